Context: an optimization exercise on an open-source flow, tuned for small area and a short achievable clock period. The choices shown serve that exercise and are no tape-out recipe.
RTL that was checked went through simulation tests only; none was proved equivalent to the original.
The runs stand in the order in which they began. Some may have run side by side, so a run need not build on the results above it, and the first need not be the original design.
The series may have gaps, and a smaller design here may also do less where the tests do not look.
Function not checked in runs 2 to 7, 9, 11 and 20: the RTL went through the layout flow alone.

==> flow/design.v <==
module Multiplier_unit	(
					input a,Sin,Cin,
					input b,
					output Sout,Cout
					);
	full_adder block0(.a(Sin),.b(a&b),.Cin(Cin),.Sout(Sout),.Cout(Cout));
endmodule 
module full_adder(
						input a,b,Cin,
						output Sout,Cout
					  );
		assign Sout = ((a^b)^Cin);
		assign Cout = (a&b)|((a^b)&Cin);
endmodule 
module Multiplier(
	input			[15:0]	A,
	input			[15:0]	B,
	output	   [31:0]   OUT
);
wire [16:-1][16:-1] Sout,Cout;
wire [15:0]cout;
genvar i,j; 
generate 
		for(i=0;i<16;i++)
		begin : row
			Multiplier_unit bits(.a(A[i]), .b(B[0]), .Sin(Sout[i][-1]), .Cin(0)            , .Sout(Sout[i][0]), .Cout(Cout[i][0]));
			assign Sout[i][-1]=0;
		end
	for(j=1;j<16;j++)
	begin : columns
		for(i=0;i<15;i++)
		begin : rows
			Multiplier_unit bits(.a(A[i]), .b(B[j]), .Sin(Sout[i+1][j-1]), .Cin(Cout[i][j-1])  , .Sout(Sout[i][j]), .Cout(Cout[i][j]));
		end
	end
		for(j=1;j<16;j++)
		begin : column
			Multiplier_unit bits(.a(A[15]), .b(B[j]), .Sin(0), .Cin(Cout[15][j-1]) , .Sout(Sout[15][j]), .Cout(Cout[15][j]));
			assign Sout[16][j]=0;
		end		 
		for(i=0;i<16;i++) 
		begin: as
			assign OUT[i]=Sout[0][i];
		end
		full_adder merge0(.a(Sout[1][15]), .b(Cout[0][15]), .Cin(1'b0), .Sout(OUT[16]), .Cout(cout[0]));
		for(i=1;i<16;i++) 
		begin: merge
			full_adder fa(.a(Sout[i+1][15]), .b(Cout[i][15]), .Cin(cout[i-1]), .Sout(OUT[i+16]), .Cout(cout[i]));
		end
endgenerate 
endmodule 
	module full_adder_1_bit(a,b,sum_dif,p,g,cin,add_sub);
				input a,b,cin,add_sub;
				output sum_dif,p,g;
				wire B;
				assign B = b ^ add_sub ;
				assign g = a & B ;
				assign p = a ^ B ;
				assign sum_dif =  a ^ B ^ cin ;
	endmodule
module carry_block_4bits(cin,p,g,carry_in,cout,P);		 
				output		[3:0] cin ;
				input 		 carry_in ;
				input  [3:0] p , g ;
				output 		 cout, P ;
				assign cin[0] = carry_in ;   						 
				assign cin[1] = ( cin[0] & p[0] ) | g[0] ; 	 
				assign cin[2] = ( cin[1] & p[1] ) | g[1] ;  	 
				assign cin[3] = ( cin[2] & p[2] ) | g[2] ;  	 
				assign cout   = ( cin[3] & p[3] ) | g[3] ;  	 
				assign P      = p[0] & p[1] & p[2] & p[3] ; 	 
	endmodule
		module FA_4bits(a,b,sum_dif,carry_in,cout,P,add_sub);
				input  [3:0] a , b ;
				wire   [3:0] cin , p , g ;
				input        carry_in , add_sub;
				output [3:0] sum_dif ;
				output       cout , P ;
							full_adder_1_bit FA_0 (a[0],b[0],sum_dif[0],p[0],g[0],cin[0],add_sub);
							full_adder_1_bit FA_1 (a[1],b[1],sum_dif[1],p[1],g[1],cin[1],add_sub);
							full_adder_1_bit FA_2 (a[2],b[2],sum_dif[2],p[2],g[2],cin[2],add_sub);
							full_adder_1_bit FA_3 (a[3],b[3],sum_dif[3],p[3],g[3],cin[3],add_sub);
			carry_block_4bits CLA_4bits_0(cin[3:0],p[3:0],g[3:0],carry_in,cout,P);
		endmodule
		module Adder(a,b,sum_dif,carry_in,C,V,add_sub);	 
				input  [31:0] a , b ;  
				wire   [7:0] cin , p ,g ;		 
				wire   [1:0] Cin;			 
				input  	carry_in , add_sub;
				output [31:0] sum_dif ;
				wire [1:0]  P, G;
				output C,V; 
				FA_4bits block0(a[3:0],b[3:0],sum_dif[3:0],cin[0],g[0],p[0],add_sub);
				FA_4bits block1(a[7:4],b[7:4],sum_dif[7:4],cin[1],g[1],p[1],add_sub);
				FA_4bits block2(a[11:8],b[11:8],sum_dif[11:8],cin[2],g[2],p[2],add_sub);
				FA_4bits block3(a[15:12],b[15:12],sum_dif[15:12],cin[3],g[3],p[3],add_sub);
				carry_block_4bits CLA_4bits_1(cin[3:0],p[3:0],g[3:0],Cin[0],G[0],P[0]); 
				FA_4bits block4(a[19:16],b[19:16],sum_dif[19:16],cin[4],g[4],p[4],add_sub);
				FA_4bits block5(a[23:20],b[23:20],sum_dif[23:20],cin[5],g[5],p[5],add_sub);
				FA_4bits block6(a[27:24],b[27:24],sum_dif[27:24],cin[6],g[6],p[6],add_sub);
				FA_4bits block7(a[31:28],b[31:28],sum_dif[31:28],cin[7],g[7],p[7],add_sub);
				carry_block_4bits CLA_4bits_2(cin[7:4],p[7:4],g[7:4],Cin[1],G[1],P[1]); 
				assign  Cin[0]  = carry_in ;
				assign  Cin[1]  = ( Cin[0] & P[0] ) | G[0] ; 
				assign  C 	 	 = ( Cin[1] & P[1] ) | G[1] ;
				assign V = C^g[6];  
		endmodule
module Register_(Q,D,Data_RW,clk); 
		input D;
		input clk,Data_RW;
		output reg Q;
		generate 
		always @ ( posedge clk )
			begin
			if(Data_RW)
					Q <= D;
				end
		endgenerate
endmodule 
module Register(D,Data_RW,data_out,select,clk); 
		input [15:0]D;
		input [3:0]select;
		input Data_RW,clk; 
		output[8:0][15:0]data_out;
		wire [8:0][15:0]Q;
		wire [8:0]decode,clock;
		wire [15:0][8:0]mux_;
		decoder_4bits deco(.sel(select),.out_put(decode));
		genvar i,j;	
		generate 
		for(j=0;j<9;j++)
		begin : wiring_address
			for(i=0;i<16;i++)
			begin : wiring_width
					Register_ cell_(Q[j][i],D[i],decode[j]&Data_RW,clk);
			end 
		end
		assign data_out=Q;
		endgenerate
endmodule 
module Register_32bits(D,Data_RW,select,clk,out); 
		input [31:0]D;
		input [3:0]select;
		input Data_RW,clk; 
		wire [8:0][31:0]Q;
		wire [8:0]decode;
		output[8:0][31:0] out;
		decoder_4bits deco(.sel(select),.out_put(decode));
		genvar i,j;	
		generate 
		for(j=0;j<9;j++)
		begin : wiring_address
		for(i=0;i<32;i++)
			begin : wiring_width
					Register_ cell_(Q[j][i],D[i],decode[j]&~Data_RW,clk);
			end 
			assign out[j][31:0]=Q[j][31:0];
		end
		endgenerate
endmodule 
module decoder_4bits(sel,out_put);
		input [3:0]sel;
		output [8:0]out_put;
					assign out_put[0]=~sel[3]&~sel[2]&~sel[1]&~sel[0];
					assign out_put[1]=~sel[3]&~sel[2]&~sel[1]&sel[0];
					assign out_put[2]=~sel[3]&~sel[2]&sel[1]&~sel[0];
					assign out_put[3]=~sel[3]&~sel[2]&sel[1]&sel[0];
					assign out_put[4]=~sel[3]&sel[2]&~sel[1]&~sel[0];
					assign out_put[5]=~sel[3]&sel[2]&~sel[1]&sel[0];
					assign out_put[6]=~sel[3]&sel[2]&sel[1]&~sel[0];
					assign out_put[7]=~sel[3]&sel[2]&sel[1]&sel[0];
					assign out_put[8]=sel[3]&~sel[2]&~sel[1]&~sel[0];
endmodule
module MUX_9_to_1bits(in_put,sel,final_out);
		input[3:0]sel;
		input[8:0] in_put;
		wire [8:0]out_put;
		output final_out;
					assign out_put[0]=in_put[0]&~sel[3]&~sel[2]&~sel[1]&~sel[0];
					assign out_put[1]=in_put[1]&~sel[3]&~sel[2]&~sel[1]&sel[0];
					assign out_put[2]=in_put[2]&~sel[3]&~sel[2]&sel[1]&~sel[0];
					assign out_put[3]=in_put[3]&~sel[3]&~sel[2]&sel[1]&sel[0];
					assign out_put[4]=in_put[4]&~sel[3]&sel[2]&~sel[1]&~sel[0];
					assign out_put[5]=in_put[5]&~sel[3]&sel[2]&~sel[1]&sel[0];
					assign out_put[6]=in_put[6]&~sel[3]&sel[2]&sel[1]&~sel[0];
					assign out_put[7]=in_put[7]&~sel[3]&sel[2]&sel[1]&sel[0];
					assign out_put[8]=in_put[8]&sel[3]&~sel[2]&~sel[1]&~sel[0];
			assign final_out = out_put[0]|out_put[1]|out_put[2]|out_put[3]|out_put[4]|out_put[5]|out_put[6]|out_put[7]|out_put[8];	
		endmodule
module FSM(clk,reset,d,sel,en); 
input   clk,reset,en;
output [3:0] d,sel;
reg [3:0] Q;
wire [3:0] b;
		always @ ( posedge clk or posedge reset )
			begin
				if(reset)
					Q <= 4'd0;
				else if(en)
					Q <= (Q==4'd8) ? 4'd0 : Q+4'd1;
			end
		assign sel=Q;
		assign b=Q;
		assign d[3]=(b[3]&~b[2]&~b[1]&~b[0])|(~b[3]&b[2]&b[1]);
		assign d[2]=(~b[3]&~b[2]&b[1]&b[0])|(~b[3]&b[2]&~b[1]);
		assign d[1]=(~b[3]&~b[2]&b[1]&~b[0])|(~b[3]&b[2]&~b[1]&b[0])|(b[3]&~b[2]&~b[1]&~b[0]);
		assign d[0]=(~b[3]&~b[2]&~b[1]&b[0])|(~b[3]&b[2]&~b[1]&~b[0])|(~b[3]&b[2]&b[1]&b[0]);
endmodule 
module 	one_hot(clk,reset,en,state); 
input 	clk,reset,en;
output 	[1:0]state;
reg Q;
		always @ ( posedge clk or posedge reset )
			begin
				if(reset)
					Q <= 1'b0;
				else if(en)
					Q <= ~Q;
			end
		assign state[0] = ~Q;
		assign state[1] = Q;
endmodule
module Dot_product(in,clk,reset,en,out,sel,done,ready);          
	input clk,reset,en;
	input [31:0]in;
	wire 	[3:0]d,sel_wire,d_wire;
	output [3:0]sel;
	wire fsm_done;
	output [31:0] out;
	output ready,done;
	wire data_RW;
	wire [1:0]state_temp;
	assign data_RW=ready;
		assign sel_wire[0] = sel[0]&data_RW;
		assign sel_wire[1] = sel[1]&data_RW;
		assign sel_wire[2] = sel[2]&data_RW;
		assign sel_wire[3] = sel[3]&data_RW;
		assign d_wire[3]=d[3]&~data_RW;
		assign d_wire[2]=d[2]&~data_RW;
		assign d_wire[1]=d[1]&~data_RW;
		assign d_wire[0]=d[0]&~data_RW;
		assign fsm_done = sel[3]&~sel[2]&~sel[1]&~sel[0]&en;  
		assign ready=state_temp[0];
		assign done=state_temp[1];
		FSM fsm(
									.clk(clk),
									.reset(reset),
									.d(d),
									.sel(sel),
									.en(en)
				 ); 
		one_hot one( 
					.clk(clk),
					.en(fsm_done),
					.reset(reset),
					.state(state_temp)
				 );
		Dot_product_ dot(
									.in(in),
									.sel(d_wire),
									.mem_sel(sel_wire),
									.data_RW(data_RW),
									.clk(clk),
									.out(out)
						     );
endmodule  
 module Dot_product_(
									in,
									sel,
									mem_sel,
									data_RW,
									clk,
									out
						      );
	input [31:0]in;							
	wire  [1:0][15:0]			data_in;
	input 						data_RW,clk; 
	wire  [8:0][15:0]			left_data_out,right_data_out;
	input [3:0] 				sel; 
	input [3:0] 				mem_sel;
	output[31:0]				out;
	wire  [5:0][15:0]			transfer;
	wire  [15:0][5:0]			transfer_rev;
	wire 	[15:0][17:0]		in_wire_rev;
	wire 	[17:0][15:0]		in_wire;
		assign data_in[1][15:0]=in[31:16];
		assign data_in[0][15:0]=in[15:0];
      Register left( 
								.D(data_in[1][15:0]),
								.Data_RW(data_RW),
								.data_out(left_data_out),
								.select(mem_sel),
								.clk(clk)
						 ); 
		Register right( 
								.D(data_in[0][15:0]),
								.Data_RW(data_RW),
								.data_out(right_data_out),
								.select(mem_sel),
								.clk(clk)
						  );
		genvar i,j;
		generate
		for(j=0;j<16;j++)
		begin : block_rev
				for(i=0;i<6;i++)
				begin : block
					assign transfer[i][j] = transfer_rev[j][i];
				end
		end
		for(j=0;j<18;j++)
		begin : block_rev_
				for(i=0;i<16;i++)
				begin : block_
					assign in_wire_rev[i][j] = in_wire[j][i];
				end
		end
		for(j=0;j<16;j++)
		begin : block
					slot_scan slot(
											.in(in_wire_rev[j][17:0]),
											.out(transfer_rev[j][5:0]),
											.sel(sel)
									  );
		end
			for(j=0;j<9;j++)
			begin : wiring
				assign in_wire[j][15:0]=left_data_out[j][15:0];
				assign in_wire[j+9][15:0]=right_data_out[j][15:0];
		end
		endgenerate
		Dot_product_single_slot S_1(	
												.a(transfer[5][15:0]),
												.b(transfer[2][15:0]),
												.c(transfer[4][15:0]),
												.d(transfer[1][15:0]),
												.e(transfer[3][15:0]),
												.f(transfer[0][15:0]),
												.x(out)
											);
endmodule  
module Dot_product_single_slot(a,b,c,d,e,f,x);
	input [15:0] a,b,c,d,e,f; 
	output[31:0] x; 
	wire 	[31:0] OUT_1,OUT_2,OUT_3,OUT_4,OUT_5;
			Multiplier M_1(.A(a),.B(b),.OUT(OUT_1));
			Multiplier M_2(.A(c),.B(d),.OUT(OUT_2));
			Multiplier M_3(.A(e),.B(f),.OUT(OUT_3));
			Adder A_1(.a(OUT_1),.b(OUT_2),.sum_dif(OUT_4),.carry_in(0),.C(),.V(),.add_sub(0));
			Adder A_2(.a(OUT_3),.b(OUT_4),.sum_dif(OUT_5),.carry_in(0),.C(),.V(),.add_sub(0));
	assign x = OUT_5;		
endmodule
	module mux_ALU_select_3_to_1_functions(slot,out,sel);
		input [2:0] slot;
		input [1:0] sel;
		wire [2:0]outlet;
		output out;
				assign outlet[2] 	= slot[2] & (~sel[1]) & (~sel[0]);                 
				assign outlet[1] 	= slot[1] & (~sel[1]) & (sel[0]);
				assign outlet[0] 	= slot[0] & (sel[1]) & (~sel[0]);
				assign out = outlet[0]|outlet[1]|outlet[2];
	endmodule
	module	slot_scan(in,out,sel);
		input [17:0]in;
		input [3:0]sel;
		output[5:0]out;
		wire [17:0]in_wire;
		assign in_wire[17]=in[17]; 
		assign in_wire[16]=in[14]; 
		assign in_wire[15]=in[11];
		assign in_wire[14]=in[16]; 
		assign in_wire[13]=in[13]; 
		assign in_wire[12]=in[10]; 
		assign in_wire[11]=in[15]; 
		assign in_wire[10]=in[12]; 
		assign in_wire[9]=in[9]; 
		assign in_wire[8]=in[8]; 
		assign in_wire[7]=in[7]; 
		assign in_wire[6]=in[6];
		assign in_wire[5]=in[5]; 
		assign in_wire[4]=in[4]; 
		assign in_wire[3]=in[3]; 
		assign in_wire[2]=in[2]; 
		assign in_wire[1]=in[1]; 
		assign in_wire[0]=in[0]; 
		genvar i,j;
			generate
			for(j=0;j<2;j++)
				begin : matrix_
					mux_ALU_select_3_to_1_functions Mux_1(.slot(in_wire[8+(j*9):6+(j*9)]),.out(out[2+(j*3)]),.sel(sel[(j*2)+1:(j*2)]));
					mux_ALU_select_3_to_1_functions Mux_2(.slot(in_wire[5+(j*9):3+(j*9)]),.out(out[1+(j*3)]),.sel(sel[(j*2)+1:(j*2)]));
					mux_ALU_select_3_to_1_functions Mux_3(.slot(in_wire[2+(j*9):0+(j*9)]),.out(out[0+(j*3)]),.sel(sel[(j*2)+1:(j*2)]));
				end
			endgenerate
	endmodule
==> flow/run.sh <==
#!/bin/bash
# synth_recipe.tcl (not shown) runs the flow's synth.tcl, then flattens the netlist and writes it again
# the make line also repeats each setting of config.mk as NAME=value (left out here)
make -C /OpenROAD-flow-scripts/flow DESIGN_CONFIG=/design/flow/config.mk WORK_HOME=/design/flow/orfs CLKGATE_MAP_FILE= SYNTH_SCRIPT=/design/flow/synth_recipe.tcl finish
==> flow/config.mk <==
export PLATFORM = sky130hd
export DESIGN_NAME = Dot_product
export DESIGN_NICKNAME = Dot_product
export VERILOG_FILES = /design/flow/design.v
export SDC_FILE = /design/flow/constraint.sdc
export NUM_CORES = 4
export LEC_CHECK = 0
export CAP_MARGIN = 20
export CORE_MARGIN = 2
export CORE_UTILIZATION = 40
export SLEW_MARGIN = 20
==> flow/constraint.sdc <==
create_clock -name core_clock -period 27.0 [get_ports {clk}]
set_input_delay 5.4000 -clock core_clock [delete_from_list [all_inputs] [get_ports {clk}]]
set_output_delay 5.4000 -clock core_clock [all_outputs]
set_load 0.01 [all_outputs]
==> summary.txt, run 1 <==
outcome: complete, no violations
Post-CTS Hold Buffers: 0
CTS sink count: 293
clk latency of the worst-skew pair: 0.55 ns
Rows: 105
ranking of synthesized cells by area: fa_1 (45%), edfxtp_1 (26%), nor2_1 (8.4%)
vias in the first global route: 21,760
skew final: 0.01975 ns
register bit count reported by yosys: 293
Yosys top cell area share: 0.4467
kind of critical path: flip-flop to primary output
Slew headroom: 0.2085
Top cell by count, worst path: fa_1
drc violations: 0
total CTS buffers: 26
DP Area: 34,600 um2
Initial DRC Count: 1,388
CTS resizes: 0
gr usage total: 0.1910
grt met3 use: 0.03021
postcts setup bufs: 0
post-route setup slack: 1.154 ns
Netlist Area Pre-Place: 32,800 um2
final hold viol count: 0
Final Setup Violations: 0
root buf cell: clkbuf_16
min cycle time layout: 25.85 ns
Post-Synthesis Cells: 2,808
Worst Setup End Kind: primary output
worst-margin pin slew: 1.172 ns
via count: 19,860
Placer Congestion: 0.8611
via/cell ratio: 5.084
clock buffer depth: 3
Initial Util: 0.4021
Ys Warns: 38
WL/cell: 20.11 um
num ports: 73
gr busiest metal: met2
first-pass GRT wire length: 124,400 um
Antenna Nets Post-Route: 0
most instantiated library cell after synthesis: nor2_1
Yosys cell types: 47
TritonRoute pass-1 iters: 5
grt ovf: 0
Die Height: 290.4 um
met1 GRT Util: 0.2583
RSZ-0062 raised after global routing: no
worst r2r path cells: 4
Die W: 290.4 um
CP Data Arrival Time: 20.45 ns
post-synth top area cell: fa_1
total core area: 81,580 um2
largest net degree at the start of global routing: 49
hold path cells: 1
crit path max fanout: 21
htree depth: 1
Seq/Total Area, Yosys: 0.2674
crit path launch type: flip-flop
CTS tree: done
GR Util met2: 0.3242
Routed WL: 78,550 um
port bufs: 72
max_cap viols: 0
TNS Setup: 0 ns
pre-CTS WS: 1.559 ns
DP HPWL: 63,470 um
Final Instance Area: 35,470 um2
initial antenna violation count: 9
Post-synth EDFFs: 288
proportion of layout cells with a drive suffix above 1: 0.06422
fin crit share: 0.9573
CP max stage cell: or4b_4
Syn Nets: 3,675
Peak Freq: 38.69 MHz
Min-Delay Path Class: flip-flop to flip-flop
Post-synth ARST share: 0.01706
clk slew on worst S/H paths: 0.07 ns
Pins Over Slew Limit: 0
Avg Synthesized Cell Area: 11.68 um2
dominant synthesized flop cell: edfxtp_1
Critical Path Max Stage Delay: 0.68 ns
Post-synth top cells: nor2_1 (735), fa_1 (732), inv_1 (416), edfxtp_1 (288), ha_1 (100)
nets: 3,683
area growth from synthesis to layout: 8.136%
CP required: 21.60 ns
die area: 84,320 um2
==> final timing paths <==
path / startpoint / slack [ns] / to
min in group asynchronous: reset / 5.04 / one.Q
hold / removal: fsm.Q[3] / 0.82 / fsm.Q[3]
hold reg to reg: fsm.Q[3] / 0.82 / fsm.Q[3]
setup reg to reg: fsm.Q[1] / 24.62 / dot.left.wiring_address[7].wiring_width[4].cell_.Q
setup / recovery: fsm.Q[2] / 1.15 / out[31]
max in group asynchronous: reset / 21.77 / fsm.Q[2]
==> sequential cells by signal, summed over array words and instances (netlist names) <==
signal                                         flops
dot.right.wiring_address.wiring_width.cell_.Q    144
fsm.Q                                              4
one.Q                                              1
dot.left.wiring_address.wiring_width.cell_.Q     144
==> final cells by class <==
type / instances / area, um2
timing repair buffer: 145 / 1339
inverter: 416 / 1562
clock buffer: 32 / 673.1
sequential: 293 / 8773
antenna: 2 / 5.005
multi-input combinational: 1934 / 21610
clock inverter: 14 / 171.4
fill: 7515 / 46110
tap: 1070 / 1339
==> stage by stage <==
| step | hold WS [ns] | std cells | util |
|---|---|---|---|
| after floorplan | 0.7381 | 2808 | - |
| after global placement | 0.7680 | 3852 | 0.4231 |
| after detailed placement | 0.7956 | 3856 | 0.4240 |
| after CTS | 0.8120 | 3902 | 0.4344 |
| after global routing | 0.8622 | 3904 | 0.4347 |
| final | 0.8219 | 3906 | 0.4348 |
==> critical path, delay by kind of cell (launching register included) <==
family | cells | cell delay (ns)
AOI/OAI and AO/OA | 6 | 1.49
xor gates and xnor gates | 3 | 0.68
adders and majority gates | 32 | 14.49
buffers and inverters | 4 | 1.00
DFF | 1 | 0.62
muxes | 2 | 0.59
and+or+nand+nor | 4 | 0.98
==> per-layer routing <==
layer | part of all wire | vias to the layer above
li1 | - | 8561
met5 | 0 | -
met1 | 0.43 | 10680
met2 | 0.49 | 530
met3 | 0.064 | 84
met4 | 0.024 | 0
==> placed cells by master (no fill, tap or decap), types with 10 or more instances in the layout <==
| cell | count |
|---|---|
| fa_1 | 732 |
| buf_4 | 68 |
| nor2b_1 | 10 |
| ha_1 | 100 |
| inv_1 | 416 |
| clkdlybuf4s50_1 | 72 |
| mux2_2 | 46 |
| clkbuf_16 | 26 |
| nand2b_1 | 57 |
| or2_1 | 36 |
| a221o_1 | 46 |
| nor2_1 | 727 |
| mux2i_1 | 44 |
| edfxtp_1 | 288 |
| nand2_1 | 59 |
==> cell families after synthesis <==
kind of cell               share of synthesized area
AOI/OAI and AO/OA                            0.02243
xor gates and xnor gates                    0.001869
adders and majority gates                     0.4849
buffers and inverters                        0.07667
DFF                                           0.2674
muxes                                        0.03013
and+or+nand+nor                               0.1166
Power of run 1 is left out: the tool's default activity adds up to more than one toggle a clock period on the data nets, which glitch-free logic cannot reach.
==> run 2: too many edits to list; what changed since run 1 <==
flow/design.v: 395 -> 2361 lines; modules unchanged: 0
  Multiplier: edited, 37 -> 2279 lines, shown in part
  Adder: edited, 23 -> 5 lines
  Register: edited, 21 -> 10 lines
  FSM: edited, 19 -> 14 lines
  Dot_product: edited, 44 -> 53 lines
  removed: Multiplier_unit, full_adder, full_adder_1_bit, carry_block_4bits, FA_4bits, Register_, Register_32bits, decoder_4bits, MUX_9_to_1bits, one_hot, Dot_product_, Dot_product_single_slot, mux_ALU_select_3_to_1_functions, slot_scan
==> module Multiplier, changes in run 2, first 73 of 2317 lines <==
@@ -1,37 +1,2279 @@
-module Multiplier(
-	input			[15:0]	A,
-	input			[15:0]	B,
-	output	   [31:0]   OUT
-);
-wire [16:-1][16:-1] Sout,Cout;
-wire [15:0]cout;
-genvar i,j; 
-generate 
-		for(i=0;i<16;i++)
-		begin : row
-			Multiplier_unit bits(.a(A[i]), .b(B[0]), .Sin(Sout[i][-1]), .Cin(0)            , .Sout(Sout[i][0]), .Cout(Cout[i][0]));
-			assign Sout[i][-1]=0;
-		end
-	for(j=1;j<16;j++)
-	begin : columns
-		for(i=0;i<15;i++)
-		begin : rows
-			Multiplier_unit bits(.a(A[i]), .b(B[j]), .Sin(Sout[i+1][j-1]), .Cin(Cout[i][j-1])  , .Sout(Sout[i][j]), .Cout(Cout[i][j]));
-		end
-	end
-		for(j=1;j<16;j++)
-		begin : column
-			Multiplier_unit bits(.a(A[15]), .b(B[j]), .Sin(0), .Cin(Cout[15][j-1]) , .Sout(Sout[15][j]), .Cout(Cout[15][j]));
-			assign Sout[16][j]=0;
-		end		 
-		for(i=0;i<16;i++) 
-		begin: as
-			assign OUT[i]=Sout[0][i];
-		end
-		full_adder merge0(.a(Sout[1][15]), .b(Cout[0][15]), .Cin(1'b0), .Sout(OUT[16]), .Cout(cout[0]));
-		for(i=1;i<16;i++) 
-		begin: merge
-			full_adder fa(.a(Sout[i+1][15]), .b(Cout[i][15]), .Cin(cout[i-1]), .Sout(OUT[i+16]), .Cout(cout[i]));
-		end
-endgenerate 
-endmodule 
+module Multiplier(a0, b0, a1, b1, a2, b2, s, c);
+  input  [15:0] a0, b0, a1, b1, a2, b2;
+  output [31:0] s, c;
+  wire s0, c0;
+  wire s1, c1;
+  wire s2, c2;
+  wire h0, k0;
+  wire s3, c3;
+  wire s4, c4;
+  wire h1, k1;
+  wire s5, c5;
+  wire h2, k2;
+  wire h3, k3;
+  wire s6, c6;
+  wire s7, c7;
+  wire s8, c8;
+  wire s9, c9;
+  wire s10, c10;
+  wire h4, k4;
+  wire s11, c11;
+  wire s12, c12;
+  wire s13, c13;
+  wire s14, c14;
+  wire s15, c15;
+  wire h5, k5;
+  wire s16, c16;
+  wire s17, c17;
+  wire s18, c18;
+  wire s19, c19;
+  wire s20, c20;
+  wire s21, c21;
+  wire s22, c22;
+  wire h6, k6;
+  wire s23, c23;
+  wire s24, c24;
==> module Adder as of run 2 <==
module Adder(a, b, sum);
  input  [31:0] a, b;
  output [31:0] sum;
  assign sum = a + b;
endmodule
==> module Register as of run 2 <==
module Register(clk, we, sel, D, Q);
  input             clk, we;
  input      [3:0]  sel;
  input      [31:0] D;
  output reg [8:0][31:0] Q;
  integer s;
  always @(posedge clk)
    for (s = 0; s < 9; s = s + 1)
      if (we && sel == s) Q[s] <= D;
endmodule
==> module FSM as of run 2 <==
module FSM(clk, reset, en, sel, ph);
  input        clk, reset, en;
  output reg [3:0] sel;
  output reg       ph;
  wire last = (sel == 4'd8);
  always @(posedge clk or posedge reset)
    if (reset) begin
      sel <= 4'd0;
      ph  <= 1'b0;
    end else if (en) begin
      sel <= last ? 4'd0 : sel + 4'd1;
      if (last) ph <= ~ph;
    end
endmodule
==> module Dot_product as of run 2 <==
module Dot_product(in, clk, reset, en, out, sel, done, ready);
  input         clk, reset, en;
  input  [31:0] in;
  output [31:0] out;
  output [3:0]  sel;
  output        done, ready;
  wire ph;
  FSM fsm(.clk(clk), .reset(reset), .en(en), .sel(sel), .ph(ph));
  assign ready = ~ph;
  assign done  = ph;
  wire [8:0][31:0] w;
  Register mem(.clk(clk), .we(~ph), .sel(sel), .D(in), .Q(w));
  reg [2:0] rs, cs;    
  always @* begin
    rs = 3'b100; cs = 3'b100;            
    if (ph)
      case (sel)
        4'd0: begin rs = 3'b100; cs = 3'b010; end
        4'd1: begin rs = 3'b100; cs = 3'b001; end
        4'd2: begin rs = 3'b010; cs = 3'b100; end
        4'd3: begin rs = 3'b010; cs = 3'b010; end
        4'd4: begin rs = 3'b010; cs = 3'b001; end
        4'd5: begin rs = 3'b001; cs = 3'b100; end
        4'd6: begin rs = 3'b001; cs = 3'b010; end
        default: begin rs = 3'b001; cs = 3'b001; end
      endcase
  end
  wire from_in = ~ph;    
  wire [2:0][15:0] a, b;    
  genvar m;
  generate
    for (m = 0; m < 3; m = m + 1) begin : lane
      wire [15:0] l = ({16{rs[0]}} & w[m][15:0])      | ({16{rs[1]}} & w[3+m][15:0])  | ({16{rs[2]}} & w[6+m][15:0]);
      wire [15:0] h = ({16{cs[0]}} & w[3*m][31:16])   | ({16{cs[1]}} & w[3*m+1][31:16]) | ({16{cs[2]}} & w[3*m+2][31:16]);
      if (m == 2) begin : late
        assign a[m] = from_in ? in[15:0]  : l;
        assign b[m] = from_in ? in[31:16] : h;
      end else begin : early
        assign a[m] = l;
        assign b[m] = h;
      end
    end
  endgenerate
  wire [31:0] s, c;
  Multiplier mul(.a0(a[0]), .b0(b[0]), .a1(a[1]), .b1(b[1]), .a2(a[2]), .b2(b[2]), .s(s), .c(c));
  reg [31:0] rsum, rcar;
  always @(posedge clk)
    if (en) begin
      rsum <= s;
      rcar <= c;
    end
  Adder add(.a(rsum), .b(rcar), .sum(out));
endmodule
==> run 2 against run 1 <==
First-iteration DRC count increased by 52%. Clock-buffer cell count grew 15. Utilization up 1.1 points. Final area grew 11%. Synthesized cell count is 19% higher. Clock skew up 0.0086 ns. Non-clock buffer count grew 6. Largest cell class unchanged. Still clean on timing, DRC and antenna. Die area up 9.0%. Critical path depth decreased by 20. Sequential share of layout area rose by 2.4 points. Register-to-register slack got worse by 8.4 ns. Hold slack lost 0.14 ns.
==> summary.txt, run 2 <==
Post-synth ARST share: 0.01401 (was 0.01706)
CP bufs+invs: 10 (was 4)
Worst Setup End Kind: flip-flop (was primary output)
Rows: 109 (was 105)
via count: 23,900 (was 19,860)
Avg Synthesized Cell Area: 10.72 um2 (was 11.68 um2)
reg2reg start: fsm.sel[0] (was fsm.Q[1])
Die Height: 303.1 um (was 290.4 um)
fin crit share: 0.4002 (was 0.9573)
WL/cell: 22.17 um (was 20.11 um)
register bit count reported by yosys: 357 (was 293)
skew final: 0.02840 ns (was 0.01975 ns)
clk latency of the worst-skew pair: 0.60 ns (was 0.55 ns)
CP max stage cell: nor2_4 (was or4b_4)
Biggest register: mem.Q
RSZ-0062 raised after global routing: no (unchanged)
outcome: complete, no violations (unchanged)
Antenna Nets Post-Route: 0 (unchanged)
CTS tree: done (unchanged)
HP Start: fsm.sel[1] (was fsm.Q[3])
drc violations: 0 (unchanged)
gr usage total: 0.2292 (was 0.1910)
TritonRoute pass-1 iters: 5 (unchanged)
postcts setup bufs: 0 (unchanged)
ranking of synthesized cells by area: fa_1 (39%), edfxtp_1 (30%), inv_1 (7.8%) (was fa_1 (45%), edfxtp_1 (26%), nor2_1 (8.4%))
Min-Delay Path Class: flip-flop to flip-flop (unchanged)
Initial Util: 0.4044 (was 0.4021)
DP HPWL: 79,580 um (was 63,470 um)
via/cell ratio: 5.201 (was 5.084)
vias in the first global route: 25,410 (was 21,760)
CP delay by family, top: adder cells (unchanged)
Final Setup Violations: 0 (unchanged)
Worst R2R End: rcar[18] (was dot.left.wiring_address[7].wiring_width[4].cell_.Q)
Yosys top cell area share: 0.3932 (was 0.4467)
Slew headroom: 0.2348 (was 0.2085)
num ports: 73 (unchanged)
kind of critical path: flip-flop to flip-flop (was flip-flop to primary output)
CTS sink count: 357 (was 293)
port bufs: 72 (unchanged)
nets: 4,206 (was 3,683)
fillers: 8,297 (was 7,515)
initial antenna violation count: 2 (was 9)
Post-synth top cells: inv_1 (748), fa_1 (703), nor2_1 (512), edfxtp_1 (352), nand2_1 (290) (was nor2_1 (735), fa_1 (732), inv_1 (416), edfxtp_1 (288), ha_1 (100))
Pins Over Slew Limit: 0 (unchanged)
CP required: 27.32 ns (was 21.60 ns)
grt ovf: 0 (unchanged)
reg-to-reg slack, setup: 16.19 ns (was 24.62 ns)
die area: 91,900 um2 (was 84,320 um2)
worst r2r path cells: 31 (was 4)
Netlist Area Pre-Place: 35,800 um2 (was 32,800 um2)
Initial DRC Count: 2,106 (was 1,388)
CTS resizes: 0 (unchanged)
Post-synth EDFFs: 352 (was 288)
crit path launch type: flip-flop (unchanged)
Post-CTS Hold Buffers: 0 (unchanged)
commonest non-fill, non-tap cell in the layout: inv_1 (was fa_1)
TNS Setup: 0 ns (unchanged)
clock buffer depth: 3 (unchanged)
Hold EP: fsm.sel[1] (was fsm.Q[3])
Peak Freq: 92.54 MHz (was 38.69 MHz)
root buf cell: clkbuf_16 (unchanged)
total CTS buffers: 40 (was 26)
total core area: 88,510 um2 (was 81,580 um2)
Critical Path Max Stage Delay: 0.58 ns (was 0.68 ns)
Ys Warns: 3 (was 38)
area growth from synthesis to layout: 10.17% (was 8.136%)
dominant synthesized flop cell: edfxtp_1 (unchanged)
Multi-input gate area: 21,790 um2 (was 21,610 um2)
min cycle time layout: 10.81 ns (was 25.85 ns)
htree depth: 2 (was 1)
first-pass GRT wire length: 156,100 um (was 124,400 um)
max reg flops: 288
worst-margin pin slew: 1.148 ns (was 1.172 ns)
crit path max fanout: 49 (was 21)
Regs by FF count: mem.Q: 288 flops, rcar: 32 flops, rsum: 32 flops (was dot.left.wiring_address.wiring_width.cell_.Q: 144 flops, dot.right.wiring_address.wiring_width.cell_.Q: 144 flops, fsm.Q: 4 flops)
Finished Layout Cells: 4,595 (was 3,906)
final hold viol count: 0 (unchanged)
most instantiated library cell after synthesis: inv_1 (was nor2_1)
max_cap viols: 0 (unchanged)
Reg area: 10,700 um2 (was 8773 um2)
CP Data Arrival Time: 11.12 ns (was 20.45 ns)
Top cell by count, worst path: fa_1 (unchanged)
Placed Instances: 4,521 (was 3,856)
post-synth top area cell: fa_1 (unchanged)
hold path cells: 2 (was 1)
Syn Nets: 4,147 (was 3,675)
Yosys cell types: 56 (was 47)
Placer Congestion: 1.010 (was 0.8611)
proportion of layout cells with a drive suffix above 1: 0.07028 (was 0.06422)
Post-Synthesis Cells: 3,339 (was 2,808)
Die W: 303.1 um (was 290.4 um)
Seq/Total Area, Yosys: 0.2988 (was 0.2674)
Routed WL: 101,900 um (was 78,550 um)
largest net degree at the start of global routing: 82 (was 49)
clk slew on worst S/H paths: 0.06 ns (was 0.07 ns)
most frequent cells in the layout: inv_1 (748), fa_1 (703), nor2_1 (510), edfxtp_1 (352), nand2_1 (290) (was fa_1 (732), nor2_1 (727), inv_1 (416), edfxtp_1 (288), ha_1 (100))
[run 2: cell count changes after synthesis, sizes merged, moves of 38 or more]
cell | before | now
a221o | 46 | 8
a22o | 2 | 65
a22oi | 1 | 71
buf | 118 | 68
edfxtp | 288 | 352
inv | 416 | 748
mux2 | 46 | 1
mux2i | 47 | 1
nand2 | 59 | 290
nor2 | 735 | 512
o21ai | 5 | 58
[run 2: layout make-up]
cell class	count	share of cell area
inverters	748	0.07120
repair buffers	151	0.03325
clock buffers	47	0.02681
clock inverters	26	0.007805
diodes	1	0.00006346
multi-input cells	2100	0.5526
flip-flops and latches	357	0.2713
well taps	1165	0.03696
[run 2: worst reg2reg max path: cells and delay by family, from the launching register on]
kind / cells / cell delay (ns)
buf+inv: 10 / 1.23
simple gates: 4 / 1.40
flops: 1 / 0.42
compound gates: 2 / 0.44
fa+ha+maj: 15 / 7.03
[run 2: worst max path at each step]
stage	from	to	slack, ns	cells past startpoint
2_1_floorplan	fsm.sel[0]	rcar[19]	17.54	32
3_3_place_gp	fsm.sel[0]	rcar[17]	16.36	31
3_5_place_dp	fsm.sel[0]	rcar[18]	16.22	31
4_1_cts	fsm.sel[0]	rcar[17]	16.19	31
5_1_grt	fsm.sel[0]	rcar[18]	15.72	31
6_report	fsm.sel[0]	rcar[18]	16.19	31
[run 2: routing by layer]
layer,GRT usage,wire length (um),share of wire
met1,0.3230,43290,0.42
met3,0.04348,9359,0.092
met4,0.08023,3995,0.039
met2,0.3568,45240,0.44
met5,0,0,0
[run 2: metrics by stage]
step	util	hold WS [ns]	area, um2	setup slack (ns)
4_1_cts	0.4454	0.6942	39430	16.19
3_3_place_gp	0.4300	0.6728	38060	16.36
5_1_grt	0.4455	0.7404	39430	15.72
3_5_place_dp	0.4300	0.6793	38060	16.22
6_report	0.4455	0.6856	39440	16.19
2_1_floorplan	-	0.6667	35800	17.54
[run 2: cells by family (layout without fill, tap and decap cells)]
family,after synthesis,in the layout,synth area share
and+or+nand+nor,992,992,0.1169
buffers and inverters,882,972,0.09466
adders and majority gates,773,773,0.4176
DFF,357,357,0.2988
AOI/OAI and AO/OA,301,301,0.06355
xor gates and xnor gates,32,32,0.007830
muxes,2,2,0.0006990
other,0,1,0
Power of run 2 is left out for the same reason.
==> inputs of run 3 (changes only) <==
==> flow/design.v (replaced) <==
module Multiplier(a0, b0, a1, b1, a2, b2, s, c);
  input  [15:0] a0, b0, a1, b1, a2, b2;
  output [31:0] s, c;
  wire s0, c0;
  wire s1, c1;
  wire s2, c2;
  wire h0, k0;
  wire s3, c3;
  wire s4, c4;
  wire h1, k1;
  wire s5, c5;
  wire h2, k2;
  wire h3, k3;
  wire s6, c6;
  wire s7, c7;
  wire s8, c8;
  wire s9, c9;
  wire s10, c10;
  wire h4, k4;
  wire s11, c11;
  wire s12, c12;
  wire s13, c13;
  wire s14, c14;
  wire s15, c15;
  wire h5, k5;
  wire s16, c16;
  wire s17, c17;
  wire s18, c18;
  wire s19, c19;
  wire s20, c20;
  wire s21, c21;
  wire s22, c22;
  wire h6, k6;
  wire s23, c23;
  wire s24, c24;
  wire s25, c25;
  wire s26, c26;
  wire s27, c27;
  wire s28, c28;
  wire s29, c29;
  wire s30, c30;
  wire h7, k7;
  wire s31, c31;
  wire s32, c32;
  wire s33, c33;
  wire s34, c34;
  wire s35, c35;
  wire s36, c36;
  wire s37, c37;
  wire s38, c38;
  wire s39, c39;
  wire s40, c40;
  wire s41, c41;
  wire s42, c42;
  wire s43, c43;
  wire s44, c44;
  wire s45, c45;
  wire s46, c46;
  wire s47, c47;
  wire s48, c48;
  wire s49, c49;
  wire s50, c50;
  wire s51, c51;
  wire s52, c52;
  wire s53, c53;
  wire s54, c54;
  wire s55, c55;
  wire s56, c56;
  wire s57, c57;
  wire s58, c58;
  wire s59, c59;
  wire s60, c60;
  wire s61, c61;
  wire s62, c62;
  wire s63, c63;
  wire s64, c64;
  wire s65, c65;
  wire s66, c66;
  wire s67, c67;
  wire s68, c68;
  wire s69, c69;
  wire s70, c70;
  wire s71, c71;
  wire s72, c72;
  wire s73, c73;
  wire s74, c74;
  wire s75, c75;
  wire s76, c76;
  wire s77, c77;
  wire s78, c78;
  wire s79, c79;
  wire s80, c80;
  wire s81, c81;
  wire s82, c82;
  wire h8, k8;
  wire s83, c83;
  wire s84, c84;
  wire s85, c85;
  wire s86, c86;
  wire s87, c87;
  wire h9, k9;
  wire s88, c88;
  wire s89, c89;
  wire s90, c90;
  wire s91, c91;
  wire s92, c92;
  wire s93, c93;
  wire s94, c94;
  wire s95, c95;
  wire s96, c96;
  wire s97, c97;
  wire h10, k10;
  wire s98, c98;
  wire s99, c99;
  wire s100, c100;
  wire s101, c101;
  wire s102, c102;
  wire s103, c103;
  wire s104, c104;
  wire s105, c105;
  wire s106, c106;
  wire s107, c107;
  wire s108, c108;
  wire s109, c109;
  wire s110, c110;
  wire s111, c111;
  wire s112, c112;
  wire s113, c113;
  wire s114, c114;
  wire s115, c115;
  wire s116, c116;
  wire s117, c117;
  wire s118, c118;
  wire s119, c119;
  wire s120, c120;
  wire s121, c121;
  wire s122, c122;
  wire s123, c123;
  wire s124, c124;
  wire s125, c125;
  wire s126, c126;
  wire s127, c127;
  wire s128, c128;
  wire s129, c129;
  wire s130, c130;
  wire s131, c131;
  wire s132, c132;
  wire s133, c133;
  wire s134, c134;
  wire s135, c135;
  wire s136, c136;
  wire s137, c137;
  wire s138, c138;
  wire s139, c139;
  wire s140, c140;
  wire s141, c141;
  wire s142, c142;
  wire s143, c143;
  wire s144, c144;
  wire s145, c145;
  wire s146, c146;
  wire s147, c147;
  wire s148, c148;
  wire s149, c149;
  wire s150, c150;
  wire s151, c151;
  wire s152, c152;
  wire s153, c153;
  wire s154, c154;
  wire s155, c155;
  wire s156, c156;
  wire s157, c157;
  wire s158, c158;
  wire s159, c159;
  wire s160, c160;
  wire s161, c161;
  wire s162, c162;
  wire s163, c163;
  wire s164, c164;
  wire s165, c165;
  wire s166, c166;
  wire s167, c167;
  wire s168, c168;
  wire s169, c169;
  wire s170, c170;
  wire s171, c171;
  wire s172, c172;
  wire s173, c173;
  wire s174, c174;
  wire s175, c175;
  wire s176, c176;
  wire s177, c177;
  wire s178, c178;
  wire h11, k11;
  wire s179, c179;
  wire s180, c180;
  wire s181, c181;
  wire s182, c182;
  wire s183, c183;
  wire s184, c184;
  wire s185, c185;
  wire s186, c186;
  wire h12, k12;
  wire s187, c187;
  wire s188, c188;
  wire s189, c189;
  wire s190, c190;
  wire s191, c191;
  wire s192, c192;
  wire s193, c193;
  wire s194, c194;
  wire s195, c195;
  wire s196, c196;
  wire s197, c197;
  wire s198, c198;
  wire s199, c199;
  wire s200, c200;
  wire s201, c201;
  wire s202, c202;
  wire s203, c203;
  wire s204, c204;
  wire s205, c205;
  wire s206, c206;
  wire s207, c207;
  wire s208, c208;
  wire s209, c209;
  wire s210, c210;
  wire s211, c211;
  wire s212, c212;
  wire s213, c213;
  wire s214, c214;
  wire s215, c215;
  wire s216, c216;
  wire s217, c217;
  wire s218, c218;
  wire s219, c219;
  wire s220, c220;
  wire s221, c221;
  wire s222, c222;
  wire s223, c223;
  wire s224, c224;
  wire s225, c225;
  wire s226, c226;
  wire s227, c227;
  wire s228, c228;
  wire s229, c229;
  wire s230, c230;
  wire s231, c231;
  wire s232, c232;
  wire s233, c233;
  wire s234, c234;
  wire s235, c235;
  wire s236, c236;
  wire s237, c237;
  wire s238, c238;
  wire s239, c239;
  wire s240, c240;
  wire s241, c241;
  wire s242, c242;
  wire s243, c243;
  wire s244, c244;
  wire s245, c245;
  wire s246, c246;
  wire s247, c247;
  wire s248, c248;
  wire s249, c249;
  wire s250, c250;
  wire s251, c251;
  wire s252, c252;
  wire s253, c253;
  wire s254, c254;
  wire s255, c255;
  wire s256, c256;
  wire s257, c257;
  wire s258, c258;
  wire s259, c259;
  wire s260, c260;
  wire s261, c261;
  wire s262, c262;
  wire s263, c263;
  wire s264, c264;
  wire s265, c265;
  wire s266, c266;
  wire s267, c267;
  wire h13, k13;
  wire s268, c268;
  wire s269, c269;
  wire s270, c270;
  wire s271, c271;
  wire s272, c272;
  wire s273, c273;
  wire s274, c274;
  wire s275, c275;
  wire s276, c276;
  wire s277, c277;
  wire s278, c278;
  wire s279, c279;
  wire s280, c280;
  wire s281, c281;
  wire s282, c282;
  wire s283, c283;
  wire s284, c284;
  wire s285, c285;
  wire s286, c286;
  wire s287, c287;
  wire s288, c288;
  wire s289, c289;
  wire s290, c290;
  wire s291, c291;
  wire s292, c292;
  wire s293, c293;
  wire s294, c294;
  wire s295, c295;
  wire s296, c296;
  wire s297, c297;
  wire s298, c298;
  wire s299, c299;
  wire s300, c300;
  wire s301, c301;
  wire s302, c302;
  wire s303, c303;
  wire s304, c304;
  wire s305, c305;
  wire s306, c306;
  wire s307, c307;
  wire s308, c308;
  wire s309, c309;
  wire s310, c310;
  wire s311, c311;
  wire s312, c312;
  wire s313, c313;
  wire s314, c314;
  wire s315, c315;
  wire s316, c316;
  wire s317, c317;
  wire s318, c318;
  wire s319, c319;
  wire s320, c320;
  wire s321, c321;
  wire s322, c322;
  wire s323, c323;
  wire s324, c324;
  wire s325, c325;
  wire s326, c326;
  wire s327, c327;
  wire s328, c328;
  wire s329, c329;
  wire s330, c330;
  wire s331, c331;
  wire s332, c332;
  wire s333, c333;
  wire s334, c334;
  wire s335, c335;
  wire s336, c336;
  wire s337, c337;
  wire h14, k14;
  wire s338, c338;
  wire s339, c339;
  wire s340, c340;
  wire s341, c341;
  wire s342, c342;
  wire s343, c343;
  wire s344, c344;
  wire s345, c345;
  wire s346, c346;
  wire s347, c347;
  wire s348, c348;
  wire s349, c349;
  wire s350, c350;
  wire s351, c351;
  wire s352, c352;
  wire s353, c353;
  wire s354, c354;
  wire s355, c355;
  wire s356, c356;
  wire s357, c357;
  wire s358, c358;
  wire s359, c359;
  wire s360, c360;
  wire s361, c361;
  wire s362, c362;
  wire s363, c363;
  wire s364, c364;
  wire s365, c365;
  wire s366, c366;
  wire s367, c367;
  wire s368, c368;
  wire s369, c369;
  wire s370, c370;
  wire s371, c371;
  wire s372, c372;
  wire s373, c373;
  wire s374, c374;
  wire s375, c375;
  wire s376, c376;
  wire s377, c377;
  wire s378, c378;
  wire s379, c379;
  wire s380, c380;
  wire s381, c381;
  wire s382, c382;
  wire s383, c383;
  wire s384, c384;
  wire s385, c385;
  wire s386, c386;
  wire s387, c387;
  wire s388, c388;
  wire s389, c389;
  wire h15, k15;
  wire s390, c390;
  wire s391, c391;
  wire s392, c392;
  wire s393, c393;
  wire s394, c394;
  wire s395, c395;
  wire s396, c396;
  wire s397, c397;
  wire s398, c398;
  wire s399, c399;
  wire s400, c400;
  wire s401, c401;
  wire s402, c402;
  wire s403, c403;
  wire s404, c404;
  wire s405, c405;
  wire s406, c406;
  wire s407, c407;
  wire s408, c408;
  wire s409, c409;
  wire s410, c410;
  wire s411, c411;
  wire s412, c412;
  wire s413, c413;
  wire s414, c414;
  wire s415, c415;
  wire s416, c416;
  wire s417, c417;
  wire s418, c418;
  wire h16, k16;
  wire s419, c419;
  wire s420, c420;
  wire s421, c421;
  wire s422, c422;
  wire s423, c423;
  wire s424, c424;
  wire s425, c425;
  wire s426, c426;
  wire s427, c427;
  wire s428, c428;
  wire s429, c429;
  wire s430, c430;
  wire s431, c431;
  wire s432, c432;
  wire s433, c433;
  wire s434, c434;
  wire s435, c435;
  wire s436, c436;
  wire s437, c437;
  wire s438, c438;
  wire s439, c439;
  wire s440, c440;
  wire s441, c441;
  wire s442, c442;
  wire s443, c443;
  wire s444, c444;
  wire s445, c445;
  wire s446, c446;
  wire s447, c447;
  wire h17, k17;
  wire s448, c448;
  wire h18, k18;
  wire s449, c449;
  wire s450, c450;
  wire h19, k19;
  wire s451, c451;
  wire s452, c452;
  wire s453, c453;
  wire h20, k20;
  wire s454, c454;
  wire s455, c455;
  wire s456, c456;
  wire s457, c457;
  wire h21, k21;
  wire s458, c458;
  wire s459, c459;
  wire s460, c460;
  wire s461, c461;
  wire h22, k22;
  wire s462, c462;
  wire s463, c463;
  wire s464, c464;
  wire s465, c465;
  wire s466, c466;
  wire s467, c467;
  wire s468, c468;
  wire s469, c469;
  wire s470, c470;
  wire s471, c471;
  wire h23, k23;
  wire s472, c472;
  wire h24, k24;
  wire s473, c473;
  wire s474, c474;
  wire h25, k25;
  wire s475, c475;
  wire s476, c476;
  wire s477, c477;
  wire h26, k26;
  wire s478, c478;
  wire s479, c479;
  wire s480, c480;
  wire s481, c481;
  wire s482, c482;
  wire s483, c483;
  wire s484, c484;
  wire s485, c485;
  wire s486, c486;
  wire s487, c487;
  wire s488, c488;
  wire s489, c489;
  wire s490, c490;
  wire s491, c491;
  wire s492, c492;
  wire s493, c493;
  wire s494, c494;
  wire s495, c495;
  wire s496, c496;
  wire s497, c497;
  wire s498, c498;
  wire s499, c499;
  wire s500, c500;
  wire s501, c501;
  wire s502, c502;
  wire s503, c503;
  wire s504, c504;
  wire s505, c505;
  wire s506, c506;
  wire s507, c507;
  wire s508, c508;
  wire s509, c509;
  wire s510, c510;
  wire s511, c511;
  wire s512, c512;
  wire s513, c513;
  wire s514, c514;
  wire s515, c515;
  wire s516, c516;
  wire s517, c517;
  wire s518, c518;
  wire s519, c519;
  wire s520, c520;
  wire s521, c521;
  wire s522, c522;
  wire s523, c523;
  wire s524, c524;
  wire s525, c525;
  wire s526, c526;
  wire s527, c527;
  wire h27, k27;
  wire s528, c528;
  wire h28, k28;
  wire s529, c529;
  wire s530, c530;
  wire h29, k29;
  wire s531, c531;
  wire s532, c532;
  wire s533, c533;
  wire s534, c534;
  wire s535, c535;
  wire s536, c536;
  wire s537, c537;
  wire s538, c538;
  wire s539, c539;
  wire s540, c540;
  wire s541, c541;
  wire s542, c542;
  wire s543, c543;
  wire s544, c544;
  wire s545, c545;
  wire s546, c546;
  wire s547, c547;
  wire s548, c548;
  wire s549, c549;
  wire s550, c550;
  wire s551, c551;
  wire s552, c552;
  wire s553, c553;
  wire s554, c554;
  wire s555, c555;
  wire s556, c556;
  wire s557, c557;
  wire s558, c558;
  wire s559, c559;
  wire s560, c560;
  wire s561, c561;
  wire s562, c562;
  wire s563, c563;
  wire s564, c564;
  wire s565, c565;
  wire s566, c566;
  wire s567, c567;
  wire s568, c568;
  wire s569, c569;
  wire s570, c570;
  wire s571, c571;
  wire s572, c572;
  wire s573, c573;
  wire s574, c574;
  wire s575, c575;
  wire s576, c576;
  wire s577, c577;
  wire s578, c578;
  wire s579, c579;
  wire s580, c580;
  wire s581, c581;
  wire s582, c582;
  wire s583, c583;
  wire s584, c584;
  wire s585, c585;
  wire s586, c586;
  wire s587, c587;
  wire s588, c588;
  wire s589, c589;
  wire s590, c590;
  wire h30, k30;
  wire s591, c591;
  wire h31, k31;
  wire s592, c592;
  wire s593, c593;
  wire s594, c594;
  wire s595, c595;
  wire s596, c596;
  wire s597, c597;
  wire s598, c598;
  wire s599, c599;
  wire s600, c600;
  wire s601, c601;
  wire s602, c602;
  wire s603, c603;
  wire s604, c604;
  wire s605, c605;
  wire s606, c606;
  wire s607, c607;
  wire s608, c608;
  wire s609, c609;
  wire s610, c610;
  wire s611, c611;
  wire s612, c612;
  wire s613, c613;
  wire s614, c614;
  wire s615, c615;
  wire s616, c616;
  wire s617, c617;
  wire s618, c618;
  wire s619, c619;
  wire s620, c620;
  wire s621, c621;
  wire s622, c622;
  wire s623, c623;
  wire s624, c624;
  wire s625, c625;
  wire s626, c626;
  wire s627, c627;
  wire s628, c628;
  wire s629, c629;
  wire s630, c630;
  wire s631, c631;
  wire s632, c632;
  wire s633, c633;
  wire s634, c634;
  wire s635, c635;
  wire s636, c636;
  wire s637, c637;
  wire s638, c638;
  wire s639, c639;
  wire s640, c640;
  wire s641, c641;
  wire s642, c642;
  wire h32, k32;
  wire s643, c643;
  wire s644, c644;
  wire s645, c645;
  wire s646, c646;
  wire s647, c647;
  wire s648, c648;
  wire s649, c649;
  wire s650, c650;
  wire s651, c651;
  wire s652, c652;
  wire s653, c653;
  wire s654, c654;
  wire s655, c655;
  wire s656, c656;
  wire s657, c657;
  wire s658, c658;
  wire s659, c659;
  wire s660, c660;
  wire s661, c661;
  wire s662, c662;
  wire s663, c663;
  wire s664, c664;
  wire s665, c665;
  wire s666, c666;
  wire s667, c667;
  wire s668, c668;
  wire s669, c669;
  wire s670, c670;
  wire s671, c671;
  wire h33, k33;
  wire s672, c672;
  wire s673, c673;
  wire s674, c674;
  wire s675, c675;
  wire s676, c676;
  wire s677, c677;
  wire s678, c678;
  wire s679, c679;
  wire s680, c680;
  wire s681, c681;
  wire s682, c682;
  wire s683, c683;
  wire s684, c684;
  wire s685, c685;
  wire s686, c686;
  wire s687, c687;
  wire s688, c688;
  wire s689, c689;
  wire s690, c690;
  wire s691, c691;
  wire s692, c692;
  wire s693, c693;
  wire s694, c694;
  wire s695, c695;
  wire s696, c696;
  wire s697, c697;
  wire s698, c698;
  wire s699, c699;
  wire s700, c700;
  wire s701, c701;
  wire s702, c702;
  FA f0(.a(~(a0[0] & b0[14])), .b(~(a0[1] & b0[13])), .c(~(a0[2] & b0[12])), .s(s0), .co(c0));
  FA f1(.a(~(a0[0] & b0[15])), .b(~(a0[1] & b0[14])), .c(~(a0[2] & b0[13])), .s(s1), .co(c1));
  FA f2(.a(~(a0[3] & b0[12])), .b(~(a0[4] & b0[11])), .c(~(a0[5] & b0[10])), .s(s2), .co(c2));
  assign h0 = ~(~(a0[6] & b0[9]) ^ ~(a0[7] & b0[8]));
  assign k0 = ~(a0[6] & b0[9]) | ~(a0[7] & b0[8]);
  FA f3(.a(~(a0[1] & b0[15])), .b(~(a0[2] & b0[14])), .c(~(a0[3] & b0[13])), .s(s3), .co(c3));
  FA f4(.a(~(a0[4] & b0[12])), .b(~(a0[5] & b0[11])), .c(~(a0[6] & b0[10])), .s(s4), .co(c4));
  assign h1 = ~(~(a0[7] & b0[9]) ^ ~(a0[8] & b0[8]));
  assign k1 = ~(a0[7] & b0[9]) | ~(a0[8] & b0[8]);
  FA f5(.a(~(a0[2] & b0[15])), .b(~(a0[3] & b0[14])), .c(~(a0[4] & b0[13])), .s(s5), .co(c5));
  assign h2 = ~(~(a0[5] & b0[12]) ^ ~(a0[6] & b0[11]));
  assign k2 = ~(a0[5] & b0[12]) | ~(a0[6] & b0[11]);
  assign h3 = ~(~(a0[0] & b0[9]) ^ ~(a0[1] & b0[8]));
  assign k3 = ~(a0[0] & b0[9]) | ~(a0[1] & b0[8]);
  FA f6(.a(~(a0[0] & b0[10])), .b(~(a0[1] & b0[9])), .c(~(a0[2] & b0[8])), .s(s6), .co(c6));
  FA f7(.a(~(a0[3] & b0[7])), .b(~(a0[4] & b0[6])), .c(~(a0[5] & b0[5])), .s(s7), .co(c7));
  FA f8(.a(~(a0[0] & b0[11])), .b(~(a0[1] & b0[10])), .c(~(a0[2] & b0[9])), .s(s8), .co(c8));
  FA f9(.a(~(a0[3] & b0[8])), .b(~(a0[4] & b0[7])), .c(~(a0[5] & b0[6])), .s(s9), .co(c9));
  FA f10(.a(~(a0[6] & b0[5])), .b(~(a0[7] & b0[4])), .c(~(a0[8] & b0[3])), .s(s10), .co(c10));
  assign h4 = ~(~(a0[9] & b0[2]) ^ ~(a0[10] & b0[1]));
  assign k4 = ~(a0[9] & b0[2]) | ~(a0[10] & b0[1]);
  FA f11(.a(~(a0[0] & b0[12])), .b(~(a0[1] & b0[11])), .c(~(a0[2] & b0[10])), .s(s11), .co(c11));
  FA f12(.a(~(a0[3] & b0[9])), .b(~(a0[4] & b0[8])), .c(~(a0[5] & b0[7])), .s(s12), .co(c12));
  FA f13(.a(~(a0[6] & b0[6])), .b(~(a0[7] & b0[5])), .c(~(a0[8] & b0[4])), .s(s13), .co(c13));
  FA f14(.a(~(a0[9] & b0[3])), .b(~(a0[10] & b0[2])), .c(~(a0[11] & b0[1])), .s(s14), .co(c14));
  FA f15(.a(~(a0[12] & b0[0])), .b(~(a1[0] & b1[12])), .c(~(a1[1] & b1[11])), .s(s15), .co(c15));
  assign h5 = ~(~(a1[2] & b1[10]) ^ ~(a1[3] & b1[9]));
  assign k5 = ~(a1[2] & b1[10]) | ~(a1[3] & b1[9]);
  FA f16(.a(~(a0[0] & b0[13])), .b(~(a0[1] & b0[12])), .c(~(a0[2] & b0[11])), .s(s16), .co(c16));
  FA f17(.a(~(a0[3] & b0[10])), .b(~(a0[4] & b0[9])), .c(~(a0[5] & b0[8])), .s(s17), .co(c17));
  FA f18(.a(~(a0[6] & b0[7])), .b(~(a0[7] & b0[6])), .c(~(a0[8] & b0[5])), .s(s18), .co(c18));
  FA f19(.a(~(a0[9] & b0[4])), .b(~(a0[10] & b0[3])), .c(~(a0[11] & b0[2])), .s(s19), .co(c19));
  FA f20(.a(~(a0[12] & b0[1])), .b(~(a0[13] & b0[0])), .c(~(a1[0] & b1[13])), .s(s20), .co(c20));
  FA f21(.a(~(a1[1] & b1[12])), .b(~(a1[2] & b1[11])), .c(~(a1[3] & b1[10])), .s(s21), .co(c21));
  FA f22(.a(~(a1[4] & b1[9])), .b(~(a1[5] & b1[8])), .c(~(a1[6] & b1[7])), .s(s22), .co(c22));
  assign h6 = ~(~(a1[7] & b1[6]) ^ ~(a1[8] & b1[5]));
  assign k6 = ~(a1[7] & b1[6]) | ~(a1[8] & b1[5]);
  FA f23(.a(s0), .b(~(a0[3] & b0[11])), .c(~(a0[4] & b0[10])), .s(s23), .co(c23));
  FA f24(.a(~(a0[5] & b0[9])), .b(~(a0[6] & b0[8])), .c(~(a0[7] & b0[7])), .s(s24), .co(c24));
  FA f25(.a(~(a0[8] & b0[6])), .b(~(a0[9] & b0[5])), .c(~(a0[10] & b0[4])), .s(s25), .co(c25));
  FA f26(.a(~(a0[11] & b0[3])), .b(~(a0[12] & b0[2])), .c(~(a0[13] & b0[1])), .s(s26), .co(c26));
  FA f27(.a(~(a0[14] & b0[0])), .b(~(a1[0] & b1[14])), .c(~(a1[1] & b1[13])), .s(s27), .co(c27));
  FA f28(.a(~(a1[2] & b1[12])), .b(~(a1[3] & b1[11])), .c(~(a1[4] & b1[10])), .s(s28), .co(c28));
  FA f29(.a(~(a1[5] & b1[9])), .b(~(a1[6] & b1[8])), .c(~(a1[7] & b1[7])), .s(s29), .co(c29));
  FA f30(.a(~(a1[8] & b1[6])), .b(~(a1[9] & b1[5])), .c(~(a1[10] & b1[4])), .s(s30), .co(c30));
  assign h7 = ~(~(a1[11] & b1[3]) ^ ~(a1[12] & b1[2]));
  assign k7 = ~(a1[11] & b1[3]) | ~(a1[12] & b1[2]);
  FA f31(.a(c0), .b(s1), .c(s2), .s(s31), .co(c31));
  FA f32(.a(h0), .b(~(a0[8] & b0[7])), .c(~(a0[9] & b0[6])), .s(s32), .co(c32));
  FA f33(.a(~(a0[10] & b0[5])), .b(~(a0[11] & b0[4])), .c(~(a0[12] & b0[3])), .s(s33), .co(c33));
  FA f34(.a(~(a0[13] & b0[2])), .b(~(a0[14] & b0[1])), .c(~(a0[15] & b0[0])), .s(s34), .co(c34));
  FA f35(.a(~(a1[0] & b1[15])), .b(~(a1[1] & b1[14])), .c(~(a1[2] & b1[13])), .s(s35), .co(c35));
  FA f36(.a(~(a1[3] & b1[12])), .b(~(a1[4] & b1[11])), .c(~(a1[5] & b1[10])), .s(s36), .co(c36));
  FA f37(.a(~(a1[6] & b1[9])), .b(~(a1[7] & b1[8])), .c(~(a1[8] & b1[7])), .s(s37), .co(c37));
  FA f38(.a(~(a1[9] & b1[6])), .b(~(a1[10] & b1[5])), .c(~(a1[11] & b1[4])), .s(s38), .co(c38));
  FA f39(.a(~(a1[12] & b1[3])), .b(~(a1[13] & b1[2])), .c(~(a1[14] & b1[1])), .s(s39), .co(c39));
  FA f40(.a(c1), .b(c2), .c(k0), .s(s40), .co(c40));
  FA f41(.a(s3), .b(s4), .c(h1), .s(s41), .co(c41));
  FA f42(.a(~(a0[9] & b0[7])), .b(~(a0[10] & b0[6])), .c(~(a0[11] & b0[5])), .s(s42), .co(c42));
  FA f43(.a(~(a0[12] & b0[4])), .b(~(a0[13] & b0[3])), .c(~(a0[14] & b0[2])), .s(s43), .co(c43));
  FA f44(.a(~(a0[15] & b0[1])), .b(~(a1[1] & b1[15])), .c(~(a1[2] & b1[14])), .s(s44), .co(c44));
  FA f45(.a(~(a1[3] & b1[13])), .b(~(a1[4] & b1[12])), .c(~(a1[5] & b1[11])), .s(s45), .co(c45));
  FA f46(.a(~(a1[6] & b1[10])), .b(~(a1[7] & b1[9])), .c(~(a1[8] & b1[8])), .s(s46), .co(c46));
  FA f47(.a(~(a1[9] & b1[7])), .b(~(a1[10] & b1[6])), .c(~(a1[11] & b1[5])), .s(s47), .co(c47));
  FA f48(.a(~(a1[12] & b1[4])), .b(~(a1[13] & b1[3])), .c(~(a1[14] & b1[2])), .s(s48), .co(c48));
  FA f49(.a(c3), .b(c4), .c(k1), .s(s49), .co(c49));
  FA f50(.a(s5), .b(h2), .c(~(a0[7] & b0[10])), .s(s50), .co(c50));
  FA f51(.a(~(a0[8] & b0[9])), .b(~(a0[9] & b0[8])), .c(~(a0[10] & b0[7])), .s(s51), .co(c51));
  FA f52(.a(~(a0[11] & b0[6])), .b(~(a0[12] & b0[5])), .c(~(a0[13] & b0[4])), .s(s52), .co(c52));
  FA f53(.a(~(a0[14] & b0[3])), .b(~(a0[15] & b0[2])), .c(~(a1[2] & b1[15])), .s(s53), .co(c53));
  FA f54(.a(~(a1[3] & b1[14])), .b(~(a1[4] & b1[13])), .c(~(a1[5] & b1[12])), .s(s54), .co(c54));
  FA f55(.a(~(a1[6] & b1[11])), .b(~(a1[7] & b1[10])), .c(~(a1[8] & b1[9])), .s(s55), .co(c55));
  FA f56(.a(~(a1[9] & b1[8])), .b(~(a1[10] & b1[7])), .c(~(a1[11] & b1[6])), .s(s56), .co(c56));
  FA f57(.a(~(a1[12] & b1[5])), .b(~(a1[13] & b1[4])), .c(~(a1[14] & b1[3])), .s(s57), .co(c57));
  FA f58(.a(c5), .b(k2), .c(~(a0[3] & b0[15])), .s(s58), .co(c58));
  FA f59(.a(~(a0[4] & b0[14])), .b(~(a0[5] & b0[13])), .c(~(a0[6] & b0[12])), .s(s59), .co(c59));
  FA f60(.a(~(a0[7] & b0[11])), .b(~(a0[8] & b0[10])), .c(~(a0[9] & b0[9])), .s(s60), .co(c60));
  FA f61(.a(~(a0[10] & b0[8])), .b(~(a0[11] & b0[7])), .c(~(a0[12] & b0[6])), .s(s61), .co(c61));
  FA f62(.a(~(a0[13] & b0[5])), .b(~(a0[14] & b0[4])), .c(~(a0[15] & b0[3])), .s(s62), .co(c62));
  FA f63(.a(~(a1[3] & b1[15])), .b(~(a1[4] & b1[14])), .c(~(a1[5] & b1[13])), .s(s63), .co(c63));
  FA f64(.a(~(a1[6] & b1[12])), .b(~(a1[7] & b1[11])), .c(~(a1[8] & b1[10])), .s(s64), .co(c64));
  FA f65(.a(~(a1[9] & b1[9])), .b(~(a1[10] & b1[8])), .c(~(a1[11] & b1[7])), .s(s65), .co(c65));
  FA f66(.a(~(a1[12] & b1[6])), .b(~(a1[13] & b1[5])), .c(~(a1[14] & b1[4])), .s(s66), .co(c66));
  FA f67(.a(~(a0[4] & b0[15])), .b(~(a0[5] & b0[14])), .c(~(a0[6] & b0[13])), .s(s67), .co(c67));
  FA f68(.a(~(a0[7] & b0[12])), .b(~(a0[8] & b0[11])), .c(~(a0[9] & b0[10])), .s(s68), .co(c68));
  FA f69(.a(~(a0[10] & b0[9])), .b(~(a0[11] & b0[8])), .c(~(a0[12] & b0[7])), .s(s69), .co(c69));
  FA f70(.a(~(a0[13] & b0[6])), .b(~(a0[14] & b0[5])), .c(~(a0[15] & b0[4])), .s(s70), .co(c70));
  FA f71(.a(~(a1[4] & b1[15])), .b(~(a1[5] & b1[14])), .c(~(a1[6] & b1[13])), .s(s71), .co(c71));
  FA f72(.a(~(a1[7] & b1[12])), .b(~(a1[8] & b1[11])), .c(~(a1[9] & b1[10])), .s(s72), .co(c72));
  FA f73(.a(~(a1[10] & b1[9])), .b(~(a1[11] & b1[8])), .c(~(a1[12] & b1[7])), .s(s73), .co(c73));
  FA f74(.a(~(a0[5] & b0[15])), .b(~(a0[6] & b0[14])), .c(~(a0[7] & b0[13])), .s(s74), .co(c74));
  FA f75(.a(~(a0[8] & b0[12])), .b(~(a0[9] & b0[11])), .c(~(a0[10] & b0[10])), .s(s75), .co(c75));
  FA f76(.a(~(a0[11] & b0[9])), .b(~(a0[12] & b0[8])), .c(~(a0[13] & b0[7])), .s(s76), .co(c76));
  FA f77(.a(~(a0[14] & b0[6])), .b(~(a0[15] & b0[5])), .c(~(a1[5] & b1[15])), .s(s77), .co(c77));
  FA f78(.a(~(a1[6] & b1[14])), .b(~(a1[7] & b1[13])), .c(~(a1[8] & b1[12])), .s(s78), .co(c78));
  FA f79(.a(~(a0[6] & b0[15])), .b(~(a0[7] & b0[14])), .c(~(a0[8] & b0[13])), .s(s79), .co(c79));
  FA f80(.a(~(a0[9] & b0[12])), .b(~(a0[10] & b0[11])), .c(~(a0[11] & b0[10])), .s(s80), .co(c80));
  FA f81(.a(~(a0[12] & b0[9])), .b(~(a0[13] & b0[8])), .c(~(a0[14] & b0[7])), .s(s81), .co(c81));
  FA f82(.a(~(a0[7] & b0[15])), .b(~(a0[8] & b0[14])), .c(~(a0[9] & b0[13])), .s(s82), .co(c82));
  assign h8 = ~(~(a0[0] & b0[6]) ^ ~(a0[1] & b0[5]));
  assign k8 = ~(a0[0] & b0[6]) | ~(a0[1] & b0[5]);
  FA f83(.a(~(a0[0] & b0[7])), .b(~(a0[1] & b0[6])), .c(~(a0[2] & b0[5])), .s(s83), .co(c83));
  FA f84(.a(~(a0[3] & b0[4])), .b(~(a0[4] & b0[3])), .c(~(a0[5] & b0[2])), .s(s84), .co(c84));
  FA f85(.a(~(a0[0] & b0[8])), .b(~(a0[1] & b0[7])), .c(~(a0[2] & b0[6])), .s(s85), .co(c85));
  FA f86(.a(~(a0[3] & b0[5])), .b(~(a0[4] & b0[4])), .c(~(a0[5] & b0[3])), .s(s86), .co(c86));
  FA f87(.a(~(a0[6] & b0[2])), .b(~(a0[7] & b0[1])), .c(~(a0[8] & b0[0])), .s(s87), .co(c87));
  assign h9 = ~(~(a1[0] & b1[8]) ^ ~(a1[1] & b1[7]));
  assign k9 = ~(a1[0] & b1[8]) | ~(a1[1] & b1[7]);
  FA f88(.a(h3), .b(~(a0[2] & b0[7])), .c(~(a0[3] & b0[6])), .s(s88), .co(c88));
  FA f89(.a(~(a0[4] & b0[5])), .b(~(a0[5] & b0[4])), .c(~(a0[6] & b0[3])), .s(s89), .co(c89));
  FA f90(.a(~(a0[7] & b0[2])), .b(~(a0[8] & b0[1])), .c(~(a0[9] & b0[0])), .s(s90), .co(c90));
  FA f91(.a(~(a1[0] & b1[9])), .b(~(a1[1] & b1[8])), .c(~(a1[2] & b1[7])), .s(s91), .co(c91));
  FA f92(.a(~(a1[3] & b1[6])), .b(~(a1[4] & b1[5])), .c(~(a1[5] & b1[4])), .s(s92), .co(c92));
  FA f93(.a(k3), .b(s6), .c(s7), .s(s93), .co(c93));
  FA f94(.a(~(a0[6] & b0[4])), .b(~(a0[7] & b0[3])), .c(~(a0[8] & b0[2])), .s(s94), .co(c94));
  FA f95(.a(~(a0[9] & b0[1])), .b(~(a0[10] & b0[0])), .c(~(a1[0] & b1[10])), .s(s95), .co(c95));
  FA f96(.a(~(a1[1] & b1[9])), .b(~(a1[2] & b1[8])), .c(~(a1[3] & b1[7])), .s(s96), .co(c96));
  FA f97(.a(~(a1[4] & b1[6])), .b(~(a1[5] & b1[5])), .c(~(a1[6] & b1[4])), .s(s97), .co(c97));
  assign h10 = ~(~(a1[7] & b1[3]) ^ ~(a1[8] & b1[2]));
  assign k10 = ~(a1[7] & b1[3]) | ~(a1[8] & b1[2]);
  FA f98(.a(c6), .b(c7), .c(s8), .s(s98), .co(c98));
  FA f99(.a(s9), .b(s10), .c(h4), .s(s99), .co(c99));
  FA f100(.a(~(a0[11] & b0[0])), .b(~(a1[0] & b1[11])), .c(~(a1[1] & b1[10])), .s(s100), .co(c100));
  FA f101(.a(~(a1[2] & b1[9])), .b(~(a1[3] & b1[8])), .c(~(a1[4] & b1[7])), .s(s101), .co(c101));
  FA f102(.a(~(a1[5] & b1[6])), .b(~(a1[6] & b1[5])), .c(~(a1[7] & b1[4])), .s(s102), .co(c102));
  FA f103(.a(~(a1[8] & b1[3])), .b(~(a1[9] & b1[2])), .c(~(a1[10] & b1[1])), .s(s103), .co(c103));
  FA f104(.a(c8), .b(c9), .c(c10), .s(s104), .co(c104));
  FA f105(.a(k4), .b(s11), .c(s12), .s(s105), .co(c105));
  FA f106(.a(s13), .b(s14), .c(s15), .s(s106), .co(c106));
  FA f107(.a(h5), .b(~(a1[4] & b1[8])), .c(~(a1[5] & b1[7])), .s(s107), .co(c107));
  FA f108(.a(~(a1[6] & b1[6])), .b(~(a1[7] & b1[5])), .c(~(a1[8] & b1[4])), .s(s108), .co(c108));
  FA f109(.a(~(a1[9] & b1[3])), .b(~(a1[10] & b1[2])), .c(~(a1[11] & b1[1])), .s(s109), .co(c109));
  FA f110(.a(c11), .b(c12), .c(c13), .s(s110), .co(c110));
  FA f111(.a(c14), .b(c15), .c(k5), .s(s111), .co(c111));
  FA f112(.a(s16), .b(s17), .c(s18), .s(s112), .co(c112));
  FA f113(.a(s19), .b(s20), .c(s21), .s(s113), .co(c113));
  FA f114(.a(s22), .b(h6), .c(~(a1[9] & b1[4])), .s(s114), .co(c114));
  FA f115(.a(~(a1[10] & b1[3])), .b(~(a1[11] & b1[2])), .c(~(a1[12] & b1[1])), .s(s115), .co(c115));
  FA f116(.a(c16), .b(c17), .c(c18), .s(s116), .co(c116));
  FA f117(.a(c19), .b(c20), .c(c21), .s(s117), .co(c117));
  FA f118(.a(c22), .b(k6), .c(s23), .s(s118), .co(c118));
  FA f119(.a(s24), .b(s25), .c(s26), .s(s119), .co(c119));
  FA f120(.a(s27), .b(s28), .c(s29), .s(s120), .co(c120));
  FA f121(.a(s30), .b(h7), .c(~(a1[13] & b1[1])), .s(s121), .co(c121));
  FA f122(.a(c23), .b(c24), .c(c25), .s(s122), .co(c122));
  FA f123(.a(c26), .b(c27), .c(c28), .s(s123), .co(c123));
  FA f124(.a(c29), .b(c30), .c(k7), .s(s124), .co(c124));
  FA f125(.a(s31), .b(s32), .c(s33), .s(s125), .co(c125));
  FA f126(.a(s34), .b(s35), .c(s36), .s(s126), .co(c126));
  FA f127(.a(s37), .b(s38), .c(s39), .s(s127), .co(c127));
  FA f128(.a(c31), .b(c32), .c(c33), .s(s128), .co(c128));
  FA f129(.a(c34), .b(c35), .c(c36), .s(s129), .co(c129));
  FA f130(.a(c37), .b(c38), .c(c39), .s(s130), .co(c130));
  FA f131(.a(s40), .b(s41), .c(s42), .s(s131), .co(c131));
  FA f132(.a(s43), .b(s44), .c(s45), .s(s132), .co(c132));
  FA f133(.a(s46), .b(s47), .c(s48), .s(s133), .co(c133));
  FA f134(.a(c40), .b(c41), .c(c42), .s(s134), .co(c134));
  FA f135(.a(c43), .b(c44), .c(c45), .s(s135), .co(c135));
  FA f136(.a(c46), .b(c47), .c(c48), .s(s136), .co(c136));
  FA f137(.a(s49), .b(s50), .c(s51), .s(s137), .co(c137));
  FA f138(.a(s52), .b(s53), .c(s54), .s(s138), .co(c138));
  FA f139(.a(s55), .b(s56), .c(s57), .s(s139), .co(c139));
  FA f140(.a(c49), .b(c50), .c(c51), .s(s140), .co(c140));
  FA f141(.a(c52), .b(c53), .c(c54), .s(s141), .co(c141));
  FA f142(.a(c55), .b(c56), .c(c57), .s(s142), .co(c142));
  FA f143(.a(s58), .b(s59), .c(s60), .s(s143), .co(c143));
  FA f144(.a(s61), .b(s62), .c(s63), .s(s144), .co(c144));
  FA f145(.a(s64), .b(s65), .c(s66), .s(s145), .co(c145));
  FA f146(.a(c58), .b(c59), .c(c60), .s(s146), .co(c146));
  FA f147(.a(c61), .b(c62), .c(c63), .s(s147), .co(c147));
  FA f148(.a(c64), .b(c65), .c(c66), .s(s148), .co(c148));
  FA f149(.a(s67), .b(s68), .c(s69), .s(s149), .co(c149));
  FA f150(.a(s70), .b(s71), .c(s72), .s(s150), .co(c150));
  FA f151(.a(s73), .b(~(a1[13] & b1[6])), .c(~(a1[14] & b1[5])), .s(s151), .co(c151));
  FA f152(.a(c67), .b(c68), .c(c69), .s(s152), .co(c152));
  FA f153(.a(c70), .b(c71), .c(c72), .s(s153), .co(c153));
  FA f154(.a(c73), .b(s74), .c(s75), .s(s154), .co(c154));
  FA f155(.a(s76), .b(s77), .c(s78), .s(s155), .co(c155));
  FA f156(.a(~(a1[9] & b1[11])), .b(~(a1[10] & b1[10])), .c(~(a1[11] & b1[9])), .s(s156), .co(c156));
  FA f157(.a(~(a1[12] & b1[8])), .b(~(a1[13] & b1[7])), .c(~(a1[14] & b1[6])), .s(s157), .co(c157));
  FA f158(.a(c74), .b(c75), .c(c76), .s(s158), .co(c158));
  FA f159(.a(c77), .b(c78), .c(s79), .s(s159), .co(c159));
  FA f160(.a(s80), .b(s81), .c(~(a0[15] & b0[6])), .s(s160), .co(c160));
  FA f161(.a(~(a1[6] & b1[15])), .b(~(a1[7] & b1[14])), .c(~(a1[8] & b1[13])), .s(s161), .co(c161));
  FA f162(.a(~(a1[9] & b1[12])), .b(~(a1[10] & b1[11])), .c(~(a1[11] & b1[10])), .s(s162), .co(c162));
  FA f163(.a(~(a1[12] & b1[9])), .b(~(a1[13] & b1[8])), .c(~(a1[14] & b1[7])), .s(s163), .co(c163));
  FA f164(.a(c79), .b(c80), .c(c81), .s(s164), .co(c164));
  FA f165(.a(s82), .b(~(a0[10] & b0[12])), .c(~(a0[11] & b0[11])), .s(s165), .co(c165));
  FA f166(.a(~(a0[12] & b0[10])), .b(~(a0[13] & b0[9])), .c(~(a0[14] & b0[8])), .s(s166), .co(c166));
  FA f167(.a(~(a0[15] & b0[7])), .b(~(a1[7] & b1[15])), .c(~(a1[8] & b1[14])), .s(s167), .co(c167));
  FA f168(.a(~(a1[9] & b1[13])), .b(~(a1[10] & b1[12])), .c(~(a1[11] & b1[11])), .s(s168), .co(c168));
  FA f169(.a(~(a1[12] & b1[10])), .b(~(a1[13] & b1[9])), .c(~(a1[14] & b1[8])), .s(s169), .co(c169));
  FA f170(.a(c82), .b(~(a0[8] & b0[15])), .c(~(a0[9] & b0[14])), .s(s170), .co(c170));
  FA f171(.a(~(a0[10] & b0[13])), .b(~(a0[11] & b0[12])), .c(~(a0[12] & b0[11])), .s(s171), .co(c171));
  FA f172(.a(~(a0[13] & b0[10])), .b(~(a0[14] & b0[9])), .c(~(a0[15] & b0[8])), .s(s172), .co(c172));
  FA f173(.a(~(a1[8] & b1[15])), .b(~(a1[9] & b1[14])), .c(~(a1[10] & b1[13])), .s(s173), .co(c173));
  FA f174(.a(~(a1[11] & b1[12])), .b(~(a1[12] & b1[11])), .c(~(a1[13] & b1[10])), .s(s174), .co(c174));
  FA f175(.a(~(a0[9] & b0[15])), .b(~(a0[10] & b0[14])), .c(~(a0[11] & b0[13])), .s(s175), .co(c175));
  FA f176(.a(~(a0[12] & b0[12])), .b(~(a0[13] & b0[11])), .c(~(a0[14] & b0[10])), .s(s176), .co(c176));
  FA f177(.a(~(a0[15] & b0[9])), .b(~(a1[9] & b1[15])), .c(~(a1[10] & b1[14])), .s(s177), .co(c177));
  FA f178(.a(~(a0[10] & b0[15])), .b(~(a0[11] & b0[14])), .c(~(a0[12] & b0[13])), .s(s178), .co(c178));
  assign h11 = ~(~(a0[0] & b0[4]) ^ ~(a0[1] & b0[3]));
  assign k11 = ~(a0[0] & b0[4]) | ~(a0[1] & b0[3]);
  FA f179(.a(~(a0[0] & b0[5])), .b(~(a0[1] & b0[4])), .c(~(a0[2] & b0[3])), .s(s179), .co(c179));
  FA f180(.a(~(a0[3] & b0[2])), .b(~(a0[4] & b0[1])), .c(~(a0[5] & b0[0])), .s(s180), .co(c180));
  FA f181(.a(h8), .b(~(a0[2] & b0[4])), .c(~(a0[3] & b0[3])), .s(s181), .co(c181));
  FA f182(.a(~(a0[4] & b0[2])), .b(~(a0[5] & b0[1])), .c(~(a0[6] & b0[0])), .s(s182), .co(c182));
  FA f183(.a(~(a1[0] & b1[6])), .b(~(a1[1] & b1[5])), .c(~(a1[2] & b1[4])), .s(s183), .co(c183));
  FA f184(.a(k8), .b(s83), .c(s84), .s(s184), .co(c184));
  FA f185(.a(~(a0[6] & b0[1])), .b(~(a0[7] & b0[0])), .c(~(a1[0] & b1[7])), .s(s185), .co(c185));
  FA f186(.a(~(a1[1] & b1[6])), .b(~(a1[2] & b1[5])), .c(~(a1[3] & b1[4])), .s(s186), .co(c186));
  assign h12 = ~(~(a1[4] & b1[3]) ^ ~(a1[5] & b1[2]));
  assign k12 = ~(a1[4] & b1[3]) | ~(a1[5] & b1[2]);
  FA f187(.a(c83), .b(c84), .c(s85), .s(s187), .co(c187));
  FA f188(.a(s86), .b(s87), .c(h9), .s(s188), .co(c188));
  FA f189(.a(~(a1[2] & b1[6])), .b(~(a1[3] & b1[5])), .c(~(a1[4] & b1[4])), .s(s189), .co(c189));
  FA f190(.a(~(a1[5] & b1[3])), .b(~(a1[6] & b1[2])), .c(~(a1[7] & b1[1])), .s(s190), .co(c190));
  FA f191(.a(c85), .b(c86), .c(c87), .s(s191), .co(c191));
  FA f192(.a(k9), .b(s88), .c(s89), .s(s192), .co(c192));
  FA f193(.a(s90), .b(s91), .c(s92), .s(s193), .co(c193));
  FA f194(.a(~(a1[6] & b1[3])), .b(~(a1[7] & b1[2])), .c(~(a1[8] & b1[1])), .s(s194), .co(c194));
  FA f195(.a(c88), .b(c89), .c(c90), .s(s195), .co(c195));
  FA f196(.a(c91), .b(c92), .c(s93), .s(s196), .co(c196));
  FA f197(.a(s94), .b(s95), .c(s96), .s(s197), .co(c197));
  FA f198(.a(s97), .b(h10), .c(~(a1[9] & b1[1])), .s(s198), .co(c198));
  FA f199(.a(c93), .b(c94), .c(c95), .s(s199), .co(c199));
  FA f200(.a(c96), .b(c97), .c(k10), .s(s200), .co(c200));
  FA f201(.a(s98), .b(s99), .c(s100), .s(s201), .co(c201));
  FA f202(.a(s101), .b(s102), .c(s103), .s(s202), .co(c202));
  FA f203(.a(c98), .b(c99), .c(c100), .s(s203), .co(c203));
  FA f204(.a(c101), .b(c102), .c(c103), .s(s204), .co(c204));
  FA f205(.a(s104), .b(s105), .c(s106), .s(s205), .co(c205));
  FA f206(.a(s107), .b(s108), .c(s109), .s(s206), .co(c206));
  FA f207(.a(c104), .b(c105), .c(c106), .s(s207), .co(c207));
  FA f208(.a(c107), .b(c108), .c(c109), .s(s208), .co(c208));
  FA f209(.a(s110), .b(s111), .c(s112), .s(s209), .co(c209));
  FA f210(.a(s113), .b(s114), .c(s115), .s(s210), .co(c210));
  FA f211(.a(c110), .b(c111), .c(c112), .s(s211), .co(c211));
  FA f212(.a(c113), .b(c114), .c(c115), .s(s212), .co(c212));
  FA f213(.a(s116), .b(s117), .c(s118), .s(s213), .co(c213));
  FA f214(.a(s119), .b(s120), .c(s121), .s(s214), .co(c214));
  FA f215(.a(c116), .b(c117), .c(c118), .s(s215), .co(c215));
  FA f216(.a(c119), .b(c120), .c(c121), .s(s216), .co(c216));
  FA f217(.a(s122), .b(s123), .c(s124), .s(s217), .co(c217));
  FA f218(.a(s125), .b(s126), .c(s127), .s(s218), .co(c218));
  FA f219(.a(c122), .b(c123), .c(c124), .s(s219), .co(c219));
  FA f220(.a(c125), .b(c126), .c(c127), .s(s220), .co(c220));
  FA f221(.a(s128), .b(s129), .c(s130), .s(s221), .co(c221));
  FA f222(.a(s131), .b(s132), .c(s133), .s(s222), .co(c222));
  FA f223(.a(c128), .b(c129), .c(c130), .s(s223), .co(c223));
  FA f224(.a(c131), .b(c132), .c(c133), .s(s224), .co(c224));
  FA f225(.a(s134), .b(s135), .c(s136), .s(s225), .co(c225));
  FA f226(.a(s137), .b(s138), .c(s139), .s(s226), .co(c226));
  FA f227(.a(c134), .b(c135), .c(c136), .s(s227), .co(c227));
  FA f228(.a(c137), .b(c138), .c(c139), .s(s228), .co(c228));
  FA f229(.a(s140), .b(s141), .c(s142), .s(s229), .co(c229));
  FA f230(.a(s143), .b(s144), .c(s145), .s(s230), .co(c230));
  FA f231(.a(c140), .b(c141), .c(c142), .s(s231), .co(c231));
  FA f232(.a(c143), .b(c144), .c(c145), .s(s232), .co(c232));
  FA f233(.a(s146), .b(s147), .c(s148), .s(s233), .co(c233));
  FA f234(.a(s149), .b(s150), .c(s151), .s(s234), .co(c234));
  FA f235(.a(c146), .b(c147), .c(c148), .s(s235), .co(c235));
  FA f236(.a(c149), .b(c150), .c(c151), .s(s236), .co(c236));
  FA f237(.a(s152), .b(s153), .c(s154), .s(s237), .co(c237));
  FA f238(.a(s155), .b(s156), .c(s157), .s(s238), .co(c238));
  FA f239(.a(c152), .b(c153), .c(c154), .s(s239), .co(c239));
  FA f240(.a(c155), .b(c156), .c(c157), .s(s240), .co(c240));
  FA f241(.a(s158), .b(s159), .c(s160), .s(s241), .co(c241));
  FA f242(.a(s161), .b(s162), .c(s163), .s(s242), .co(c242));
  FA f243(.a(c158), .b(c159), .c(c160), .s(s243), .co(c243));
  FA f244(.a(c161), .b(c162), .c(c163), .s(s244), .co(c244));
  FA f245(.a(s164), .b(s165), .c(s166), .s(s245), .co(c245));
  FA f246(.a(s167), .b(s168), .c(s169), .s(s246), .co(c246));
  FA f247(.a(c164), .b(c165), .c(c166), .s(s247), .co(c247));
  FA f248(.a(c167), .b(c168), .c(c169), .s(s248), .co(c248));
  FA f249(.a(s170), .b(s171), .c(s172), .s(s249), .co(c249));
  FA f250(.a(s173), .b(s174), .c(~(a1[14] & b1[9])), .s(s250), .co(c250));
  FA f251(.a(c170), .b(c171), .c(c172), .s(s251), .co(c251));
  FA f252(.a(c173), .b(c174), .c(s175), .s(s252), .co(c252));
  FA f253(.a(s176), .b(s177), .c(~(a1[11] & b1[13])), .s(s253), .co(c253));
  FA f254(.a(~(a1[12] & b1[12])), .b(~(a1[13] & b1[11])), .c(~(a1[14] & b1[10])), .s(s254), .co(c254));
  FA f255(.a(c175), .b(c176), .c(c177), .s(s255), .co(c255));
  FA f256(.a(s178), .b(~(a0[13] & b0[12])), .c(~(a0[14] & b0[11])), .s(s256), .co(c256));
  FA f257(.a(~(a0[15] & b0[10])), .b(~(a1[10] & b1[15])), .c(~(a1[11] & b1[14])), .s(s257), .co(c257));
  FA f258(.a(~(a1[12] & b1[13])), .b(~(a1[13] & b1[12])), .c(~(a1[14] & b1[11])), .s(s258), .co(c258));
  FA f259(.a(c178), .b(~(a0[11] & b0[15])), .c(~(a0[12] & b0[14])), .s(s259), .co(c259));
  FA f260(.a(~(a0[13] & b0[13])), .b(~(a0[14] & b0[12])), .c(~(a0[15] & b0[11])), .s(s260), .co(c260));
  FA f261(.a(~(a1[11] & b1[15])), .b(~(a1[12] & b1[14])), .c(~(a1[13] & b1[13])), .s(s261), .co(c261));
  FA f262(.a(~(a0[12] & b0[15])), .b(~(a0[13] & b0[14])), .c(~(a0[14] & b0[13])), .s(s262), .co(c262));
  FA f263(.a(~(a0[0] & b0[3])), .b(~(a0[1] & b0[2])), .c(~(a0[2] & b0[1])), .s(s263), .co(c263));
  FA f264(.a(h11), .b(~(a0[2] & b0[2])), .c(~(a0[3] & b0[1])), .s(s264), .co(c264));
  FA f265(.a(~(a0[4] & b0[0])), .b(~(a1[0] & b1[4])), .c(~(a1[1] & b1[3])), .s(s265), .co(c265));
  FA f266(.a(k11), .b(s179), .c(s180), .s(s266), .co(c266));
  FA f267(.a(~(a1[0] & b1[5])), .b(~(a1[1] & b1[4])), .c(~(a1[2] & b1[3])), .s(s267), .co(c267));
  assign h13 = ~(~(a1[3] & b1[2]) ^ ~(a1[4] & b1[1]));
  assign k13 = ~(a1[3] & b1[2]) | ~(a1[4] & b1[1]);
  FA f268(.a(c179), .b(c180), .c(s181), .s(s268), .co(c268));
  FA f269(.a(s182), .b(s183), .c(~(a1[3] & b1[3])), .s(s269), .co(c269));
  FA f270(.a(~(a1[4] & b1[2])), .b(~(a1[5] & b1[1])), .c(~(a1[6] & b1[0])), .s(s270), .co(c270));
  FA f271(.a(c181), .b(c182), .c(c183), .s(s271), .co(c271));
  FA f272(.a(s184), .b(s185), .c(s186), .s(s272), .co(c272));
  FA f273(.a(h12), .b(~(a1[6] & b1[1])), .c(~(a1[7] & b1[0])), .s(s273), .co(c273));
  FA f274(.a(c184), .b(c185), .c(c186), .s(s274), .co(c274));
  FA f275(.a(k12), .b(s187), .c(s188), .s(s275), .co(c275));
  FA f276(.a(s189), .b(s190), .c(~(a1[8] & b1[0])), .s(s276), .co(c276));
  FA f277(.a(c187), .b(c188), .c(c189), .s(s277), .co(c277));
  FA f278(.a(c190), .b(s191), .c(s192), .s(s278), .co(c278));
  FA f279(.a(s193), .b(s194), .c(~(a1[9] & b1[0])), .s(s279), .co(c279));
  FA f280(.a(c191), .b(c192), .c(c193), .s(s280), .co(c280));
  FA f281(.a(c194), .b(s195), .c(s196), .s(s281), .co(c281));
  FA f282(.a(s197), .b(s198), .c(~(a1[10] & b1[0])), .s(s282), .co(c282));
  FA f283(.a(c195), .b(c196), .c(c197), .s(s283), .co(c283));
  FA f284(.a(c198), .b(s199), .c(s200), .s(s284), .co(c284));
  FA f285(.a(s201), .b(s202), .c(~(a1[11] & b1[0])), .s(s285), .co(c285));
  FA f286(.a(c199), .b(c200), .c(c201), .s(s286), .co(c286));
  FA f287(.a(c202), .b(s203), .c(s204), .s(s287), .co(c287));
  FA f288(.a(s205), .b(s206), .c(~(a1[12] & b1[0])), .s(s288), .co(c288));
  FA f289(.a(c203), .b(c204), .c(c205), .s(s289), .co(c289));
  FA f290(.a(c206), .b(s207), .c(s208), .s(s290), .co(c290));
  FA f291(.a(s209), .b(s210), .c(~(a1[13] & b1[0])), .s(s291), .co(c291));
  FA f292(.a(c207), .b(c208), .c(c209), .s(s292), .co(c292));
  FA f293(.a(c210), .b(s211), .c(s212), .s(s293), .co(c293));
  FA f294(.a(s213), .b(s214), .c(~(a1[14] & b1[0])), .s(s294), .co(c294));
  FA f295(.a(c211), .b(c212), .c(c213), .s(s295), .co(c295));
  FA f296(.a(c214), .b(s215), .c(s216), .s(s296), .co(c296));
  FA f297(.a(s217), .b(s218), .c(~(a1[15] & b1[0])), .s(s297), .co(c297));
  FA f298(.a(c215), .b(c216), .c(c217), .s(s298), .co(c298));
  FA f299(.a(c218), .b(s219), .c(s220), .s(s299), .co(c299));
  FA f300(.a(s221), .b(s222), .c(~(a1[15] & b1[1])), .s(s300), .co(c300));
  FA f301(.a(c219), .b(c220), .c(c221), .s(s301), .co(c301));
  FA f302(.a(c222), .b(s223), .c(s224), .s(s302), .co(c302));
  FA f303(.a(s225), .b(s226), .c(~(a1[15] & b1[2])), .s(s303), .co(c303));
  FA f304(.a(c223), .b(c224), .c(c225), .s(s304), .co(c304));
  FA f305(.a(c226), .b(s227), .c(s228), .s(s305), .co(c305));
  FA f306(.a(s229), .b(s230), .c(~(a1[15] & b1[3])), .s(s306), .co(c306));
  FA f307(.a(c227), .b(c228), .c(c229), .s(s307), .co(c307));
  FA f308(.a(c230), .b(s231), .c(s232), .s(s308), .co(c308));
  FA f309(.a(s233), .b(s234), .c(~(a1[15] & b1[4])), .s(s309), .co(c309));
  FA f310(.a(c231), .b(c232), .c(c233), .s(s310), .co(c310));
  FA f311(.a(c234), .b(s235), .c(s236), .s(s311), .co(c311));
  FA f312(.a(s237), .b(s238), .c(~(a1[15] & b1[5])), .s(s312), .co(c312));
  FA f313(.a(c235), .b(c236), .c(c237), .s(s313), .co(c313));
  FA f314(.a(c238), .b(s239), .c(s240), .s(s314), .co(c314));
  FA f315(.a(s241), .b(s242), .c(~(a1[15] & b1[6])), .s(s315), .co(c315));
  FA f316(.a(c239), .b(c240), .c(c241), .s(s316), .co(c316));
  FA f317(.a(c242), .b(s243), .c(s244), .s(s317), .co(c317));
  FA f318(.a(s245), .b(s246), .c(~(a1[15] & b1[7])), .s(s318), .co(c318));
  FA f319(.a(c243), .b(c244), .c(c245), .s(s319), .co(c319));
  FA f320(.a(c246), .b(s247), .c(s248), .s(s320), .co(c320));
  FA f321(.a(s249), .b(s250), .c(~(a1[15] & b1[8])), .s(s321), .co(c321));
  FA f322(.a(c247), .b(c248), .c(c249), .s(s322), .co(c322));
  FA f323(.a(c250), .b(s251), .c(s252), .s(s323), .co(c323));
  FA f324(.a(s253), .b(s254), .c(~(a1[15] & b1[9])), .s(s324), .co(c324));
  FA f325(.a(c251), .b(c252), .c(c253), .s(s325), .co(c325));
  FA f326(.a(c254), .b(s255), .c(s256), .s(s326), .co(c326));
  FA f327(.a(s257), .b(s258), .c(~(a1[15] & b1[10])), .s(s327), .co(c327));
  FA f328(.a(c255), .b(c256), .c(c257), .s(s328), .co(c328));
  FA f329(.a(c258), .b(s259), .c(s260), .s(s329), .co(c329));
  FA f330(.a(s261), .b(~(a1[14] & b1[12])), .c(~(a1[15] & b1[11])), .s(s330), .co(c330));
  FA f331(.a(c259), .b(c260), .c(c261), .s(s331), .co(c331));
  FA f332(.a(s262), .b(~(a0[15] & b0[12])), .c(~(a1[12] & b1[15])), .s(s332), .co(c332));
  FA f333(.a(~(a1[13] & b1[14])), .b(~(a1[14] & b1[13])), .c(~(a1[15] & b1[12])), .s(s333), .co(c333));
  FA f334(.a(c262), .b(~(a0[13] & b0[15])), .c(~(a0[14] & b0[14])), .s(s334), .co(c334));
  FA f335(.a(~(a0[15] & b0[13])), .b(~(a1[13] & b1[15])), .c(~(a1[14] & b1[14])), .s(s335), .co(c335));
  FA f336(.a(~(a0[0] & b0[2])), .b(~(a0[1] & b0[1])), .c(~(a0[2] & b0[0])), .s(s336), .co(c336));
  FA f337(.a(s263), .b(~(a0[3] & b0[0])), .c(~(a1[0] & b1[3])), .s(s337), .co(c337));
  assign h14 = ~(~(a1[1] & b1[2]) ^ ~(a1[2] & b1[1]));
  assign k14 = ~(a1[1] & b1[2]) | ~(a1[2] & b1[1]);
  FA f338(.a(c263), .b(s264), .c(s265), .s(s338), .co(c338));
  FA f339(.a(~(a1[2] & b1[2])), .b(~(a1[3] & b1[1])), .c(~(a1[4] & b1[0])), .s(s339), .co(c339));
  FA f340(.a(c264), .b(c265), .c(s266), .s(s340), .co(c340));
  FA f341(.a(s267), .b(h13), .c(~(a1[5] & b1[0])), .s(s341), .co(c341));
  FA f342(.a(c266), .b(c267), .c(k13), .s(s342), .co(c342));
  FA f343(.a(s268), .b(s269), .c(s270), .s(s343), .co(c343));
  FA f344(.a(c268), .b(c269), .c(c270), .s(s344), .co(c344));
  FA f345(.a(s271), .b(s272), .c(s273), .s(s345), .co(c345));
  FA f346(.a(c271), .b(c272), .c(c273), .s(s346), .co(c346));
  FA f347(.a(s274), .b(s275), .c(s276), .s(s347), .co(c347));
  FA f348(.a(c274), .b(c275), .c(c276), .s(s348), .co(c348));
  FA f349(.a(s277), .b(s278), .c(s279), .s(s349), .co(c349));
  FA f350(.a(c277), .b(c278), .c(c279), .s(s350), .co(c350));
  FA f351(.a(s280), .b(s281), .c(s282), .s(s351), .co(c351));
  FA f352(.a(c280), .b(c281), .c(c282), .s(s352), .co(c352));
  FA f353(.a(s283), .b(s284), .c(s285), .s(s353), .co(c353));
  FA f354(.a(c283), .b(c284), .c(c285), .s(s354), .co(c354));
  FA f355(.a(s286), .b(s287), .c(s288), .s(s355), .co(c355));
  FA f356(.a(c286), .b(c287), .c(c288), .s(s356), .co(c356));
  FA f357(.a(s289), .b(s290), .c(s291), .s(s357), .co(c357));
  FA f358(.a(c289), .b(c290), .c(c291), .s(s358), .co(c358));
  FA f359(.a(s292), .b(s293), .c(s294), .s(s359), .co(c359));
  FA f360(.a(c292), .b(c293), .c(c294), .s(s360), .co(c360));
  FA f361(.a(s295), .b(s296), .c(s297), .s(s361), .co(c361));
  FA f362(.a(c295), .b(c296), .c(c297), .s(s362), .co(c362));
  FA f363(.a(s298), .b(s299), .c(s300), .s(s363), .co(c363));
  FA f364(.a(c298), .b(c299), .c(c300), .s(s364), .co(c364));
  FA f365(.a(s301), .b(s302), .c(s303), .s(s365), .co(c365));
  FA f366(.a(c301), .b(c302), .c(c303), .s(s366), .co(c366));
  FA f367(.a(s304), .b(s305), .c(s306), .s(s367), .co(c367));
  FA f368(.a(c304), .b(c305), .c(c306), .s(s368), .co(c368));
  FA f369(.a(s307), .b(s308), .c(s309), .s(s369), .co(c369));
  FA f370(.a(c307), .b(c308), .c(c309), .s(s370), .co(c370));
  FA f371(.a(s310), .b(s311), .c(s312), .s(s371), .co(c371));
  FA f372(.a(c310), .b(c311), .c(c312), .s(s372), .co(c372));
  FA f373(.a(s313), .b(s314), .c(s315), .s(s373), .co(c373));
  FA f374(.a(c313), .b(c314), .c(c315), .s(s374), .co(c374));
  FA f375(.a(s316), .b(s317), .c(s318), .s(s375), .co(c375));
  FA f376(.a(c316), .b(c317), .c(c318), .s(s376), .co(c376));
  FA f377(.a(s319), .b(s320), .c(s321), .s(s377), .co(c377));
  FA f378(.a(c319), .b(c320), .c(c321), .s(s378), .co(c378));
  FA f379(.a(s322), .b(s323), .c(s324), .s(s379), .co(c379));
  FA f380(.a(c322), .b(c323), .c(c324), .s(s380), .co(c380));
  FA f381(.a(s325), .b(s326), .c(s327), .s(s381), .co(c381));
  FA f382(.a(c325), .b(c326), .c(c327), .s(s382), .co(c382));
  FA f383(.a(s328), .b(s329), .c(s330), .s(s383), .co(c383));
  FA f384(.a(c328), .b(c329), .c(c330), .s(s384), .co(c384));
  FA f385(.a(s331), .b(s332), .c(s333), .s(s385), .co(c385));
  FA f386(.a(c331), .b(c332), .c(c333), .s(s386), .co(c386));
  FA f387(.a(s334), .b(s335), .c(~(a1[15] & b1[13])), .s(s387), .co(c387));
  FA f388(.a(c334), .b(c335), .c(~(a0[14] & b0[15])), .s(s388), .co(c388));
  FA f389(.a(~(a0[15] & b0[14])), .b(~(a1[14] & b1[15])), .c(~(a1[15] & b1[14])), .s(s389), .co(c389));
  assign h15 = ~(~(a0[0] & b0[1]) ^ ~(a0[1] & b0[0]));
  assign k15 = ~(a0[0] & b0[1]) | ~(a0[1] & b0[0]);
  FA f390(.a(s336), .b(~(a1[0] & b1[2])), .c(~(a1[1] & b1[1])), .s(s390), .co(c390));
  FA f391(.a(c336), .b(s337), .c(h14), .s(s391), .co(c391));
  FA f392(.a(c337), .b(k14), .c(s338), .s(s392), .co(c392));
  FA f393(.a(c338), .b(c339), .c(s340), .s(s393), .co(c393));
  FA f394(.a(c340), .b(c341), .c(s342), .s(s394), .co(c394));
  FA f395(.a(c342), .b(c343), .c(s344), .s(s395), .co(c395));
  FA f396(.a(c344), .b(c345), .c(s346), .s(s396), .co(c396));
  FA f397(.a(c346), .b(c347), .c(s348), .s(s397), .co(c397));
  FA f398(.a(c348), .b(c349), .c(s350), .s(s398), .co(c398));
  FA f399(.a(c350), .b(c351), .c(s352), .s(s399), .co(c399));
  FA f400(.a(c352), .b(c353), .c(s354), .s(s400), .co(c400));
  FA f401(.a(c354), .b(c355), .c(s356), .s(s401), .co(c401));
  FA f402(.a(c356), .b(c357), .c(s358), .s(s402), .co(c402));
  FA f403(.a(c358), .b(c359), .c(s360), .s(s403), .co(c403));
  FA f404(.a(c360), .b(c361), .c(s362), .s(s404), .co(c404));
  FA f405(.a(c362), .b(c363), .c(s364), .s(s405), .co(c405));
  FA f406(.a(c364), .b(c365), .c(s366), .s(s406), .co(c406));
  FA f407(.a(c366), .b(c367), .c(s368), .s(s407), .co(c407));
  FA f408(.a(c368), .b(c369), .c(s370), .s(s408), .co(c408));
  FA f409(.a(c370), .b(c371), .c(s372), .s(s409), .co(c409));
  FA f410(.a(c372), .b(c373), .c(s374), .s(s410), .co(c410));
  FA f411(.a(c374), .b(c375), .c(s376), .s(s411), .co(c411));
  FA f412(.a(c376), .b(c377), .c(s378), .s(s412), .co(c412));
  FA f413(.a(c378), .b(c379), .c(s380), .s(s413), .co(c413));
  FA f414(.a(c380), .b(c381), .c(s382), .s(s414), .co(c414));
  FA f415(.a(c382), .b(c383), .c(s384), .s(s415), .co(c415));
  FA f416(.a(c384), .b(c385), .c(s386), .s(s416), .co(c416));
  FA f417(.a(c386), .b(c387), .c(s388), .s(s417), .co(c417));
  FA f418(.a(c388), .b(c389), .c(~(a0[15] & b0[15])), .s(s418), .co(c418));
  assign h16 = ~(h15 ^ ~(a1[0] & b1[1]));
  assign k16 = h15 | ~(a1[0] & b1[1]);
  FA f419(.a(k15), .b(s390), .c(~(a1[2] & b1[0])), .s(s419), .co(c419));
  FA f420(.a(c390), .b(s391), .c(~(a1[3] & b1[0])), .s(s420), .co(c420));
  FA f421(.a(c391), .b(s392), .c(s339), .s(s421), .co(c421));
  FA f422(.a(c392), .b(s393), .c(s341), .s(s422), .co(c422));
  FA f423(.a(c393), .b(s394), .c(s343), .s(s423), .co(c423));
  FA f424(.a(c394), .b(s395), .c(s345), .s(s424), .co(c424));
  FA f425(.a(c395), .b(s396), .c(s347), .s(s425), .co(c425));
  FA f426(.a(c396), .b(s397), .c(s349), .s(s426), .co(c426));
  FA f427(.a(c397), .b(s398), .c(s351), .s(s427), .co(c427));
  FA f428(.a(c398), .b(s399), .c(s353), .s(s428), .co(c428));
  FA f429(.a(c399), .b(s400), .c(s355), .s(s429), .co(c429));
  FA f430(.a(c400), .b(s401), .c(s357), .s(s430), .co(c430));
  FA f431(.a(c401), .b(s402), .c(s359), .s(s431), .co(c431));
  FA f432(.a(c402), .b(s403), .c(s361), .s(s432), .co(c432));
  FA f433(.a(c403), .b(s404), .c(s363), .s(s433), .co(c433));
  FA f434(.a(c404), .b(s405), .c(s365), .s(s434), .co(c434));
  FA f435(.a(c405), .b(s406), .c(s367), .s(s435), .co(c435));
  FA f436(.a(c406), .b(s407), .c(s369), .s(s436), .co(c436));
  FA f437(.a(c407), .b(s408), .c(s371), .s(s437), .co(c437));
  FA f438(.a(c408), .b(s409), .c(s373), .s(s438), .co(c438));
  FA f439(.a(c409), .b(s410), .c(s375), .s(s439), .co(c439));
  FA f440(.a(c410), .b(s411), .c(s377), .s(s440), .co(c440));
  FA f441(.a(c411), .b(s412), .c(s379), .s(s441), .co(c441));
  FA f442(.a(c412), .b(s413), .c(s381), .s(s442), .co(c442));
  FA f443(.a(c413), .b(s414), .c(s383), .s(s443), .co(c443));
  FA f444(.a(c414), .b(s415), .c(s385), .s(s444), .co(c444));
  FA f445(.a(c415), .b(s416), .c(s387), .s(s445), .co(c445));
  FA f446(.a(c416), .b(s417), .c(s389), .s(s446), .co(c446));
  FA f447(.a(c417), .b(s418), .c(~(a1[15] & b1[15])), .s(s447), .co(c447));
  assign h17 = ~(c427 ^ s428);
  assign k17 = c427 | s428;
  FA f448(.a(c428), .b(s429), .c(~(a2[0] & b2[12])), .s(s448), .co(c448));
  assign h18 = ~(~(a2[1] & b2[11]) ^ ~(a2[2] & b2[10]));
  assign k18 = ~(a2[1] & b2[11]) | ~(a2[2] & b2[10]);
  FA f449(.a(c429), .b(s430), .c(~(a2[0] & b2[13])), .s(s449), .co(c449));
  FA f450(.a(~(a2[1] & b2[12])), .b(~(a2[2] & b2[11])), .c(~(a2[3] & b2[10])), .s(s450), .co(c450));
  assign h19 = ~(~(a2[4] & b2[9]) ^ ~(a2[5] & b2[8]));
  assign k19 = ~(a2[4] & b2[9]) | ~(a2[5] & b2[8]);
  FA f451(.a(c430), .b(s431), .c(~(a2[0] & b2[14])), .s(s451), .co(c451));
  FA f452(.a(~(a2[1] & b2[13])), .b(~(a2[2] & b2[12])), .c(~(a2[3] & b2[11])), .s(s452), .co(c452));
  FA f453(.a(~(a2[4] & b2[10])), .b(~(a2[5] & b2[9])), .c(~(a2[6] & b2[8])), .s(s453), .co(c453));
  assign h20 = ~(~(a2[7] & b2[7]) ^ ~(a2[8] & b2[6]));
  assign k20 = ~(a2[7] & b2[7]) | ~(a2[8] & b2[6]);
  FA f454(.a(c431), .b(s432), .c(~(a2[0] & b2[15])), .s(s454), .co(c454));
  FA f455(.a(~(a2[1] & b2[14])), .b(~(a2[2] & b2[13])), .c(~(a2[3] & b2[12])), .s(s455), .co(c455));
  FA f456(.a(~(a2[4] & b2[11])), .b(~(a2[5] & b2[10])), .c(~(a2[6] & b2[9])), .s(s456), .co(c456));
  FA f457(.a(~(a2[7] & b2[8])), .b(~(a2[8] & b2[7])), .c(~(a2[9] & b2[6])), .s(s457), .co(c457));
  assign h21 = ~(~(a2[10] & b2[5]) ^ ~(a2[11] & b2[4]));
  assign k21 = ~(a2[10] & b2[5]) | ~(a2[11] & b2[4]);
  FA f458(.a(c432), .b(s433), .c(~(a2[1] & b2[15])), .s(s458), .co(c458));
  FA f459(.a(~(a2[2] & b2[14])), .b(~(a2[3] & b2[13])), .c(~(a2[4] & b2[12])), .s(s459), .co(c459));
  FA f460(.a(~(a2[5] & b2[11])), .b(~(a2[6] & b2[10])), .c(~(a2[7] & b2[9])), .s(s460), .co(c460));
  FA f461(.a(~(a2[8] & b2[8])), .b(~(a2[9] & b2[7])), .c(~(a2[10] & b2[6])), .s(s461), .co(c461));
  assign h22 = ~(~(a2[11] & b2[5]) ^ ~(a2[12] & b2[4]));
  assign k22 = ~(a2[11] & b2[5]) | ~(a2[12] & b2[4]);
  FA f462(.a(c433), .b(s434), .c(~(a2[2] & b2[15])), .s(s462), .co(c462));
  FA f463(.a(~(a2[3] & b2[14])), .b(~(a2[4] & b2[13])), .c(~(a2[5] & b2[12])), .s(s463), .co(c463));
  FA f464(.a(~(a2[6] & b2[11])), .b(~(a2[7] & b2[10])), .c(~(a2[8] & b2[9])), .s(s464), .co(c464));
  FA f465(.a(~(a2[9] & b2[8])), .b(~(a2[10] & b2[7])), .c(~(a2[11] & b2[6])), .s(s465), .co(c465));
  FA f466(.a(c434), .b(s435), .c(~(a2[3] & b2[15])), .s(s466), .co(c466));
  FA f467(.a(~(a2[4] & b2[14])), .b(~(a2[5] & b2[13])), .c(~(a2[6] & b2[12])), .s(s467), .co(c467));
  FA f468(.a(~(a2[7] & b2[11])), .b(~(a2[8] & b2[10])), .c(~(a2[9] & b2[9])), .s(s468), .co(c468));
  FA f469(.a(c435), .b(s436), .c(~(a2[4] & b2[15])), .s(s469), .co(c469));
  FA f470(.a(~(a2[5] & b2[14])), .b(~(a2[6] & b2[13])), .c(~(a2[7] & b2[12])), .s(s470), .co(c470));
  FA f471(.a(c436), .b(s437), .c(~(a2[5] & b2[15])), .s(s471), .co(c471));
  assign h23 = ~(c423 ^ s424);
  assign k23 = c423 | s424;
  FA f472(.a(c424), .b(s425), .c(~(a2[0] & b2[8])), .s(s472), .co(c472));
  assign h24 = ~(~(a2[1] & b2[7]) ^ ~(a2[2] & b2[6]));
  assign k24 = ~(a2[1] & b2[7]) | ~(a2[2] & b2[6]);
  FA f473(.a(c425), .b(s426), .c(~(a2[0] & b2[9])), .s(s473), .co(c473));
  FA f474(.a(~(a2[1] & b2[8])), .b(~(a2[2] & b2[7])), .c(~(a2[3] & b2[6])), .s(s474), .co(c474));
  assign h25 = ~(~(a2[4] & b2[5]) ^ ~(a2[5] & b2[4]));
  assign k25 = ~(a2[4] & b2[5]) | ~(a2[5] & b2[4]);
  FA f475(.a(c426), .b(s427), .c(~(a2[0] & b2[10])), .s(s475), .co(c475));
  FA f476(.a(~(a2[1] & b2[9])), .b(~(a2[2] & b2[8])), .c(~(a2[3] & b2[7])), .s(s476), .co(c476));
  FA f477(.a(~(a2[4] & b2[6])), .b(~(a2[5] & b2[5])), .c(~(a2[6] & b2[4])), .s(s477), .co(c477));
  assign h26 = ~(~(a2[7] & b2[3]) ^ ~(a2[8] & b2[2]));
  assign k26 = ~(a2[7] & b2[3]) | ~(a2[8] & b2[2]);
  FA f478(.a(h17), .b(~(a2[0] & b2[11])), .c(~(a2[1] & b2[10])), .s(s478), .co(c478));
  FA f479(.a(~(a2[2] & b2[9])), .b(~(a2[3] & b2[8])), .c(~(a2[4] & b2[7])), .s(s479), .co(c479));
  FA f480(.a(~(a2[5] & b2[6])), .b(~(a2[6] & b2[5])), .c(~(a2[7] & b2[4])), .s(s480), .co(c480));
  FA f481(.a(~(a2[8] & b2[3])), .b(~(a2[9] & b2[2])), .c(~(a2[10] & b2[1])), .s(s481), .co(c481));
  FA f482(.a(k17), .b(s448), .c(h18), .s(s482), .co(c482));
  FA f483(.a(~(a2[3] & b2[9])), .b(~(a2[4] & b2[8])), .c(~(a2[5] & b2[7])), .s(s483), .co(c483));
  FA f484(.a(~(a2[6] & b2[6])), .b(~(a2[7] & b2[5])), .c(~(a2[8] & b2[4])), .s(s484), .co(c484));
  FA f485(.a(~(a2[9] & b2[3])), .b(~(a2[10] & b2[2])), .c(~(a2[11] & b2[1])), .s(s485), .co(c485));
  FA f486(.a(c448), .b(k18), .c(s449), .s(s486), .co(c486));
  FA f487(.a(s450), .b(h19), .c(~(a2[6] & b2[7])), .s(s487), .co(c487));
  FA f488(.a(~(a2[7] & b2[6])), .b(~(a2[8] & b2[5])), .c(~(a2[9] & b2[4])), .s(s488), .co(c488));
  FA f489(.a(~(a2[10] & b2[3])), .b(~(a2[11] & b2[2])), .c(~(a2[12] & b2[1])), .s(s489), .co(c489));
  FA f490(.a(c449), .b(c450), .c(k19), .s(s490), .co(c490));
  FA f491(.a(s451), .b(s452), .c(s453), .s(s491), .co(c491));
  FA f492(.a(h20), .b(~(a2[9] & b2[5])), .c(~(a2[10] & b2[4])), .s(s492), .co(c492));
  FA f493(.a(~(a2[11] & b2[3])), .b(~(a2[12] & b2[2])), .c(~(a2[13] & b2[1])), .s(s493), .co(c493));
  FA f494(.a(c451), .b(c452), .c(c453), .s(s494), .co(c494));
  FA f495(.a(k20), .b(s454), .c(s455), .s(s495), .co(c495));
  FA f496(.a(s456), .b(s457), .c(h21), .s(s496), .co(c496));
  FA f497(.a(~(a2[12] & b2[3])), .b(~(a2[13] & b2[2])), .c(~(a2[14] & b2[1])), .s(s497), .co(c497));
  FA f498(.a(c454), .b(c455), .c(c456), .s(s498), .co(c498));
  FA f499(.a(c457), .b(k21), .c(s458), .s(s499), .co(c499));
  FA f500(.a(s459), .b(s460), .c(s461), .s(s500), .co(c500));
  FA f501(.a(h22), .b(~(a2[13] & b2[3])), .c(~(a2[14] & b2[2])), .s(s501), .co(c501));
  FA f502(.a(c458), .b(c459), .c(c460), .s(s502), .co(c502));
  FA f503(.a(c461), .b(k22), .c(s462), .s(s503), .co(c503));
  FA f504(.a(s463), .b(s464), .c(s465), .s(s504), .co(c504));
  FA f505(.a(~(a2[12] & b2[5])), .b(~(a2[13] & b2[4])), .c(~(a2[14] & b2[3])), .s(s505), .co(c505));
  FA f506(.a(c462), .b(c463), .c(c464), .s(s506), .co(c506));
  FA f507(.a(c465), .b(s466), .c(s467), .s(s507), .co(c507));
  FA f508(.a(s468), .b(~(a2[10] & b2[8])), .c(~(a2[11] & b2[7])), .s(s508), .co(c508));
  FA f509(.a(~(a2[12] & b2[6])), .b(~(a2[13] & b2[5])), .c(~(a2[14] & b2[4])), .s(s509), .co(c509));
  FA f510(.a(c466), .b(c467), .c(c468), .s(s510), .co(c510));
  FA f511(.a(s469), .b(s470), .c(~(a2[8] & b2[11])), .s(s511), .co(c511));
  FA f512(.a(~(a2[9] & b2[10])), .b(~(a2[10] & b2[9])), .c(~(a2[11] & b2[8])), .s(s512), .co(c512));
  FA f513(.a(~(a2[12] & b2[7])), .b(~(a2[13] & b2[6])), .c(~(a2[14] & b2[5])), .s(s513), .co(c513));
  FA f514(.a(c469), .b(c470), .c(s471), .s(s514), .co(c514));
  FA f515(.a(~(a2[6] & b2[14])), .b(~(a2[7] & b2[13])), .c(~(a2[8] & b2[12])), .s(s515), .co(c515));
  FA f516(.a(~(a2[9] & b2[11])), .b(~(a2[10] & b2[10])), .c(~(a2[11] & b2[9])), .s(s516), .co(c516));
  FA f517(.a(~(a2[12] & b2[8])), .b(~(a2[13] & b2[7])), .c(~(a2[14] & b2[6])), .s(s517), .co(c517));
  FA f518(.a(c471), .b(c437), .c(s438), .s(s518), .co(c518));
  FA f519(.a(~(a2[6] & b2[15])), .b(~(a2[7] & b2[14])), .c(~(a2[8] & b2[13])), .s(s519), .co(c519));
  FA f520(.a(~(a2[9] & b2[12])), .b(~(a2[10] & b2[11])), .c(~(a2[11] & b2[10])), .s(s520), .co(c520));
  FA f521(.a(~(a2[12] & b2[9])), .b(~(a2[13] & b2[8])), .c(~(a2[14] & b2[7])), .s(s521), .co(c521));
  FA f522(.a(c438), .b(s439), .c(~(a2[7] & b2[15])), .s(s522), .co(c522));
  FA f523(.a(~(a2[8] & b2[14])), .b(~(a2[9] & b2[13])), .c(~(a2[10] & b2[12])), .s(s523), .co(c523));
  FA f524(.a(~(a2[11] & b2[11])), .b(~(a2[12] & b2[10])), .c(~(a2[13] & b2[9])), .s(s524), .co(c524));
  FA f525(.a(c439), .b(s440), .c(~(a2[8] & b2[15])), .s(s525), .co(c525));
  FA f526(.a(~(a2[9] & b2[14])), .b(~(a2[10] & b2[13])), .c(~(a2[11] & b2[12])), .s(s526), .co(c526));
  FA f527(.a(c440), .b(s441), .c(~(a2[9] & b2[15])), .s(s527), .co(c527));
  assign h27 = ~(c420 ^ s421);
  assign k27 = c420 | s421;
  FA f528(.a(c421), .b(s422), .c(~(a2[0] & b2[5])), .s(s528), .co(c528));
  assign h28 = ~(~(a2[1] & b2[4]) ^ ~(a2[2] & b2[3]));
  assign k28 = ~(a2[1] & b2[4]) | ~(a2[2] & b2[3]);
  FA f529(.a(c422), .b(s423), .c(~(a2[0] & b2[6])), .s(s529), .co(c529));
  FA f530(.a(~(a2[1] & b2[5])), .b(~(a2[2] & b2[4])), .c(~(a2[3] & b2[3])), .s(s530), .co(c530));
  assign h29 = ~(~(a2[4] & b2[2]) ^ ~(a2[5] & b2[1]));
  assign k29 = ~(a2[4] & b2[2]) | ~(a2[5] & b2[1]);
  FA f531(.a(h23), .b(~(a2[0] & b2[7])), .c(~(a2[1] & b2[6])), .s(s531), .co(c531));
  FA f532(.a(~(a2[2] & b2[5])), .b(~(a2[3] & b2[4])), .c(~(a2[4] & b2[3])), .s(s532), .co(c532));
  FA f533(.a(~(a2[5] & b2[2])), .b(~(a2[6] & b2[1])), .c(~(a2[7] & b2[0])), .s(s533), .co(c533));
  FA f534(.a(k23), .b(s472), .c(h24), .s(s534), .co(c534));
  FA f535(.a(~(a2[3] & b2[5])), .b(~(a2[4] & b2[4])), .c(~(a2[5] & b2[3])), .s(s535), .co(c535));
  FA f536(.a(~(a2[6] & b2[2])), .b(~(a2[7] & b2[1])), .c(~(a2[8] & b2[0])), .s(s536), .co(c536));
  FA f537(.a(c472), .b(k24), .c(s473), .s(s537), .co(c537));
  FA f538(.a(s474), .b(h25), .c(~(a2[6] & b2[3])), .s(s538), .co(c538));
  FA f539(.a(~(a2[7] & b2[2])), .b(~(a2[8] & b2[1])), .c(~(a2[9] & b2[0])), .s(s539), .co(c539));
  FA f540(.a(c473), .b(c474), .c(k25), .s(s540), .co(c540));
  FA f541(.a(s475), .b(s476), .c(s477), .s(s541), .co(c541));
  FA f542(.a(h26), .b(~(a2[9] & b2[1])), .c(~(a2[10] & b2[0])), .s(s542), .co(c542));
  FA f543(.a(c475), .b(c476), .c(c477), .s(s543), .co(c543));
  FA f544(.a(k26), .b(s478), .c(s479), .s(s544), .co(c544));
  FA f545(.a(s480), .b(s481), .c(~(a2[11] & b2[0])), .s(s545), .co(c545));
  FA f546(.a(c478), .b(c479), .c(c480), .s(s546), .co(c546));
  FA f547(.a(c481), .b(s482), .c(s483), .s(s547), .co(c547));
  FA f548(.a(s484), .b(s485), .c(~(a2[12] & b2[0])), .s(s548), .co(c548));
  FA f549(.a(c482), .b(c483), .c(c484), .s(s549), .co(c549));
  FA f550(.a(c485), .b(s486), .c(s487), .s(s550), .co(c550));
  FA f551(.a(s488), .b(s489), .c(~(a2[13] & b2[0])), .s(s551), .co(c551));
  FA f552(.a(c486), .b(c487), .c(c488), .s(s552), .co(c552));
  FA f553(.a(c489), .b(s490), .c(s491), .s(s553), .co(c553));
  FA f554(.a(s492), .b(s493), .c(~(a2[14] & b2[0])), .s(s554), .co(c554));
  FA f555(.a(c490), .b(c491), .c(c492), .s(s555), .co(c555));
  FA f556(.a(c493), .b(s494), .c(s495), .s(s556), .co(c556));
  FA f557(.a(s496), .b(s497), .c(~(a2[15] & b2[0])), .s(s557), .co(c557));
  FA f558(.a(c494), .b(c495), .c(c496), .s(s558), .co(c558));
  FA f559(.a(c497), .b(s498), .c(s499), .s(s559), .co(c559));
  FA f560(.a(s500), .b(s501), .c(~(a2[15] & b2[1])), .s(s560), .co(c560));
  FA f561(.a(c498), .b(c499), .c(c500), .s(s561), .co(c561));
  FA f562(.a(c501), .b(s502), .c(s503), .s(s562), .co(c562));
  FA f563(.a(s504), .b(s505), .c(~(a2[15] & b2[2])), .s(s563), .co(c563));
  FA f564(.a(c502), .b(c503), .c(c504), .s(s564), .co(c564));
  FA f565(.a(c505), .b(s506), .c(s507), .s(s565), .co(c565));
  FA f566(.a(s508), .b(s509), .c(~(a2[15] & b2[3])), .s(s566), .co(c566));
  FA f567(.a(c506), .b(c507), .c(c508), .s(s567), .co(c567));
  FA f568(.a(c509), .b(s510), .c(s511), .s(s568), .co(c568));
  FA f569(.a(s512), .b(s513), .c(~(a2[15] & b2[4])), .s(s569), .co(c569));
  FA f570(.a(c510), .b(c511), .c(c512), .s(s570), .co(c570));
  FA f571(.a(c513), .b(s514), .c(s515), .s(s571), .co(c571));
  FA f572(.a(s516), .b(s517), .c(~(a2[15] & b2[5])), .s(s572), .co(c572));
  FA f573(.a(c514), .b(c515), .c(c516), .s(s573), .co(c573));
  FA f574(.a(c517), .b(s518), .c(s519), .s(s574), .co(c574));
  FA f575(.a(s520), .b(s521), .c(~(a2[15] & b2[6])), .s(s575), .co(c575));
  FA f576(.a(c518), .b(c519), .c(c520), .s(s576), .co(c576));
  FA f577(.a(c521), .b(s522), .c(s523), .s(s577), .co(c577));
  FA f578(.a(s524), .b(~(a2[14] & b2[8])), .c(~(a2[15] & b2[7])), .s(s578), .co(c578));
  FA f579(.a(c522), .b(c523), .c(c524), .s(s579), .co(c579));
  FA f580(.a(s525), .b(s526), .c(~(a2[12] & b2[11])), .s(s580), .co(c580));
  FA f581(.a(~(a2[13] & b2[10])), .b(~(a2[14] & b2[9])), .c(~(a2[15] & b2[8])), .s(s581), .co(c581));
  FA f582(.a(c525), .b(c526), .c(s527), .s(s582), .co(c582));
  FA f583(.a(~(a2[10] & b2[14])), .b(~(a2[11] & b2[13])), .c(~(a2[12] & b2[12])), .s(s583), .co(c583));
  FA f584(.a(~(a2[13] & b2[11])), .b(~(a2[14] & b2[10])), .c(~(a2[15] & b2[9])), .s(s584), .co(c584));
  FA f585(.a(c527), .b(c441), .c(s442), .s(s585), .co(c585));
  FA f586(.a(~(a2[10] & b2[15])), .b(~(a2[11] & b2[14])), .c(~(a2[12] & b2[13])), .s(s586), .co(c586));
  FA f587(.a(~(a2[13] & b2[12])), .b(~(a2[14] & b2[11])), .c(~(a2[15] & b2[10])), .s(s587), .co(c587));
  FA f588(.a(c442), .b(s443), .c(~(a2[11] & b2[15])), .s(s588), .co(c588));
  FA f589(.a(~(a2[12] & b2[14])), .b(~(a2[13] & b2[13])), .c(~(a2[14] & b2[12])), .s(s589), .co(c589));
  FA f590(.a(c443), .b(s444), .c(~(a2[12] & b2[15])), .s(s590), .co(c590));
  assign h30 = ~(k16 ^ s419);
  assign k30 = k16 | s419;
  FA f591(.a(c419), .b(s420), .c(~(a2[0] & b2[3])), .s(s591), .co(c591));
  assign h31 = ~(~(a2[1] & b2[2]) ^ ~(a2[2] & b2[1]));
  assign k31 = ~(a2[1] & b2[2]) | ~(a2[2] & b2[1]);
  FA f592(.a(h27), .b(~(a2[0] & b2[4])), .c(~(a2[1] & b2[3])), .s(s592), .co(c592));
  FA f593(.a(~(a2[2] & b2[2])), .b(~(a2[3] & b2[1])), .c(~(a2[4] & b2[0])), .s(s593), .co(c593));
  FA f594(.a(k27), .b(s528), .c(h28), .s(s594), .co(c594));
  FA f595(.a(~(a2[3] & b2[2])), .b(~(a2[4] & b2[1])), .c(~(a2[5] & b2[0])), .s(s595), .co(c595));
  FA f596(.a(c528), .b(k28), .c(s529), .s(s596), .co(c596));
  FA f597(.a(s530), .b(h29), .c(~(a2[6] & b2[0])), .s(s597), .co(c597));
  FA f598(.a(c529), .b(c530), .c(k29), .s(s598), .co(c598));
  FA f599(.a(s531), .b(s532), .c(s533), .s(s599), .co(c599));
  FA f600(.a(c531), .b(c532), .c(c533), .s(s600), .co(c600));
  FA f601(.a(s534), .b(s535), .c(s536), .s(s601), .co(c601));
  FA f602(.a(c534), .b(c535), .c(c536), .s(s602), .co(c602));
  FA f603(.a(s537), .b(s538), .c(s539), .s(s603), .co(c603));
  FA f604(.a(c537), .b(c538), .c(c539), .s(s604), .co(c604));
  FA f605(.a(s540), .b(s541), .c(s542), .s(s605), .co(c605));
  FA f606(.a(c540), .b(c541), .c(c542), .s(s606), .co(c606));
  FA f607(.a(s543), .b(s544), .c(s545), .s(s607), .co(c607));
  FA f608(.a(c543), .b(c544), .c(c545), .s(s608), .co(c608));
  FA f609(.a(s546), .b(s547), .c(s548), .s(s609), .co(c609));
  FA f610(.a(c546), .b(c547), .c(c548), .s(s610), .co(c610));
  FA f611(.a(s549), .b(s550), .c(s551), .s(s611), .co(c611));
  FA f612(.a(c549), .b(c550), .c(c551), .s(s612), .co(c612));
  FA f613(.a(s552), .b(s553), .c(s554), .s(s613), .co(c613));
  FA f614(.a(c552), .b(c553), .c(c554), .s(s614), .co(c614));
  FA f615(.a(s555), .b(s556), .c(s557), .s(s615), .co(c615));
  FA f616(.a(c555), .b(c556), .c(c557), .s(s616), .co(c616));
  FA f617(.a(s558), .b(s559), .c(s560), .s(s617), .co(c617));
  FA f618(.a(c558), .b(c559), .c(c560), .s(s618), .co(c618));
  FA f619(.a(s561), .b(s562), .c(s563), .s(s619), .co(c619));
  FA f620(.a(c561), .b(c562), .c(c563), .s(s620), .co(c620));
  FA f621(.a(s564), .b(s565), .c(s566), .s(s621), .co(c621));
  FA f622(.a(c564), .b(c565), .c(c566), .s(s622), .co(c622));
  FA f623(.a(s567), .b(s568), .c(s569), .s(s623), .co(c623));
  FA f624(.a(c567), .b(c568), .c(c569), .s(s624), .co(c624));
  FA f625(.a(s570), .b(s571), .c(s572), .s(s625), .co(c625));
  FA f626(.a(c570), .b(c571), .c(c572), .s(s626), .co(c626));
  FA f627(.a(s573), .b(s574), .c(s575), .s(s627), .co(c627));
  FA f628(.a(c573), .b(c574), .c(c575), .s(s628), .co(c628));
  FA f629(.a(s576), .b(s577), .c(s578), .s(s629), .co(c629));
  FA f630(.a(c576), .b(c577), .c(c578), .s(s630), .co(c630));
  FA f631(.a(s579), .b(s580), .c(s581), .s(s631), .co(c631));
  FA f632(.a(c579), .b(c580), .c(c581), .s(s632), .co(c632));
  FA f633(.a(s582), .b(s583), .c(s584), .s(s633), .co(c633));
  FA f634(.a(c582), .b(c583), .c(c584), .s(s634), .co(c634));
  FA f635(.a(s585), .b(s586), .c(s587), .s(s635), .co(c635));
  FA f636(.a(c585), .b(c586), .c(c587), .s(s636), .co(c636));
  FA f637(.a(s588), .b(s589), .c(~(a2[15] & b2[11])), .s(s637), .co(c637));
  FA f638(.a(c588), .b(c589), .c(s590), .s(s638), .co(c638));
  FA f639(.a(~(a2[13] & b2[14])), .b(~(a2[14] & b2[13])), .c(~(a2[15] & b2[12])), .s(s639), .co(c639));
  FA f640(.a(c590), .b(c444), .c(s445), .s(s640), .co(c640));
  FA f641(.a(~(a2[13] & b2[15])), .b(~(a2[14] & b2[14])), .c(~(a2[15] & b2[13])), .s(s641), .co(c641));
  FA f642(.a(c445), .b(s446), .c(~(a2[14] & b2[15])), .s(s642), .co(c642));
  assign h32 = ~(h16 ^ ~(a1[1] & b1[0]));
  assign k32 = h16 | ~(a1[1] & b1[0]);
  FA f643(.a(h30), .b(~(a2[0] & b2[2])), .c(~(a2[1] & b2[1])), .s(s643), .co(c643));
  FA f644(.a(k30), .b(s591), .c(h31), .s(s644), .co(c644));
  FA f645(.a(c591), .b(k31), .c(s592), .s(s645), .co(c645));
  FA f646(.a(c592), .b(c593), .c(s594), .s(s646), .co(c646));
  FA f647(.a(c594), .b(c595), .c(s596), .s(s647), .co(c647));
  FA f648(.a(c596), .b(c597), .c(s598), .s(s648), .co(c648));
  FA f649(.a(c598), .b(c599), .c(s600), .s(s649), .co(c649));
  FA f650(.a(c600), .b(c601), .c(s602), .s(s650), .co(c650));
  FA f651(.a(c602), .b(c603), .c(s604), .s(s651), .co(c651));
  FA f652(.a(c604), .b(c605), .c(s606), .s(s652), .co(c652));
  FA f653(.a(c606), .b(c607), .c(s608), .s(s653), .co(c653));
  FA f654(.a(c608), .b(c609), .c(s610), .s(s654), .co(c654));
  FA f655(.a(c610), .b(c611), .c(s612), .s(s655), .co(c655));
  FA f656(.a(c612), .b(c613), .c(s614), .s(s656), .co(c656));
  FA f657(.a(c614), .b(c615), .c(s616), .s(s657), .co(c657));
  FA f658(.a(c616), .b(c617), .c(s618), .s(s658), .co(c658));
  FA f659(.a(c618), .b(c619), .c(s620), .s(s659), .co(c659));
  FA f660(.a(c620), .b(c621), .c(s622), .s(s660), .co(c660));
  FA f661(.a(c622), .b(c623), .c(s624), .s(s661), .co(c661));
  FA f662(.a(c624), .b(c625), .c(s626), .s(s662), .co(c662));
  FA f663(.a(c626), .b(c627), .c(s628), .s(s663), .co(c663));
  FA f664(.a(c628), .b(c629), .c(s630), .s(s664), .co(c664));
  FA f665(.a(c630), .b(c631), .c(s632), .s(s665), .co(c665));
  FA f666(.a(c632), .b(c633), .c(s634), .s(s666), .co(c666));
  FA f667(.a(c634), .b(c635), .c(s636), .s(s667), .co(c667));
  FA f668(.a(c636), .b(c637), .c(s638), .s(s668), .co(c668));
  FA f669(.a(c638), .b(c639), .c(s640), .s(s669), .co(c669));
  FA f670(.a(c640), .b(c641), .c(s642), .s(s670), .co(c670));
  FA f671(.a(c642), .b(c446), .c(s447), .s(s671), .co(c671));
  assign h33 = ~(~(a0[0] & b0[0]) ^ ~(a1[0] & b1[0]));
  assign k33 = ~(a0[0] & b0[0]) | ~(a1[0] & b1[0]);
  FA f672(.a(h32), .b(~(a2[0] & b2[1])), .c(~(a2[1] & b2[0])), .s(s672), .co(c672));
  FA f673(.a(k32), .b(s643), .c(~(a2[2] & b2[0])), .s(s673), .co(c673));
  FA f674(.a(c643), .b(s644), .c(~(a2[3] & b2[0])), .s(s674), .co(c674));
  FA f675(.a(c644), .b(s645), .c(s593), .s(s675), .co(c675));
  FA f676(.a(c645), .b(s646), .c(s595), .s(s676), .co(c676));
  FA f677(.a(c646), .b(s647), .c(s597), .s(s677), .co(c677));
  FA f678(.a(c647), .b(s648), .c(s599), .s(s678), .co(c678));
  FA f679(.a(c648), .b(s649), .c(s601), .s(s679), .co(c679));
  FA f680(.a(c649), .b(s650), .c(s603), .s(s680), .co(c680));
  FA f681(.a(c650), .b(s651), .c(s605), .s(s681), .co(c681));
  FA f682(.a(c651), .b(s652), .c(s607), .s(s682), .co(c682));
  FA f683(.a(c652), .b(s653), .c(s609), .s(s683), .co(c683));
  FA f684(.a(c653), .b(s654), .c(s611), .s(s684), .co(c684));
  FA f685(.a(c654), .b(s655), .c(s613), .s(s685), .co(c685));
  FA f686(.a(c655), .b(s656), .c(s615), .s(s686), .co(c686));
  FA f687(.a(c656), .b(s657), .c(s617), .s(s687), .co(c687));
  FA f688(.a(c657), .b(s658), .c(s619), .s(s688), .co(c688));
  FA f689(.a(c658), .b(s659), .c(s621), .s(s689), .co(c689));
  FA f690(.a(c659), .b(s660), .c(s623), .s(s690), .co(c690));
  FA f691(.a(c660), .b(s661), .c(s625), .s(s691), .co(c691));
  FA f692(.a(c661), .b(s662), .c(s627), .s(s692), .co(c692));
  FA f693(.a(c662), .b(s663), .c(s629), .s(s693), .co(c693));
  FA f694(.a(c663), .b(s664), .c(s631), .s(s694), .co(c694));
  FA f695(.a(c664), .b(s665), .c(s633), .s(s695), .co(c695));
  FA f696(.a(c665), .b(s666), .c(s635), .s(s696), .co(c696));
  FA f697(.a(c666), .b(s667), .c(s637), .s(s697), .co(c697));
  FA f698(.a(c667), .b(s668), .c(s639), .s(s698), .co(c698));
  FA f699(.a(c668), .b(s669), .c(s641), .s(s699), .co(c699));
  FA f700(.a(c669), .b(s670), .c(~(a2[15] & b2[14])), .s(s700), .co(c700));
  FA f701(.a(c670), .b(s671), .c(~(a2[15] & b2[15])), .s(s701), .co(c701));
  FA f702(.a(c671), .b(c447), .c(c418), .s(s702), .co(c702));
  assign s[0] = h33;
  assign c[0] = ~(a2[0] & b2[0]);
  assign s[1] = k33;
  assign c[1] = s672;
  assign s[2] = c672;
  assign c[2] = s673;
  assign s[3] = c673;
  assign c[3] = s674;
  assign s[4] = c674;
  assign c[4] = s675;
  assign s[5] = c675;
  assign c[5] = s676;
  assign s[6] = c676;
  assign c[6] = s677;
  assign s[7] = c677;
  assign c[7] = s678;
  assign s[8] = c678;
  assign c[8] = s679;
  assign s[9] = c679;
  assign c[9] = s680;
  assign s[10] = c680;
  assign c[10] = s681;
  assign s[11] = c681;
  assign c[11] = s682;
  assign s[12] = c682;
  assign c[12] = s683;
  assign s[13] = c683;
  assign c[13] = s684;
  assign s[14] = c684;
  assign c[14] = s685;
  assign s[15] = c685;
  assign c[15] = s686;
  assign s[16] = c686;
  assign c[16] = s687;
  assign s[17] = c687;
  assign c[17] = s688;
  assign s[18] = c688;
  assign c[18] = s689;
  assign s[19] = c689;
  assign c[19] = s690;
  assign s[20] = c690;
  assign c[20] = s691;
  assign s[21] = c691;
  assign c[21] = s692;
  assign s[22] = c692;
  assign c[22] = s693;
  assign s[23] = c693;
  assign c[23] = s694;
  assign s[24] = c694;
  assign c[24] = s695;
  assign s[25] = c695;
  assign c[25] = s696;
  assign s[26] = c696;
  assign c[26] = s697;
  assign s[27] = c697;
  assign c[27] = s698;
  assign s[28] = c698;
  assign c[28] = s699;
  assign s[29] = c699;
  assign c[29] = s700;
  assign s[30] = c700;
  assign c[30] = s701;
  assign s[31] = c701;
  assign c[31] = s702;
endmodule
module Adder(a, b, sum);
  input  [31:0] a, b;
  output [31:0] sum;
  assign sum = a + b;
endmodule
module FA(a, b, c, s, co);
  input  a, b, c;
  output s, co;
  assign s  = a ^ b ^ c;
  assign co = (a & b) | (a & c) | (b & c);
endmodule
module FSM(sel, ph, nsel, nph, nrs, ncs);
  input      [3:0] sel;
  input            ph;
  output     [3:0] nsel;
  output           nph;
  output reg [2:0] nrs, ncs;
  wire last = (sel == 4'd8);
  assign nsel = last ? 4'd0 : sel + 4'd1;
  assign nph  = last ? ~ph : ph;
  always @* begin
    nrs = 3'b100; ncs = 3'b100;
    if (nph)
      case (nsel)
        4'd0: begin nrs = 3'b100; ncs = 3'b010; end
        4'd1: begin nrs = 3'b100; ncs = 3'b001; end
        4'd2: begin nrs = 3'b010; ncs = 3'b100; end
        4'd3: begin nrs = 3'b010; ncs = 3'b010; end
        4'd4: begin nrs = 3'b010; ncs = 3'b001; end
        4'd5: begin nrs = 3'b001; ncs = 3'b100; end
        4'd6: begin nrs = 3'b001; ncs = 3'b010; end
        default: begin nrs = 3'b001; ncs = 3'b001; end
      endcase
  end
endmodule
module Dot_product(in, clk, reset, en, out, sel, done, ready);
  input         clk, reset, en;
  input  [31:0] in;
  output [31:0] out;
  output [3:0]  sel;
  output        done, ready;
  reg  [3:0] cnt;
  reg        ph;
  reg  [2:0] rs, cs;
  wire [3:0] nsel;
  wire       nph;
  wire [2:0] nrs, ncs;
  FSM fsm(.sel(cnt), .ph(ph), .nsel(nsel), .nph(nph), .nrs(nrs), .ncs(ncs));
  always @(posedge clk or posedge reset)
    if (reset) begin
      cnt <= 4'd0;
      ph  <= 1'b0;
      rs  <= 3'b100;
      cs  <= 3'b100;
    end else if (en) begin
      cnt <= nsel;
      ph  <= nph;
      rs  <= nrs;
      cs  <= ncs;
    end
  assign sel   = cnt;
  assign ready = ~ph;
  assign done  = ph;
  reg [8:0][31:0] w;
  integer s;
  always @(posedge clk)
    for (s = 0; s < 9; s = s + 1)
      if (!ph && cnt == s) w[s] <= in;
  wire from_in = ~ph;    
  wire [2:0][15:0] a, b;    
  genvar m;
  generate
    for (m = 0; m < 3; m = m + 1) begin : lane
      wire [15:0] l = ({16{rs[0]}} & w[m][15:0])      | ({16{rs[1]}} & w[3+m][15:0])  | ({16{rs[2]}} & w[6+m][15:0]);
      wire [15:0] h = ({16{cs[0]}} & w[3*m][31:16])   | ({16{cs[1]}} & w[3*m+1][31:16]) | ({16{cs[2]}} & w[3*m+2][31:16]);
      if (m == 2) begin : late
        assign a[m] = from_in ? in[15:0]  : l;
        assign b[m] = from_in ? in[31:16] : h;
      end else begin : early
        assign a[m] = l;
        assign b[m] = h;
      end
    end
  endgenerate
  wire [31:0] sn, cn;    
  Multiplier mul(.a0(a[0]), .b0(b[0]), .a1(a[1]), .b1(b[1]), .a2(a[2]), .b2(b[2]), .s(sn), .c(cn));
  reg [31:0] rsum, rcar;    
  always @(posedge clk)
    if (en) begin
      rsum <= sn;
      rcar <= cn;
    end
  Adder add(.a(~rsum), .b(~rcar), .sum(out));
endmodule
--- a/flow/config.mk
+++ b/flow/config.mk
@@ -9,3 +9,5 @@
 export CORE_MARGIN = 2
 export CORE_UTILIZATION = 40
 export SLEW_MARGIN = 20
+export SYNTH_HIERARCHICAL = 1
+export SYNTH_MINIMUM_KEEP_SIZE = 0
==> run 3 against run 2 <==
Still clean on timing, DRC and antenna. Critical path depth shrank 20. Area after synthesis shrank 4.0%. Non-clock buffer count shrank 26. Clock skew grew 0.016 ns. Wire length shrank 7.3%. Sequential cell count grew 6. Via count shrank 9.3%. Die area shrank 4.0%. Final cell count shrank 16%.
==> summary.txt, run 3 <==
via/cell ratio: 5.607 (was 5.201)
outcome: complete, no violations (unchanged)
clock buffer depth: 3 (unchanged)
vias in the first global route: 23,980 (was 25,410)
grt ovf: 0 (unchanged)
Critical Path Max Stage Delay: 0.61 ns (was 0.58 ns)
CP delay by family, top: compound AO/OA/AOI/OAI gates (was adder cells)
area growth from synthesis to layout: 5.987% (was 10.17%)
diode count: 0 (was 1)
Initial Util: 0.4035 (was 0.4044)
crit path launch type: flip-flop (unchanged)
first-pass GRT wire length: 145,100 um (was 156,100 um)
Post-CTS Hold Buffers: 0 (unchanged)
Placed Instances: 3,794 (was 4,521)
DP HPWL: 66,800 um (was 79,580 um)
Seq/Total Area, Yosys: 0.3157 (was 0.2988)
clk latency of the worst-skew pair: 0.62 ns (was 0.60 ns)
Post-Synthesis Cells: 2,770 (was 3,339)
WL/cell: 24.44 um (was 22.17 um)
Netlist Area Pre-Place: 34,360 um2 (was 35,800 um2)
final hold slack: 0.5082 ns (was 0.6856 ns)
post-synth top area cell: fa_1 (unchanged)
Post-synth top cells: nand2_1 (733), fa_1 (704), edfxtp_1 (352), inv_1 (213), buf_4 (108) (was inv_1 (748), fa_1 (703), nor2_1 (512), edfxtp_1 (352), nand2_1 (290))
clk slew on worst S/H paths: 0.06 ns (about the same)
most instantiated library cell after synthesis: nand2_1 (was inv_1)
num ports: 73 (unchanged)
max reg flops: 288 (unchanged)
crit path max fanout: 4 (was 49)
postcts setup bufs: 0 (unchanged)
TNS Setup: 0 ns (unchanged)
RSZ-0062 raised after global routing: no (unchanged)
Biggest register: w (was mem.Q)
CP Data Arrival Time: 4.04 ns (was 11.12 ns)
Yosys cell types: 67 (was 56)
Finished Layout Cells: 3,866 (was 4,595)
gr usage total: 0.2150 (was 0.2292)
ranking of synthesized cells by area: fa_1 (41%), edfxtp_1 (31%), nand2_1 (8.0%) (was fa_1 (39%), edfxtp_1 (30%), inv_1 (7.8%))
most frequent cells in the layout: nand2_1 (733), fa_1 (704), edfxtp_1 (352), inv_1 (213), a222oi_1 (96) (was inv_1 (748), fa_1 (703), nor2_1 (510), edfxtp_1 (352), nand2_1 (290))
nets: 3,500 (was 4,206)
dominant synthesized flop cell: edfxtp_1 (unchanged)
Post-synth ARST share: 0.03030 (was 0.01401)
TritonRoute pass-1 iters: 8 (was 5)
CP bufs+invs: 2 (was 10)
CP Cell Sequence: inv_1 > ha_1 > fa_1 > a21o_1 > a31o_2 > nand3_1 > o221ai_1 > a311oi_1 > o21bai_1 > xor2_1 > clkdlybuf4s50_1
worst-margin pin slew: 1.126 ns (was 1.148 ns)
Yosys top cell area share: 0.4102 (was 0.3932)
root buf cell: clkbuf_16 (unchanged)
Ys Warns: 8 (was 3)
Regs by FF count: w: 288 flops, rcar: 32 flops, rsum: 32 flops (was mem.Q: 288 flops, rcar: 32 flops, rsum: 32 flops)
Post-synth EDFFs: 352 (unchanged)
drc violations: 0 (unchanged)
Avg Synthesized Cell Area: 12.40 um2 (was 10.72 um2)
Pins Over Slew Limit: 0 (unchanged)
via count: 21,680 (was 23,900)
commonest non-fill, non-tap cell in the layout: nand2_1 (was inv_1)
CTS sink count: 363 (was 357)
min cycle time layout: 9.443 ns (was 10.81 ns)
total core area: 85,150 um2 (was 88,510 um2)
fin crit share: 0.3497 (was 0.4002)
Routed WL: 94,490 um (was 101,900 um)
CTS resizes: 0 (unchanged)
Min-Delay Path Class: flip-flop to flip-flop (unchanged)
kind of critical path: flip-flop to primary output (was flip-flop to flip-flop)
register bit count reported by yosys: 363 (was 357)
fillers: 7,852 (was 8,297)
CP max stage cell: clkdlybuf4s50_1 (was nor2_4)
proportion of layout cells with a drive suffix above 1: 0.05143 (was 0.07028)
Worst Setup End Kind: primary output (was flip-flop)
Rows: 107 (was 109)
port bufs: 72 (unchanged)
Die W: 297.1 um (was 303.1 um)
Syn Nets: 3,578 (was 4,147)
Initial DRC Count: 2,644 (was 2,106)
Placer Congestion: 0.9381 (was 1.010)
CP required: 21.60 ns (was 27.32 ns)
Peak Freq: 105.9 MHz (was 92.54 MHz)
Die Height: 297.1 um (was 303.1 um)
total CTS buffers: 40 (unchanged)
Slew headroom: 0.2488 (was 0.2348)
initial antenna violation count: 0 (was 2)
largest net degree at the start of global routing: 77 (was 82)
Antenna Nets Post-Route: 0 (unchanged)
die area: 88,250 um2 (was 91,900 um2)
final hold viol count: 0 (unchanged)
skew final: 0.04481 ns (was 0.02840 ns)
htree depth: 2 (unchanged)
Final Setup Violations: 0 (unchanged)
max_cap viols: 0 (unchanged)
CTS tree: done (unchanged)
[run 3: changes by cell type after synthesis, moves of 57 or more]
cell / change
inv_1: -535
nor2_1: -456
nand2_1: +443
buf_4: +107
a222oi_1: +85
a22o_1: -64
a22oi_1: -62
or2_2: -59
buf_6: +57
[run 3: per-layer routing]
| metal | global-route usage | vias to the layer above | wire length (um) |
|---|---|---|---|
| met1 | 0.2870 | 11310 | 37570 |
| li1 | - | 8801 | - |
| met2 | 0.3413 | 1283 | 43380 |
| met4 | 0.08201 | 0 | 3523 |
| met5 | 0 | - | 0 |
| met3 | 0.05200 | 283 | 10010 |
[run 3: worst register-to-register path, delay by kind of cell (launching register included)]
| kind | cells | cell delay, ns |
|---|---|---|
| fa+ha+maj | 14 | 7.04 |
| flops | 1 | 0.56 |
| compound gates | 1 | 0.16 |
| simple gates | 1 | 0.21 |
| buf+inv | 2 | 1.17 |
[run 3: through the flow]
stage                     utilization  setup WS (ns)  area [um2]
after floorplan                     -          17.76       34360
after global placement         0.4128          17.06       35150
after detailed placement       0.4128          16.97       35150
after CTS                      0.4277          17.41       36410
after global routing           0.4277          17.32       36410
final                          0.4277          17.56       36410
[run 3: cell type report]
| class | count | area (um2) | area share |
|---|---|---|---|
| Clock inverter | 27 | 247.7 | 0.006803 |
| Timing Repair Buffer | 125 | 1116 | 0.03065 |
| Multi-Input combinational cell | 1949 | 20950 | 0.5753 |
| Sequential cell | 363 | 10850 | 0.2979 |
| Clock buffer | 45 | 1020 | 0.02800 |
| Tap cell | 1144 | 1431 | 0.03931 |
| Inverter | 213 | 799.5 | 0.02196 |
[run 3: Yosys stat by module (local to each module, per instance)]
| module | cells | area (um2) |
|---|---|---|
| Dot_product | 718 | 12970 |
| Multiplier | 1070 | 5298 |
| Adder | 241 | 1744 |
| FSM | 38 | 270.3 |
| FA | 1 | 20.02 |
[run 3: kinds of logic after synthesis]
group                    Yosys count  synth area share
buffers and inverters            458           0.07608
flip-flops                       363            0.3157
AO/OA/AOI/OAI                    237           0.05521
multiplexers                      12          0.003860
AND/OR/NAND/NOR                  897            0.1056
XOR/XNOR                          30          0.008194
adder cells (fa/ha/maj)          773            0.4353
[run 3: path summary, 6_finish.rpt]
check                        start  endpoint  slack (ns)  depth (start not counted)
setup reg to reg             rs[2]  rcar[19]       17.61                         18
min in group asynchronous    reset    cnt[3]        5.13                          2
setup / recovery           rsum[0]   out[26]       17.56                         11
hold reg to reg              rs[0]     rs[0]        0.51                          1
max in group asynchronous    reset     rs[2]       21.52                          2
hold / removal               rs[0]     rs[0]        0.51                          1
Power of run 3 is left out for the same reason.
--- run 4: outline of the changes from run 3 ---
flow/design.v: 1670 -> 3107 lines; modules unchanged: 2
  Multiplier: edited, 1576 -> 2993 lines, shown in part
  Adder: edited, 5 -> 7 lines
  HA: new, 6 lines
  PP: new, 5 lines
  Dot_product: edited, 59 -> 66 lines
==> module Multiplier, changes in run 4, first 100 of 3102 lines <==
@@ -1,6 +1,520 @@
-module Multiplier(a0, b0, a1, b1, a2, b2, s, c);
-  input  [15:0] a0, b0, a1, b1, a2, b2;
-  output [31:0] s, c;
+module Multiplier(a0n, b0n, a1n, b1n, a2n, b2n, s, c, ci);
+  input  [15:0] a0n, b0n, a1n, b1n, a2n, b2n;
+  output [31:0] s;
+  output [31:5] c;
+  output        ci;
+  wire p0_0_0;
+  wire p0_0_1;
+  wire p0_0_2;
+  wire p0_0_3;
+  wire p0_0_4;
+  wire p0_0_5;
+  wire p0_0_6;
+  wire p0_0_7;
+  wire p0_0_8;
+  wire p0_0_9;
+  wire p0_0_10;
+  wire p0_0_11;
+  wire p0_0_12;
+  wire p0_0_13;
+  wire p0_0_14;
+  wire p0_0_15;
+  wire p0_1_0;
+  wire p0_1_1;
+  wire p0_1_2;
+  wire p0_1_3;
+  wire p0_1_4;
+  wire p0_1_5;
+  wire p0_1_6;
+  wire p0_1_7;
+  wire p0_1_8;
+  wire p0_1_9;
+  wire p0_1_10;
+  wire p0_1_11;
+  wire p0_1_12;
+  wire p0_1_13;
+  wire p0_1_14;
+  wire p0_1_15;
+  wire p0_2_0;
+  wire p0_2_1;
+  wire p0_2_2;
+  wire p0_2_3;
+  wire p0_2_4;
+  wire p0_2_5;
+  wire p0_2_6;
+  wire p0_2_7;
+  wire p0_2_8;
+  wire p0_2_9;
+  wire p0_2_10;
+  wire p0_2_11;
+  wire p0_2_12;
+  wire p0_2_13;
+  wire p0_2_14;
+  wire p0_2_15;
+  wire p0_3_0;
+  wire p0_3_1;
+  wire p0_3_2;
+  wire p0_3_3;
+  wire p0_3_4;
+  wire p0_3_5;
+  wire p0_3_6;
+  wire p0_3_7;
+  wire p0_3_8;
+  wire p0_3_9;
+  wire p0_3_10;
+  wire p0_3_11;
+  wire p0_3_12;
+  wire p0_3_13;
+  wire p0_3_14;
+  wire p0_3_15;
+  wire p0_4_0;
+  wire p0_4_1;
+  wire p0_4_2;
+  wire p0_4_3;
+  wire p0_4_4;
+  wire p0_4_5;
+  wire p0_4_6;
+  wire p0_4_7;
+  wire p0_4_8;
+  wire p0_4_9;
+  wire p0_4_10;
+  wire p0_4_11;
+  wire p0_4_12;
+  wire p0_4_13;
+  wire p0_4_14;
+  wire p0_4_15;
+  wire p0_5_0;
+  wire p0_5_1;
+  wire p0_5_2;
+  wire p0_5_3;
+  wire p0_5_4;
+  wire p0_5_5;
+  wire p0_5_6;
+  wire p0_5_7;
+  wire p0_5_8;
+  wire p0_5_9;
+  wire p0_5_10;
==> module Adder as of run 4 <==
module Adder(a, b, ci, sum);
  parameter N = 32;
  input  [N-1:0] a, b;
  input          ci;
  output [N-1:0] sum;
  assign sum = a + b + ci;
endmodule
==> module HA as of run 4 <==
module HA(a, b, s, co);
  input  a, b;
  output s, co;
  assign s  = a ^ b;
  assign co = a & b;
endmodule
==> module PP as of run 4 <==
module PP(an, bn, p);
  input  an, bn;
  output p;
  assign p = ~(an | bn);
endmodule
==> module Dot_product as of run 4 <==
module Dot_product(in, clk, reset, en, out, sel, done, ready);
  input         clk, reset, en;
  input  [31:0] in;
  output [31:0] out;
  output [3:0]  sel;
  output        done, ready;
  reg  [3:0] cnt;
  reg        ph;
  reg  [2:0] rs, cs;
  wire [3:0] nsel;
  wire       nph;
  wire [2:0] nrs, ncs;
  FSM fsm(.sel(cnt), .ph(ph), .nsel(nsel), .nph(nph), .nrs(nrs), .ncs(ncs));
  always @(posedge clk or posedge reset)
    if (reset) begin
      cnt <= 4'd0;
      ph  <= 1'b0;
      rs  <= 3'b100;
      cs  <= 3'b100;
    end else if (en) begin
      cnt <= nsel;
      ph  <= nph;
      rs  <= nrs;
      cs  <= ncs;
    end
  assign sel   = cnt;
  assign ready = ~ph;
  assign done  = ph;
  reg [8:0][31:0] w;
  integer k;
  always @(posedge clk)
    for (k = 0; k < 9; k = k + 1)
      if (!ph && cnt == k) w[k] <= in;
  wire from_in = ~ph;    
  localparam K = 4;    
  wire [2:0][15:0] an, bn;    
  genvar m;
  generate
    for (m = 0; m < 3; m = m + 1) begin : lane
      wire [15:0] l = ({16{rs[0]}} & w[m][15:0])      | ({16{rs[1]}} & w[3+m][15:0])  | ({16{rs[2]}} & w[6+m][15:0]);
      wire [15:0] h = ({16{cs[0]}} & w[3*m][31:16])   | ({16{cs[1]}} & w[3*m+1][31:16]) | ({16{cs[2]}} & w[3*m+2][31:16]);
      if (m == 2) begin : late
        assign an[m] = ~(from_in ? in[15:0]  : l);
        assign bn[m] = ~(from_in ? in[31:16] : h);
      end else begin : early
        assign an[m] = ~l;
        assign bn[m] = ~h;
      end
    end
  endgenerate
  wire [31:0]  s;
  wire [31:K+1] c;
  wire        ci;
  Multiplier mul(.a0n(an[0]), .b0n(bn[0]), .a1n(an[1]), .b1n(bn[1]), .a2n(an[2]), .b2n(bn[2]), .s(s), .c(c), .ci(ci));
  reg [31:0]  rsum;
  reg [31:K+1] rcar;
  reg         rci;
  always @(posedge clk)
    if (en) begin
      rsum <= s;
      rcar <= c;
      rci  <= ci;
    end
  assign out[K:0] = rsum[K:0];
  Adder #(.N(31 - K)) add(.a(rsum[31:K+1]), .b(rcar), .ci(rci), .sum(out[31:K+1]));
endmodule
==> run 4 against run 3 <==
Via count decreased by 2.0%. Clock skew shrank 0.018 ns. Utilization grew 2.3 points. Clock-buffer cell count up 1. Die area is 7.2% lower. Critical path depth down 1. Final area down 2.4%. Area after synthesis is 7.3% lower. Non-clock buffer count rose by 34. Highest routed layer is now met5.
==> summary.txt, run 4 <==
DP HPWL: 68,810 um (was 66,800 um)
Post-synth top cells: nor2_1 (826), fa_1 (709), edfxtp_1 (348), a222oi_1 (96), ha_1 (64) (was nand2_1 (733), fa_1 (704), edfxtp_1 (352), inv_1 (213), buf_4 (108))
CP Cell Sequence: clkdlybuf4s50_1 > nor2_1 > a21o_1 > nor2_1 > fa_1 > fa_1 > fa_1 > fa_1 > fa_1 > fa_1 (was inv_1 > ha_1 > fa_1 > a21o_1 > a31o_2 > nand3_1 > o221ai_1 > a311oi_1 > o21bai_1 > xor2_1 > clkdlybuf4s50_1)
htree depth: 2 (unchanged)
port bufs: 72 (unchanged)
main combinational cell family by area after synthesis: adder cells (unchanged)
nets: 3,324 (was 3,500)
final hold viol count: 0 (unchanged)
kind of critical path: input port to flip-flop (was flip-flop to primary output)
Post-synth EDFFs: 348 (was 352)
max_cap viols: 0 (unchanged)
CP required: 27.30 ns (was 21.60 ns)
Rows: 103 (was 107)
root buf cell: clkbuf_16 (unchanged)
clk slew on worst S/H paths: 0.06 ns (about the same)
Final Instance Area: 35,540 um2 (was 36,410 um2)
min cycle time layout: 9.564 ns (was 9.443 ns)
Top cell by count, worst path: fa_1
crit path max fanout: 16 (was 4)
met2 WL: 46,160 um (was 43,380 um)
CP Data Arrival Time: 9.87 ns (was 4.04 ns)
register bit count reported by yosys: 359 (was 363)
first-pass GRT wire length: 149,300 um (was 145,100 um)
Antenna Nets Post-Route: 0 (unchanged)
postcts setup bufs: 0 (unchanged)
skew final: 0.02655 ns (was 0.04481 ns)
fin crit share: 0.3542 (was 0.3497)
Synth Area in Compound Gates: 0.05851 (was 0.05521)
RSZ-0062 raised after global routing: no (unchanged)
TNS Setup: 0 ns (unchanged)
Die W: 286.1 um (was 297.1 um)
ranking of synthesized cells by area: fa_1 (45%), edfxtp_1 (33%), nor2_1 (9.7%) (was fa_1 (41%), edfxtp_1 (31%), nand2_1 (8.0%))
post-route setup slack: 17.44 ns (was 17.56 ns)
Yosys top cell area share: 0.4458 (was 0.4102)
grt ovf: 0 (unchanged)
worst-margin pin slew: 1.027 ns (was 1.126 ns)
crit path launch type: input port (was flip-flop)
Regs by FF count: w: 288 flops, rsum: 32 flops, rcar: 27 flops (was w: 288 flops, rcar: 32 flops, rsum: 32 flops)
Synth Area in XOR/XNOR: 0.007466 (was 0.008194)
commonest non-fill, non-tap cell in the layout: nor2_1 (was nand2_1)
area growth from synthesis to layout: 11.62% (was 5.987%)
Met1 Routed Length: 39,040 um (was 37,570 um)
Pins Over Slew Limit: 0 (unchanged)
Ys Warns: 14 (was 8)
CP max stage cell: fa_1 (was clkdlybuf4s50_1)
clock buffer depth: 3 (unchanged)
total CTS buffers: 38 (was 40)
simple-gate share of the synthesized area: 0.1112 (was 0.1056)
WL/cell: 27.48 um (was 24.44 um)
Worst Setup End Kind: flip-flop (was primary output)
TritonRoute pass-1 iters: 9 (was 8)
DP Area: 34,290 um2 (was 35,150 um2)
Min-Delay Path Class: flip-flop to flip-flop (unchanged)
max reg flops: 288 (unchanged)
CTS resizes: 0 (unchanged)
mux contribution to synthesized area: 0.003851 (was 0.003860)
Initial DRC Count: 2,720 (was 2,644)
Syn Nets: 3,176 (was 3,578)
Final Setup Violations: 0 (unchanged)
proportion of layout cells with a drive suffix above 1: 0.07033 (was 0.05143)
Biggest register: w (unchanged)
Post-synth ARST share: 0.03064 (was 0.03030)
clk latency of the worst-skew pair: 0.59 ns (was 0.62 ns)
Post-Synthesis Cells: 2,368 (was 2,770)
via/cell ratio: 5.906 (was 5.607)
CTS sink count: 359 (was 363)
gr usage total: 0.2451 (was 0.2150)
Finished Layout Cells: 3,597 (was 3,866)
pre-CTS WS: 16.88 ns (was 16.97 ns)
Post-CTS Hold Buffers: 0 (unchanged)
Slew headroom: 0.3153 (was 0.2488)
Placer Congestion: 0.9239 (was 0.9381)
drc violations: 0 (unchanged)
Placed Instances: 3,526 (was 3,794)
Synth Area in Adders: 0.4709 (was 0.4353)
met3 WL post-DR: 9592 um (was 10,010 um)
die area: 81,880 um2 (was 88,250 um2)
most frequent cells in the layout: nor2_1 (820), fa_1 (709), edfxtp_1 (348), a222oi_1 (96), buf_4 (88) (was nand2_1 (733), fa_1 (704), edfxtp_1 (352), inv_1 (213), a222oi_1 (96))
num ports: 73 (unchanged)
outcome: complete, no violations (unchanged)
Seq/Total Area, Yosys: 0.3369 (was 0.3157)
via count: 21,240 (was 21,680)
vias in the first global route: 23,570 (was 23,980)
initial antenna violation count: 3 (was 0)
Yosys cell types: 66 (was 67)
Initial Util: 0.4037 (was 0.4035)
total core area: 78,870 um2 (was 85,150 um2)
largest net degree at the start of global routing: 67 (was 77)
Avg Synthesized Cell Area: 13.45 um2 (was 12.40 um2)
Critical Path Max Stage Delay: 0.58 ns (was 0.61 ns)
most instantiated library cell after synthesis: nor2_1 (was nand2_1)
fillers: 7,082 (was 7,852)
post-synth top area cell: fa_1 (unchanged)
Die Height: 286.1 um (was 297.1 um)
Netlist Area Pre-Place: 31,840 um2 (was 34,360 um2)
Routed WL: 98,830 um (was 94,490 um)
max layer used: met5 (was met4)
Peak Freq: 104.6 MHz (was 105.9 MHz)
CTS tree: done (unchanged)
dominant synthesized flop cell: edfxtp_1 (unchanged)
## run 4: cell count changes after synthesis, moves of 11 or more
cell / before / now
a21o_1: 19 / 38
a21oi_1: 62 / 31
and2_1: 61 / 2
buf_4: 108 / 8
buf_6: 57 / 6
clkbuf_1: 27 / 16
clkbuf_2: 32 / 0
inv_1: 213 / 17
nand2_1: 733 / 31
nor2_1: 56 / 826
## run 4: Yosys stat by module, one instance, submodules excluded, a selection
module,flops+latches,times used,cells
HA,0,35,1
FSM,0,1,45
Dot_product,359,1,591
PP,0,768,1
FA,0,707,1
## run 4: per-stage QoR
step	hold slack, ns	utilization
3_3_place_gp	0.4928	0.4348
4_1_cts	0.5092	0.4505
3_5_place_dp	0.4961	0.4348
6_report	0.5057	0.4506
2_1_floorplan	0.6331	-
5_1_grt	0.5261	0.4506
## run 4: logic make-up after synthesis
kind of cell	after synthesis
buffers and inverters	68
multiplexers	11
AO/OA/AOI/OAI	225
XOR/XNOR	25
flip-flops	359
adder cells (fa/ha/maj)	773
AND/OR/NAND/NOR	907
## run 4: layout make-up
cell class                      count  area, um2  share of cell area
Antenna cell                        2      5.005           0.0001408
Clock buffer                       46      980.9             0.02760
Clock inverter                     23      256.5            0.007217
Inverter                           17      63.81            0.001795
Multi-Input combinational cell   1941      20810              0.5856
Sequential cell                   359      10740              0.3021
Tap cell                         1050       1314             0.03696
Timing Repair Buffer              159       1371             0.03858
## run 4: critical path: cells and delay by family
kind	cells	cell delay [ns]
AND/OR/NAND/NOR	2	0.48
buffers and inverters	1	0.56
adder cells (fa/ha/maj)	6	2.84
AO/OA/AOI/OAI	1	0.57
## run 4: layer usage
layer / global-route usage / vias to the layer above
li1: - / 8417
met1: 0.3298 / 11230
met2: 0.3964 / 1294
met3: 0.05008 / 305
met4: 0.08874 / 2
met5: 0 / -
## run 4: worst paths after layout
| path | from | endpoint | slack [ns] | depth (start not counted) |
|---|---|---|---|---|
| max in group asynchronous | reset | ph | 21.46 | 2 |
| min in group asynchronous | reset | ph | 5.17 | 2 |
| max reg2reg | cs[0] | rcar[22] | 18.60 | 18 |
| min | rs[0] | rs[0] | 0.51 | 1 |
| min reg2reg | rs[0] | rs[0] | 0.51 | 1 |
| max | in[2] | rcar[18] | 17.44 | 10 |
Power of run 4 is left out for the same reason.
==> inputs of run 5 (changes only) <==
--- a/flow/config.mk
+++ b/flow/config.mk
@@ -7,7 +7,7 @@
 export LEC_CHECK = 0
 export CAP_MARGIN = 20
 export CORE_MARGIN = 2
-export CORE_UTILIZATION = 40
+export CORE_UTILIZATION = 65
 export SLEW_MARGIN = 20
 export SYNTH_HIERARCHICAL = 1
 export SYNTH_MINIMUM_KEEP_SIZE = 0
==> run 5 against run 4 <==
Critical path depth stayed put. First-iteration DRC count grew 21%. Fmax fell by 0.16%. Sequential share of layout area up 0.41 points. Wire length fell by 3.3%. Register-to-register slack got worse by 0.16 ns. Die area fell by 38%. Via count up 2.6%. Area after synthesis stayed put. Global-route usage up 15 points. Setup slack lost 0.015 ns. Hold slack improved by 0.11 ns. Highest routed layer is now met4.
==> summary.txt, run 5 <==
clock buffer depth: 3 (unchanged)
TritonRoute pass-1 iters: 7 (was 9)
CTS sink count: 359 (unchanged)
Placer Congestion: 0.9389 (was 0.9239)
vias in the first global route: 24,100 (was 23,570)
via/cell ratio: 6.882 (was 5.906)
ranking of synthesized cells by area: fa_1 (45%), edfxtp_1 (33%), nor2_1 (9.7%) (unchanged)
kind of critical path: input port to flip-flop (unchanged)
gr usage total: 0.3998 (was 0.2451)
postcts setup bufs: 0 (unchanged)
Synth Area in Compound Gates: 0.05851 (unchanged)
Initial Util: 0.6546 (was 0.4037)
Regs by FF count: w: 288 flops, rsum: 32 flops, rcar: 27 flops (unchanged)
outcome: complete, no violations (unchanged)
die area: 50,770 um2 (was 81,880 um2)
Die W: 225.3 um (was 286.1 um)
Final Setup Violations: 0 (unchanged)
clk latency of the worst-skew pair: 0.59 ns (about the same)
Post-synth ARST share: 0.03064 (unchanged)
Syn Nets: 3,176 (unchanged)
final hold viol count: 0 (unchanged)
TNS Setup: 0 ns (unchanged)
proportion of layout cells with a drive suffix above 1: 0.07073 (was 0.07033)
min cycle time layout: 9.579 ns (was 9.564 ns)
drc violations: 0 (unchanged)
largest net degree at the start of global routing: 74 (was 67)
Post-Synthesis Cells: 2,368 (unchanged)
CTS resizes: 0 (unchanged)
first-pass GRT wire length: 145,700 um (was 149,300 um)
Min-Delay Path Class: flip-flop to flip-flop (unchanged)
fin crit share: 0.3548 (was 0.3542)
Seq/Total Area, Yosys: 0.3369 (unchanged)
Routed WL: 95,530 um (was 98,830 um)
crit path launch type: input port (unchanged)
Worst Setup End Kind: flip-flop (unchanged)
Netlist Area Pre-Place: 31,840 um2 (unchanged)
DP HPWL: 65,490 um (was 68,810 um)
Post-synth top cells: nor2_1 (826), fa_1 (709), edfxtp_1 (348), a222oi_1 (96), ha_1 (64) (unchanged)
Peak Freq: 104.4 MHz (was 104.6 MHz)
worst-margin pin slew: 1.083 ns (was 1.027 ns)
CTS tree: done (unchanged)
Antenna Nets Post-Route: 0 (unchanged)
register bit count reported by yosys: 359 (unchanged)
port bufs: 72 (unchanged)
diode count: 0 (was 2)
skew final: 0.02947 ns (was 0.02655 ns)
clk slew on worst S/H paths: 0.06 ns (about the same)
most frequent cells in the layout: nor2_1 (820), fa_1 (709), edfxtp_1 (348), a222oi_1 (96), buf_4 (87) (was nor2_1 (820), fa_1 (709), edfxtp_1 (348), a222oi_1 (96), buf_4 (88))
Synth Area in XOR/XNOR: 0.007466 (unchanged)
Post-CTS Hold Buffers: 0 (unchanged)
root buf cell: clkbuf_16 (unchanged)
most instantiated library cell after synthesis: nor2_1 (unchanged)
htree depth: 2 (unchanged)
Ys Warns: 14 (unchanged)
Yosys cell types: 66 (unchanged)
post-synth top area cell: fa_1 (unchanged)
num ports: 73 (unchanged)
main combinational cell family by area after synthesis: adder cells (unchanged)
Slew headroom: 0.2780 (was 0.3153)
Yosys top cell area share: 0.4458 (unchanged)
max_cap viols: 0 (unchanged)
total core area: 48,650 um2 (was 78,870 um2)
Pins Over Slew Limit: 0 (unchanged)
area growth from synthesis to layout: 10.06% (was 11.62%)
max reg flops: 288 (unchanged)
crit path max fanout: 16 (unchanged)
Avg Synthesized Cell Area: 13.45 um2 (unchanged)
total CTS buffers: 38 (unchanged)
commonest non-fill, non-tap cell in the layout: nor2_1 (unchanged)
via count: 21,790 (was 21,240)
Post-synth EDFFs: 348 (unchanged)
Initial DRC Count: 3,297 (was 2,720)
dominant synthesized flop cell: edfxtp_1 (unchanged)
CP required: 27.33 ns (was 27.30 ns)
Biggest register: w (unchanged)
grt ovf: 0 (unchanged)
nets: 3,323 (was 3,324)
mux contribution to synthesized area: 0.003851 (unchanged)
WL/cell: 30.16 um (was 27.48 um)
initial antenna violation count: 0 (was 3)
RSZ-0062 raised after global routing: no (unchanged)
Rows: 81 (was 103)
CP Data Arrival Time: 9.91 ns (was 9.87 ns)
simple-gate share of the synthesized area: 0.1112 (unchanged)
Die Height: 225.3 um (was 286.1 um)
Synth Area in Adders: 0.4709 (unchanged)
[run 5: per-module statistics from Yosys (local to each module, per instance), a selection]
module       cells inside  flops+latches
Dot_product           591            359
PP                      1              0
HA                      1              0
FA                      1              0
FSM                    45              0
[run 5: critical path, cell delays in order]
cell	delay, ns
clkdlybuf4s50_1	0.56
nor2_1	0.15
a21o_1	0.69
nor2_1	0.17
fa_1	0.55
fa_1	0.55
fa_1	0.44
fa_1	0.42
fa_1	0.54
fa_1	0.43
[run 5: metal layers]
layer / GRT usage / wire length (um) / vias to the layer above
li1: - / - / 8422
met1: 0.5341 / 34060 / 11290
met2: 0.6085 / 43280 / 1654
met3: 0.1374 / 13180 / 430
met4: 0.1675 / 5015 / 0
met5: 0 / 0 / -
[run 5: path summary, 6_finish.rpt]
check                            start        to  slack, ns  cells past startpoint
worst max-delay path            in[12]  rcar[17]      17.42                     10
worst min-delay path             cs[2]     cs[2]       0.62                      1
worst max register to register   rs[2]  rcar[17]      18.44                     16
worst min register to register   cs[2]     cs[2]       0.62                      1
max in group asynchronous        reset        ph      21.50                      2
min in group asynchronous        reset     cs[1]       5.14                      2
[run 5: per-stage QoR]
stage	utilization	hold WS [ns]	setup slack [ns]	cell area, um2	cells
global route	0.7204	0.6304	17.26	35040	3167
global placement	0.6938	0.6064	16.93	33750	3097
finish	0.7204	0.6173	17.42	35040	3167
floorplan	-	0.6331	18.07	31840	2368
detailed placement	0.6938	0.6111	16.88	33750	3097
CTS	0.7204	0.6199	17.48	35040	3167
[run 5: logic make-up (layout without fill, tap and decap cells)]
family / count (synthesis) / count (layout)
buf+inv: 68 / 245
xor+xnor: 25 / 25
simple gates: 907 / 907
fa+ha+maj: 773 / 773
compound gates: 225 / 225
flops: 359 / 359
mux: 11 / 11
[run 5: cell type report]
| class | count | area, um2 |
|---|---|---|
| multi-input combinational | 1941 | 20810 |
| fill | 3316 | 13600 |
| sequential | 359 | 10730 |
| timing repair buffer | 158 | 1364 |
| clock buffer | 43 | 969.7 |
| tap | 622 | 778.2 |
| clock inverter | 27 | 326.6 |
| inverter | 17 | 63.81 |
Power of run 5 is left out for the same reason.
==> inputs of run 6 (changes only) <==
==> flow/flow/run.sh (new file) <==
#!/bin/bash
# Standard ORFS layout, with timing repair aimed below the achieved period
# (repair margin) and fast port buffers.  Each make run logs to its own file
# here; ORFS keeps every tool's log under orfs/logs/.
set -euo pipefail
bash standard.sh finish \
  SETUP_SLACK_MARGIN=18.5 \
  "BUFFER_PORTS_ARGS=-buffer_cell sky130_fd_sc_hd__buf_4" \
  > make_finish.log 2>&1
==> flow/standard.sh (new file) <==
#!/bin/bash
# synth_recipe.tcl (not shown) runs the flow's synth.tcl, then flattens the netlist and writes it again
# the make line also repeats each setting of config.mk as NAME=value (left out here)
make -C /OpenROAD-flow-scripts/flow DESIGN_CONFIG=/design/flow/config.mk WORK_HOME=/design/flow/orfs CLKGATE_MAP_FILE= SYNTH_SCRIPT=/design/flow/synth_recipe.tcl "${@:-finish}"
removed: flow/run.sh
==> run 6 against run 5 <==
Fmax grew 12%. Global-route usage is 0.84 points higher. Critical endpoint is now rcar[14]. Largest cell class unchanged. Sequential cell count is the same. Via count grew 4.1%. Utilization is 3.8 points higher. Critical path depth rose by 1. Final area rose by 5.2%. Synthesized cell count stayed put. Still clean on timing, DRC and antenna.
==> summary.txt, run 6 <==
Critical Path Max Stage Delay: 0.56 ns (was 0.69 ns)
Post-CTS Hold Buffers: 0 (unchanged)
final core occ: 0.7580 (was 0.7204)
grt met3 use: 0.1265 (was 0.1374)
final hold slack: 0.7745 ns (was 0.6173 ns)
CP required: 27.30 ns (was 27.33 ns)
fin crit share: 0.3168 (was 0.3548)
nets: 3,455 (was 3,323)
area growth from synthesis to layout: 15.80% (was 10.06%)
most frequent cells in the layout: nor2_1 (748), fa_1 (669), edfxtp_1 (348), buf_4 (245), a222oi_1 (96) (was nor2_1 (820), fa_1 (709), edfxtp_1 (348), a222oi_1 (96), buf_4 (87))
register bit count reported by yosys: 359 (unchanged)
TNS Setup: 0 ns (unchanged)
largest net degree at the start of global routing: 77 (was 74)
Post-Synthesis Cells: 2,368 (unchanged)
vias in the first global route: 24,430 (was 24,100)
Multi-input gate area: 21,680 um2 (was 20,810 um2)
Die Height: 225.3 um (unchanged)
diode count: 0 (unchanged)
grt ovf: 0 (unchanged)
Min-Delay Path Class: flip-flop to flip-flop (unchanged)
Finished Layout Cells: 3,295 (was 3,167)
dominant synthesized flop cell: edfxtp_1 (unchanged)
Slew headroom: 0.08524 (was 0.2780)
Netlist Area Pre-Place: 31,840 um2 (unchanged)
Initial Util: 0.6546 (unchanged)
crit path max fanout: 7 (was 16)
port bufs: 72 (unchanged)
Reg area: 10,740 um2 (was 10,730 um2)
Pins Over Slew Limit: 0 (unchanged)
first-pass GRT wire length: 148,400 um (was 145,700 um)
gr usage total: 0.4081 (was 0.3998)
drc violations: 0 (unchanged)
Antenna Nets Post-Route: 0 (unchanged)
CP max stage cell: fa_2 (was a21o_1)
met1 GRT Util: 0.5400 (was 0.5341)
die area: 50,770 um2 (unchanged)
WL/cell: 30.44 um (was 30.16 um)
Post-synth ARST share: 0.03064 (unchanged)
most instantiated library cell after synthesis: nor2_1 (unchanged)
Placed Instances: 3,090 (was 3,097)
RSZ-0062 raised after global routing: yes (was no)
TritonRoute pass-1 iters: 7 (unchanged)
gr busiest metal: met2 (unchanged)
htree depth: 2 (unchanged)
worst-margin pin slew: 1.372 ns (was 1.083 ns)
Post-synth top cells: nor2_1 (826), fa_1 (709), edfxtp_1 (348), a222oi_1 (96), ha_1 (64) (unchanged)
max_cap viols: 0 (unchanged)
Biggest register: w (unchanged)
proportion of layout cells with a drive suffix above 1: 0.2005 (was 0.07073)
max reg flops: 288 (unchanged)
ranking of synthesized cells by area: fa_1 (45%), edfxtp_1 (33%), nor2_1 (9.7%) (unchanged)
Yosys cell types: 66 (unchanged)
Seq/Total Area, Yosys: 0.3369 (unchanged)
post-synth top area cell: fa_1 (unchanged)
Rows: 81 (unchanged)
Worst Setup End Kind: flip-flop (unchanged)
initial antenna violation count: 0 (unchanged)
skew final: 0.03109 ns (was 0.02947 ns)
CTS sink count: 359 (unchanged)
clk slew on worst S/H paths: 0.06 ns (about the same)
Routed WL: 100,300 um (was 95,530 um)
Avg Synthesized Cell Area: 13.45 um2 (unchanged)
via/cell ratio: 6.885 (was 6.882)
Post-synth EDFFs: 348 (unchanged)
total CTS buffers: 37 (was 38)
CP Data Arrival Time: 8.85 ns (was 9.91 ns)
Die W: 225.3 um (unchanged)
Regs by FF count: w: 288 flops, rsum: 32 flops, rcar: 27 flops (unchanged)
Initial DRC Count: 3,140 (was 3,297)
DP HPWL: 64,660 um (was 65,490 um)
num ports: 73 (unchanged)
final hold viol count: 0 (unchanged)
Peak Freq: 116.9 MHz (was 104.4 MHz)
Ys Warns: 14 (unchanged)
fillers: 3,053 (was 3,316)
Placer Congestion: 0.9288 (was 0.9389)
GR Util met2: 0.6223 (was 0.6085)
clk latency of the worst-skew pair: 0.59 ns (about the same)
crit path launch type: input port (unchanged)
CP Cell Sequence: buf_12 > nor2_4 > a21o_4 > buf_6 > nor2_4 > fa_1 > fa_2 > fa_1 > fa_2 > fa_1 > fa_2 (was clkdlybuf4s50_1 > nor2_1 > a21o_1 > nor2_1 > fa_1 > fa_1 > fa_1 > fa_1 > fa_1 > fa_1)
min cycle time layout: 8.553 ns (was 9.579 ns)
clock buffer depth: 3 (unchanged)
root buf cell: clkbuf_16 (unchanged)
total core area: 48,650 um2 (unchanged)
via count: 22,690 (was 21,790)
kind of critical path: input port to flip-flop (unchanged)
CTS tree: done (unchanged)
commonest non-fill, non-tap cell in the layout: nor2_1 (unchanged)
Syn Nets: 3,176 (unchanged)
Yosys top cell area share: 0.4458 (unchanged)
Final Setup Violations: 0 (unchanged)
outcome: complete, no violations (unchanged)
[run 6: cell counts after synthesis]
No cell type changed its count.
[run 6: Yosys stat by module (local to each module, per instance), excerpt]
module / flip-flops and latches / cells / area (um2) / copies in the design
FSM: 0 / 45 / 336.6 / 1
HA: 0 / 1 / 12.51 / 35
PP: 0 / 1 / 3.754 / 768
Dot_product: 359 / 591 / 12490 / 1
FA: 0 / 1 / 20.02 / 707
[run 6: cell type report]
class,instances,share of cell area
multi-input cells,1947,0.5879
flip-flops and latches,359,0.2913
repair buffers,285,0.06532
clock buffers,41,0.02552
well taps,622,0.02111
clock inverters,24,0.007126
inverters,17,0.001731
[run 6: worst paths after layout]
check,from,to,slack [ns],depth (start not counted)
min in group asynchronous,reset,cnt[2],4.83,2
worst max register to register,rs[0],rcar[21],18.59,18
max in group asynchronous,reset,ph,21.82,2
worst max-delay path,in[19],rcar[14],18.45,11
worst min-delay path,cnt[0],cnt[0],0.77,1
worst min register to register,cnt[0],cnt[0],0.77,1
[run 6: what timing repair did]
item	CTS	global route
setup endpoints to repair	37	29
gates resized for setup	56	115
setup buffers	60	72
hold endpoints to repair	0	0
pin swaps	25	62
cloned	3	3
[run 6: layer usage]
| layer | vias up | share of wire | wire [um] |
|---|---|---|---|
| met4 | 0 | 0.062 | 6260 |
| met1 | 11650 | 0.35 | 34960 |
| li1 | 8704 | - | - |
| met5 | - | 0 | 0 |
| met3 | 485 | 0.14 | 13730 |
| met2 | 1845 | 0.45 | 45330 |
[run 6: critical path, delay by kind of cell]
family,cells,cell delay [ns]
simple gates,2,0.12
compound gates,1,0.27
buf+inv,2,0.23
fa+ha+maj,6,2.82
[run 6: logic make-up (layout without fill, tap and decap cells)]
group                      after synthesis  after routing  synth area share
and+or+nand+nor                        907            907            0.1112
adders and majority gates              773            773            0.4709
DFF                                    359            359            0.3369
AOI/OAI and AO/OA                      225            231           0.05851
buffers and inverters                   68            367           0.01116
xor gates and xnor gates                25             25          0.007466
muxes                                   11             11          0.003851
[run 6: per-stage QoR]
stage,setup WS [ns],instance area [um2]
6_report,18.45,36870
5_1_grt,18.37,36870
2_1_floorplan,18.22,32160
3_3_place_gp,17.67,33840
4_1_cts,18.40,35780
3_5_place_dp,17.54,33840
Power of run 6 is left out for the same reason.
## Run 7: large edit since run 6, in outline
flow/design.v: 3107 -> 3149 lines; modules unchanged: 4
  Multiplier: edited, 2993 -> 2993 lines, shown in part
  Adder: edited, 7 -> 34 lines
  GN: new, 5 lines
  AND2: new, 5 lines
  XOR2: new, 5 lines
  Dot_product: edited, 66 -> 66 lines
==> module Multiplier, changes in run 7, first 104 of 2088 lines <==
@@ -1,7 +1,7 @@
 module Multiplier(a0n, b0n, a1n, b1n, a2n, b2n, s, c, ci);
   input  [15:0] a0n, b0n, a1n, b1n, a2n, b2n;
   output [31:0] s;
-  output [31:5] c;
+  output [31:6] c;
   output        ci;
   wire p0_0_0;
   wire p0_0_1;
@@ -515,6 +515,262 @@
   wire p1_15_13;
   wire p1_15_14;
   wire p1_15_15;
+  wire p2_0_0;
+  wire p2_0_1;
+  wire p2_0_2;
+  wire p2_0_3;
+  wire p2_0_4;
+  wire p2_0_5;
+  wire p2_0_6;
+  wire p2_0_7;
+  wire p2_0_8;
+  wire p2_0_9;
+  wire p2_0_10;
+  wire p2_0_11;
+  wire p2_0_12;
+  wire p2_0_13;
+  wire p2_0_14;
+  wire p2_0_15;
+  wire p2_1_0;
+  wire p2_1_1;
+  wire p2_1_2;
+  wire p2_1_3;
+  wire p2_1_4;
+  wire p2_1_5;
+  wire p2_1_6;
+  wire p2_1_7;
+  wire p2_1_8;
+  wire p2_1_9;
+  wire p2_1_10;
+  wire p2_1_11;
+  wire p2_1_12;
+  wire p2_1_13;
+  wire p2_1_14;
+  wire p2_1_15;
+  wire p2_2_0;
+  wire p2_2_1;
+  wire p2_2_2;
+  wire p2_2_3;
+  wire p2_2_4;
+  wire p2_2_5;
+  wire p2_2_6;
+  wire p2_2_7;
+  wire p2_2_8;
+  wire p2_2_9;
+  wire p2_2_10;
+  wire p2_2_11;
+  wire p2_2_12;
+  wire p2_2_13;
+  wire p2_2_14;
+  wire p2_2_15;
+  wire p2_3_0;
+  wire p2_3_1;
+  wire p2_3_2;
+  wire p2_3_3;
+  wire p2_3_4;
+  wire p2_3_5;
+  wire p2_3_6;
+  wire p2_3_7;
+  wire p2_3_8;
+  wire p2_3_9;
+  wire p2_3_10;
+  wire p2_3_11;
+  wire p2_3_12;
+  wire p2_3_13;
+  wire p2_3_14;
+  wire p2_3_15;
+  wire p2_4_0;
+  wire p2_4_1;
+  wire p2_4_2;
+  wire p2_4_3;
+  wire p2_4_4;
+  wire p2_4_5;
+  wire p2_4_6;
+  wire p2_4_7;
+  wire p2_4_8;
+  wire p2_4_9;
+  wire p2_4_10;
+  wire p2_4_11;
+  wire p2_4_12;
+  wire p2_4_13;
+  wire p2_4_14;
+  wire p2_4_15;
+  wire p2_5_0;
+  wire p2_5_1;
+  wire p2_5_2;
+  wire p2_5_3;
+  wire p2_5_4;
+  wire p2_5_5;
+  wire p2_5_6;
+  wire p2_5_7;
+  wire p2_5_8;
+  wire p2_5_9;
+  wire p2_5_10;
==> module Adder as of run 7 <==
module Adder(a, b, ci, sum);
  parameter N = 32;
  input  [N-1:0] a, b;
  input          ci;
  output [N-1:0] sum;
  localparam L = $clog2(N + 1);
  wire [N:0] g [0:L];
  wire [N:0] p [0:L];
  assign g[0][0] = ci;
  genvar k, i;
  generate
    for (i = 0; i < N; i = i + 1) begin : pg
      HA h(.a(a[i]), .b(b[i]), .s(p[0][i+1]), .co(g[0][i+1]));
    end
    for (k = 0; k < L; k = k + 1) begin : lvl
      for (i = 0; i <= N; i = i + 1) begin : node
        if (i < (1 << k)) begin : pass
          assign g[k+1][i] = g[k][i];
          if (i > 0) begin : pp
            assign p[k+1][i] = p[k][i];
          end
        end else if (i < (2 << k)) begin : gonly    
          GN n(.gh(g[k][i]), .ph(p[k][i]), .gl(g[k][i - (1 << k)]), .g(g[k+1][i]));
        end else begin : full
          GN n(.gh(g[k][i]), .ph(p[k][i]), .gl(g[k][i - (1 << k)]), .g(g[k+1][i]));
          AND2 m(.a(p[k][i]), .b(p[k][i - (1 << k)]), .y(p[k+1][i]));
        end
      end
    end
    for (i = 0; i < N; i = i + 1) begin : sm
      XOR2 x(.a(p[0][i+1]), .b(g[L][i]), .y(sum[i]));
    end
  endgenerate
endmodule
==> module GN as of run 7 <==
module GN(gh, ph, gl, g);
  input  gh, ph, gl;
  output g;
  assign g = gh | (ph & gl);
endmodule
==> module AND2 as of run 7 <==
module AND2(a, b, y);
  input  a, b;
  output y;
  assign y = a & b;
endmodule
==> module XOR2 as of run 7 <==
module XOR2(a, b, y);
  input  a, b;
  output y;
  assign y = a ^ b;
endmodule
==> module Dot_product, changes in run 7 <==
@@ -32,7 +32,7 @@
     for (k = 0; k < 9; k = k + 1)
       if (!ph && cnt == k) w[k] <= in;
   wire from_in = ~ph;    
-  localparam K = 4;    
+  localparam K = 5;    
   wire [2:0][15:0] an, bn;    
   genvar m;
   generate
--- a/flow/config.mk
+++ b/flow/config.mk
@@ -8,6 +8,7 @@
 export CAP_MARGIN = 20
 export CORE_MARGIN = 2
 export CORE_UTILIZATION = 65
+export CTS_BUF_LIST = sky130_fd_sc_hd__clkbuf_8
 export SLEW_MARGIN = 20
 export SYNTH_HIERARCHICAL = 1
 export SYNTH_MINIMUM_KEEP_SIZE = 0
==> run 7 against run 6 <==
Still clean. Final area down 3.1%. Clock-buffer cell count up 20. Via count down 3.7%. Fmax up 1.1%. First-iteration DRC count down 1.1%. Hold slack better by 0.087 ns. Utilization down 2.6 points. Non-clock buffer count down 110. Sequential cell count down 1. Critical path depth down 1. Global-route usage down 1.6 points. Critical endpoint is now rcar[15]. Largest cell class unchanged. Highest routed layer unchanged.
==> summary.txt, run 7 <==
worst-margin pin slew: 1.158 ns (was 1.372 ns)
commonest non-fill, non-tap cell in the layout: nor2_1 (unchanged)
CP required: 27.42 ns (was 27.30 ns)
Slew headroom: 0.2280 (was 0.08524)
CP Cell Sequence: buf_4 > nor2_1 > a21o_4 > nor2_2 > fa_1 > fa_1 > fa_1 > fa_2 > fa_1 > fa_2 (was buf_12 > nor2_4 > a21o_4 > buf_6 > nor2_4 > fa_1 > fa_2 > fa_1 > fa_2 > fa_1 > fa_2)
port bufs: 72 (unchanged)
proportion of layout cells with a drive suffix above 1: 0.1527 (was 0.2005)
clock buffer depth: 3 (unchanged)
post-route setup slack: 18.54 ns (was 18.45 ns)
Post-synth ARST share: 0.03073 (was 0.03064)
total core area: 48,850 um2 (was 48,650 um2)
crit path max fanout: 14 (was 7)
final hold viol count: 0 (unchanged)
Initial DRC Count: 3,107 (was 3,140)
RSZ-0062 raised after global routing: yes (unchanged)
fin crit share: 0.3133 (was 0.3168)
Post-synth EDFFs: 347 (was 348)
Rows: 81 (unchanged)
CP delay by family, top: adder cells (unchanged)
largest net degree at the start of global routing: 72 (was 77)
clk slew on worst S/H paths: 0.06 ns (about the same)
die area: 51,190 um2 (was 50,770 um2)
ranking of synthesized cells by area: fa_1 (44%), edfxtp_1 (32%), nor2_1 (9.4%) (was fa_1 (45%), edfxtp_1 (33%), nor2_1 (9.7%))
register bit count reported by yosys: 358 (was 359)
Regs by FF count: w: 288 flops, rsum: 32 flops, rcar: 26 flops (was w: 288 flops, rsum: 32 flops, rcar: 27 flops)
DP HPWL: 66,080 um (was 64,660 um)
num ports: 73 (unchanged)
Ys Warns: 16 (was 14)
Placer Congestion: 0.9388 (was 0.9288)
Routed WL: 95,080 um (was 100,300 um)
Antenna Nets Post-Route: 0 (unchanged)
Biggest register: w (unchanged)
Post-Synthesis Cells: 2,376 (was 2,368)
Critical Path Max Stage Delay: 0.58 ns (was 0.56 ns)
Top cell by count, worst path: fa_1
gr usage total: 0.3925 (was 0.4081)
max_cap viols: 0 (unchanged)
outcome: complete, no violations (unchanged)
clk latency of the worst-skew pair: 0.69 ns (was 0.59 ns)
Die W: 226.3 um (was 225.3 um)
via count: 21,850 (was 22,690)
Yosys top cell area share: 0.4414 (was 0.4458)
dominant synthesized flop cell: edfxtp_1 (unchanged)
total CTS buffers: 59 (was 37)
Post-synth top cells: nor2_1 (808), fa_1 (708), edfxtp_1 (347), a21o_1 (133), a222oi_1 (96) (was nor2_1 (826), fa_1 (709), edfxtp_1 (348), a222oi_1 (96), ha_1 (64))
crit path launch type: input port (unchanged)
pre-CTS WS: 17.72 ns (was 17.54 ns)
CTS sink count: 358 (was 359)
post-synth top area cell: fa_1 (unchanged)
htree depth: 2 (unchanged)
Worst Setup End Kind: flip-flop (unchanged)
Avg Synthesized Cell Area: 13.51 um2 (was 13.45 um2)
area growth from synthesis to layout: 11.33% (was 15.80%)
Yosys cell types: 45 (was 66)
most instantiated library cell after synthesis: nor2_1 (unchanged)
nets: 3,376 (was 3,455)
drc violations: 0 (unchanged)
Peak Freq: 118.2 MHz (was 116.9 MHz)
max reg flops: 288 (unchanged)
Syn Nets: 3,183 (was 3,176)
via/cell ratio: 6.651 (was 6.885)
CTS tree: done (unchanged)
TNS Setup: 0 ns (unchanged)
grt ovf: 0 (unchanged)
WL/cell: 28.94 um (was 30.44 um)
initial antenna violation count: 1 (was 0)
first-pass GRT wire length: 145,100 um (was 148,400 um)
Min-Delay Path Class: flip-flop to flip-flop (unchanged)
skew final: 0.05570 ns (was 0.03109 ns)
CP max stage cell: fa_1 (was fa_2)
root buf cell: clkbuf_8 (was clkbuf_16)
kind of critical path: input port to flip-flop (unchanged)
Die Height: 226.3 um (was 225.3 um)
CP Data Arrival Time: 8.88 ns (was 8.85 ns)
Pins Over Slew Limit: 0 (unchanged)
TritonRoute pass-1 iters: 7 (unchanged)
most frequent cells in the layout: nor2_1 (751), fa_1 (681), edfxtp_1 (347), buf_4 (173), a21o_1 (101) (was nor2_1 (748), fa_1 (669), edfxtp_1 (348), buf_4 (245), a222oi_1 (96))
Final Setup Violations: 0 (unchanged)
Seq/Total Area, Yosys: 0.3332 (was 0.3369)
CP bufs+invs: 1 (was 2)
min cycle time layout: 8.459 ns (was 8.553 ns)
Initial Util: 0.6573 (was 0.6546)
Netlist Area Pre-Place: 32,110 um2 (was 31,840 um2)
vias in the first global route: 24,510 (was 24,430)
## run 7: cell types whose count changed in the layout (fill, tap and decap cells not counted), sizes merged, moves of 7 or more
cell / before / now
nor2: 826 / 808
and2: 3 / 76
xor2: 11 / 27
a21oi: 34 / 4
a21o: 44 / 137
o211ai: 7 / 0
o21ai: 17 / 4
inv: 20 / 31
nand2: 31 / 5
xnor2: 14 / 1
buf: 284 / 175
clkbuf: 42 / 61
## run 7: layout make-up
type | count | area (um2)
Multi-Input combinational cell | 1967 | 21660
Fill cell | 3384 | 13100
Sequential cell | 358 | 10710
Timing Repair Buffer | 175 | 1346
Clock buffer | 61 | 839.6
Tap cell | 664 | 830.8
Clock inverter | 51 | 324.1
Inverter | 8 | 32.53
Antenna cell | 1 | 2.502
## run 7: path summary, 6_finish.rpt
kind	cells after the start	slack [ns]	start	to
max in group asynchronous	2	21.85	reset	cs[2]
max reg2reg	16	19.22	rs[0]	rcar[15]
min	1	0.86	cnt[0]	cnt[0]
max	10	18.54	in[0]	rcar[15]
min in group asynchronous	2	4.77	reset	ph
min reg2reg	1	0.86	cnt[0]	cnt[0]
## run 7: repair_timing
item,CTS,global route
resized for setup,7,9
endpoints found under the setup margin,6,22
cloned,0,3
buffers inserted,0,23
hold buffers,0,0
## run 7: metrics by stage
stage	hold WS [ns]	instance area, um2	cells	util
finish	0.8615	35750	3285	0.7318
global route	0.8971	35740	3284	0.7317
CTS	0.8730	35460	3257	0.7260
detailed placement	0.8421	34260	3145	0.7012
global placement	0.8142	34260	3145	0.7012
floorplan	0.6331	32490	2376	-
## run 7: logic make-up (layout without fill, tap and decap cells)
logic type	count (synthesis)	in the layout	synth area share
AOI/OAI and AO/OA	247	250	0.06574
xor gates and xnor gates	28	28	0.008223
adders and majority gates	772	772	0.4664
buffers and inverters	54	295	0.009236
DFF	358	358	0.3332
muxes	10	10	0.003507
other	0	1	0
and+or+nand+nor	907	907	0.1137
## run 7: modules after synthesis, one instance, submodules excluded, a selection
module,cell area (um2),flip-flops and latches
FSM,394.1,0
Dot_product,12470,358
HA,12.51,0
PP,3.754,0
FA,20.02,0
XOR2,8.758,0
## run 7: worst register-to-register path, stage by stage, from the launching register on
cell	delay (ns)
dfrtp_1	0.62
buf_4	0.39
a222oi_1	0.53
buf_4	0.27
nor2_1	0.08
fa_1	0.53
fa_1	0.45
fa_1	0.40
fa_1	0.45
fa_1	0.49
ha_1	0.31
fa_1	0.62
fa_1	0.46
fa_1	0.53
fa_1	0.44
fa_1	0.54
fa_2	0.43
## run 7: metal layers
metal	up-vias	part of all wire	GRT usage
met3	430	0.12	0.09758
met4	0	0.061	0.2001
met5	-	0	0
li1	8519	-	-
met2	1616	0.46	0.6106
met1	11280	0.35	0.5232
Power of run 7 is left out for the same reason.
==> inputs of run 8 (changes only) <==
--- a/flow/design.v
+++ b/flow/design.v
@@ -2996,7 +2996,7 @@
   input  [N-1:0] a, b;
   input          ci;
   output [N-1:0] sum;
-  localparam L = $clog2(N + 1);
+  localparam L = (N < 2) ? 1 : (N < 4) ? 2 : (N < 8) ? 3 : (N < 16) ? 4 : (N < 32) ? 5 : 6;    
   wire [N:0] g [0:L];
   wire [N:0] p [0:L];
   assign g[0][0] = ci;
==> run 8 against run 7 <==
Utilization unchanged. Largest cell class unchanged. Highest routed layer unchanged. Wire length unchanged. Final cell count unchanged. Fmax stayed put. Hold slack unchanged. First-iteration DRC count unchanged. Critical path type unchanged. Still clean. Die area unchanged. Non-clock buffer count is the same. Clock skew did not move. Global-route usage unchanged.
==> summary.txt, run 8 <==
port bufs: 72 (unchanged)
Regs by FF count: w: 288 flops, rsum: 32 flops, rcar: 26 flops (unchanged)
register bit count reported by yosys: 358 (unchanged)
via/cell ratio: 6.651 (unchanged)
WL/cell: 28.94 um (unchanged)
most frequent cells in the layout: nor2_1 (751), fa_1 (681), edfxtp_1 (347), buf_4 (173), a21o_1 (101) (unchanged)
htree depth: 2 (unchanged)
proportion of layout cells with a drive suffix above 1: 0.1527 (unchanged)
Hold EP: cnt[0] (unchanged)
crit path max fanout: 14 (unchanged)
met1 GRT Util: 0.5232 (unchanged)
gr usage total: 0.3925 (unchanged)
via count: 21,850 (unchanged)
first-pass GRT wire length: 145,100 um (unchanged)
Biggest register: w (unchanged)
most instantiated library cell after synthesis: nor2_1 (unchanged)
Die Height: 226.3 um (unchanged)
Pins Over Slew Limit: 0 (unchanged)
post-route setup slack: 18.54 ns (unchanged)
Antenna Nets Post-Route: 0 (unchanged)
die area: 51,190 um2 (unchanged)
Ys Warns: 16 (unchanged)
min cycle time layout: 8.459 ns (unchanged)
Yosys top cell area share: 0.4414 (unchanged)
TNS Setup: 0 ns (unchanged)
grt ovf: 0 (unchanged)
Post-synth EDFFs: 347 (unchanged)
Post-synth top cells: nor2_1 (808), fa_1 (708), edfxtp_1 (347), a21o_1 (133), a222oi_1 (96) (unchanged)
worst-margin pin slew: 1.158 ns (unchanged)
RSZ-0062 raised after global routing: yes (unchanged)
initial antenna violation count: 1 (unchanged)
Rows: 81 (unchanged)
ranking of synthesized cells by area: fa_1 (44%), edfxtp_1 (32%), nor2_1 (9.4%) (unchanged)
nets: 3,376 (unchanged)
total CTS buffers: 59 (unchanged)
CP max stage cell: fa_1 (unchanged)
largest net degree at the start of global routing: 72 (unchanged)
CTS tree: done (unchanged)
Slew headroom: 0.2280 (unchanged)
vias in the first global route: 24,510 (unchanged)
post-synth top area cell: fa_1 (unchanged)
total core area: 48,850 um2 (unchanged)
Final Setup Violations: 0 (unchanged)
worst r2r path cells: 16 (unchanged)
kind of critical path: input port to flip-flop (unchanged)
outcome: complete, no violations (unchanged)
final hold viol count: 0 (unchanged)
Placed Instances: 3,145 (unchanged)
skew final: 0.05570 ns (unchanged)
pre-CTS WS: 17.72 ns (unchanged)
clk slew on worst S/H paths: 0.06 ns (about the same)
Die W: 226.3 um (unchanged)
root buf cell: clkbuf_8 (unchanged)
Worst R2R End: rcar[15] (unchanged)
CP Data Arrival Time: 8.88 ns (about the same)
Avg Synthesized Cell Area: 13.51 um2 (unchanged)
fin crit share: 0.3133 (unchanged)
CTS sink count: 358 (unchanged)
max_cap viols: 0 (unchanged)
GR Util met2: 0.6106 (unchanged)
Final Instance Area: 35,750 um2 (unchanged)
Post-synth ARST share: 0.03073 (unchanged)
reg2reg start: rs[0] (unchanged)
clock buffer depth: 3 (unchanged)
CP Cell Sequence: buf_4 > nor2_1 > a21o_4 > nor2_2 > fa_1 > fa_1 > fa_1 > fa_2 > fa_1 > fa_2 (unchanged)
dominant synthesized flop cell: edfxtp_1 (unchanged)
Post-Synthesis Cells: 2,376 (unchanged)
drc violations: 0 (unchanged)
Post-CTS Hold Buffers: 0 (unchanged)
Min-Delay Path Class: flip-flop to flip-flop (unchanged)
clk latency of the worst-skew pair: 0.69 ns (about the same)
Initial Util: 0.6573 (unchanged)
commonest non-fill, non-tap cell in the layout: nor2_1 (unchanged)
gr busiest metal: met2 (unchanged)
grt met3 use: 0.09758 (unchanged)
Netlist Area Pre-Place: 32,110 um2 (unchanged)
hold path cells: 1 (unchanged)
Finished Layout Cells: 3,285 (unchanged)
CP required: 27.42 ns (about the same)
Seq/Total Area, Yosys: 0.3332 (unchanged)
Initial DRC Count: 3,107 (unchanged)
Peak Freq: 118.2 MHz (unchanged)
num ports: 73 (unchanged)
HP Start: cnt[0] (unchanged)
Critical Path Max Stage Delay: 0.58 ns (about the same)
CP bufs+invs: 1 (unchanged)
Worst Setup End Kind: flip-flop (unchanged)
Top cell by count, worst path: fa_1 (unchanged)
DP HPWL: 66,080 um (unchanged)
max reg flops: 288 (unchanged)
Placer Congestion: 0.9388 (unchanged)
Routed WL: 95,080 um (unchanged)
DP Area: 34,260 um2 (unchanged)
reg-to-reg slack, setup: 19.22 ns (about the same)
crit path launch type: input port (unchanged)
CP delay by family, top: adder cells (unchanged)
Yosys cell types: 45 (unchanged)
TritonRoute pass-1 iters: 7 (unchanged)
Syn Nets: 3,183 (unchanged)
area growth from synthesis to layout: 11.33% (unchanged)
-- run 8: cells by family after synthesis --
group                      share of synthesized area
AOI/OAI and AO/OA                            0.06574
buffers and inverters                       0.009236
muxes                                       0.003507
xor gates and xnor gates                    0.008223
and+or+nand+nor                               0.1137
adders and majority gates                     0.4664
DFF                                           0.3332
-- run 8: worst max-delay path by stage --
stage / start / end / slack [ns] / depth (start not counted)
6_report: in[0] / rcar[15] / 18.54 / 10
5_1_grt: in[4] / rcar[19] / 18.49 / 11
4_1_cts: in[5] / rcar[21] / 18.50 / 10
3_5_place_dp: in[4] / rcar[21] / 17.72 / 10
3_3_place_gp: in[3] / rcar[17] / 17.71 / 10
2_1_floorplan: in[22] / rcar[17] / 18.24 / 9
-- run 8: timing repair --
action,in CTS,in global routing
endpoints found under the setup margin,6,22
setup buffers,0,23
resized for setup,7,9
gates cloned,0,3
-- run 8: final cells by class --
cell class | count | area, um2
Fill cell | 3384 | 13100
Antenna cell | 1 | 2.502
Clock inverter | 51 | 324.1
Timing Repair Buffer | 175 | 1346
Multi-Input combinational cell | 1967 | 21660
Inverter | 8 | 32.53
Sequential cell | 358 | 10710
Clock buffer | 61 | 839.6
Tap cell | 664 | 830.8
-- run 8: metal layers --
layer	part of all wire	up-vias
met4	0.061	0
met1	0.35	11280
met3	0.12	430
met5	0	-
met2	0.46	1616
li1	-	8519
-- run 8: Yosys stat by module, one instance, submodules excluded, a selection --
module	copies in the design	flops+latches	cells	area, um2
HA	60	0	1	12.51
FSM	1	0	50	394.1
PP	768	0	1	3.754
AND2	74	0	1	6.256
GN	99	0	1	7.507
FA	708	0	1	20.02
Dot_product	1	358	591	12470
XOR2	26	0	1	8.758
-- run 8: metrics by stage --
stage          utilization  hold WS, ns
2_1_floorplan            -       0.6331
3_3_place_gp        0.7012       0.8142
3_5_place_dp        0.7012       0.8421
4_1_cts             0.7260       0.8730
5_1_grt             0.7317       0.8971
6_report            0.7318       0.8615
Power of run 8 is left out for the same reason.
==> inputs of run 9 (changes only) <==
--- a/flow/design.v
+++ b/flow/design.v
@@ -1,5 +1,5 @@
-module Multiplier(a0n, b0n, a1n, b1n, a2n, b2n, s, c, ci);
-  input  [15:0] a0n, b0n, a1n, b1n, a2n, b2n;
+module Multiplier(a0n, b0n, a1n, b1n, a2n0, a2n1, b2n0, b2n1, s, c, ci);
+  input  [15:0] a0n, b0n, a1n, b1n, a2n0, a2n1, b2n0, b2n1;
   output [31:0] s;
   output [31:6] c;
   output        ci;
@@ -1992,262 +1992,262 @@
   PP q1_15_13(.an(a1n[15]), .bn(b1n[13]), .p(p1_15_13));
   PP q1_15_14(.an(a1n[15]), .bn(b1n[14]), .p(p1_15_14));
   PP q1_15_15(.an(a1n[15]), .bn(b1n[15]), .p(p1_15_15));
-  PP q2_0_0(.an(a2n[0]), .bn(b2n[0]), .p(p2_0_0));
-  PP q2_0_1(.an(a2n[0]), .bn(b2n[1]), .p(p2_0_1));
-  PP q2_0_2(.an(a2n[0]), .bn(b2n[2]), .p(p2_0_2));
-  PP q2_0_3(.an(a2n[0]), .bn(b2n[3]), .p(p2_0_3));
-  PP q2_0_4(.an(a2n[0]), .bn(b2n[4]), .p(p2_0_4));
-  PP q2_0_5(.an(a2n[0]), .bn(b2n[5]), .p(p2_0_5));
-  PP q2_0_6(.an(a2n[0]), .bn(b2n[6]), .p(p2_0_6));
-  PP q2_0_7(.an(a2n[0]), .bn(b2n[7]), .p(p2_0_7));
-  PP q2_0_8(.an(a2n[0]), .bn(b2n[8]), .p(p2_0_8));
-  PP q2_0_9(.an(a2n[0]), .bn(b2n[9]), .p(p2_0_9));
-  PP q2_0_10(.an(a2n[0]), .bn(b2n[10]), .p(p2_0_10));
-  PP q2_0_11(.an(a2n[0]), .bn(b2n[11]), .p(p2_0_11));
-  PP q2_0_12(.an(a2n[0]), .bn(b2n[12]), .p(p2_0_12));
-  PP q2_0_13(.an(a2n[0]), .bn(b2n[13]), .p(p2_0_13));
-  PP q2_0_14(.an(a2n[0]), .bn(b2n[14]), .p(p2_0_14));
-  PP q2_0_15(.an(a2n[0]), .bn(b2n[15]), .p(p2_0_15));
-  PP q2_1_0(.an(a2n[1]), .bn(b2n[0]), .p(p2_1_0));
-  PP q2_1_1(.an(a2n[1]), .bn(b2n[1]), .p(p2_1_1));
-  PP q2_1_2(.an(a2n[1]), .bn(b2n[2]), .p(p2_1_2));
-  PP q2_1_3(.an(a2n[1]), .bn(b2n[3]), .p(p2_1_3));
-  PP q2_1_4(.an(a2n[1]), .bn(b2n[4]), .p(p2_1_4));
-  PP q2_1_5(.an(a2n[1]), .bn(b2n[5]), .p(p2_1_5));
-  PP q2_1_6(.an(a2n[1]), .bn(b2n[6]), .p(p2_1_6));
-  PP q2_1_7(.an(a2n[1]), .bn(b2n[7]), .p(p2_1_7));
-  PP q2_1_8(.an(a2n[1]), .bn(b2n[8]), .p(p2_1_8));
-  PP q2_1_9(.an(a2n[1]), .bn(b2n[9]), .p(p2_1_9));
-  PP q2_1_10(.an(a2n[1]), .bn(b2n[10]), .p(p2_1_10));
-  PP q2_1_11(.an(a2n[1]), .bn(b2n[11]), .p(p2_1_11));
-  PP q2_1_12(.an(a2n[1]), .bn(b2n[12]), .p(p2_1_12));
-  PP q2_1_13(.an(a2n[1]), .bn(b2n[13]), .p(p2_1_13));
-  PP q2_1_14(.an(a2n[1]), .bn(b2n[14]), .p(p2_1_14));
-  PP q2_1_15(.an(a2n[1]), .bn(b2n[15]), .p(p2_1_15));
-  PP q2_2_0(.an(a2n[2]), .bn(b2n[0]), .p(p2_2_0));
-  PP q2_2_1(.an(a2n[2]), .bn(b2n[1]), .p(p2_2_1));
-  PP q2_2_2(.an(a2n[2]), .bn(b2n[2]), .p(p2_2_2));
-  PP q2_2_3(.an(a2n[2]), .bn(b2n[3]), .p(p2_2_3));
-  PP q2_2_4(.an(a2n[2]), .bn(b2n[4]), .p(p2_2_4));
-  PP q2_2_5(.an(a2n[2]), .bn(b2n[5]), .p(p2_2_5));
-  PP q2_2_6(.an(a2n[2]), .bn(b2n[6]), .p(p2_2_6));
-  PP q2_2_7(.an(a2n[2]), .bn(b2n[7]), .p(p2_2_7));
-  PP q2_2_8(.an(a2n[2]), .bn(b2n[8]), .p(p2_2_8));
-  PP q2_2_9(.an(a2n[2]), .bn(b2n[9]), .p(p2_2_9));
-  PP q2_2_10(.an(a2n[2]), .bn(b2n[10]), .p(p2_2_10));
-  PP q2_2_11(.an(a2n[2]), .bn(b2n[11]), .p(p2_2_11));
-  PP q2_2_12(.an(a2n[2]), .bn(b2n[12]), .p(p2_2_12));
-  PP q2_2_13(.an(a2n[2]), .bn(b2n[13]), .p(p2_2_13));
-  PP q2_2_14(.an(a2n[2]), .bn(b2n[14]), .p(p2_2_14));
-  PP q2_2_15(.an(a2n[2]), .bn(b2n[15]), .p(p2_2_15));
-  PP q2_3_0(.an(a2n[3]), .bn(b2n[0]), .p(p2_3_0));
-  PP q2_3_1(.an(a2n[3]), .bn(b2n[1]), .p(p2_3_1));
-  PP q2_3_2(.an(a2n[3]), .bn(b2n[2]), .p(p2_3_2));
-  PP q2_3_3(.an(a2n[3]), .bn(b2n[3]), .p(p2_3_3));
-  PP q2_3_4(.an(a2n[3]), .bn(b2n[4]), .p(p2_3_4));
-  PP q2_3_5(.an(a2n[3]), .bn(b2n[5]), .p(p2_3_5));
-  PP q2_3_6(.an(a2n[3]), .bn(b2n[6]), .p(p2_3_6));
-  PP q2_3_7(.an(a2n[3]), .bn(b2n[7]), .p(p2_3_7));
-  PP q2_3_8(.an(a2n[3]), .bn(b2n[8]), .p(p2_3_8));
-  PP q2_3_9(.an(a2n[3]), .bn(b2n[9]), .p(p2_3_9));
-  PP q2_3_10(.an(a2n[3]), .bn(b2n[10]), .p(p2_3_10));
-  PP q2_3_11(.an(a2n[3]), .bn(b2n[11]), .p(p2_3_11));
-  PP q2_3_12(.an(a2n[3]), .bn(b2n[12]), .p(p2_3_12));
-  PP q2_3_13(.an(a2n[3]), .bn(b2n[13]), .p(p2_3_13));
-  PP q2_3_14(.an(a2n[3]), .bn(b2n[14]), .p(p2_3_14));
-  PP q2_3_15(.an(a2n[3]), .bn(b2n[15]), .p(p2_3_15));
-  PP q2_4_0(.an(a2n[4]), .bn(b2n[0]), .p(p2_4_0));
-  PP q2_4_1(.an(a2n[4]), .bn(b2n[1]), .p(p2_4_1));
-  PP q2_4_2(.an(a2n[4]), .bn(b2n[2]), .p(p2_4_2));
-  PP q2_4_3(.an(a2n[4]), .bn(b2n[3]), .p(p2_4_3));
-  PP q2_4_4(.an(a2n[4]), .bn(b2n[4]), .p(p2_4_4));
-  PP q2_4_5(.an(a2n[4]), .bn(b2n[5]), .p(p2_4_5));
-  PP q2_4_6(.an(a2n[4]), .bn(b2n[6]), .p(p2_4_6));
-  PP q2_4_7(.an(a2n[4]), .bn(b2n[7]), .p(p2_4_7));
-  PP q2_4_8(.an(a2n[4]), .bn(b2n[8]), .p(p2_4_8));
-  PP q2_4_9(.an(a2n[4]), .bn(b2n[9]), .p(p2_4_9));
-  PP q2_4_10(.an(a2n[4]), .bn(b2n[10]), .p(p2_4_10));
-  PP q2_4_11(.an(a2n[4]), .bn(b2n[11]), .p(p2_4_11));
-  PP q2_4_12(.an(a2n[4]), .bn(b2n[12]), .p(p2_4_12));
-  PP q2_4_13(.an(a2n[4]), .bn(b2n[13]), .p(p2_4_13));
-  PP q2_4_14(.an(a2n[4]), .bn(b2n[14]), .p(p2_4_14));
-  PP q2_4_15(.an(a2n[4]), .bn(b2n[15]), .p(p2_4_15));
-  PP q2_5_0(.an(a2n[5]), .bn(b2n[0]), .p(p2_5_0));
-  PP q2_5_1(.an(a2n[5]), .bn(b2n[1]), .p(p2_5_1));
-  PP q2_5_2(.an(a2n[5]), .bn(b2n[2]), .p(p2_5_2));
-  PP q2_5_3(.an(a2n[5]), .bn(b2n[3]), .p(p2_5_3));
-  PP q2_5_4(.an(a2n[5]), .bn(b2n[4]), .p(p2_5_4));
-  PP q2_5_5(.an(a2n[5]), .bn(b2n[5]), .p(p2_5_5));
-  PP q2_5_6(.an(a2n[5]), .bn(b2n[6]), .p(p2_5_6));
-  PP q2_5_7(.an(a2n[5]), .bn(b2n[7]), .p(p2_5_7));
-  PP q2_5_8(.an(a2n[5]), .bn(b2n[8]), .p(p2_5_8));
-  PP q2_5_9(.an(a2n[5]), .bn(b2n[9]), .p(p2_5_9));
-  PP q2_5_10(.an(a2n[5]), .bn(b2n[10]), .p(p2_5_10));
-  PP q2_5_11(.an(a2n[5]), .bn(b2n[11]), .p(p2_5_11));
-  PP q2_5_12(.an(a2n[5]), .bn(b2n[12]), .p(p2_5_12));
-  PP q2_5_13(.an(a2n[5]), .bn(b2n[13]), .p(p2_5_13));
-  PP q2_5_14(.an(a2n[5]), .bn(b2n[14]), .p(p2_5_14));
-  PP q2_5_15(.an(a2n[5]), .bn(b2n[15]), .p(p2_5_15));
-  PP q2_6_0(.an(a2n[6]), .bn(b2n[0]), .p(p2_6_0));
-  PP q2_6_1(.an(a2n[6]), .bn(b2n[1]), .p(p2_6_1));
-  PP q2_6_2(.an(a2n[6]), .bn(b2n[2]), .p(p2_6_2));
-  PP q2_6_3(.an(a2n[6]), .bn(b2n[3]), .p(p2_6_3));
-  PP q2_6_4(.an(a2n[6]), .bn(b2n[4]), .p(p2_6_4));
-  PP q2_6_5(.an(a2n[6]), .bn(b2n[5]), .p(p2_6_5));
-  PP q2_6_6(.an(a2n[6]), .bn(b2n[6]), .p(p2_6_6));
-  PP q2_6_7(.an(a2n[6]), .bn(b2n[7]), .p(p2_6_7));
-  PP q2_6_8(.an(a2n[6]), .bn(b2n[8]), .p(p2_6_8));
-  PP q2_6_9(.an(a2n[6]), .bn(b2n[9]), .p(p2_6_9));
-  PP q2_6_10(.an(a2n[6]), .bn(b2n[10]), .p(p2_6_10));
-  PP q2_6_11(.an(a2n[6]), .bn(b2n[11]), .p(p2_6_11));
-  PP q2_6_12(.an(a2n[6]), .bn(b2n[12]), .p(p2_6_12));
-  PP q2_6_13(.an(a2n[6]), .bn(b2n[13]), .p(p2_6_13));
-  PP q2_6_14(.an(a2n[6]), .bn(b2n[14]), .p(p2_6_14));
-  PP q2_6_15(.an(a2n[6]), .bn(b2n[15]), .p(p2_6_15));
-  PP q2_7_0(.an(a2n[7]), .bn(b2n[0]), .p(p2_7_0));
-  PP q2_7_1(.an(a2n[7]), .bn(b2n[1]), .p(p2_7_1));
-  PP q2_7_2(.an(a2n[7]), .bn(b2n[2]), .p(p2_7_2));
-  PP q2_7_3(.an(a2n[7]), .bn(b2n[3]), .p(p2_7_3));
-  PP q2_7_4(.an(a2n[7]), .bn(b2n[4]), .p(p2_7_4));
-  PP q2_7_5(.an(a2n[7]), .bn(b2n[5]), .p(p2_7_5));
-  PP q2_7_6(.an(a2n[7]), .bn(b2n[6]), .p(p2_7_6));
-  PP q2_7_7(.an(a2n[7]), .bn(b2n[7]), .p(p2_7_7));
-  PP q2_7_8(.an(a2n[7]), .bn(b2n[8]), .p(p2_7_8));
-  PP q2_7_9(.an(a2n[7]), .bn(b2n[9]), .p(p2_7_9));
-  PP q2_7_10(.an(a2n[7]), .bn(b2n[10]), .p(p2_7_10));
-  PP q2_7_11(.an(a2n[7]), .bn(b2n[11]), .p(p2_7_11));
-  PP q2_7_12(.an(a2n[7]), .bn(b2n[12]), .p(p2_7_12));
-  PP q2_7_13(.an(a2n[7]), .bn(b2n[13]), .p(p2_7_13));
-  PP q2_7_14(.an(a2n[7]), .bn(b2n[14]), .p(p2_7_14));
-  PP q2_7_15(.an(a2n[7]), .bn(b2n[15]), .p(p2_7_15));
-  PP q2_8_0(.an(a2n[8]), .bn(b2n[0]), .p(p2_8_0));
-  PP q2_8_1(.an(a2n[8]), .bn(b2n[1]), .p(p2_8_1));
-  PP q2_8_2(.an(a2n[8]), .bn(b2n[2]), .p(p2_8_2));
-  PP q2_8_3(.an(a2n[8]), .bn(b2n[3]), .p(p2_8_3));
-  PP q2_8_4(.an(a2n[8]), .bn(b2n[4]), .p(p2_8_4));
-  PP q2_8_5(.an(a2n[8]), .bn(b2n[5]), .p(p2_8_5));
-  PP q2_8_6(.an(a2n[8]), .bn(b2n[6]), .p(p2_8_6));
-  PP q2_8_7(.an(a2n[8]), .bn(b2n[7]), .p(p2_8_7));
-  PP q2_8_8(.an(a2n[8]), .bn(b2n[8]), .p(p2_8_8));
-  PP q2_8_9(.an(a2n[8]), .bn(b2n[9]), .p(p2_8_9));
-  PP q2_8_10(.an(a2n[8]), .bn(b2n[10]), .p(p2_8_10));
-  PP q2_8_11(.an(a2n[8]), .bn(b2n[11]), .p(p2_8_11));
-  PP q2_8_12(.an(a2n[8]), .bn(b2n[12]), .p(p2_8_12));
-  PP q2_8_13(.an(a2n[8]), .bn(b2n[13]), .p(p2_8_13));
-  PP q2_8_14(.an(a2n[8]), .bn(b2n[14]), .p(p2_8_14));
-  PP q2_8_15(.an(a2n[8]), .bn(b2n[15]), .p(p2_8_15));
-  PP q2_9_0(.an(a2n[9]), .bn(b2n[0]), .p(p2_9_0));
-  PP q2_9_1(.an(a2n[9]), .bn(b2n[1]), .p(p2_9_1));
-  PP q2_9_2(.an(a2n[9]), .bn(b2n[2]), .p(p2_9_2));
-  PP q2_9_3(.an(a2n[9]), .bn(b2n[3]), .p(p2_9_3));
-  PP q2_9_4(.an(a2n[9]), .bn(b2n[4]), .p(p2_9_4));
-  PP q2_9_5(.an(a2n[9]), .bn(b2n[5]), .p(p2_9_5));
-  PP q2_9_6(.an(a2n[9]), .bn(b2n[6]), .p(p2_9_6));
-  PP q2_9_7(.an(a2n[9]), .bn(b2n[7]), .p(p2_9_7));
-  PP q2_9_8(.an(a2n[9]), .bn(b2n[8]), .p(p2_9_8));
-  PP q2_9_9(.an(a2n[9]), .bn(b2n[9]), .p(p2_9_9));
-  PP q2_9_10(.an(a2n[9]), .bn(b2n[10]), .p(p2_9_10));
-  PP q2_9_11(.an(a2n[9]), .bn(b2n[11]), .p(p2_9_11));
-  PP q2_9_12(.an(a2n[9]), .bn(b2n[12]), .p(p2_9_12));
-  PP q2_9_13(.an(a2n[9]), .bn(b2n[13]), .p(p2_9_13));
-  PP q2_9_14(.an(a2n[9]), .bn(b2n[14]), .p(p2_9_14));
-  PP q2_9_15(.an(a2n[9]), .bn(b2n[15]), .p(p2_9_15));
-  PP q2_10_0(.an(a2n[10]), .bn(b2n[0]), .p(p2_10_0));
-  PP q2_10_1(.an(a2n[10]), .bn(b2n[1]), .p(p2_10_1));
-  PP q2_10_2(.an(a2n[10]), .bn(b2n[2]), .p(p2_10_2));
-  PP q2_10_3(.an(a2n[10]), .bn(b2n[3]), .p(p2_10_3));
-  PP q2_10_4(.an(a2n[10]), .bn(b2n[4]), .p(p2_10_4));
-  PP q2_10_5(.an(a2n[10]), .bn(b2n[5]), .p(p2_10_5));
-  PP q2_10_6(.an(a2n[10]), .bn(b2n[6]), .p(p2_10_6));
-  PP q2_10_7(.an(a2n[10]), .bn(b2n[7]), .p(p2_10_7));
-  PP q2_10_8(.an(a2n[10]), .bn(b2n[8]), .p(p2_10_8));
-  PP q2_10_9(.an(a2n[10]), .bn(b2n[9]), .p(p2_10_9));
-  PP q2_10_10(.an(a2n[10]), .bn(b2n[10]), .p(p2_10_10));
-  PP q2_10_11(.an(a2n[10]), .bn(b2n[11]), .p(p2_10_11));
-  PP q2_10_12(.an(a2n[10]), .bn(b2n[12]), .p(p2_10_12));
-  PP q2_10_13(.an(a2n[10]), .bn(b2n[13]), .p(p2_10_13));
-  PP q2_10_14(.an(a2n[10]), .bn(b2n[14]), .p(p2_10_14));
-  PP q2_10_15(.an(a2n[10]), .bn(b2n[15]), .p(p2_10_15));
-  PP q2_11_0(.an(a2n[11]), .bn(b2n[0]), .p(p2_11_0));
-  PP q2_11_1(.an(a2n[11]), .bn(b2n[1]), .p(p2_11_1));
-  PP q2_11_2(.an(a2n[11]), .bn(b2n[2]), .p(p2_11_2));
-  PP q2_11_3(.an(a2n[11]), .bn(b2n[3]), .p(p2_11_3));
-  PP q2_11_4(.an(a2n[11]), .bn(b2n[4]), .p(p2_11_4));
-  PP q2_11_5(.an(a2n[11]), .bn(b2n[5]), .p(p2_11_5));
-  PP q2_11_6(.an(a2n[11]), .bn(b2n[6]), .p(p2_11_6));
-  PP q2_11_7(.an(a2n[11]), .bn(b2n[7]), .p(p2_11_7));
-  PP q2_11_8(.an(a2n[11]), .bn(b2n[8]), .p(p2_11_8));
-  PP q2_11_9(.an(a2n[11]), .bn(b2n[9]), .p(p2_11_9));
-  PP q2_11_10(.an(a2n[11]), .bn(b2n[10]), .p(p2_11_10));
-  PP q2_11_11(.an(a2n[11]), .bn(b2n[11]), .p(p2_11_11));
-  PP q2_11_12(.an(a2n[11]), .bn(b2n[12]), .p(p2_11_12));
-  PP q2_11_13(.an(a2n[11]), .bn(b2n[13]), .p(p2_11_13));
-  PP q2_11_14(.an(a2n[11]), .bn(b2n[14]), .p(p2_11_14));
-  PP q2_11_15(.an(a2n[11]), .bn(b2n[15]), .p(p2_11_15));
-  PP q2_12_0(.an(a2n[12]), .bn(b2n[0]), .p(p2_12_0));
-  PP q2_12_1(.an(a2n[12]), .bn(b2n[1]), .p(p2_12_1));
-  PP q2_12_2(.an(a2n[12]), .bn(b2n[2]), .p(p2_12_2));
-  PP q2_12_3(.an(a2n[12]), .bn(b2n[3]), .p(p2_12_3));
-  PP q2_12_4(.an(a2n[12]), .bn(b2n[4]), .p(p2_12_4));
-  PP q2_12_5(.an(a2n[12]), .bn(b2n[5]), .p(p2_12_5));
-  PP q2_12_6(.an(a2n[12]), .bn(b2n[6]), .p(p2_12_6));
-  PP q2_12_7(.an(a2n[12]), .bn(b2n[7]), .p(p2_12_7));
-  PP q2_12_8(.an(a2n[12]), .bn(b2n[8]), .p(p2_12_8));
-  PP q2_12_9(.an(a2n[12]), .bn(b2n[9]), .p(p2_12_9));
-  PP q2_12_10(.an(a2n[12]), .bn(b2n[10]), .p(p2_12_10));
-  PP q2_12_11(.an(a2n[12]), .bn(b2n[11]), .p(p2_12_11));
-  PP q2_12_12(.an(a2n[12]), .bn(b2n[12]), .p(p2_12_12));
-  PP q2_12_13(.an(a2n[12]), .bn(b2n[13]), .p(p2_12_13));
-  PP q2_12_14(.an(a2n[12]), .bn(b2n[14]), .p(p2_12_14));
-  PP q2_12_15(.an(a2n[12]), .bn(b2n[15]), .p(p2_12_15));
-  PP q2_13_0(.an(a2n[13]), .bn(b2n[0]), .p(p2_13_0));
-  PP q2_13_1(.an(a2n[13]), .bn(b2n[1]), .p(p2_13_1));
-  PP q2_13_2(.an(a2n[13]), .bn(b2n[2]), .p(p2_13_2));
-  PP q2_13_3(.an(a2n[13]), .bn(b2n[3]), .p(p2_13_3));
-  PP q2_13_4(.an(a2n[13]), .bn(b2n[4]), .p(p2_13_4));
-  PP q2_13_5(.an(a2n[13]), .bn(b2n[5]), .p(p2_13_5));
-  PP q2_13_6(.an(a2n[13]), .bn(b2n[6]), .p(p2_13_6));
-  PP q2_13_7(.an(a2n[13]), .bn(b2n[7]), .p(p2_13_7));
-  PP q2_13_8(.an(a2n[13]), .bn(b2n[8]), .p(p2_13_8));
-  PP q2_13_9(.an(a2n[13]), .bn(b2n[9]), .p(p2_13_9));
-  PP q2_13_10(.an(a2n[13]), .bn(b2n[10]), .p(p2_13_10));
-  PP q2_13_11(.an(a2n[13]), .bn(b2n[11]), .p(p2_13_11));
-  PP q2_13_12(.an(a2n[13]), .bn(b2n[12]), .p(p2_13_12));
-  PP q2_13_13(.an(a2n[13]), .bn(b2n[13]), .p(p2_13_13));
-  PP q2_13_14(.an(a2n[13]), .bn(b2n[14]), .p(p2_13_14));
-  PP q2_13_15(.an(a2n[13]), .bn(b2n[15]), .p(p2_13_15));
-  PP q2_14_0(.an(a2n[14]), .bn(b2n[0]), .p(p2_14_0));
-  PP q2_14_1(.an(a2n[14]), .bn(b2n[1]), .p(p2_14_1));
-  PP q2_14_2(.an(a2n[14]), .bn(b2n[2]), .p(p2_14_2));
-  PP q2_14_3(.an(a2n[14]), .bn(b2n[3]), .p(p2_14_3));
-  PP q2_14_4(.an(a2n[14]), .bn(b2n[4]), .p(p2_14_4));
-  PP q2_14_5(.an(a2n[14]), .bn(b2n[5]), .p(p2_14_5));
-  PP q2_14_6(.an(a2n[14]), .bn(b2n[6]), .p(p2_14_6));
-  PP q2_14_7(.an(a2n[14]), .bn(b2n[7]), .p(p2_14_7));
-  PP q2_14_8(.an(a2n[14]), .bn(b2n[8]), .p(p2_14_8));
-  PP q2_14_9(.an(a2n[14]), .bn(b2n[9]), .p(p2_14_9));
-  PP q2_14_10(.an(a2n[14]), .bn(b2n[10]), .p(p2_14_10));
-  PP q2_14_11(.an(a2n[14]), .bn(b2n[11]), .p(p2_14_11));
-  PP q2_14_12(.an(a2n[14]), .bn(b2n[12]), .p(p2_14_12));
-  PP q2_14_13(.an(a2n[14]), .bn(b2n[13]), .p(p2_14_13));
-  PP q2_14_14(.an(a2n[14]), .bn(b2n[14]), .p(p2_14_14));
-  PP q2_14_15(.an(a2n[14]), .bn(b2n[15]), .p(p2_14_15));
-  PP q2_15_0(.an(a2n[15]), .bn(b2n[0]), .p(p2_15_0));
-  PP q2_15_1(.an(a2n[15]), .bn(b2n[1]), .p(p2_15_1));
-  PP q2_15_2(.an(a2n[15]), .bn(b2n[2]), .p(p2_15_2));
-  PP q2_15_3(.an(a2n[15]), .bn(b2n[3]), .p(p2_15_3));
-  PP q2_15_4(.an(a2n[15]), .bn(b2n[4]), .p(p2_15_4));
-  PP q2_15_5(.an(a2n[15]), .bn(b2n[5]), .p(p2_15_5));
-  PP q2_15_6(.an(a2n[15]), .bn(b2n[6]), .p(p2_15_6));
-  PP q2_15_7(.an(a2n[15]), .bn(b2n[7]), .p(p2_15_7));
-  PP q2_15_8(.an(a2n[15]), .bn(b2n[8]), .p(p2_15_8));
-  PP q2_15_9(.an(a2n[15]), .bn(b2n[9]), .p(p2_15_9));
-  PP q2_15_10(.an(a2n[15]), .bn(b2n[10]), .p(p2_15_10));
-  PP q2_15_11(.an(a2n[15]), .bn(b2n[11]), .p(p2_15_11));
-  PP q2_15_12(.an(a2n[15]), .bn(b2n[12]), .p(p2_15_12));
-  PP q2_15_13(.an(a2n[15]), .bn(b2n[13]), .p(p2_15_13));
-  PP q2_15_14(.an(a2n[15]), .bn(b2n[14]), .p(p2_15_14));
-  PP q2_15_15(.an(a2n[15]), .bn(b2n[15]), .p(p2_15_15));
+  PP q2_0_0(.an(a2n0[0]), .bn(b2n0[0]), .p(p2_0_0));
+  PP q2_0_1(.an(a2n0[0]), .bn(b2n0[1]), .p(p2_0_1));
+  PP q2_0_2(.an(a2n0[0]), .bn(b2n0[2]), .p(p2_0_2));
+  PP q2_0_3(.an(a2n0[0]), .bn(b2n0[3]), .p(p2_0_3));
+  PP q2_0_4(.an(a2n0[0]), .bn(b2n0[4]), .p(p2_0_4));
+  PP q2_0_5(.an(a2n0[0]), .bn(b2n0[5]), .p(p2_0_5));
+  PP q2_0_6(.an(a2n0[0]), .bn(b2n0[6]), .p(p2_0_6));
+  PP q2_0_7(.an(a2n0[0]), .bn(b2n0[7]), .p(p2_0_7));
+  PP q2_0_8(.an(a2n1[0]), .bn(b2n0[8]), .p(p2_0_8));
+  PP q2_0_9(.an(a2n1[0]), .bn(b2n0[9]), .p(p2_0_9));
+  PP q2_0_10(.an(a2n1[0]), .bn(b2n0[10]), .p(p2_0_10));
+  PP q2_0_11(.an(a2n1[0]), .bn(b2n0[11]), .p(p2_0_11));
+  PP q2_0_12(.an(a2n1[0]), .bn(b2n0[12]), .p(p2_0_12));
+  PP q2_0_13(.an(a2n1[0]), .bn(b2n0[13]), .p(p2_0_13));
+  PP q2_0_14(.an(a2n1[0]), .bn(b2n0[14]), .p(p2_0_14));
+  PP q2_0_15(.an(a2n1[0]), .bn(b2n0[15]), .p(p2_0_15));
+  PP q2_1_0(.an(a2n0[1]), .bn(b2n0[0]), .p(p2_1_0));
+  PP q2_1_1(.an(a2n0[1]), .bn(b2n0[1]), .p(p2_1_1));
+  PP q2_1_2(.an(a2n0[1]), .bn(b2n0[2]), .p(p2_1_2));
+  PP q2_1_3(.an(a2n0[1]), .bn(b2n0[3]), .p(p2_1_3));
+  PP q2_1_4(.an(a2n0[1]), .bn(b2n0[4]), .p(p2_1_4));
+  PP q2_1_5(.an(a2n0[1]), .bn(b2n0[5]), .p(p2_1_5));
+  PP q2_1_6(.an(a2n0[1]), .bn(b2n0[6]), .p(p2_1_6));
+  PP q2_1_7(.an(a2n0[1]), .bn(b2n0[7]), .p(p2_1_7));
+  PP q2_1_8(.an(a2n1[1]), .bn(b2n0[8]), .p(p2_1_8));
+  PP q2_1_9(.an(a2n1[1]), .bn(b2n0[9]), .p(p2_1_9));
+  PP q2_1_10(.an(a2n1[1]), .bn(b2n0[10]), .p(p2_1_10));
+  PP q2_1_11(.an(a2n1[1]), .bn(b2n0[11]), .p(p2_1_11));
+  PP q2_1_12(.an(a2n1[1]), .bn(b2n0[12]), .p(p2_1_12));
+  PP q2_1_13(.an(a2n1[1]), .bn(b2n0[13]), .p(p2_1_13));
+  PP q2_1_14(.an(a2n1[1]), .bn(b2n0[14]), .p(p2_1_14));
+  PP q2_1_15(.an(a2n1[1]), .bn(b2n0[15]), .p(p2_1_15));
+  PP q2_2_0(.an(a2n0[2]), .bn(b2n0[0]), .p(p2_2_0));
+  PP q2_2_1(.an(a2n0[2]), .bn(b2n0[1]), .p(p2_2_1));
+  PP q2_2_2(.an(a2n0[2]), .bn(b2n0[2]), .p(p2_2_2));
+  PP q2_2_3(.an(a2n0[2]), .bn(b2n0[3]), .p(p2_2_3));
+  PP q2_2_4(.an(a2n0[2]), .bn(b2n0[4]), .p(p2_2_4));
+  PP q2_2_5(.an(a2n0[2]), .bn(b2n0[5]), .p(p2_2_5));
+  PP q2_2_6(.an(a2n0[2]), .bn(b2n0[6]), .p(p2_2_6));
+  PP q2_2_7(.an(a2n0[2]), .bn(b2n0[7]), .p(p2_2_7));
+  PP q2_2_8(.an(a2n1[2]), .bn(b2n0[8]), .p(p2_2_8));
+  PP q2_2_9(.an(a2n1[2]), .bn(b2n0[9]), .p(p2_2_9));
+  PP q2_2_10(.an(a2n1[2]), .bn(b2n0[10]), .p(p2_2_10));
+  PP q2_2_11(.an(a2n1[2]), .bn(b2n0[11]), .p(p2_2_11));
+  PP q2_2_12(.an(a2n1[2]), .bn(b2n0[12]), .p(p2_2_12));
+  PP q2_2_13(.an(a2n1[2]), .bn(b2n0[13]), .p(p2_2_13));
+  PP q2_2_14(.an(a2n1[2]), .bn(b2n0[14]), .p(p2_2_14));
+  PP q2_2_15(.an(a2n1[2]), .bn(b2n0[15]), .p(p2_2_15));
+  PP q2_3_0(.an(a2n0[3]), .bn(b2n0[0]), .p(p2_3_0));
+  PP q2_3_1(.an(a2n0[3]), .bn(b2n0[1]), .p(p2_3_1));
+  PP q2_3_2(.an(a2n0[3]), .bn(b2n0[2]), .p(p2_3_2));
+  PP q2_3_3(.an(a2n0[3]), .bn(b2n0[3]), .p(p2_3_3));
+  PP q2_3_4(.an(a2n0[3]), .bn(b2n0[4]), .p(p2_3_4));
+  PP q2_3_5(.an(a2n0[3]), .bn(b2n0[5]), .p(p2_3_5));
+  PP q2_3_6(.an(a2n0[3]), .bn(b2n0[6]), .p(p2_3_6));
+  PP q2_3_7(.an(a2n0[3]), .bn(b2n0[7]), .p(p2_3_7));
+  PP q2_3_8(.an(a2n1[3]), .bn(b2n0[8]), .p(p2_3_8));
+  PP q2_3_9(.an(a2n1[3]), .bn(b2n0[9]), .p(p2_3_9));
+  PP q2_3_10(.an(a2n1[3]), .bn(b2n0[10]), .p(p2_3_10));
+  PP q2_3_11(.an(a2n1[3]), .bn(b2n0[11]), .p(p2_3_11));
+  PP q2_3_12(.an(a2n1[3]), .bn(b2n0[12]), .p(p2_3_12));
+  PP q2_3_13(.an(a2n1[3]), .bn(b2n0[13]), .p(p2_3_13));
+  PP q2_3_14(.an(a2n1[3]), .bn(b2n0[14]), .p(p2_3_14));
+  PP q2_3_15(.an(a2n1[3]), .bn(b2n0[15]), .p(p2_3_15));
+  PP q2_4_0(.an(a2n0[4]), .bn(b2n0[0]), .p(p2_4_0));
+  PP q2_4_1(.an(a2n0[4]), .bn(b2n0[1]), .p(p2_4_1));
+  PP q2_4_2(.an(a2n0[4]), .bn(b2n0[2]), .p(p2_4_2));
+  PP q2_4_3(.an(a2n0[4]), .bn(b2n0[3]), .p(p2_4_3));
+  PP q2_4_4(.an(a2n0[4]), .bn(b2n0[4]), .p(p2_4_4));
+  PP q2_4_5(.an(a2n0[4]), .bn(b2n0[5]), .p(p2_4_5));
+  PP q2_4_6(.an(a2n0[4]), .bn(b2n0[6]), .p(p2_4_6));
+  PP q2_4_7(.an(a2n0[4]), .bn(b2n0[7]), .p(p2_4_7));
+  PP q2_4_8(.an(a2n1[4]), .bn(b2n0[8]), .p(p2_4_8));
+  PP q2_4_9(.an(a2n1[4]), .bn(b2n0[9]), .p(p2_4_9));
+  PP q2_4_10(.an(a2n1[4]), .bn(b2n0[10]), .p(p2_4_10));
+  PP q2_4_11(.an(a2n1[4]), .bn(b2n0[11]), .p(p2_4_11));
+  PP q2_4_12(.an(a2n1[4]), .bn(b2n0[12]), .p(p2_4_12));
+  PP q2_4_13(.an(a2n1[4]), .bn(b2n0[13]), .p(p2_4_13));
+  PP q2_4_14(.an(a2n1[4]), .bn(b2n0[14]), .p(p2_4_14));
+  PP q2_4_15(.an(a2n1[4]), .bn(b2n0[15]), .p(p2_4_15));
+  PP q2_5_0(.an(a2n0[5]), .bn(b2n0[0]), .p(p2_5_0));
+  PP q2_5_1(.an(a2n0[5]), .bn(b2n0[1]), .p(p2_5_1));
+  PP q2_5_2(.an(a2n0[5]), .bn(b2n0[2]), .p(p2_5_2));
+  PP q2_5_3(.an(a2n0[5]), .bn(b2n0[3]), .p(p2_5_3));
+  PP q2_5_4(.an(a2n0[5]), .bn(b2n0[4]), .p(p2_5_4));
+  PP q2_5_5(.an(a2n0[5]), .bn(b2n0[5]), .p(p2_5_5));
+  PP q2_5_6(.an(a2n0[5]), .bn(b2n0[6]), .p(p2_5_6));
+  PP q2_5_7(.an(a2n0[5]), .bn(b2n0[7]), .p(p2_5_7));
+  PP q2_5_8(.an(a2n1[5]), .bn(b2n0[8]), .p(p2_5_8));
+  PP q2_5_9(.an(a2n1[5]), .bn(b2n0[9]), .p(p2_5_9));
+  PP q2_5_10(.an(a2n1[5]), .bn(b2n0[10]), .p(p2_5_10));
+  PP q2_5_11(.an(a2n1[5]), .bn(b2n0[11]), .p(p2_5_11));
+  PP q2_5_12(.an(a2n1[5]), .bn(b2n0[12]), .p(p2_5_12));
+  PP q2_5_13(.an(a2n1[5]), .bn(b2n0[13]), .p(p2_5_13));
+  PP q2_5_14(.an(a2n1[5]), .bn(b2n0[14]), .p(p2_5_14));
+  PP q2_5_15(.an(a2n1[5]), .bn(b2n0[15]), .p(p2_5_15));
+  PP q2_6_0(.an(a2n0[6]), .bn(b2n0[0]), .p(p2_6_0));
+  PP q2_6_1(.an(a2n0[6]), .bn(b2n0[1]), .p(p2_6_1));
+  PP q2_6_2(.an(a2n0[6]), .bn(b2n0[2]), .p(p2_6_2));
+  PP q2_6_3(.an(a2n0[6]), .bn(b2n0[3]), .p(p2_6_3));
+  PP q2_6_4(.an(a2n0[6]), .bn(b2n0[4]), .p(p2_6_4));
+  PP q2_6_5(.an(a2n0[6]), .bn(b2n0[5]), .p(p2_6_5));
+  PP q2_6_6(.an(a2n0[6]), .bn(b2n0[6]), .p(p2_6_6));
+  PP q2_6_7(.an(a2n0[6]), .bn(b2n0[7]), .p(p2_6_7));
+  PP q2_6_8(.an(a2n1[6]), .bn(b2n0[8]), .p(p2_6_8));
+  PP q2_6_9(.an(a2n1[6]), .bn(b2n0[9]), .p(p2_6_9));
+  PP q2_6_10(.an(a2n1[6]), .bn(b2n0[10]), .p(p2_6_10));
+  PP q2_6_11(.an(a2n1[6]), .bn(b2n0[11]), .p(p2_6_11));
+  PP q2_6_12(.an(a2n1[6]), .bn(b2n0[12]), .p(p2_6_12));
+  PP q2_6_13(.an(a2n1[6]), .bn(b2n0[13]), .p(p2_6_13));
+  PP q2_6_14(.an(a2n1[6]), .bn(b2n0[14]), .p(p2_6_14));
+  PP q2_6_15(.an(a2n1[6]), .bn(b2n0[15]), .p(p2_6_15));
+  PP q2_7_0(.an(a2n0[7]), .bn(b2n0[0]), .p(p2_7_0));
+  PP q2_7_1(.an(a2n0[7]), .bn(b2n0[1]), .p(p2_7_1));
+  PP q2_7_2(.an(a2n0[7]), .bn(b2n0[2]), .p(p2_7_2));
+  PP q2_7_3(.an(a2n0[7]), .bn(b2n0[3]), .p(p2_7_3));
+  PP q2_7_4(.an(a2n0[7]), .bn(b2n0[4]), .p(p2_7_4));
+  PP q2_7_5(.an(a2n0[7]), .bn(b2n0[5]), .p(p2_7_5));
+  PP q2_7_6(.an(a2n0[7]), .bn(b2n0[6]), .p(p2_7_6));
+  PP q2_7_7(.an(a2n0[7]), .bn(b2n0[7]), .p(p2_7_7));
+  PP q2_7_8(.an(a2n1[7]), .bn(b2n0[8]), .p(p2_7_8));
+  PP q2_7_9(.an(a2n1[7]), .bn(b2n0[9]), .p(p2_7_9));
+  PP q2_7_10(.an(a2n1[7]), .bn(b2n0[10]), .p(p2_7_10));
+  PP q2_7_11(.an(a2n1[7]), .bn(b2n0[11]), .p(p2_7_11));
+  PP q2_7_12(.an(a2n1[7]), .bn(b2n0[12]), .p(p2_7_12));
+  PP q2_7_13(.an(a2n1[7]), .bn(b2n0[13]), .p(p2_7_13));
+  PP q2_7_14(.an(a2n1[7]), .bn(b2n0[14]), .p(p2_7_14));
+  PP q2_7_15(.an(a2n1[7]), .bn(b2n0[15]), .p(p2_7_15));
+  PP q2_8_0(.an(a2n0[8]), .bn(b2n1[0]), .p(p2_8_0));
+  PP q2_8_1(.an(a2n0[8]), .bn(b2n1[1]), .p(p2_8_1));
+  PP q2_8_2(.an(a2n0[8]), .bn(b2n1[2]), .p(p2_8_2));
+  PP q2_8_3(.an(a2n0[8]), .bn(b2n1[3]), .p(p2_8_3));
+  PP q2_8_4(.an(a2n0[8]), .bn(b2n1[4]), .p(p2_8_4));
+  PP q2_8_5(.an(a2n0[8]), .bn(b2n1[5]), .p(p2_8_5));
+  PP q2_8_6(.an(a2n0[8]), .bn(b2n1[6]), .p(p2_8_6));
+  PP q2_8_7(.an(a2n0[8]), .bn(b2n1[7]), .p(p2_8_7));
+  PP q2_8_8(.an(a2n1[8]), .bn(b2n1[8]), .p(p2_8_8));
+  PP q2_8_9(.an(a2n1[8]), .bn(b2n1[9]), .p(p2_8_9));
+  PP q2_8_10(.an(a2n1[8]), .bn(b2n1[10]), .p(p2_8_10));
+  PP q2_8_11(.an(a2n1[8]), .bn(b2n1[11]), .p(p2_8_11));
+  PP q2_8_12(.an(a2n1[8]), .bn(b2n1[12]), .p(p2_8_12));
+  PP q2_8_13(.an(a2n1[8]), .bn(b2n1[13]), .p(p2_8_13));
+  PP q2_8_14(.an(a2n1[8]), .bn(b2n1[14]), .p(p2_8_14));
+  PP q2_8_15(.an(a2n1[8]), .bn(b2n1[15]), .p(p2_8_15));
+  PP q2_9_0(.an(a2n0[9]), .bn(b2n1[0]), .p(p2_9_0));
+  PP q2_9_1(.an(a2n0[9]), .bn(b2n1[1]), .p(p2_9_1));
+  PP q2_9_2(.an(a2n0[9]), .bn(b2n1[2]), .p(p2_9_2));
+  PP q2_9_3(.an(a2n0[9]), .bn(b2n1[3]), .p(p2_9_3));
+  PP q2_9_4(.an(a2n0[9]), .bn(b2n1[4]), .p(p2_9_4));
+  PP q2_9_5(.an(a2n0[9]), .bn(b2n1[5]), .p(p2_9_5));
+  PP q2_9_6(.an(a2n0[9]), .bn(b2n1[6]), .p(p2_9_6));
+  PP q2_9_7(.an(a2n0[9]), .bn(b2n1[7]), .p(p2_9_7));
+  PP q2_9_8(.an(a2n1[9]), .bn(b2n1[8]), .p(p2_9_8));
+  PP q2_9_9(.an(a2n1[9]), .bn(b2n1[9]), .p(p2_9_9));
+  PP q2_9_10(.an(a2n1[9]), .bn(b2n1[10]), .p(p2_9_10));
+  PP q2_9_11(.an(a2n1[9]), .bn(b2n1[11]), .p(p2_9_11));
+  PP q2_9_12(.an(a2n1[9]), .bn(b2n1[12]), .p(p2_9_12));
+  PP q2_9_13(.an(a2n1[9]), .bn(b2n1[13]), .p(p2_9_13));
+  PP q2_9_14(.an(a2n1[9]), .bn(b2n1[14]), .p(p2_9_14));
+  PP q2_9_15(.an(a2n1[9]), .bn(b2n1[15]), .p(p2_9_15));
+  PP q2_10_0(.an(a2n0[10]), .bn(b2n1[0]), .p(p2_10_0));
+  PP q2_10_1(.an(a2n0[10]), .bn(b2n1[1]), .p(p2_10_1));
+  PP q2_10_2(.an(a2n0[10]), .bn(b2n1[2]), .p(p2_10_2));
+  PP q2_10_3(.an(a2n0[10]), .bn(b2n1[3]), .p(p2_10_3));
+  PP q2_10_4(.an(a2n0[10]), .bn(b2n1[4]), .p(p2_10_4));
+  PP q2_10_5(.an(a2n0[10]), .bn(b2n1[5]), .p(p2_10_5));
+  PP q2_10_6(.an(a2n0[10]), .bn(b2n1[6]), .p(p2_10_6));
+  PP q2_10_7(.an(a2n0[10]), .bn(b2n1[7]), .p(p2_10_7));
+  PP q2_10_8(.an(a2n1[10]), .bn(b2n1[8]), .p(p2_10_8));
+  PP q2_10_9(.an(a2n1[10]), .bn(b2n1[9]), .p(p2_10_9));
+  PP q2_10_10(.an(a2n1[10]), .bn(b2n1[10]), .p(p2_10_10));
+  PP q2_10_11(.an(a2n1[10]), .bn(b2n1[11]), .p(p2_10_11));
+  PP q2_10_12(.an(a2n1[10]), .bn(b2n1[12]), .p(p2_10_12));
+  PP q2_10_13(.an(a2n1[10]), .bn(b2n1[13]), .p(p2_10_13));
+  PP q2_10_14(.an(a2n1[10]), .bn(b2n1[14]), .p(p2_10_14));
+  PP q2_10_15(.an(a2n1[10]), .bn(b2n1[15]), .p(p2_10_15));
+  PP q2_11_0(.an(a2n0[11]), .bn(b2n1[0]), .p(p2_11_0));
+  PP q2_11_1(.an(a2n0[11]), .bn(b2n1[1]), .p(p2_11_1));
+  PP q2_11_2(.an(a2n0[11]), .bn(b2n1[2]), .p(p2_11_2));
+  PP q2_11_3(.an(a2n0[11]), .bn(b2n1[3]), .p(p2_11_3));
+  PP q2_11_4(.an(a2n0[11]), .bn(b2n1[4]), .p(p2_11_4));
+  PP q2_11_5(.an(a2n0[11]), .bn(b2n1[5]), .p(p2_11_5));
+  PP q2_11_6(.an(a2n0[11]), .bn(b2n1[6]), .p(p2_11_6));
+  PP q2_11_7(.an(a2n0[11]), .bn(b2n1[7]), .p(p2_11_7));
+  PP q2_11_8(.an(a2n1[11]), .bn(b2n1[8]), .p(p2_11_8));
+  PP q2_11_9(.an(a2n1[11]), .bn(b2n1[9]), .p(p2_11_9));
+  PP q2_11_10(.an(a2n1[11]), .bn(b2n1[10]), .p(p2_11_10));
+  PP q2_11_11(.an(a2n1[11]), .bn(b2n1[11]), .p(p2_11_11));
+  PP q2_11_12(.an(a2n1[11]), .bn(b2n1[12]), .p(p2_11_12));
+  PP q2_11_13(.an(a2n1[11]), .bn(b2n1[13]), .p(p2_11_13));
+  PP q2_11_14(.an(a2n1[11]), .bn(b2n1[14]), .p(p2_11_14));
+  PP q2_11_15(.an(a2n1[11]), .bn(b2n1[15]), .p(p2_11_15));
+  PP q2_12_0(.an(a2n0[12]), .bn(b2n1[0]), .p(p2_12_0));
+  PP q2_12_1(.an(a2n0[12]), .bn(b2n1[1]), .p(p2_12_1));
+  PP q2_12_2(.an(a2n0[12]), .bn(b2n1[2]), .p(p2_12_2));
+  PP q2_12_3(.an(a2n0[12]), .bn(b2n1[3]), .p(p2_12_3));
+  PP q2_12_4(.an(a2n0[12]), .bn(b2n1[4]), .p(p2_12_4));
+  PP q2_12_5(.an(a2n0[12]), .bn(b2n1[5]), .p(p2_12_5));
+  PP q2_12_6(.an(a2n0[12]), .bn(b2n1[6]), .p(p2_12_6));
+  PP q2_12_7(.an(a2n0[12]), .bn(b2n1[7]), .p(p2_12_7));
+  PP q2_12_8(.an(a2n1[12]), .bn(b2n1[8]), .p(p2_12_8));
+  PP q2_12_9(.an(a2n1[12]), .bn(b2n1[9]), .p(p2_12_9));
+  PP q2_12_10(.an(a2n1[12]), .bn(b2n1[10]), .p(p2_12_10));
+  PP q2_12_11(.an(a2n1[12]), .bn(b2n1[11]), .p(p2_12_11));
+  PP q2_12_12(.an(a2n1[12]), .bn(b2n1[12]), .p(p2_12_12));
+  PP q2_12_13(.an(a2n1[12]), .bn(b2n1[13]), .p(p2_12_13));
+  PP q2_12_14(.an(a2n1[12]), .bn(b2n1[14]), .p(p2_12_14));
+  PP q2_12_15(.an(a2n1[12]), .bn(b2n1[15]), .p(p2_12_15));
+  PP q2_13_0(.an(a2n0[13]), .bn(b2n1[0]), .p(p2_13_0));
+  PP q2_13_1(.an(a2n0[13]), .bn(b2n1[1]), .p(p2_13_1));
+  PP q2_13_2(.an(a2n0[13]), .bn(b2n1[2]), .p(p2_13_2));
+  PP q2_13_3(.an(a2n0[13]), .bn(b2n1[3]), .p(p2_13_3));
+  PP q2_13_4(.an(a2n0[13]), .bn(b2n1[4]), .p(p2_13_4));
+  PP q2_13_5(.an(a2n0[13]), .bn(b2n1[5]), .p(p2_13_5));
+  PP q2_13_6(.an(a2n0[13]), .bn(b2n1[6]), .p(p2_13_6));
+  PP q2_13_7(.an(a2n0[13]), .bn(b2n1[7]), .p(p2_13_7));
+  PP q2_13_8(.an(a2n1[13]), .bn(b2n1[8]), .p(p2_13_8));
+  PP q2_13_9(.an(a2n1[13]), .bn(b2n1[9]), .p(p2_13_9));
+  PP q2_13_10(.an(a2n1[13]), .bn(b2n1[10]), .p(p2_13_10));
+  PP q2_13_11(.an(a2n1[13]), .bn(b2n1[11]), .p(p2_13_11));
+  PP q2_13_12(.an(a2n1[13]), .bn(b2n1[12]), .p(p2_13_12));
+  PP q2_13_13(.an(a2n1[13]), .bn(b2n1[13]), .p(p2_13_13));
+  PP q2_13_14(.an(a2n1[13]), .bn(b2n1[14]), .p(p2_13_14));
+  PP q2_13_15(.an(a2n1[13]), .bn(b2n1[15]), .p(p2_13_15));
+  PP q2_14_0(.an(a2n0[14]), .bn(b2n1[0]), .p(p2_14_0));
+  PP q2_14_1(.an(a2n0[14]), .bn(b2n1[1]), .p(p2_14_1));
+  PP q2_14_2(.an(a2n0[14]), .bn(b2n1[2]), .p(p2_14_2));
+  PP q2_14_3(.an(a2n0[14]), .bn(b2n1[3]), .p(p2_14_3));
+  PP q2_14_4(.an(a2n0[14]), .bn(b2n1[4]), .p(p2_14_4));
+  PP q2_14_5(.an(a2n0[14]), .bn(b2n1[5]), .p(p2_14_5));
+  PP q2_14_6(.an(a2n0[14]), .bn(b2n1[6]), .p(p2_14_6));
+  PP q2_14_7(.an(a2n0[14]), .bn(b2n1[7]), .p(p2_14_7));
+  PP q2_14_8(.an(a2n1[14]), .bn(b2n1[8]), .p(p2_14_8));
+  PP q2_14_9(.an(a2n1[14]), .bn(b2n1[9]), .p(p2_14_9));
+  PP q2_14_10(.an(a2n1[14]), .bn(b2n1[10]), .p(p2_14_10));
+  PP q2_14_11(.an(a2n1[14]), .bn(b2n1[11]), .p(p2_14_11));
+  PP q2_14_12(.an(a2n1[14]), .bn(b2n1[12]), .p(p2_14_12));
+  PP q2_14_13(.an(a2n1[14]), .bn(b2n1[13]), .p(p2_14_13));
+  PP q2_14_14(.an(a2n1[14]), .bn(b2n1[14]), .p(p2_14_14));
+  PP q2_14_15(.an(a2n1[14]), .bn(b2n1[15]), .p(p2_14_15));
+  PP q2_15_0(.an(a2n0[15]), .bn(b2n1[0]), .p(p2_15_0));
+  PP q2_15_1(.an(a2n0[15]), .bn(b2n1[1]), .p(p2_15_1));
+  PP q2_15_2(.an(a2n0[15]), .bn(b2n1[2]), .p(p2_15_2));
+  PP q2_15_3(.an(a2n0[15]), .bn(b2n1[3]), .p(p2_15_3));
+  PP q2_15_4(.an(a2n0[15]), .bn(b2n1[4]), .p(p2_15_4));
+  PP q2_15_5(.an(a2n0[15]), .bn(b2n1[5]), .p(p2_15_5));
+  PP q2_15_6(.an(a2n0[15]), .bn(b2n1[6]), .p(p2_15_6));
+  PP q2_15_7(.an(a2n0[15]), .bn(b2n1[7]), .p(p2_15_7));
+  PP q2_15_8(.an(a2n1[15]), .bn(b2n1[8]), .p(p2_15_8));
+  PP q2_15_9(.an(a2n1[15]), .bn(b2n1[9]), .p(p2_15_9));
+  PP q2_15_10(.an(a2n1[15]), .bn(b2n1[10]), .p(p2_15_10));
+  PP q2_15_11(.an(a2n1[15]), .bn(b2n1[11]), .p(p2_15_11));
+  PP q2_15_12(.an(a2n1[15]), .bn(b2n1[12]), .p(p2_15_12));
+  PP q2_15_13(.an(a2n1[15]), .bn(b2n1[13]), .p(p2_15_13));
+  PP q2_15_14(.an(a2n1[15]), .bn(b2n1[14]), .p(p2_15_14));
+  PP q2_15_15(.an(a2n1[15]), .bn(b2n1[15]), .p(p2_15_15));
   FA f0(.a(p0_0_14), .b(p0_10_4), .c(p0_11_3), .s(s0), .co(c0));
   FA f1(.a(p0_0_15), .b(p0_10_5), .c(p0_11_4), .s(s1), .co(c1));
   FA f2(.a(p0_12_3), .b(p0_13_2), .c(p0_14_1), .s(s2), .co(c2));
@@ -3057,6 +3057,11 @@
   output p;
   assign p = ~(an | bn);
 endmodule
+module LMUX(s, x, y, yn);
+  input  s, x, y;
+  output yn;
+  assign yn = ~(s ? x : y);
+endmodule
 module FSM(sel, ph, nsel, nph, nrs, ncs);
   input      [3:0] sel;
   input            ph;
@@ -3089,6 +3094,7 @@
   output        done, ready;
   reg  [3:0] cnt;
   reg        ph;
+  reg        fi;       
   reg  [2:0] rs, cs;
   wire [3:0] nsel;
   wire       nph;
@@ -3098,11 +3104,13 @@
     if (reset) begin
       cnt <= 4'd0;
       ph  <= 1'b0;
+      fi  <= 1'b1;
       rs  <= 3'b100;
       cs  <= 3'b100;
     end else if (en) begin
       cnt <= nsel;
       ph  <= nph;
+      fi  <= ~nph;
       rs  <= nrs;
       cs  <= ncs;
     end
@@ -3114,27 +3122,31 @@
   always @(posedge clk)
     for (k = 0; k < 9; k = k + 1)
       if (!ph && cnt == k) w[k] <= in;
-  wire from_in = ~ph;    
   localparam K = 5;    
-  wire [2:0][15:0] an, bn;    
+  wire [2:0][15:0] l, h;    
   genvar m;
   generate
     for (m = 0; m < 3; m = m + 1) begin : lane
-      wire [15:0] l = ({16{rs[0]}} & w[m][15:0])      | ({16{rs[1]}} & w[3+m][15:0])  | ({16{rs[2]}} & w[6+m][15:0]);
-      wire [15:0] h = ({16{cs[0]}} & w[3*m][31:16])   | ({16{cs[1]}} & w[3*m+1][31:16]) | ({16{cs[2]}} & w[3*m+2][31:16]);
-      if (m == 2) begin : late
-        assign an[m] = ~(from_in ? in[15:0]  : l);
-        assign bn[m] = ~(from_in ? in[31:16] : h);
-      end else begin : early
-        assign an[m] = ~l;
-        assign bn[m] = ~h;
+      assign l[m] = ({16{rs[0]}} & w[m][15:0])      | ({16{rs[1]}} & w[3+m][15:0])  | ({16{rs[2]}} & w[6+m][15:0]);
+      assign h[m] = ({16{cs[0]}} & w[3*m][31:16])   | ({16{cs[1]}} & w[3*m+1][31:16]) | ({16{cs[2]}} & w[3*m+2][31:16]);
+    end
+  endgenerate
+  wire [1:0][15:0] a2n, b2n;
+  genvar i, j;
+  generate
+    for (j = 0; j < 2; j = j + 1) begin : cp
+      for (i = 0; i < 16; i = i + 1) begin : bt
+        LMUX ma(.s(fi), .x(in[i]),      .y(l[2][i]), .yn(a2n[j][i]));
+        LMUX mb(.s(fi), .x(in[16 + i]), .y(h[2][i]), .yn(b2n[j][i]));
       end
     end
   endgenerate
   wire [31:0]  s;
   wire [31:K+1] c;
   wire        ci;
-  Multiplier mul(.a0n(an[0]), .b0n(bn[0]), .a1n(an[1]), .b1n(bn[1]), .a2n(an[2]), .b2n(bn[2]), .s(s), .c(c), .ci(ci));
+  Multiplier mul(.a0n(~l[0]), .b0n(~h[0]), .a1n(~l[1]), .b1n(~h[1]),
+                 .a2n0(a2n[0]), .a2n1(a2n[1]), .b2n0(b2n[0]), .b2n1(b2n[1]),
+                 .s(s), .c(c), .ci(ci));
   reg [31:0]  rsum;
   reg [31:K+1] rcar;
   reg         rci;
==> run 9 against run 8 <==
Hold slack worse by 0.35 ns. Via count up 3.5%. Sequential cell count up 1. Critical path depth unchanged. First-iteration DRC count down 4.5%. Highest routed layer unchanged.
==> summary.txt, run 9 <==
dominant synthesized flop cell: edfxtp_1 (unchanged)
final hold viol count: 0 (unchanged)
Min-Delay Path Class: flip-flop to flip-flop (unchanged)
Worst R2R End: rcar[19] (was rcar[15])
Seq/Total Area, Yosys: 0.3298 (was 0.3332)
total CTS buffers: 56 (was 59)
Final Setup Violations: 0 (unchanged)
Worst Setup End Kind: flip-flop (unchanged)
commonest non-fill, non-tap cell in the layout: nor2_1 (unchanged)
Rows: 81 (unchanged)
Die Height: 227.7 um (was 226.3 um)
Placer Congestion: 0.9544 (was 0.9388)
Pins Over Slew Limit: 0 (unchanged)
min cycle time layout: 8.469 ns (was 8.459 ns)
most instantiated library cell after synthesis: nor2_1 (unchanged)
Ys Warns: 16 (unchanged)
clk slew on worst S/H paths: 0.06 ns (about the same)
WL/cell: 30.07 um (was 28.94 um)
Yosys cell types: 46 (was 45)
Post-CTS Hold Buffers: 0 (unchanged)
Syn Nets: 3,211 (was 3,183)
drc violations: 0 (unchanged)
skew final: 0.03723 ns (was 0.05570 ns)
TNS Setup: 0 ns (unchanged)
Synth Area in XOR/XNOR: 0.008119 (was 0.008223)
mux contribution to synthesized area: 0.02347 (was 0.003507)
crit path max fanout: 11 (was 14)
kind of critical path: input port to flip-flop (unchanged)
Post-Synthesis Cells: 2,404 (was 2,376)
Slew headroom: 0.2954 (was 0.2280)
max_cap viols: 0 (unchanged)
Biggest register: w (unchanged)
final core occ: 0.7535 (was 0.7318)
post-synth top area cell: fa_1 (unchanged)
area growth from synthesis to layout: 13.90% (was 11.33%)
Synth Area in Compound Gates: 0.05753 (was 0.06574)
worst r2r path cells: 16 (unchanged)
clock buffer depth: 3 (unchanged)
Initial Util: 0.6615 (was 0.6573)
Regs by FF count: w: 288 flops, rsum: 32 flops, rcar: 26 flops (unchanged)
first-pass GRT wire length: 151,700 um (was 145,100 um)
DP HPWL: 72,690 um (was 66,080 um)
via count: 22,610 (was 21,850)
via/cell ratio: 6.722 (was 6.651)
ranking of synthesized cells by area: fa_1 (44%), edfxtp_1 (32%), nor2_1 (9.0%) (was fa_1 (44%), edfxtp_1 (32%), nor2_1 (9.4%))
port bufs: 72 (unchanged)
initial antenna violation count: 0 (was 1)
most frequent cells in the layout: nor2_1 (761), fa_1 (660), edfxtp_1 (347), buf_4 (197), a21o_1 (101) (was nor2_1 (751), fa_1 (681), edfxtp_1 (347), buf_4 (173), a21o_1 (101))
CTS tree: done (unchanged)
Post-synth ARST share: 0.03343 (was 0.03073)
crit path launch type: input port (unchanged)
Avg Synthesized Cell Area: 13.53 um2 (was 13.51 um2)
simple-gate share of the synthesized area: 0.1087 (was 0.1137)
fin crit share: 0.3137 (was 0.3133)
outcome: complete, no violations (unchanged)
CP Data Arrival Time: 8.87 ns (was 8.88 ns)
vias in the first global route: 25,080 (was 24,510)
reg2reg start: cs[2] (was rs[0])
max reg flops: 288 (unchanged)
Worst Setup EP: rcar[14] (was rcar[15])
htree depth: 2 (unchanged)
Netlist Area Pre-Place: 32,520 um2 (was 32,110 um2)
grt ovf: 0 (unchanged)
Routed WL: 101,100 um (was 95,080 um)
proportion of layout cells with a drive suffix above 1: 0.1638 (was 0.1527)
Yosys top cell area share: 0.4359 (was 0.4414)
TritonRoute pass-1 iters: 9 (was 7)
RSZ-0062 raised after global routing: yes (unchanged)
gr usage total: 0.4110 (was 0.3925)
root buf cell: clkbuf_8 (unchanged)
Post-synth EDFFs: 347 (unchanged)
CP required: 27.40 ns (was 27.42 ns)
die area: 51,830 um2 (was 51,190 um2)
nets: 3,465 (was 3,376)
reg-to-reg slack, setup: 19.03 ns (was 19.22 ns)
clk latency of the worst-skew pair: 0.66 ns (was 0.69 ns)
Initial DRC Count: 2,968 (was 3,107)
Synth Area in Adders: 0.4605 (was 0.4664)
critical path startpoint: in[29] (was in[0])
Die W: 227.7 um (was 226.3 um)
num ports: 73 (unchanged)
main combinational cell family by area after synthesis: adder cells (unchanged)
worst-margin pin slew: 1.057 ns (was 1.158 ns)
diode count: 0 (was 1)
register bit count reported by yosys: 359 (was 358)
largest net degree at the start of global routing: 66 (was 72)
Post-synth top cells: nor2_1 (776), fa_1 (708), edfxtp_1 (347), a21o_1 (101), a222oi_1 (96) (was nor2_1 (808), fa_1 (708), edfxtp_1 (347), a21o_1 (133), a222oi_1 (96))
CTS sink count: 359 (was 358)
Antenna Nets Post-Route: 0 (unchanged)
Peak Freq: 118.1 MHz (was 118.2 MHz)
total core area: 49,150 um2 (was 48,850 um2)
==> run 9: cell count changes after synthesis, sizes merged <==
cell and change:
a21o -32, buf -12, clkbuf +5, dfstp +1
inv +33, mux2i +65, nor2 -32
==> run 9: cell type report <==
| type | instances | area, um2 |
|---|---|---|
| Timing Repair Buffer | 235 | 2102 |
| Sequential cell | 359 | 10730 |
| Fill cell | 3039 | 12120 |
| Tap cell | 664 | 830.8 |
| Clock inverter | 42 | 352.8 |
| Clock buffer | 57 | 784.5 |
| Inverter | 41 | 156.4 |
| Multi-Input combinational cell | 1965 | 22080 |
==> run 9: worst min-delay path by stage <==
stage | to | cells past startpoint | from
after floorplan | cnt[3] | 1 | cnt[3]
after global placement | cs[0] | 1 | cs[0]
after detailed placement | rs[1] | 1 | rs[1]
after CTS | rs[1] | 1 | rs[1]
after global routing | rs[0] | 1 | rs[0]
final | rs[0] | 1 | rs[0]
==> run 9: logic make-up (layout without fill, tap and decap cells) <==
kind of cell	Yosys count	in the layout
compound gates	215	215
xor+xnor	28	28
fa+ha+maj	772	772
buf+inv	80	375
flops	359	359
mux	75	75
simple gates	875	875
==> run 9: Yosys stat by module (local to each module, per instance), a selection <==
| module | times used | cells inside | cell area, um2 | flops+latches |
|---|---|---|---|---|
| HA | 60 | 1 | 12.51 | 0 |
| FA | 708 | 1 | 20.02 | 0 |
| LMUX | 64 | 1 | 10.01 | 0 |
| FSM | 1 | 50 | 394.1 | 0 |
| XOR2 | 26 | 1 | 8.758 | 0 |
| PP | 768 | 1 | 3.754 | 0 |
| Dot_product | 1 | 555 | 12240 | 359 |
| GN | 99 | 1 | 7.507 | 0 |
==> run 9: per-layer routing <==
metal	part of all wire	global-route usage	vias up
li1	-	-	8721
met1	0.34	0.5322	11510
met2	0.45	0.6217	1870
met3	0.14	0.1414	505
met4	0.066	0.2203	0
met5	0	0	-
==> run 9: through the flow <==
| stage | cells | hold WS [ns] | cell area [um2] | worst slack, ns |
|---|---|---|---|---|
| detailed placement | 3190 | 0.5037 | 34490 | 17.17 |
| CTS | 3309 | 0.5132 | 36160 | 18.44 |
| global route | 3363 | 0.5380 | 37040 | 18.48 |
| finish | 3363 | 0.5143 | 37040 | 18.53 |
| global placement | 3190 | 0.4912 | 34480 | 17.20 |
| floorplan | 2404 | 0.6330 | 32610 | 18.09 |
==> run 9: what timing repair did <==
item                                    4_1_cts  5_1_grt
setup buffers                                20       52
resized for setup                            64       53
pin swaps                                     0       14
endpoints found under the hold margin         0        0
endpoints found under the setup margin       36       28
==> run 9: worst max-delay path: stages <==
cell and delay (ns):
buf_4 0.17, mux2i_4 0.30, buf_6 0.17, nor2_1 0.05, fa_1 0.47, fa_2 0.55
fa_1 0.44, fa_2 0.36, fa_1 0.51, fa_2 0.44
Power of run 9 is left out for the same reason.
==> inputs of run 10 (changes only) <==
==> flow/design.v: back to that of run 8 <==
--- a/flow/flow/run.sh
+++ b/flow/flow/run.sh
@@ -4,6 +4,6 @@
 # here; ORFS keeps every tool's log under orfs/logs/.
 set -euo pipefail
 bash standard.sh finish \
-  SETUP_SLACK_MARGIN=18.5 \
+  SETUP_SLACK_MARGIN=19 \
   "BUFFER_PORTS_ARGS=-buffer_cell sky130_fd_sc_hd__buf_4" \
   > make_finish.log 2>&1
--- a/flow/config.mk
+++ b/flow/config.mk
@@ -8,7 +8,7 @@
 export CAP_MARGIN = 20
 export CORE_MARGIN = 2
 export CORE_UTILIZATION = 65
-export CTS_BUF_LIST = sky130_fd_sc_hd__clkbuf_8
+export CTS_BUF_LIST = sky130_fd_sc_hd__clkbuf_4
 export SLEW_MARGIN = 20
 export SYNTH_HIERARCHICAL = 1
 export SYNTH_MINIMUM_KEEP_SIZE = 0
==> run 10 against run 9 <==
Still clean. Critical path depth is 2 higher. Wire length barely moved. Clock-buffer cell count increased by 72. Die area fell by 1.2%. First-iteration DRC count down 5.7%. Sequential share of layout area down 1.4 points. Global-route usage grew 0.38 points.
==> summary.txt, run 10 <==
outcome: complete, no violations (unchanged)
via/cell ratio: 6.612 (was 6.722)
Antenna Nets Post-Route: 0 (unchanged)
min cycle time layout: 8.339 ns (was 8.469 ns)
Initial Util: 0.6573 (was 0.6615)
Post-synth ARST share: 0.03073 (was 0.03343)
TNS Setup: 0 ns (unchanged)
Min-Delay Path Class: flip-flop to flip-flop (unchanged)
Die W: 226.3 um (was 227.7 um)
WL/cell: 28.97 um (was 30.07 um)
CTS sink count: 358 (was 359)
root buf cell: clkbuf_4 (was clkbuf_8)
register bit count reported by yosys: 358 (was 359)
Post-CTS Hold Buffers: 0 (unchanged)
crit path max fanout: 5 (was 11)
Netlist Area Pre-Place: 32,110 um2 (was 32,520 um2)
num ports: 73 (unchanged)
skew final: 0.06456 ns (was 0.03723 ns)
htree depth: 3 (was 2)
largest net degree at the start of global routing: 77 (was 66)
Post-synth EDFFs: 347 (unchanged)
Yosys cell types: 45 (was 46)
final hold viol count: 0 (unchanged)
nets: 3,561 (was 3,465)
clk latency of the worst-skew pair: 0.90 ns (was 0.66 ns)
post-synth top area cell: fa_1 (unchanged)
first-pass GRT wire length: 151,900 um (was 151,700 um)
Die Height: 226.3 um (was 227.7 um)
commonest non-fill, non-tap cell in the layout: nor2_1 (unchanged)
CP max stage cell: fa_2 (unchanged)
Post-synth top cells: nor2_1 (808), fa_1 (708), edfxtp_1 (347), a21o_1 (133), a222oi_1 (96) (was nor2_1 (776), fa_1 (708), edfxtp_1 (347), a21o_1 (101), a222oi_1 (96))
die area: 51,190 um2 (was 51,830 um2)
CP delay by family, top: adder cells (unchanged)
Worst Setup End Kind: flip-flop (unchanged)
Rows: 81 (unchanged)
CP Cell Sequence: buf_12 > nor2_4 > buf_12 > a21o_4 > buf_12 > nor2_4 > fa_2 > fa_2 > fa_2 > fa_2 > fa_2 > fa_2 (was buf_4 > mux2i_4 > buf_6 > nor2_1 > fa_1 > fa_2 > fa_1 > fa_2 > fa_1 > fa_2)
Avg Synthesized Cell Area: 13.51 um2 (was 13.53 um2)
dominant synthesized flop cell: edfxtp_1 (unchanged)
gr usage total: 0.4148 (was 0.4110)
via count: 23,090 (was 22,610)
drc violations: 0 (unchanged)
clock buffer depth: 3 (unchanged)
RSZ-0062 raised after global routing: yes (unchanged)
most instantiated library cell after synthesis: nor2_1 (unchanged)
CTS tree: done (unchanged)
vias in the first global route: 25,770 (was 25,080)
proportion of layout cells with a drive suffix above 1: 0.2900 (was 0.1638)
clk slew on worst S/H paths: 0.07 ns (was 0.06 ns)
Seq/Total Area, Yosys: 0.3332 (was 0.3298)
Routed WL: 101,200 um (was 101,100 um)
initial antenna violation count: 2 (was 0)
total CTS buffers: 90 (was 56)
max reg flops: 288 (unchanged)
DP HPWL: 66,220 um (was 72,690 um)
Peak Freq: 119.9 MHz (was 118.1 MHz)
met1 GRT Util: 0.5156 (was 0.5322)
CP bufs+invs: 3 (was 2)
grt met3 use: 0.1330 (was 0.1414)
Post-Synthesis Cells: 2,376 (was 2,404)
kind of critical path: input port to flip-flop (unchanged)
fillers: 2,848 (was 3,039)
Syn Nets: 3,183 (was 3,211)
Critical Path Max Stage Delay: 0.55 ns (about the same)
Initial DRC Count: 2,798 (was 2,968)
Slew headroom: 0.2401 (was 0.2954)
gr busiest metal: met2 (unchanged)
Top cell by count, worst path: fa_2
Final Setup Violations: 0 (unchanged)
ranking of synthesized cells by area: fa_1 (44%), edfxtp_1 (32%), nor2_1 (9.4%) (was fa_1 (44%), edfxtp_1 (32%), nor2_1 (9.0%))
most frequent cells in the layout: nor2_1 (678), fa_1 (600), edfxtp_1 (347), buf_4 (225), clkbuf_4 (129) (was nor2_1 (761), fa_1 (660), edfxtp_1 (347), buf_4 (197), a21o_1 (101))
CP Data Arrival Time: 8.94 ns (was 8.87 ns)
Placer Congestion: 0.9481 (was 0.9544)
Pins Over Slew Limit: 0 (unchanged)
Regs by FF count: w: 288 flops, rsum: 32 flops, rcar: 26 flops (unchanged)
port bufs: 72 (unchanged)
max_cap viols: 0 (unchanged)
TritonRoute pass-1 iters: 10 (was 9)
crit path launch type: input port (unchanged)
worst-margin pin slew: 1.140 ns (was 1.057 ns)
CP required: 27.60 ns (was 27.40 ns)
Ys Warns: 16 (unchanged)
total core area: 48,850 um2 (was 49,150 um2)
fin crit share: 0.3089 (was 0.3137)
GR Util met2: 0.6276 (was 0.6217)
Yosys top cell area share: 0.4414 (was 0.4359)
area growth from synthesis to layout: 20.91% (was 13.90%)
Biggest register: w (unchanged)
grt ovf: 0 (unchanged)
[run 10: cell types whose count changed after synthesis, sizes merged, moves of 5 or more]
cell    previous run  this run
nor2             776       808
inv               41         8
mux2i             65         0
a21o             102       134
clkbuf            18        13
buf               21        33
[run 10: final timing paths]
kind,from,endpoint,slack [ns],cells past startpoint
hold reg to reg,rs[0],rs[0],0.53,1
min in group asynchronous,reset,rs[1],4.57,2
hold / removal,rs[0],rs[0],0.53,1
setup / recovery,in[10],rcar[21],18.66,12
setup reg to reg,rs[1],rcar[15],19.01,16
max in group asynchronous,reset,ph,21.99,2
[run 10: timing repair]
item | 4_1_cts | 5_1_grt
cloned | 6 | 0
setup endpoints to repair | 50 | 60
setup buffers | 109 | 61
pin swaps | 110 | 85
resized for setup | 269 | 136
[run 10: stage by stage]
stage            util  instance area (um2)  worst slack [ns]  cells  hold slack (ns)
2_1_floorplan       -                32550             18.24   2376           0.6331
3_3_place_gp   0.7027                34330             17.74   3147           0.4928
3_5_place_dp   0.7027                34330             17.63   3147           0.5074
4_1_cts        0.7712                37670             18.69   3424           0.5214
5_1_grt        0.7946                38810             18.63   3489           0.5516
6_report       0.7947                38820             18.66   3492           0.5292
[run 10: logic make-up (layout without fill, tap and decap cells)]
logic type | count (synthesis) | in the layout | synth area share
other | 0 | 4 | 0
adder cells (fa/ha/maj) | 772 | 772 | 0.4664
buffers and inverters | 54 | 496 | 0.009236
AND/OR/NAND/NOR | 907 | 907 | 0.1137
XOR/XNOR | 28 | 28 | 0.008223
multiplexers | 10 | 10 | 0.003507
flip-flops | 358 | 358 | 0.3332
AO/OA/AOI/OAI | 247 | 253 | 0.06574
[run 10: Yosys stat by module, one instance, submodules excluded, a selection]
module,cell area [um2],times used
Dot_product,12470,1
FSM,394.1,1
FA,20.02,708
HA,12.51,60
XOR2,8.758,26
GN,7.507,99
AND2,6.256,74
PP,3.754,768
[run 10: area by class of cell]
class                      instances  area [um2]  share of cell area
sequential                       358       10700              0.2757
multi-input combinational       1970       22880              0.5893
inverter                           8       32.53           0.0008380
clock buffer                     129       968.4             0.02495
clock inverter                    33       222.7            0.005737
antenna                            4       10.01           0.0002578
tap                              664       830.8             0.02140
timing repair buffer             326        3179             0.08189
[run 10: worst register-to-register path, delay by kind of cell (launching register included)]
kind                     cells  cell delay (ns)
adder cells (fa/ha/maj)     12             5.57
buffers and inverters        2             0.74
flip-flops                   1             0.67
AO/OA/AOI/OAI                1             0.58
AND/OR/NAND/NOR              1             0.10
[run 10: layer usage]
metal  vias up  share of wire
li1       8952              -
met1     11850           0.34
met2      1751           0.46
met3       533           0.12
met4         4          0.077
met5         -         0.0013
Power of run 10 is left out for the same reason.
==> inputs of run 11 (changes only) <==
--- a/flow/design.v
+++ b/flow/design.v
@@ -3057,6 +3057,11 @@
   output p;
   assign p = ~(an | bn);
 endmodule
+module LMUX(s, sn, x, y, yn);
+  input  s, sn, x, y;
+  output yn;
+  assign yn = ~((s & x) | (sn & y));
+endmodule
 module FSM(sel, ph, nsel, nph, nrs, ncs);
   input      [3:0] sel;
   input            ph;
@@ -3089,6 +3094,7 @@
   output        done, ready;
   reg  [3:0] cnt;
   reg        ph;
+  reg        fi;       
   reg  [2:0] rs, cs;
   wire [3:0] nsel;
   wire       nph;
@@ -3098,11 +3104,13 @@
     if (reset) begin
       cnt <= 4'd0;
       ph  <= 1'b0;
+      fi  <= 1'b1;
       rs  <= 3'b100;
       cs  <= 3'b100;
     end else if (en) begin
       cnt <= nsel;
       ph  <= nph;
+      fi  <= ~nph;
       rs  <= nrs;
       cs  <= ncs;
     end
@@ -3114,27 +3122,27 @@
   always @(posedge clk)
     for (k = 0; k < 9; k = k + 1)
       if (!ph && cnt == k) w[k] <= in;
-  wire from_in = ~ph;    
   localparam K = 5;    
-  wire [2:0][15:0] an, bn;    
-  genvar m;
+  wire [2:0][15:0] l, h;    
+  genvar m, i;
   generate
     for (m = 0; m < 3; m = m + 1) begin : lane
-      wire [15:0] l = ({16{rs[0]}} & w[m][15:0])      | ({16{rs[1]}} & w[3+m][15:0])  | ({16{rs[2]}} & w[6+m][15:0]);
-      wire [15:0] h = ({16{cs[0]}} & w[3*m][31:16])   | ({16{cs[1]}} & w[3*m+1][31:16]) | ({16{cs[2]}} & w[3*m+2][31:16]);
-      if (m == 2) begin : late
-        assign an[m] = ~(from_in ? in[15:0]  : l);
-        assign bn[m] = ~(from_in ? in[31:16] : h);
-      end else begin : early
-        assign an[m] = ~l;
-        assign bn[m] = ~h;
-      end
+      assign l[m] = ({16{rs[0]}} & w[m][15:0])      | ({16{rs[1]}} & w[3+m][15:0])  | ({16{rs[2]}} & w[6+m][15:0]);
+      assign h[m] = ({16{cs[0]}} & w[3*m][31:16])   | ({16{cs[1]}} & w[3*m+1][31:16]) | ({16{cs[2]}} & w[3*m+2][31:16]);
+    end
+  endgenerate
+  wire [15:0] a2n, b2n;
+  generate
+    for (i = 0; i < 16; i = i + 1) begin : sel2
+      LMUX ma(.s(fi), .sn(ph), .x(in[i]),      .y(l[2][i]), .yn(a2n[i]));
+      LMUX mb(.s(fi), .sn(ph), .x(in[16 + i]), .y(h[2][i]), .yn(b2n[i]));
     end
   endgenerate
   wire [31:0]  s;
   wire [31:K+1] c;
   wire        ci;
-  Multiplier mul(.a0n(an[0]), .b0n(bn[0]), .a1n(an[1]), .b1n(bn[1]), .a2n(an[2]), .b2n(bn[2]), .s(s), .c(c), .ci(ci));
+  Multiplier mul(.a0n(~l[0]), .b0n(~h[0]), .a1n(~l[1]), .b1n(~h[1]), .a2n(a2n), .b2n(b2n),
+                 .s(s), .c(c), .ci(ci));
   reg [31:0]  rsum;
   reg [31:K+1] rcar;
   reg         rci;
--- a/flow/flow/run.sh
+++ b/flow/flow/run.sh
@@ -4,6 +4,6 @@
 # here; ORFS keeps every tool's log under orfs/logs/.
 set -euo pipefail
 bash standard.sh finish \
-  SETUP_SLACK_MARGIN=19 \
+  SETUP_SLACK_MARGIN=18.5 \
   "BUFFER_PORTS_ARGS=-buffer_cell sky130_fd_sc_hd__buf_4" \
   > make_finish.log 2>&1
--- a/flow/config.mk
+++ b/flow/config.mk
@@ -8,7 +8,7 @@
 export CAP_MARGIN = 20
 export CORE_MARGIN = 2
 export CORE_UTILIZATION = 65
-export CTS_BUF_LIST = sky130_fd_sc_hd__clkbuf_4
+export CTS_BUF_LIST = sky130_fd_sc_hd__clkbuf_8
 export SLEW_MARGIN = 20
 export SYNTH_HIERARCHICAL = 1
 export SYNTH_MINIMUM_KEEP_SIZE = 0
==> run 11 against run 10 <==
Largest cell class unchanged. Wire length is 2.6% lower. First-iteration DRC count is 10% higher. Final area is 6.4% lower. Sequential cell count is 1 higher. Clock skew is 0.039 ns lower. Clock-buffer cell count is 72 lower. Utilization is 5.3 points lower.
==> summary.txt, run 11 <==
outcome: complete, no violations (unchanged)
area growth from synthesis to layout: 12.53% (was 20.91%)
ranking of synthesized cells by area: fa_1 (44%), edfxtp_1 (32%), nor2_1 (9.0%) (was fa_1 (44%), edfxtp_1 (32%), nor2_1 (9.4%))
kind of critical path: input port to flip-flop (unchanged)
CTS tree: done (unchanged)
Routed WL: 98,550 um (was 101,200 um)
root buf cell: clkbuf_8 (was clkbuf_4)
largest net degree at the start of global routing: 59 (was 77)
die area: 51,450 um2 (was 51,190 um2)
htree depth: 2 (was 3)
Peak Freq: 117.3 MHz (was 119.9 MHz)
Post-synth top cells: nor2_1 (776), fa_1 (708), edfxtp_1 (347), a21o_1 (101), a222oi_1 (96) (was nor2_1 (808), fa_1 (708), edfxtp_1 (347), a21o_1 (133), a222oi_1 (96))
TNS Setup: 0 ns (unchanged)
Post-synth EDFFs: 347 (unchanged)
post-synth top area cell: fa_1 (unchanged)
port bufs: 72 (unchanged)
clk latency of the worst-skew pair: 0.69 ns (was 0.90 ns)
Die Height: 226.8 um (was 226.3 um)
DP HPWL: 68,110 um (was 66,220 um)
CP bufs+invs: 2 (was 3)
Pins Over Slew Limit: 0 (unchanged)
initial antenna violation count: 2 (unchanged)
most frequent cells in the layout: nor2_1 (767), fa_1 (660), edfxtp_1 (347), buf_4 (200), a21o_1 (101) (was nor2_1 (678), fa_1 (600), edfxtp_1 (347), buf_4 (225), clkbuf_4 (129))
register bit count reported by yosys: 359 (was 358)
Slew headroom: 0.2849 (was 0.2401)
Top cell by count, worst path: fa_2 (unchanged)
Multi-input gate area: 21,360 um2 (was 22,880 um2)
skew final: 0.02604 ns (was 0.06456 ns)
RSZ-0062 raised after global routing: yes (unchanged)
Netlist Area Pre-Place: 32,280 um2 (was 32,110 um2)
vias in the first global route: 24,870 (was 25,770)
Rows: 81 (unchanged)
Post-Synthesis Cells: 2,372 (was 2,376)
fillers: 3,239 (was 2,848)
nets: 3,440 (was 3,561)
Antenna Nets Post-Route: 0 (unchanged)
Avg Synthesized Cell Area: 13.61 um2 (was 13.51 um2)
grt ovf: 0 (unchanged)
max_cap viols: 0 (unchanged)
Seq/Total Area, Yosys: 0.3323 (was 0.3332)
Reg area: 10,730 um2 (was 10,700 um2)
worst-margin pin slew: 1.073 ns (was 1.140 ns)
dominant synthesized flop cell: edfxtp_1 (unchanged)
Placer Congestion: 0.9525 (was 0.9481)
CP max stage cell: fa_2 (unchanged)
final hold viol count: 0 (unchanged)
Min-Delay Path Class: flip-flop to flip-flop (unchanged)
via count: 22,360 (was 23,090)
WL/cell: 29.49 um (was 28.97 um)
Post-CTS Hold Buffers: 0 (unchanged)
Syn Nets: 3,179 (was 3,183)
commonest non-fill, non-tap cell in the layout: nor2_1 (unchanged)
crit path launch type: input port (unchanged)
TritonRoute pass-1 iters: 9 (was 10)
via/cell ratio: 6.690 (was 6.612)
Critical Path Max Stage Delay: 0.58 ns (was 0.55 ns)
Initial Util: 0.6594 (was 0.6573)
total core area: 48,950 um2 (was 48,850 um2)
crit path max fanout: 16 (was 5)
CTS sink count: 359 (was 358)
min cycle time layout: 8.523 ns (was 8.339 ns)
Post-synth ARST share: 0.03343 (was 0.03073)
Yosys top cell area share: 0.4391 (was 0.4414)
most instantiated library cell after synthesis: nor2_1 (unchanged)
Final Setup Violations: 0 (unchanged)
first-pass GRT wire length: 149,100 um (was 151,900 um)
proportion of layout cells with a drive suffix above 1: 0.1610 (was 0.2900)
CP required: 27.43 ns (was 27.60 ns)
num ports: 73 (unchanged)
CP Data Arrival Time: 8.95 ns (was 8.94 ns)
Yosys cell types: 47 (was 45)
Regs by FF count: w: 288 flops, rsum: 32 flops, rcar: 26 flops (unchanged)
gr usage total: 0.4031 (was 0.4148)
Die W: 226.8 um (was 226.3 um)
CP delay by family, top: adder cells (unchanged)
Initial DRC Count: 3,085 (was 2,798)
clock buffer depth: 3 (unchanged)
fin crit share: 0.3157 (was 0.3089)
total CTS buffers: 57 (was 90)
clk slew on worst S/H paths: 0.07 ns (about the same)
Worst Setup End Kind: flip-flop (unchanged)
drc violations: 0 (unchanged)
CP Cell Sequence: buf_4 > a22oi_2 > buf_12 > nor2_1 > fa_1 > fa_2 > fa_2 > fa_2 > fa_2 > fa_1 (was buf_12 > nor2_4 > buf_12 > a21o_4 > buf_12 > nor2_4 > fa_2 > fa_2 > fa_2 > fa_2 > fa_2 > fa_2)
max reg flops: 288 (unchanged)
Biggest register: w (unchanged)
Ys Warns: 16 (unchanged)
[run 11: changes by cell type in the layout (fill, tap and decap cells not counted), sizes merged]
cell	previous run	this run
a21o	140	102
a22oi	0	32
buf	326	237
bufinv	2	3
clkbuf	129	61
clkinv	26	20
clkinvlp	0	2
dfstp	2	3
diode	4	1
inv	13	62
mux2i	0	1
nor2	808	776
[run 11: stage by stage]
stage / hold WS, ns / utilization / area (um2) / std cells / worst slack [ns]
2_1_floorplan: 0.6330 / - / 32380 / 2372 / 18.02
3_3_place_gp: 0.4934 / 0.7025 / 34390 / 3176 / 17.24
3_5_place_dp: 0.5008 / 0.7027 / 34400 / 3177 / 17.17
4_1_cts: 0.5152 / 0.7300 / 35730 / 3296 / 18.50
5_1_grt: 0.5605 / 0.7420 / 36320 / 3342 / 18.44
6_report: 0.5135 / 0.7420 / 36320 / 3342 / 18.48
[run 11: metal layers]
layer  part of all wire  track usage  up-vias
met1               0.35       0.5252    11500
met5            0.00058            0        -
met4              0.068       0.2016        4
li1                   -            -     8645
met2               0.45       0.6214     1728
met3               0.13       0.1244      479
[run 11: timing repair]
action                                  CTS  global route
gates cloned                              0             7
pin swaps                                 7            10
endpoints found under the setup margin   32            15
setup buffers                            16            38
gates resized for setup                  16            48
[run 11: logic make-up after synthesis]
logic type                 after synthesis  synth area share
DFF                                    359            0.3323
buffers and inverters                   80           0.01190
AOI/OAI and AO/OA                      247           0.07036
adders and majority gates              772            0.4639
and+or+nand+nor                        875            0.1096
xor gates and xnor gates                28          0.008180
muxes                                   11          0.003799
[run 11: area by class of cell]
class / instances / area share
Tap cell: 664 / 0.02287
Timing Repair Buffer: 241 / 0.05942
Inverter: 41 / 0.004306
Multi-Input combinational cell: 1933 / 0.5880
Sequential cell: 359 / 0.2953
Antenna cell: 1 / 0.00006890
Clock buffer: 57 / 0.02160
Clock inverter: 46 / 0.008440
[run 11: per-module statistics from Yosys, one instance, submodules excluded, excerpt]
module / cells / copies in the design / flops+latches / cell area [um2]
Dot_product: 555 / 1 / 359 / 12240
FSM: 50 / 1 / 0 / 394.1
FA: 1 / 708 / 0 / 20.02
HA: 1 / 60 / 0 / 12.51
LMUX: 1 / 32 / 0 / 12.51
XOR2: 1 / 26 / 0 / 8.758
GN: 1 / 99 / 0 / 7.507
AND2: 1 / 74 / 0 / 6.256
PP: 1 / 768 / 0 / 3.754
[run 11: path summary, 6_finish.rpt]
kind,start,to,slack [ns],cells past startpoint
min in group asynchronous,reset,cnt[0],4.75,2
max in group asynchronous,reset,ph,21.89,2
worst min register to register,rs[0],rs[0],0.51,1
worst min-delay path,rs[0],rs[0],0.51,1
worst max-delay path,in[25],rcar[20],18.48,10
worst max register to register,rs[1],rcar[18],19.08,16
Power of run 11 is left out for the same reason.
==> inputs of run 12 (changes only) <==
--- a/flow/design.v
+++ b/flow/design.v
@@ -3057,11 +3057,6 @@
   output p;
   assign p = ~(an | bn);
 endmodule
-module LMUX(s, sn, x, y, yn);
-  input  s, sn, x, y;
-  output yn;
-  assign yn = ~((s & x) | (sn & y));
-endmodule
 module FSM(sel, ph, nsel, nph, nrs, ncs);
   input      [3:0] sel;
   input            ph;
@@ -3094,7 +3089,6 @@
   output        done, ready;
   reg  [3:0] cnt;
   reg        ph;
-  reg        fi;       
   reg  [2:0] rs, cs;
   wire [3:0] nsel;
   wire       nph;
@@ -3104,13 +3098,11 @@
     if (reset) begin
       cnt <= 4'd0;
       ph  <= 1'b0;
-      fi  <= 1'b1;
       rs  <= 3'b100;
       cs  <= 3'b100;
     end else if (en) begin
       cnt <= nsel;
       ph  <= nph;
-      fi  <= ~nph;
       rs  <= nrs;
       cs  <= ncs;
     end
@@ -3122,27 +3114,27 @@
   always @(posedge clk)
     for (k = 0; k < 9; k = k + 1)
       if (!ph && cnt == k) w[k] <= in;
+  wire from_in = ~ph;    
   localparam K = 5;    
-  wire [2:0][15:0] l, h;    
-  genvar m, i;
+  wire [2:0][15:0] an, bn;    
+  genvar m;
   generate
     for (m = 0; m < 3; m = m + 1) begin : lane
-      assign l[m] = ({16{rs[0]}} & w[m][15:0])      | ({16{rs[1]}} & w[3+m][15:0])  | ({16{rs[2]}} & w[6+m][15:0]);
-      assign h[m] = ({16{cs[0]}} & w[3*m][31:16])   | ({16{cs[1]}} & w[3*m+1][31:16]) | ({16{cs[2]}} & w[3*m+2][31:16]);
-    end
-  endgenerate
-  wire [15:0] a2n, b2n;
-  generate
-    for (i = 0; i < 16; i = i + 1) begin : sel2
-      LMUX ma(.s(fi), .sn(ph), .x(in[i]),      .y(l[2][i]), .yn(a2n[i]));
-      LMUX mb(.s(fi), .sn(ph), .x(in[16 + i]), .y(h[2][i]), .yn(b2n[i]));
+      wire [15:0] l = ({16{rs[0]}} & w[m][15:0])      | ({16{rs[1]}} & w[3+m][15:0])  | ({16{rs[2]}} & w[6+m][15:0]);
+      wire [15:0] h = ({16{cs[0]}} & w[3*m][31:16])   | ({16{cs[1]}} & w[3*m+1][31:16]) | ({16{cs[2]}} & w[3*m+2][31:16]);
+      if (m == 2) begin : late
+        assign an[m] = ~(from_in ? in[15:0]  : l);
+        assign bn[m] = ~(from_in ? in[31:16] : h);
+      end else begin : early
+        assign an[m] = ~l;
+        assign bn[m] = ~h;
+      end
     end
   endgenerate
   wire [31:0]  s;
   wire [31:K+1] c;
   wire        ci;
-  Multiplier mul(.a0n(~l[0]), .b0n(~h[0]), .a1n(~l[1]), .b1n(~h[1]), .a2n(a2n), .b2n(b2n),
-                 .s(s), .c(c), .ci(ci));
+  Multiplier mul(.a0n(an[0]), .b0n(bn[0]), .a1n(an[1]), .b1n(bn[1]), .a2n(an[2]), .b2n(bn[2]), .s(s), .c(c), .ci(ci));
   reg [31:0]  rsum;
   reg [31:K+1] rcar;
   reg         rci;
--- a/flow/flow/run.sh
+++ b/flow/flow/run.sh
@@ -4,6 +4,6 @@
 # here; ORFS keeps every tool's log under orfs/logs/.
 set -euo pipefail
 bash standard.sh finish \
-  SETUP_SLACK_MARGIN=18.5 \
+  SETUP_SLACK_MARGIN=18 \
   "BUFFER_PORTS_ARGS=-buffer_cell sky130_fd_sc_hd__buf_4" \
   > make_finish.log 2>&1
==> run 12 against run 11 <==
Utilization is 2.5 points lower. Critical path depth is the same. Via count decreased by 3.0%. Setup slack worse by 0.45 ns. Area after synthesis is 0.52% lower. Hold slack improved by 0.37 ns. Die area decreased by 0.52%. Non-clock buffer count decreased by 81. Clock-buffer cell count rose by 3. Highest routed layer is now met4.
==> summary.txt, run 12 <==
first-pass GRT wire length: 144,600 um (was 149,100 um)
crit path max fanout: 16 (unchanged)
Post-Synthesis Cells: 2,376 (was 2,372)
fin crit share: 0.3324 (was 0.3157)
CP required: 27.41 ns (was 27.43 ns)
final hold viol count: 0 (unchanged)
port bufs: 72 (unchanged)
total core area: 48,850 um2 (was 48,950 um2)
reg2reg start: cs[2] (was rs[1])
CTS sink count: 358 (was 359)
Slew headroom: 0.2667 (was 0.2849)
Netlist Area Pre-Place: 32,110 um2 (was 32,280 um2)
worst-margin pin slew: 1.100 ns (was 1.073 ns)
Biggest register: w (unchanged)
Ys Warns: 16 (unchanged)
proportion of layout cells with a drive suffix above 1: 0.1090 (was 0.1610)
worst r2r path cells: 15 (was 16)
kind of critical path: input port to flip-flop (unchanged)
Post-synth EDFFs: 347 (unchanged)
Regs by FF count: w: 288 flops, rsum: 32 flops, rcar: 26 flops (unchanged)
grt ovf: 0 (unchanged)
most instantiated library cell after synthesis: nor2_1 (unchanged)
Worst R2R End: rcar[20] (was rcar[18])
clk slew on worst S/H paths: 0.06 ns (was 0.07 ns)
post-synth top area cell: fa_1 (unchanged)
largest net degree at the start of global routing: 71 (was 59)
diode count: 0 (was 1)
dominant synthesized flop cell: edfxtp_1 (unchanged)
Avg Synthesized Cell Area: 13.51 um2 (was 13.61 um2)
total CTS buffers: 58 (was 57)
Die Height: 226.3 um (was 226.8 um)
RSZ-0062 raised after global routing: yes (unchanged)
Syn Nets: 3,183 (was 3,179)
area growth from synthesis to layout: 9.025% (was 12.53%)
die area: 51,190 um2 (was 51,450 um2)
Post-synth top cells: nor2_1 (808), fa_1 (708), edfxtp_1 (347), a21o_1 (133), a222oi_1 (96) (was nor2_1 (776), fa_1 (708), edfxtp_1 (347), a21o_1 (101), a222oi_1 (96))
Seq/Total Area, Yosys: 0.3332 (was 0.3323)
most frequent cells in the layout: nor2_1 (802), fa_1 (708), edfxtp_1 (347), buf_4 (159), a21o_1 (115) (was nor2_1 (767), fa_1 (660), edfxtp_1 (347), buf_4 (200), a21o_1 (101))
HP Start: cnt[0] (was rs[0])
Initial DRC Count: 2,949 (was 3,085)
ranking of synthesized cells by area: fa_1 (44%), edfxtp_1 (32%), nor2_1 (9.4%) (was fa_1 (44%), edfxtp_1 (32%), nor2_1 (9.0%))
WL/cell: 28.83 um (was 29.49 um)
Routed WL: 93,730 um (was 98,550 um)
post-route setup slack: 18.02 ns (was 18.48 ns)
Initial Util: 0.6573 (was 0.6594)
via count: 21,700 (was 22,360)
max reg flops: 288 (unchanged)
DP HPWL: 65,320 um (was 68,110 um)
max_cap viols: 0 (unchanged)
Min-Delay Path Class: flip-flop to flip-flop (unchanged)
reg-to-reg slack, setup: 19.14 ns (was 19.08 ns)
gr usage total: 0.3929 (was 0.4031)
initial antenna violation count: 0 (was 2)
pre-CTS WS: 17.35 ns (was 17.17 ns)
Antenna Nets Post-Route: 0 (unchanged)
Hold EP: cnt[0] (was rs[0])
clk latency of the worst-skew pair: 0.69 ns (about the same)
Die W: 226.3 um (was 226.8 um)
fillers: 3,445 (was 3,239)
htree depth: 2 (unchanged)
via/cell ratio: 6.674 (was 6.690)
final hold slack: 0.8824 ns (was 0.5135 ns)
skew final: 0.03228 ns (was 0.02604 ns)
Pins Over Slew Limit: 0 (unchanged)
Peak Freq: 111.4 MHz (was 117.3 MHz)
hold path cells: 1 (unchanged)
drc violations: 0 (unchanged)
num ports: 73 (unchanged)
vias in the first global route: 24,570 (was 24,870)
postcts setup bufs: 0 (was 16)
clock buffer depth: 3 (unchanged)
Worst Setup End Kind: flip-flop (unchanged)
Rows: 81 (unchanged)
CP Data Arrival Time: 9.39 ns (was 8.95 ns)
outcome: complete, no violations (unchanged)
Post-synth ARST share: 0.03073 (was 0.03343)
CTS tree: done (unchanged)
register bit count reported by yosys: 358 (was 359)
crit path launch type: input port (unchanged)
Placer Congestion: 0.9161 (was 0.9525)
nets: 3,357 (was 3,440)
root buf cell: clkbuf_8 (unchanged)
Final Setup Violations: 0 (unchanged)
commonest non-fill, non-tap cell in the layout: nor2_1 (unchanged)
TNS Setup: 0 ns (unchanged)
min cycle time layout: 8.976 ns (was 8.523 ns)
Yosys cell types: 45 (was 47)
Yosys top cell area share: 0.4414 (was 0.4391)
TritonRoute pass-1 iters: 7 (was 9)
## run 12: cells by family (layout without fill, tap and decap cells)
kind of cell / Yosys count / in the layout / synth area share
adders and majority gates: 772 / 772 / 0.4664
and+or+nand+nor: 907 / 907 / 0.1137
buffers and inverters: 54 / 265 / 0.009236
muxes: 10 / 10 / 0.003507
xor gates and xnor gates: 28 / 28 / 0.008223
DFF: 358 / 358 / 0.3332
AOI/OAI and AO/OA: 247 / 247 / 0.06574
## run 12: worst max path at each step
| stage | depth (start not counted) | end | from | slack, ns |
|---|---|---|---|---|
| 3_3_place_gp | 10 | rcar[17] | in[4] | 17.35 |
| 4_1_cts | 10 | rcar[17] | in[4] | 18.07 |
| 5_1_grt | 10 | rcar[17] | in[8] | 17.99 |
| 6_report | 10 | rcar[18] | in[11] | 18.02 |
| 2_1_floorplan | 9 | rcar[16] | in[19] | 18.08 |
| 3_5_place_dp | 10 | rcar[17] | in[4] | 17.35 |
## run 12: critical path, cell delays in order
cell and delay (ns):
buf_4 0.15, nor2_1 0.09, a21o_1 0.70, nor2_1 0.15, fa_1 0.54, fa_1 0.58
fa_1 0.44, fa_1 0.39, fa_1 0.52, fa_1 0.41
## run 12: modules after synthesis (local to each module, per instance), a selection
module	cell area (um2)	times used	cells inside	flip-flops and latches
Dot_product	12470	1	591	358
HA	12.51	60	1	0
PP	3.754	768	1	0
AND2	6.256	74	1	0
FA	20.02	708	1	0
FSM	394.1	1	50	0
GN	7.507	99	1	0
XOR2	8.758	26	1	0
## run 12: area by class of cell
class                   instances  area [um2]  area share
flip-flops and latches        358       10700      0.3056
clock buffers                  60       825.8     0.02359
multi-input cells            1964       21190      0.6054
inverters                       8       32.53   0.0009293
clock inverters                37       220.2    0.006291
repair buffers                160        1204     0.03439
well taps                     664       830.8     0.02373
## run 12: layer usage
metal | GRT usage | part of all wire
met1 | 0.5156 | 0.35
met2 | 0.6035 | 0.46
met3 | 0.1138 | 0.12
met4 | 0.2088 | 0.063
met5 | 0 | 0
## run 12: what timing repair did
| action | CTS | global route |
|---|---|---|
| hold buffers | 0 | 0 |
| resized for setup | 0 | 18 |
| setup endpoints to repair | 0 | 18 |
## run 12: per-stage QoR
step,cell area [um2],utilization,std cells
floorplan,32110,-,2376
global placement,33930,0.6945,3153
detailed placement,33940,0.6947,3154
CTS,34980,0.7161,3251
global route,35000,0.7166,3251
finish,35000,0.7166,3251
Power of run 12 is left out for the same reason.
==> inputs of run 13 (changes only) <==
--- a/flow/flow/run.sh
+++ b/flow/flow/run.sh
@@ -4,6 +4,6 @@
 # here; ORFS keeps every tool's log under orfs/logs/.
 set -euo pipefail
 bash standard.sh finish \
-  SETUP_SLACK_MARGIN=18 \
+  SETUP_SLACK_MARGIN=18.7 \
   "BUFFER_PORTS_ARGS=-buffer_cell sky130_fd_sc_hd__buf_4" \
   > make_finish.log 2>&1
==> run 13 against run 12 <==
Via count increased by 2.8%. Fmax increased by 6.0%. Clock skew increased by 0.026 ns. Utilization increased by 3.8 points. Final area increased by 5.3%. Highest routed layer unchanged. Global-route usage increased by 0.37 points. Critical path depth increased by 2. Still clean. Area after synthesis unchanged. Largest cell class unchanged. Sequential share of layout area decreased by 1.5 points. First-iteration DRC count decreased by 3.1%. Sequential cell count unchanged. Clock-buffer cell count increased by 3.
==> summary.txt, run 13 <==
Post-synth EDFFs: 347 (unchanged)
max reg flops: 288 (unchanged)
Regs by FF count: w: 288 flops, rsum: 32 flops, rcar: 26 flops (unchanged)
Final Instance Area: 36,860 um2 (was 35,000 um2)
most instantiated library cell after synthesis: nor2_1 (unchanged)
ranking of synthesized cells by area: fa_1 (44%), edfxtp_1 (32%), nor2_1 (9.4%) (unchanged)
vias in the first global route: 25,060 (was 24,570)
Die Height: 226.3 um (unchanged)
die area: 51,190 um2 (unchanged)
htree depth: 2 (unchanged)
Placer Congestion: 0.9203 (was 0.9161)
dominant synthesized flop cell: edfxtp_1 (unchanged)
Post-Synthesis Cells: 2,376 (unchanged)
Post-synth ARST share: 0.03073 (unchanged)
Peak Freq: 118.0 MHz (was 111.4 MHz)
via/cell ratio: 6.643 (was 6.674)
via count: 22,300 (was 21,700)
clk slew on worst S/H paths: 0.06 ns (about the same)
Post-CTS Hold Buffers: 0 (unchanged)
CP required: 27.40 ns (was 27.41 ns)
total core area: 48,850 um2 (unchanged)
Worst Setup End Kind: flip-flop (unchanged)
root buf cell: clkbuf_8 (unchanged)
CP Data Arrival Time: 8.87 ns (was 9.39 ns)
max layer used: met4 (unchanged)
max_cap viols: 0 (unchanged)
crit path max fanout: 4 (was 16)
area growth from synthesis to layout: 14.81% (was 9.025%)
Syn Nets: 3,183 (unchanged)
Met1 Routed Length: 33,640 um (was 33,070 um)
RSZ-0062 raised after global routing: yes (unchanged)
Yosys top cell area share: 0.4414 (unchanged)
Initial Util: 0.6573 (unchanged)
drc violations: 0 (unchanged)
CTS tree: done (unchanged)
register bit count reported by yosys: 358 (unchanged)
outcome: complete, no violations (unchanged)
Biggest register: w (unchanged)
nets: 3,448 (was 3,357)
Slew headroom: 0.2083 (was 0.2667)
Pins Over Slew Limit: 0 (unchanged)
Netlist Area Pre-Place: 32,110 um2 (unchanged)
port bufs: 72 (unchanged)
Antenna Nets Post-Route: 0 (unchanged)
Seq/Total Area, Yosys: 0.3332 (unchanged)
Avg Synthesized Cell Area: 13.51 um2 (unchanged)
WL/cell: 28.75 um (was 28.83 um)
TNS Setup: 0 ns (unchanged)
skew final: 0.05870 ns (was 0.03228 ns)
kind of critical path: input port to flip-flop (unchanged)
total CTS buffers: 59 (was 58)
CTS sink count: 358 (unchanged)
crit path launch type: input port (unchanged)
Final Setup Violations: 0 (unchanged)
DP Area: 34,300 um2 (was 33,940 um2)
commonest non-fill, non-tap cell in the layout: nor2_1 (unchanged)
first-pass GRT wire length: 146,100 um (was 144,600 um)
fin crit share: 0.3137 (was 0.3324)
Routed WL: 96,530 um (was 93,730 um)
met2 WL: 44,380 um (was 43,400 um)
worst-margin pin slew: 1.188 ns (was 1.100 ns)
Post-synth top cells: nor2_1 (808), fa_1 (708), edfxtp_1 (347), a21o_1 (133), a222oi_1 (96) (unchanged)
Initial DRC Count: 2,859 (was 2,949)
Rows: 81 (unchanged)
largest net degree at the start of global routing: 74 (was 71)
Yosys cell types: 45 (unchanged)
post-synth top area cell: fa_1 (unchanged)
DP HPWL: 65,960 um (was 65,320 um)
TritonRoute pass-1 iters: 10 (was 7)
grt ovf: 0 (unchanged)
Die W: 226.3 um (unchanged)
num ports: 73 (unchanged)
Min-Delay Path Class: flip-flop to flip-flop (unchanged)
initial antenna violation count: 1 (was 0)
most frequent cells in the layout: nor2_1 (727), fa_1 (652), edfxtp_1 (347), buf_4 (209), a21o_1 (100) (was nor2_1 (802), fa_1 (708), edfxtp_1 (347), buf_4 (159), a21o_1 (115))
met3 WL post-DR: 11,610 um (was 11,390 um)
fillers: 3,252 (was 3,445)
clk latency of the worst-skew pair: 0.70 ns (was 0.69 ns)
Ys Warns: 16 (unchanged)
gr usage total: 0.3966 (was 0.3929)
min cycle time layout: 8.471 ns (was 8.976 ns)
proportion of layout cells with a drive suffix above 1: 0.1973 (was 0.1090)
final hold viol count: 0 (unchanged)
clock buffer depth: 3 (unchanged)
run 13: cell counts after synthesis:
Identical to the previous run, type by type.
run 13: area by class of cell:
| class | instances | area, um2 | area share |
|---|---|---|---|
| antenna | 1 | 2.502 | 0.00006788 |
| sequential | 358 | 10700 | 0.2903 |
| timing repair buffer | 246 | 2108 | 0.05719 |
| clock inverter | 49 | 375.4 | 0.01018 |
| inverter | 8 | 32.53 | 0.0008825 |
| clock buffer | 63 | 867.1 | 0.02352 |
| multi-input combinational | 1968 | 21940 | 0.5953 |
| tap | 664 | 830.8 | 0.02254 |
run 13: cell families (layout without fill, tap and decap cells):
group                    count (synthesis)  in the layout  synth area share
buffers and inverters                   54            366          0.009236
XOR/XNOR                                28             28          0.008223
flip-flops                             358            358            0.3332
AND/OR/NAND/NOR                        907            907            0.1137
multiplexers                            10             10          0.003507
adder cells (fa/ha/maj)                772            772            0.4664
other                                    0              1                 0
AO/OA/AOI/OAI                          247            251           0.06574
run 13: routing by layer:
metal / vias to the layer above / GRT usage
met4: 0 / 0.2286
li1: 8669 / -
met1: 11520 / 0.5086
met2: 1626 / 0.6172
met3: 491 / 0.1092
met5: - / 0
run 13: stage by stage:
step	setup slack [ns]	util	std cells	hold WS [ns]
floorplan	18.24	-	2376	0.6331
global placement	17.70	0.7021	3146	0.4937
detailed placement	17.62	0.7021	3146	0.4986
CTS	18.58	0.7454	3334	0.5125
global route	18.50	0.7546	3357	0.5273
finish	18.53	0.7546	3357	0.5104
run 13: final timing paths:
path / from / endpoint / slack, ns / cells past startpoint
min in group asynchronous: reset / cs[0] / 4.74 / 2
worst min register to register: rs[1] / rs[1] / 0.51 / 1
max in group asynchronous: reset / ph / 21.88 / 2
worst min-delay path: rs[1] / rs[1] / 0.51 / 1
worst max-delay path: in[10] / rcar[21] / 18.53 / 12
worst max register to register: rs[0] / rcar[19] / 19.10 / 16
run 13: repair_timing:
| action | in CTS | in global routing |
|---|---|---|
| gates resized for setup | 60 | 67 |
| endpoints found under the setup margin | 28 | 33 |
| buffers inserted | 73 | 20 |
| cloned | 3 | 1 |
| pin swaps | 22 | 29 |
run 13: worst max-delay path: stages:
cell    delay (ns)
buf_12        0.08
nor2_4        0.04
buf_12        0.14
a21o_4        0.23
buf_12        0.14
nor2_4        0.09
fa_2          0.45
fa_1          0.52
fa_2          0.45
fa_2          0.36
fa_2          0.54
fa_2          0.42
run 13: Yosys stat by module, one instance, submodules excluded, excerpt:
| module | flops+latches | times used | cells inside |
|---|---|---|---|
| Dot_product | 358 | 1 | 591 |
| FSM | 0 | 1 | 50 |
| FA | 0 | 708 | 1 |
| HA | 0 | 60 | 1 |
| XOR2 | 0 | 26 | 1 |
| GN | 0 | 99 | 1 |
| AND2 | 0 | 74 | 1 |
| PP | 0 | 768 | 1 |
Power of run 13 is left out for the same reason.
==> inputs of run 14 (changes only) <==
--- a/flow/design.v
+++ b/flow/design.v
@@ -3007,16 +3007,17 @@
     end
     for (k = 0; k < L; k = k + 1) begin : lvl
       for (i = 0; i <= N; i = i + 1) begin : node
-        if (i < (1 << k)) begin : pass
+        localparam integer J = ((i >> k) << k) - 1;
+        if (((i >> k) & 1) == 0) begin : pass
           assign g[k+1][i] = g[k][i];
           if (i > 0) begin : pp
             assign p[k+1][i] = p[k][i];
           end
         end else if (i < (2 << k)) begin : gonly    
-          GN n(.gh(g[k][i]), .ph(p[k][i]), .gl(g[k][i - (1 << k)]), .g(g[k+1][i]));
+          GN n(.gh(g[k][i]), .ph(p[k][i]), .gl(g[k][J]), .g(g[k+1][i]));
         end else begin : full
-          GN n(.gh(g[k][i]), .ph(p[k][i]), .gl(g[k][i - (1 << k)]), .g(g[k+1][i]));
-          AND2 m(.a(p[k][i]), .b(p[k][i - (1 << k)]), .y(p[k+1][i]));
+          GN n(.gh(g[k][i]), .ph(p[k][i]), .gl(g[k][J]), .g(g[k+1][i]));
+          AND2 m(.a(p[k][i]), .b(p[k][J]), .y(p[k+1][i]));
         end
       end
     end
--- a/flow/flow/run.sh
+++ b/flow/flow/run.sh
@@ -4,6 +4,6 @@
 # here; ORFS keeps every tool's log under orfs/logs/.
 set -euo pipefail
 bash standard.sh finish \
-  SETUP_SLACK_MARGIN=18.7 \
+  SETUP_SLACK_MARGIN=18.5 \
   "BUFFER_PORTS_ARGS=-buffer_cell sky130_fd_sc_hd__buf_4" \
   > make_finish.log 2>&1
--- a/flow/config.mk
+++ b/flow/config.mk
@@ -8,7 +8,9 @@
 export CAP_MARGIN = 20
 export CORE_MARGIN = 2
 export CORE_UTILIZATION = 65
-export CTS_BUF_LIST = sky130_fd_sc_hd__clkbuf_8
+export CTS_BUF_LIST = sky130_fd_sc_hd__clkbuf_16
+export CTS_CLUSTER_DIAMETER = 60
+export CTS_CLUSTER_SIZE = 24
 export SLEW_MARGIN = 20
 export SYNTH_HIERARCHICAL = 1
 export SYNTH_MINIMUM_KEEP_SIZE = 0
==> run 14 against run 13 <==
Utilization fell by 1.3 points. Critical path type unchanged. Still clean on timing, DRC and antenna. Clock-buffer cell count fell by 35. Clock skew fell by 0.035 ns.
==> summary.txt, run 14 <==
outcome: complete, no violations (unchanged)
Final Setup Violations: 0 (unchanged)
Yosys top cell area share: 0.4495 (was 0.4414)
TritonRoute pass-1 iters: 8 (was 10)
CP bufs+invs: 1 (was 3)
Placer Congestion: 0.9461 (was 0.9203)
Placed Instances: 3,012 (was 3,146)
Met1 Routed Length: 31,470 um (was 33,640 um)
Post-CTS Hold Buffers: 0 (unchanged)
Finished Layout Cells: 3,138 (was 3,357)
CTS sink count: 358 (unchanged)
clk latency of the worst-skew pair: 0.62 ns (was 0.70 ns)
clk slew on worst S/H paths: 0.09 ns (was 0.06 ns)
hold path cells: 1 (unchanged)
nets: 3,307 (was 3,448)
CP required: 27.35 ns (was 27.40 ns)
Syn Nets: 3,099 (was 3,183)
CTS tree: done (unchanged)
die area: 50,280 um2 (was 51,190 um2)
Worst Setup EP: rcar[19] (was rcar[21])
Post-synth top cells: nor2_1 (808), fa_1 (708), edfxtp_1 (347), a222oi_1 (96), a21o_1 (91) (was nor2_1 (808), fa_1 (708), edfxtp_1 (347), a21o_1 (133), a222oi_1 (96))
Die Height: 224.2 um (was 226.3 um)
final hold viol count: 0 (unchanged)
crit path max fanout: 6 (was 4)
CP delay by family, top: adder cells (unchanged)
grt ovf: 0 (unchanged)
max reg flops: 288 (unchanged)
most frequent cells in the layout: nor2_1 (740), fa_1 (676), edfxtp_1 (347), buf_4 (204), a222oi_1 (96) (was nor2_1 (727), fa_1 (652), edfxtp_1 (347), buf_4 (209), a21o_1 (100))
port bufs: 72 (unchanged)
Yosys cell types: 45 (unchanged)
CP max stage cell: fa_1 (was fa_2)
DP HPWL: 59,880 um (was 65,960 um)
Initial DRC Count: 3,166 (was 2,859)
WL/cell: 30.14 um (was 28.75 um)
reg-to-reg slack, setup: 18.83 ns (was 19.10 ns)
initial antenna violation count: 1 (unchanged)
Rows: 80 (was 81)
ranking of synthesized cells by area: fa_1 (45%), edfxtp_1 (33%), nor2_1 (9.6%) (was fa_1 (44%), edfxtp_1 (32%), nor2_1 (9.4%))
skew final: 0.02349 ns (was 0.05870 ns)
crit path launch type: input port (unchanged)
Ys Warns: 16 (unchanged)
Antenna Nets Post-Route: 0 (unchanged)
largest net degree at the start of global routing: 71 (was 74)
via count: 21,390 (was 22,300)
Die W: 224.2 um (was 226.3 um)
via/cell ratio: 6.817 (was 6.643)
Routed WL: 94,570 um (was 96,530 um)
proportion of layout cells with a drive suffix above 1: 0.1717 (was 0.1973)
total CTS buffers: 28 (was 59)
final core occ: 0.7416 (was 0.7546)
first-pass GRT wire length: 137,900 um (was 146,100 um)
register bit count reported by yosys: 358 (unchanged)
area growth from synthesis to layout: 12.54% (was 14.81%)
Crit. path cell count: 10 (was 12)
reg2reg start: rs[2] (was rs[0])
fin crit share: 0.3172 (was 0.3137)
Regs by FF count: w: 288 flops, rsum: 32 flops, rcar: 26 flops (unchanged)
Post-synth ARST share: 0.03073 (unchanged)
htree depth: 1 (was 2)
Worst R2R End: rcar[17] (was rcar[19])
Critical Path Max Stage Delay: 0.59 ns (was 0.54 ns)
most instantiated library cell after synthesis: nor2_1 (unchanged)
Worst Setup End Kind: flip-flop (unchanged)
TNS Setup: 0 ns (unchanged)
max_cap viols: 0 (unchanged)
CP Data Arrival Time: 8.92 ns (was 8.87 ns)
kind of critical path: input port to flip-flop (unchanged)
num ports: 73 (unchanged)
gr usage total: 0.3763 (was 0.3966)
Top cell by count, worst path: fa_1 (was fa_2)
met2 WL: 43,880 um (was 44,380 um)
post-synth top area cell: fa_1 (unchanged)
Min-Delay Path Class: flip-flop to flip-flop (unchanged)
clock buffer depth: 3 (unchanged)
total core area: 47,850 um2 (was 48,850 um2)
max layer used: met5 (was met4)
Pins Over Slew Limit: 0 (unchanged)
critical path startpoint: in[23] (was in[10])
Netlist Area Pre-Place: 31,530 um2 (was 32,110 um2)
Post-Synthesis Cells: 2,292 (was 2,376)
Avg Synthesized Cell Area: 13.76 um2 (was 13.51 um2)
dominant synthesized flop cell: edfxtp_1 (unchanged)
drc violations: 0 (unchanged)
worst-margin pin slew: 1.405 ns (was 1.188 ns)
Slew headroom: 0.06330 (was 0.2083)
Initial Util: 0.6590 (was 0.6573)
Seq/Total Area, Yosys: 0.3393 (was 0.3332)
commonest non-fill, non-tap cell in the layout: nor2_1 (unchanged)
CP Cell Sequence: buf_12 > nor2_4 > a21o_4 > nor2_4 > fa_1 > fa_1 > fa_1 > fa_2 > fa_1 > fa_2 (was buf_12 > nor2_4 > buf_12 > a21o_4 > buf_12 > nor2_4 > fa_2 > fa_1 > fa_2 > fa_2 > fa_2 > fa_2)
root buf cell: clkbuf_16 (was clkbuf_8)
Post-synth EDFFs: 347 (unchanged)
Peak Freq: 116.8 MHz (was 118.0 MHz)
Biggest register: w (unchanged)
met3 WL post-DR: 12,400 um (was 11,610 um)
min cycle time layout: 8.565 ns (was 8.471 ns)
RSZ-0062 raised after global routing: yes (unchanged)
vias in the first global route: 23,620 (was 25,060)
worst r2r path cells: 16 (unchanged)
-- run 14: metal layers --
layer,up-vias,track usage
li1,8253,-
met2,1654,0.5937
met3,447,0.09131
met1,11040,0.4866
met4,2,0.2138
met5,-,0.01173
-- run 14: area by class of cell --
| class | instances | area [um2] |
|---|---|---|
| well taps | 615 | 769.5 |
| inverters | 8 | 32.53 |
| repair buffers | 211 | 1663 |
| diodes | 1 | 2.502 |
| clock buffers | 28 | 700.7 |
| flip-flops and latches | 358 | 10700 |
| clock inverters | 24 | 325.3 |
| fillers | 3156 | 12360 |
| multi-input cells | 1893 | 21290 |
-- run 14: logic make-up (layout without fill, tap and decap cells) --
family,after synthesis,in the layout,synth area share
flops,358,358,0.3393
simple gates,865,865,0.1075
buf+inv,54,271,0.009405
compound gates,205,218,0.05695
xor+xnor,28,28,0.008374
mux,10,10,0.003572
other cells,0,1,0
fa+ha+maj,772,772,0.4749
-- run 14: through the flow --
stage | instance area, um2 | setup WS, ns | hold slack, ns
2_1_floorplan | 31920 | 18.24 | 0.6331
3_3_place_gp | 33620 | 17.76 | 0.6224
3_5_place_dp | 33620 | 17.69 | 0.6380
4_1_cts | 34830 | 18.47 | 0.6582
5_1_grt | 35480 | 18.41 | 0.7001
6_report | 35480 | 18.43 | 0.6731
-- run 14: how the worst min path moves through the flow --
| stage | from | end | slack, ns |
|---|---|---|---|
| after floorplan | cnt[3] | cnt[3] | 0.63 |
| final | cs[1] | cs[1] | 0.67 |
| after CTS | cs[1] | cs[1] | 0.66 |
| after global placement | cs[1] | cs[1] | 0.62 |
| after detailed placement | cs[1] | cs[1] | 0.64 |
| after global routing | cs[1] | cs[1] | 0.70 |
-- run 14: per-module statistics from Yosys, one instance, submodules excluded, a selection --
module,times used,flops+latches
FA,708,0
FSM,1,0
Dot_product,1,358
AND2,32,0
XOR2,26,0
GN,57,0
HA,60,0
PP,768,0
-- run 14: timing repair --
item / in CTS / in global routing
cloned: 0 / 13
gates resized for setup: 12 / 40
pin swaps: 0 / 12
setup endpoints to repair: 31 / 26
setup buffers: 17 / 42
Power of run 14 is left out for the same reason.
==> inputs of run 15 (changes only) <==
--- a/flow/config.mk
+++ b/flow/config.mk
@@ -8,9 +8,9 @@
 export CAP_MARGIN = 20
 export CORE_MARGIN = 2
 export CORE_UTILIZATION = 65
-export CTS_BUF_LIST = sky130_fd_sc_hd__clkbuf_16
+export CTS_BUF_LIST = sky130_fd_sc_hd__clkbuf_8
 export CTS_CLUSTER_DIAMETER = 60
-export CTS_CLUSTER_SIZE = 24
+export CTS_CLUSTER_SIZE = 16
 export SLEW_MARGIN = 20
 export SYNTH_HIERARCHICAL = 1
 export SYNTH_MINIMUM_KEEP_SIZE = 0
==> run 15 against run 14 <==
Still clean. Non-clock buffer count is 35 lower. Largest cell class unchanged. Utilization decreased by 1.7 points. Global-route usage fell by 0.30 points. Synthesized cell count did not move. Fmax barely moved.
==> summary.txt, run 15 <==
kind of critical path: input port to flip-flop (unchanged)
Met1 Routed Length: 31,170 um (was 31,470 um)
dominant synthesized flop cell: edfxtp_1 (unchanged)
commonest non-fill, non-tap cell in the layout: nor2_1 (unchanged)
Syn Nets: 3,099 (unchanged)
clock buffer depth: 3 (unchanged)
met2 WL: 42,270 um (was 43,880 um)
Post-Synthesis Cells: 2,292 (unchanged)
TNS Setup: 0 ns (unchanged)
final hold viol count: 0 (unchanged)
Yosys top cell area share: 0.4495 (unchanged)
Regs by FF count: w: 288 flops, rsum: 32 flops, rcar: 26 flops (unchanged)
Biggest register: w (unchanged)
area growth from synthesis to layout: 10.04% (was 12.54%)
WL/cell: 29.31 um (was 30.14 um)
clk latency of the worst-skew pair: 0.65 ns (was 0.62 ns)
critical path startpoint: in[19] (was in[23])
CTS sink count: 358 (unchanged)
Post-synth ARST share: 0.03073 (unchanged)
Antenna Nets Post-Route: 0 (unchanged)
CP bufs+invs: 1 (unchanged)
Crit. path cell count: 10 (unchanged)
DP HPWL: 59,880 um (unchanged)
total CTS buffers: 35 (was 28)
crit path max fanout: 10 (was 6)
CTS tree: done (unchanged)
skew final: 0.03165 ns (was 0.02349 ns)
crit path launch type: input port (unchanged)
vias in the first global route: 23,450 (was 23,620)
Worst R2R End: rcar[18] (was rcar[17])
initial antenna violation count: 0 (was 1)
grt ovf: 0 (unchanged)
via count: 21,090 (was 21,390)
Multi-input gate area: 21,170 um2 (was 21,290 um2)
Peak Freq: 116.8 MHz (about the same)
Worst Setup End Kind: flip-flop (unchanged)
via/cell ratio: 6.799 (was 6.817)
Critical Path Max Stage Delay: 0.58 ns (was 0.59 ns)
hold path cells: 1 (unchanged)
outcome: complete, no violations (unchanged)
TritonRoute pass-1 iters: 9 (was 8)
max layer used: met4 (was met5)
Placer Congestion: 0.9461 (unchanged)
CP required: 27.38 ns (was 27.35 ns)
Worst Setup EP: rcar[19] (unchanged)
worst r2r path cells: 16 (unchanged)
Avg Synthesized Cell Area: 13.76 um2 (unchanged)
Top cell by count, worst path: fa_1 (unchanged)
max_cap viols: 0 (unchanged)
CP Data Arrival Time: 8.94 ns (was 8.92 ns)
Reg area: 10,700 um2 (unchanged)
fillers: 3,261 (was 3,156)
Die W: 224.2 um (unchanged)
first-pass GRT wire length: 136,700 um (was 137,900 um)
register bit count reported by yosys: 358 (unchanged)
gr usage total: 0.3733 (was 0.3763)
max reg flops: 288 (unchanged)
reg2reg start: rs[2] (unchanged)
reg-to-reg slack, setup: 18.86 ns (was 18.83 ns)
Min-Delay Path Class: flip-flop to flip-flop (unchanged)
Pins Over Slew Limit: 0 (unchanged)
htree depth: 2 (was 1)
Initial Util: 0.6590 (unchanged)
root buf cell: clkbuf_8 (was clkbuf_16)
fin crit share: 0.3170 (was 0.3172)
Netlist Area Pre-Place: 31,530 um2 (unchanged)
min cycle time layout: 8.558 ns (was 8.565 ns)
total core area: 47,850 um2 (unchanged)
largest net degree at the start of global routing: 71 (unchanged)
proportion of layout cells with a drive suffix above 1: 0.1545 (was 0.1717)
drc violations: 0 (unchanged)
Post-synth EDFFs: 347 (unchanged)
die area: 50,280 um2 (unchanged)
Rows: 80 (unchanged)
post-synth top area cell: fa_1 (unchanged)
Post-synth top cells: nor2_1 (808), fa_1 (708), edfxtp_1 (347), a222oi_1 (96), a21o_1 (91) (unchanged)
num ports: 73 (unchanged)
most frequent cells in the layout: nor2_1 (749), fa_1 (678), edfxtp_1 (347), buf_4 (175), a222oi_1 (96) (was nor2_1 (740), fa_1 (676), edfxtp_1 (347), buf_4 (204), a222oi_1 (96))
port bufs: 72 (unchanged)
most instantiated library cell after synthesis: nor2_1 (unchanged)
Yosys cell types: 45 (unchanged)
Die Height: 224.2 um (unchanged)
Seq/Total Area, Yosys: 0.3393 (unchanged)
ranking of synthesized cells by area: fa_1 (45%), edfxtp_1 (33%), nor2_1 (9.6%) (unchanged)
clk slew on worst S/H paths: 0.09 ns (about the same)
worst-margin pin slew: 1.363 ns (was 1.405 ns)
RSZ-0062 raised after global routing: yes (unchanged)
Slew headroom: 0.09145 (was 0.06330)
CP delay by family, top: adder cells (unchanged)
Routed WL: 90,910 um (was 94,570 um)
CP max stage cell: fa_1 (unchanged)
CP Cell Sequence: buf_4 > nor2_2 > a21o_4 > nor2_1 > fa_1 > fa_1 > fa_1 > fa_2 > fa_1 > fa_2 (was buf_12 > nor2_4 > a21o_4 > nor2_4 > fa_1 > fa_1 > fa_1 > fa_2 > fa_1 > fa_2)
Ys Warns: 16 (unchanged)
Final Setup Violations: 0 (unchanged)
met3 WL post-DR: 11,120 um (was 12,400 um)
nets: 3,272 (was 3,307)
Initial DRC Count: 2,782 (was 3,166)
==> run 15: per-module statistics from Yosys, one instance, submodules excluded, excerpt <==
| module | flops+latches | cells inside |
|---|---|---|
| AND2 | 0 | 1 |
| Dot_product | 358 | 591 |
| FA | 0 | 1 |
| FSM | 0 | 50 |
| GN | 0 | 1 |
| HA | 0 | 1 |
| PP | 0 | 1 |
| XOR2 | 0 | 1 |
==> run 15: worst min path at each step <==
stage	startpoint	end	slack, ns
finish	cs[1]	cs[1]	0.66
global route	cs[1]	cs[1]	0.70
CTS	cs[1]	cs[1]	0.65
detailed placement	cs[1]	cs[1]	0.64
global placement	cs[1]	cs[1]	0.62
floorplan	cnt[3]	cnt[3]	0.63
==> run 15: cell type report <==
type / count / share of cell area
diodes: 1 / 0.00007213
well taps: 615 / 0.02218
flip-flops and latches: 358 / 0.3085
repair buffers: 176 / 0.03844
inverters: 8 / 0.0009377
multi-input cells: 1886 / 0.6101
clock buffers: 35 / 0.01388
clock inverters: 23 / 0.005915
==> run 15: metrics by stage <==
step / setup WS, ns / hold WS (ns) / cells / instance area (um2) / utilization
2_1_floorplan: 18.24 / 0.6331 / 2292 / 31920 / -
3_3_place_gp: 17.76 / 0.6224 / 3012 / 33620 / 0.7026
3_5_place_dp: 17.69 / 0.6380 / 3012 / 33620 / 0.7026
4_1_cts: 18.49 / 0.6500 / 3073 / 34380 / 0.7185
5_1_grt: 18.40 / 0.6964 / 3101 / 34690 / 0.7251
6_report: 18.44 / 0.6586 / 3102 / 34690 / 0.7251
==> run 15: timing repair <==
| item | CTS | global route |
|---|---|---|
| cloned | 0 | 6 |
| hold buffers | 0 | 0 |
| setup endpoints to repair | 23 | 20 |
| setup buffers | 3 | 22 |
| gates resized for setup | 11 | 19 |
| pin swaps | 0 | 5 |
==> run 15: per-layer routing <==
layer,up-vias,global-route usage
li1,8156,-
met2,1535,0.5906
met1,10950,0.4868
met4,0,0.2057
met3,454,0.08779
met5,-,0.003910
==> run 15: logic make-up (layout without fill, tap and decap cells) <==
| kind of cell | count (synthesis) | after routing | share of synthesized area |
|---|---|---|---|
| buffers and inverters | 54 | 242 | 0.009405 |
| AO/OA/AOI/OAI | 205 | 211 | 0.05695 |
| XOR/XNOR | 28 | 28 | 0.008374 |
| AND/OR/NAND/NOR | 865 | 865 | 0.1075 |
| other | 0 | 1 | 0 |
| multiplexers | 10 | 10 | 0.003572 |
| adder cells (fa/ha/maj) | 772 | 772 | 0.4749 |
| flip-flops | 358 | 358 | 0.3393 |
Power of run 15 is left out for the same reason.
==> inputs of run 16 (changes only) <==
--- a/flow/config.mk
+++ b/flow/config.mk
@@ -9,8 +9,6 @@
 export CORE_MARGIN = 2
 export CORE_UTILIZATION = 65
 export CTS_BUF_LIST = sky130_fd_sc_hd__clkbuf_8
-export CTS_CLUSTER_DIAMETER = 60
-export CTS_CLUSTER_SIZE = 16
 export SLEW_MARGIN = 20
 export SYNTH_HIERARCHICAL = 1
 export SYNTH_MINIMUM_KEEP_SIZE = 0
==> run 16 against run 15 <==
Still clean. Synthesized cell count is the same. Area after synthesis unchanged. Register-to-register slack improved by 0.11 ns. Non-clock buffer count decreased by 10. Highest routed layer unchanged.
==> summary.txt, run 16 <==
Regs by FF count: w: 288 flops, rsum: 32 flops, rcar: 26 flops (unchanged)
vias in the first global route: 23,650 (was 23,450)
first-pass GRT wire length: 136,800 um (was 136,700 um)
Ys Warns: 16 (unchanged)
Avg Synthesized Cell Area: 13.76 um2 (unchanged)
outcome: complete, no violations (unchanged)
TritonRoute pass-1 iters: 9 (unchanged)
total CTS buffers: 58 (was 35)
die area: 50,280 um2 (unchanged)
CTS sink count: 358 (unchanged)
Slew headroom: 0.1262 (was 0.09145)
fin crit share: 0.3134 (was 0.3170)
via/cell ratio: 6.713 (was 6.799)
commonest non-fill, non-tap cell in the layout: nor2_1 (unchanged)
htree depth: 2 (unchanged)
root buf cell: clkbuf_8 (unchanged)
Worst Setup End Kind: flip-flop (unchanged)
max reg flops: 288 (unchanged)
Crit. path cell count: 10 (unchanged)
Seq/Total Area, Yosys: 0.3393 (unchanged)
clk latency of the worst-skew pair: 0.72 ns (was 0.65 ns)
crit path launch type: input port (unchanged)
max_cap viols: 0 (unchanged)
TNS Setup: 0 ns (unchanged)
CP bufs+invs: 1 (unchanged)
post-synth top area cell: fa_1 (unchanged)
clk slew on worst S/H paths: 0.06 ns (was 0.09 ns)
RSZ-0062 raised after global routing: yes (unchanged)
diode count: 0 (was 1)
area growth from synthesis to layout: 10.79% (was 10.04%)
DP HPWL: 59,880 um (unchanged)
Post-synth ARST share: 0.03073 (unchanged)
Syn Nets: 3,099 (unchanged)
worst-margin pin slew: 1.311 ns (was 1.363 ns)
port bufs: 72 (unchanged)
clock buffer depth: 3 (unchanged)
Placer Congestion: 0.9461 (unchanged)
drc violations: 0 (unchanged)
largest net degree at the start of global routing: 71 (unchanged)
final hold slack: 0.6542 ns (was 0.6586 ns)
Peak Freq: 118.2 MHz (was 116.8 MHz)
Initial DRC Count: 2,787 (was 2,782)
gr usage total: 0.3736 (was 0.3733)
Routed WL: 89,810 um (was 90,910 um)
total core area: 47,850 um2 (unchanged)
worst r2r path cells: 16 (unchanged)
crit path max fanout: 15 (was 10)
CP required: 27.46 ns (was 27.38 ns)
Final Setup Violations: 0 (unchanged)
Post-Synthesis Cells: 2,292 (unchanged)
nets: 3,282 (was 3,272)
Die Height: 224.2 um (unchanged)
most frequent cells in the layout: nor2_1 (751), fa_1 (681), edfxtp_1 (347), buf_4 (166), a222oi_1 (96) (was nor2_1 (749), fa_1 (678), edfxtp_1 (347), buf_4 (175), a222oi_1 (96))
Post-synth EDFFs: 347 (unchanged)
num ports: 73 (unchanged)
Post-synth top cells: nor2_1 (808), fa_1 (708), edfxtp_1 (347), a222oi_1 (96), a21o_1 (91) (unchanged)
Die W: 224.2 um (unchanged)
Antenna Nets Post-Route: 0 (unchanged)
Biggest register: w (unchanged)
dominant synthesized flop cell: edfxtp_1 (unchanged)
skew final: 0.05911 ns (was 0.03165 ns)
Yosys cell types: 45 (unchanged)
CP Data Arrival Time: 8.92 ns (was 8.94 ns)
ranking of synthesized cells by area: fa_1 (45%), edfxtp_1 (33%), nor2_1 (9.6%) (unchanged)
Finished Layout Cells: 3,137 (was 3,102)
kind of critical path: input port to flip-flop (unchanged)
Min-Delay Path Class: flip-flop to flip-flop (unchanged)
Rows: 80 (unchanged)
CP max stage cell: fa_1 (unchanged)
reg-to-reg slack, setup: 18.97 ns (was 18.86 ns)
WL/cell: 28.63 um (was 29.31 um)
Initial Util: 0.6590 (unchanged)
hold path cells: 1 (unchanged)
CP Cell Sequence: buf_4 > nor2_2 > a21o_4 > nor2_2 > fa_1 > fa_1 > fa_1 > fa_2 > fa_1 > fa_2 (was buf_4 > nor2_2 > a21o_4 > nor2_1 > fa_1 > fa_1 > fa_1 > fa_2 > fa_1 > fa_2)
Netlist Area Pre-Place: 31,530 um2 (unchanged)
initial antenna violation count: 0 (unchanged)
grt ovf: 0 (unchanged)
via count: 21,060 (was 21,090)
Yosys top cell area share: 0.4495 (unchanged)
proportion of layout cells with a drive suffix above 1: 0.1550 (was 0.1545)
CTS tree: done (unchanged)
Pins Over Slew Limit: 0 (unchanged)
most instantiated library cell after synthesis: nor2_1 (unchanged)
CP delay by family, top: adder cells (unchanged)
Critical Path Max Stage Delay: 0.59 ns (was 0.58 ns)
min cycle time layout: 8.461 ns (was 8.558 ns)
Placed Instances: 3,012 (unchanged)
final hold viol count: 0 (unchanged)
Top cell by count, worst path: fa_1 (unchanged)
register bit count reported by yosys: 358 (unchanged)
[run 16: cell count changes in the layout (fill, tap and decap cells not counted), moves of 4 or more]
cell / previous run / this run
buf_4: 175 / 166
inv_1: 13 / 19
clkinv_1: 0 / 18
clkbuf_8: 35 / 58
inv_6: 4 / 0
clkinv_2: 2 / 15
[run 16: final cells by class]
type                            count  area (um2)
Multi-Input combinational cell   1883       21110
Inverter                            8       32.53
Timing Repair Buffer              166        1246
Sequential cell                   358       10700
Tap cell                          615       769.5
Fill cell                        3244       12920
Clock buffer                       58       798.3
Clock inverter                     49       275.3
[run 16: worst paths after layout]
check                       start  endpoint
setup reg to reg            rs[2]  rcar[17]
setup / recovery           in[10]  rcar[19]
hold reg to reg             cs[1]     cs[1]
hold / removal              cs[1]     cs[1]
min in group asynchronous   reset    cnt[1]
max in group asynchronous   reset        ph
[run 16: Yosys stat by module, one instance, submodules excluded, excerpt]
module       times used  cells  flops+latches  area (um2)
PP                  768      1              0       3.754
FSM                   1     50              0       394.1
FA                  708      1              0       20.02
HA                   60      1              0       12.51
XOR2                 26      1              0       8.758
GN                   57      1              0       7.507
Dot_product           1    591            358       12470
AND2                 32      1              0       6.256
[run 16: repair_timing]
action	in CTS	in global routing
hold buffers	0	0
resized for setup	8	13
setup endpoints to repair	17	24
setup buffers	0	15
cloned	0	3
pin swaps	0	2
[run 16: metal layers]
| metal | vias up | part of all wire | routed length (um) | track usage |
|---|---|---|---|---|
| met2 | 1558 | 0.47 | 42230 | 0.5921 |
| met1 | 10870 | 0.34 | 30670 | 0.4851 |
| li1 | 8199 | - | - | - |
| met5 | - | 0 | 0 | 0 |
| met4 | 0 | 0.067 | 5977 | 0.2059 |
| met3 | 429 | 0.12 | 10930 | 0.09040 |
[run 16: logic make-up (layout without fill, tap and decap cells)]
kind of cell,after synthesis,in the layout,synth area share
AND/OR/NAND/NOR,865,865,0.1075
adder cells (fa/ha/maj),772,772,0.4749
buffers and inverters,54,281,0.009405
multiplexers,10,10,0.003572
flip-flops,358,358,0.3393
XOR/XNOR,28,28,0.008374
AO/OA/AOI/OAI,205,208,0.05695
[run 16: stage by stage]
stage | utilization | setup WS, ns | instance area (um2)
detailed placement | 0.7026 | 17.69 | 33620
finish | 0.7300 | 18.54 | 34930
global placement | 0.7026 | 17.76 | 33620
CTS | 0.7258 | 18.50 | 34720
global route | 0.7300 | 18.46 | 34930
floorplan | - | 18.24 | 31920
Power of run 16 is left out for the same reason.
==> inputs of run 17 (changes only) <==
--- a/flow/flow/run.sh
+++ b/flow/flow/run.sh
@@ -5,5 +5,5 @@
 set -euo pipefail
 bash standard.sh finish \
   SETUP_SLACK_MARGIN=18.5 \
-  "BUFFER_PORTS_ARGS=-buffer_cell sky130_fd_sc_hd__buf_4" \
+  "BUFFER_PORTS_ARGS=-buffer_cell sky130_fd_sc_hd__buf_2" \
   > make_finish.log 2>&1
==> run 17 against run 16 <==
Sequential cell count stayed put. Register-to-register slack better by 0.21 ns. First-iteration DRC count is 7.4% higher. Final cell count is 1.8% higher. Utilization is 1.1 points higher. Clock-buffer cell count stayed put. Die area stayed put. Critical endpoint is now rcar[17].
==> summary.txt, run 17 <==
outcome: complete, no violations (unchanged)
final hold viol count: 0 (unchanged)
Antenna Nets Post-Route: 0 (unchanged)
dominant synthesized flop cell: edfxtp_1 (unchanged)
CP Cell Sequence: clkbuf_4 > nor2_4 > a21o_4 > nor2_2 > fa_1 > fa_1 > fa_2 > fa_2 > fa_1 > fa_1 (was buf_4 > nor2_2 > a21o_4 > nor2_2 > fa_1 > fa_1 > fa_1 > fa_2 > fa_1 > fa_2)
reg2reg start: rs[2] (unchanged)
num ports: 73 (unchanged)
clk latency of the worst-skew pair: 0.70 ns (was 0.72 ns)
kind of critical path: input port to flip-flop (unchanged)
Die Height: 224.2 um (unchanged)
grt ovf: 0 (unchanged)
CP required: 27.44 ns (was 27.46 ns)
Slew headroom: 0.05219 (was 0.1262)
first-pass GRT wire length: 138,400 um (was 136,800 um)
clock buffer depth: 3 (unchanged)
htree depth: 2 (unchanged)
CP max stage cell: fa_1 (unchanged)
initial antenna violation count: 1 (was 0)
most instantiated library cell after synthesis: nor2_1 (unchanged)
Die W: 224.2 um (unchanged)
DP HPWL: 60,540 um (was 59,880 um)
Yosys top cell area share: 0.4495 (unchanged)
Avg Synthesized Cell Area: 13.76 um2 (unchanged)
Initial DRC Count: 2,994 (was 2,787)
Routed WL: 94,700 um (was 89,810 um)
fin crit share: 0.3150 (was 0.3134)
Pins Over Slew Limit: 0 (unchanged)
via count: 21,630 (was 21,060)
Worst R2R End: rcar[17] (unchanged)
skew final: 0.03687 ns (was 0.05911 ns)
Top cell by count, worst path: fa_1 (unchanged)
reg-to-reg slack, setup: 19.18 ns (was 18.97 ns)
TritonRoute pass-1 iters: 7 (was 9)
register bit count reported by yosys: 358 (unchanged)
Post-CTS Hold Buffers: 0 (unchanged)
WL/cell: 29.67 um (was 28.63 um)
vias in the first global route: 23,720 (was 23,650)
Yosys cell types: 45 (unchanged)
Regs by FF count: w: 288 flops, rsum: 32 flops, rcar: 26 flops (unchanged)
via/cell ratio: 6.776 (was 6.713)
Netlist Area Pre-Place: 31,530 um2 (unchanged)
Post-synth EDFFs: 347 (unchanged)
Syn Nets: 3,099 (unchanged)
Rows: 80 (unchanged)
Peak Freq: 117.6 MHz (was 118.2 MHz)
root buf cell: clkbuf_8 (unchanged)
Final Setup Violations: 0 (unchanged)
proportion of layout cells with a drive suffix above 1: 0.1786 (was 0.1550)
die area: 50,280 um2 (unchanged)
crit path max fanout: 10 (was 15)
TNS Setup: 0 ns (unchanged)
commonest non-fill, non-tap cell in the layout: nor2_1 (unchanged)
Post-Synthesis Cells: 2,292 (unchanged)
Hold EP: cs[1] (unchanged)
CTS tree: done (unchanged)
area growth from synthesis to layout: 12.46% (was 10.79%)
total core area: 47,850 um2 (unchanged)
total CTS buffers: 58 (unchanged)
Post-synth ARST share: 0.03073 (unchanged)
most frequent cells in the layout: nor2_1 (736), fa_1 (680), edfxtp_1 (347), buf_4 (138), a222oi_1 (96) (was nor2_1 (751), fa_1 (681), edfxtp_1 (347), buf_4 (166), a222oi_1 (96))
Ys Warns: 16 (unchanged)
nets: 3,336 (was 3,282)
CP Data Arrival Time: 8.95 ns (was 8.92 ns)
worst r2r path cells: 16 (unchanged)
RSZ-0062 raised after global routing: yes (unchanged)
ranking of synthesized cells by area: fa_1 (45%), edfxtp_1 (33%), nor2_1 (9.6%) (unchanged)
max_cap viols: 0 (unchanged)
largest net degree at the start of global routing: 72 (was 71)
HP Start: cs[1] (unchanged)
drc violations: 0 (unchanged)
Initial Util: 0.6590 (unchanged)
min cycle time layout: 8.505 ns (was 8.461 ns)
crit path launch type: input port (unchanged)
CTS sink count: 358 (unchanged)
Worst Setup End Kind: flip-flop (unchanged)
hold path cells: 1 (unchanged)
Critical Path Max Stage Delay: 0.58 ns (was 0.59 ns)
Post-synth top cells: nor2_1 (808), fa_1 (708), edfxtp_1 (347), a222oi_1 (96), a21o_1 (91) (unchanged)
Seq/Total Area, Yosys: 0.3393 (unchanged)
max reg flops: 288 (unchanged)
Biggest register: w (unchanged)
gr usage total: 0.3783 (was 0.3736)
post-synth top area cell: fa_1 (unchanged)
worst-margin pin slew: 1.422 ns (was 1.311 ns)
clk slew on worst S/H paths: 0.06 ns (about the same)
Min-Delay Path Class: flip-flop to flip-flop (unchanged)
port bufs: 72 (unchanged)
Placer Congestion: 0.9606 (was 0.9461)
run 17: modules after synthesis, one instance, submodules excluded, excerpt:
module,copies in the design,cells inside,cell area [um2],flops+latches
AND2,32,1,6.256,0
Dot_product,1,591,12470,358
FA,708,1,20.02,0
FSM,1,50,394.1,0
GN,57,1,7.507,0
HA,60,1,12.51,0
PP,768,1,3.754,0
XOR2,26,1,8.758,0
run 17: cell type report:
class                   count  area [um2]
clock buffers              58       798.3
flip-flops and latches    358       10710
clock inverters            49       407.9
multi-input cells        1892       21280
fillers                  3151       12390
well taps                 615       769.5
inverters                   8       32.53
diodes                      1       2.502
repair buffers            211        1468
run 17: metal layers:
layer,vias up,share of wire,GRT usage
li1,8322,-,-
met5,-,0,0
met2,1774,0.46,0.5973
met4,0,0.067,0.1863
met3,450,0.14,0.09941
met1,11080,0.34,0.4972
run 17: worst max-delay path by stage:
stage                           to  slack [ns]   start  depth (start not counted)
after CTS                 rcar[16]       18.50   in[2]                         10
after floorplan           rcar[17]       18.24  in[22]                          9
after global placement    rcar[19]       17.72  in[26]                         10
final                     rcar[17]       18.50  in[20]                         10
after global routing      rcar[18]       18.44  in[22]                         11
after detailed placement  rcar[19]       17.67  in[26]                         10
run 17: metrics by stage:
step	area, um2	instances	hold WS (ns)	util	worst slack (ns)
6_report	35460	3192	0.5072	0.7411	18.50
5_1_grt	35460	3192	0.5460	0.7411	18.44
4_1_cts	34720	3121	0.5116	0.7256	18.50
3_5_place_dp	33440	3013	0.4983	0.6990	17.67
3_3_place_gp	33440	3012	0.4911	0.6989	17.72
2_1_floorplan	31920	2292	0.6331	-	18.24
run 17: cell families after synthesis:
logic type | Yosys count | synth area share
and+or+nand+nor | 865 | 0.1075
adders and majority gates | 772 | 0.4749
DFF | 358 | 0.3393
AOI/OAI and AO/OA | 205 | 0.05695
buffers and inverters | 54 | 0.009405
xor gates and xnor gates | 28 | 0.008374
muxes | 10 | 0.003572
run 17: repair_timing:
action | 4_1_cts | 5_1_grt
gates resized for setup | 12 | 50
buffers inserted | 1 | 57
endpoints found under the setup margin | 17 | 23
cloned | 0 | 12
pin swaps | 0 | 13
run 17: worst max-delay path, delay by kind of cell:
kind | cells | cell delay [ns]
AOI/OAI and AO/OA | 1 | 0.26
and+or+nand+nor | 2 | 0.23
adders and majority gates | 6 | 2.85
buffers and inverters | 1 | 0.17
Power of run 17 is left out for the same reason.
==> inputs of run 18 (changes only) <==
--- a/flow/flow/run.sh
+++ b/flow/flow/run.sh
@@ -5,5 +5,5 @@
 set -euo pipefail
 bash standard.sh finish \
   SETUP_SLACK_MARGIN=18.5 \
-  "BUFFER_PORTS_ARGS=-buffer_cell sky130_fd_sc_hd__buf_2" \
+  "BUFFER_PORTS_ARGS=-buffer_cell sky130_fd_sc_hd__buf_4" \
   > make_finish.log 2>&1
--- a/flow/config.mk
+++ b/flow/config.mk
@@ -7,7 +7,7 @@
 export LEC_CHECK = 0
 export CAP_MARGIN = 20
 export CORE_MARGIN = 2
-export CORE_UTILIZATION = 65
+export CORE_UTILIZATION = 78
 export CTS_BUF_LIST = sky130_fd_sc_hd__clkbuf_8
 export SLEW_MARGIN = 20
 export SYNTH_HIERARCHICAL = 1
==> run 18 against run 17 <==
Still clean on timing, DRC and antenna. Via count grew 7.2%. Synthesized cell count did not move. Critical path depth is the same. Global-route usage up 12 points. Die area down 16%. Critical endpoint unchanged.
==> summary.txt, run 18 <==
via/cell ratio: 7.524 (was 6.776)
clk slew on worst S/H paths: 0.06 ns (about the same)
skew final: 0.06930 ns (was 0.03687 ns)
initial antenna violation count: 3 (was 1)
final core occ: 0.8837 (was 0.7411)
Post-Synthesis Cells: 2,292 (unchanged)
CTS tree: done (unchanged)
Yosys cell types: 45 (unchanged)
total CTS buffers: 56 (was 58)
Routed WL: 102,100 um (was 94,700 um)
dominant synthesized flop cell: edfxtp_1 (unchanged)
Worst Setup End Kind: flip-flop (unchanged)
max_cap viols: 0 (unchanged)
max reg flops: 288 (unchanged)
outcome: complete, no violations (unchanged)
Syn Nets: 3,099 (unchanged)
kind of critical path: input port to flip-flop (unchanged)
RSZ-0062 raised after global routing: yes (unchanged)
DP Area: 33,520 um2 (was 33,440 um2)
CP Data Arrival Time: 9.04 ns (was 8.95 ns)
largest net degree at the start of global routing: 72 (unchanged)
CP required: 27.48 ns (was 27.44 ns)
final hold viol count: 0 (unchanged)
grt ovf: 0 (unchanged)
Die Height: 205.1 um (was 224.2 um)
crit path max fanout: 16 (was 10)
num ports: 73 (unchanged)
first-pass GRT wire length: 149,500 um (was 138,400 um)
most instantiated library cell after synthesis: nor2_1 (unchanged)
Ys Warns: 16 (unchanged)
ranking of synthesized cells by area: fa_1 (45%), edfxtp_1 (33%), nor2_1 (9.6%) (unchanged)
Post-synth EDFFs: 347 (unchanged)
Min-Delay Path Class: flip-flop to flip-flop (unchanged)
die area: 42,050 um2 (was 50,280 um2)
Seq/Total Area, Yosys: 0.3393 (unchanged)
drc violations: 0 (unchanged)
fin crit share: 0.3171 (was 0.3150)
Slew headroom: 0.07646 (was 0.05219)
Antenna Nets Post-Route: 0 (unchanged)
Initial Util: 0.7917 (was 0.6590)
Post-synth ARST share: 0.03073 (unchanged)
Post-CTS Hold Buffers: 0 (unchanged)
TritonRoute pass-1 iters: 10 (was 7)
Placer Congestion: 1.005 (was 0.9606)
Rows: 73 (was 80)
commonest non-fill, non-tap cell in the layout: nor2_1 (unchanged)
Avg Synthesized Cell Area: 13.76 um2 (unchanged)
worst-margin pin slew: 1.385 ns (was 1.422 ns)
total core area: 39,820 um2 (was 47,850 um2)
Yosys top cell area share: 0.4495 (unchanged)
Netlist Area Pre-Place: 31,530 um2 (unchanged)
area growth from synthesis to layout: 11.62% (was 12.46%)
Regs by FF count: w: 288 flops, rsum: 32 flops, rcar: 26 flops (unchanged)
via count: 23,200 (was 21,630)
DP HPWL: 62,900 um (was 60,540 um)
vias in the first global route: 25,430 (was 23,720)
gr usage total: 0.5026 (was 0.3783)
most frequent cells in the layout: nor2_1 (745), fa_1 (679), edfxtp_1 (347), buf_4 (188), a222oi_1 (96) (was nor2_1 (736), fa_1 (680), edfxtp_1 (347), buf_4 (138), a222oi_1 (96))
Die W: 205.1 um (was 224.2 um)
clk latency of the worst-skew pair: 0.74 ns (was 0.70 ns)
Final Instance Area: 35,190 um2 (was 35,460 um2)
TNS Setup: 0 ns (unchanged)
nets: 3,315 (was 3,336)
register bit count reported by yosys: 358 (unchanged)
post-synth top area cell: fa_1 (unchanged)
Initial DRC Count: 4,254 (was 2,994)
proportion of layout cells with a drive suffix above 1: 0.1687 (was 0.1786)
Final Setup Violations: 0 (unchanged)
root buf cell: clkbuf_8 (unchanged)
Post-synth top cells: nor2_1 (808), fa_1 (708), edfxtp_1 (347), a222oi_1 (96), a21o_1 (91) (unchanged)
htree depth: 2 (unchanged)
Biggest register: w (unchanged)
crit path launch type: input port (unchanged)
Peak Freq: 116.8 MHz (was 117.6 MHz)
port bufs: 72 (unchanged)
CTS sink count: 358 (unchanged)
clock buffer depth: 3 (unchanged)
Pins Over Slew Limit: 0 (unchanged)
WL/cell: 33.13 um (was 29.67 um)
min cycle time layout: 8.563 ns (was 8.505 ns)
## run 18: kinds of logic after synthesis
group / synth area share
and+or+nand+nor: 0.1075
muxes: 0.003572
DFF: 0.3393
xor gates and xnor gates: 0.008374
AOI/OAI and AO/OA: 0.05695
buffers and inverters: 0.009405
adders and majority gates: 0.4749
## run 18: cell type report
| cell class | count | area (um2) |
|---|---|---|
| Antenna cell | 3 | 7.507 |
| Clock buffer | 56 | 770.7 |
| Clock inverter | 49 | 284.0 |
| Fill cell | 1649 | 4632 |
| Inverter | 8 | 32.53 |
| Multi-Input combinational cell | 1885 | 21190 |
| Sequential cell | 358 | 10700 |
| Tap cell | 525 | 656.9 |
| Timing Repair Buffer | 199 | 1548 |
## run 18: through the flow
stage               setup WS (ns)  std cells  hold WS, ns
floorplan                   18.24       2292       0.6331
detailed placement          17.58       2925       0.8239
finish                      18.44       3083       0.8691
global route                18.39       3081       0.9188
CTS                         18.50       3036       0.8628
global placement            17.82       2924       0.8323
## run 18: repair_timing
action | in CTS | in global routing
pin swaps | 0 | 15
buffers inserted | 6 | 38
gates cloned | 0 | 5
endpoints found under the setup margin | 20 | 26
gates resized for setup | 13 | 28
## run 18: modules after synthesis (local to each module, per instance), a selection
module | flip-flops and latches | copies in the design | cells inside
AND2 | 0 | 32 | 1
HA | 0 | 60 | 1
GN | 0 | 57 | 1
Dot_product | 358 | 1 | 591
FSM | 0 | 1 | 50
PP | 0 | 768 | 1
FA | 0 | 708 | 1
XOR2 | 0 | 26 | 1
## run 18: final timing paths
path	slack [ns]	cells past startpoint	start	to
worst max-delay path	18.44	10	in[2]	rcar[17]
worst min-delay path	0.87	1	cnt[0]	cnt[0]
worst max register to register	19.12	16	rs[2]	rcar[15]
worst min register to register	0.87	1	cnt[0]	cnt[0]
max in group asynchronous	21.91	2	reset	ph
min in group asynchronous	4.73	2	reset	cnt[0]
## run 18: per-layer routing
layer | up-vias | track usage | wire (um)
li1 | 8267 | - | -
met1 | 11320 | 0.5969 | 29710
met2 | 2723 | 0.7476 | 45490
met3 | 883 | 0.2267 | 17650
met4 | 2 | 0.3343 | 9212
met5 | - | 0.003571 | 67
## run 18: worst max-delay path: stages
cell and delay, ns:
buf_4 0.15, nor2_1 0.16, a21o_4 0.37, nor2_1 0.10, fa_1 0.49, fa_1 0.55
fa_2 0.47, fa_2 0.38, fa_1 0.54, fa_1 0.42
Power of run 18 is left out for the same reason.
==> inputs of run 19 (changes only) <==
--- a/flow/flow/run.sh
+++ b/flow/flow/run.sh
@@ -4,6 +4,6 @@
 # here; ORFS keeps every tool's log under orfs/logs/.
 set -euo pipefail
 bash standard.sh finish \
-  SETUP_SLACK_MARGIN=18.5 \
+  SETUP_SLACK_MARGIN=18.6 \
   "BUFFER_PORTS_ARGS=-buffer_cell sky130_fd_sc_hd__buf_4" \
   > make_finish.log 2>&1
--- a/flow/config.mk
+++ b/flow/config.mk
@@ -7,7 +7,7 @@
 export LEC_CHECK = 0
 export CAP_MARGIN = 20
 export CORE_MARGIN = 2
-export CORE_UTILIZATION = 78
+export CORE_UTILIZATION = 65
 export CTS_BUF_LIST = sky130_fd_sc_hd__clkbuf_8
 export SLEW_MARGIN = 20
 export SYNTH_HIERARCHICAL = 1
==> run 19 against run 18 <==
First-iteration DRC count fell by 28%. Final area grew 2.1%. Setup slack improved by 0.11 ns. Synthesized cell count unchanged. Non-clock buffer count increased by 43. Utilization decreased by 13 points. Sequential cell count stayed put. Largest cell class unchanged. Hold slack got worse by 0.36 ns. Die area is 20% higher. Via count decreased by 5.6%. Highest routed layer is now met4.
==> summary.txt, run 19 <==
total core area: 47,850 um2 (was 39,820 um2)
Syn Nets: 3,099 (unchanged)
reg2reg start: rs[1] (was rs[2])
Critical Path Max Stage Delay: 0.59 ns (was 0.55 ns)
CP required: 27.46 ns (was 27.48 ns)
total CTS buffers: 58 (was 56)
Post-synth EDFFs: 347 (unchanged)
largest net degree at the start of global routing: 73 (was 72)
num ports: 73 (unchanged)
Yosys top cell area share: 0.4495 (unchanged)
Hold EP: cs[1] (was cnt[0])
worst-margin pin slew: 1.447 ns (was 1.385 ns)
Post-synth ARST share: 0.03073 (unchanged)
CP Data Arrival Time: 8.92 ns (was 9.04 ns)
Biggest register: w (unchanged)
RSZ-0062 raised after global routing: yes (unchanged)
worst r2r path cells: 16 (unchanged)
Top cell by count, worst path: fa_1 (unchanged)
Rows: 80 (was 73)
CTS tree: done (unchanged)
most instantiated library cell after synthesis: nor2_1 (unchanged)
CP max stage cell: fa_1 (unchanged)
gr usage total: 0.3978 (was 0.5026)
post-synth top area cell: fa_1 (unchanged)
kind of critical path: input port to flip-flop (unchanged)
Slew headroom: 0.03525 (was 0.07646)
max reg flops: 288 (unchanged)
reg-to-reg slack, setup: 19.20 ns (was 19.12 ns)
crit path max fanout: 10 (was 16)
most frequent cells in the layout: nor2_1 (727), fa_1 (669), edfxtp_1 (347), buf_4 (220), a222oi_1 (96) (was nor2_1 (745), fa_1 (679), edfxtp_1 (347), buf_4 (188), a222oi_1 (96))
TNS Setup: 0 ns (unchanged)
Peak Freq: 118.3 MHz (was 116.8 MHz)
Min-Delay Path Class: flip-flop to flip-flop (unchanged)
root buf cell: clkbuf_8 (unchanged)
Final Setup Violations: 0 (unchanged)
Die W: 224.2 um (was 205.1 um)
outcome: complete, no violations (unchanged)
TritonRoute pass-1 iters: 6 (was 10)
Seq/Total Area, Yosys: 0.3393 (unchanged)
max_cap viols: 0 (unchanged)
grt met3 use: 0.1282 (was 0.2267)
Yosys cell types: 45 (unchanged)
met1 GRT Util: 0.5093 (was 0.5969)
Netlist Area Pre-Place: 31,530 um2 (unchanged)
Avg Synthesized Cell Area: 13.76 um2 (unchanged)
port bufs: 72 (unchanged)
Worst Setup End Kind: flip-flop (unchanged)
Post-CTS Hold Buffers: 0 (unchanged)
Routed WL: 97,220 um (was 102,100 um)
hold path cells: 1 (unchanged)
Post-Synthesis Cells: 2,292 (unchanged)
dominant synthesized flop cell: edfxtp_1 (unchanged)
Worst R2R End: rcar[15] (unchanged)
Die Height: 224.2 um (was 205.1 um)
final hold viol count: 0 (unchanged)
Placer Congestion: 0.9470 (was 1.005)
GR Util met2: 0.6061 (was 0.7476)
die area: 50,280 um2 (was 42,050 um2)
drc violations: 0 (unchanged)
commonest non-fill, non-tap cell in the layout: nor2_1 (unchanged)
proportion of layout cells with a drive suffix above 1: 0.1961 (was 0.1687)
clk slew on worst S/H paths: 0.06 ns (about the same)
ranking of synthesized cells by area: fa_1 (45%), edfxtp_1 (33%), nor2_1 (9.6%) (unchanged)
HP Start: cs[1] (was cnt[0])
CTS sink count: 358 (unchanged)
fin crit share: 0.3130 (was 0.3171)
Pins Over Slew Limit: 0 (unchanged)
fillers: 3,086 (was 1,649)
register bit count reported by yosys: 358 (unchanged)
Antenna Nets Post-Route: 0 (unchanged)
grt ovf: 0 (unchanged)
Initial DRC Count: 3,064 (was 4,254)
skew final: 0.07040 ns (was 0.06930 ns)
clk latency of the worst-skew pair: 0.73 ns (was 0.74 ns)
Ys Warns: 16 (unchanged)
via count: 21,900 (was 23,200)
Regs by FF count: w: 288 flops, rsum: 32 flops, rcar: 26 flops (unchanged)
via/cell ratio: 6.808 (was 7.524)
initial antenna violation count: 1 (was 3)
nets: 3,364 (was 3,315)
area growth from synthesis to layout: 13.97% (was 11.62%)
clock buffer depth: 3 (unchanged)
min cycle time layout: 8.451 ns (was 8.563 ns)
DP HPWL: 59,730 um (was 62,900 um)
WL/cell: 30.22 um (was 33.13 um)
first-pass GRT wire length: 143,800 um (was 149,500 um)
crit path launch type: input port (unchanged)
vias in the first global route: 23,940 (was 25,430)
Post-synth top cells: nor2_1 (808), fa_1 (708), edfxtp_1 (347), a222oi_1 (96), a21o_1 (91) (unchanged)
Initial Util: 0.6590 (was 0.7917)
CP Cell Sequence: buf_6 > nor2_4 > a21o_4 > buf_6 > nor2_4 > fa_1 > fa_1 > fa_2 > fa_2 > fa_1 > fa_1 (was buf_4 > nor2_1 > a21o_4 > nor2_1 > fa_1 > fa_1 > fa_2 > fa_2 > fa_1 > fa_1)
gr busiest metal: met2 (unchanged)
htree depth: 2 (unchanged)
## run 19: cell count changes in the layout (fill, tap and decap cells not counted), sizes merged
cell / change
buf: +44
a21o: +4
clkbuf: +1
clkinvlp: -2
bufinv: +2
clkinv: -1
diode: -2
inv: -2
## run 19: through the flow
| step | utilization | instances | cell area [um2] | setup slack (ns) | hold WS, ns |
|---|---|---|---|---|---|
| after floorplan | - | 2292 | 31920 | 18.24 | 0.6331 |
| after global placement | 0.7029 | 3013 | 33630 | 17.73 | 0.4921 |
| after detailed placement | 0.7029 | 3013 | 33630 | 17.70 | 0.5013 |
| after CTS | 0.7391 | 3179 | 35360 | 18.57 | 0.5149 |
| after global routing | 0.7510 | 3217 | 35930 | 18.51 | 0.5423 |
| final | 0.7510 | 3217 | 35930 | 18.55 | 0.5139 |
## run 19: worst max path at each step
stage / startpoint / end / slack, ns / cells after the start
CTS: in[10] / rcar[15] / 18.57 / 11
global placement: in[26] / rcar[19] / 17.73 / 10
global route: in[14] / rcar[17] / 18.51 / 10
finish: in[10] / rcar[17] / 18.55 / 11
floorplan: in[22] / rcar[17] / 18.24 / 9
detailed placement: in[8] / rcar[19] / 17.70 / 10
## run 19: repair_timing
action,in CTS,in global routing
pin swaps,6,30
gates resized for setup,31,64
cloned,2,7
buffers inserted,60,27
endpoints found under the setup margin,25,27
## run 19: kinds of logic after synthesis
family / count (synthesis) / share of synthesized area
and+or+nand+nor: 865 / 0.1075
adders and majority gates: 772 / 0.4749
DFF: 358 / 0.3393
AOI/OAI and AO/OA: 205 / 0.05695
buffers and inverters: 54 / 0.009405
xor gates and xnor gates: 28 / 0.008374
muxes: 10 / 0.003572
## run 19: worst max-delay path, delay by kind of cell
family	cells	cell delay, ns
adders and majority gates	6	2.84
buffers and inverters	2	0.25
AOI/OAI and AO/OA	1	0.22
and+or+nand+nor	2	0.19
## run 19: cell type report
type                       count  area [um2]  area share
sequential                   358       10700      0.2978
timing repair buffer         242        1931     0.05373
clock inverter                46       309.0    0.008600
multi-input combinational   1889       21390      0.5953
inverter                       8       32.53   0.0009053
clock buffer                  58       798.3     0.02221
antenna                        1       2.502  0.00006964
tap                          615       769.5     0.02141
## run 19: modules after synthesis (local to each module, per instance), a selection
module / flip-flops and latches / area, um2 / copies in the design
FA: 0 / 20.02 / 708
PP: 0 / 3.754 / 768
FSM: 0 / 394.1 / 1
Dot_product: 358 / 12470 / 1
AND2: 0 / 6.256 / 32
HA: 0 / 12.51 / 60
GN: 0 / 7.507 / 57
XOR2: 0 / 8.758 / 26
## run 19: metal layers
metal,share of wire,routed length [um],vias up
li1,-,-,8366
met3,0.14,13680,468
met5,0,0,-
met2,0.45,43830,1815
met1,0.33,32450,11250
met4,0.075,7258,0
Power of run 19 is left out for the same reason.
==> inputs of run 20 (changes only) <==
--- a/flow/design.v
+++ b/flow/design.v
@@ -3058,6 +3058,11 @@
   output p;
   assign p = ~(an | bn);
 endmodule
+module LSEL(x, s, y, yn);
+  input  x, s, y;
+  output yn;
+  assign yn = ~((x & s) | y);
+endmodule
 module FSM(sel, ph, nsel, nph, nrs, ncs);
   input      [3:0] sel;
   input            ph;
@@ -3115,27 +3120,32 @@
   always @(posedge clk)
     for (k = 0; k < 9; k = k + 1)
       if (!ph && cnt == k) w[k] <= in;
-  wire from_in = ~ph;    
   localparam K = 5;    
-  wire [2:0][15:0] an, bn;    
-  genvar m;
+  wire [2:0][15:0] l, h;    
+  genvar m, i;
+  generate
+    for (m = 0; m < 2; m = m + 1) begin : lane
+      assign l[m] = ({16{rs[0]}} & w[m][15:0])      | ({16{rs[1]}} & w[3+m][15:0])  | ({16{rs[2]}} & w[6+m][15:0]);
+      assign h[m] = ({16{cs[0]}} & w[3*m][31:16])   | ({16{cs[1]}} & w[3*m+1][31:16]) | ({16{cs[2]}} & w[3*m+2][31:16]);
+    end
+  endgenerate
+  wire [2:0] rs2 = rs & {3{ph}};
+  wire [2:0] cs2 = cs & {3{ph}};
+  assign l[2] = ({16{rs2[0]}} & w[2][15:0])  | ({16{rs2[1]}} & w[5][15:0])  | ({16{rs2[2]}} & w[8][15:0]);
+  assign h[2] = ({16{cs2[0]}} & w[6][31:16]) | ({16{cs2[1]}} & w[7][31:16]) | ({16{cs2[2]}} & w[8][31:16]);
+  wire fi = ~ph;
+  wire [15:0] a2n, b2n;
   generate
-    for (m = 0; m < 3; m = m + 1) begin : lane
-      wire [15:0] l = ({16{rs[0]}} & w[m][15:0])      | ({16{rs[1]}} & w[3+m][15:0])  | ({16{rs[2]}} & w[6+m][15:0]);
-      wire [15:0] h = ({16{cs[0]}} & w[3*m][31:16])   | ({16{cs[1]}} & w[3*m+1][31:16]) | ({16{cs[2]}} & w[3*m+2][31:16]);
-      if (m == 2) begin : late
-        assign an[m] = ~(from_in ? in[15:0]  : l);
-        assign bn[m] = ~(from_in ? in[31:16] : h);
-      end else begin : early
-        assign an[m] = ~l;
-        assign bn[m] = ~h;
-      end
+    for (i = 0; i < 16; i = i + 1) begin : sel2
+      LSEL ma(.x(in[i]),      .s(fi), .y(l[2][i]), .yn(a2n[i]));
+      LSEL mb(.x(in[16 + i]), .s(fi), .y(h[2][i]), .yn(b2n[i]));
     end
   endgenerate
   wire [31:0]  s;
   wire [31:K+1] c;
   wire        ci;
-  Multiplier mul(.a0n(an[0]), .b0n(bn[0]), .a1n(an[1]), .b1n(bn[1]), .a2n(an[2]), .b2n(bn[2]), .s(s), .c(c), .ci(ci));
+  Multiplier mul(.a0n(~l[0]), .b0n(~h[0]), .a1n(~l[1]), .b1n(~h[1]), .a2n(a2n), .b2n(b2n),
+                 .s(s), .c(c), .ci(ci));
   reg [31:0]  rsum;
   reg [31:K+1] rcar;
   reg         rci;
--- a/flow/flow/run.sh
+++ b/flow/flow/run.sh
@@ -4,6 +4,6 @@
 # here; ORFS keeps every tool's log under orfs/logs/.
 set -euo pipefail
 bash standard.sh finish \
-  SETUP_SLACK_MARGIN=18.6 \
+  SETUP_SLACK_MARGIN=18.5 \
   "BUFFER_PORTS_ARGS=-buffer_cell sky130_fd_sc_hd__buf_4" \
   > make_finish.log 2>&1
==> run 20 against run 19 <==
Clock-buffer cell count decreased by 2. Synthesized cell count increased by 3.0%. First-iteration DRC count decreased by 22%. Fmax decreased by 0.28%.
==> summary.txt, run 20 <==
clock buffer depth: 3 (unchanged)
GR Util met2: 0.5958 (was 0.6061)
Post-synth top cells: nor2_1 (776), fa_1 (708), edfxtp_1 (347), nand3_1 (132) (was nor2_1 (808), fa_1 (708), edfxtp_1 (347), a222oi_1 (96), a21o_1 (91))
Avg Synthesized Cell Area: 13.47 um2 (was 13.76 um2)
Post-synth EDFFs: 347 (unchanged)
proportion of layout cells with a drive suffix above 1: 0.1468 (was 0.1961)
Die Height: 225.1 um (was 224.2 um)
outcome: complete, no violations (unchanged)
skew final: 0.04530 ns (was 0.07040 ns)
Biggest register: w (unchanged)
crit path max fanout: 16 (was 10)
Placer Congestion: 0.9319 (was 0.9470)
WL/cell: 28.40 um (was 30.22 um)
final hold viol count: 0 (unchanged)
Regs by FF count: w: 288 flops, rsum: 32 flops, rcar: 26 flops (unchanged)
CP required: 27.44 ns (was 27.46 ns)
most instantiated library cell after synthesis: nor2_1 (unchanged)
drc violations: 0 (unchanged)
commonest non-fill, non-tap cell in the layout: nor2_1 (unchanged)
Pins Over Slew Limit: 0 (unchanged)
die area: 50,670 um2 (was 50,280 um2)
Post-synth ARST share: 0.03073 (unchanged)
CTS sink count: 358 (unchanged)
Final Setup Violations: 0 (unchanged)
total core area: 48,650 um2 (was 47,850 um2)
Slew headroom: 0.2722 (was 0.03525)
ranking of synthesized cells by area: fa_1 (45%), edfxtp_1 (33%), nor2_1 (9.2%) (was fa_1 (45%), edfxtp_1 (33%), nor2_1 (9.6%))
fin crit share: 0.3139 (was 0.3130)
htree depth: 2 (unchanged)
Die W: 225.1 um (was 224.2 um)
RSZ-0062 raised after global routing: yes (unchanged)
total CTS buffers: 56 (was 58)
dominant synthesized flop cell: edfxtp_1 (unchanged)
Routed WL: 91,750 um (was 97,220 um)
max reg flops: 288 (unchanged)
nets: 3,373 (was 3,364)
HP Start: cnt[2] (was cs[1])
max_cap viols: 0 (unchanged)
CP Data Arrival Time: 8.91 ns (was 8.92 ns)
largest net degree at the start of global routing: 72 (was 73)
gr usage total: 0.3860 (was 0.3978)
Initial DRC Count: 2,398 (was 3,064)
first-pass GRT wire length: 140,700 um (was 143,800 um)
post-synth top area cell: fa_1 (unchanged)
fillers: 3,305 (was 3,086)
Syn Nets: 3,167 (was 3,099)
num ports: 73 (unchanged)
root buf cell: clkbuf_8 (unchanged)
TritonRoute pass-1 iters: 8 (was 6)
vias in the first global route: 23,860 (was 23,940)
Post-CTS Hold Buffers: 0 (unchanged)
grt ovf: 0 (unchanged)
gr busiest metal: met2 (unchanged)
Initial Util: 0.6532 (was 0.6590)
Rows: 81 (was 80)
Worst Setup End Kind: flip-flop (unchanged)
Yosys cell types: 46 (was 45)
port bufs: 72 (unchanged)
DP HPWL: 61,060 um (was 59,730 um)
Netlist Area Pre-Place: 31,780 um2 (was 31,530 um2)
clk slew on worst S/H paths: 0.06 ns (about the same)
Min-Delay Path Class: flip-flop to flip-flop (unchanged)
Antenna Nets Post-Route: 0 (unchanged)
critical path startpoint: in[22] (was in[10])
worst-margin pin slew: 1.092 ns (was 1.447 ns)
area growth from synthesis to layout: 10.95% (was 13.97%)
clk latency of the worst-skew pair: 0.70 ns (was 0.73 ns)
kind of critical path: input port to flip-flop (unchanged)
grt met3 use: 0.1172 (was 0.1282)
Peak Freq: 118.0 MHz (was 118.3 MHz)
via/cell ratio: 6.662 (was 6.808)
Ys Warns: 16 (unchanged)
Post-Synthesis Cells: 2,360 (was 2,292)
register bit count reported by yosys: 358 (unchanged)
met1 GRT Util: 0.4908 (was 0.5093)
Seq/Total Area, Yosys: 0.3366 (was 0.3393)
CTS tree: done (unchanged)
crit path launch type: input port (unchanged)
via count: 21,520 (was 21,900)
most frequent cells in the layout: nor2_1 (768), fa_1 (663), edfxtp_1 (347), buf_4 (176), nand3_1 (132) (was nor2_1 (727), fa_1 (669), edfxtp_1 (347), buf_4 (220), a222oi_1 (96))
min cycle time layout: 8.475 ns (was 8.451 ns)
initial antenna violation count: 2 (was 1)
TNS Setup: 0 ns (unchanged)
reg2reg start: rs[0] (was rs[1])
diode count: 0 (was 1)
Yosys top cell area share: 0.4460 (was 0.4495)
==> run 20: Yosys stat by module (local to each module, per instance), a selection <==
module / times used / flip-flops and latches / cells inside / area (um2)
FSM: 1 / 0 / 50 / 394.1
HA: 60 / 0 / 1 / 12.51
XOR2: 26 / 0 / 1 / 8.758
GN: 57 / 0 / 1 / 7.507
AND2: 32 / 0 / 1 / 6.256
PP: 768 / 0 / 1 / 3.754
==> run 20: cell type report <==
| class | count | area, um2 | share of cell area |
|---|---|---|---|
| multi-input combinational | 1944 | 21050 | 0.5969 |
| sequential | 358 | 10700 | 0.3035 |
| timing repair buffer | 198 | 1638 | 0.04645 |
| tap | 622 | 778.2 | 0.02207 |
| clock buffer | 56 | 770.7 | 0.02186 |
| clock inverter | 45 | 291.5 | 0.008269 |
| inverter | 8 | 32.53 | 0.0009227 |
==> run 20: layer usage <==
layer	up-vias	wire length, um
met5	-	8
met4	2	6456
met3	440	11860
met2	1541	42300
met1	11110	31120
li1	8430	-
==> run 20: worst max-delay path, cell delays in order <==
cell	delay, ns
buf_4	0.15
a21oi_4	0.17
buf_8	0.20
nor2_1	0.10
fa_1	0.53
fa_1	0.59
fa_1	0.44
fa_2	0.36
fa_1	0.51
fa_2	0.43
==> run 20: path summary, 6_finish.rpt <==
check / to / slack (ns) / cells past startpoint
min in group asynchronous: cs[0] / 4.74 / 2
min reg2reg: cnt[2] / 0.83 / 1
min: cnt[2] / 0.83 / 1
max: rcar[18] / 18.52 / 10
max in group asynchronous: ph / 21.93 / 2
max reg2reg: rcar[18] / 18.96 / 16
==> run 20: through the flow <==
step	instances	utilization	hold WS (ns)	setup WS, ns	cell area (um2)
final	3231	0.7248	0.8300	18.52	35260
after global routing	3231	0.7248	0.8575	18.49	35260
after CTS	3231	0.7234	0.8089	18.53	35190
after detailed placement	3111	0.6964	0.8065	17.32	33880
after global placement	3111	0.6961	0.7830	17.24	33860
after floorplan	2360	-	0.6475	18.06	31930
==> run 20: logic make-up (layout without fill, tap and decap cells) <==
kind of cell    count (synthesis)  count (layout)  share of synthesized area
fa+ha+maj                     772             772                     0.4712
flops                         358             358                     0.3366
buf+inv                        58             307                   0.009056
xor+xnor                       28              28                   0.008308
mux                            10              10                   0.003544
simple gates                  961             961                     0.1236
compound gates                173             173                    0.04768
==> run 20: timing repair <==
action | 4_1_cts | 5_1_grt
endpoints found under the setup margin | 34 | 14
setup buffers | 19 | 0
pin swaps | 7 | 0
resized for setup | 5 | 17
Power of run 20 is left out for the same reason.

[afterwards: timing with drivers on the ports]
The results above use ideal ports. As a check the final layouts listed here were re-extracted and re-timed, cells and wires unchanged.
Step 1 assumes that a clkbuf_16 drives the clock port and a buf_2 every other input.
Step 2, shift: input delay + t, output delay - t, t = (earliest + latest rising clock arrival at the registers) / 2. This alone moves slack from input paths to output paths.
a / b / c = ideal ports / drivers / drivers and shift; a / b = the first two.
run	t, ns	setup slack, ns	worst setup path at the end	slew at the worst register clock pin (ns)	pins driven straight from the clock port
run 1	0.587	1.154 / 1.108 / 1.695	register to output	0.07 / 0.07	1
run 2	0.647	16.194 / 16.194 / 16.194	register to register	0.08 / 0.08	1
run 3	0.659	17.557 / 17.490 / 16.960	input to register	0.08 / 0.08	1
run 4	0.637	17.436 / 17.460 / 16.823	input to register	0.06 / 0.06	1
run 5	0.644	17.421 / 17.456 / 16.812	input to register	0.06 / 0.06	1
run 6	0.631	18.447 / 18.386 / 17.799	input to register	0.06 / 0.06	1
run 7	0.718	18.541 / 18.568 / 17.850	input to register	0.07 / 0.07	1
run 8	0.718	18.541 / 18.568 / 17.850	input to register	0.07 / 0.07	1
run 9	0.704	18.531 / 18.543 / 17.839	input to register	0.07 / 0.07	1
run 10	0.921	18.661 / 18.636 / 17.715	input to register	0.08 / 0.08	1
run 11	0.732	18.477 / 18.502 / 17.770	input to register	0.07 / 0.07	1
run 12	0.722	18.024 / 18.036 / 17.314	input to register	0.08 / 0.08	1
run 13	0.732	18.529 / 18.498 / 17.767	input to register	0.08 / 0.08	1
run 14	0.673	18.435 / 18.432 / 17.759	input to register	0.09 / 0.09	1
run 15	0.685	18.442 / 18.460 / 17.775	input to register	0.10 / 0.10	1
run 16	0.739	18.540 / 18.543 / 17.804	input to register	0.07 / 0.07	1
run 17	0.738	18.495 / 18.508 / 17.770	input to register	0.07 / 0.07	1
run 18	0.762	18.437 / 18.453 / 17.692	input to register	0.07 / 0.07	1
run 19	0.750	18.549 / 18.552 / 17.802	input to register	0.06 / 0.06	1
run 20	0.730	18.525 / 18.554 / 17.824	input to register	0.07 / 0.07	1
After both steps every run listed still meets setup and hold. For run 10, which loses most, drivers alone change the setup slack by -0.025 ns; drivers and shift together by -0.946 ns.
